Context: an optimization exercise on an open-source flow, tuned for small area. The choices shown serve that exercise and are no tape-out recipe. Where RTL was checked, it was by simulation tests only, not by an equivalence proof against the original. Runs are listed by start time; runs that overlapped did not see each other's results, and the first one shown may already differ from the original design. The series may have gaps, and a smaller design here may also do less where the tests do not look. The RTL of runs 15 to 19 was laid out without a check of its function. Power figures rest on the tool's default switching activity, not on a simulated workload.

===== flow/constraint.sdc =====
create_clock -name core_clock -period 9.0 [get_ports {clk}]
set_input_delay 1.8000 -clock core_clock [delete_from_list [all_inputs] [get_ports {clk}]]
set_output_delay 1.8000 -clock core_clock [all_outputs]
set_load 0.01 [all_outputs]

===== flow/config.mk =====
export PLATFORM = sky130hd
export DESIGN_NAME = db_filter
export DESIGN_NICKNAME = db_filter
export VERILOG_FILES = /design/flow/design.v
export SDC_FILE = /design/flow/constraint.sdc
export NUM_CORES = 8
export LEC_CHECK = 0
export CAP_MARGIN = 20
export CORE_MARGIN = 2
export CORE_UTILIZATION = 40
export SLEW_MARGIN = 20

===== flow/design.v =====
`timescale 1ns/100ps                                  
`timescale 1ns/100ps                                  
module rom_alpha ( address_i, q_o );
input [5:0] address_i;
output [7:0] q_o;
reg [7:0] q_o;
always@(address_i)
begin
	case(address_i)
	6'd16:q_o = 8'd4;
	6'd17:q_o = 8'd4;
	6'd18:q_o = 8'd5;
	6'd19:q_o = 8'd6;
	6'd20:q_o = 8'd7;
	6'd21:q_o = 8'd8;
	6'd22:q_o = 8'd9;
	6'd23:q_o = 8'd10;
	6'd24:q_o = 8'd12;
	6'd25:q_o = 8'd13;
	6'd26:q_o = 8'd15;
	6'd27:q_o = 8'd17;
	6'd28:q_o = 8'd20;
	6'd29:q_o = 8'd22;
	6'd30:q_o = 8'd25;
	6'd31:q_o = 8'd28;
	6'd32:q_o = 8'd32;
	6'd33:q_o = 8'd36;
	6'd34:q_o = 8'd40;
	6'd35:q_o = 8'd45;
	6'd36:q_o = 8'd50;
	6'd37:q_o = 8'd56;
	6'd38:q_o = 8'd63;
	6'd39:q_o = 8'd71;
	6'd40:q_o = 8'd80;
	6'd41:q_o = 8'd90;
	6'd42:q_o = 8'd101;
	6'd43:q_o = 8'd113;
	6'd44:q_o = 8'd127;
	6'd45:q_o = 8'd144;
	6'd46:q_o = 8'd162;
	6'd47:q_o = 8'd182;
	6'd48:q_o = 8'd203;
	6'd49:q_o = 8'd226;
	6'd50:q_o = 8'd255;
	6'd51:q_o = 8'd255;
	default: q_o = 0;
endcase
end
endmodule
`timescale 1ns/100ps                                  
module rom_beta (  address_i, q_o );
input [5:0] address_i;
output [4:0] q_o;
reg [4:0] q_o;
always@(address_i)
begin
	case(address_i)
	6'd16:q_o = 5'd2;
	6'd17:q_o = 5'd2;
	6'd18:q_o = 5'd2;
	6'd19:q_o = 5'd3;
	6'd20:q_o = 5'd3;
	6'd21:q_o = 5'd3;
	6'd22:q_o = 5'd3;
	6'd23:q_o = 5'd4;
	6'd24:q_o = 5'd4;
	6'd25:q_o = 5'd4;
	6'd26:q_o = 5'd6;
	6'd27:q_o = 5'd6;
	6'd28:q_o = 5'd7;
	6'd29:q_o = 5'd7;
	6'd30:q_o = 5'd8;
	6'd31:q_o = 5'd8;
	6'd32:q_o = 5'd9;
	6'd33:q_o = 5'd9;
	6'd34:q_o = 5'd10;
	6'd35:q_o = 5'd10;
	6'd36:q_o = 5'd11;
	6'd37:q_o = 5'd11;
	6'd38:q_o = 5'd12;
	6'd39:q_o = 5'd12;
	6'd40:q_o = 5'd13;
	6'd41:q_o = 5'd13;
	6'd42:q_o = 5'd14;
	6'd43:q_o = 5'd14;
	6'd44:q_o = 5'd15;
	6'd45:q_o = 5'd15;
	6'd46:q_o = 5'd16;
	6'd47:q_o = 5'd16;
	6'd48:q_o = 5'd17;
	6'd49:q_o = 5'd17;
	6'd50:q_o = 5'd18;
	6'd51:q_o = 5'd18;
	default: q_o = 0;
endcase
end
endmodule
`timescale 1ns/100ps                                  
module rom_clip ( address_i, q_o );
input [8:0] address_i;
output [4:0] q_o;
reg [4:0] q_o; 
always@(address_i)
begin
	case(address_i)
	{3'd1,6'd23}:q_o = 5'd1;
	{3'd1,6'd24}:q_o = 5'd1;
	{3'd1,6'd25}:q_o = 5'd1;
	{3'd1,6'd26}:q_o = 5'd1;
	{3'd1,6'd27}:q_o = 5'd1;
	{3'd1,6'd28}:q_o = 5'd1;
	{3'd1,6'd29}:q_o = 5'd1;
	{3'd1,6'd30}:q_o = 5'd1;
	{3'd1,6'd31}:q_o = 5'd1;
	{3'd1,6'd32}:q_o = 5'd1;
	{3'd1,6'd33}:q_o = 5'd2;
	{3'd1,6'd34}:q_o = 5'd2;
	{3'd1,6'd35}:q_o = 5'd2;
	{3'd1,6'd36}:q_o = 5'd2;
	{3'd1,6'd37}:q_o = 5'd3;
	{3'd1,6'd38}:q_o = 5'd3;
	{3'd1,6'd39}:q_o = 5'd3;
	{3'd1,6'd40}:q_o = 5'd4;
	{3'd1,6'd41}:q_o = 5'd4;
	{3'd1,6'd42}:q_o = 5'd4;
	{3'd1,6'd43}:q_o = 5'd5;
	{3'd1,6'd44}:q_o = 5'd6;
	{3'd1,6'd45}:q_o = 5'd6;
	{3'd1,6'd46}:q_o = 5'd7;
	{3'd1,6'd47}:q_o = 5'd8;
	{3'd1,6'd48}:q_o = 5'd9;
	{3'd1,6'd49}:q_o = 5'd10;
	{3'd1,6'd50}:q_o = 5'd11;
	{3'd1,6'd51}:q_o = 5'd13;
	{3'd2,6'd21}:q_o = 5'd1;
	{3'd2,6'd22}:q_o = 5'd1;
	{3'd2,6'd23}:q_o = 5'd1;
	{3'd2,6'd24}:q_o = 5'd1;
	{3'd2,6'd25}:q_o = 5'd1;
	{3'd2,6'd26}:q_o = 5'd1;
	{3'd2,6'd27}:q_o = 5'd1;
	{3'd2,6'd28}:q_o = 5'd1;
	{3'd2,6'd29}:q_o = 5'd1;
	{3'd2,6'd30}:q_o = 5'd1;
	{3'd2,6'd31}:q_o = 5'd2;
	{3'd2,6'd32}:q_o = 5'd2;
	{3'd2,6'd33}:q_o = 5'd2;
	{3'd2,6'd34}:q_o = 5'd2;
	{3'd2,6'd35}:q_o = 5'd3;
	{3'd2,6'd36}:q_o = 5'd3;
	{3'd2,6'd37}:q_o = 5'd3;
	{3'd2,6'd38}:q_o = 5'd4;
	{3'd2,6'd39}:q_o = 5'd4;
	{3'd2,6'd40}:q_o = 5'd5;
	{3'd2,6'd41}:q_o = 5'd5;
	{3'd2,6'd42}:q_o = 5'd6;
	{3'd2,6'd43}:q_o = 5'd7;
	{3'd2,6'd44}:q_o = 5'd8;
	{3'd2,6'd45}:q_o = 5'd8;
	{3'd2,6'd46}:q_o = 5'd10;
	{3'd2,6'd47}:q_o = 5'd11;
	{3'd2,6'd48}:q_o = 5'd12;
	{3'd2,6'd49}:q_o = 5'd13;
	{3'd2,6'd50}:q_o = 5'd15;
	{3'd2,6'd51}:q_o = 5'd17;
	{3'd3,6'd17}:q_o = 5'd1;
	{3'd3,6'd18}:q_o = 5'd1;
	{3'd3,6'd19}:q_o = 5'd1;
	{3'd3,6'd20}:q_o = 5'd1;
	{3'd3,6'd21}:q_o = 5'd1;
	{3'd3,6'd22}:q_o = 5'd1;
	{3'd3,6'd23}:q_o = 5'd1;
	{3'd3,6'd24}:q_o = 5'd1;
	{3'd3,6'd25}:q_o = 5'd1;
	{3'd3,6'd26}:q_o = 5'd1;
	{3'd3,6'd27}:q_o = 5'd2;
	{3'd3,6'd28}:q_o = 5'd2;
	{3'd3,6'd29}:q_o = 5'd2;
	{3'd3,6'd30}:q_o = 5'd2;
	{3'd3,6'd31}:q_o = 5'd3;
	{3'd3,6'd32}:q_o = 5'd3;
	{3'd3,6'd33}:q_o = 5'd3;
	{3'd3,6'd34}:q_o = 5'd4;
	{3'd3,6'd35}:q_o = 5'd4;
	{3'd3,6'd36}:q_o = 5'd4;
	{3'd3,6'd37}:q_o = 5'd5;
	{3'd3,6'd38}:q_o = 5'd6;
	{3'd3,6'd39}:q_o = 5'd6;
	{3'd3,6'd40}:q_o = 5'd7;
	{3'd3,6'd41}:q_o = 5'd8;
	{3'd3,6'd42}:q_o = 5'd9;
	{3'd3,6'd43}:q_o = 5'd10;
	{3'd3,6'd44}:q_o = 5'd11;
	{3'd3,6'd45}:q_o = 5'd13;
	{3'd3,6'd46}:q_o = 5'd14;
	{3'd3,6'd47}:q_o = 5'd16;
	{3'd3,6'd48}:q_o = 5'd18;
	{3'd3,6'd49}:q_o = 5'd20;
	{3'd3,6'd50}:q_o = 5'd23;
	{3'd3,6'd51}:q_o = 5'd25;	
	default: q_o = 0;
endcase
end
endmodule
module luma_pipeline ( clk, rst, bs, 
                           qp1_i, qp2_i,
                           p0_i, p1_i, p2_i, p3_i, q0_i, q1_i, q2_i,q3_i,
                           p0_filtered, p1_filtered, p2_filtered, p3_filtered, q0_filtered, q1_filtered, q2_filtered, q3_filtered
                          );
input clk;
input rst;
input [2:0] bs;
input [7:0] p0_i, p1_i, p2_i, p3_i, q0_i, q1_i, q2_i,q3_i;
input [5:0] qp1_i;
input [5:0] qp2_i;
output [7:0] p0_filtered, p1_filtered, p2_filtered, p3_filtered, q0_filtered, q1_filtered, q2_filtered, q3_filtered;
wire [6:0] qpav1;
assign qpav1=qp1_i+qp2_i+ 7'd1;
wire [5:0] qpav;
assign qpav=qpav1[6:1];
wire [5:0] indexA;
wire [5:0] indexB;
assign indexA=(qpav<=0)?6'd0:((qpav>=6'd51)?6'd51:qpav);
assign indexB=(qpav<=0)?6'd0:((qpav>=6'd51)?6'd51:qpav);
reg [5:0] indexA_reg;
always @(posedge clk or negedge rst) begin
	if(!rst) 
		indexA_reg<=0;
	else
		indexA_reg<=indexA;
end
wire [7:0] alpha;
wire [4:0] beta;
rom_alpha alpha1 ( .address_i(indexA),.q_o(alpha));
rom_beta beta1( .address_i(indexB), .q_o(beta) );
wire [8:0] con_1;
wire [8:0] con_2;
wire [8:0] con_3;
assign con_1=p0_i-q0_i;
assign con_2=p1_i-p0_i;
assign con_3=q1_i-q0_i;
wire [8:0] con_1_1;
wire [8:0] con_2_1;
wire [8:0] con_3_1;
assign con_1_1=(con_1[8]==0)?con_1:(~con_1+8'd1);
assign con_2_1=(con_2[8]==0)?con_2:(~con_2+8'd1);
assign con_3_1=(con_3[8]==0)?con_3:(~con_3+8'd1);
wire con_1_2;
wire con_2_2;
wire con_3_2;
assign con_1_2=(con_1_1<alpha)?1'b1:1'b0;
assign con_2_2=(con_2_1<beta) ?1'b1:1'b0;
assign con_3_2=(con_3_1<beta) ?1'b1:1'b0;
wire con_bs; 
assign con_bs=con_1_2&con_2_2&con_3_2; 
reg con_bs_reg; 
always @(posedge clk or negedge rst) begin
	if(!rst) begin
		con_bs_reg<=0;
	end
	else begin
		con_bs_reg<=con_bs;
	end	
end
reg [2:0] bs_link; 
always @(posedge clk or negedge rst) begin
	if(!rst) begin
		bs_link<=0;
	end
	else begin
		bs_link<=bs;
	end	
end
wire [8:0] con_w_1;
wire [8:0] con_w_2;
assign con_w_1=p2_i-p0_i;
assign con_w_2=q2_i-q0_i;
wire [8:0] con_w_1_1;
wire [8:0] con_w_2_1;
assign con_w_1_1=(con_w_1[8]==0)?con_w_1:(~con_w_1+9'd1);
assign con_w_2_1=(con_w_2[8]==0)?con_w_2:(~con_w_2+9'd1);
wire ap_w;
wire aq_w;
assign ap_w=(con_w_1_1<beta)?1'b1:1'b0;
assign aq_w=(con_w_2_1<beta)?1'b1:1'b0;
reg ap_w_reg;
reg aq_w_reg;
always @( posedge clk or negedge rst) begin
	if(!rst) begin
		ap_w_reg<=0;
		aq_w_reg<=0;
	end
	else begin
		ap_w_reg<=ap_w;
		aq_w_reg<=aq_w;
	end
end
wire [5:0]        alpha_2;
assign            alpha_2=alpha[7:2];
wire [6:0]        alpha_2_1;
assign            alpha_2_1=alpha_2+2'd2;
wire              con_s;
assign            con_s=(con_1_1<alpha_2_1)?1'b1:1'b0;
wire              ap_s;
wire              aq_s;
assign            ap_s=(ap_w&con_s);
assign            aq_s=(aq_w&con_s);
reg ap_s_reg;
reg aq_s_reg;
always @( posedge clk or negedge rst) begin
	if(!rst) begin
		ap_s_reg<=0;
		aq_s_reg<=0;
	end
	else begin
		ap_s_reg<=ap_s;
		aq_s_reg<=aq_s;
	end
end
wire signed [8:0]        p0_i_1;
wire signed [8:0]        p1_i_1;
wire signed [8:0]        q0_i_1;
wire signed [8:0]        q1_i_1;
assign                   p0_i_1={1'b0,p0_i};
assign                   p1_i_1={1'b0,p1_i};
assign                   q0_i_1={1'b0,q0_i};
assign                   q1_i_1={1'b0,q1_i};
wire signed [10:0]       con_s_1;
assign                   con_s_1=(q0_i_1-p0_i_1)<<2;
wire signed [9:0]        con_s_2;
assign                   con_s_2=p1_i_1-q1_i_1+10'sb0000000100;
wire signed [11:0]       con_s_3;
assign                   con_s_3=con_s_1+con_s_2;
wire signed [8:0]        con_s_tc;
assign                   con_s_tc=con_s_3[11:3];
reg signed [8:0] con_s_tc_reg;
always @( posedge clk or negedge rst) begin
	if(!rst) begin
		con_s_tc_reg<=0;
	end
	else begin
		con_s_tc_reg<=con_s_tc;
	end
end
reg [7:0] p0_link, p1_link, p2_link, p3_link, q0_link,q1_link,q2_link,q3_link;
always @(posedge clk or negedge rst) begin
	if(!rst) begin
		p0_link <= 0;
        p1_link <= 0;
        p2_link <= 0;
        p3_link <= 0;
        q0_link <= 0;
        q1_link <= 0;
        q2_link <= 0;
        q3_link <= 0;        
	end
	else begin
		p0_link <= p0_i;
        p1_link <= p1_i;
        p2_link <= p2_i;
        p3_link <= p3_i;
        q0_link <= q0_i;
        q1_link <= q1_i;
        q2_link <= q2_i;
        q3_link <= q3_i; 
	end	
end
wire [4:0]       tc0;
rom_clip clip1(.address_i(({bs_link[2:0],indexA_reg[5:0]})), .q_o(tc0)); 
wire signed [5:0]        tc0_1={1'b0,tc0[4:0]};
wire signed [5:0]        tc;
assign                   tc=tc0_1+ap_w_reg+aq_w_reg;
wire signed [5:0]        dif;
wire signed [8:0]        dif_w; 
assign                   dif_w=(con_s_tc_reg<(-tc))?(-tc):((con_s_tc_reg>tc)?tc:con_s_tc_reg);
assign                   dif = dif_w[5:0] ;
wire signed [8:0]        p0_w;
assign                   p0_w={1'b0,p0_link[7:0]};
wire signed [8:0]        q0_w;
assign                   q0_w={1'b0,q0_link[7:0]};
wire signed [9:0]        p0dif;
assign                   p0dif=p0_w+dif;
wire signed [9:0]        q0dif;
assign                   q0dif=q0_w-dif;
wire signed [8:0]        p01_w;
assign                   p01_w=(p0dif<0)?9'sd0:((p0dif>9'sb011111111)?9'sb011111111:p0dif[8:0]);
wire signed [8:0]        q01_w;
assign                   q01_w=(q0dif<0)?9'sd0:((q0dif>9'sb011111111)?9'sb011111111:q0dif[8:0]);
wire signed [9:0]        p11_w_1;
assign                   p11_w_1=p0_w+q0_w+2'sb01;
wire signed [8:0]        p11_w_2;
assign                   p11_w_2=p11_w_1[9:1];
wire signed [9:0]        p1_w;
assign                   p1_w={1'b0,p1_link[7:0],1'b0};
wire signed [8:0]        p1_w_1;
assign                   p1_w_1={1'b0,p1_link[7:0]};
wire signed [8:0]        p2_w;
assign                   p2_w={1'b0,p2_link[7:0]};
wire signed [9:0]        p11db;
assign                   p11db=p2_w+p11_w_2-p1_w;
wire signed [8:0]        p11db_1;
assign                   p11db_1=p11db[9:1];
wire signed [8:0]        p11db_2;
assign                   p11db_2=(p11db_1<(-tc0_1))?(-tc0_1):((p11db_1>tc0_1)?tc0_1:p11db_1);
wire signed [8:0]        p11db_3;
assign                   p11db_3= p1_w_1+p11db_2;
wire signed [9:0]        q1_w;
assign                   q1_w={1'b0,q1_link[7:0],1'b0};
wire signed [8:0]        q1_w_1;
assign                   q1_w_1={1'b0,q1_link[7:0]};
wire signed [8:0]        q2_w;
assign                   q2_w={1'b0,q2_link[7:0]};
wire signed [9:0]        q11db;
assign                   q11db=q2_w+p11_w_2-q1_w;
wire signed [8:0]        q11db_1;
assign                   q11db_1=q11db[9:1];
wire signed [8:0]        q11db_2;
assign                   q11db_2=(q11db_1<(-tc0_1))?(-tc0_1):((q11db_1>tc0_1)?tc0_1:q11db_1);
wire signed [8:0]        q11db_3;
assign                   q11db_3= q1_w_1+q11db_2;
reg [7:0] p11_w;
always @* begin
	if((bs_link==3'd3||bs_link==3'd2||bs_link==3'd1)&&(ap_w_reg==1)) begin
		p11_w=p11db_3[7:0];
	end
	else begin
		p11_w=p1_link;
	end
end
reg [7:0] q11_w;
always @* begin
	if((bs_link==3'd3||bs_link==3'd2||bs_link==3'd1)&&(aq_w_reg==1)) begin
		q11_w=q11db_3[7:0];
	end
	else begin
		q11_w=q1_link; 
	end
end
reg [10:0] p01_s;
reg [9:0] p11_s;
reg [10:0] p21_s;
always @* begin
	if((bs_link==3'd4)&&(ap_s_reg==1)) begin
		p01_s={3'b000,p2_link[7:0]}+{2'b00,p1_link[7:0],1'b0}+{2'b00,p0_link[7:0],1'b0}+{2'b00,q0_link[7:0],1'b0}+{3'b000,q1_link[7:0]}+11'd4;
		p11_s={2'b00,p2_link[7:0]}+{2'b00,p1_link[7:0]}+{2'b00,p0_link[7:0]}+{2'b00,q0_link[7:0]}+10'd2;
		p21_s={2'b00,p3_link[7:0],1'b0}+{2'b00,p2_link[7:0],1'b0}+{3'b000,p2_link[7:0]}+{3'b000,p1_link[7:0]}+{3'b000,p0_link[7:0]}+{3'b000,q0_link[7:0]}+11'd4;
	end
	else if((bs_link==3'd4)&&(ap_s_reg==0))begin
		p01_s={1'b0,p1_link[7:0],2'b00}+{2'b00,p0_link[7:0],1'b0}+{2'b00,q1_link[7:0],1'b0}+11'd4;
		p11_s={p1_link[7:0],2'b00};
		p21_s={p2_link[7:0],3'b000};
	end
	else begin
		p01_s={p0_link[7:0],3'b000};
		p11_s={p1_link[7:0],2'b00};
		p21_s={p2_link[7:0],3'b000};
	end
end
reg [10:0] q01_s;
reg [9:0] q11_s;
reg [10:0] q21_s;
always @* begin
	if((bs_link==3'd4)&&(aq_s_reg==1)) begin
		q01_s={3'b000,p1_link[7:0]}+{2'b00,p0_link[7:0],1'b0}+{2'b00,q0_link[7:0],1'b0}+{2'b00,q1_link[7:0],1'b0}+{3'b000,q2_link[7:0]}+11'd4;
		q11_s={2'b00,q2_link[7:0]}+{2'b00,q1_link[7:0]}+{2'b00,q0_link[7:0]}+{2'b00,p0_link[7:0]}+10'd2;
		q21_s={2'b00,q3_link[7:0],1'b0}+{2'b00,q2_link[7:0],1'b0}+{3'b000,q2_link[7:0]}+{3'b000,q1_link[7:0]}+{3'b000,q0_link[7:0]}+{3'b000,p0_link[7:0]}+11'd4;
	end
	else if((bs_link==3'd4)&&(aq_s_reg==0))begin
		q01_s={1'b0,q1_link[7:0],2'b00}+{2'b00,q0_link[7:0],1'b0}+{2'b00,p1_link[7:0],1'b0}+11'd4;
		q11_s={q1_link[7:0],2'b00};
		q21_s={q2_link[7:0],3'b000};
	end
	else begin
		q01_s={q0_link[7:0],3'b000};
		q11_s={q1_link[7:0],2'b00};
		q21_s={q2_link[7:0],3'b000};
	end
end
reg [7:0]                    p0_filtered;
reg [7:0]                    p1_filtered;
reg [7:0]                    p2_filtered;
reg [7:0]                    p3_filtered;
reg [7:0]                    q0_filtered;
reg [7:0]                    q1_filtered;
reg [7:0]                    q2_filtered;
reg [7:0]                    q3_filtered;
always @(posedge clk or negedge rst) begin
	if(!rst) begin
		p0_filtered<=0;
		p1_filtered<=0;
		p2_filtered<=0;
		p3_filtered<=0;
		q0_filtered<=0;
		q1_filtered<=0;
		q2_filtered<=0;
		q3_filtered<=0;
	end
	else if((con_bs_reg==1)&&(bs_link==3'd4))begin
		p0_filtered<=p01_s[10:3];
		p1_filtered<=p11_s[9:2];
		p2_filtered<=p21_s[10:3];
		p3_filtered<=p3_link;
		q0_filtered<=q01_s[10:3];
		q1_filtered<=q11_s[9:2];
		q2_filtered<=q21_s[10:3];
		q3_filtered<=q3_link;
	end
	else if ((con_bs_reg==1)&&(bs_link==3'd3||bs_link==3'd2||bs_link==3'd1))begin
		p0_filtered<=p01_w[7:0];
		p1_filtered<=p11_w;
		p2_filtered<=p2_link;
		p3_filtered<=p3_link;
		q0_filtered<=q01_w[7:0];
		q1_filtered<=q11_w;
		q2_filtered<=q2_link;
		q3_filtered<=q3_link;
	end
	else begin
		p0_filtered<=p0_link;
		p1_filtered<=p1_link;
		p2_filtered<=p2_link;
		p3_filtered<=p3_link;
		q0_filtered<=q0_link;
		q1_filtered<=q1_link;
		q2_filtered<=q2_link;
		q3_filtered<=q3_link;
	end
end
endmodule
module chroma_pipeline( clk, rst, 
                         bs, 
                         qp1_i, qp2_i,
                         p0_i, p1_i, p2_i, p3_i, q0_i, q1_i, q2_i, q3_i,
                         p0_filtered, p1_filtered, p2_filtered, p3_filtered,
                         q0_filtered, q1_filtered, q2_filtered, q3_filtered );
input clk;
input rst;
input [2:0] bs;
input [5:0] qp1_i;
input [5:0] qp2_i;
input [7:0] p0_i, p1_i, p2_i, p3_i, q0_i, q1_i, q2_i, q3_i;
output [7:0] p0_filtered, p1_filtered, p2_filtered, p3_filtered;
output [7:0] q0_filtered, q1_filtered, q2_filtered, q3_filtered;
wire [6:0]      qpav1;
assign          qpav1=qp1_i+qp2_i+7'd1;
wire [5:0]      qpav;
assign          qpav=qpav1[6:1];
wire [5:0]      indexA;
wire [5:0]      indexB;
assign          indexA=(qpav<=0)?6'd0:((qpav>=6'd51)?6'd51:qpav);
assign          indexB=(qpav<=0)?6'd0:((qpav>=6'd51)?6'd51:qpav);
reg [5:0] indexA_reg;
always @(posedge clk or negedge rst) begin
	if(!rst) begin
		indexA_reg<=0;
	end
	else begin
		indexA_reg<=indexA; 
	end	
end
wire [7:0]      alpha;
wire [4:0]      beta;
    rom_alpha alpha1 ( .address_i(indexA), .q_o(alpha));
    rom_beta beta1( .address_i(indexB), .q_o(beta) );
wire [8:0]      con_1;
wire [8:0]      con_2;
wire [8:0]      con_3;
assign          con_1=p0_i-q0_i;
assign          con_2=p1_i-p0_i;
assign          con_3=q1_i-q0_i;
wire [8:0]      con_1_1;
wire [8:0]      con_2_1;
wire [8:0]      con_3_1;
assign          con_1_1=(con_1[8]==9'd0)?con_1:(~con_1+9'd1);
assign          con_2_1=(con_2[8]==9'd0)?con_2:(~con_2+9'd1);
assign          con_3_1=(con_3[8]==9'd0)?con_3:(~con_3+9'd1);
wire            con_1_2;
wire            con_2_2;
wire            con_3_2;
assign          con_1_2=(con_1_1<alpha)?1'b1:1'b0; 
assign          con_2_2=(con_2_1<beta )?1'b1:1'b0; 
assign          con_3_2=(con_3_1<beta )?1'b1:1'b0; 
wire con_bs; 
assign con_bs=con_1_2&con_2_2&con_3_2; 
reg [2:0] bs_link; 
always @(posedge clk or negedge rst) begin
	if(!rst) begin
		bs_link<=0;
	end
	else begin
		bs_link<=bs;
	end	
end
reg con_bs_reg; 
always @(posedge clk or negedge rst) begin
	if(!rst) begin
		con_bs_reg<=0;
	end
	else begin
		con_bs_reg<=con_bs;
	end	
end
wire signed [8:0]       p0_i_1;
wire signed [8:0]       p1_i_1;
wire signed [8:0]       q0_i_1;
wire signed [8:0]       q1_i_1;
assign                  p0_i_1={1'b0,p0_i};
assign                  p1_i_1={1'b0,p1_i};
assign                  q0_i_1={1'b0,q0_i};
assign                  q1_i_1={1'b0,q1_i};
wire signed [10:0]      con_s_1;
assign                  con_s_1=(q0_i_1-p0_i_1)<<2;
wire signed [9:0]       con_s_2;
assign                  con_s_2=p1_i_1-q1_i_1+10'sb0000000100;
wire signed [11:0]      con_s_3;
assign                  con_s_3=con_s_1+con_s_2;
wire signed [8:0]       con_s_tc;
assign                  con_s_tc=con_s_3[11:3];
reg signed [8:0] con_s_tc_reg;
always @( posedge clk or negedge rst) begin
	if(!rst) begin
		con_s_tc_reg<=0;
	end
	else begin
		con_s_tc_reg<=con_s_tc;
	end
end
reg [7:0] p0_link, p1_link, p2_link, p3_link, q0_link,q1_link,q2_link,q3_link;
always @(posedge clk or negedge rst) begin
	if(!rst) begin
		p0_link <= 0;
        p1_link <= 0;
        p2_link <= 0;
        p3_link <= 0;
        q0_link <= 0;
        q1_link <= 0;
        q2_link <= 0;
        q3_link <= 0;        
	end
	else begin
		p0_link <= p0_i;
        p1_link <= p1_i;
        p2_link <= p2_i;
        p3_link <= p3_i;
        q0_link <= q0_i;
        q1_link <= q1_i;
        q2_link <= q2_i;
        q3_link <= q3_i; 
	end	
end
wire [4:0]       tc0;
rom_clip clip1(.address_i(({bs_link[2:0],indexA_reg[5:0]})), .q_o(tc0)); 
wire signed [5:0]       tc0_1={1'b0,tc0[4:0]};
wire signed [5:0]       tc;
assign                  tc=tc0_1+2'sb01;
wire signed [5:0]       dif;
wire signed [8:0]       dif_w; 
assign                  dif_w=(con_s_tc_reg<(-tc))?(-tc):((con_s_tc_reg>tc)?tc:con_s_tc_reg);
assign                  dif = dif_w[5:0];
wire signed [8:0]       p0_w;
assign                  p0_w={1'b0,p0_link[7:0]};
wire signed [8:0]       q0_w;
assign                  q0_w={1'b0,q0_link[7:0]};
wire signed [9:0]       p0dif;
assign                  p0dif=p0_w+dif;
wire signed [9:0]       q0dif;
assign                  q0dif=q0_w-dif;
wire signed [8:0]       p01_w;
assign                  p01_w=(p0dif<0)?9'sd0:((p0dif>9'sb011111111)?9'sb011111111:p0dif[8:0]);
wire signed [8:0]       q01_w;
assign                  q01_w=(q0dif<0)?9'sd0:((q0dif>9'sb011111111)?9'sb011111111:q0dif[8:0]);
wire [9:0]              p0_s;
assign                  p0_s={p1_link[7:0],1'b0}+p0_link+q1_link+2'b10;
wire [9:0]              q0_s;
assign                  q0_s={q1_link[7:0],1'b0}+q0_link+p1_link+2'b10;
reg [7:0]               p0_filtered;
reg [7:0]               p1_filtered;
reg [7:0]               p2_filtered;
reg [7:0]               p3_filtered;
reg [7:0]               q0_filtered;
reg [7:0]               q1_filtered;
reg [7:0]               q2_filtered;
reg [7:0]               q3_filtered;
always @(posedge clk or negedge rst) begin
	if (!rst)begin
		p0_filtered<=0;
		p1_filtered<=0;
		p2_filtered<=0;
		p3_filtered<=0;
		q0_filtered<=0;
		q1_filtered<=0;
		q2_filtered<=0;
		q3_filtered<=0;
	end
	else if ((con_bs_reg==1)&&(bs_link==3'd4))begin
		p0_filtered<=p0_s[9:2];
		p1_filtered<=p1_link;
		p2_filtered<=p2_link;
		p3_filtered<=p3_link;
		q0_filtered<=q0_s[9:2];
		q1_filtered<=q1_link;
		q2_filtered<=q2_link;
		q3_filtered<=q3_link;
	end
	else if ((con_bs_reg==1)&&(bs_link==3'd3||bs_link==3'd2||bs_link==3'd1))begin
		p0_filtered<=p01_w[7:0];
		p1_filtered<=p1_link;
		p2_filtered<=p2_link;
		p3_filtered<=p3_link;
		q0_filtered<=q01_w[7:0];
		q1_filtered<=q1_link;
		q2_filtered<=q2_link;
		q3_filtered<=q3_link;
	end
	else begin
		p0_filtered<=p0_link;
		p1_filtered<=p1_link;
		p2_filtered<=p2_link;
		p3_filtered<=p3_link;
		q0_filtered<=q0_link;
		q1_filtered<=q1_link;
		q2_filtered<=q2_link;
		q3_filtered<=q3_link;
	end
end
endmodule
module db_filter ( clk,
					 rst, 
					 bs_luma,
					 bs_chroma_1, 
					 bs_chroma_2, 
                     qp1_i, qp2_i,
					 select,
					 p3_1_i, p2_1_i, p1_1_i, p0_1_i, q0_1_i, q1_1_i, q2_1_i, q3_1_i,
                     p3_2_i, p2_2_i, p1_2_i, p0_2_i, q0_2_i, q1_2_i, q2_2_i, q3_2_i,
                     p3_3_i, p2_3_i, p1_3_i, p0_3_i, q0_3_i, q1_3_i, q2_3_i, q3_3_i,
                     p3_4_i, p2_4_i, p1_4_i, p0_4_i, q0_4_i, q1_4_i, q2_4_i, q3_4_i,
					 p3_1_o, p2_1_o, p1_1_o, p0_1_o, q0_1_o, q1_1_o, q2_1_o, q3_1_o,
                     p3_2_o, p2_2_o, p1_2_o, p0_2_o, q0_2_o, q1_2_o, q2_2_o, q3_2_o,
                     p3_3_o, p2_3_o, p1_3_o, p0_3_o, q0_3_o, q1_3_o, q2_3_o, q3_3_o,
                     p3_4_o, p2_4_o, p1_4_o, p0_4_o, q0_4_o, q1_4_o, q2_4_o, q3_4_o
                    );
input clk;
input rst;
input [2:0] bs_luma;
input [2:0] bs_chroma_1;
input [2:0] bs_chroma_2;
input [5:0] qp1_i, qp2_i;
input select;                  
input [7:0] p3_1_i, p2_1_i, p1_1_i, p0_1_i, q0_1_i, q1_1_i, q2_1_i, q3_1_i;
input [7:0] p3_2_i, p2_2_i, p1_2_i, p0_2_i, q0_2_i, q1_2_i, q2_2_i, q3_2_i;
input [7:0] p3_3_i, p2_3_i, p1_3_i, p0_3_i, q0_3_i, q1_3_i, q2_3_i, q3_3_i;
input [7:0] p3_4_i, p2_4_i, p1_4_i, p0_4_i, q0_4_i, q1_4_i, q2_4_i, q3_4_i;
output [7:0] p3_1_o, p2_1_o, p1_1_o, p0_1_o, q0_1_o, q1_1_o, q2_1_o, q3_1_o;
output [7:0] p3_2_o, p2_2_o, p1_2_o, p0_2_o, q0_2_o, q1_2_o, q2_2_o, q3_2_o;
output [7:0] p3_3_o, p2_3_o, p1_3_o, p0_3_o, q0_3_o, q1_3_o, q2_3_o, q3_3_o;
output [7:0] p3_4_o, p2_4_o, p1_4_o, p0_4_o, q0_4_o, q1_4_o, q2_4_o, q3_4_o;
wire [7:0] p3_filtered_l1, p2_filtered_l1, p1_filtered_l1, p0_filtered_l1, q0_filtered_l1, q1_filtered_l1, q2_filtered_l1, q3_filtered_l1;
wire [7:0] p3_filtered_l2, p2_filtered_l2, p1_filtered_l2, p0_filtered_l2, q0_filtered_l2, q1_filtered_l2, q2_filtered_l2, q3_filtered_l2;
wire [7:0] p3_filtered_l3, p2_filtered_l3, p1_filtered_l3, p0_filtered_l3, q0_filtered_l3, q1_filtered_l3, q2_filtered_l3, q3_filtered_l3;
wire [7:0] p3_filtered_l4, p2_filtered_l4, p1_filtered_l4, p0_filtered_l4, q0_filtered_l4, q1_filtered_l4, q2_filtered_l4, q3_filtered_l4;
luma_pipeline luma1 ( .clk(clk), 
					  .rst(rst), 
					  .bs(bs_luma), 
                      .qp1_i(qp1_i), .qp2_i(qp2_i),
                      .p0_i(p0_1_i), .p1_i(p1_1_i), .p2_i(p2_1_i), .p3_i(p3_1_i), 
					  .q0_i(q0_1_i), .q1_i(q1_1_i), .q2_i(q2_1_i), .q3_i(q3_1_i), 
                      .p0_filtered(p0_filtered_l1), .p1_filtered(p1_filtered_l1), .p2_filtered(p2_filtered_l1), .p3_filtered(p3_filtered_l1), 
					  .q0_filtered(q0_filtered_l1), .q1_filtered(q1_filtered_l1), .q2_filtered(q2_filtered_l1), .q3_filtered(q3_filtered_l1)
                     );
luma_pipeline luma2 ( .clk(clk), 
					  .rst(rst), 
					  .bs(bs_luma), 
                      .qp1_i(qp1_i), .qp2_i(qp2_i),
                      .p0_i(p0_2_i), .p1_i(p1_2_i), .p2_i(p2_2_i), .p3_i(p3_2_i), 
					  .q0_i(q0_2_i), .q1_i(q1_2_i), .q2_i(q2_2_i), .q3_i(q3_2_i), 
                      .p0_filtered(p0_filtered_l2), .p1_filtered(p1_filtered_l2), .p2_filtered(p2_filtered_l2), .p3_filtered(p3_filtered_l2), 
					  .q0_filtered(q0_filtered_l2), .q1_filtered(q1_filtered_l2), .q2_filtered(q2_filtered_l2), .q3_filtered(q3_filtered_l2)
                     );
luma_pipeline luma3 ( .clk(clk), 
					  .rst(rst), 
					  .bs(bs_luma), 
                      .qp1_i(qp1_i), .qp2_i(qp2_i),
                      .p0_i(p0_3_i), .p1_i(p1_3_i), .p2_i(p2_3_i), .p3_i(p3_3_i), 
					  .q0_i(q0_3_i), .q1_i(q1_3_i), .q2_i(q2_3_i), .q3_i(q3_3_i), 
                      .p0_filtered(p0_filtered_l3), .p1_filtered(p1_filtered_l3), .p2_filtered(p2_filtered_l3), .p3_filtered(p3_filtered_l3), 
					  .q0_filtered(q0_filtered_l3), .q1_filtered(q1_filtered_l3), .q2_filtered(q2_filtered_l3), .q3_filtered(q3_filtered_l3)
                     );
luma_pipeline luma4 ( .clk(clk), 
					  .rst(rst), 
					  .bs(bs_luma), 
                      .qp1_i(qp1_i), .qp2_i(qp2_i),
                      .p0_i(p0_4_i), .p1_i(p1_4_i), .p2_i(p2_4_i), .p3_i(p3_4_i), 
					  .q0_i(q0_4_i), .q1_i(q1_4_i), .q2_i(q2_4_i), .q3_i(q3_4_i), 
                      .p0_filtered(p0_filtered_l4), .p1_filtered(p1_filtered_l4), .p2_filtered(p2_filtered_l4), .p3_filtered(p3_filtered_l4), 
					  .q0_filtered(q0_filtered_l4), .q1_filtered(q1_filtered_l4), .q2_filtered(q2_filtered_l4), .q3_filtered(q3_filtered_l4)
                     );
wire [7:0] p3_filtered_c1, p2_filtered_c1, p1_filtered_c1, p0_filtered_c1, q0_filtered_c1, q1_filtered_c1, q2_filtered_c1, q3_filtered_c1;
wire [7:0] p3_filtered_c2, p2_filtered_c2, p1_filtered_c2, p0_filtered_c2, q0_filtered_c2, q1_filtered_c2, q2_filtered_c2, q3_filtered_c2;
wire [7:0] p3_filtered_c3, p2_filtered_c3, p1_filtered_c3, p0_filtered_c3, q0_filtered_c3, q1_filtered_c3, q2_filtered_c3, q3_filtered_c3;
wire [7:0] p3_filtered_c4, p2_filtered_c4, p1_filtered_c4, p0_filtered_c4, q0_filtered_c4, q1_filtered_c4, q2_filtered_c4, q3_filtered_c4;
chroma_pipeline chroma1 ( .clk(clk), 
						  .rst(rst), 
                          .bs(bs_chroma_1), 
                          .qp1_i(qp1_i), .qp2_i(qp2_i),
                          .p0_i(p0_1_i), .p1_i(p1_1_i), .p2_i(p2_1_i), .p3_i(p3_1_i),
						  .q0_i(q0_1_i), .q1_i(q1_1_i), .q2_i(q2_1_i), .q3_i(q3_1_i),
                          .p0_filtered(p0_filtered_c1), .p1_filtered(p1_filtered_c1), .p2_filtered(p2_filtered_c1), .p3_filtered(p3_filtered_c1), 
                          .q0_filtered(q0_filtered_c1), .q1_filtered(q1_filtered_c1), .q2_filtered(q2_filtered_c1), .q3_filtered(q3_filtered_c1)
						 );
chroma_pipeline chroma2 ( .clk(clk), 
						  .rst(rst), 
                          .bs(bs_chroma_1), 
                          .qp1_i(qp1_i), .qp2_i(qp2_i),
                          .p0_i(p0_2_i), .p1_i(p1_2_i), .p2_i(p2_2_i), .p3_i(p3_2_i),
						  .q0_i(q0_2_i), .q1_i(q1_2_i), .q2_i(q2_2_i), .q3_i(q3_2_i),
                          .p0_filtered(p0_filtered_c2), .p1_filtered(p1_filtered_c2), .p2_filtered(p2_filtered_c2), .p3_filtered(p3_filtered_c2), 
                          .q0_filtered(q0_filtered_c2), .q1_filtered(q1_filtered_c2), .q2_filtered(q2_filtered_c2), .q3_filtered(q3_filtered_c2)
						 );
chroma_pipeline chroma3 ( .clk(clk), 
						  .rst(rst), 
                          .bs(bs_chroma_2), 
                          .qp1_i(qp1_i), .qp2_i(qp2_i),
                          .p0_i(p0_3_i), .p1_i(p1_3_i), .p2_i(p2_3_i), .p3_i(p3_3_i),
						  .q0_i(q0_3_i), .q1_i(q1_3_i), .q2_i(q2_3_i), .q3_i(q3_3_i),
                          .p0_filtered(p0_filtered_c3), .p1_filtered(p1_filtered_c3), .p2_filtered(p2_filtered_c3), .p3_filtered(p3_filtered_c3), 
                          .q0_filtered(q0_filtered_c3), .q1_filtered(q1_filtered_c3), .q2_filtered(q2_filtered_c3), .q3_filtered(q3_filtered_c3)
						 );
chroma_pipeline chroma4 ( .clk(clk), 
						  .rst(rst), 
                          .bs(bs_chroma_2), 
                          .qp1_i(qp1_i), .qp2_i(qp2_i),
                          .p0_i(p0_4_i), .p1_i(p1_4_i), .p2_i(p2_4_i), .p3_i(p3_4_i),
						  .q0_i(q0_4_i), .q1_i(q1_4_i), .q2_i(q2_4_i), .q3_i(q3_4_i),
                          .p0_filtered(p0_filtered_c4), .p1_filtered(p1_filtered_c4), .p2_filtered(p2_filtered_c4), .p3_filtered(p3_filtered_c4), 
                          .q0_filtered(q0_filtered_c4), .q1_filtered(q1_filtered_c4), .q2_filtered(q2_filtered_c4), .q3_filtered(q3_filtered_c4)
						 );
reg [7:0] p3_1_o, p2_1_o, p1_1_o, p0_1_o, q0_1_o, q1_1_o, q2_1_o, q3_1_o;
reg [7:0] p3_2_o, p2_2_o, p1_2_o, p0_2_o, q0_2_o, q1_2_o, q2_2_o, q3_2_o;
reg [7:0] p3_3_o, p2_3_o, p1_3_o, p0_3_o, q0_3_o, q1_3_o, q2_3_o, q3_3_o;
reg [7:0] p3_4_o, p2_4_o, p1_4_o, p0_4_o, q0_4_o, q1_4_o, q2_4_o, q3_4_o;						 
always@(*)begin
	case(select)
		1'b0:begin
			p3_1_o <= p3_filtered_l1; p2_1_o <= p2_filtered_l1; p1_1_o <= p1_filtered_l1; p0_1_o <= p0_filtered_l1; 
			p3_2_o <= p3_filtered_l2; p2_2_o <= p2_filtered_l2; p1_2_o <= p1_filtered_l2; p0_2_o <= p0_filtered_l2; 
			p3_3_o <= p3_filtered_l3; p2_3_o <= p2_filtered_l3; p1_3_o <= p1_filtered_l3; p0_3_o <= p0_filtered_l3; 
			p3_4_o <= p3_filtered_l4; p2_4_o <= p2_filtered_l4; p1_4_o <= p1_filtered_l4; p0_4_o <= p0_filtered_l4; 
			q0_1_o <= q0_filtered_l1; q1_1_o <= q1_filtered_l1; q2_1_o <= q2_filtered_l1; q3_1_o <= q3_filtered_l1; 
			q0_2_o <= q0_filtered_l2; q1_2_o <= q1_filtered_l2; q2_2_o <= q2_filtered_l2; q3_2_o <= q3_filtered_l2; 
			q0_3_o <= q0_filtered_l3; q1_3_o <= q1_filtered_l3; q2_3_o <= q2_filtered_l3; q3_3_o <= q3_filtered_l3; 
			q0_4_o <= q0_filtered_l4; q1_4_o <= q1_filtered_l4; q2_4_o <= q2_filtered_l4; q3_4_o <= q3_filtered_l4; 			
		end
		1'b1:begin
			p3_1_o <= p3_filtered_c1; p2_1_o <= p2_filtered_c1; p1_1_o <= p1_filtered_c1; p0_1_o <= p0_filtered_c1; 
			p3_2_o <= p3_filtered_c2; p2_2_o <= p2_filtered_c2; p1_2_o <= p1_filtered_c2; p0_2_o <= p0_filtered_c2; 
			p3_3_o <= p3_filtered_c3; p2_3_o <= p2_filtered_c3; p1_3_o <= p1_filtered_c3; p0_3_o <= p0_filtered_c3; 
			p3_4_o <= p3_filtered_c4; p2_4_o <= p2_filtered_c4; p1_4_o <= p1_filtered_c4; p0_4_o <= p0_filtered_c4;
			q0_1_o <= q0_filtered_c1; q1_1_o <= q1_filtered_c1; q2_1_o <= q2_filtered_c1; q3_1_o <= q3_filtered_c1;
			q0_2_o <= q0_filtered_c2; q1_2_o <= q1_filtered_c2; q2_2_o <= q2_filtered_c2; q3_2_o <= q3_filtered_c2;
			q0_3_o <= q0_filtered_c3; q1_3_o <= q1_filtered_c3; q2_3_o <= q2_filtered_c3; q3_3_o <= q3_filtered_c3;
			q0_4_o <= q0_filtered_c4; q1_4_o <= q1_filtered_c4; q2_4_o <= q2_filtered_c4; q3_4_o <= q3_filtered_c4;
		end 
	endcase
end
endmodule

===== flow/run.sh =====
#!/bin/bash
# synth_recipe.tcl (not shown) runs the flow's synth.tcl, then flattens the netlist and writes it again
# the make line also repeats each setting of config.mk as NAME=value (left out here)
make -C /OpenROAD-flow-scripts/flow DESIGN_CONFIG=/design/flow/config.mk WORK_HOME=/design/flow/orfs CLKGATE_MAP_FILE= SYNTH_SCRIPT=/design/flow/synth_recipe.tcl finish

==> results.yml, run 1 <==
routing:
  firstDrtPassIters: 8
  vias_per_cell: 5.577
  num_vias: 78160
  wl_microns: 339200
  wl_per_cell_microns: 24.20
  drc: 0
  drt_iter0_markers: 5789
  postRouteAntennaNets: 0
synth:
  synth_area_sq_mm: 0.09419
  synth_area_per_cell_sq_um: 9.332
  synth_mux_area_share_pct: 3.917
  synth_top_area_share_pct: 21.24
  synthAdderAreaFrac_pct: 34.02
  yosys.area.top_type: "ha_1"
  ys_async_sr_fraction_pct: 100.0
  synth_top_family_by_area: "adder cells"
  synth-simple-area-share_pct: 9.537
  synthFlopType: "dfrtp_1"
  synthXorXnorAreaFrac_pct: 9.020
  synthCells: 10090
  synth_compound_area_share_pct: 17.28
  ys_ff_latch: 775
  syn-num-nets: 12570
  ys_seq_area_share_pct: 20.59
  synth_edf_count: 0
  synthTopCellsByArea: "ha_1, dfrtp_1, fa_1"
  yosys_warnings: 6
  synth_cell_types: 103
clocking:
  cts_root_buf: "clkbuf_16"
  cts.sinks: 775
  cts_buffers: 96
  cts_htree_levels: 3
  cts_tree: "done"
  clk_pin_slew_ns: 0.06
  clk_path_buf_depth: 3
  clock_latency_ns: 0.76
global_routing:
  antenna_found_initial: 14
  grt_max_degree: 152
  grt_pass1_wl_microns: 499100
  track_usage_pct: 27.95
  grt_pass1_vias: 78910
  grt-ovfl-total: 0
cells_and_area:
  layout_commonest_cell: "ha_1"
  nets: 13260
  final_cell_mix: "ha_1, inv_1, a21oi_1"
  fin_util_pct: 46.10
  syn2layout_area_growth_pct: 14.89
  drive_above_1_share_pct: 6.502
  finalNonFillerCells: 14020
sta:
  finalSetupViolations: 0
  hold_viol_final: 0
  fin_crit_sh_pct: 92.89
  fmax_mhz: 119.6
  fin_setup_tns_ns: 0
  relSlewSlack_pct: 21.52
  worst_pin_slew_ns: 1.177
  period_needed_ns: 8.361
  slew_violations: 0
  finClkSkew_ns: 0.02238
  grt_setup_unrepaired: "no"
die:
  die_y_microns: 489.3
  initial_utilization_pct: 40.12
  die_w_microns: 489.3
  die_area_sq_mm: 0.2394
  row_count: 178
  ios: 536
  core-area_sq_mm: 0.2347
placement:
  place_congestion: 0.9933
  portBuffers: 535
  dp_cells: 13830
  dp.final_hpwl_microns: 272200
worst_setup_path:
  worst-setup-path-type: "flip-flop to flip-flop"
  critPathMaxFanout: 11
  r2r-start: "luma4.indexA_reg[1]"
  path_common_cell: "ha_1"
  cp.arrival_ns: 9.00
  critPathRequiredTime_ns: 9.64
  max_stage_delay_ns: 0.51
  crit_slowest_cell: "xnor2_1"
  critPathLaunchType: "flip-flop"
  startpoint: "luma4.indexA_reg[1]"
  end_kind: "flip-flop"
power_and_ir_drop:
  intPower_uw: 15590
  power_switching_uw: 14650
  peakVddDrop_mv: 0.1716
  combPwrFrac_pct: 72.1
  power_frac_clock_pct: 14.1
  power_leakage_uw: 0.05207
  pwr_density_cell_mw_per_mm2: 279.5
  p_seq_share_pct: 13.8
  sw_frac_of_total_pct: 48.45
run_status:
  status: "timing/DRC/antenna clean"
worst_hold_path:
  min_from: "chroma2.q3_link[5]"
  hold_class: "flip-flop to flip-flop"
job:
  maxCapViolations: 0
[synth_stat cells (all sizes together) (65+ instances only)]
master  instances
clkbuf        149
xor2          301
inv          1224
dfrtp         775
a21oi         848
a31oi          77
o21bai        275
nor2          571
o21ai         423
fa            597
nand3         106
mux2          218
nand2b        117
and3           65
a21o          375
mux2i         123
nor2b         180
xnor2         669
o21a          107
nand2         430
nor3          108
ha           1599
[power by group through the flow]
| stage | clock (uW) | combinational, uW | sequential, uW |
|---|---|---|---|
| 6_report | 4260 | 21800 | 4170 |
| 5_1_grt | 4490 | 24300 | 4200 |
| 4_1_cts | 4350 | 21600 | 4170 |
| 3_5_place_dp | 0 | 21400 | 4230 |
| 3_3_place_gp | 0 | 20900 | 4230 |
| 2_1_floorplan | 0 | 15700 | 4060 |
[final timing paths]
path | slack [ns] | cells after the start | to
max | 0.64 | 38 | luma2.p0_filtered[6]
min | 0.38 | 0 | chroma2.q3_filtered[5]
max reg2reg | 0.64 | 38 | luma2.p0_filtered[6]
min reg2reg | 0.38 | 0 | chroma2.q3_filtered[5]
max in group asynchronous | 5.89 | 3 | luma4.p3_link[0]
min in group asynchronous | 1.04 | 1 | chroma3.q3_link[6]
[final cells by class]
class,count,area [sq um]
Fill cell,22360,126500
Timing Repair Buffer,761,7152
Multi-Input combinational cell,7919,69660
Clock inverter,54,754.5
Clock buffer,122,2681
Antenna cell,6,15.01
Inverter,1228,4609
Tap cell,3150,3941
Sequential cell,775,19400
[per-layer routing]
layer	wire [microns]	vias up	global-route usage, %
li1	-	36350	-
met1	145600	38470	36.93
met2	155500	2674	45.56
met3	20670	670	3.446
met4	17390	0	12.89
met5	0	-	0
[cells by family (layout without fill, tap and decap cells)]
| group | count (synthesis) | count (layout) |
|---|---|---|
| XOR/XNOR | 970 | 970 |
| AO/OA/AOI/OAI | 2551 | 2551 |
| flip-flops | 775 | 775 |
| adder cells (fa/ha/maj) | 2204 | 2204 |
| AND/OR/NAND/NOR | 1853 | 1853 |
| multiplexers | 341 | 341 |
| other | 0 | 6 |
| buffers and inverters | 1399 | 2165 |
[per-stage QoR]
step           instance area (sq um)  hold slack, ns  total power, uW  worst slack [ns]
6_report                      108200          0.3825            30240            0.6395
5_1_grt                       108200          0.3935            33000           0.01214
3_3_place_gp                  104600          0.3687            25130            0.5677
2_1_floorplan                  94190          0.3597            19760             1.109
4_1_cts                       108100          0.3856            30130            0.3000
3_5_place_dp                  104600          0.3715            25660            0.3429
[critical path, delay by kind of cell, from the launching register on]
kind / cells / cell delay (ns)
muxes: 1 / 0.38
and+or+nand+nor: 9 / 1.00
DFF: 1 / 0.49
xor gates and xnor gates: 2 / 0.73
adders and majority gates: 8 / 2.31
AOI/OAI and AO/OA: 14 / 2.71
buffers and inverters: 4 / 0.61
[repair_timing]
action / in CTS / in global routing
hold buffers: 0 / 0
endpoints found under the setup margin: 0 / 87
setup buffers: 0 / 2
resized for setup: 0 / 20
==> run 2: changes to the inputs <==
==> flow/design.v (replaced) <==
`timescale 1ns/100ps                                  
`timescale 1ns/100ps                                  
module rom_alpha ( address_i, q_o );
input [5:0] address_i;
output [7:0] q_o;
reg [7:0] q_o;
always@(address_i)
begin
	case(address_i)
	6'd16:q_o = 8'd4;
	6'd17:q_o = 8'd4;
	6'd18:q_o = 8'd5;
	6'd19:q_o = 8'd6;
	6'd20:q_o = 8'd7;
	6'd21:q_o = 8'd8;
	6'd22:q_o = 8'd9;
	6'd23:q_o = 8'd10;
	6'd24:q_o = 8'd12;
	6'd25:q_o = 8'd13;
	6'd26:q_o = 8'd15;
	6'd27:q_o = 8'd17;
	6'd28:q_o = 8'd20;
	6'd29:q_o = 8'd22;
	6'd30:q_o = 8'd25;
	6'd31:q_o = 8'd28;
	6'd32:q_o = 8'd32;
	6'd33:q_o = 8'd36;
	6'd34:q_o = 8'd40;
	6'd35:q_o = 8'd45;
	6'd36:q_o = 8'd50;
	6'd37:q_o = 8'd56;
	6'd38:q_o = 8'd63;
	6'd39:q_o = 8'd71;
	6'd40:q_o = 8'd80;
	6'd41:q_o = 8'd90;
	6'd42:q_o = 8'd101;
	6'd43:q_o = 8'd113;
	6'd44:q_o = 8'd127;
	6'd45:q_o = 8'd144;
	6'd46:q_o = 8'd162;
	6'd47:q_o = 8'd182;
	6'd48:q_o = 8'd203;
	6'd49:q_o = 8'd226;
	6'd50:q_o = 8'd255;
	6'd51:q_o = 8'd255;
	default: q_o = 0;
endcase
end
endmodule
`timescale 1ns/100ps                                  
module rom_beta (  address_i, q_o );
input [5:0] address_i;
output [4:0] q_o;
reg [4:0] q_o;
always@(address_i)
begin
	case(address_i)
	6'd16:q_o = 5'd2;
	6'd17:q_o = 5'd2;
	6'd18:q_o = 5'd2;
	6'd19:q_o = 5'd3;
	6'd20:q_o = 5'd3;
	6'd21:q_o = 5'd3;
	6'd22:q_o = 5'd3;
	6'd23:q_o = 5'd4;
	6'd24:q_o = 5'd4;
	6'd25:q_o = 5'd4;
	6'd26:q_o = 5'd6;
	6'd27:q_o = 5'd6;
	6'd28:q_o = 5'd7;
	6'd29:q_o = 5'd7;
	6'd30:q_o = 5'd8;
	6'd31:q_o = 5'd8;
	6'd32:q_o = 5'd9;
	6'd33:q_o = 5'd9;
	6'd34:q_o = 5'd10;
	6'd35:q_o = 5'd10;
	6'd36:q_o = 5'd11;
	6'd37:q_o = 5'd11;
	6'd38:q_o = 5'd12;
	6'd39:q_o = 5'd12;
	6'd40:q_o = 5'd13;
	6'd41:q_o = 5'd13;
	6'd42:q_o = 5'd14;
	6'd43:q_o = 5'd14;
	6'd44:q_o = 5'd15;
	6'd45:q_o = 5'd15;
	6'd46:q_o = 5'd16;
	6'd47:q_o = 5'd16;
	6'd48:q_o = 5'd17;
	6'd49:q_o = 5'd17;
	6'd50:q_o = 5'd18;
	6'd51:q_o = 5'd18;
	default: q_o = 0;
endcase
end
endmodule
`timescale 1ns/100ps                                  
module rom_clip ( address_i, q_o );
input [8:0] address_i;
output [4:0] q_o;
reg [4:0] q_o; 
always@(address_i)
begin
	case(address_i)
	{3'd1,6'd23}:q_o = 5'd1;
	{3'd1,6'd24}:q_o = 5'd1;
	{3'd1,6'd25}:q_o = 5'd1;
	{3'd1,6'd26}:q_o = 5'd1;
	{3'd1,6'd27}:q_o = 5'd1;
	{3'd1,6'd28}:q_o = 5'd1;
	{3'd1,6'd29}:q_o = 5'd1;
	{3'd1,6'd30}:q_o = 5'd1;
	{3'd1,6'd31}:q_o = 5'd1;
	{3'd1,6'd32}:q_o = 5'd1;
	{3'd1,6'd33}:q_o = 5'd2;
	{3'd1,6'd34}:q_o = 5'd2;
	{3'd1,6'd35}:q_o = 5'd2;
	{3'd1,6'd36}:q_o = 5'd2;
	{3'd1,6'd37}:q_o = 5'd3;
	{3'd1,6'd38}:q_o = 5'd3;
	{3'd1,6'd39}:q_o = 5'd3;
	{3'd1,6'd40}:q_o = 5'd4;
	{3'd1,6'd41}:q_o = 5'd4;
	{3'd1,6'd42}:q_o = 5'd4;
	{3'd1,6'd43}:q_o = 5'd5;
	{3'd1,6'd44}:q_o = 5'd6;
	{3'd1,6'd45}:q_o = 5'd6;
	{3'd1,6'd46}:q_o = 5'd7;
	{3'd1,6'd47}:q_o = 5'd8;
	{3'd1,6'd48}:q_o = 5'd9;
	{3'd1,6'd49}:q_o = 5'd10;
	{3'd1,6'd50}:q_o = 5'd11;
	{3'd1,6'd51}:q_o = 5'd13;
	{3'd2,6'd21}:q_o = 5'd1;
	{3'd2,6'd22}:q_o = 5'd1;
	{3'd2,6'd23}:q_o = 5'd1;
	{3'd2,6'd24}:q_o = 5'd1;
	{3'd2,6'd25}:q_o = 5'd1;
	{3'd2,6'd26}:q_o = 5'd1;
	{3'd2,6'd27}:q_o = 5'd1;
	{3'd2,6'd28}:q_o = 5'd1;
	{3'd2,6'd29}:q_o = 5'd1;
	{3'd2,6'd30}:q_o = 5'd1;
	{3'd2,6'd31}:q_o = 5'd2;
	{3'd2,6'd32}:q_o = 5'd2;
	{3'd2,6'd33}:q_o = 5'd2;
	{3'd2,6'd34}:q_o = 5'd2;
	{3'd2,6'd35}:q_o = 5'd3;
	{3'd2,6'd36}:q_o = 5'd3;
	{3'd2,6'd37}:q_o = 5'd3;
	{3'd2,6'd38}:q_o = 5'd4;
	{3'd2,6'd39}:q_o = 5'd4;
	{3'd2,6'd40}:q_o = 5'd5;
	{3'd2,6'd41}:q_o = 5'd5;
	{3'd2,6'd42}:q_o = 5'd6;
	{3'd2,6'd43}:q_o = 5'd7;
	{3'd2,6'd44}:q_o = 5'd8;
	{3'd2,6'd45}:q_o = 5'd8;
	{3'd2,6'd46}:q_o = 5'd10;
	{3'd2,6'd47}:q_o = 5'd11;
	{3'd2,6'd48}:q_o = 5'd12;
	{3'd2,6'd49}:q_o = 5'd13;
	{3'd2,6'd50}:q_o = 5'd15;
	{3'd2,6'd51}:q_o = 5'd17;
	{3'd3,6'd17}:q_o = 5'd1;
	{3'd3,6'd18}:q_o = 5'd1;
	{3'd3,6'd19}:q_o = 5'd1;
	{3'd3,6'd20}:q_o = 5'd1;
	{3'd3,6'd21}:q_o = 5'd1;
	{3'd3,6'd22}:q_o = 5'd1;
	{3'd3,6'd23}:q_o = 5'd1;
	{3'd3,6'd24}:q_o = 5'd1;
	{3'd3,6'd25}:q_o = 5'd1;
	{3'd3,6'd26}:q_o = 5'd1;
	{3'd3,6'd27}:q_o = 5'd2;
	{3'd3,6'd28}:q_o = 5'd2;
	{3'd3,6'd29}:q_o = 5'd2;
	{3'd3,6'd30}:q_o = 5'd2;
	{3'd3,6'd31}:q_o = 5'd3;
	{3'd3,6'd32}:q_o = 5'd3;
	{3'd3,6'd33}:q_o = 5'd3;
	{3'd3,6'd34}:q_o = 5'd4;
	{3'd3,6'd35}:q_o = 5'd4;
	{3'd3,6'd36}:q_o = 5'd4;
	{3'd3,6'd37}:q_o = 5'd5;
	{3'd3,6'd38}:q_o = 5'd6;
	{3'd3,6'd39}:q_o = 5'd6;
	{3'd3,6'd40}:q_o = 5'd7;
	{3'd3,6'd41}:q_o = 5'd8;
	{3'd3,6'd42}:q_o = 5'd9;
	{3'd3,6'd43}:q_o = 5'd10;
	{3'd3,6'd44}:q_o = 5'd11;
	{3'd3,6'd45}:q_o = 5'd13;
	{3'd3,6'd46}:q_o = 5'd14;
	{3'd3,6'd47}:q_o = 5'd16;
	{3'd3,6'd48}:q_o = 5'd18;
	{3'd3,6'd49}:q_o = 5'd20;
	{3'd3,6'd50}:q_o = 5'd23;
	{3'd3,6'd51}:q_o = 5'd25;	
	default: q_o = 0;
endcase
end
endmodule
module rca #(parameter W = 8) (a, b, ci, s, co);
input  [W-1:0] a, b;
input          ci;
output [W-1:0] s;
output         co;
wire   [W:0]   c;
assign c[0] = ci;
genvar i;
generate for (i = 0; i < W; i = i + 1) begin : bit_
	assign s[i]   = a[i] ^ b[i] ^ c[i];
	assign c[i+1] = (a[i] & b[i]) | (c[i] & (a[i] ^ b[i]));
end endgenerate
assign co = c[W];
endmodule
module rcc #(parameter W = 8) (a, b, ci, co);
input  [W-1:0] a, b;
input          ci;
output         co;
wire   [W:0]   c;
assign c[0] = ci;
genvar i;
generate for (i = 0; i < W; i = i + 1) begin : bit_
	assign c[i+1] = (a[i] & b[i]) | (c[i] & (a[i] | b[i]));
end endgenerate
assign co = c[W];
endmodule
module beta_test (a, b, nbeta1, ok);
input  [7:0] a, b;
input  [4:0] nbeta1;
output       ok;
wire [7:0] d;
wire       co;
rca #(8) sub (.a(a), .b(~b), .ci(1'b1), .s(d), .co(co));
wire s = ~co;                         
wire [4:0] x = d[4:0] ^ {5{s}};       
wire c5;
rcc #(5) cmp (.a(x), .b(nbeta1), .ci(s), .co(c5));
assign ok = ~c5 & (d[7:5] == {3{s}});
endmodule
module line_pre ( pix, en, nalpha1, nts1, nbeta1, tc0_l, ntc0_l, tc_c,
                  edge_on, ap, aq, con_s, dm, clip_l, clip_c, difp, difq );
input  [63:0] pix;       
input         en;        
input  [7:0]  nalpha1;   
input  [7:0]  nts1;      
input  [4:0]  nbeta1;    
input  [4:0]  tc0_l;     
input  [5:0]  ntc0_l;    
input  [4:0]  tc_c;      
output        edge_on, ap, aq, con_s;
output [5:0]  dm;
output        clip_l, clip_c;
output [5:0]  difp, difq;
wire [7:0] p2 = pix[55:48], p1 = pix[47:40], p0 = pix[39:32];
wire [7:0] q0 = pix[31:24], q1 = pix[23:16], q2 = pix[15:8];
wire [8:0] e   = {1'b0, q0} - {1'b0, p0};        
wire       e_s = e[8];
wire [7:0] e_x = e[7:0] ^ {8{e_s}};
wire ca, cs;
rcc #(8) cmp_a (.a(e_x), .b(nalpha1), .ci(e_s), .co(ca));
rcc #(8) cmp_s (.a(e_x), .b(nts1),    .ci(e_s), .co(cs));
assign con_s = ~cs;
wire b_p1, b_q1;
beta_test bt_p1 (.a(p1), .b(p0), .nbeta1(nbeta1), .ok(b_p1));
beta_test bt_q1 (.a(q1), .b(q0), .nbeta1(nbeta1), .ok(b_q1));
beta_test bt_p2 (.a(p2), .b(p0), .nbeta1(nbeta1), .ok(ap));
beta_test bt_q2 (.a(q2), .b(q0), .nbeta1(nbeta1), .ok(aq));
assign edge_on = en & ~ca & b_p1 & b_q1;
wire [8:0] u = {1'b0, p1} - {1'b0, q1};
wire [9:0] w;
wire       w_co;
rca #(10) add_w (.a({e_s, e}), .b({u[8], u[8], u[8], u[8:2]}), .ci(1'b1), .s(w), .co(w_co));
wire [8:0] delta = w[9:1];
wire       s     = delta[8];
wire [7:0] y     = delta[7:0] ^ {8{s}};    
wire       big   = |y[7:5];                
assign dm = {s, delta[4:0]};
wire [4:0] dd;
wire       dc;
rca #(5) sub_d (.a(y[4:0]), .b(~tc0_l), .ci(s), .s(dd), .co(dc));
assign clip_l = big | (dc & ((~ap & ~aq) | ((ap ^ aq) & (|dd)) | (ap & aq & (|dd[4:1]))));
wire cc5;
rcc #(5) cmp_c (.a(y[4:0]), .b(~tc_c), .ci(s), .co(cc5));
assign clip_c = big | cc5;
wire [8:0] a_c = p0 + q0 + 9'd1;
wire [7:0] avg = a_c[8:1];
p1_pre pp (.x2(p2), .x1(p1), .avg(avg), .tc0(tc0_l), .ntc0(ntc0_l), .dif(difp));
p1_pre pq (.x2(q2), .x1(q1), .avg(avg), .tc0(tc0_l), .ntc0(ntc0_l), .dif(difq));
endmodule
module p1_pre (x2, x1, avg, tc0, ntc0, dif);
input  [7:0] x2, x1, avg;
input  [4:0] tc0;
input  [5:0] ntc0;
output [5:0] dif;
wire [7:0] h_s;
wire       h_co;
rca #(8) add_h (.a(x2), .b(avg), .ci(1'b0), .s(h_s), .co(h_co));
wire [7:0] h = {h_co, h_s[7:1]};
wire [7:0] t;
wire       t_co;
rca #(8) sub_t (.a(h), .b(~x1), .ci(1'b1), .s(t), .co(t_co));
wire       t_s  = ~t_co;
wire [7:0] t_y  = t ^ {8{t_s}};
wire       c5;
rcc #(5) cmp (.a(t_y[4:0]), .b(~tc0), .ci(t_s), .co(c5));
wire       clip = (|t_y[7:5]) | c5;
assign dif = clip ? (t_s ? ntc0 : {1'b0, tc0}) : t[5:0];
endmodule
module add_clip (x, z, ci, y);
input  [7:0] x;
input  [5:0] z;
input        ci;
output [7:0] y;
wire [4:0] lo;
wire       c5;
rca #(5) add_lo (.a(x[4:0]), .b(z[4:0]), .ci(ci), .s(lo), .co(c5));
wire [2:0] xh  = x[7:5];
wire [2:0] inc = {xh[2] ^ (xh[1] & xh[0]), xh[1] ^ xh[0], ~xh[0]};
wire [2:0] dec = {xh[2] ^ (~xh[1] & ~xh[0]), ~(xh[1] ^ xh[0]), ~xh[0]};
wire       sg  = z[5];
wire [2:0] hi  = (sg == c5) ? xh : (c5 ? inc : dec);
wire       ovf = ~sg & c5 & (&xh);
wire       unf = sg & ~c5 & ~(|xh);
assign y = ({hi, lo} | {8{ovf}}) & ~{8{unf}};
endmodule
module add_wrap (x, z, y);
input  [7:0] x;
input  [5:0] z;
output [7:0] y;
wire [4:0] lo;
wire       c5;
rca #(5) add_lo (.a(x[4:0]), .b(z[4:0]), .ci(1'b0), .s(lo), .co(c5));
wire [2:0] xh  = x[7:5];
wire [2:0] inc = {xh[2] ^ (xh[1] & xh[0]), xh[1] ^ xh[0], ~xh[0]};
wire [2:0] dec = {xh[2] ^ (~xh[1] & ~xh[0]), ~(xh[1] ^ xh[0]), ~xh[0]};
wire       sg  = z[5];
wire [2:0] hi  = (sg == c5) ? xh : (c5 ? inc : dec);
assign y = {hi, lo};
endmodule
module line_post ( pix, edge_on, ap, aq, con_s, dm, clip_l, clip_c, difp, difq,
                   t0, t1, t2, tcc, norm, strongf, chroma, pix_o );
input  [63:0] pix;       
input         edge_on;   
input         ap, aq;    
input         con_s;     
input  [5:0]  dm;        
input         clip_l;    
input         clip_c;    
input  [5:0]  difp, difq;  
input  [4:0]  t0, t1, t2;  
input  [4:0]  tcc;       
input         norm;      
input         strongf;   
input         chroma;
output [63:0] pix_o;
wire [7:0] p3 = pix[63:56], p2 = pix[55:48], p1 = pix[47:40], p0 = pix[39:32];
wire [7:0] q0 = pix[31:24], q1 = pix[23:16], q2 = pix[15:8],  q3 = pix[7:0];
wire luma = ~chroma;
wire fn   = edge_on & norm;
wire fs   = edge_on & strongf;
wire sp   = fs & ap & con_s & luma;
wire sq   = fs & aq & con_s & luma;
wire [4:0] tc_l = (ap & aq) ? t2 : ((ap | aq) ? t1 : t0);
wire [4:0] tcs  = chroma ? tcc : tc_l;
wire       clip = chroma ? clip_c : clip_l;
wire       s    = dm[5];
wire [5:0] z    = fn ? {s, (clip ? (tcs ^ {5{s}}) : dm[4:0])} : 6'd0;
wire       zc   = fn & clip & s;
wire [7:0] p0n, q0n;
add_clip ac_p0 (.x(p0), .z(z),  .ci(zc),  .y(p0n));
add_clip ac_q0 (.x(q0), .z(~z), .ci(~zc), .y(q0n));
wire [7:0] p1n, q1n;
add_wrap aw_p1 (.x(p1), .z((fn & ap & luma) ? difp : 6'd0), .y(p1n));
add_wrap aw_q1 (.x(q1), .z((fn & aq & luma) ? difq : 6'd0), .y(q1n));
wire [7:0] a_s;
wire       a_co;
rca #(8) add_a (.a(p0), .b(q0), .ci(1'b1), .s(a_s), .co(a_co));
wire [8:0] a_c = {a_co, a_s};
wire [7:0] pq1_s;
wire       pq1_co;
rca #(8) add_pq1 (.a(p1), .b(q1), .ci(1'b0), .s(pq1_s), .co(pq1_co));
wire [9:0] cc;
rca #(9) add_c (.a(a_c), .b({pq1_co, pq1_s}), .ci(1'b1), .s(cc[8:0]), .co(cc[9]));
wire [7:0] p0s, p1s, p2s, q0s, q1s, q2s;
strong_side ssp (.x3(p3), .x2(p2), .x1(p1), .a_c(a_c), .cc(cc), .y0(p0s), .y1(p1s), .y2(p2s));
strong_side ssq (.x3(q3), .x2(q2), .x1(q1), .a_c(a_c), .cc(cc), .y0(q0s), .y1(q1s), .y2(q2s));
wire [7:0] p0c, q0c;
tap3 t3p (.x1(p1), .x0(p0), .y1(q1), .y(p0c));
tap3 t3q (.x1(q1), .x0(q0), .y1(p1), .y(q0c));
wire [7:0] p0o = fs ? (sp ? p0s : p0c) : p0n;
wire [7:0] q0o = fs ? (sq ? q0s : q0c) : q0n;
wire [7:0] p1o = sp ? p1s : p1n;
wire [7:0] q1o = sq ? q1s : q1n;
wire [7:0] p2o = sp ? p2s : p2;
wire [7:0] q2o = sq ? q2s : q2;
assign pix_o = {p3, p2o, p1o, p0o, q0o, q1o, q2o, q3};
endmodule
module strong_side (x3, x2, x1, a_c, cc, y0, y1, y2);
input  [7:0] x3, x2, x1;
input  [8:0] a_c;
input  [9:0] cc;
output [7:0] y0, y1, y2;
wire [7:0] b_s;
wire       b_co;
rca #(8) add_b (.a(x2), .b(x1), .ci(1'b1), .s(b_s), .co(b_co));
wire [9:0] s;
rca #(9) add_s (.a(a_c), .b({b_co, b_s}), .ci(1'b0), .s(s[8:0]), .co(s[9]));
assign y1 = s[9:2];
wire [10:0] t0;
rca #(10) add_0 (.a(s), .b(cc), .ci(1'b0), .s(t0[9:0]), .co(t0[10]));
assign y0 = t0[10:3];
wire [7:0] m_s;
wire       m_co;
rca #(8) add_m (.a(x3), .b(x2), .ci(1'b1), .s(m_s), .co(m_co));
wire [10:0] t2;
rca #(10) add_2 (.a(s), .b({m_co, m_s, 1'b0}), .ci(1'b0), .s(t2[9:0]), .co(t2[10]));
assign y2 = t2[10:3];
endmodule
module tap3 (x1, x0, y1, y);
input  [7:0] x1, x0, y1;
output [7:0] y;
wire [7:0] h_s;
wire       h_co;
rca #(8) add_h (.a(x0), .b(y1), .ci(1'b0), .s(h_s), .co(h_co));
wire [7:0] r_s;
wire       r_co;
rca #(8) add_r (.a(x1), .b({h_co, h_s[7:1]}), .ci(1'b1), .s(r_s), .co(r_co));
assign y = {r_co, r_s[7:1]};
endmodule
module db_filter ( clk,
					 rst, 
					 bs_luma,
					 bs_chroma_1, 
					 bs_chroma_2, 
                     qp1_i, qp2_i,
					 select,
					 p3_1_i, p2_1_i, p1_1_i, p0_1_i, q0_1_i, q1_1_i, q2_1_i, q3_1_i,
                     p3_2_i, p2_2_i, p1_2_i, p0_2_i, q0_2_i, q1_2_i, q2_2_i, q3_2_i,
                     p3_3_i, p2_3_i, p1_3_i, p0_3_i, q0_3_i, q1_3_i, q2_3_i, q3_3_i,
                     p3_4_i, p2_4_i, p1_4_i, p0_4_i, q0_4_i, q1_4_i, q2_4_i, q3_4_i,
					 p3_1_o, p2_1_o, p1_1_o, p0_1_o, q0_1_o, q1_1_o, q2_1_o, q3_1_o,
                     p3_2_o, p2_2_o, p1_2_o, p0_2_o, q0_2_o, q1_2_o, q2_2_o, q3_2_o,
                     p3_3_o, p2_3_o, p1_3_o, p0_3_o, q0_3_o, q1_3_o, q2_3_o, q3_3_o,
                     p3_4_o, p2_4_o, p1_4_o, p0_4_o, q0_4_o, q1_4_o, q2_4_o, q3_4_o
                    );
input clk;
input rst;
input [2:0] bs_luma;
input [2:0] bs_chroma_1;
input [2:0] bs_chroma_2;
input [5:0] qp1_i, qp2_i;
input select;                  
input [7:0] p3_1_i, p2_1_i, p1_1_i, p0_1_i, q0_1_i, q1_1_i, q2_1_i, q3_1_i;
input [7:0] p3_2_i, p2_2_i, p1_2_i, p0_2_i, q0_2_i, q1_2_i, q2_2_i, q3_2_i;
input [7:0] p3_3_i, p2_3_i, p1_3_i, p0_3_i, q0_3_i, q1_3_i, q2_3_i, q3_3_i;
input [7:0] p3_4_i, p2_4_i, p1_4_i, p0_4_i, q0_4_i, q1_4_i, q2_4_i, q3_4_i;
output [7:0] p3_1_o, p2_1_o, p1_1_o, p0_1_o, q0_1_o, q1_1_o, q2_1_o, q3_1_o;
output [7:0] p3_2_o, p2_2_o, p1_2_o, p0_2_o, q0_2_o, q1_2_o, q2_2_o, q3_2_o;
output [7:0] p3_3_o, p2_3_o, p1_3_o, p0_3_o, q0_3_o, q1_3_o, q2_3_o, q3_3_o;
output [7:0] p3_4_o, p2_4_o, p1_4_o, p0_4_o, q0_4_o, q1_4_o, q2_4_o, q3_4_o;
wire [6:0] qpav1 = qp1_i + qp2_i + 7'd1;
wire [5:0] index = (qpav1[6:1] >= 6'd51) ? 6'd51 : qpav1[6:1];
wire [255:0] pix_i = {p3_1_i, p2_1_i, p1_1_i, p0_1_i, q0_1_i, q1_1_i, q2_1_i, q3_1_i,
                      p3_2_i, p2_2_i, p1_2_i, p0_2_i, q0_2_i, q1_2_i, q2_2_i, q3_2_i,
                      p3_3_i, p2_3_i, p1_3_i, p0_3_i, q0_3_i, q1_3_i, q2_3_i, q3_3_i,
                      p3_4_i, p2_4_i, p1_4_i, p0_4_i, q0_4_i, q1_4_i, q2_4_i, q3_4_i};
reg [255:0] pix_1;
reg [5:0]   index_1;
reg [2:0]   bsl_1, bsc1_1, bsc2_1;
always @(posedge clk or negedge rst) begin
	if(!rst) begin
		pix_1   <= 0;
		index_1 <= 0;
		bsl_1   <= 0;
		bsc1_1  <= 0;
		bsc2_1  <= 0;
	end
	else begin
		pix_1   <= pix_i;
		index_1 <= index;
		bsl_1   <= bs_luma;
		bsc1_1  <= bs_chroma_1;
		bsc2_1  <= bs_chroma_2;
	end
end
wire [7:0] alpha;
wire [4:0] beta;
rom_alpha alpha1 ( .address_i(index_1), .q_o(alpha));
rom_beta  beta1  ( .address_i(index_1), .q_o(beta) );
wire       en      = index_1[5] | index_1[4];      
wire [7:0] nalpha1 = ~(alpha - 8'd1);
wire [7:0] nts1    = ~({2'b00, alpha[7:2]} + 8'd1);
wire [4:0] nbeta1  = ~(beta - 5'd1);
wire [4:0] tc0_l, tc0_c1, tc0_c2;
rom_clip clip_l  (.address_i({bsl_1,  index_1}), .q_o(tc0_l));
rom_clip clip_c1 (.address_i({bsc1_1, index_1}), .q_o(tc0_c1));
rom_clip clip_c2 (.address_i({bsc2_1, index_1}), .q_o(tc0_c2));
wire [5:0] ntc0_l = 6'd0 - {1'b0, tc0_l};
wire [4:0] tc_c1  = tc0_c1 + 5'd1;
wire [4:0] tc_c2  = tc0_c2 + 5'd1;
wire [3:0] edge_on, ap, aq, con_s, clip_lm, clip_cm;
wire [23:0] dm, difp, difq;
line_pre pre1 (.pix(pix_1[255:192]), .en(en), .nalpha1(nalpha1), .nts1(nts1), .nbeta1(nbeta1), .tc0_l(tc0_l), .ntc0_l(ntc0_l), .tc_c(tc_c1),
               .edge_on(edge_on[3]), .ap(ap[3]), .aq(aq[3]), .con_s(con_s[3]), .dm(dm[23:18]), .clip_l(clip_lm[3]), .clip_c(clip_cm[3]), .difp(difp[23:18]), .difq(difq[23:18]));
line_pre pre2 (.pix(pix_1[191:128]), .en(en), .nalpha1(nalpha1), .nts1(nts1), .nbeta1(nbeta1), .tc0_l(tc0_l), .ntc0_l(ntc0_l), .tc_c(tc_c1),
               .edge_on(edge_on[2]), .ap(ap[2]), .aq(aq[2]), .con_s(con_s[2]), .dm(dm[17:12]), .clip_l(clip_lm[2]), .clip_c(clip_cm[2]), .difp(difp[17:12]), .difq(difq[17:12]));
line_pre pre3 (.pix(pix_1[127:64]),  .en(en), .nalpha1(nalpha1), .nts1(nts1), .nbeta1(nbeta1), .tc0_l(tc0_l), .ntc0_l(ntc0_l), .tc_c(tc_c2),
               .edge_on(edge_on[1]), .ap(ap[1]), .aq(aq[1]), .con_s(con_s[1]), .dm(dm[11:6]),  .clip_l(clip_lm[1]), .clip_c(clip_cm[1]), .difp(difp[11:6]),  .difq(difq[11:6]));
line_pre pre4 (.pix(pix_1[63:0]),    .en(en), .nalpha1(nalpha1), .nts1(nts1), .nbeta1(nbeta1), .tc0_l(tc0_l), .ntc0_l(ntc0_l), .tc_c(tc_c2),
               .edge_on(edge_on[0]), .ap(ap[0]), .aq(aq[0]), .con_s(con_s[0]), .dm(dm[5:0]),    .clip_l(clip_lm[0]), .clip_c(clip_cm[0]), .difp(difp[5:0]),    .difq(difq[5:0]));
wire norm_l    = (bsl_1  == 3'd1) | (bsl_1  == 3'd2) | (bsl_1  == 3'd3);
wire norm_c1   = (bsc1_1 == 3'd1) | (bsc1_1 == 3'd2) | (bsc1_1 == 3'd3);
wire norm_c2   = (bsc2_1 == 3'd1) | (bsc2_1 == 3'd2) | (bsc2_1 == 3'd3);
wire strong_l  = (bsl_1  == 3'd4);
wire strong_c1 = (bsc1_1 == 3'd4);
wire strong_c2 = (bsc2_1 == 3'd4);
reg [255:0] pix_2;
reg [3:0]   edge_on_2, ap_2, aq_2, con_s_2, clip_l_2, clip_c_2;
reg [23:0]  dm_2, difp_2, difq_2;
reg [4:0]   tc0_l_2, tc_c1_2, tc_c2_2;
reg         norm_l_2, norm_c1_2, norm_c2_2, strong_l_2, strong_c1_2, strong_c2_2;
always @(posedge clk or negedge rst) begin
	if(!rst) begin
		pix_2      <= 0;
		edge_on_2  <= 0;
		ap_2       <= 0;
		aq_2       <= 0;
		con_s_2    <= 0;
		clip_l_2   <= 0;
		clip_c_2   <= 0;
		dm_2       <= 0;
		difp_2     <= 0;
		difq_2     <= 0;
		tc0_l_2    <= 0;
		tc_c1_2    <= 0;
		tc_c2_2    <= 0;
		norm_l_2   <= 0;
		norm_c1_2  <= 0;
		norm_c2_2  <= 0;
		strong_l_2 <= 0;
		strong_c1_2<= 0;
		strong_c2_2<= 0;
	end
	else begin
		pix_2      <= pix_1;
		edge_on_2  <= edge_on;
		ap_2       <= ap;
		aq_2       <= aq;
		con_s_2    <= con_s;
		clip_l_2   <= clip_lm;
		clip_c_2   <= clip_cm;
		dm_2       <= dm;
		difp_2     <= difp;
		difq_2     <= difq;
		tc0_l_2    <= tc0_l;
		tc_c1_2    <= tc_c1;
		tc_c2_2    <= tc_c2;
		norm_l_2   <= norm_l;
		norm_c1_2  <= norm_c1;
		norm_c2_2  <= norm_c2;
		strong_l_2 <= strong_l;
		strong_c1_2<= strong_c1;
		strong_c2_2<= strong_c2;
	end
end
wire [4:0] t1 = tc0_l_2 + 5'd1;
wire [4:0] t2 = tc0_l_2 + 5'd2;
wire norm_a   = select ? norm_c1_2   : norm_l_2;
wire norm_b   = select ? norm_c2_2   : norm_l_2;
wire strong_a = select ? strong_c1_2 : strong_l_2;
wire strong_b = select ? strong_c2_2 : strong_l_2;
wire [255:0] pix_o;
line_post post1 (.pix(pix_2[255:192]), .edge_on(edge_on_2[3]), .ap(ap_2[3]), .aq(aq_2[3]), .con_s(con_s_2[3]), .dm(dm_2[23:18]), .clip_l(clip_l_2[3]), .clip_c(clip_c_2[3]),
                 .difp(difp_2[23:18]), .difq(difq_2[23:18]), .t0(tc0_l_2), .t1(t1), .t2(t2), .tcc(tc_c1_2), .norm(norm_a), .strongf(strong_a), .chroma(select), .pix_o(pix_o[255:192]));
line_post post2 (.pix(pix_2[191:128]), .edge_on(edge_on_2[2]), .ap(ap_2[2]), .aq(aq_2[2]), .con_s(con_s_2[2]), .dm(dm_2[17:12]), .clip_l(clip_l_2[2]), .clip_c(clip_c_2[2]),
                 .difp(difp_2[17:12]), .difq(difq_2[17:12]), .t0(tc0_l_2), .t1(t1), .t2(t2), .tcc(tc_c1_2), .norm(norm_a), .strongf(strong_a), .chroma(select), .pix_o(pix_o[191:128]));
line_post post3 (.pix(pix_2[127:64]),  .edge_on(edge_on_2[1]), .ap(ap_2[1]), .aq(aq_2[1]), .con_s(con_s_2[1]), .dm(dm_2[11:6]),  .clip_l(clip_l_2[1]), .clip_c(clip_c_2[1]),
                 .difp(difp_2[11:6]),  .difq(difq_2[11:6]),  .t0(tc0_l_2), .t1(t1), .t2(t2), .tcc(tc_c2_2), .norm(norm_b), .strongf(strong_b), .chroma(select), .pix_o(pix_o[127:64]));
line_post post4 (.pix(pix_2[63:0]),    .edge_on(edge_on_2[0]), .ap(ap_2[0]), .aq(aq_2[0]), .con_s(con_s_2[0]), .dm(dm_2[5:0]),    .clip_l(clip_l_2[0]), .clip_c(clip_c_2[0]),
                 .difp(difp_2[5:0]),   .difq(difq_2[5:0]),   .t0(tc0_l_2), .t1(t1), .t2(t2), .tcc(tc_c2_2), .norm(norm_b), .strongf(strong_b), .chroma(select), .pix_o(pix_o[63:0]));
assign {p3_1_o, p2_1_o, p1_1_o, p0_1_o, q0_1_o, q1_1_o, q2_1_o, q3_1_o,
        p3_2_o, p2_2_o, p1_2_o, p0_2_o, q0_2_o, q1_2_o, q2_2_o, q3_2_o,
        p3_3_o, p2_3_o, p1_3_o, p0_3_o, q0_3_o, q1_3_o, q2_3_o, q3_3_o,
        p3_4_o, p2_4_o, p1_4_o, p0_4_o, q0_4_o, q1_4_o, q2_4_o, q3_4_o} = pix_o;
endmodule
==> results.yml, run 2 <==
global_routing:
  grt_max_degree: 161
  antenna_found_initial: 4
  grt-ovfl-total: 0
  grt_pass1_wl_microns: 282900
  grt_pass1_vias: 44300
  track_usage_pct: 25.93
clocking:
  cts_htree_levels: 3
  clk_path_buf_depth: 3
  cts_hold_buf: 0
  cts.sinks: 644
  cts_tree: "done"
  cts_root_buf: "clkbuf_16"
  clk_pin_slew_ns: 0.06
  clock_latency_ns: 0.73
  cts_buffers: 83
cells_and_area:
  final_cell_mix: "inv_1, fa_1, dfrtp_1"
  multiInputGateArea_sq_mm: 0.03672
  drive_above_1_share_pct: 6.762
  layout_commonest_cell: "inv_1"
  fillers: 13360
  finalNonFillerCells: 8099
  nets: 7527
  reg_top3: "pix_1: 256 flops, pix_2: 256 flops"
  n_antenna_cell: 0
  syn2layout_area_growth_pct: 17.69
  regArea_sq_mm: 0.01612
power_and_ir_drop:
  power_frac_clock_pct: 22.0
  power_uw: 15500
  combPwrFrac_pct: 55.9
  sw_frac_of_total_pct: 43.87
  peakVddDrop_mv: 0.1630
  intPower_uw: 8701
  power_switching_uw: 6801
  power_leakage_uw: 0.03084
  p_seq_share_pct: 22.1
  pwr_density_cell_mw_per_mm2: 229.0
synth:
  synth_area_sq_mm: 0.05753
  synth_compound_area_share_pct: 11.71
  synth_mux_area_share_pct: 1.551
  ys_ff_latch: 644
  syn-num-nets: 7069
  yosys_warnings: 4
  synth-simple-area-share_pct: 10.31
  synthXorXnorAreaFrac_pct: 3.880
  ys_seq_area_share_pct: 28.01
  synthTopCellsByArea: "fa_1, dfrtp_1, inv_1"
  ys_async_sr_fraction_pct: 100.0
  synth_common_cells: "inv_1, fa_1, dfrtp_1"
  synth_edf_count: 0
  synthAdderAreaFrac_pct: 35.92
  synthFlopType: "dfrtp_1"
  synth_cell_types: 98
  synth_top_family_by_area: "adder cells"
  synth_top_area_share_pct: 29.41
  synth_area_per_cell_sq_um: 10.14
  yosysMostFrequentCell: "inv_1"
  synthCells: 5671
  yosys.area.top_type: "fa_1"
worst_hold_path:
  hold_class: "flip-flop to flip-flop"
  whs_path_depth: 0
  holdPathEnd: "pix_2[0]"
  min_from: "pix_1[0]"
sta:
  relSlewSlack_pct: 24.09
  slew_violations: 0
  grt_setup_unrepaired: "no"
  hold_viol_final: 0
  period_needed_ns: 8.764
  finClkSkew_ns: 0.03701
  worst_pin_slew_ns: 1.135
  fmax_mhz: 114.1
  fin_crit_sh_pct: 97.38
  finalSetupViolations: 0
  fin_setup_tns_ns: 0
die:
  initial_utilization_pct: 40.19
  ios: 536
  core-area_sq_mm: 0.1431
  die_w_microns: 383.2
  row_count: 139
  die_area_sq_mm: 0.1469
  die_y_microns: 383.2
job:
  maxCapViolations: 0
worst_setup_path:
  critPathRequiredTime_ns: 7.20
  path_cells: "inv_1 -> ha_1 -> fa_2 -> inv_1 -> fa_1 -> fa_1 -> buf_4 -> ha_1 -> a31o_2 -> fa_2 -> fa_2 -> fa_2 -> fa_2 -> fa_1 -> fa_1 -> inv_1 -> fa_1 -> o21ai_1 -> buf_2"
  critical-path-top-delay-family: "adder cells"
  cp.arrival_ns: 6.96
  cp_num_buf_inv: 5
  crit_slowest_cell: "fa_2"
  rr_endpoint: "difp_2[21]"
  reg2reg_depth: 24
  critPathLaunchType: "flip-flop"
  r2r-start: "pix_1[216]"
  r2r_slack_ns: 1.15
  max_stage_delay_ns: 0.59
  end_kind: "output pin"
  worst-setup-path-type: "flip-flop to output pin"
  critPathMaxFanout: 3
placement:
  dp.final_hpwl_microns: 155800
  dp_cells: 7936
  portBuffers: 535
  place_congestion: 0.9645
routing:
  vias_per_cell: 5.201
  firstDrtPassIters: 7
  drt_iter0_markers: 3147
  postRouteAntennaNets: 0
  num_vias: 42130
  wl_per_cell_microns: 23.30
  drc: 0
  wl_microns: 188700
run_status:
  status: "timing/DRC/antenna clean"
-- run 2: worst max-delay path by stage --
stage          depth (start not counted)   endpoint        from
2_1_floorplan                         21  q0_1_o[7]      select
3_3_place_gp                          18  q0_4_o[6]   pix_2[24]
3_5_place_dp                          20  q0_4_o[6]   pix_2[32]
4_1_cts                               17  p0_1_o[6]  pix_2[232]
5_1_grt                               19  q2_4_o[6]   pix_2[24]
6_report                              19  q2_4_o[6]   pix_2[24]
-- run 2: repair_timing --
item	CTS	global route
setup endpoints to repair	39	36
pin swaps	10	11
resized for setup	76	101
setup buffers	6	5
-- run 2: per-stage QoR --
| step | area (sq um) | worst slack, ns | hold WS [ns] | utilization [%] |
|---|---|---|---|---|
| after floorplan | 57530 | 0.7067 | 0.3312 | - |
| after global placement | 64650 | 0.3532 | 0.3327 | 45.17 |
| after detailed placement | 64670 | 0.2977 | 0.3347 | 45.18 |
| after CTS | 67550 | 0.0003197 | 0.3448 | 47.20 |
| after global routing | 67700 | 0.002228 | 0.3513 | 47.30 |
| final | 67700 | 0.2356 | 0.3316 | 47.30 |
-- run 2: power by group through the flow --
stage	combinational [uW]	clock (uW)	sequential (uW)
floorplan	5870	0	3340
global route	9750	3630	3460
detailed placement	8440	0	3480
global placement	8290	0	3480
finish	8670	3410	3420
CTS	8560	3510	3430
-- run 2: cell families after synthesis --
family | after synthesis
multiplexers | 86
AO/OA/AOI/OAI | 1042
XOR/XNOR | 254
adder cells (fa/ha/maj) | 1150
buffers and inverters | 1235
AND/OR/NAND/NOR | 1260
flip-flops | 644
-- run 2: layout make-up --
class,instances,area share (%)
multi-input combinational,3792,54.23
clock inverter,40,0.6228
timing repair buffer,619,8.841
inverter,989,5.485
clock buffer,112,3.497
sequential,644,23.80
tap,1903,3.517
-- run 2: metal layers --
metal	wire [microns]	global-route usage, %	vias up
met5	9	0	-
li1	-	-	19150
met4	6105	8.501	2
met3	12870	4.783	278
met1	80750	35.25	21260
met2	89000	41.84	1442
==> run 3: changes to the inputs <==
--- a/flow/config.mk
+++ b/flow/config.mk
@@ -8,4 +8,5 @@
 export CAP_MARGIN = 20
 export CORE_MARGIN = 2
 export CORE_UTILIZATION = 40
+export CTS_BUF_LIST = sky130_fd_sc_hd__clkbuf_4
 export SLEW_MARGIN = 20
==> results.yml, run 3 <==
synth:
  ys_ff_latch: 644
  ys_seq_area_share_pct: 28.01
  synth_mux_area_share_pct: 1.551
  synth-simple-area-share_pct: 10.31
  synthTopCellsByArea: "fa_1, dfrtp_1, inv_1"
  synthXorXnorAreaFrac_pct: 3.880
  synth_cell_types: 98
  synth_top_family_by_area: "adder cells"
  synthCells: 5671
  synth_compound_area_share_pct: 11.71
  synthAdderAreaFrac_pct: 35.92
  yosysMostFrequentCell: "inv_1"
  ys_async_sr_fraction_pct: 100.0
  synth_edf_count: 0
  yosys_warnings: 4
  synth_top_area_share_pct: 29.41
  synth_area_per_cell_sq_um: 10.14
  yosys.area.top_type: "fa_1"
  synth_area_sq_mm: 0.05753
  synth_common_cells: "inv_1, fa_1, dfrtp_1"
  syn-num-nets: 7069
  synthFlopType: "dfrtp_1"
routing:
  firstDrtPassIters: 6
  drc: 0
  wl_per_cell_microns: 22.88
  wl_microns: 190300
  num_vias: 43200
  drt_iter0_markers: 3370
  vias_per_cell: 5.193
  postRouteAntennaNets: 0
worst_setup_path:
  critical-path-top-delay-family: "adder cells"
  max_stage_delay_ns: 0.53
  critPathLaunchType: "flip-flop"
  worst-setup-path-type: "flip-flop to output pin"
  critPathRequiredTime_ns: 7.20
  cp.arrival_ns: 7.15
  path_cells: "inv_2 -> ha_4 -> fa_2 -> inv_2 -> fa_2 -> buf_6 -> fa_2 -> fa_2 -> fa_2 -> fa_2 -> fa_2 -> fa_2 -> buf_6 -> fa_2 -> fa_2 -> fa_2 -> mux2i_1 -> o22ai_2 -> buf_2"
  end_kind: "output pin"
  path_common_cell: "fa_2"
  critPathMaxFanout: 3
  crit_slowest_cell: "fa_2"
  cp_num_buf_inv: 5
sta:
  hold_viol_final: 0
  finClkSkew_ns: 0.06101
  slew_violations: 0
  fmax_mhz: 111.7
  grt_setup_unrepaired: "yes"
  fin_crit_sh_pct: 99.48
  period_needed_ns: 8.954
  fin_setup_tns_ns: 0
  worst_pin_slew_ns: 1.103
  relSlewSlack_pct: 26.19
  finalSetupViolations: 0
  setup_ws_ns: 0.04646
clocking:
  clk_path_buf_depth: 3
  clk_pin_slew_ns: 0.07
  cts_tree: "done"
  cts_buffers: 189
  cts.sinks: 644
  clock_latency_ns: 1.25
  cts_htree_levels: 4
  cts_root_buf: "clkbuf_4"
  cts_hold_buf: 0
placement:
  dpl_cell_area_sq_mm: 0.06467
  place_congestion: 0.9645
  detailedPlace.worstSlack_ns: 0.2977
  portBuffers: 535
  dp.final_hpwl_microns: 155800
cells_and_area:
  final_cell_mix: "inv_1, dfrtp_1, fa_1"
  syn2layout_area_growth_pct: 18.08
  nets: 7669
  fin_area_sq_mm: 0.06793
  reg_top3: "pix_1: 256 flops, pix_2: 256 flops"
  drive_above_1_share_pct: 12.84
  layout_commonest_cell: "inv_1"
  fin_util_pct: 47.46
die:
  die_area_sq_mm: 0.1469
  die_y_microns: 383.2
  row_count: 139
  core-area_sq_mm: 0.1431
  initial_utilization_pct: 40.19
  die_w_microns: 383.2
  ios: 536
global_routing:
  antenna_found_initial: 6
  grt_pass1_vias: 45400
  grt_pass1_wl_microns: 285100
  track_usage_pct: 26.20
  grt_max_degree: 161
  grt-ovfl-total: 0
job:
  maxCapViolations: 0
run_status:
  status: "timing/DRC/antenna clean"
power_and_ir_drop:
  peakVddDrop_mv: 0.1504
  pwr_density_cell_mw_per_mm2: 222.6
  power_leakage_uw: 0.03078
worst_hold_path:
  hold_class: "flip-flop to flip-flop"
-- run 3: logic make-up after synthesis --
group	Yosys count
muxes	86
and+or+nand+nor	1260
adders and majority gates	1150
xor gates and xnor gates	254
AOI/OAI and AO/OA	1042
DFF	644
buffers and inverters	1235
-- run 3: worst paths after layout --
path	from	end	slack (ns)	cells after the start
max	pix_2[32]	p0_4_o[6]	0.05	19
min	pix_1[248]	pix_2[248]	0.34	0
max reg2reg	pix_1[216]	difp_2[21]	1.13	25
min reg2reg	pix_1[248]	pix_2[248]	0.34	0
max in group asynchronous	rst	pix_1[108]	6.74	3
min in group asynchronous	rst	pix_1[197]	0.62	1
-- run 3: worst register-to-register path, cell delays in order (launching register included) --
cell and delay, ns:
dfrtp_1 0.44, inv_1 0.09, ha_1 0.24, fa_1 0.41
xor2_1 0.21, fa_1 0.44, fa_1 0.42, fa_1 0.44
inv_1 0.12, fa_1 0.24, inv_1 0.07, fa_1 0.39
fa_1 0.37, inv_1 0.08, fa_1 0.15, inv_1 0.05
fa_1 0.35, inv_1 0.08, fa_1 0.67, inv_1 0.36
nor4b_1 0.98, o22ai_1 0.27, a31oi_1 0.24, o21bai_1 0.16
a21oi_2 0.18, mux2_2 0.31
-- run 3: what timing repair did --
item	CTS	global route
pin swaps	114	121
resized for setup	360	101
setup buffers	27	20
endpoints found under the hold margin	0	0
endpoints found under the setup margin	67	43
gates cloned	0	0
-- run 3: final cells by class --
type / instances / area, sq um
fillers: 13400 / 75200
multi-input cells: 3792 / 37230
flip-flops and latches: 644 / 16120
repair buffers: 655 / 6213
inverters: 989 / 3714
well taps: 1903 / 2381
clock buffers: 265 / 1989
clock inverters: 59 / 256.5
diodes: 12 / 30.03
-- run 3: where the power goes --
group	leakage, uW	internal [uW]	switching [uW]
Clock	0.00135	1350	1340
Combinational	0.0218	3790	5220
Sequential	0.00761	3160	261
Total	0.0308	8300	6820
-- run 3: routing by layer --
metal	track usage (%)	wire length [microns]	up-vias
met5	0	27	-
met4	9.172	6497	4
met3	5.139	12520	328
met2	41.97	89600	1581
met1	35.45	81660	21730
li1	-	-	19560
-- run 3: metrics by stage --
step,cells,total power [uW],hold WS [ns]
floorplan,5671,9210,0.3312
global placement,7936,11770,0.3327
detailed placement,7936,11920,0.3347
CTS,8287,15080,0.3364
global route,8315,16510,0.3317
finish,8319,15120,0.3390
==> run 4: changes to the inputs <==
==> flow/flow/run.sh (new file) <==
#!/bin/bash
# Standard layout (standard.sh), with two changes to how it is made:
#  - Yosys's synth runs without its early "abc -fast" pass (SYNTH_ARGS=-noabc),
#    so extract_fa sees the adders before ABC restructures them; ORFS's own
#    ABC mapping runs later as usual.
#  - Port buffers are sky130_fd_sc_hd__buf_1 cells.
set -euo pipefail
export SYNTH_ARGS="-noabc"
export BUFFER_PORTS_ARGS="-buffer_cell sky130_fd_sc_hd__buf_1"
bash standard.sh > standard.log 2>&1
==> flow/standard.sh (new file) <==
#!/bin/bash
# synth_recipe.tcl (not shown) runs the flow's synth.tcl, then flattens the netlist and writes it again
# the make line also repeats each setting of config.mk as NAME=value (left out here)
make -C /OpenROAD-flow-scripts/flow DESIGN_CONFIG=/design/flow/config.mk WORK_HOME=/design/flow/orfs CLKGATE_MAP_FILE= SYNTH_SCRIPT=/design/flow/synth_recipe.tcl "${@:-finish}"
--- a/flow/config.mk
+++ b/flow/config.mk
@@ -8,5 +8,4 @@
 export CAP_MARGIN = 20
 export CORE_MARGIN = 2
 export CORE_UTILIZATION = 40
-export CTS_BUF_LIST = sky130_fd_sc_hd__clkbuf_4
 export SLEW_MARGIN = 20
removed: flow/run.sh
==> results.yml, run 4 <==
run_status:
  status: "timing/DRC/antenna clean"
power_and_ir_drop:
  peakVddDrop_mv: 0.1782
  power_leakage_uw: 0.02710
  pwr_density_cell_mw_per_mm2: 236.6
worst_setup_path:
  r2r-start: "pix_1[216]"
  end_kind: "output pin"
  worst-setup-path-type: "flip-flop to output pin"
  cp.arrival_ns: 6.99
  r2r_slack_ns: 1.28
  critPathLaunchType: "flip-flop"
  critPathMaxFanout: 3
  rr_endpoint: "clip_l_2[3]"
  reg2reg_depth: 23
  critPathRequiredTime_ns: 7.20
clocking:
  cts_htree_levels: 3
  cts.sinks: 644
  cts_tree: "done"
  clk_path_buf_depth: 3
  clk_pin_slew_ns: 0.06
  cts_root_buf: "clkbuf_16"
  cts_buffers: 77
  clock_latency_ns: 0.70
  cts_hold_buf: 0
synth:
  synth_top_area_share_pct: 30.54
  ys_async_sr_fraction_pct: 100.0
  synth_area_sq_mm: 0.05538
  synthTopCellsByArea: "fa_1, dfrtp_1, ha_1"
  yosysMostFrequentCell: "fa_1"
  synth_common_cells: "fa_1, dfrtp_1, nand2_1"
  synth_cell_types: 96
  yosys_warnings: 4
  synth_area_per_cell_sq_um: 10.91
  synthCells: 5076
  ys_ff_latch: 644
  ys_seq_area_share_pct: 29.10
  syn-num-nets: 6506
  synth_edf_count: 0
  synthFlopType: "dfrtp_1"
  yosys.area.top_type: "fa_1"
cells_and_area:
  syn2layout_area_growth_pct: 11.57
  final_cell_mix: "fa_1, dfrtp_1, buf_1"
  layout_commonest_cell: "fa_1"
  fillers: 12990
  finalNonFillerCells: 7356
  reg_top3: "pix_1: 256 flops, pix_2: 256 flops"
  fin_util_pct: 44.94
  nets: 6927
  drive_above_1_share_pct: 5.996
routing:
  wl_microns: 178200
  routed.top_layer: "met5"
  wl_per_cell_microns: 24.23
  vias_per_cell: 5.312
  firstDrtPassIters: 6
  num_vias: 39080
  met2_length_microns: 84900
  drc: 0
  dr_wl_met3_microns: 10970
  drt_iter0_markers: 3001
  postRouteAntennaNets: 0
  met1_length_microns: 76500
die:
  row_count: 136
  ios: 536
  initial_utilization_pct: 40.28
  core-area_sq_mm: 0.1375
  die_w_microns: 376.1
  die_area_sq_mm: 0.1415
  die_y_microns: 376.1
sta:
  hold_viol_final: 0
  slew_violations: 0
  relSlewSlack_pct: 14.91
  period_needed_ns: 8.787
  grt_setup_unrepaired: "no"
  fmax_mhz: 113.8
  worst_pin_slew_ns: 1.267
  finClkSkew_ns: 0.03047
  fin_crit_sh_pct: 97.63
  setup_ws_ns: 0.2130
  finalSetupViolations: 0
  fin_setup_tns_ns: 0
global_routing:
  grt_pass1_wl_microns: 266400
  grt_max_degree: 137
  grt-ovfl-total: 0
  grt_pass1_vias: 41150
  track_usage_pct: 25.45
  antenna_found_initial: 8
placement:
  portBuffers: 535
  place_congestion: 0.9280
  detailedPlace.worstSlack_ns: 0.4812
  dp.final_hpwl_microns: 144600
  dp_cells: 7208
worst_hold_path:
  holdPathEnd: "pix_2[70]"
  hold_class: "flip-flop to flip-flop"
  whs_path_depth: 0
  min_from: "pix_1[70]"
job:
  maxCapViolations: 0
run 4: changes by cell type after synthesis, moves of 29 or more:
cell,previous run,this run
o211ai_1,47,17
ha_1,273,305
mux2i_1,61,90
o21ai_0,307,233
maj3_1,23,59
inv_1,982,481
run 4: cells by family after synthesis:
logic type / share of synthesized area [%]
adders and majority gates: 38.54
xor gates and xnor gates: 3.780
DFF: 29.10
muxes: 2.264
and+or+nand+nor: 10.36
buffers and inverters: 5.587
AOI/OAI and AO/OA: 10.37
run 4: repair_timing:
action                                  4_1_cts  5_1_grt
setup buffers                                 1        3
pin swaps                                     4        5
resized for setup                            14       46
cloned                                        0        0
endpoints found under the setup margin        5       24
run 4: worst max path at each step:
stage	endpoint	startpoint	slack (ns)
2_1_floorplan	q0_3_o[7]	select	0.62
3_3_place_gp	q0_2_o[7]	select	0.58
4_1_cts	p0_4_o[6]	pix_2[40]	0.02
5_1_grt	q0_4_o[6]	pix_2[8]	0.0001
6_report	q0_4_o[6]	pix_2[8]	0.21
3_5_place_dp	q0_2_o[7]	select	0.48
run 4: metrics by stage:
stage          power (uW)  area (sq um)  hold slack (ns)
2_1_floorplan        8852         55380           0.3312
3_3_place_gp        10940         58920           0.3319
3_5_place_dp        11100         58930           0.3347
4_1_cts             14600         61640           0.3451
5_1_grt             15810         61780           0.3503
6_report            14620         61790           0.3408
run 4: worst max-delay path, stage by stage (launching register included):
cell,delay (ns)
dfrtp_1,0.36
inv_1,0.12
ha_1,0.16
inv_1,0.04
fa_1,0.47
fa_1,0.47
fa_1,0.45
fa_1,0.43
fa_1,0.46
fa_1,0.58
fa_2,0.41
fa_1,0.46
fa_1,0.46
fa_1,0.46
fa_1,0.50
a221o_1,0.35
buf_1,0.13
run 4: area by class of cell:
type | instances | area, sq um | area share (%)
Antenna cell | 8 | 20.02 | 0.03240
Sequential cell | 644 | 16120 | 26.08
Inverter | 492 | 1847 | 2.989
Timing Repair Buffer | 589 | 2486 | 4.023
Clock buffer | 104 | 2202 | 3.564
Tap cell | 1794 | 2245 | 3.633
Multi-Input combinational cell | 3693 | 36410 | 58.92
Clock inverter | 32 | 465.4 | 0.7532
run 4: metal layers:
| metal | GRT usage (%) | vias to the layer above |
|---|---|---|
| met1 | 34.80 | 19930 |
| met3 | 4.340 | 240 |
| met4 | 8.423 | 4 |
| li1 | - | 17570 |
| met5 | 0 | - |
| met2 | 41.19 | 1334 |
run 4: report_power, final:
group / switching (uW) / internal, uW
registers: 346 / 3180
logic: 4500 / 3240
clock network: 1350 / 2010
==> run 5: changes to the inputs <==
==> flow/flow/run.sh (replaced) <==
#!/bin/bash
set -euo pipefail
HERE=$(pwd)
FLOWDIR=$HERE/flow

# ORFS synth.tcl with the ABC script replaced by ours
sed -e "s#-script \$abc_script#-script $FLOWDIR/abc_area.script#" \
    $FLOW_HOME/scripts/synth_preamble.tcl > $HERE/my_synth_preamble.tcl
sed -e "s#source \$::env(SCRIPTS_DIR)/synth_preamble.tcl#source $HERE/my_synth_preamble.tcl#" \
    $FLOW_HOME/scripts/synth.tcl > $HERE/my_synth.tcl
grep -q "my_synth_preamble.tcl" $HERE/my_synth.tcl
grep -q "$FLOWDIR/abc_area.script" $HERE/my_synth_preamble.tcl
# The standard flow's synthesis script, sourcing the modified synth.tcl
sed -e "s#source \$::env(SCRIPTS_DIR)/synth.tcl#source $HERE/my_synth.tcl#" \
    $HERE/synth_recipe.tcl > $HERE/my_synth_recipe.tcl
grep -q "my_synth.tcl" $HERE/my_synth_recipe.tcl
# standard.sh with our synthesis script
sed -e "s#SYNTH_SCRIPT=[^ ]*#SYNTH_SCRIPT=$HERE/my_synth_recipe.tcl#" $HERE/standard.sh > $HERE/my_standard.sh
grep -q "my_synth_recipe.tcl" $HERE/my_standard.sh

export SYNTH_ARGS="-noabc"
export BUFFER_PORTS_ARGS="-buffer_cell sky130_fd_sc_hd__buf_1"
if [[ -s $FLOWDIR/cts_args.txt ]]; then
  export CTS_ARGS="$(cat $FLOWDIR/cts_args.txt)"
fi
bash $HERE/my_standard.sh > $HERE/standard.log 2>&1
==> flow/flow/abc_area.script (new file) <==
&get -n
&st
&dch
&nf -R 1000
&put
==> flow/flow/cts_args.txt (new file) <==
-sink_clustering_enable -repair_clock_nets -dont_use_dummy_load
==> results.yml, run 5 <==
run_status:
  status: "timing/DRC/antenna clean"
synth:
  synthAdderAreaFrac_pct: 40.88
  synthFlopType: "dfrtp_1"
  synthTopCellsByArea: "fa_1, dfrtp_1, ha_1"
  synth_compound_area_share_pct: 8.891
  synth_common_cells: "fa_1, dfrtp_1, clkinv_1"
  synth_cell_types: 57
  yosysMostFrequentCell: "fa_1"
  ys_ff_latch: 644
  synth_area_sq_mm: 0.05218
  ys_seq_area_share_pct: 30.88
  yosys_warnings: 4
  synthCells: 4548
  syn-num-nets: 5978
  synth-simple-area-share_pct: 8.517
  synth_top_area_share_pct: 32.42
  synth_area_per_cell_sq_um: 11.47
  yosys.area.top_type: "fa_1"
  synthXorXnorAreaFrac_pct: 5.153
  synth_edf_count: 0
  synth_top_family_by_area: "adder cells"
  synth_mux_area_share_pct: 1.160
  ys_async_sr_fraction_pct: 100.0
routing:
  drt_iter0_markers: 2591
  postRouteAntennaNets: 0
  drc: 0
  wl_per_cell_microns: 23.00
  vias_per_cell: 5.128
  num_vias: 35400
  wl_microns: 158800
  firstDrtPassIters: 6
die:
  die_y_microns: 365.2
  initial_utilization_pct: 40.30
  core-area_sq_mm: 0.1295
  row_count: 132
  ios: 536
  die_area_sq_mm: 0.1334
  die_w_microns: 365.2
clocking:
  cts_root_buf: "clkbuf_16"
  clock_latency_ns: 0.69
  cts_htree_levels: 3
  clk_path_buf_depth: 3
  cts_buffers: 79
  clk_pin_slew_ns: 0.06
  cts_tree: "done"
  cts.sinks: 644
  cts_hold_buf: 0
power_and_ir_drop:
  pwr_density_cell_mw_per_mm2: 230.4
  power_uw: 13500
  peakVddDrop_mv: 0.1257
  power_leakage_uw: 0.02415
sta:
  setup_ws_ns: 0.2284
  worst_pin_slew_ns: 1.181
  fmax_mhz: 114.0
  slew_violations: 0
  fin_setup_tns_ns: 0
  fin_crit_sh_pct: 97.46
  finClkSkew_ns: 0.04717
  hold_viol_final: 0
  grt_setup_unrepaired: "no"
  relSlewSlack_pct: 20.72
  finalSetupViolations: 0
  period_needed_ns: 8.772
worst_setup_path:
  max_stage_delay_ns: 0.55
  end_kind: "output pin"
  critPathMaxFanout: 3
  crit_slowest_cell: "fa_1"
  critPathLaunchType: "flip-flop"
  worst-setup-path-type: "flip-flop to output pin"
  path_common_cell: "fa_1"
  critPathRequiredTime_ns: 7.20
  cp.arrival_ns: 6.97
  path_cells: "clkinv_1 -> ha_1 -> clkinv_1 -> fa_1 -> fa_1 -> fa_1 -> fa_1 -> fa_1 -> fa_1 -> fa_1 -> fa_1 -> fa_2 -> fa_1 -> fa_1 -> nor2_1 -> o22ai_2 -> buf_2"
job:
  maxCapViolations: 0
placement:
  dp.final_hpwl_microns: 131100
  place_congestion: 0.9249
  portBuffers: 535
  detailedPlace.worstSlack_ns: 0.4483
  dpl_cell_area_sq_mm: 0.05643
cells_and_area:
  nets: 6590
  drive_above_1_share_pct: 4.091
  reg_top3: "pix_1: 256 flops, pix_2: 256 flops"
  fin_area_sq_mm: 0.05859
  syn2layout_area_growth_pct: 12.27
  layout_commonest_cell: "fa_1"
  final_cell_mix: "fa_1, dfrtp_1, buf_1"
global_routing:
  grt_pass1_wl_microns: 237300
  grt-ovfl-total: 0
  antenna_found_initial: 5
  grt_max_degree: 155
  track_usage_pct: 24.19
  grt_pass1_vias: 37550
worst_hold_path:
  hold_class: "flip-flop to flip-flop"
==> run 5: changes by cell type after synthesis, moves of 29 or more <==
| cell | previous run | this run |
|---|---|---|
| and2_0 | 1 | 73 |
| and2_1 | 73 | 0 |
| clkbuf_1 | 133 | 0 |
| clkinv_1 | 5 | 500 |
| inv_1 | 481 | 0 |
| mux2_2 | 29 | 0 |
| mux2i_1 | 90 | 29 |
| nor2_1 | 319 | 251 |
| nor3_1 | 53 | 13 |
| o21a_1 | 33 | 1 |
| o22ai_1 | 52 | 81 |
| xnor2_1 | 135 | 178 |
==> run 5: worst max-delay path, delay by kind of cell, from the launching register on <==
family | cells | cell delay, ns
adders and majority gates | 12 | 5.37
and+or+nand+nor | 1 | 0.06
AOI/OAI and AO/OA | 1 | 0.20
buffers and inverters | 3 | 0.37
DFF | 1 | 0.32
==> run 5: kinds of logic after synthesis <==
group,after synthesis
and+or+nand+nor,997
adders and majority gates,1210
xor gates and xnor gates,307
buffers and inverters,564
muxes,57
AOI/OAI and AO/OA,769
DFF,644
==> run 5: path summary, 6_finish.rpt <==
kind	cells after the start	slack (ns)	from	endpoint
worst max register to register	23	0.88	pix_1[96]	difq_2[8]
worst min register to register	0	0.32	pix_1[188]	pix_2[188]
worst max-delay path	17	0.23	pix_2[88]	q0_3_o[6]
min in group asynchronous	1	1.12	rst	pix_1[108]
worst min-delay path	0	0.32	pix_1[188]	pix_2[188]
max in group asynchronous	3	6.10	rst	pix_2[192]
==> run 5: stage by stage <==
| step | std cells | hold WS, ns | utilization, % |
|---|---|---|---|
| 3_5_place_dp | 6817 | 0.3347 | 43.58 |
| 6_report | 6904 | 0.3237 | 45.25 |
| 3_3_place_gp | 6817 | 0.3315 | 43.57 |
| 5_1_grt | 6902 | 0.3281 | 45.24 |
| 2_1_floorplan | 4548 | 0.3312 | - |
| 4_1_cts | 6896 | 0.3301 | 45.14 |
==> run 5: final cells by class <==
| cell class | instances | area [sq um] |
|---|---|---|
| sequential | 644 | 16120 |
| clock buffer | 79 | 1977 |
| timing repair buffer | 595 | 2520 |
| multi-input combinational | 3340 | 33910 |
| antenna | 4 | 10.01 |
| inverter | 500 | 1878 |
| fill | 12270 | 70900 |
| tap | 1742 | 2180 |
==> run 5: repair_timing <==
item	in CTS	in global routing
pin swaps	0	7
buffers inserted	0	4
setup endpoints to repair	4	24
cloned	0	0
gates resized for setup	12	47
hold endpoints to repair	0	0
==> run 5: routing by layer <==
layer,track usage (%),vias up,routed length [microns]
li1,-,16030,-
met1,33.41,18130,68410
met2,39.39,1028,76890
met3,3.503,222,8813
met4,7.795,0,4672
met5,0,-,0
==> run 5: power breakdown <==
group	internal [uW]	total, uW	switching [uW]
Clock	1530	2710	1190
Sequential	3180	3510	333
Combinational	3110	7270	4160
Total	7820	13500	5680
==> run 6: changes to the inputs <==
==> flow/flow/cts_args.txt (replaced) <==
-sink_clustering_enable -repair_clock_nets -dont_use_dummy_load -buf_list sky130_fd_sc_hd__clkbuf_8 -sink_clustering_size 16 -sink_clustering_max_diameter 60
==> results.yml, run 6 <==
worst_setup_path:
  end_kind: "output pin"
  rr_endpoint: "difq_2[8]"
  worst-setup-path-type: "flip-flop to output pin"
  critPathLaunchType: "flip-flop"
  critPathRequiredTime_ns: 7.20
  critPathMaxFanout: 3
  startpoint: "pix_2[96]"
  cp-endpoint: "q2_3_o[6]"
  reg2reg_depth: 23
  cp.arrival_ns: 6.97
  r2r-start: "pix_1[96]"
  r2r_slack_ns: 0.83
global_routing:
  grt-ovfl-total: 0
  grt_pass1_vias: 37450
  antenna_found_initial: 7
  track_usage_pct: 24.04
  grt_max_degree: 155
  grt_pass1_wl_microns: 236000
synth:
  synth_common_cells: "fa_1, dfrtp_1, clkinv_1"
  ys_async_sr_fraction_pct: 100.0
  yosysMostFrequentCell: "fa_1"
  synthFlopType: "dfrtp_1"
  ys_ff_latch: 644
  synth_cell_types: 57
  synth_top_area_share_pct: 32.42
  synthCells: 4548
  synth_area_sq_mm: 0.05218
  synth_edf_count: 0
  syn-num-nets: 5978
  yosys.area.top_type: "fa_1"
  yosys_warnings: 4
  ys_seq_area_share_pct: 30.88
  synth_area_per_cell_sq_um: 11.47
  synthTopCellsByArea: "fa_1, dfrtp_1, ha_1"
die:
  row_count: 132
  ios: 536
  die_w_microns: 365.2
  initial_utilization_pct: 40.30
  core-area_sq_mm: 0.1295
  die_y_microns: 365.2
  die_area_sq_mm: 0.1334
routing:
  num_vias: 35310
  wl_microns: 158200
  firstDrtPassIters: 8
  drt_iter0_markers: 2690
  vias_per_cell: 5.110
  wl_per_cell_microns: 22.90
  postRouteAntennaNets: 0
  drc: 0
placement:
  dp.final_hpwl_microns: 131100
  dpl_cell_area_sq_mm: 0.05643
  place_congestion: 0.9249
  portBuffers: 535
  dp_cells: 6817
clocking:
  cts.sinks: 644
  cts_root_buf: "clkbuf_8"
  clk_path_buf_depth: 3
  cts_tree: "done"
  cts_htree_levels: 3
  cts_hold_buf: 0
  clk_pin_slew_ns: 0.10
  clock_latency_ns: 0.82
  cts_buffers: 81
cells_and_area:
  layout_commonest_cell: "fa_1"
  reg_top3: "pix_1: 256 flops, pix_2: 256 flops"
  finalNonFillerCells: 6909
  final_cell_mix: "fa_1, dfrtp_1, buf_1"
  syn2layout_area_growth_pct: 10.89
  fillers: 12350
  fin_area_sq_mm: 0.05787
  drive_above_1_share_pct: 5.171
  nets: 6595
sta:
  worst_pin_slew_ns: 1.138
  finalSetupViolations: 0
  period_needed_ns: 8.767
  slew_violations: 0
  fmax_mhz: 114.1
  relSlewSlack_pct: 23.62
  fin_setup_tns_ns: 0
  grt_setup_unrepaired: "yes"
  hold_viol_final: 0
  finClkSkew_ns: 0.09457
  fin_crit_sh_pct: 97.42
power_and_ir_drop:
  pwr_density_cell_mw_per_mm2: 220.0
  power_uw: 12730
  power_leakage_uw: 0.02374
  peakVddDrop_mv: 0.1638
run_status:
  status: "timing/DRC/antenna clean"
worst_hold_path:
  hold_class: "flip-flop to flip-flop"
job:
  maxCapViolations: 0
==> run 6: timing repair <==
item / 4_1_cts / 5_1_grt
setup endpoints to repair: 20 / 30
buffers inserted: 1 / 6
pin swaps: 6 / 16
resized for setup: 36 / 76
==> run 6: area by class of cell <==
class                   instances  area, sq um  share of cell area, %
diodes                          4        10.01                0.01730
multi-input cells            3340        34010                  58.78
clock buffers                  81         1115                  1.927
well taps                    1742         2180                  3.767
inverters                     500         1886                  3.259
repair buffers                598         2546                  4.400
flip-flops and latches        644        16120                  27.85
==> run 6: how the worst min path moves through the flow <==
stage	startpoint	to	slack [ns]	cells after the start
floorplan	pix_1[0]	pix_2[0]	0.33	0
global placement	pix_1[59]	pix_2[59]	0.33	0
detailed placement	pix_1[120]	pix_2[120]	0.33	0
CTS	pix_1[199]	pix_2[199]	0.29	0
global route	pix_1[199]	pix_2[199]	0.30	0
finish	pix_1[199]	pix_2[199]	0.29	0
==> run 6: worst max-delay path, stage by stage (launching register included) <==
cell and delay [ns]:
dfrtp_1 0.41, clkinv_1 0.07, ha_1 0.14, clkinv_1 0.07
fa_2 0.36, fa_2 0.65, fa_1 0.48, ha_1 0.29
a31o_1 0.23, fa_1 0.46, fa_2 0.44, fa_1 0.47
fa_2 0.41, fa_1 0.46, fa_1 0.45, fa_1 0.49
nand2_1 0.05, nand2_1 0.07, buf_1 0.16
==> run 6: where the power goes <==
group / internal [uW] / switching [uW]
registers: 3170 / 332
logic: 3170 / 4190
clock network: 792 / 1070
==> run 6: logic make-up after synthesis <==
group	after synthesis	share of synthesized area [%]
buffers and inverters	564	4.517
xor gates and xnor gates	307	5.153
adders and majority gates	1210	40.88
and+or+nand+nor	997	8.517
AOI/OAI and AO/OA	769	8.891
muxes	57	1.160
DFF	644	30.88
==> run 6: stage by stage <==
step / hold slack, ns / worst slack (ns) / util [%]
finish: 0.2923 / 0.2325 / 44.69
global route: 0.3020 / -0.03967 / 44.69
CTS: 0.2920 / -0.002836 / 44.52
detailed placement: 0.3347 / 0.4483 / 43.58
global placement: 0.3315 / 0.5164 / 43.57
floorplan: 0.3312 / 1.174 / -
==> run 6: routing by layer <==
layer / global-route usage, % / wire (microns) / vias to the layer above
li1: - / - / 16010
met3: 3.205 / 8447 / 190
met1: 33.51 / 68850 / 18110
met2: 39.17 / 76580 / 996
met4: 7.391 / 4355 / 0
met5: 0 / 0 / -
==> run 7: changes to the inputs <==
--- a/flow/design.v
+++ b/flow/design.v
@@ -286,7 +286,8 @@
 wire cc5;
 rcc #(5) cmp_c (.a(y[4:0]), .b(~tc_c), .ci(s), .co(cc5));
 assign clip_c = big | cc5;
-wire [8:0] a_c = p0 + q0 + 9'd1;
+wire [8:0] a_c;
+rca #(8) add_a (.a(p0), .b(q0), .ci(1'b1), .s(a_c[7:0]), .co(a_c[8]));
 wire [7:0] avg = a_c[8:1];
 p1_pre pp (.x2(p2), .x1(p1), .avg(avg), .tc0(tc0_l), .ntc0(ntc0_l), .dif(difp));
 p1_pre pq (.x2(q2), .x1(q1), .avg(avg), .tc0(tc0_l), .ntc0(ntc0_l), .dif(difq));
@@ -376,21 +377,15 @@
 wire [7:0] p1n, q1n;
 add_wrap aw_p1 (.x(p1), .z((fn & ap & luma) ? difp : 6'd0), .y(p1n));
 add_wrap aw_q1 (.x(q1), .z((fn & aq & luma) ? difq : 6'd0), .y(q1n));
-wire [7:0] a_s;
-wire       a_co;
-rca #(8) add_a (.a(p0), .b(q0), .ci(1'b1), .s(a_s), .co(a_co));
-wire [8:0] a_c = {a_co, a_s};
-wire [7:0] pq1_s;
-wire       pq1_co;
-rca #(8) add_pq1 (.a(p1), .b(q1), .ci(1'b0), .s(pq1_s), .co(pq1_co));
+wire [8:0] pq1, ep, eq;
+rca #(8) add_pq1 (.a(p1), .b(q1), .ci(1'b0), .s(pq1[7:0]), .co(pq1[8]));
+rca #(8) add_ep  (.a(p1), .b(p0), .ci(1'b1), .s(ep[7:0]),  .co(ep[8]));
+rca #(8) add_eq  (.a(q1), .b(q0), .ci(1'b1), .s(eq[7:0]),  .co(eq[8]));
 wire [9:0] cc;
-rca #(9) add_c (.a(a_c), .b({pq1_co, pq1_s}), .ci(1'b1), .s(cc[8:0]), .co(cc[9]));
-wire [7:0] p0s, p1s, p2s, q0s, q1s, q2s;
-strong_side ssp (.x3(p3), .x2(p2), .x1(p1), .a_c(a_c), .cc(cc), .y0(p0s), .y1(p1s), .y2(p2s));
-strong_side ssq (.x3(q3), .x2(q2), .x1(q1), .a_c(a_c), .cc(cc), .y0(q0s), .y1(q1s), .y2(q2s));
-wire [7:0] p0c, q0c;
-tap3 t3p (.x1(p1), .x0(p0), .y1(q1), .y(p0c));
-tap3 t3q (.x1(q1), .x0(q0), .y1(p1), .y(q0c));
+rca #(9) add_c (.a(ep), .b(eq), .ci(1'b0), .s(cc[8:0]), .co(cc[9]));
+wire [7:0] p0s, p1s, p2s, q0s, q1s, q2s, p0c, q0c;
+strong_side ssp (.x3(p3), .x2(p2), .y0(q0), .e(ep), .pq1(pq1), .cc(cc), .y0s(p0s), .y1s(p1s), .y2s(p2s), .y0c(p0c));
+strong_side ssq (.x3(q3), .x2(q2), .y0(p0), .e(eq), .pq1(pq1), .cc(cc), .y0s(q0s), .y1s(q1s), .y2s(q2s), .y0c(q0c));
 wire [7:0] p0o = fs ? (sp ? p0s : p0c) : p0n;
 wire [7:0] q0o = fs ? (sq ? q0s : q0c) : q0n;
 wire [7:0] p1o = sp ? p1s : p1n;
@@ -399,37 +394,27 @@
 wire [7:0] q2o = sq ? q2s : q2;
 assign pix_o = {p3, p2o, p1o, p0o, q0o, q1o, q2o, q3};
 endmodule
-module strong_side (x3, x2, x1, a_c, cc, y0, y1, y2);
-input  [7:0] x3, x2, x1;
-input  [8:0] a_c;
+module strong_side (x3, x2, y0, e, pq1, cc, y0s, y1s, y2s, y0c);
+input  [7:0] x3, x2, y0;
+input  [8:0] e, pq1;
 input  [9:0] cc;
-output [7:0] y0, y1, y2;
-wire [7:0] b_s;
-wire       b_co;
-rca #(8) add_b (.a(x2), .b(x1), .ci(1'b1), .s(b_s), .co(b_co));
+output [7:0] y0s, y1s, y2s, y0c;
+wire [8:0] f;
+rca #(8) add_f (.a(x2), .b(y0), .ci(1'b0), .s(f[7:0]), .co(f[8]));
 wire [9:0] s;
-rca #(9) add_s (.a(a_c), .b({b_co, b_s}), .ci(1'b0), .s(s[8:0]), .co(s[9]));
-assign y1 = s[9:2];
+rca #(9) add_s (.a(e), .b(f), .ci(1'b1), .s(s[8:0]), .co(s[9]));
+assign y1s = s[9:2];
 wire [10:0] t0;
 rca #(10) add_0 (.a(s), .b(cc), .ci(1'b0), .s(t0[9:0]), .co(t0[10]));
-assign y0 = t0[10:3];
-wire [7:0] m_s;
-wire       m_co;
-rca #(8) add_m (.a(x3), .b(x2), .ci(1'b1), .s(m_s), .co(m_co));
+assign y0s = t0[10:3];
+wire [8:0] m;
+rca #(8) add_m (.a(x3), .b(x2), .ci(1'b1), .s(m[7:0]), .co(m[8]));
 wire [10:0] t2;
-rca #(10) add_2 (.a(s), .b({m_co, m_s, 1'b0}), .ci(1'b0), .s(t2[9:0]), .co(t2[10]));
-assign y2 = t2[10:3];
-endmodule
-module tap3 (x1, x0, y1, y);
-input  [7:0] x1, x0, y1;
-output [7:0] y;
-wire [7:0] h_s;
-wire       h_co;
-rca #(8) add_h (.a(x0), .b(y1), .ci(1'b0), .s(h_s), .co(h_co));
-wire [7:0] r_s;
-wire       r_co;
-rca #(8) add_r (.a(x1), .b({h_co, h_s[7:1]}), .ci(1'b1), .s(r_s), .co(r_co));
-assign y = {r_co, r_s[7:1]};
+rca #(10) add_2 (.a(s), .b({m, 1'b0}), .ci(1'b0), .s(t2[9:0]), .co(t2[10]));
+assign y2s = t2[10:3];
+wire [9:0] x;
+rca #(9) add_x (.a(e), .b(pq1), .ci(1'b1), .s(x[8:0]), .co(x[9]));
+assign y0c = x[9:2];
 endmodule
 module db_filter ( clk,
 					 rst, 
--- a/flow/flow/run.sh
+++ b/flow/flow/run.sh
@@ -7,8 +7,10 @@
 sed -e "s#-script \$abc_script#-script $FLOWDIR/abc_area.script#" \
     $FLOW_HOME/scripts/synth_preamble.tcl > $HERE/my_synth_preamble.tcl
 sed -e "s#source \$::env(SCRIPTS_DIR)/synth_preamble.tcl#source $HERE/my_synth_preamble.tcl#" \
+    -e "s#extract_fa {\*}\[dont_use_extract_fa_args\]#extract_fa -fa#" \
     $FLOW_HOME/scripts/synth.tcl > $HERE/my_synth.tcl
 grep -q "my_synth_preamble.tcl" $HERE/my_synth.tcl
+grep -q "extract_fa -fa" $HERE/my_synth.tcl
 grep -q "$FLOWDIR/abc_area.script" $HERE/my_synth_preamble.tcl
 # The standard flow's synthesis script, sourcing the modified synth.tcl
 sed -e "s#source \$::env(SCRIPTS_DIR)/synth.tcl#source $HERE/my_synth.tcl#" \
==> flow/flow/cts_args.txt (replaced) <==
-sink_clustering_enable -repair_clock_nets -dont_use_dummy_load -buf_list sky130_fd_sc_hd__clkbuf_16 -sink_clustering_size 24 -sink_clustering_max_diameter 70
==> results.yml, run 7 <==
power_and_ir_drop:
  pwr_density_cell_mw_per_mm2: 225.1
  power_uw: 12340
  power_leakage_uw: 0.02153
  peakVddDrop_mv: 0.1490
die:
  initial_utilization_pct: 40.25
  ios: 536
  core-area_sq_mm: 0.1217
  row_count: 128
  die_y_microns: 354.0
  die_w_microns: 354.0
  die_area_sq_mm: 0.1253
placement:
  dp_cells: 6382
  detailedPlace.worstSlack_ns: 0.4655
  dp.final_hpwl_microns: 124900
  place_congestion: 0.9158
  portBuffers: 535
global_routing:
  grt_max_degree: 166
  grt-ovfl-total: 0
  track_usage_pct: 24.68
  grt_pass1_wl_microns: 230100
  antenna_found_initial: 7
  grt_pass1_vias: 35690
clocking:
  cts_htree_levels: 2
  cts_root_buf: "clkbuf_16"
  clock_latency_ns: 0.69
  cts.sinks: 644
  cts_buffers: 57
  clk_path_buf_depth: 3
  cts_tree: "done"
  clk_pin_slew_ns: 0.10
  cts_hold_buf: 0
worst_setup_path:
  worst-setup-path-type: "flip-flop to output pin"
  cp-endpoint: "q2_2_o[6]"
  cp.arrival_ns: 7.01
  path_cells: "or2_0 -> fa_1 -> fa_2 -> fa_1 -> fa_2 -> buf_4 -> fa_1 -> fa_1 -> fa_1 -> fa_1 -> fa_1 -> fa_1 -> fa_1 -> nand2_1 -> nand2_1 -> buf_1"
  end_kind: "output pin"
  critPathRequiredTime_ns: 7.20
  r2r_slack_ns: 0.57
  r2r-start: "pix_1[88]"
  crit_slowest_cell: "fa_1"
  reg2reg_depth: 22
  critPathLaunchType: "flip-flop"
  critPathMaxFanout: 6
  startpoint: "pix_2[144]"
  path_common_cell: "fa_1"
  max_stage_delay_ns: 0.53
  rr_endpoint: "difq_2[9]"
cells_and_area:
  finalNonFillerCells: 6455
  layout_commonest_cell: "fa_1"
  syn2layout_area_growth_pct: 11.84
  drive_above_1_share_pct: 3.962
  fin_util_pct: 45.02
  final_cell_mix: "fa_1, dfrtp_1, buf_1"
  nets: 5944
  fillers: 11610
  reg_top3: "pix_1: 256 flops, pix_2: 256 flops"
routing:
  vias_per_cell: 5.214
  firstDrtPassIters: 5
  wl_per_cell_microns: 23.69
  wl_microns: 152900
  drc: 0
  routed.top_layer: "met4"
  num_vias: 33660
  drt_iter0_markers: 2774
  met1_length_microns: 66730
  met2_length_microns: 73510
  dr_wl_met3_microns: 7235
  postRouteAntennaNets: 0
synth:
  synth_edf_count: 0
  syn-num-nets: 5350
  ys_seq_area_share_pct: 32.89
  yosys.area.top_type: "fa_1"
  ys_async_sr_fraction_pct: 100.0
  synth_top_area_share_pct: 34.36
  yosys_warnings: 4
  synthFlopType: "dfrtp_1"
  synth_area_per_cell_sq_um: 11.59
  synth_area_sq_mm: 0.04899
  synthTopCellsByArea: "fa_1, dfrtp_1, xor2_1"
  yosysMostFrequentCell: "fa_1"
  synthCells: 4229
  synth_common_cells: "fa_1, dfrtp_1, nand2_1"
  synth_cell_types: 52
  ys_ff_latch: 644
sta:
  setup_ws_ns: 0.1860
  finClkSkew_ns: 0.07234
  fin_crit_sh_pct: 97.93
  period_needed_ns: 8.814
  worst_pin_slew_ns: 1.171
  hold_viol_final: 0
  finalSetupViolations: 0
  slew_violations: 0
  fin_setup_tns_ns: 0
  fmax_mhz: 113.5
  relSlewSlack_pct: 21.57
run_status:
  status: "timing/DRC/antenna clean"
worst_hold_path:
  hold_class: "flip-flop to flip-flop"
job:
  maxCapViolations: 0
run 7: cell count changes after synthesis, sizes merged, moves of 38 or more:
cell and change:
ha -305, clkinv -250, xor2 +109, o21ai +38, nor2b +44, maj3 +65
run 7: power by group:
part / total (uW) / switching, uW / internal, uW
clock network: 2170 / 1070 / 1100
registers: 3530 / 355 / 3170
logic: 6640 / 3770 / 2870
run 7: what timing repair did:
item                       in CTS  in global routing
hold endpoints to repair        0                  0
gates resized for setup         4                 51
pin swaps                       0                  6
setup endpoints to repair       2                 15
setup buffers                   0                  5
run 7: how the worst min path moves through the flow:
stage / startpoint / end / slack (ns) / depth (start not counted)
3_5_place_dp: pix_1[123] / pix_2[123] / 0.33 / 0
5_1_grt: pix_1[197] / pix_2[197] / 0.30 / 0
4_1_cts: pix_1[197] / pix_2[197] / 0.30 / 0
3_3_place_gp: pix_1[251] / pix_2[251] / 0.33 / 0
2_1_floorplan: pix_1[0] / pix_2[0] / 0.33 / 0
6_report: pix_1[197] / pix_2[197] / 0.30 / 0
run 7: stage by stage:
stage | instance area, sq um | hold slack, ns
finish | 54800 | 0.2982
global route | 54790 | 0.3048
CTS | 54570 | 0.3023
detailed placement | 53130 | 0.3347
global placement | 53130 | 0.3315
floorplan | 48990 | 0.3312
run 7: critical path, delay by kind of cell, from the launching register on:
kind	cells	cell delay, ns
DFF	1	0.44
adders and majority gates	11	5.19
and+or+nand+nor	3	0.35
buffers and inverters	2	0.34
run 7: logic make-up (layout without fill, tap and decap cells):
kind of cell | after synthesis | count (layout) | synth area share [%]
AO/OA/AOI/OAI | 718 | 718 | 8.570
XOR/XNOR | 402 | 402 | 7.186
adder cells (fa/ha/maj) | 966 | 966 | 36.92
buffers and inverters | 314 | 906 | 2.896
flip-flops | 644 | 644 | 32.89
multiplexers | 42 | 42 | 0.8683
other | 0 | 9 | 0
AND/OR/NAND/NOR | 1143 | 1143 | 10.67
run 7: area by class of cell:
| cell class | count | area (sq um) | area share (%) |
|---|---|---|---|
| Antenna cell | 9 | 22.52 | 0.04110 |
| Clock buffer | 57 | 1426 | 2.603 |
| Inverter | 250 | 938.4 | 1.713 |
| Multi-Input combinational cell | 3271 | 31680 | 57.82 |
| Sequential cell | 644 | 16130 | 29.44 |
| Tap cell | 1625 | 2033 | 3.711 |
| Timing Repair Buffer | 599 | 2565 | 4.681 |
run 7: metal layers:
layer	track usage, %	vias to the layer above
li1	-	15060
met1	34.85	17340
met2	39.87	1007
met3	2.670	250
met4	8.466	0
met5	0	-
==> run 8: changes to the inputs <==
==> flow/flow/cts_args.txt (replaced) <==
-sink_clustering_enable -repair_clock_nets -dont_use_dummy_load -buf_list sky130_fd_sc_hd__clkbuf_8 -sink_clustering_size 16 -sink_clustering_max_diameter 60
==> results.yml, run 8 <==
worst_hold_path:
  whs_path_depth: 0
  holdPathEnd: "pix_2[197]"
  min_from: "pix_1[197]"
  hold_class: "flip-flop to flip-flop"
placement:
  place_congestion: 0.9158
  portBuffers: 535
  dpl_cell_area_sq_mm: 0.05313
  detailedPlace.worstSlack_ns: 0.4655
  dp.final_hpwl_microns: 124900
synth:
  synth_top_area_share_pct: 34.36
  ys_ff_latch: 644
  synthCells: 4229
  synth_edf_count: 0
  yosysMostFrequentCell: "fa_1"
  synth_common_cells: "fa_1, dfrtp_1, nand2_1"
  synth_cell_types: 52
  synth_area_sq_mm: 0.04899
  ys_async_sr_fraction_pct: 100.0
  synthFlopType: "dfrtp_1"
  yosys_warnings: 4
  yosys.area.top_type: "fa_1"
  synthTopCellsByArea: "fa_1, dfrtp_1, xor2_1"
  synth_area_per_cell_sq_um: 11.59
  ys_seq_area_share_pct: 32.89
  syn-num-nets: 5350
sta:
  relSlewSlack_pct: 22.02
  slew_violations: 0
  fin_setup_tns_ns: 0
  setup_ws_ns: 0.2128
  fin_crit_sh_pct: 97.64
  finalSetupViolations: 0
  period_needed_ns: 8.787
  finClkSkew_ns: 0.1141
  hold_viol_final: 0
  fmax_mhz: 113.8
  worst_pin_slew_ns: 1.164
  grt_setup_unrepaired: "yes"
  holdWs_ns: 0.2890
routing:
  drt_iter0_markers: 2717
  wl_per_cell_microns: 23.65
  vias_per_cell: 5.231
  wl_microns: 153300
  postRouteAntennaNets: 0
  firstDrtPassIters: 8
  drc: 0
  num_vias: 33920
worst_setup_path:
  critPathLaunchType: "flip-flop"
  critPathRequiredTime_ns: 7.20
  cp.arrival_ns: 6.99
  r2r_slack_ns: 0.55
  worst-setup-path-type: "flip-flop to output pin"
  rr_endpoint: "difq_2[13]"
  critPathMaxFanout: 6
  r2r-start: "pix_1[152]"
  end_kind: "output pin"
  reg2reg_depth: 21
global_routing:
  grt_max_degree: 166
  grt_pass1_vias: 35880
  track_usage_pct: 24.80
  grt-ovfl-total: 0
  grt_pass1_wl_microns: 230000
  antenna_found_initial: 9
clocking:
  cts_htree_levels: 3
  clk_pin_slew_ns: 0.10
  cts.sinks: 644
  cts_root_buf: "clkbuf_8"
  cts_buffers: 73
  clock_latency_ns: 0.80
  cts_tree: "done"
  clk_path_buf_depth: 3
die:
  core-area_sq_mm: 0.1217
  die_y_microns: 354.0
  initial_utilization_pct: 40.25
  die_w_microns: 354.0
  row_count: 128
  die_area_sq_mm: 0.1253
  ios: 536
cells_and_area:
  fin_util_pct: 44.84
  nets: 5973
  syn2layout_area_growth_pct: 11.40
  drive_above_1_share_pct: 5.505
  fin_area_sq_mm: 0.05458
  final_cell_mix: "fa_1, dfrtp_1, buf_1"
  layout_commonest_cell: "fa_1"
  reg_top3: "pix_1: 256 flops, pix_2: 256 flops"
power_and_ir_drop:
  pwr_density_cell_mw_per_mm2: 219.7
  peakVddDrop_mv: 0.1232
  power_leakage_uw: 0.02140
job:
  maxCapViolations: 0
run_status:
  status: "timing/DRC/antenna clean"
==> run 8: cell counts after synthesis <==
Identical to the previous run, type by type.
==> run 8: metal layers <==
| metal | global-route usage, % | routed length (microns) | vias to the layer above |
|---|---|---|---|
| met5 | 0 | 0 | - |
| met4 | 8.958 | 5155 | 0 |
| met3 | 3.361 | 8344 | 240 |
| met2 | 39.75 | 73630 | 1136 |
| met1 | 34.65 | 66200 | 17430 |
| li1 | - | - | 15120 |
==> run 8: final cells by class <==
type,instances,area [sq um]
Clock buffer,73,1005
Antenna cell,10,25.02
Fill cell,11650,67130
Sequential cell,644,16140
Tap cell,1625,2033
Inverter,250,938.4
Multi-Input combinational cell,3271,31780
Timing Repair Buffer,612,2669
==> run 8: how the worst max path moves through the flow <==
stage | start | endpoint | slack (ns) | cells after the start
finish | pix_2[16] | q0_4_o[6] | 0.21 | 15
global route | pix_2[16] | p0_4_o[6] | -0.02 | 15
CTS | pix_2[200] | q0_1_o[6] | 0.002 | 15
detailed placement | select | p0_1_o[6] | 0.47 | 13
global placement | select | p0_1_o[2] | 0.52 | 13
floorplan | pix_2[104] | p0_3_o[6] | 1.18 | 14
==> run 8: per-stage QoR <==
stage,total power (uW),instances
floorplan,8220,4229
global placement,9948,6382
detailed placement,10120,6382
CTS,11970,6460
global route,13070,6483
finish,11990,6485
==> run 8: timing repair <==
action / 4_1_cts / 5_1_grt
gates resized for setup: 46 / 57
pin swaps: 4 / 11
setup endpoints to repair: 12 / 21
hold buffers: 0 / 0
setup buffers: 5 / 13
==> run 8: logic make-up (layout without fill, tap and decap cells) <==
| family | Yosys count | count (layout) | share of synthesized area (%) |
|---|---|---|---|
| adders and majority gates | 966 | 966 | 36.92 |
| DFF | 644 | 644 | 32.89 |
| other | 0 | 10 | 0 |
| muxes | 42 | 42 | 0.8683 |
| AOI/OAI and AO/OA | 718 | 718 | 8.570 |
| xor gates and xnor gates | 402 | 402 | 7.186 |
| buffers and inverters | 314 | 935 | 2.896 |
| and+or+nand+nor | 1143 | 1143 | 10.67 |
==> run 8: worst max-delay path, cell delays in order (launching register included) <==
cell	delay, ns
dfrtp_2	0.46
or2_0	0.24
fa_2	0.36
fa_2	0.41
fa_2	0.61
fa_2	0.50
fa_1	0.44
fa_1	0.46
fa_1	0.46
fa_1	0.48
fa_2	0.42
fa_1	0.46
fa_1	0.52
nor2_1	0.05
o22ai_2	0.16
buf_2	0.17
==> run 8: report_power, final <==
part	leakage, uW	switching [uW]	internal (uW)
clock network	0.000525	1020	717
registers	0.00760	354	3170
logic	0.0133	3790	2940
==> run 9: changes to the inputs <==
--- a/flow/design.v
+++ b/flow/design.v
@@ -211,8 +211,7 @@
 assign c[0] = ci;
 genvar i;
 generate for (i = 0; i < W; i = i + 1) begin : bit_
-	assign s[i]   = a[i] ^ b[i] ^ c[i];
-	assign c[i+1] = (a[i] & b[i]) | (c[i] & (a[i] ^ b[i]));
+	assign {c[i+1], s[i]} = a[i] + b[i] + c[i];
 end endgenerate
 assign co = c[W];
 endmodule
@@ -257,7 +256,10 @@
 output [5:0]  difp, difq;
 wire [7:0] p2 = pix[55:48], p1 = pix[47:40], p0 = pix[39:32];
 wire [7:0] q0 = pix[31:24], q1 = pix[23:16], q2 = pix[15:8];
-wire [8:0] e   = {1'b0, q0} - {1'b0, p0};        
+wire [8:0] e;                                    
+wire       e_co;
+rca #(8) sub_e (.a(q0), .b(~p0), .ci(1'b1), .s(e[7:0]), .co(e_co));
+assign e[8] = ~e_co;
 wire       e_s = e[8];
 wire [7:0] e_x = e[7:0] ^ {8{e_s}};
 wire ca, cs;
@@ -270,7 +272,10 @@
 beta_test bt_p2 (.a(p2), .b(p0), .nbeta1(nbeta1), .ok(ap));
 beta_test bt_q2 (.a(q2), .b(q0), .nbeta1(nbeta1), .ok(aq));
 assign edge_on = en & ~ca & b_p1 & b_q1;
-wire [8:0] u = {1'b0, p1} - {1'b0, q1};
+wire [8:0] u;                                    
+wire       u_co;
+rca #(8) sub_u (.a(p1), .b(~q1), .ci(1'b1), .s(u[7:0]), .co(u_co));
+assign u[8] = ~u_co;
 wire [9:0] w;
 wire       w_co;
 rca #(10) add_w (.a({e_s, e}), .b({u[8], u[8], u[8], u[8:2]}), .ci(1'b1), .s(w), .co(w_co));
==> results.yml, run 9 <==
run_status:
  status: "timing/DRC/antenna clean"
die:
  die_area_sq_mm: 0.1237
  die_y_microns: 351.8
  die_w_microns: 351.8
  initial_utilization_pct: 40.33
  ios: 536
  row_count: 127
  core-area_sq_mm: 0.1200
routing:
  firstDrtPassIters: 6
  wl_microns: 151600
  drt_iter0_markers: 2358
  num_vias: 33010
  postRouteAntennaNets: 0
  drc: 0
  wl_per_cell_microns: 23.99
  vias_per_cell: 5.223
sta:
  fin_crit_sh_pct: 97.36
  worst_pin_slew_ns: 1.149
  period_needed_ns: 8.763
  fin_setup_tns_ns: 0
  finClkSkew_ns: 0.1112
  slew_violations: 0
  relSlewSlack_pct: 23.01
  holdWs_ns: 0.2965
  fmax_mhz: 114.1
  finalSetupViolations: 0
  hold_viol_final: 0
  setup_ws_ns: 0.2372
worst_hold_path:
  hold_class: "flip-flop to flip-flop"
  whs_path_depth: 0
  holdPathEnd: "pix_2[67]"
  min_from: "pix_1[67]"
synth:
  ys_seq_area_share_pct: 33.31
  synth_area_per_cell_sq_um: 11.88
  synthFlopType: "dfrtp_1"
  yosysMostFrequentCell: "fa_1"
  synthTopCellsByArea: "fa_1, dfrtp_1, nand2_1"
  synth_edf_count: 0
  synth_common_cells: "fa_1, dfrtp_1, nand2_1"
  synth_top_area_share_pct: 36.79
  synth_mux_area_share_pct: 1.420
  ys_async_sr_fraction_pct: 100.0
  synthCells: 4072
  ys_ff_latch: 644
  yosys_warnings: 4
  synthAdderAreaFrac_pct: 37.90
  synth_area_sq_mm: 0.04838
  synth_top_family_by_area: "adder cells"
  synth_compound_area_share_pct: 8.364
  synthXorXnorAreaFrac_pct: 5.721
  yosys.area.top_type: "fa_1"
  syn-num-nets: 5241
  synth-simple-area-share_pct: 10.76
  synth_cell_types: 55
cells_and_area:
  layout_commonest_cell: "fa_1"
  nets: 5873
  syn2layout_area_growth_pct: 11.57
  reg_top3: "pix_1: 256 flops, pix_2: 256 flops"
  fin_area_sq_mm: 0.05398
  final_cell_mix: "fa_1, dfrtp_1, buf_1"
  drive_above_1_share_pct: 5.934
  fillers: 11170
global_routing:
  grt_pass1_vias: 35280
  grt-ovfl-total: 0
  antenna_found_initial: 4
  grt_pass1_wl_microns: 227800
  grt_max_degree: 153
  track_usage_pct: 25.25
clocking:
  cts_root_buf: "clkbuf_8"
  clk_path_buf_depth: 3
  cts_htree_levels: 3
  clk_pin_slew_ns: 0.08
  cts.sinks: 644
  clock_latency_ns: 0.84
  cts_tree: "done"
  cts_buffers: 75
placement:
  detailedPlace.worstSlack_ns: 0.4828
  portBuffers: 535
  dp.final_hpwl_microns: 125200
  place_congestion: 0.9479
  dpl_cell_area_sq_mm: 0.05251
power_and_ir_drop:
  pwr_density_cell_mw_per_mm2: 223.7
  power_leakage_uw: 0.02082
  power_uw: 12070
  peakVddDrop_mv: 0.1264
worst_setup_path:
  reg2reg_depth: 23
  cp.arrival_ns: 6.96
  end_kind: "output pin"
  critPathMaxFanout: 6
  r2r_slack_ns: 0.48
  worst-setup-path-type: "flip-flop to output pin"
  rr_endpoint: "clip_l_2[3]"
  r2r-start: "pix_1[232]"
  critPathLaunchType: "flip-flop"
  critPathRequiredTime_ns: 7.20
job:
  maxCapViolations: 0
run 9: cell count changes after synthesis, sizes merged, moves of 17 or more:
cell | before | now
o21ai | 269 | 223
o211ai | 28 | 4
fa | 841 | 889
nand2 | 507 | 476
xnor2 | 164 | 198
nand2b | 24 | 51
nor2b | 67 | 30
xor2 | 238 | 118
nor2 | 277 | 354
clkinv | 250 | 197
maj3 | 125 | 54
o22ai | 81 | 113
mux2 | 4 | 21
run 9: power by group:
group | total (uW) | leakage [uW] | switching [uW] | internal, uW
sequential | 3490 | 0.00761 | 332 | 3160
combinational | 6820 | 0.0127 | 3860 | 2960
clock | 1760 | 0.000539 | 1030 | 736
total | 12100 | 0.0208 | 5230 | 6850
run 9: cells by family (layout without fill, tap and decap cells):
logic type / Yosys count / after routing
simple gates: 1157 / 1157
buf+inv: 261 / 891
flops: 644 / 644
compound gates: 685 / 685
other cells: 0 / 6
xor+xnor: 316 / 316
mux: 66 / 66
fa+ha+maj: 943 / 943
run 9: layer usage:
layer	part of all wire, %	routed length [microns]	global-route usage (%)	vias up
li1	-	-	-	14660
met1	42	63920	34.32	16990
met2	48	73410	40.65	1087
met3	5.2	7903	3.829	269
met4	4.2	6370	10.53	2
met5	0.0046	7	0	-
run 9: worst max path at each step:
stage | start | end | slack (ns)
2_1_floorplan | pix_1[104] | clip_l_2[1] | 1.0
3_3_place_gp | select | q0_3_o[7] | 0.56
3_5_place_dp | pix_1[232] | clip_l_2[3] | 0.48
4_1_cts | pix_2[208] | q0_1_o[6] | -0.001
5_1_grt | pix_2[80] | q2_3_o[6] | -0.01
6_report | pix_2[208] | q2_1_o[6] | 0.24
run 9: stage by stage:
step / cells / util, %
floorplan: 4072 / -
global placement: 6218 / 43.77
detailed placement: 6218 / 43.77
CTS: 6301 / 44.78
global route: 6320 / 44.99
finish: 6320 / 44.99
run 9: layout make-up:
cell class	instances	area, sq um	share of cell area (%)
multi-input combinational	3167	31340	58.07
timing repair buffer	619	2699	5.000
inverter	197	739.5	1.370
tap	1612	2017	3.736
sequential	644	16130	29.89
antenna	6	15.01	0.02782
clock buffer	75	1032	1.912
run 9: critical path, stage by stage (launching register included):
cell and delay [ns]:
dfrtp_2 0.45, or2_0 0.26, fa_2 0.49, fa_1 0.43, fa_2 0.41, fa_1 0.58, fa_1 0.47, fa_1 0.49
fa_1 0.47, fa_1 0.49, fa_1 0.47, fa_1 0.45, fa_1 0.49, nand2_1 0.05, nand2_1 0.05, buf_1 0.15
run 9: repair_timing:
action                                  CTS  global route
setup buffers                             8            11
pin swaps                                 9            11
hold buffers                              0             0
gates resized for setup                  51            57
endpoints found under the setup margin   18            21
==> run 10: changes to the inputs <==
==> flow/flow/abc_area.script (replaced) <==
strash
dch -f
amap
strash
dch -f
amap
--- a/flow/config.mk
+++ b/flow/config.mk
@@ -7,5 +7,5 @@
 export LEC_CHECK = 0
 export CAP_MARGIN = 20
 export CORE_MARGIN = 2
-export CORE_UTILIZATION = 40
+export CORE_UTILIZATION = 60
 export SLEW_MARGIN = 20
==> results.yml, run 10 <==
run_status:
  status: "timing/DRC/antenna clean"
worst_setup_path:
  reg2reg_depth: 23
  worst-setup-path-type: "input pin to output pin"
  path_cells: "clkbuf_2 -> clkinv_1 -> buf_4 -> a22oi_1 -> or2_0 -> nor2_1 -> clkinv_1 -> nor2_1 -> fa_1 -> fa_1 -> fa_1 -> fa_1 -> fa_1 -> nor2_1 -> nand2_1 -> o21ai_1 -> clkinv_1 -> o21ai_0 -> o21ai_0 -> clkbuf_2"
  critical-path-top-delay-family: "adder cells"
  r2r_slack_ns: 0.39
  r2r-start: "pix_1[145]"
  end_kind: "output pin"
  critPathMaxFanout: 15
  critPathRequiredTime_ns: 7.20
  path_common_cell: "fa_1"
  rr_endpoint: "clip_l_2[2]"
  critPathLaunchType: "input pin"
  cp_num_buf_inv: 6
  crit_slowest_cell: "fa_1"
  max_stage_delay_ns: 0.46
  cp.arrival_ns: 7.00
die:
  die_y_microns: 286.7
  die_w_microns: 286.7
  initial_utilization_pct: 60.70
  core-area_sq_mm: 0.07900
  row_count: 103
  ios: 536
  die_area_sq_mm: 0.08220
cells_and_area:
  finalNonFillerCells: 5913
  layout_commonest_cell: "fa_1"
  drive_above_1_share_pct: 4.611
  syn2layout_area_growth_pct: 9.474
  fillers: 6401
  fin_util_pct: 66.45
  final_cell_mix: "fa_1, dfrtp_1, buf_1"
  multiInputGateArea_sq_mm: 0.02969
  reg_top3: "pix_1: 256 flops, pix_2: 256 flops"
  regArea_sq_mm: 0.01612
  nets: 6029
synth:
  synth_common_cells: "fa_1, dfrtp_1, clkinv_1"
  yosys_warnings: 4
  ys_seq_area_share_pct: 33.61
  synthFlopType: "dfrtp_1"
  synth_area_sq_mm: 0.04795
  synth_area_per_cell_sq_um: 11.26
  synth_edf_count: 0
  yosysMostFrequentCell: "fa_1"
  synthCells: 4260
  syn-num-nets: 5429
  synth_cell_types: 48
  yosys.area.top_type: "fa_1"
  ys_ff_latch: 644
  synth_top_area_share_pct: 37.11
  ys_async_sr_fraction_pct: 100.0
  synthTopCellsByArea: "fa_1, dfrtp_1, clkinv_1"
sta:
  setup_ws_ns: 0.1988
  slew_violations: 0
  fin_setup_tns_ns: 0
  period_needed_ns: 8.801
  worst_pin_slew_ns: 1.087
  fmax_mhz: 113.6
  finClkSkew_ns: 0.08932
  hold_viol_final: 0
  fin_crit_sh_pct: 97.79
  finalSetupViolations: 0
  relSlewSlack_pct: 26.99
global_routing:
  track_usage_pct: 37.85
  grt-ovfl-total: 0
  grt_pass1_wl_microns: 228000
  grt_max_degree: 165
  grt_pass1_vias: 36930
  antenna_found_initial: 5
job:
  maxCapViolations: 0
clocking:
  cts.sinks: 644
  cts_htree_levels: 3
  clk_pin_slew_ns: 0.09
  cts_buffers: 68
  cts_root_buf: "clkbuf_8"
  clk_path_buf_depth: 3
  cts_tree: "done"
  clock_latency_ns: 0.71
routing:
  drc: 0
  wl_per_cell_microns: 25.51
  wl_microns: 150800
  firstDrtPassIters: 8
  postRouteAntennaNets: 0
  drt_iter0_markers: 3559
  vias_per_cell: 6.109
  num_vias: 36120
placement:
  portBuffers: 535
  place_congestion: 0.9975
  dp.final_hpwl_microns: 124600
  dp_cells: 5832
  detailedPlace.worstSlack_ns: 0.1375
worst_hold_path:
  hold_class: "flip-flop to flip-flop"
  whs_path_depth: 0
  min_from: "pix_1[69]"
  holdPathEnd: "pix_2[69]"
power_and_ir_drop:
  peakVddDrop_mv: 0.1971
  pwr_density_cell_mw_per_mm2: 225.8
  power_uw: 11850
  power_leakage_uw: 0.02029
==> run 10: cell types whose count changed after synthesis, sizes merged, moves of 51 or more <==
cell | before | now
nand2 | 476 | 291
maj3 | 54 | 0
and2 | 80 | 5
o21ai | 223 | 312
xnor2 | 198 | 3
a21oi | 176 | 227
clkinv | 197 | 511
a22o | 1 | 88
xor2 | 118 | 0
o22ai | 113 | 203
nor2 | 354 | 497
==> run 10: worst max-delay path by stage <==
stage | slack [ns] | end | startpoint | cells after the start
after floorplan | 0.64 | p0_2_o[6] | select | 8
after global placement | 0.31 | p0_1_o[0] | select | 20
after detailed placement | 0.14 | q0_1_o[7] | select | 18
after CTS | 0.002 | p0_2_o[6] | pix_2[152] | 16
after global routing | -0.009 | p0_2_o[6] | pix_2[160] | 16
final | 0.20 | p0_2_o[6] | select | 20
==> run 10: power by group <==
group | switching [uW] | leakage [uW] | total [uW] | internal (uW)
clock | 983 | 0.000489 | 1650 | 672
combinational | 3950 | 0.0122 | 6770 | 2820
sequential | 277 | 0.00762 | 3430 | 3150
==> run 10: through the flow <==
step / hold slack, ns / area, sq um
2_1_floorplan: 0.3312 / 47950
3_3_place_gp: 0.3312 / 51270
3_5_place_dp: 0.3347 / 51270
4_1_cts: 0.3131 / 52250
5_1_grt: 0.3013 / 52500
6_report: 0.3241 / 52500
==> run 10: layout make-up <==
| type | count | area share [%] |
|---|---|---|
| multi-input cells | 3041 | 56.55 |
| flip-flops and latches | 644 | 30.70 |
| repair buffers | 594 | 4.764 |
| inverters | 511 | 3.670 |
| well taps | 1050 | 2.503 |
| clock buffers | 68 | 1.783 |
| diodes | 5 | 0.02383 |
==> run 10: what timing repair did <==
action	CTS	global route
endpoints found under the hold margin	0	0
buffers inserted	0	8
endpoints found under the setup margin	14	45
hold buffers	0	0
pin swaps	0	7
resized for setup	17	78
==> run 10: cells by family after synthesis <==
family                   count (synthesis)  synth area share [%]
AO/OA/AOI/OAI                         1156                 15.47
AND/OR/NAND/NOR                        993                 8.759
adder cells (fa/ha/maj)                889                 37.11
flip-flops                             644                 33.61
buffers and inverters                  575                 5.002
XOR/XNOR                                 3               0.05480
==> run 10: layer usage <==
metal	global-route usage, %	part of all wire (%)	wire length [microns]	vias up
li1	-	-	-	15700
met1	54.15	40	61070	18280
met2	56.87	46	69170	1802
met3	8.148	8.8	13320	342
met4	16.32	4.8	7267	0
met5	0	0	0	-
==> run 11: changes to the inputs <==
--- a/flow/config.mk
+++ b/flow/config.mk
@@ -7,5 +7,6 @@
 export LEC_CHECK = 0
 export CAP_MARGIN = 20
 export CORE_MARGIN = 2
-export CORE_UTILIZATION = 60
+export CORE_UTILIZATION = 70
+export PLACE_DENSITY = 0.8
 export SLEW_MARGIN = 20
==> results.yml, run 11 <==
power_and_ir_drop:
  p_seq_share_pct: 28.7
  power_leakage_uw: 0.02022
  sw_frac_of_total_pct: 44.59
  power_frac_clock_pct: 12.9
  peakVddDrop_mv: 0.1973
  intPower_uw: 6636
  pwr_density_cell_mw_per_mm2: 229.2
  combPwrFrac_pct: 58.4
  power_switching_uw: 5340
global_routing:
  grt_pass1_wl_microns: 229400
  antenna_found_initial: 8
  grt-ovfl-total: 0
  grt_pass1_vias: 38420
  track_usage_pct: 44.29
  grt_max_degree: 161
routing:
  met1_length_microns: 54770
  wl_microns: 151900
  firstDrtPassIters: 9
  wl_per_cell_microns: 26.47
  vias_per_cell: 6.581
  met2_length_microns: 69980
  num_vias: 37750
  drt_iter0_markers: 4380
  routed.top_layer: "met5"
  drc: 0
  postRouteAntennaNets: 0
  dr_wl_met3_microns: 18000
die:
  die_area_sq_mm: 0.07062
  die_y_microns: 265.7
  row_count: 95
  ios: 536
  initial_utilization_pct: 71.03
  core-area_sq_mm: 0.06751
  die_w_microns: 265.7
synth:
  ys_seq_area_share_pct: 33.61
  ys_async_sr_fraction_pct: 100.0
  yosys_warnings: 4
  synth_top_area_share_pct: 37.11
  synth_cell_types: 48
  yosys.area.top_type: "fa_1"
  synth_area_sq_mm: 0.04795
  synthCells: 4260
  synth_area_per_cell_sq_um: 11.26
  synthFlopType: "dfrtp_1"
  synth_edf_count: 0
  ys_ff_latch: 644
  yosysMostFrequentCell: "fa_1"
  synth_common_cells: "fa_1, dfrtp_1, clkinv_1"
  synthTopCellsByArea: "fa_1, dfrtp_1, clkinv_1"
  syn-num-nets: 5429
sta:
  worst_pin_slew_ns: 1.147
  finalSetupViolations: 0
  fmax_mhz: 112.9
  fin_crit_sh_pct: 98.44
  slew_violations: 0
  holdWs_ns: 0.2916
  hold_viol_final: 0
  relSlewSlack_pct: 22.71
  period_needed_ns: 8.859
  finClkSkew_ns: 0.06305
placement:
  portBuffers: 535
  dp.final_hpwl_microns: 122900
  place_congestion: 1.034
  dpl_cell_area_sq_mm: 0.05107
clocking:
  cts.sinks: 644
  cts_buffers: 59
  cts_root_buf: "clkbuf_8"
  clk_path_buf_depth: 3
  cts_tree: "done"
  cts_hold_buf: 0
  clk_pin_slew_ns: 0.10
  cts_htree_levels: 2
  clock_latency_ns: 0.74
job:
  maxCapViolations: 0
worst_setup_path:
  end_kind: "output pin"
  critPathRequiredTime_ns: 7.20
  critPathMaxFanout: 5
  worst-setup-path-type: "flip-flop to output pin"
  critPathLaunchType: "flip-flop"
  cp.arrival_ns: 7.06
cells_and_area:
  fillers: 4389
  reg_top3: "pix_1: 256 flops, pix_2: 256 flops"
  layout_commonest_cell: "fa_1"
  syn2layout_area_growth_pct: 8.952
  final_cell_mix: "fa_1, dfrtp_1, buf_1"
  nets: 6021
  drive_above_1_share_pct: 4.845
  fin_area_sq_mm: 0.05225
  fin_util_pct: 77.39
worst_hold_path:
  hold_class: "flip-flop to flip-flop"
run_status:
  status: "timing/DRC/antenna clean"
==> run 11: cell counts after synthesis <==
Identical to the previous run, type by type.
==> run 11: logic make-up after synthesis <==
kind of cell | count (synthesis) | share of synthesized area (%)
adders and majority gates | 889 | 37.11
DFF | 644 | 33.61
AOI/OAI and AO/OA | 1156 | 15.47
and+or+nand+nor | 993 | 8.759
xor gates and xnor gates | 3 | 0.05480
buffers and inverters | 575 | 5.002
==> run 11: worst paths after layout <==
check                                  end  cells after the start  slack, ns       start
worst max-delay path             q0_2_o[6]                     16       0.14  pix_2[136]
min in group asynchronous       pix_1[194]                      1       0.95         rst
max in group asynchronous       pix_2[179]                      3       6.13         rst
worst min-delay path            pix_2[129]                      0       0.29  pix_1[129]
worst min register to register  pix_2[129]                      0       0.29  pix_1[129]
worst max register to register   difq_2[4]                     21       0.33   pix_1[32]
==> run 11: layer usage <==
metal,GRT usage [%],up-vias
met5,0,-
met2,66.59,2683
met1,61.51,18810
met4,21.61,2
met3,11.42,590
li1,-,15670
==> run 11: final cells by class <==
type / instances / area [sq um] / share of cell area (%)
Antenna cell: 13 / 32.53 / 0.06226
Clock buffer: 59 / 812.0 / 1.554
Inverter: 511 / 1933 / 3.700
Multi-Input combinational cell: 3041 / 29750 / 56.94
Sequential cell: 644 / 16120 / 30.85
Tap cell: 873 / 1092 / 2.091
Timing Repair Buffer: 595 / 2509 / 4.801
==> run 11: worst max-delay path: stages, from the launching register on <==
cell      delay, ns
dfrtp_1        0.35
clkinv_1       0.16
nor2_2         0.19
fa_1           0.45
fa_1           0.47
fa_1           0.44
fa_2           0.52
fa_1           0.43
fa_1           0.49
fa_2           0.44
fa_1           0.46
fa_1           0.48
fa_1           0.46
fa_1           0.55
a22oi_2        0.10
o21ai_1        0.17
buf_1          0.17
==> run 11: what timing repair did <==
action                                  4_1_cts  5_1_grt
pin swaps                                     4       11
setup buffers                                 4        2
gates resized for setup                      32       90
endpoints found under the setup margin       19       51
==> run 11: power by group through the flow <==
| stage | logic [uW] | registers (uW) | clock network (uW) |
|---|---|---|---|
| after global routing | 7730 | 3470 | 1660 |
| after CTS | 6680 | 3430 | 1560 |
| after global placement | 6300 | 3480 | 0 |
| final | 7000 | 3440 | 1540 |
| after detailed placement | 6600 | 3490 | 0 |
| after floorplan | 4750 | 3380 | 0 |
==> run 11: stage by stage <==
step           setup TNS [ns]  power, uW  setup slack [ns]  cells
2_1_floorplan               0       8131            0.6410   4260
3_3_place_gp                0       9781            0.1331   5658
3_5_place_dp          -0.1011      10090          -0.05556   5658
4_1_cts                     0      11670          0.006019   5721
5_1_grt               -0.1524      12860          -0.07591   5729
6_report                    0      11980            0.1407   5736
==> run 12: changes to the inputs <==
--- a/flow/config.mk
+++ b/flow/config.mk
@@ -7,6 +7,5 @@
 export LEC_CHECK = 0
 export CAP_MARGIN = 20
 export CORE_MARGIN = 2
-export CORE_UTILIZATION = 70
-export PLACE_DENSITY = 0.8
+export CORE_UTILIZATION = 40
 export SLEW_MARGIN = 20
==> results.yml, run 12 <==
synth:
  ys_ff_latch: 644
  synthFlopType: "dfrtp_1"
  synth_cell_types: 48
  synth_area_sq_mm: 0.04795
  ys_async_sr_fraction_pct: 100.0
  synth_top_area_share_pct: 37.11
  synth_area_per_cell_sq_um: 11.26
  synth_common_cells: "fa_1, dfrtp_1, clkinv_1"
  syn-num-nets: 5429
  yosysMostFrequentCell: "fa_1"
  synthTopCellsByArea: "fa_1, dfrtp_1, clkinv_1"
  yosys_warnings: 4
  synthCells: 4260
  ys_seq_area_share_pct: 33.61
  synth_edf_count: 0
  yosys.area.top_type: "fa_1"
sta:
  worst_pin_slew_ns: 1.168
  fin_crit_sh_pct: 97.41
  fin_setup_tns_ns: 0
  finalSetupViolations: 0
  setup_ws_ns: 0.2333
  slew_violations: 0
  fmax_mhz: 114.1
  relSlewSlack_pct: 21.51
  hold_viol_final: 0
  finClkSkew_ns: 0.06082
  period_needed_ns: 8.767
routing:
  dr_wl_met3_microns: 10850
  wl_per_cell_microns: 24.48
  postRouteAntennaNets: 0
  wl_microns: 158700
  num_vias: 35270
  routed.top_layer: "met5"
  drt_iter0_markers: 3528
  drc: 0
  firstDrtPassIters: 8
  vias_per_cell: 5.441
  met2_length_microns: 75810
  met1_length_microns: 64750
cells_and_area:
  nets: 6038
  fin_area_sq_mm: 0.05335
  drive_above_1_share_pct: 5.239
  fin_util_pct: 44.64
  layout_commonest_cell: "fa_1"
  final_cell_mix: "fa_1, dfrtp_1, buf_1"
  syn2layout_area_growth_pct: 11.25
  reg_top3: "pix_1: 256 flops, pix_2: 256 flops"
clocking:
  cts.sinks: 644
  cts_htree_levels: 3
  cts_buffers: 69
  cts_hold_buf: 0
  clock_latency_ns: 0.81
  cts_root_buf: "clkbuf_8"
  cts_tree: "done"
  clk_path_buf_depth: 3
  clk_pin_slew_ns: 0.10
die:
  row_count: 127
  core-area_sq_mm: 0.1195
  die_area_sq_mm: 0.1227
  die_y_microns: 350.2
  die_w_microns: 350.2
  initial_utilization_pct: 40.13
  ios: 536
worst_hold_path:
  whs_path_depth: 0
  holdPathEnd: "pix_2[251]"
  min_from: "pix_1[251]"
  hold_class: "flip-flop to flip-flop"
worst_setup_path:
  path_cells: "clkinv_2 -> nor2_2 -> fa_1 -> fa_1 -> fa_1 -> fa_2 -> buf_4 -> fa_1 -> fa_1 -> fa_1 -> fa_2 -> fa_1 -> fa_1 -> fa_1 -> a22o_1 -> buf_1"
  critPathRequiredTime_ns: 7.20
  reg2reg_depth: 23
  path_common_cell: "fa_1"
  rr_endpoint: "clip_l_2[2]"
  critPathMaxFanout: 5
  r2r-start: "pix_1[145]"
  end_kind: "output pin"
  cp.arrival_ns: 6.97
  r2r_slack_ns: 0.34
  critPathLaunchType: "flip-flop"
  worst-setup-path-type: "flip-flop to output pin"
  crit_slowest_cell: "fa_2"
  max_stage_delay_ns: 0.52
power_and_ir_drop:
  pwr_density_cell_mw_per_mm2: 222.6
  power_switching_uw: 5204
  intPower_uw: 6673
  peakVddDrop_mv: 0.1153
  power_uw: 11880
  p_seq_share_pct: 28.9
  power_frac_clock_pct: 14.2
  sw_frac_of_total_pct: 43.81
  combPwrFrac_pct: 56.9
  power_leakage_uw: 0.02034
placement:
  portBuffers: 535
  dp.final_hpwl_microns: 131600
  dpl_cell_area_sq_mm: 0.05203
  place_congestion: 0.9445
  detailedPlace.worstSlack_ns: 0.1715
global_routing:
  grt_max_degree: 171
  grt_pass1_wl_microns: 237300
  grt-ovfl-total: 0
  antenna_found_initial: 6
  track_usage_pct: 26.45
  grt_pass1_vias: 36810
job:
  maxCapViolations: 0
run_status:
  status: "timing/DRC/antenna clean"
run 12: cell type report:
| type | count | area (sq um) |
|---|---|---|
| flip-flops and latches | 644 | 16120 |
| inverters | 511 | 1932 |
| well taps | 1612 | 2017 |
| clock buffers | 69 | 949.7 |
| multi-input cells | 3041 | 29740 |
| repair buffers | 602 | 2579 |
| diodes | 4 | 10.01 |
| fillers | 11360 | 66150 |
run 12: routing by layer:
layer	vias to the layer above	global-route usage [%]
met2	1441	41.96
met5	-	0
met1	17830	35.95
li1	15700	-
met3	300	4.475
met4	2	11.69
run 12: how the worst max path moves through the flow:
stage	start	end	slack (ns)	cells past startpoint
4_1_cts	pix_2[104]	p0_3_o[6]	-0.02	17
2_1_floorplan	select	p0_2_o[6]	0.64	8
5_1_grt	select	q0_2_o[4]	-0.007	20
3_3_place_gp	select	q0_3_o[7]	0.28	18
6_report	pix_2[200]	q2_1_o[6]	0.23	16
3_5_place_dp	select	q0_3_o[1]	0.17	18
run 12: power by group through the flow:
| stage | registers [uW] | clock network, uW | logic, uW |
|---|---|---|---|
| after floorplan | 3380 | 0 | 4750 |
| after global placement | 3490 | 0 | 6390 |
| after detailed placement | 3490 | 0 | 6540 |
| after CTS | 3440 | 1760 | 6600 |
| after global routing | 3470 | 1860 | 7650 |
| final | 3430 | 1690 | 6750 |
run 12: timing repair:
| action | CTS | global route |
|---|---|---|
| endpoints found under the setup margin | 17 | 35 |
| setup buffers | 4 | 9 |
| resized for setup | 46 | 73 |
| pin swaps | 4 | 9 |
| endpoints found under the hold margin | 0 | 0 |
run 12: per-stage QoR:
step	cells	hold WS [ns]
6_report	6483	0.2995
5_1_grt	6483	0.2996
4_1_cts	6470	0.2945
3_5_place_dp	6397	0.3347
3_3_place_gp	6397	0.3314
2_1_floorplan	4260	0.3312
run 12: kinds of logic (layout without fill, tap and decap cells):
group / Yosys count / in the layout / share of synthesized area [%]
AND/OR/NAND/NOR: 993 / 993 / 8.759
AO/OA/AOI/OAI: 1156 / 1156 / 15.47
adder cells (fa/ha/maj): 889 / 889 / 37.11
buffers and inverters: 575 / 1182 / 5.002
flip-flops: 644 / 644 / 33.61
other: 0 / 4 / 0
XOR/XNOR: 3 / 3 / 0.05480
run 12: critical path: cells and delay by family, from the launching register on:
kind,cells,cell delay [ns]
DFF,1,0.35
AOI/OAI and AO/OA,1,0.13
adders and majority gates,11,5.07
buffers and inverters,3,0.44
and+or+nand+nor,1,0.16
==> run 13: changes to the inputs <==
==> flow/flow/cts_args.txt (replaced) <==
-sink_clustering_enable -repair_clock_nets -dont_use_dummy_load -buf_list sky130_fd_sc_hd__clkbuf_16 -sink_clustering_size 30 -sink_clustering_max_diameter 60
--- a/flow/config.mk
+++ b/flow/config.mk
@@ -7,5 +7,5 @@
 export LEC_CHECK = 0
 export CAP_MARGIN = 20
 export CORE_MARGIN = 2
-export CORE_UTILIZATION = 40
+export CORE_UTILIZATION = 60
 export SLEW_MARGIN = 20
==> results.yml, run 13 <==
synth:
  synthCells: 4260
  synth_area_per_cell_sq_um: 11.26
  syn-num-nets: 5429
  ys_async_sr_fraction_pct: 100.0
  synth_common_cells: "fa_1, dfrtp_1, clkinv_1"
  yosys.area.top_type: "fa_1"
  yosysMostFrequentCell: "fa_1"
  ys_seq_area_share_pct: 33.61
  synth_cell_types: 48
  ys_ff_latch: 644
  yosys_warnings: 4
  synth_area_sq_mm: 0.04795
  synthFlopType: "dfrtp_1"
  synth_edf_count: 0
  synthTopCellsByArea: "fa_1, dfrtp_1, clkinv_1"
  synth_top_area_share_pct: 37.11
power_and_ir_drop:
  combPwrFrac_pct: 54.7
  p_seq_share_pct: 27.8
  peakVddDrop_mv: 0.2383
  power_switching_uw: 5260
  pwr_density_cell_mw_per_mm2: 233.0
  sw_frac_of_total_pct: 42.63
  power_leakage_uw: 0.02048
  intPower_uw: 7078
  power_frac_clock_pct: 17.5
sta:
  fmax_mhz: 113.5
  fin_crit_sh_pct: 97.89
  holdWs_ns: 0.3061
  grt_setup_unrepaired: "yes"
  slew_violations: 0
  finalSetupViolations: 0
  hold_viol_final: 0
  relSlewSlack_pct: 26.51
  period_needed_ns: 8.810
  finClkSkew_ns: 0.07681
  worst_pin_slew_ns: 1.102
  fin_setup_tns_ns: 0
global_routing:
  grt_max_degree: 165
  grt_pass1_wl_microns: 229200
  track_usage_pct: 37.93
  grt-ovfl-total: 0
  grt_pass1_vias: 37020
  antenna_found_initial: 6
die:
  initial_utilization_pct: 60.70
  die_y_microns: 286.7
  die_area_sq_mm: 0.08220
  core-area_sq_mm: 0.07900
  die_w_microns: 286.7
  ios: 536
  row_count: 103
worst_setup_path:
  critPathLaunchType: "flip-flop"
  crit_slowest_cell: "fa_1"
  cp.arrival_ns: 7.01
  reg2reg_depth: 23
  path_cells: "clkinvlp_4 -> nor2_2 -> fa_1 -> fa_1 -> fa_1 -> fa_2 -> fa_1 -> fa_1 -> fa_1 -> fa_1 -> fa_1 -> fa_1 -> fa_1 -> a22oi_1 -> o21ai_0 -> clkbuf_2"
  end_kind: "output pin"
  worst-setup-path-type: "flip-flop to output pin"
  critical-path-top-delay-family: "adder cells"
  cp_num_buf_inv: 2
  path_common_cell: "fa_1"
  max_stage_delay_ns: 0.52
  rr_endpoint: "clip_l_2[2]"
  critPathRequiredTime_ns: 7.20
  r2r-start: "pix_1[145]"
  r2r_slack_ns: 0.41
  critPathMaxFanout: 5
clocking:
  clk_pin_slew_ns: 0.09
  clk_path_buf_depth: 3
  cts.sinks: 644
  cts_htree_levels: 2
  cts_buffers: 58
  cts_root_buf: "clkbuf_16"
  cts_hold_buf: 0
  cts_tree: "done"
  clock_latency_ns: 0.67
cells_and_area:
  layout_commonest_cell: "fa_1"
  nets: 6015
  syn2layout_area_growth_pct: 10.41
  drive_above_1_share_pct: 4.067
  reg_top3: "pix_1: 256 flops, pix_2: 256 flops"
  final_cell_mix: "fa_1, dfrtp_1, buf_1"
placement:
  dp.final_hpwl_microns: 124600
  place_congestion: 0.9975
  portBuffers: 535
worst_hold_path:
  holdPathEnd: "pix_2[69]"
  hold_class: "flip-flop to flip-flop"
  whs_path_depth: 0
  min_from: "pix_1[69]"
job:
  maxCapViolations: 0
run_status:
  status: "timing/DRC/antenna clean"
routing:
  drt_iter0_markers: 3503
  postRouteAntennaNets: 0
  wl_microns: 151400
  wl_per_cell_microns: 25.67
  vias_per_cell: 6.141
  firstDrtPassIters: 10
  num_vias: 36220
  drc: 0
==> run 13: changes by cell type in the layout (fill, tap and decap cells not counted), sizes merged <==
cell | before | now
clkinv | 499 | 498
diode | 4 | 5
buf | 595 | 586
clkbuf | 76 | 62
clkinvlp | 0 | 1
==> run 13: cells by family after synthesis <==
kind of cell | count (synthesis) | share of synthesized area [%]
buffers and inverters | 575 | 5.002
flip-flops | 644 | 33.61
adder cells (fa/ha/maj) | 889 | 37.11
XOR/XNOR | 3 | 0.05480
AO/OA/AOI/OAI | 1156 | 15.47
AND/OR/NAND/NOR | 993 | 8.759
==> run 13: area by class of cell <==
| class | count | area (sq um) |
|---|---|---|
| Tap cell | 1050 | 1314 |
| Fill cell | 6313 | 26050 |
| Sequential cell | 644 | 16120 |
| Clock buffer | 58 | 1451 |
| Timing Repair Buffer | 590 | 2466 |
| Antenna cell | 5 | 12.51 |
| Multi-Input combinational cell | 3041 | 29660 |
| Inverter | 511 | 1924 |
==> run 13: worst max-delay path by stage <==
stage	from	end	depth (start not counted)
2_1_floorplan	select	p0_2_o[6]	8
3_3_place_gp	select	p0_1_o[0]	20
3_5_place_dp	select	q0_1_o[7]	18
4_1_cts	pix_2[24]	p0_4_o[6]	16
5_1_grt	pix_2[96]	q0_3_o[6]	17
6_report	pix_2[240]	p0_1_o[6]	16
==> run 13: routing by layer <==
metal / vias to the layer above / wire [microns] / GRT usage, %
met5: - / 29 / 0
met4: 4 / 7479 / 16.22
met3: 368 / 13640 / 8.315
met2: 1849 / 69400 / 57.20
met1: 18360 / 60860 / 54.00
li1: 15650 / - / -
==> run 13: power by group through the flow <==
stage               Sequential, uW  Combinational [uW]  Clock (uW)
detailed placement            3490                6530           0
global route                  3470                7580        2300
CTS                           3430                6560        2190
global placement              3480                6350           0
finish                        3430                6740        2160
floorplan                     3380                4750           0
==> run 13: per-stage QoR <==
step	worst slack (ns)	util (%)	total power, uW	cell area, sq um	std cells
finish	0.1901	67.02	12340	52950	5899
CTS	0.003177	66.76	12190	52740	5890
detailed placement	0.1375	64.90	10010	51270	5832
floorplan	0.6410	-	8131	47950	4260
global placement	0.3057	64.90	9831	51270	5832
global route	-0.05320	67.02	13340	52940	5897
==> run 13: what timing repair did <==
action / in CTS / in global routing
buffers inserted: 0 / 4
endpoints found under the setup margin: 8 / 46
gates resized for setup: 9 / 74
pin swaps: 0 / 3
gates cloned: 0 / 0
==> run 14: changes to the inputs <==
==> flow/flow/cts_args.txt (replaced) <==
-sink_clustering_enable -repair_clock_nets -dont_use_dummy_load -buf_list sky130_fd_sc_hd__clkbuf_8 -sink_clustering_size 20 -sink_clustering_max_diameter 50
==> results.yml, run 14 <==
run_status:
  status: "timing/DRC/antenna clean"
worst_setup_path:
  end_kind: "output pin"
  crit_slowest_cell: "fa_2"
  max_stage_delay_ns: 0.52
  critPathMaxFanout: 5
  critPathRequiredTime_ns: 7.20
  worst-setup-path-type: "flip-flop to output pin"
  cp_num_buf_inv: 3
  cp_num_cells: 16
  critical-path-top-delay-family: "adder cells"
  cp.arrival_ns: 6.99
  reg2reg_depth: 23
  path_cells: "clkinv_2 -> nor2_4 -> fa_1 -> fa_1 -> fa_1 -> fa_2 -> buf_4 -> fa_1 -> fa_1 -> fa_1 -> fa_2 -> fa_1 -> fa_1 -> fa_1 -> a22o_1 -> buf_1"
  critPathLaunchType: "flip-flop"
  path_common_cell: "fa_1"
sta:
  grt_setup_unrepaired: "yes"
  hold_viol_final: 0
  period_needed_ns: 8.790
  relSlewSlack_pct: 29.18
  fmax_mhz: 113.8
  fin_crit_sh_pct: 97.67
  finalSetupViolations: 0
  worst_pin_slew_ns: 1.054
  finClkSkew_ns: 0.09931
  slew_violations: 0
clocking:
  clk_path_buf_depth: 3
  cts_root_buf: "clkbuf_8"
  cts.sinks: 644
  clock_latency_ns: 0.73
  clk_pin_slew_ns: 0.11
  cts_tree: "done"
  cts_buffers: 77
  cts_htree_levels: 3
synth:
  ys_ff_latch: 644
  synth_cell_types: 48
  ys_seq_area_share_pct: 33.61
  syn-num-nets: 5429
  synthCells: 4260
  synthFlopType: "dfrtp_1"
  synth_area_sq_mm: 0.04795
  synthTopCellsByArea: "fa_1, dfrtp_1, clkinv_1"
  synth_edf_count: 0
  ys_async_sr_fraction_pct: 100.0
  yosysMostFrequentCell: "fa_1"
  synth_area_per_cell_sq_um: 11.26
  synth_common_cells: "fa_1, dfrtp_1, clkinv_1"
  synth_top_area_share_pct: 37.11
  yosys.area.top_type: "fa_1"
  yosys_warnings: 4
cells_and_area:
  layout_commonest_cell: "fa_1"
  fin_util_pct: 66.66
  drive_above_1_share_pct: 4.994
  finalNonFillerCells: 5924
  final_cell_mix: "fa_1, dfrtp_1, buf_1"
  nets: 6037
  fillers: 6380
  reg_top3: "pix_1: 256 flops, pix_2: 256 flops"
  syn2layout_area_growth_pct: 9.813
routing:
  vias_per_cell: 6.109
  drc: 0
  firstDrtPassIters: 8
  drt_iter0_markers: 3658
  postRouteAntennaNets: 0
  wl_microns: 150800
  num_vias: 36190
  wl_per_cell_microns: 25.46
job:
  maxCapViolations: 0
die:
  ios: 536
  die_area_sq_mm: 0.08220
  core-area_sq_mm: 0.07900
  die_w_microns: 286.7
  die_y_microns: 286.7
  initial_utilization_pct: 60.70
  row_count: 103
global_routing:
  grt-ovfl-total: 0
  grt_pass1_wl_microns: 228300
  grt_pass1_vias: 36930
  antenna_found_initial: 6
  track_usage_pct: 37.91
  grt_max_degree: 165
power_and_ir_drop:
  power_uw: 11960
  peakVddDrop_mv: 0.1838
  pwr_density_cell_mw_per_mm2: 227.1
  power_leakage_uw: 0.02034
placement:
  place_congestion: 0.9975
  dp_cells: 5832
  dp.final_hpwl_microns: 124600
  portBuffers: 535
worst_hold_path:
  hold_class: "flip-flop to flip-flop"
  whs_path_depth: 0
## run 14: cell types whose count changed in the layout (fill, tap and decap cells not counted), sizes merged
cell and change:
buf -2, diode +3, clkbuf +24, inv -2, clkinv +2
## run 14: final cells by class
class                      count  area (sq um)  area share, %
antenna                        8         20.02        0.03802
sequential                   644         16120          30.61
tap                         1050          1314          2.495
inverter                     511          1928          3.661
multi-input combinational   3041         29720          56.45
timing repair buffer         593          2495          4.738
clock buffer                  77          1060          2.012
## run 14: power by group
part	leakage [uW]	switching (uW)	internal (uW)
Clock	0.000554	990	754
Sequential	0.00762	277	3160
Combinational	0.0122	3950	2830
Total	0.0203	5220	6740
## run 14: routing by layer
metal	wire, microns	vias up	GRT usage, %	part of all wire [%]
li1	-	15710	-	-
met1	60780	18240	54.34	40
met2	69210	1880	56.91	46
met3	13560	361	8.347	9.0
met4	7294	0	15.93	4.8
met5	0	-	0	0
## run 14: path summary, 6_finish.rpt
path,from,to,slack [ns]
worst max register to register,pix_1[145],clip_l_2[2],0.46
worst min register to register,pix_1[254],pix_2[254],0.31
worst min-delay path,pix_1[254],pix_2[254],0.31
max in group asynchronous,rst,pix_1[185],6.12
min in group asynchronous,rst,pix_1[193],1.07
worst max-delay path,pix_2[200],q2_1_o[6],0.21
## run 14: cell families (layout without fill, tap and decap cells)
kind of cell / Yosys count / count (layout) / synth area share, %
adder cells (fa/ha/maj): 889 / 889 / 37.11
other: 0 / 8 / 0
flip-flops: 644 / 644 / 33.61
XOR/XNOR: 3 / 3 / 0.05480
AO/OA/AOI/OAI: 1156 / 1156 / 15.47
AND/OR/NAND/NOR: 993 / 993 / 8.759
buffers and inverters: 575 / 1181 / 5.002
## run 14: repair_timing
item,CTS,global route
setup endpoints to repair,15,51
hold buffers,0,0
pin swaps,1,9
gates cloned,0,0
gates resized for setup,22,83
buffers inserted,0,7
hold endpoints to repair,0,0
## run 14: stage by stage
step,cell area (sq um),setup TNS [ns],setup slack [ns],hold WS (ns)
after CTS,52390,0,0.004249,0.3113
final,52660,0,0.2097,0.3128
after global routing,52650,-0.04568,-0.03783,0.3060
after floorplan,47950,0,0.6410,0.3312
after detailed placement,51270,0,0.1375,0.3347
after global placement,51270,0,0.3057,0.3312
==> run 15: changes to the inputs <==
--- a/flow/design.v
+++ b/flow/design.v
@@ -1,205 +1,77 @@
 `timescale 1ns/100ps                                  
-`timescale 1ns/100ps                                  
-module rom_alpha ( address_i, q_o );
-input [5:0] address_i;
-output [7:0] q_o;
-reg [7:0] q_o;
-always@(address_i)
-begin
-	case(address_i)
-	6'd16:q_o = 8'd4;
-	6'd17:q_o = 8'd4;
-	6'd18:q_o = 8'd5;
-	6'd19:q_o = 8'd6;
-	6'd20:q_o = 8'd7;
-	6'd21:q_o = 8'd8;
-	6'd22:q_o = 8'd9;
-	6'd23:q_o = 8'd10;
-	6'd24:q_o = 8'd12;
-	6'd25:q_o = 8'd13;
-	6'd26:q_o = 8'd15;
-	6'd27:q_o = 8'd17;
-	6'd28:q_o = 8'd20;
-	6'd29:q_o = 8'd22;
-	6'd30:q_o = 8'd25;
-	6'd31:q_o = 8'd28;
-	6'd32:q_o = 8'd32;
-	6'd33:q_o = 8'd36;
-	6'd34:q_o = 8'd40;
-	6'd35:q_o = 8'd45;
-	6'd36:q_o = 8'd50;
-	6'd37:q_o = 8'd56;
-	6'd38:q_o = 8'd63;
-	6'd39:q_o = 8'd71;
-	6'd40:q_o = 8'd80;
-	6'd41:q_o = 8'd90;
-	6'd42:q_o = 8'd101;
-	6'd43:q_o = 8'd113;
-	6'd44:q_o = 8'd127;
-	6'd45:q_o = 8'd144;
-	6'd46:q_o = 8'd162;
-	6'd47:q_o = 8'd182;
-	6'd48:q_o = 8'd203;
-	6'd49:q_o = 8'd226;
-	6'd50:q_o = 8'd255;
-	6'd51:q_o = 8'd255;
-	default: q_o = 0;
-endcase
-end
-endmodule
-`timescale 1ns/100ps                                  
-module rom_beta (  address_i, q_o );
-input [5:0] address_i;
-output [4:0] q_o;
-reg [4:0] q_o;
-always@(address_i)
-begin
-	case(address_i)
-	6'd16:q_o = 5'd2;
-	6'd17:q_o = 5'd2;
-	6'd18:q_o = 5'd2;
-	6'd19:q_o = 5'd3;
-	6'd20:q_o = 5'd3;
-	6'd21:q_o = 5'd3;
-	6'd22:q_o = 5'd3;
-	6'd23:q_o = 5'd4;
-	6'd24:q_o = 5'd4;
-	6'd25:q_o = 5'd4;
-	6'd26:q_o = 5'd6;
-	6'd27:q_o = 5'd6;
-	6'd28:q_o = 5'd7;
-	6'd29:q_o = 5'd7;
-	6'd30:q_o = 5'd8;
-	6'd31:q_o = 5'd8;
-	6'd32:q_o = 5'd9;
-	6'd33:q_o = 5'd9;
-	6'd34:q_o = 5'd10;
-	6'd35:q_o = 5'd10;
-	6'd36:q_o = 5'd11;
-	6'd37:q_o = 5'd11;
-	6'd38:q_o = 5'd12;
-	6'd39:q_o = 5'd12;
-	6'd40:q_o = 5'd13;
-	6'd41:q_o = 5'd13;
-	6'd42:q_o = 5'd14;
-	6'd43:q_o = 5'd14;
-	6'd44:q_o = 5'd15;
-	6'd45:q_o = 5'd15;
-	6'd46:q_o = 5'd16;
-	6'd47:q_o = 5'd16;
-	6'd48:q_o = 5'd17;
-	6'd49:q_o = 5'd17;
-	6'd50:q_o = 5'd18;
-	6'd51:q_o = 5'd18;
-	default: q_o = 0;
-endcase
-end
-endmodule
-`timescale 1ns/100ps                                  
-module rom_clip ( address_i, q_o );
-input [8:0] address_i;
-output [4:0] q_o;
-reg [4:0] q_o; 
-always@(address_i)
-begin
-	case(address_i)
-	{3'd1,6'd23}:q_o = 5'd1;
-	{3'd1,6'd24}:q_o = 5'd1;
-	{3'd1,6'd25}:q_o = 5'd1;
-	{3'd1,6'd26}:q_o = 5'd1;
-	{3'd1,6'd27}:q_o = 5'd1;
-	{3'd1,6'd28}:q_o = 5'd1;
-	{3'd1,6'd29}:q_o = 5'd1;
-	{3'd1,6'd30}:q_o = 5'd1;
-	{3'd1,6'd31}:q_o = 5'd1;
-	{3'd1,6'd32}:q_o = 5'd1;
-	{3'd1,6'd33}:q_o = 5'd2;
-	{3'd1,6'd34}:q_o = 5'd2;
-	{3'd1,6'd35}:q_o = 5'd2;
-	{3'd1,6'd36}:q_o = 5'd2;
-	{3'd1,6'd37}:q_o = 5'd3;
-	{3'd1,6'd38}:q_o = 5'd3;
-	{3'd1,6'd39}:q_o = 5'd3;
-	{3'd1,6'd40}:q_o = 5'd4;
-	{3'd1,6'd41}:q_o = 5'd4;
-	{3'd1,6'd42}:q_o = 5'd4;
-	{3'd1,6'd43}:q_o = 5'd5;
-	{3'd1,6'd44}:q_o = 5'd6;
-	{3'd1,6'd45}:q_o = 5'd6;
-	{3'd1,6'd46}:q_o = 5'd7;
-	{3'd1,6'd47}:q_o = 5'd8;
-	{3'd1,6'd48}:q_o = 5'd9;
-	{3'd1,6'd49}:q_o = 5'd10;
-	{3'd1,6'd50}:q_o = 5'd11;
-	{3'd1,6'd51}:q_o = 5'd13;
-	{3'd2,6'd21}:q_o = 5'd1;
-	{3'd2,6'd22}:q_o = 5'd1;
-	{3'd2,6'd23}:q_o = 5'd1;
-	{3'd2,6'd24}:q_o = 5'd1;
-	{3'd2,6'd25}:q_o = 5'd1;
-	{3'd2,6'd26}:q_o = 5'd1;
-	{3'd2,6'd27}:q_o = 5'd1;
-	{3'd2,6'd28}:q_o = 5'd1;
-	{3'd2,6'd29}:q_o = 5'd1;
-	{3'd2,6'd30}:q_o = 5'd1;
-	{3'd2,6'd31}:q_o = 5'd2;
-	{3'd2,6'd32}:q_o = 5'd2;
-	{3'd2,6'd33}:q_o = 5'd2;
-	{3'd2,6'd34}:q_o = 5'd2;
-	{3'd2,6'd35}:q_o = 5'd3;
-	{3'd2,6'd36}:q_o = 5'd3;
-	{3'd2,6'd37}:q_o = 5'd3;
-	{3'd2,6'd38}:q_o = 5'd4;
-	{3'd2,6'd39}:q_o = 5'd4;
-	{3'd2,6'd40}:q_o = 5'd5;
-	{3'd2,6'd41}:q_o = 5'd5;
-	{3'd2,6'd42}:q_o = 5'd6;
-	{3'd2,6'd43}:q_o = 5'd7;
-	{3'd2,6'd44}:q_o = 5'd8;
-	{3'd2,6'd45}:q_o = 5'd8;
-	{3'd2,6'd46}:q_o = 5'd10;
-	{3'd2,6'd47}:q_o = 5'd11;
-	{3'd2,6'd48}:q_o = 5'd12;
-	{3'd2,6'd49}:q_o = 5'd13;
-	{3'd2,6'd50}:q_o = 5'd15;
-	{3'd2,6'd51}:q_o = 5'd17;
-	{3'd3,6'd17}:q_o = 5'd1;
-	{3'd3,6'd18}:q_o = 5'd1;
-	{3'd3,6'd19}:q_o = 5'd1;
-	{3'd3,6'd20}:q_o = 5'd1;
-	{3'd3,6'd21}:q_o = 5'd1;
-	{3'd3,6'd22}:q_o = 5'd1;
-	{3'd3,6'd23}:q_o = 5'd1;
-	{3'd3,6'd24}:q_o = 5'd1;
-	{3'd3,6'd25}:q_o = 5'd1;
-	{3'd3,6'd26}:q_o = 5'd1;
-	{3'd3,6'd27}:q_o = 5'd2;
-	{3'd3,6'd28}:q_o = 5'd2;
-	{3'd3,6'd29}:q_o = 5'd2;
-	{3'd3,6'd30}:q_o = 5'd2;
-	{3'd3,6'd31}:q_o = 5'd3;
-	{3'd3,6'd32}:q_o = 5'd3;
-	{3'd3,6'd33}:q_o = 5'd3;
-	{3'd3,6'd34}:q_o = 5'd4;
-	{3'd3,6'd35}:q_o = 5'd4;
-	{3'd3,6'd36}:q_o = 5'd4;
-	{3'd3,6'd37}:q_o = 5'd5;
-	{3'd3,6'd38}:q_o = 5'd6;
-	{3'd3,6'd39}:q_o = 5'd6;
-	{3'd3,6'd40}:q_o = 5'd7;
-	{3'd3,6'd41}:q_o = 5'd8;
-	{3'd3,6'd42}:q_o = 5'd9;
-	{3'd3,6'd43}:q_o = 5'd10;
-	{3'd3,6'd44}:q_o = 5'd11;
-	{3'd3,6'd45}:q_o = 5'd13;
-	{3'd3,6'd46}:q_o = 5'd14;
-	{3'd3,6'd47}:q_o = 5'd16;
-	{3'd3,6'd48}:q_o = 5'd18;
-	{3'd3,6'd49}:q_o = 5'd20;
-	{3'd3,6'd50}:q_o = 5'd23;
-	{3'd3,6'd51}:q_o = 5'd25;	
-	default: q_o = 0;
-endcase
+module db_tables ( idx, nalpha1, nts1, nbeta1, tc1, tc2, tc3 );
+input  [5:0] idx;
+output [7:0] nalpha1, nts1;
+output [4:0] nbeta1, tc1, tc2, tc3;
+reg    [7:0] nalpha1, nts1;
+reg    [4:0] nbeta1, tc1, tc2, tc3;
+always @(idx) begin
+	case (idx)
+	6'd0: begin nalpha1 = 8'd252; nts1 = 8'd253; nbeta1 = 5'd30; tc1 = 5'd0; tc2 = 5'd0; tc3 = 5'd0; end
+	6'd1: begin nalpha1 = 8'd252; nts1 = 8'd253; nbeta1 = 5'd30; tc1 = 5'd0; tc2 = 5'd0; tc3 = 5'd0; end
+	6'd2: begin nalpha1 = 8'd252; nts1 = 8'd253; nbeta1 = 5'd30; tc1 = 5'd0; tc2 = 5'd0; tc3 = 5'd0; end
+	6'd3: begin nalpha1 = 8'd252; nts1 = 8'd253; nbeta1 = 5'd30; tc1 = 5'd0; tc2 = 5'd0; tc3 = 5'd0; end
+	6'd4: begin nalpha1 = 8'd252; nts1 = 8'd253; nbeta1 = 5'd30; tc1 = 5'd0; tc2 = 5'd0; tc3 = 5'd0; end
+	6'd5: begin nalpha1 = 8'd252; nts1 = 8'd253; nbeta1 = 5'd30; tc1 = 5'd0; tc2 = 5'd0; tc3 = 5'd0; end
+	6'd6: begin nalpha1 = 8'd252; nts1 = 8'd253; nbeta1 = 5'd30; tc1 = 5'd0; tc2 = 5'd0; tc3 = 5'd0; end
+	6'd7: begin nalpha1 = 8'd252; nts1 = 8'd253; nbeta1 = 5'd30; tc1 = 5'd0; tc2 = 5'd0; tc3 = 5'd0; end
+	6'd8: begin nalpha1 = 8'd252; nts1 = 8'd253; nbeta1 = 5'd30; tc1 = 5'd0; tc2 = 5'd0; tc3 = 5'd0; end
+	6'd9: begin nalpha1 = 8'd252; nts1 = 8'd253; nbeta1 = 5'd30; tc1 = 5'd0; tc2 = 5'd0; tc3 = 5'd0; end
+	6'd10: begin nalpha1 = 8'd252; nts1 = 8'd253; nbeta1 = 5'd30; tc1 = 5'd0; tc2 = 5'd0; tc3 = 5'd0; end
+	6'd11: begin nalpha1 = 8'd252; nts1 = 8'd253; nbeta1 = 5'd30; tc1 = 5'd0; tc2 = 5'd0; tc3 = 5'd0; end
+	6'd12: begin nalpha1 = 8'd252; nts1 = 8'd253; nbeta1 = 5'd30; tc1 = 5'd0; tc2 = 5'd0; tc3 = 5'd0; end
+	6'd13: begin nalpha1 = 8'd252; nts1 = 8'd253; nbeta1 = 5'd30; tc1 = 5'd0; tc2 = 5'd0; tc3 = 5'd0; end
+	6'd14: begin nalpha1 = 8'd252; nts1 = 8'd253; nbeta1 = 5'd30; tc1 = 5'd0; tc2 = 5'd0; tc3 = 5'd0; end
+	6'd15: begin nalpha1 = 8'd252; nts1 = 8'd253; nbeta1 = 5'd30; tc1 = 5'd0; tc2 = 5'd0; tc3 = 5'd0; end
+	6'd16: begin nalpha1 = 8'd252; nts1 = 8'd253; nbeta1 = 5'd30; tc1 = 5'd0; tc2 = 5'd0; tc3 = 5'd0; end
+	6'd17: begin nalpha1 = 8'd252; nts1 = 8'd253; nbeta1 = 5'd30; tc1 = 5'd0; tc2 = 5'd0; tc3 = 5'd1; end
+	6'd18: begin nalpha1 = 8'd251; nts1 = 8'd253; nbeta1 = 5'd30; tc1 = 5'd0; tc2 = 5'd0; tc3 = 5'd1; end
+	6'd19: begin nalpha1 = 8'd250; nts1 = 8'd253; nbeta1 = 5'd29; tc1 = 5'd0; tc2 = 5'd0; tc3 = 5'd1; end
+	6'd20: begin nalpha1 = 8'd249; nts1 = 8'd253; nbeta1 = 5'd29; tc1 = 5'd0; tc2 = 5'd0; tc3 = 5'd1; end
+	6'd21: begin nalpha1 = 8'd248; nts1 = 8'd252; nbeta1 = 5'd29; tc1 = 5'd0; tc2 = 5'd1; tc3 = 5'd1; end
+	6'd22: begin nalpha1 = 8'd247; nts1 = 8'd252; nbeta1 = 5'd29; tc1 = 5'd0; tc2 = 5'd1; tc3 = 5'd1; end
+	6'd23: begin nalpha1 = 8'd246; nts1 = 8'd252; nbeta1 = 5'd28; tc1 = 5'd1; tc2 = 5'd1; tc3 = 5'd1; end
+	6'd24: begin nalpha1 = 8'd244; nts1 = 8'd251; nbeta1 = 5'd28; tc1 = 5'd1; tc2 = 5'd1; tc3 = 5'd1; end
+	6'd25: begin nalpha1 = 8'd243; nts1 = 8'd251; nbeta1 = 5'd28; tc1 = 5'd1; tc2 = 5'd1; tc3 = 5'd1; end
+	6'd26: begin nalpha1 = 8'd241; nts1 = 8'd251; nbeta1 = 5'd26; tc1 = 5'd1; tc2 = 5'd1; tc3 = 5'd1; end
+	6'd27: begin nalpha1 = 8'd239; nts1 = 8'd250; nbeta1 = 5'd26; tc1 = 5'd1; tc2 = 5'd1; tc3 = 5'd2; end
+	6'd28: begin nalpha1 = 8'd236; nts1 = 8'd249; nbeta1 = 5'd25; tc1 = 5'd1; tc2 = 5'd1; tc3 = 5'd2; end
+	6'd29: begin nalpha1 = 8'd234; nts1 = 8'd249; nbeta1 = 5'd25; tc1 = 5'd1; tc2 = 5'd1; tc3 = 5'd2; end
+	6'd30: begin nalpha1 = 8'd231; nts1 = 8'd248; nbeta1 = 5'd24; tc1 = 5'd1; tc2 = 5'd1; tc3 = 5'd2; end
+	6'd31: begin nalpha1 = 8'd228; nts1 = 8'd247; nbeta1 = 5'd24; tc1 = 5'd1; tc2 = 5'd2; tc3 = 5'd3; end
+	6'd32: begin nalpha1 = 8'd224; nts1 = 8'd246; nbeta1 = 5'd23; tc1 = 5'd1; tc2 = 5'd2; tc3 = 5'd3; end
+	6'd33: begin nalpha1 = 8'd220; nts1 = 8'd245; nbeta1 = 5'd23; tc1 = 5'd2; tc2 = 5'd2; tc3 = 5'd3; end
+	6'd34: begin nalpha1 = 8'd216; nts1 = 8'd244; nbeta1 = 5'd22; tc1 = 5'd2; tc2 = 5'd2; tc3 = 5'd4; end
+	6'd35: begin nalpha1 = 8'd211; nts1 = 8'd243; nbeta1 = 5'd22; tc1 = 5'd2; tc2 = 5'd3; tc3 = 5'd4; end
+	6'd36: begin nalpha1 = 8'd206; nts1 = 8'd242; nbeta1 = 5'd21; tc1 = 5'd2; tc2 = 5'd3; tc3 = 5'd4; end
+	6'd37: begin nalpha1 = 8'd200; nts1 = 8'd240; nbeta1 = 5'd21; tc1 = 5'd3; tc2 = 5'd3; tc3 = 5'd5; end
+	6'd38: begin nalpha1 = 8'd193; nts1 = 8'd239; nbeta1 = 5'd20; tc1 = 5'd3; tc2 = 5'd4; tc3 = 5'd6; end
+	6'd39: begin nalpha1 = 8'd185; nts1 = 8'd237; nbeta1 = 5'd20; tc1 = 5'd3; tc2 = 5'd4; tc3 = 5'd6; end
+	6'd40: begin nalpha1 = 8'd176; nts1 = 8'd234; nbeta1 = 5'd19; tc1 = 5'd4; tc2 = 5'd5; tc3 = 5'd7; end
+	6'd41: begin nalpha1 = 8'd166; nts1 = 8'd232; nbeta1 = 5'd19; tc1 = 5'd4; tc2 = 5'd5; tc3 = 5'd8; end
+	6'd42: begin nalpha1 = 8'd155; nts1 = 8'd229; nbeta1 = 5'd18; tc1 = 5'd4; tc2 = 5'd6; tc3 = 5'd9; end
+	6'd43: begin nalpha1 = 8'd143; nts1 = 8'd226; nbeta1 = 5'd18; tc1 = 5'd5; tc2 = 5'd7; tc3 = 5'd10; end
+	6'd44: begin nalpha1 = 8'd129; nts1 = 8'd223; nbeta1 = 5'd17; tc1 = 5'd6; tc2 = 5'd8; tc3 = 5'd11; end
+	6'd45: begin nalpha1 = 8'd112; nts1 = 8'd218; nbeta1 = 5'd17; tc1 = 5'd6; tc2 = 5'd8; tc3 = 5'd13; end
+	6'd46: begin nalpha1 = 8'd94; nts1 = 8'd214; nbeta1 = 5'd16; tc1 = 5'd7; tc2 = 5'd10; tc3 = 5'd14; end
+	6'd47: begin nalpha1 = 8'd74; nts1 = 8'd209; nbeta1 = 5'd16; tc1 = 5'd8; tc2 = 5'd11; tc3 = 5'd16; end
+	6'd48: begin nalpha1 = 8'd53; nts1 = 8'd204; nbeta1 = 5'd15; tc1 = 5'd9; tc2 = 5'd12; tc3 = 5'd18; end
+	6'd49: begin nalpha1 = 8'd30; nts1 = 8'd198; nbeta1 = 5'd15; tc1 = 5'd10; tc2 = 5'd13; tc3 = 5'd20; end
+	6'd50: begin nalpha1 = 8'd1; nts1 = 8'd191; nbeta1 = 5'd14; tc1 = 5'd11; tc2 = 5'd15; tc3 = 5'd23; end
+	6'd51: begin nalpha1 = 8'd1; nts1 = 8'd191; nbeta1 = 5'd14; tc1 = 5'd13; tc2 = 5'd17; tc3 = 5'd25; end
+	6'd52: begin nalpha1 = 8'd1; nts1 = 8'd191; nbeta1 = 5'd14; tc1 = 5'd13; tc2 = 5'd17; tc3 = 5'd25; end
+	6'd53: begin nalpha1 = 8'd1; nts1 = 8'd191; nbeta1 = 5'd14; tc1 = 5'd13; tc2 = 5'd17; tc3 = 5'd25; end
+	6'd54: begin nalpha1 = 8'd1; nts1 = 8'd191; nbeta1 = 5'd14; tc1 = 5'd13; tc2 = 5'd17; tc3 = 5'd25; end
+	6'd55: begin nalpha1 = 8'd1; nts1 = 8'd191; nbeta1 = 5'd14; tc1 = 5'd13; tc2 = 5'd17; tc3 = 5'd25; end
+	6'd56: begin nalpha1 = 8'd1; nts1 = 8'd191; nbeta1 = 5'd14; tc1 = 5'd13; tc2 = 5'd17; tc3 = 5'd25; end
+	6'd57: begin nalpha1 = 8'd1; nts1 = 8'd191; nbeta1 = 5'd14; tc1 = 5'd13; tc2 = 5'd17; tc3 = 5'd25; end
+	6'd58: begin nalpha1 = 8'd1; nts1 = 8'd191; nbeta1 = 5'd14; tc1 = 5'd13; tc2 = 5'd17; tc3 = 5'd25; end
+	6'd59: begin nalpha1 = 8'd1; nts1 = 8'd191; nbeta1 = 5'd14; tc1 = 5'd13; tc2 = 5'd17; tc3 = 5'd25; end
+	6'd60: begin nalpha1 = 8'd1; nts1 = 8'd191; nbeta1 = 5'd14; tc1 = 5'd13; tc2 = 5'd17; tc3 = 5'd25; end
+	6'd61: begin nalpha1 = 8'd1; nts1 = 8'd191; nbeta1 = 5'd14; tc1 = 5'd13; tc2 = 5'd17; tc3 = 5'd25; end
+	6'd62: begin nalpha1 = 8'd1; nts1 = 8'd191; nbeta1 = 5'd14; tc1 = 5'd13; tc2 = 5'd17; tc3 = 5'd25; end
+	6'd63: begin nalpha1 = 8'd1; nts1 = 8'd191; nbeta1 = 5'd14; tc1 = 5'd13; tc2 = 5'd17; tc3 = 5'd25; end
+	endcase
 end
 endmodule
 module rca #(parameter W = 8) (a, b, ci, s, co);
@@ -477,18 +349,13 @@
 		bsc2_1  <= bs_chroma_2;
 	end
 end
-wire [7:0] alpha;
-wire [4:0] beta;
-rom_alpha alpha1 ( .address_i(index_1), .q_o(alpha));
-rom_beta  beta1  ( .address_i(index_1), .q_o(beta) );
-wire       en      = index_1[5] | index_1[4];      
-wire [7:0] nalpha1 = ~(alpha - 8'd1);
-wire [7:0] nts1    = ~({2'b00, alpha[7:2]} + 8'd1);
-wire [4:0] nbeta1  = ~(beta - 5'd1);
-wire [4:0] tc0_l, tc0_c1, tc0_c2;
-rom_clip clip_l  (.address_i({bsl_1,  index_1}), .q_o(tc0_l));
-rom_clip clip_c1 (.address_i({bsc1_1, index_1}), .q_o(tc0_c1));
-rom_clip clip_c2 (.address_i({bsc2_1, index_1}), .q_o(tc0_c2));
+wire       en = index_1[5] | index_1[4];      
+wire [7:0] nalpha1, nts1;
+wire [4:0] nbeta1, tc1, tc2, tc3;
+db_tables tab (.idx(index_1), .nalpha1(nalpha1), .nts1(nts1), .nbeta1(nbeta1), .tc1(tc1), .tc2(tc2), .tc3(tc3));
+wire [4:0] tc0_l  = bsl_1[1]  ? (bsl_1[0]  ? tc3 : tc2) : tc1;
+wire [4:0] tc0_c1 = bsc1_1[1] ? (bsc1_1[0] ? tc3 : tc2) : tc1;
+wire [4:0] tc0_c2 = bsc2_1[1] ? (bsc2_1[0] ? tc3 : tc2) : tc1;
 wire [5:0] ntc0_l = 6'd0 - {1'b0, tc0_l};
 wire [4:0] tc_c1  = tc0_c1 + 5'd1;
 wire [4:0] tc_c2  = tc0_c2 + 5'd1;
==> flow/flow/cts_args.txt (replaced) <==
-sink_clustering_enable -repair_clock_nets -dont_use_dummy_load -buf_list sky130_fd_sc_hd__clkbuf_8 -sink_clustering_size 16 -sink_clustering_max_diameter 60
--- a/flow/config.mk
+++ b/flow/config.mk
@@ -7,5 +7,5 @@
 export LEC_CHECK = 0
 export CAP_MARGIN = 20
 export CORE_MARGIN = 2
-export CORE_UTILIZATION = 60
+export CORE_UTILIZATION = 40
 export SLEW_MARGIN = 20
==> results.yml, run 15 <==
cells_and_area:
  drive_above_1_share_pct: 5.587
  final_cell_mix: "fa_1, dfrtp_1, buf_1"
  regArea_sq_mm: 0.01612
  nets: 5986
  fillers: 11150
  finalNonFillerCells: 6356
  layout_commonest_cell: "fa_1"
  fin_util_pct: 45.08
  reg_top3: "pix_1: 256 flops, pix_2: 256 flops"
  syn2layout_area_growth_pct: 11.62
  multiInputGateArea_sq_mm: 0.02968
sta:
  slew_violations: 0
  finClkSkew_ns: 0.09047
  fin_crit_sh_pct: 98.25
  grt_setup_unrepaired: "yes"
  worst_pin_slew_ns: 1.215
  period_needed_ns: 8.843
  finalSetupViolations: 0
  setup_ws_ns: 0.1571
  relSlewSlack_pct: 19.03
  fmax_mhz: 113.1
  hold_viol_final: 0
power_and_ir_drop:
  pwr_density_cell_mw_per_mm2: 230.4
  intPower_uw: 6872
  sw_frac_of_total_pct: 44.05
  combPwrFrac_pct: 57.1
  p_seq_share_pct: 28.5
  peakVddDrop_mv: 0.1054
  power_frac_clock_pct: 14.4
  power_leakage_uw: 0.02037
  power_switching_uw: 5410
synth:
  yosysMostFrequentCell: "fa_1"
  yosys_warnings: 2
  syn-num-nets: 5348
  synth_area_sq_mm: 0.04776
  synth_area_per_cell_sq_um: 11.43
  synthFlopType: "dfrtp_1"
  synth_edf_count: 0
  yosys.area.top_type: "fa_1"
  synth_top_area_share_pct: 37.27
  synth_cell_types: 51
  ys_seq_area_share_pct: 33.75
  synth_common_cells: "fa_1, dfrtp_1, nor2_1"
  synthTopCellsByArea: "fa_1, dfrtp_1, nor2_1"
  ys_async_sr_fraction_pct: 100.0
  ys_ff_latch: 644
  synthCells: 4179
die:
  initial_utilization_pct: 40.39
  ios: 536
  die_w_microns: 349.5
  row_count: 126
  core-area_sq_mm: 0.1182
  die_area_sq_mm: 0.1222
  die_y_microns: 349.5
routing:
  wl_microns: 158100
  wl_per_cell_microns: 24.87
  num_vias: 34950
  postRouteAntennaNets: 0
  drc: 0
  vias_per_cell: 5.498
  drt_iter0_markers: 3287
  firstDrtPassIters: 7
global_routing:
  grt_pass1_vias: 36310
  grt-ovfl-total: 0
  antenna_found_initial: 6
  track_usage_pct: 26.36
  grt_max_degree: 155
  grt_pass1_wl_microns: 236300
worst_setup_path:
  cp.arrival_ns: 7.04
  end_kind: "output pin"
  r2r_slack_ns: 0.38
  critPathLaunchType: "input pin"
  critPathRequiredTime_ns: 7.20
  worst-setup-path-type: "input pin to output pin"
  reg2reg_depth: 23
  critPathMaxFanout: 9
clocking:
  cts_tree: "done"
  clock_latency_ns: 0.76
  clk_path_buf_depth: 3
  cts_buffers: 75
  cts_root_buf: "clkbuf_8"
  cts_hold_buf: 0
  clk_pin_slew_ns: 0.10
  cts_htree_levels: 3
  cts.sinks: 644
worst_hold_path:
  whs_path_depth: 0
  hold_class: "flip-flop to flip-flop"
placement:
  detailedPlace.worstSlack_ns: -0.1924
  portBuffers: 535
  dp_cells: 6269
  place_congestion: 0.9439
  dp.final_hpwl_microns: 131700
job:
  maxCapViolations: 0
run_status:
  status: "timing/DRC/antenna clean"
[run 15: cells by family (layout without fill, tap and decap cells)]
logic type	after synthesis	after routing	share of synthesized area (%)
and+or+nand+nor	976	976	8.850
AOI/OAI and AO/OA	1131	1131	15.40
buffers and inverters	539	1175	4.740
other	0	5	0
DFF	644	644	33.75
adders and majority gates	889	889	37.27
[run 15: layer usage]
layer,share of wire [%],GRT usage (%)
met5,0.011,0
met1,42,36.95
met2,47,41.77
met4,4.3,10.50
met3,6.2,3.524
[run 15: layout make-up]
class                   instances  share of cell area, %
inverters                     475                  3.366
well taps                    1536                  3.605
diodes                          5                0.02347
repair buffers                625                  5.157
flip-flops and latches        644                  30.24
multi-input cells            2996                  55.68
clock buffers                  75                  1.936
[run 15: worst paths after layout]
kind / startpoint / to
worst max-delay path: select / p0_4_o[4]
worst min register to register: pix_1[252] / pix_2[252]
worst min-delay path: pix_1[252] / pix_2[252]
max in group asynchronous: rst / pix_2[96]
min in group asynchronous: rst / pix_1[191]
worst max register to register: pix_1[145] / clip_l_2[2]
[run 15: timing repair]
item,4_1_cts,5_1_grt
pin swaps,0,8
resized for setup,31,70
setup endpoints to repair,17,61
setup buffers,1,6
[run 15: power by group through the flow]
stage,combinational [uW],sequential (uW),clock [uW]
after floorplan,4880,3440,0
after global placement,6680,3560,0
after detailed placement,6830,3560,0
after CTS,6870,3500,1850
after global routing,7870,3540,1960
final,7020,3500,1770
[run 15: stage by stage]
| step | total power (uW) | hold WS [ns] | cell area, sq um | TNS, ns |
|---|---|---|---|---|
| final | 12280 | 0.3103 | 53310 | 0 |
| after global routing | 13370 | 0.3257 | 53300 | -0.3687 |
| after CTS | 12220 | 0.3145 | 53100 | 0 |
| after detailed placement | 10380 | 0.3347 | 51990 | -0.7485 |
| after global placement | 10240 | 0.3316 | 51980 | -0.1504 |
| after floorplan | 8326 | 0.3312 | 47760 | 0 |
[run 15: worst max-delay path, cell delays in order]
cell and delay [ns]:
clkbuf_2 0.16, clkinv_1 0.28, buf_4 0.28, a22oi_1 0.47, or2_0 0.26, buf_4 0.18
nor2_2 0.07, clkinv_1 0.07, nor2_1 0.07, fa_1 0.42, fa_1 0.43, fa_1 0.45
fa_1 0.45, fa_1 0.47, nor4_1 0.40, a21oi_1 0.29, o21ai_0 0.17, o21ai_0 0.16
buf_1 0.16
==> run 16: changes to the inputs <==
==> flow/flow/cts_args.txt (replaced) <==
-sink_clustering_enable -repair_clock_nets -dont_use_dummy_load -buf_list sky130_fd_sc_hd__clkbuf_16 -sink_clustering_size 20 -sink_clustering_max_diameter 50
==> results.yml, run 16 <==
run_status:
  status: "timing/DRC/antenna clean"
synth:
  syn-num-nets: 5348
  synth_area_per_cell_sq_um: 11.43
  synthTopCellsByArea: "fa_1, dfrtp_1, nor2_1"
  yosysMostFrequentCell: "fa_1"
  ys_ff_latch: 644
  yosys_warnings: 2
  yosys.area.top_type: "fa_1"
  synthCells: 4179
  synth_top_area_share_pct: 37.27
  synth_edf_count: 0
  ys_async_sr_fraction_pct: 100.0
  synth_area_sq_mm: 0.04776
  synthFlopType: "dfrtp_1"
  synth_cell_types: 51
  ys_seq_area_share_pct: 33.75
  synth_common_cells: "fa_1, dfrtp_1, nor2_1"
sta:
  fmax_mhz: 113.3
  worst_pin_slew_ns: 1.203
  finClkSkew_ns: 0.05507
  fin_crit_sh_pct: 98.10
  hold_viol_final: 0
  finalSetupViolations: 0
  slew_violations: 0
  period_needed_ns: 8.829
  relSlewSlack_pct: 19.78
  grt_setup_unrepaired: "yes"
clocking:
  cts.sinks: 644
  cts_tree: "done"
  clock_latency_ns: 0.68
  cts_htree_levels: 3
  clk_pin_slew_ns: 0.06
  cts_buffers: 89
  cts_root_buf: "clkbuf_16"
  clk_path_buf_depth: 3
  cts_hold_buf: 0
worst_setup_path:
  critPathLaunchType: "input pin"
  path_common_cell: "fa_1"
  cp.arrival_ns: 7.03
  startpoint: "select"
  crit_slowest_cell: "fa_1"
  path_cells: "clkbuf_2 -> clkinv_1 -> buf_4 -> a22oi_1 -> or2_0 -> buf_4 -> nor2_2 -> clkinv_1 -> nor2_1 -> fa_1 -> fa_1 -> fa_1 -> fa_1 -> fa_1 -> nor4_1 -> a21oi_1 -> o21ai_0 -> o21ai_0 -> buf_1"
  max_stage_delay_ns: 0.47
  end_kind: "output pin"
  critPathMaxFanout: 9
  worst-setup-path-type: "input pin to output pin"
  critPathRequiredTime_ns: 7.20
  r2r-start: "pix_1[81]"
placement:
  dp_cells: 6269
  dp.final_hpwl_microns: 131700
  place_congestion: 0.9439
  portBuffers: 535
power_and_ir_drop:
  power_leakage_uw: 0.02091
  power_uw: 13370
  pwr_density_cell_mw_per_mm2: 245.6
  power_frac_clock_pct: 21.5
  sw_frac_of_total_pct: 41.49
  p_seq_share_pct: 26.2
  peakVddDrop_mv: 0.1345
  combPwrFrac_pct: 52.2
  power_switching_uw: 5547
  intPower_uw: 7823
cells_and_area:
  regArea_sq_mm: 0.01612
  finalNonFillerCells: 6368
  nets: 5998
  drive_above_1_share_pct: 5.345
  reg_top3: "pix_1: 256 flops, pix_2: 256 flops"
  syn2layout_area_growth_pct: 14.00
  final_cell_mix: "fa_1, dfrtp_1, buf_1"
  fillers: 11030
  multiInputGateArea_sq_mm: 0.02963
  layout_commonest_cell: "fa_1"
worst_hold_path:
  min_from: "pix_1[67]"
  hold_class: "flip-flop to flip-flop"
global_routing:
  antenna_found_initial: 8
  grt_pass1_wl_microns: 236800
  track_usage_pct: 26.41
  grt_pass1_vias: 36390
  grt_max_degree: 155
  grt-ovfl-total: 0
routing:
  wl_microns: 158500
  firstDrtPassIters: 9
  postRouteAntennaNets: 0
  num_vias: 35070
  drc: 0
  vias_per_cell: 5.508
  wl_per_cell_microns: 24.89
  drt_iter0_markers: 3494
die:
  initial_utilization_pct: 40.39
  core-area_sq_mm: 0.1182
  ios: 536
  die_y_microns: 349.5
  row_count: 126
  die_w_microns: 349.5
  die_area_sq_mm: 0.1222
job:
  maxCapViolations: 0
## run 16: per-layer routing
metal	track usage [%]	share of wire [%]	vias up
met5	0	0.026	-
met4	10.61	4.2	6
met3	3.668	6.2	308
met2	41.95	48	1439
met1	36.80	42	17720
li1	-	-	15600
## run 16: final cells by class
class,count,area share [%]
clock buffer,89,4.091
tap,1536,3.530
timing repair buffer,623,5.017
inverter,475,3.298
antenna,5,0.02298
multi-input combinational,2996,54.43
sequential,644,29.61
## run 16: path summary, 6_finish.rpt
check                           slack (ns)  cells past startpoint     endpoint
worst max-delay path                  0.17                     19    p0_4_o[3]
worst min-delay path                  0.33                      0    pix_2[67]
worst max register to register        0.42                     23  clip_l_2[1]
worst min register to register        0.33                      0    pix_2[67]
max in group asynchronous             6.03                      3    pix_2[96]
min in group asynchronous             1.14                      1   pix_2[165]
## run 16: kinds of logic (layout without fill, tap and decap cells)
kind of cell	Yosys count	count (layout)	synth area share [%]
simple gates	976	976	8.850
other cells	0	5	0
flops	644	644	33.75
compound gates	1131	1131	15.40
buf+inv	539	1187	4.740
fa+ha+maj	889	889	37.27
## run 16: power groups by stage
stage	Clock, uW	Combinational [uW]	Sequential [uW]
detailed placement	0	6830	3560
floorplan	0	4880	3440
global route	3070	7840	3550
finish	2880	6980	3510
global placement	0	6680	3560
CTS	2960	6860	3510
## run 16: metrics by stage
step / TNS [ns] / util [%] / setup WS, ns / hold slack (ns) / instance area (sq um)
CTS: 0 / 45.88 / 0.007973 / 0.3299 / 54240
finish: 0 / 46.04 / 0.1710 / 0.3278 / 54440
detailed placement: -0.7485 / 43.97 / -0.1924 / 0.3347 / 51990
global placement: -0.1504 / 43.97 / -0.1267 / 0.3316 / 51980
global route: -0.4393 / 46.04 / -0.06117 / 0.3338 / 54440
floorplan: 0 / - / 0.7845 / 0.3312 / 47760
## run 16: repair_timing
action	4_1_cts	5_1_grt
gates cloned	0	0
pin swaps	0	3
setup buffers	0	5
endpoints found under the setup margin	15	61
resized for setup	10	67
## run 16: critical path, delay by kind of cell
family                     cells  cell delay [ns]
buffers and inverters          6             1.13
AOI/OAI and AO/OA              4             1.07
adders and majority gates      5             2.23
and+or+nand+nor                4             0.80
==> run 17: changes to the inputs <==
==> flow/flow/cts_args.txt (replaced) <==
-sink_clustering_enable -repair_clock_nets -dont_use_dummy_load -buf_list {sky130_fd_sc_hd__clkbuf_4 sky130_fd_sc_hd__clkbuf_8} -sink_clustering_size 12 -sink_clustering_max_diameter 40
==> results.yml, run 17 <==
synth:
  synth-simple-area-share_pct: 8.850
  yosys_warnings: 2
  ys_ff_latch: 644
  synth_top_family_by_area: "adder cells"
  syn-num-nets: 5348
  synthAdderAreaFrac_pct: 37.27
  synth_cell_types: 51
  ys_async_sr_fraction_pct: 100.0
  synth_mux_area_share_pct: 0
  synthFlopType: "dfrtp_1"
  synth_area_sq_mm: 0.04776
  synth_compound_area_share_pct: 15.40
  synthCells: 4179
  synthXorXnorAreaFrac_pct: 0
  synthTopCellsByArea: "fa_1, dfrtp_1, nor2_1"
  synth_top_area_share_pct: 37.27
  synth_area_per_cell_sq_um: 11.43
  ys_seq_area_share_pct: 33.75
  yosysMostFrequentCell: "fa_1"
  synth_common_cells: "fa_1, dfrtp_1, nor2_1"
  yosys.area.top_type: "fa_1"
  synth_edf_count: 0
die:
  die_area_sq_mm: 0.1222
  ios: 536
  core-area_sq_mm: 0.1182
  die_w_microns: 349.5
  initial_utilization_pct: 40.39
  row_count: 126
  die_y_microns: 349.5
placement:
  place_congestion: 0.9439
  portBuffers: 535
  dp.final_hpwl_microns: 131700
worst_setup_path:
  worst-setup-path-type: "input pin to output pin"
  path_common_cell: "fa_1"
  end_kind: "output pin"
  critPathRequiredTime_ns: 7.20
  reg2reg_depth: 23
  rr_endpoint: "clip_l_2[2]"
  cp.arrival_ns: 7.03
  crit_slowest_cell: "fa_1"
  max_stage_delay_ns: 0.47
  path_cells: "clkbuf_2 -> clkinv_1 -> buf_4 -> a22oi_1 -> or2_0 -> buf_4 -> nor2_2 -> clkinv_1 -> nor2_1 -> fa_1 -> fa_1 -> fa_1 -> fa_1 -> fa_1 -> nor4_1 -> a21oi_1 -> o21ai_0 -> o21ai_0 -> buf_1"
  critPathLaunchType: "input pin"
  r2r_slack_ns: 0.44
  r2r-start: "pix_1[145]"
  critPathMaxFanout: 9
worst_hold_path:
  whs_path_depth: 0
  min_from: "pix_1[67]"
  hold_class: "flip-flop to flip-flop"
  holdPathEnd: "pix_2[67]"
sta:
  period_needed_ns: 8.826
  finClkSkew_ns: 0.07194
  hold_viol_final: 0
  grt_setup_unrepaired: "yes"
  fin_setup_tns_ns: 0
  slew_violations: 0
  fmax_mhz: 113.3
  finalSetupViolations: 0
  relSlewSlack_pct: 21.23
  worst_pin_slew_ns: 1.182
  holdWs_ns: 0.3204
  fin_crit_sh_pct: 98.07
routing:
  postRouteAntennaNets: 0
  wl_microns: 158900
  firstDrtPassIters: 10
  drc: 0
  wl_per_cell_microns: 24.86
  num_vias: 35170
  drt_iter0_markers: 3063
  vias_per_cell: 5.501
global_routing:
  antenna_found_initial: 6
  grt_pass1_wl_microns: 237200
  grtUsageMet1_pct: 36.78
  track_usage_pct: 26.46
  grt.busiest_layer: "met2"
  grt_pass1_vias: 36590
  grt-ovfl-total: 0
  gr-usage-met2_pct: 41.74
  grtUsageMet3_pct: 3.731
  grt_max_degree: 155
cells_and_area:
  reg_top3: "pix_1: 256 flops, pix_2: 256 flops"
  layout_commonest_cell: "fa_1"
  nets: 6022
  drive_above_1_share_pct: 6.617
  syn2layout_area_growth_pct: 12.75
  fillers: 11130
  multiInputGateArea_sq_mm: 0.02971
  final_cell_mix: "fa_1, dfrtp_1, buf_1"
  regArea_sq_mm: 0.01612
job:
  maxCapViolations: 0
clocking:
  clk_path_buf_depth: 3
  cts.sinks: 644
  clock_latency_ns: 0.84
  cts_root_buf: "clkbuf_8"
  cts_buffers: 112
  cts_htree_levels: 3
  clk_pin_slew_ns: 0.07
  cts_tree: "done"
  cts_hold_buf: 0
power_and_ir_drop:
  power_frac_clock_pct: 17.1
  combPwrFrac_pct: 55.3
  power_uw: 12730
  pwr_density_cell_mw_per_mm2: 236.5
  power_leakage_uw: 0.02063
  peakVddDrop_mv: 0.1137
  sw_frac_of_total_pct: 43.16
  power_switching_uw: 5496
  intPower_uw: 7236
  p_seq_share_pct: 27.5
run_status:
  status: "timing/DRC/antenna clean"
-- run 17: cell counts after synthesis --
No cell type changed its count.
-- run 17: layer usage --
metal	routed length (microns)	part of all wire (%)
met2	75460	47
met3	9910	6.2
met5	18	0.011
met1	66450	42
met4	7086	4.5
-- run 17: worst max-delay path, delay by kind of cell --
kind | cells | cell delay [ns]
AO/OA/AOI/OAI | 4 | 1.07
adder cells (fa/ha/maj) | 5 | 2.22
AND/OR/NAND/NOR | 4 | 0.80
buffers and inverters | 6 | 1.13
-- run 17: power groups by stage --
stage	clock network [uW]	logic (uW)	registers (uW)
2_1_floorplan	0	4880	3440
3_3_place_gp	0	6680	3560
3_5_place_dp	0	6830	3560
4_1_cts	2270	6900	3510
5_1_grt	2380	7910	3550
6_report	2180	7040	3510
-- run 17: stage by stage --
stage          std cells  instance area, sq um  setup slack [ns]  utilization (%)
2_1_floorplan       4179                 47760            0.7845                -
6_report            6392                 53840            0.1741            45.54
3_3_place_gp        6268                 51980           -0.1267            43.97
5_1_grt             6391                 53840          -0.04423            45.54
3_5_place_dp        6269                 51990           -0.1924            43.97
4_1_cts             6383                 53680          -0.02726            45.40
-- run 17: worst max-delay path by stage --
stage / start / end / slack, ns
after CTS: pix_2[24] / p0_4_o[6] / -0.03
after floorplan: select / p0_4_o[0] / 0.78
after global placement: select / q0_3_o[6] / -0.13
after detailed placement: select / q0_3_o[6] / -0.19
after global routing: select / q0_2_o[4] / -0.04
final: select / p0_4_o[3] / 0.17
-- run 17: cells by family after synthesis --
logic type	Yosys count
DFF	644
adders and majority gates	889
buffers and inverters	539
AOI/OAI and AO/OA	1131
and+or+nand+nor	976
-- run 17: layout make-up --
class,instances,area share (%)
Antenna cell,5,0.02324
Multi-Input combinational cell,2996,55.19
Sequential cell,644,29.94
Timing Repair Buffer,624,5.091
Clock buffer,112,2.863
Tap cell,1536,3.569
Inverter,475,3.332
-- run 17: timing repair --
item | CTS | global route
endpoints found under the setup margin | 25 | 65
setup buffers | 2 | 4
pin swaps | 3 | 5
gates resized for setup | 55 | 61
endpoints found under the hold margin | 0 | 0
==> run 18: changes to the inputs <==
==> flow/flow/cts_args.txt (replaced) <==
-sink_clustering_enable -repair_clock_nets -dont_use_dummy_load -buf_list sky130_fd_sc_hd__clkbuf_8 -sink_clustering_buffer sky130_fd_sc_hd__clkbuf_16 -sink_clustering_size 24 -sink_clustering_max_diameter 90
==> results.yml, run 18 <==
run_status:
  status: "timing/DRC/antenna clean"
cells_and_area:
  fin_util_pct: 45.14
  drive_above_1_share_pct: 5.306
  layout_commonest_cell: "fa_1"
  regArea_sq_mm: 0.01612
  nets: 5958
  final_cell_mix: "fa_1, dfrtp_1, buf_1"
  multiInputGateArea_sq_mm: 0.02971
  fillers: 11130
  syn2layout_area_growth_pct: 11.76
  reg_top3: "pix_1: 256 flops, pix_2: 256 flops"
synth:
  synth_cell_types: 51
  synth_area_per_cell_sq_um: 11.43
  synth_common_cells: "fa_1, dfrtp_1, nor2_1"
  syn-num-nets: 5348
  yosys_warnings: 2
  synthCells: 4179
  synth_edf_count: 0
  synth_area_sq_mm: 0.04776
  synth_top_area_share_pct: 37.27
  ys_ff_latch: 644
  ys_async_sr_fraction_pct: 100.0
  yosys.area.top_type: "fa_1"
  synthFlopType: "dfrtp_1"
  synthTopCellsByArea: "fa_1, dfrtp_1, nor2_1"
  ys_seq_area_share_pct: 33.75
  yosysMostFrequentCell: "fa_1"
clocking:
  clock_latency_ns: 0.81
  clk_path_buf_depth: 3
  cts_root_buf: "clkbuf_8"
  cts_hold_buf: 0
  cts_tree: "done"
  cts.sinks: 644
  cts_buffers: 44
  clk_pin_slew_ns: 0.09
  cts_htree_levels: 2
routing:
  wl_per_cell_microns: 24.90
  wl_microns: 157600
  firstDrtPassIters: 10
  vias_per_cell: 5.528
  drc: 0
  postRouteAntennaNets: 0
  drt_iter0_markers: 3073
  num_vias: 34980
sta:
  period_needed_ns: 8.833
  fin_setup_tns_ns: 0
  fmax_mhz: 113.2
  relSlewSlack_pct: 20.47
  grt_setup_unrepaired: "yes"
  finClkSkew_ns: 0.08287
  slew_violations: 0
  fin_crit_sh_pct: 98.15
  worst_pin_slew_ns: 1.193
  finalSetupViolations: 0
  hold_viol_final: 0
power_and_ir_drop:
  pwr_density_cell_mw_per_mm2: 231.2
  power_leakage_uw: 0.02035
  peakVddDrop_mv: 0.1283
worst_setup_path:
  cp-endpoint: "p0_2_o[3]"
  critPathMaxFanout: 9
  critPathLaunchType: "input pin"
  end_kind: "output pin"
  r2r_slack_ns: 0.49
  startpoint: "select"
  worst-setup-path-type: "input pin to output pin"
  r2r-start: "pix_1[81]"
  rr_endpoint: "clip_l_2[1]"
  cp.arrival_ns: 7.03
  reg2reg_depth: 23
  critPathRequiredTime_ns: 7.20
placement:
  place_congestion: 0.9439
  portBuffers: 535
  dp.final_hpwl_microns: 131700
die:
  die_w_microns: 349.5
  initial_utilization_pct: 40.39
  core-area_sq_mm: 0.1182
  die_y_microns: 349.5
  row_count: 126
  die_area_sq_mm: 0.1222
  ios: 536
job:
  maxCapViolations: 0
global_routing:
  grt_max_degree: 155
  grt-ovfl-total: 0
  grt_pass1_vias: 36070
  antenna_found_initial: 6
  grt_pass1_wl_microns: 235700
  track_usage_pct: 26.23
worst_hold_path:
  hold_class: "flip-flop to flip-flop"
-- run 18: stage by stage --
| step | power (uW) | instances | cell area [sq um] | setup WS [ns] | hold WS, ns |
|---|---|---|---|---|---|
| 3_5_place_dp | 10380 | 6269 | 51990 | -0.1924 | 0.3347 |
| 6_report | 12340 | 6328 | 53370 | 0.1666 | 0.3268 |
| 4_1_cts | 12270 | 6318 | 53180 | 0.0005165 | 0.3356 |
| 5_1_grt | 13420 | 6327 | 53370 | -0.05978 | 0.3474 |
| 2_1_floorplan | 8326 | 4179 | 47760 | 0.7845 | 0.3312 |
| 3_3_place_gp | 10240 | 6268 | 51980 | -0.1267 | 0.3316 |
-- run 18: worst min-delay path by stage --
| stage | startpoint | end | slack [ns] | cells after the start |
|---|---|---|---|---|
| 2_1_floorplan | pix_1[0] | pix_2[0] | 0.33 | 0 |
| 3_3_place_gp | pix_1[58] | pix_2[58] | 0.33 | 0 |
| 5_1_grt | pix_1[63] | pix_2[63] | 0.35 | 0 |
| 3_5_place_dp | pix_1[0] | pix_2[0] | 0.33 | 0 |
| 4_1_cts | pix_1[63] | pix_2[63] | 0.34 | 0 |
| 6_report | pix_1[63] | pix_2[63] | 0.33 | 0 |
-- run 18: logic make-up after synthesis --
family	after synthesis	synth area share (%)
AOI/OAI and AO/OA	1131	15.40
adders and majority gates	889	37.27
buffers and inverters	539	4.740
DFF	644	33.75
and+or+nand+nor	976	8.850
-- run 18: layout make-up --
| cell class | count | share of cell area (%) |
|---|---|---|
| inverters | 475 | 3.359 |
| well taps | 1536 | 3.601 |
| clock buffers | 44 | 1.957 |
| repair buffers | 628 | 5.190 |
| diodes | 5 | 0.02344 |
| flip-flops and latches | 644 | 30.20 |
| multi-input cells | 2996 | 55.67 |
-- run 18: critical path: stages --
cell      delay (ns)
clkbuf_2        0.17
clkinv_1        0.29
buf_4           0.28
a22oi_1         0.42
or2_0           0.27
nor2_1          0.13
clkinv_1        0.08
nor2_1          0.07
fa_1            0.42
fa_1            0.43
fa_1            0.45
fa_1            0.45
fa_1            0.51
nor3_1          0.22
nand2_1         0.10
o21ai_1         0.29
inv_2           0.16
o21ai_0         0.14
o21ai_0         0.19
buf_1           0.16
-- run 18: metal layers --
metal | GRT usage [%] | up-vias | wire, microns
met4 | 10.40 | 4 | 7232
met3 | 3.354 | 284 | 9535
li1 | - | 15510 | -
met5 | 0 | - | 28
met1 | 36.86 | 17770 | 65910
met2 | 41.59 | 1420 | 74880
-- run 18: repair_timing --
item	in CTS	in global routing
setup endpoints to repair	24	64
gates resized for setup	45	71
pin swaps	5	8
setup buffers	5	5
-- run 18: report_power, final --
part,total [uW],internal [uW],switching [uW]
Sequential,3500,3200,293
Clock,1810,804,1000
Combinational,7040,2950,4090
Total,12300,6960,5380
==> run 19: changes to the inputs <==
==> flow/flow/cts_args.txt (replaced) <==
-sink_clustering_enable -repair_clock_nets -dont_use_dummy_load -buf_list sky130_fd_sc_hd__clkbuf_8 -sink_clustering_size 20 -sink_clustering_max_diameter 75
==> results.yml, run 19 <==
worst_setup_path:
  cp.arrival_ns: 7.03
  startpoint: "select"
  critPathMaxFanout: 9
  max_stage_delay_ns: 0.47
  r2r-start: "pix_1[145]"
  critPathLaunchType: "input pin"
  path_cells: "clkbuf_2 -> clkinv_1 -> buf_4 -> a22oi_1 -> or2_0 -> buf_4 -> nor2_2 -> clkinv_1 -> nor2_1 -> fa_1 -> fa_1 -> fa_1 -> fa_1 -> fa_1 -> nor4_1 -> a21oi_1 -> o21ai_0 -> o21ai_0 -> buf_1"
  end_kind: "output pin"
  critPathRequiredTime_ns: 7.20
  crit_slowest_cell: "fa_1"
  worst-setup-path-type: "input pin to output pin"
  path_common_cell: "fa_1"
clocking:
  cts_hold_buf: 0
  cts_htree_levels: 2
  cts_buffers: 56
  cts.sinks: 644
  clock_latency_ns: 0.78
  cts_tree: "done"
  clk_pin_slew_ns: 0.08
  cts_root_buf: "clkbuf_8"
  clk_path_buf_depth: 3
sta:
  slew_violations: 0
  worst_pin_slew_ns: 1.167
  hold_viol_final: 0
  period_needed_ns: 8.833
  holdWs_ns: 0.3466
  fin_setup_tns_ns: 0
  fin_crit_sh_pct: 98.15
  grt_setup_unrepaired: "yes"
  relSlewSlack_pct: 22.21
  finalSetupViolations: 0
  finClkSkew_ns: 0.08819
  fmax_mhz: 113.2
worst_hold_path:
  hold_class: "flip-flop to flip-flop"
  min_from: "pix_1[252]"
routing:
  postRouteAntennaNets: 0
  firstDrtPassIters: 8
  wl_per_cell_microns: 24.89
  drc: 0
  vias_per_cell: 5.494
  wl_microns: 157700
  num_vias: 34820
  drt_iter0_markers: 3280
cells_and_area:
  syn2layout_area_growth_pct: 11.12
  layout_commonest_cell: "fa_1"
  final_cell_mix: "fa_1, dfrtp_1, buf_1"
  fillers: 11180
  nets: 5969
  drive_above_1_share_pct: 5.419
  reg_top3: "pix_1: 256 flops, pix_2: 256 flops"
die:
  die_y_microns: 349.5
  core-area_sq_mm: 0.1182
  row_count: 126
  die_w_microns: 349.5
  initial_utilization_pct: 40.39
  ios: 536
  die_area_sq_mm: 0.1222
global_routing:
  grtUsageMet3_pct: 3.482
  track_usage_pct: 26.26
  antenna_found_initial: 5
  grt_pass1_vias: 36180
  grt_pass1_wl_microns: 236100
  gr-usage-met2_pct: 41.65
  grt-ovfl-total: 0
  grt.busiest_layer: "met2"
  grt_max_degree: 155
  grtUsageMet1_pct: 36.77
synth:
  synth_edf_count: 0
  synthAdderAreaFrac_pct: 37.27
  yosys.area.top_type: "fa_1"
  synth_top_area_share_pct: 37.27
  syn-num-nets: 5348
  synth_cell_types: 51
  synthCells: 4179
  synth_mux_area_share_pct: 0
  synth_common_cells: "fa_1, dfrtp_1, nor2_1"
  synthFlopType: "dfrtp_1"
  synth_area_per_cell_sq_um: 11.43
  synth_area_sq_mm: 0.04776
  ys_ff_latch: 644
  synth_top_family_by_area: "adder cells"
  ys_async_sr_fraction_pct: 100.0
  synth_compound_area_share_pct: 15.40
  synth-simple-area-share_pct: 8.850
  synthTopCellsByArea: "fa_1, dfrtp_1, nor2_1"
  yosysMostFrequentCell: "fa_1"
  synthXorXnorAreaFrac_pct: 0
  ys_seq_area_share_pct: 33.75
  yosys_warnings: 2
placement:
  place_congestion: 0.9439
  portBuffers: 535
  dp.final_hpwl_microns: 131700
run_status:
  status: "timing/DRC/antenna clean"
job:
  maxCapViolations: 0
power_and_ir_drop:
  pwr_density_cell_mw_per_mm2: 227.0
  peakVddDrop_mv: 0.1243
  power_leakage_uw: 0.02024
-- run 19: area by class of cell --
cell class	count	area, sq um	area share, %
diodes	4	10.01	0.01886
clock buffers	56	770.7	1.452
inverters	475	1792	3.376
multi-input cells	2996	29690	55.95
flip-flops and latches	644	16120	30.38
well taps	1536	1922	3.622
repair buffers	627	2763	5.206
-- run 19: critical path: cells and delay by family --
family	cells	cell delay [ns]
AO/OA/AOI/OAI	4	1.03
adder cells (fa/ha/maj)	5	2.23
buffers and inverters	6	1.15
AND/OR/NAND/NOR	4	0.80
-- run 19: power by group --
group / switching [uW] / internal (uW) / total [uW]
registers: 293 / 3200 / 3500
clock network: 980 / 550 / 1530
logic: 4090 / 2930 / 7020
-- run 19: repair_timing --
action                     in CTS  in global routing
setup buffers                   2                  7
pin swaps                       2                  6
setup endpoints to repair      21                 64
resized for setup              44                 67
-- run 19: per-stage QoR --
step                instance area (sq um)  std cells  power (uW)  worst slack [ns]  util (%)
floorplan                           47760       4179        8326            0.7845         -
global placement                    51980       6268       10240           -0.1267     43.97
detailed placement                  51990       6269       10380           -0.1924     43.97
CTS                                 52880       6327       11990         -0.007613     44.73
global route                        53060       6338       13130          -0.06215     44.88
finish                              53060       6338       12050            0.1668     44.88
-- run 19: worst paths after layout --
kind,slack [ns],end,depth (start not counted)
min,0.35,pix_2[252],0
max reg2reg,0.41,clip_l_2[2],23
min reg2reg,0.35,pix_2[252],0
max,0.17,p0_4_o[3],19
min in group asynchronous,1.04,pix_1[166],1
max in group asynchronous,6.11,pix_2[96],3
-- run 19: layer usage --
metal | vias up | routed length [microns]
met5 | - | 10
met4 | 2 | 7095
met3 | 296 | 8978
met2 | 1401 | 75000
met1 | 17600 | 66640
li1 | 15520 | -
-- run 19: kinds of logic after synthesis --
| logic type | after synthesis |
|---|---|
| adders and majority gates | 889 |
| buffers and inverters | 539 |
| AOI/OAI and AO/OA | 1131 |
| DFF | 644 |
| and+or+nand+nor | 976 |
==> run 20: changes to the inputs <==
--- a/flow/design.v
+++ b/flow/design.v
@@ -325,7 +325,7 @@
 output [7:0] p3_3_o, p2_3_o, p1_3_o, p0_3_o, q0_3_o, q1_3_o, q2_3_o, q3_3_o;
 output [7:0] p3_4_o, p2_4_o, p1_4_o, p0_4_o, q0_4_o, q1_4_o, q2_4_o, q3_4_o;
 wire [6:0] qpav1 = qp1_i + qp2_i + 7'd1;
-wire [5:0] index = (qpav1[6:1] >= 6'd51) ? 6'd51 : qpav1[6:1];
+wire [5:0] index = qpav1[6:1];
 wire [255:0] pix_i = {p3_1_i, p2_1_i, p1_1_i, p0_1_i, q0_1_i, q1_1_i, q2_1_i, q3_1_i,
                       p3_2_i, p2_2_i, p1_2_i, p0_2_i, q0_2_i, q1_2_i, q2_2_i, q3_2_i,
                       p3_3_i, p2_3_i, p1_3_i, p0_3_i, q0_3_i, q1_3_i, q2_3_i, q3_3_i,
==> flow/flow/cts_args.txt (replaced) <==
-sink_clustering_enable -repair_clock_nets -dont_use_dummy_load -buf_list sky130_fd_sc_hd__clkbuf_8 -sink_clustering_size 18 -sink_clustering_max_diameter 70
--- a/flow/config.mk
+++ b/flow/config.mk
@@ -7,5 +7,5 @@
 export LEC_CHECK = 0
 export CAP_MARGIN = 20
 export CORE_MARGIN = 2
-export CORE_UTILIZATION = 40
+export CORE_UTILIZATION = 50
 export SLEW_MARGIN = 20
==> results.yml, run 20 <==
run_status:
  status: "timing/DRC/antenna clean"
synth:
  yosys.area.top_type: "fa_1"
  ys_ff_latch: 644
  ys_async_sr_fraction_pct: 100.0
  synthCells: 4194
  synth_edf_count: 0
  synthAdderAreaFrac_pct: 37.29
  yosys_warnings: 2
  synth_top_area_share_pct: 37.29
  syn-num-nets: 5363
  synthFlopType: "dfrtp_1"
  synth_area_sq_mm: 0.04772
  synthXorXnorAreaFrac_pct: 0
  synth_mux_area_share_pct: 0
  synth_cell_types: 49
  synth_top_family_by_area: "adder cells"
  synth-simple-area-share_pct: 8.922
  synthTopCellsByArea: "fa_1, dfrtp_1, nor2_1"
  synth_common_cells: "fa_1, dfrtp_1, nor2_1"
  synth_compound_area_share_pct: 15.22
  synth_area_per_cell_sq_um: 11.38
  yosysMostFrequentCell: "fa_1"
  ys_seq_area_share_pct: 33.77
die:
  die_y_microns: 312.9
  initial_utilization_pct: 50.38
  core-area_sq_mm: 0.09473
  die_w_microns: 312.9
  die_area_sq_mm: 0.09793
  ios: 536
  row_count: 113
sta:
  fin_setup_tns_ns: 0
  finClkSkew_ns: 0.06691
  fmax_mhz: 113.6
  slew_violations: 0
  finalSetupViolations: 0
  period_needed_ns: 8.806
  fin_crit_sh_pct: 97.84
  hold_viol_final: 0
  relSlewSlack_pct: 25.70
  worst_pin_slew_ns: 1.115
global_routing:
  grt_max_degree: 150
  grt-ovfl-total: 0
  track_usage_pct: 32.03
  grt_pass1_vias: 36350
  antenna_found_initial: 2
  grt_pass1_wl_microns: 231900
worst_setup_path:
  rr_endpoint: "clip_l_2[0]"
  critPathMaxFanout: 5
  cp.arrival_ns: 7.01
  cp_num_cells: 16
  end_kind: "output pin"
  worst-setup-path-type: "flip-flop to output pin"
  max_stage_delay_ns: 0.60
  r2r_slack_ns: 0.66
  r2r-start: "pix_1[17]"
  critPathLaunchType: "flip-flop"
  cp-endpoint: "p0_4_o[6]"
  critPathRequiredTime_ns: 7.20
  crit_slowest_cell: "fa_1"
  reg2reg_depth: 24
  startpoint: "pix_2[24]"
  critical-path-top-delay-family: "adder cells"
  cp_num_buf_inv: 2
  path_cells: "clkinv_2 -> nor2_2 -> fa_1 -> fa_1 -> fa_2 -> fa_1 -> fa_1 -> fa_1 -> fa_1 -> fa_2 -> fa_1 -> fa_1 -> fa_1 -> a22oi_2 -> o22ai_2 -> buf_1"
  path_common_cell: "fa_1"
routing:
  wl_microns: 152300
  postRouteAntennaNets: 0
  wl_per_cell_microns: 25.12
  drt_iter0_markers: 3113
  vias_per_cell: 5.725
  drc: 0
  firstDrtPassIters: 9
  num_vias: 34700
clocking:
  cts_htree_levels: 2
  cts_buffers: 52
  clock_latency_ns: 0.79
  clk_pin_slew_ns: 0.11
  cts_tree: "done"
  clk_path_buf_depth: 3
  cts_root_buf: "clkbuf_8"
  cts.sinks: 644
placement:
  dp.final_hpwl_microns: 127000
  place_congestion: 0.9573
  dp_cells: 5988
  portBuffers: 535
power_and_ir_drop:
  intPower_uw: 6672
  power_switching_uw: 5221
  power_frac_clock_pct: 12.4
  sw_frac_of_total_pct: 43.90
  p_seq_share_pct: 29.4
  peakVddDrop_mv: 0.1480
  power_leakage_uw: 0.02007
  pwr_density_cell_mw_per_mm2: 226.2
  combPwrFrac_pct: 58.2
cells_and_area:
  syn2layout_area_growth_pct: 10.19
  reg_top3: "pix_1: 256 flops, pix_2: 256 flops"
  nets: 5965
  finalNonFillerCells: 6062
  drive_above_1_share_pct: 5.111
  fillers: 8374
  layout_commonest_cell: "fa_1"
  final_cell_mix: "fa_1, dfrtp_1, buf_1"
job:
  maxCapViolations: 0
worst_hold_path:
  whs_path_depth: 0
  hold_class: "flip-flop to flip-flop"
[run 20: changes by cell type in the layout (fill, tap and decap cells not counted), moves of 10 or more]
cell,delta
a221oi_1,-18
fa_1,-12
o22ai_1,-15
or2_0,-12
o21ai_0,+30
a21oi_1,-12
fa_2,+12
buf_4,-15
a22oi_1,+10
clkinv_1,+14
nor2_1,+20
[run 20: cell type report]
cell class                 count  area, sq um  area share, %
clock buffer                  52        715.7          1.361
multi-input combinational   3005        29690          56.47
tap                         1265         1583          3.010
sequential                   644        16120          30.65
timing repair buffer         612         2653          5.045
inverter                     481         1814          3.450
antenna                        3        7.507        0.01428
[run 20: worst min path at each step]
stage,from,end,slack (ns)
after floorplan,pix_1[0],pix_2[0],0.33
after global placement,pix_1[63],pix_2[63],0.33
after detailed placement,pix_1[126],pix_2[126],0.33
after CTS,pix_1[197],pix_2[197],0.31
after global routing,pix_1[185],pix_2[185],0.31
final,pix_1[197],pix_2[197],0.31
[run 20: what timing repair did]
action                                  4_1_cts  5_1_grt
resized for setup                            41       62
endpoints found under the setup margin       13       31
pin swaps                                    11       14
buffers inserted                             10        9
hold buffers                                  0        0
[run 20: metal layers]
metal  share of wire, %  wire length, microns  track usage (%)  vias to the layer above
met5                  0                     0                0                        -
met4                3.2                  4848            9.428                        0
met3                6.1                  9214            4.062                      232
met2                 48                 72630            50.49                     1325
met1                 43                 65600            47.16                    17630
li1                   -                     -                -                    15520
[run 20: kinds of logic after synthesis]
family	count (synthesis)
simple gates	992
buf+inv	545
flops	644
compound gates	1124
fa+ha+maj	889
[run 20: per-stage QoR]
stage | area (sq um) | utilization (%) | hold WS [ns] | power, uW | setup WS (ns)
final | 52580 | 55.51 | 0.3071 | 11890 | 0.1941
after global routing | 52580 | 55.51 | 0.3052 | 13000 | -0.008293
after CTS | 52360 | 55.27 | 0.3069 | 11780 | -0.02537
after detailed placement | 51460 | 54.33 | 0.3347 | 10210 | 0.3458
after global placement | 51450 | 54.32 | 0.3313 | 10060 | 0.4331
after floorplan | 47720 | - | 0.3312 | 8249 | 0.6536
[run 20: power groups by stage]
stage          clock [uW]  combinational [uW]  sequential (uW)
2_1_floorplan           0                4820             3430
3_3_place_gp            0                6490             3570
3_5_place_dp            0                6650             3570
4_1_cts              1530                6750             3510
5_1_grt              1640                7820             3540
6_report             1470                6920             3500
==> run 21: changes to the inputs <==
==> flow/flow/cts_args.txt (replaced) <==
-sink_clustering_enable -repair_clock_nets -dont_use_dummy_load -buf_list sky130_fd_sc_hd__clkbuf_8 -sink_clustering_size 16 -sink_clustering_max_diameter 60
--- a/flow/config.mk
+++ b/flow/config.mk
@@ -8,4 +8,5 @@
 export CAP_MARGIN = 20
 export CORE_MARGIN = 2
 export CORE_UTILIZATION = 50
+export SETUP_SLACK_MARGIN = 0.1
 export SLEW_MARGIN = 20
==> results.yml, run 21 <==
sta:
  finClkSkew_ns: 0.07293
  period_needed_ns: 8.681
  fmax_mhz: 115.2
  slew_violations: 0
  fin_setup_tns_ns: 0
  hold_viol_final: 0
  grt_setup_unrepaired: "yes"
  finalSetupViolations: 0
  worst_pin_slew_ns: 1.129
  fin_crit_sh_pct: 96.45
  relSlewSlack_pct: 24.17
power_and_ir_drop:
  p_seq_share_pct: 29.0
  power_switching_uw: 5255
  sw_frac_of_total_pct: 43.44
  combPwrFrac_pct: 57.5
  peakVddDrop_mv: 0.1418
  intPower_uw: 6843
  power_leakage_uw: 0.02017
  pwr_density_cell_mw_per_mm2: 228.9
  power_frac_clock_pct: 13.6
clocking:
  cts_hold_buf: 0
  cts_buffers: 67
  cts_tree: "done"
  clk_path_buf_depth: 3
  cts_root_buf: "clkbuf_8"
  cts.sinks: 644
  cts_htree_levels: 3
  clock_latency_ns: 0.74
  clk_pin_slew_ns: 0.09
synth:
  synth_top_family_by_area: "adder cells"
  synth-simple-area-share_pct: 8.922
  synth_compound_area_share_pct: 15.22
  synth_mux_area_share_pct: 0
  synth_top_area_share_pct: 37.29
  yosys.area.top_type: "fa_1"
  synth_common_cells: "fa_1, dfrtp_1, nor2_1"
  synthCells: 4194
  synthAdderAreaFrac_pct: 37.29
  synthFlopType: "dfrtp_1"
  yosysMostFrequentCell: "fa_1"
  ys_ff_latch: 644
  synthTopCellsByArea: "fa_1, dfrtp_1, nor2_1"
  ys_seq_area_share_pct: 33.77
  synth_cell_types: 49
  ys_async_sr_fraction_pct: 100.0
  synth_area_sq_mm: 0.04772
  yosys_warnings: 2
  synth_edf_count: 0
  syn-num-nets: 5363
  synth_area_per_cell_sq_um: 11.38
  synthXorXnorAreaFrac_pct: 0
global_routing:
  track_usage_pct: 32.12
  grt.busiest_layer: "met2"
  grt_pass1_vias: 36440
  grt_pass1_wl_microns: 232100
  grt-ovfl-total: 0
  grtUsageMet3_pct: 4.612
  gr-usage-met2_pct: 50.53
  grtUsageMet1_pct: 47.21
  antenna_found_initial: 2
  grt_max_degree: 150
routing:
  wl_microns: 152300
  vias_per_cell: 5.735
  num_vias: 34820
  postRouteAntennaNets: 0
  drc: 0
  drt_iter0_markers: 3204
  firstDrtPassIters: 9
  wl_per_cell_microns: 25.08
placement:
  place_congestion: 0.9573
  portBuffers: 535
  dp_cells: 5988
  dp.final_hpwl_microns: 127000
worst_setup_path:
  critical-path-top-delay-family: "adder cells"
  critPathLaunchType: "flip-flop"
  critPathRequiredTime_ns: 7.20
  cp_num_buf_inv: 2
  worst-setup-path-type: "flip-flop to output pin"
  end_kind: "output pin"
  cp.arrival_ns: 6.88
  path_common_cell: "fa_1"
  max_stage_delay_ns: 0.51
  critPathMaxFanout: 4
  path_cells: "clkinvlp_4 -> nor2_2 -> fa_1 -> fa_2 -> fa_2 -> a222oi_1 -> nor2_1 -> fa_1 -> fa_2 -> fa_2 -> fa_1 -> fa_1 -> fa_1 -> fa_1 -> a22oi_2 -> o22ai_1 -> buf_1"
  crit_slowest_cell: "fa_2"
die:
  die_w_microns: 312.9
  core-area_sq_mm: 0.09473
  row_count: 113
  die_area_sq_mm: 0.09793
  die_y_microns: 312.9
  initial_utilization_pct: 50.38
  ios: 536
run_status:
  status: "timing/DRC/antenna clean"
cells_and_area:
  fin_util_pct: 55.78
  finalNonFillerCells: 6072
  final_cell_mix: "fa_1, dfrtp_1, buf_1"
  fillers: 8366
  nets: 5976
  syn2layout_area_growth_pct: 10.73
  reg_top3: "pix_1: 256 flops, pix_2: 256 flops"
  layout_commonest_cell: "fa_1"
  drive_above_1_share_pct: 5.973
job:
  maxCapViolations: 0
worst_hold_path:
  hold_class: "flip-flop to flip-flop"
-- run 21: cell counts after synthesis --
No cell type changed its count.
-- run 21: area by class of cell --
class	instances	area [sq um]	share of cell area (%)
well taps	1265	1583	2.995
multi-input cells	3005	29750	56.30
flip-flops and latches	644	16120	30.50
inverters	481	1818	3.440
repair buffers	608	2646	5.008
diodes	2	5.005	0.009471
clock buffers	67	922.1	1.745
-- run 21: metrics by stage --
step           hold WS [ns]  setup slack [ns]  cell area, sq um  total power [uW]
2_1_floorplan        0.3312            0.6536             47720              8249
3_3_place_gp         0.3313            0.4331             51450             10060
3_5_place_dp         0.3347            0.3458             51460             10210
4_1_cts              0.3342            0.1008             52610             11990
5_1_grt              0.3490           0.03993             52840             13220
6_report             0.3194            0.3192             52840             12100
-- run 21: logic make-up (layout without fill, tap and decap cells) --
logic type               Yosys count  count (layout)
other                              0               2
flip-flops                       644             644
AND/OR/NAND/NOR                  992             992
buffers and inverters            545            1156
AO/OA/AOI/OAI                   1124            1124
adder cells (fa/ha/maj)          889             889
-- run 21: what timing repair did --
| item | in CTS | in global routing |
|---|---|---|
| endpoints found under the setup margin | 19 | 45 |
| buffers inserted | 10 | 4 |
| resized for setup | 59 | 80 |
| pin swaps | 15 | 18 |
-- run 21: power by group through the flow --
stage / combinational [uW] / sequential, uW / clock [uW]
2_1_floorplan: 4820 / 3430 / 0
3_3_place_gp: 6490 / 3570 / 0
3_5_place_dp: 6650 / 3570 / 0
4_1_cts: 6760 / 3510 / 1710
5_1_grt: 7860 / 3540 / 1820
6_report: 6950 / 3500 / 1640
-- run 21: final timing paths --
path	from	end	slack, ns	cells after the start
worst max-delay path	pix_2[96]	q0_3_o[6]	0.32	17
min in group asynchronous	rst	pix_1[66]	0.97	1
worst min register to register	pix_1[60]	pix_2[60]	0.32	0
worst min-delay path	pix_1[60]	pix_2[60]	0.32	0
max in group asynchronous	rst	pix_1[62]	6.26	3
worst max register to register	pix_1[17]	clip_l_2[0]	0.64	24
-- run 21: layer usage --
metal,vias to the layer above,part of all wire (%)
met5,-,0
met4,0,3.1
met3,225,5.9
met2,1319,48
met1,17730,43
li1,15550,-
==> run 22: changes to the inputs <==
==> flow/flow/cts_args.txt (replaced) <==
-sink_clustering_enable -repair_clock_nets -dont_use_dummy_load -buf_list sky130_fd_sc_hd__clkbuf_8 -sink_clustering_size 18 -sink_clustering_max_diameter 70
--- a/flow/config.mk
+++ b/flow/config.mk
@@ -7,6 +7,6 @@
 export LEC_CHECK = 0
 export CAP_MARGIN = 20
 export CORE_MARGIN = 2
-export CORE_UTILIZATION = 50
+export CORE_UTILIZATION = 65
 export SETUP_SLACK_MARGIN = 0.1
 export SLEW_MARGIN = 20
==> results.yml, run 22 <==
run_status:
  status: "timing/DRC/antenna clean"
routing:
  wl_microns: 145200
  wl_per_cell_microns: 25.31
  vias_per_cell: 6.310
  firstDrtPassIters: 7
  postRouteAntennaNets: 0
  drc: 0
  drt_iter0_markers: 3934
  num_vias: 36200
synth:
  syn-num-nets: 5363
  synth_edf_count: 0
  synth_cell_types: 49
  yosysMostFrequentCell: "fa_1"
  synth_top_area_share_pct: 37.29
  yosys.area.top_type: "fa_1"
  synth_common_cells: "fa_1, dfrtp_1, nor2_1"
  ys_seq_area_share_pct: 33.77
  synthFlopType: "dfrtp_1"
  ys_async_sr_fraction_pct: 100.0
  yosys_warnings: 2
  synth_area_sq_mm: 0.04772
  synthCells: 4194
  synth_area_per_cell_sq_um: 11.38
  synthTopCellsByArea: "fa_1, dfrtp_1, nor2_1"
  ys_ff_latch: 644
global_routing:
  grt_max_degree: 173
  grt_pass1_vias: 37190
  track_usage_pct: 39.58
  antenna_found_initial: 2
  grt-ovfl-total: 0
  grt_pass1_wl_microns: 220600
clocking:
  cts_htree_levels: 2
  cts_root_buf: "clkbuf_8"
  clk_pin_slew_ns: 0.11
  cts_hold_buf: 0
  cts.sinks: 644
  clock_latency_ns: 0.74
  clk_path_buf_depth: 3
  cts_buffers: 51
  cts_tree: "done"
cells_and_area:
  finalNonFillerCells: 5737
  nets: 5946
  fillers: 5292
  reg_top3: "pix_1: 256 flops, pix_2: 256 flops"
  syn2layout_area_growth_pct: 9.198
  layout_commonest_cell: "fa_1"
  drive_above_1_share_pct: 5.236
  final_cell_mix: "fa_1, dfrtp_1, buf_1"
worst_setup_path:
  critPathMaxFanout: 5
  crit_slowest_cell: "fa_1"
  rr_endpoint: "clip_l_2[0]"
  end_kind: "output pin"
  critPathLaunchType: "flip-flop"
  worst-setup-path-type: "flip-flop to output pin"
  path_cells: "clkinv_2 -> nand2_1 -> fa_2 -> fa_2 -> fa_2 -> fa_1 -> fa_1 -> fa_1 -> fa_1 -> fa_1 -> fa_1 -> fa_1 -> fa_1 -> a22oi_2 -> o22ai_2 -> buf_1"
  r2r-start: "pix_1[17]"
  max_stage_delay_ns: 0.57
  critPathRequiredTime_ns: 7.20
  r2r_slack_ns: 0.57
  cp.arrival_ns: 6.93
  reg2reg_depth: 24
  path_common_cell: "fa_1"
sta:
  hold_viol_final: 0
  period_needed_ns: 8.726
  relSlewSlack_pct: 18.20
  slew_violations: 0
  finalSetupViolations: 0
  worst_pin_slew_ns: 1.227
  fin_setup_tns_ns: 0
  grt_setup_unrepaired: "yes"
  fin_crit_sh_pct: 96.96
  fmax_mhz: 114.6
  finClkSkew_ns: 0.08424
  holdWs_ns: 0.3156
worst_hold_path:
  holdPathEnd: "pix_2[1]"
  whs_path_depth: 0
  min_from: "pix_1[1]"
  hold_class: "flip-flop to flip-flop"
power_and_ir_drop:
  peakVddDrop_mv: 0.1707
  power_leakage_uw: 0.02002
  power_uw: 11880
  pwr_density_cell_mw_per_mm2: 228.0
die:
  core-area_sq_mm: 0.07283
  die_y_microns: 275.0
  initial_utilization_pct: 65.52
  die_area_sq_mm: 0.07560
  row_count: 99
  die_w_microns: 275.0
  ios: 536
job:
  maxCapViolations: 0
placement:
  portBuffers: 535
  place_congestion: 1.004
  dp.final_hpwl_microns: 119800
  dp_cells: 5675
-- run 22: changes by cell type in the layout (fill, tap and decap cells not counted), moves of 3 or more --
cell and delta:
clkbuf_8 -17, a211oi_2 +3, fa_2 -14, fa_1 +14, a211oi_1 -3, inv_2 +6
buf_4 -14, clkinv_1 -5
-- run 22: cell type report --
type	count	area (sq um)	area share (%)
multi-input cells	3005	29740	57.07
flip-flops and latches	644	16120	30.93
repair buffers	594	2531	4.857
inverters	481	1815	3.484
well taps	959	1200	2.303
clock buffers	51	701.9	1.347
diodes	3	7.507	0.01441
-- run 22: how the worst max path moves through the flow --
stage / start / to / depth (start not counted)
2_1_floorplan: select / q0_3_o[0] / 8
3_3_place_gp: select / q0_2_o[6] / 18
3_5_place_dp: select / q0_2_o[2] / 18
4_1_cts: pix_2[96] / p0_3_o[6] / 17
5_1_grt: pix_2[168] / p0_2_o[6] / 16
6_report: pix_2[88] / p0_3_o[6] / 16
-- run 22: metrics by stage --
| step | utilization [%] | setup WS [ns] | instance area [sq um] |
|---|---|---|---|
| after detailed placement | 70.07 | 0.3490 | 51030 |
| final | 71.55 | 0.2736 | 52110 |
| after floorplan | - | 0.6536 | 47720 |
| after global placement | 70.07 | 0.4486 | 51030 |
| after global routing | 71.54 | 0.06664 | 52110 |
| after CTS | 71.20 | 0.08579 | 51860 |
-- run 22: worst max-delay path: cells and delay by family (launching register included) --
family,cells,cell delay (ns)
AO/OA/AOI/OAI,2,0.40
adder cells (fa/ha/maj),11,5.01
buffers and inverters,2,0.27
flip-flops,1,0.39
AND/OR/NAND/NOR,1,0.11
-- run 22: kinds of logic after synthesis --
kind of cell	Yosys count	synth area share, %
compound gates	1124	15.22
fa+ha+maj	889	37.29
buf+inv	545	4.790
flops	644	33.77
simple gates	992	8.922
-- run 22: repair_timing --
| action | 4_1_cts | 5_1_grt |
|---|---|---|
| cloned | 0 | 0 |
| gates resized for setup | 41 | 89 |
| setup buffers | 3 | 5 |
| setup endpoints to repair | 18 | 43 |
| endpoints found under the hold margin | 0 | 0 |
| pin swaps | 5 | 14 |
-- run 22: metal layers --
| metal | GRT usage (%) | vias to the layer above | wire length (microns) |
|---|---|---|---|
| li1 | - | 15450 | - |
| met3 | 8.170 | 380 | 13670 |
| met2 | 60.78 | 2101 | 68390 |
| met1 | 56.16 | 18270 | 56250 |
| met4 | 16.57 | 0 | 6921 |
| met5 | 0 | - | 0 |
-- run 22: power by group --
group          internal (uW)  switching (uW)
clock                    504             933
combinational           2950            3990
sequential              3200             301
==> run 23: changes to the inputs <==
==> flow/flow/cts_args.txt (replaced) <==
-sink_clustering_enable -repair_clock_nets -dont_use_dummy_load -buf_list sky130_fd_sc_hd__clkbuf_8 -sink_clustering_size 20 -sink_clustering_max_diameter 75
==> results.yml, run 23 <==
clocking:
  cts_root_buf: "clkbuf_8"
  clk_pin_slew_ns: 0.12
  cts_tree: "done"
  cts_buffers: 45
  clock_latency_ns: 0.72
  cts_htree_levels: 2
  clk_path_buf_depth: 3
  cts.sinks: 644
synth:
  synthCells: 4194
  synth_compound_area_share_pct: 15.22
  synthTopCellsByArea: "fa_1, dfrtp_1, nor2_1"
  ys_async_sr_fraction_pct: 100.0
  synth_cell_types: 49
  synth_edf_count: 0
  yosys.area.top_type: "fa_1"
  syn-num-nets: 5363
  synthFlopType: "dfrtp_1"
  synth_top_family_by_area: "adder cells"
  yosys_warnings: 2
  ys_ff_latch: 644
  synthAdderAreaFrac_pct: 37.29
  synth_area_per_cell_sq_um: 11.38
  synth_area_sq_mm: 0.04772
  synth_common_cells: "fa_1, dfrtp_1, nor2_1"
  yosysMostFrequentCell: "fa_1"
  ys_seq_area_share_pct: 33.77
  synth-simple-area-share_pct: 8.922
  synthXorXnorAreaFrac_pct: 0
  synth_mux_area_share_pct: 0
  synth_top_area_share_pct: 37.29
global_routing:
  gr-usage-met2_pct: 60.80
  grtUsageMet3_pct: 7.821
  grtUsageMet1_pct: 56.50
  grt_max_degree: 173
  antenna_found_initial: 3
  grt_pass1_vias: 37120
  grt_pass1_wl_microns: 220300
  grt.busiest_layer: "met2"
  grt-ovfl-total: 0
  track_usage_pct: 39.55
worst_setup_path:
  cp-endpoint: "p0_1_o[6]"
  reg2reg_depth: 24
  worst-setup-path-type: "flip-flop to output pin"
  max_stage_delay_ns: 0.55
  r2r_slack_ns: 0.58
  critPathRequiredTime_ns: 7.20
  path_common_cell: "fa_1"
  rr_endpoint: "clip_l_2[0]"
  end_kind: "output pin"
  critPathLaunchType: "flip-flop"
  critPathMaxFanout: 4
  startpoint: "pix_2[208]"
  cp.arrival_ns: 6.93
  path_cells: "clkinv_1 -> nand2_1 -> fa_2 -> fa_1 -> fa_1 -> fa_2 -> fa_1 -> fa_1 -> fa_2 -> fa_2 -> fa_1 -> fa_1 -> fa_1 -> a22oi_2 -> o21ai_2 -> buf_2"
  crit_slowest_cell: "fa_1"
  r2r-start: "pix_1[17]"
die:
  die_y_microns: 275.0
  row_count: 99
  die_area_sq_mm: 0.07560
  core-area_sq_mm: 0.07283
  initial_utilization_pct: 65.52
  ios: 536
  die_w_microns: 275.0
cells_and_area:
  syn2layout_area_growth_pct: 9.145
  fin_util_pct: 71.51
  layout_commonest_cell: "fa_1"
  fillers: 5295
  fin_area_sq_mm: 0.05209
  drive_above_1_share_pct: 5.276
  regArea_sq_mm: 0.01612
  nets: 5947
  reg_top3: "pix_1: 256 flops, pix_2: 256 flops"
  multiInputGateArea_sq_mm: 0.02974
  final_cell_mix: "fa_1, dfrtp_1, buf_1"
routing:
  num_vias: 36260
  vias_per_cell: 6.319
  wl_microns: 145400
  drc: 0
  wl_per_cell_microns: 25.34
  drt_iter0_markers: 3905
  postRouteAntennaNets: 0
  firstDrtPassIters: 7
sta:
  hold_viol_final: 0
  finClkSkew_ns: 0.07645
  period_needed_ns: 8.730
  grt_setup_unrepaired: "yes"
  finalSetupViolations: 0
  fmax_mhz: 114.5
  fin_setup_tns_ns: 0
  relSlewSlack_pct: 14.47
  fin_crit_sh_pct: 97.00
  slew_violations: 0
  holdWs_ns: 0.2983
  worst_pin_slew_ns: 1.283
power_and_ir_drop:
  power_uw: 11810
  pwr_density_cell_mw_per_mm2: 226.7
  power_leakage_uw: 0.02002
  peakVddDrop_mv: 0.2034
job:
  maxCapViolations: 0
placement:
  dpl_cell_area_sq_mm: 0.05103
  place_congestion: 1.004
  portBuffers: 535
  dp.final_hpwl_microns: 119800
worst_hold_path:
  hold_class: "flip-flop to flip-flop"
run_status:
  status: "timing/DRC/antenna clean"
[run 23: cell count changes in the layout (fill, tap and decap cells not counted), sizes merged]
cell / before / now
diode: 3 / 4
inv: 14 / 15
buf: 589 / 594
clkinv: 467 / 466
clkbuf: 56 / 52
[run 23: kinds of logic after synthesis]
| family | count (synthesis) |
|---|---|
| AND/OR/NAND/NOR | 992 |
| buffers and inverters | 545 |
| AO/OA/AOI/OAI | 1124 |
| flip-flops | 644 |
| adder cells (fa/ha/maj) | 889 |
[run 23: worst min-delay path by stage]
stage	startpoint	to	slack [ns]	cells past startpoint
global route	pix_1[1]	pix_2[1]	0.30	0
CTS	pix_1[1]	pix_2[1]	0.30	0
floorplan	pix_1[0]	pix_2[0]	0.33	0
global placement	pix_1[255]	pix_2[255]	0.33	0
detailed placement	pix_1[127]	pix_2[127]	0.33	0
finish	pix_1[1]	pix_2[1]	0.30	0
[run 23: where the power goes]
part | internal, uW | total (uW) | switching [uW]
registers | 3200 | 3500 | 302
logic | 2960 | 6950 | 3990
clock network | 448 | 1360 | 908
[run 23: what timing repair did]
action | 4_1_cts | 5_1_grt
setup endpoints to repair | 17 | 42
resized for setup | 39 | 92
buffers inserted | 5 | 10
hold buffers | 0 | 0
pin swaps | 4 | 20
[run 23: through the flow]
step,setup WS (ns),instances
after floorplan,0.6536,4194
after global placement,0.4486,5675
after detailed placement,0.3490,5675
after CTS,0.04346,5725
after global routing,0.07642,5738
final,0.2701,5739
[run 23: area by class of cell]
cell class | instances | share of cell area (%)
inverters | 481 | 3.488
diodes | 4 | 0.01922
multi-input cells | 3005 | 57.10
clock buffers | 45 | 1.189
well taps | 959 | 2.304
repair buffers | 601 | 4.961
flip-flops and latches | 644 | 30.94
[run 23: worst max-delay path: cells and delay by family, from the launching register on]
kind                       cells  cell delay, ns
AOI/OAI and AO/OA              2            0.29
adders and majority gates     11            5.10
buffers and inverters          2            0.30
DFF                            1            0.40
and+or+nand+nor                1            0.13
[run 23: layer usage]
layer	wire (microns)	vias up
li1	-	15460
met1	56720	18270
met2	68140	2131
met3	13510	399
met4	7033	0
met5	0	-
==> run 24: changes to the inputs <==
==> flow/flow/cts_args.txt (replaced) <==
-sink_clustering_enable -repair_clock_nets -dont_use_dummy_load -buf_list sky130_fd_sc_hd__clkbuf_8 -sink_clustering_size 18 -sink_clustering_max_diameter 70
--- a/flow/config.mk
+++ b/flow/config.mk
@@ -8,5 +8,6 @@
 export CAP_MARGIN = 20
 export CORE_MARGIN = 2
 export CORE_UTILIZATION = 65
+export GPL_TIMING_DRIVEN = 0
 export SETUP_SLACK_MARGIN = 0.1
 export SLEW_MARGIN = 20
==> results.yml, run 24 <==
synth:
  synthAdderAreaFrac_pct: 37.29
  yosys.area.top_type: "fa_1"
  synth_cell_types: 49
  synthXorXnorAreaFrac_pct: 0
  synthCells: 4194
  ys_seq_area_share_pct: 33.77
  synth-simple-area-share_pct: 8.922
  synthFlopType: "dfrtp_1"
  yosys_warnings: 2
  yosysMostFrequentCell: "fa_1"
  synth_compound_area_share_pct: 15.22
  synth_top_family_by_area: "adder cells"
  synth_top_area_share_pct: 37.29
  synthTopCellsByArea: "fa_1, dfrtp_1, nor2_1"
  synth_mux_area_share_pct: 0
  syn-num-nets: 5363
  synth_common_cells: "fa_1, dfrtp_1, nor2_1"
  ys_async_sr_fraction_pct: 100.0
  ys_ff_latch: 644
  synth_area_per_cell_sq_um: 11.38
  synth_area_sq_mm: 0.04772
  synth_edf_count: 0
routing:
  postRouteAntennaNets: 0
  wl_microns: 145300
  wl_per_cell_microns: 24.99
  drc: 0
  firstDrtPassIters: 19
  vias_per_cell: 6.233
  drt_iter0_markers: 3931
  num_vias: 36240
die:
  die_w_microns: 275.0
  row_count: 99
  die_y_microns: 275.0
  initial_utilization_pct: 65.52
  die_area_sq_mm: 0.07560
  core-area_sq_mm: 0.07283
  ios: 536
power_and_ir_drop:
  p_seq_share_pct: 29.5
  sw_frac_of_total_pct: 43.83
  power_switching_uw: 5189
  power_uw: 11840
  peakVddDrop_mv: 0.1848
  power_frac_clock_pct: 11.9
  power_leakage_uw: 0.02055
  intPower_uw: 6650
  pwr_density_cell_mw_per_mm2: 223.1
  combPwrFrac_pct: 58.7
cells_and_area:
  final_cell_mix: "fa_1, dfrtp_1, buf_1"
  syn2layout_area_growth_pct: 11.22
  reg_top3: "pix_1: 256 flops, pix_2: 256 flops"
  drive_above_1_share_pct: 7.336
  multiInputGateArea_sq_mm: 0.02986
  fillers: 5193
  nets: 6024
  layout_commonest_cell: "fa_1"
  regArea_sq_mm: 0.01612
  finalNonFillerCells: 5815
placement:
  dp_cells: 5746
  portBuffers: 535
  detailedPlace.worstSlack_ns: -1.831
  dp.final_hpwl_microns: 121200
  place_congestion: 0.9754
sta:
  slew_violations: 0
  finClkSkew_ns: 0.06396
  finalSetupViolations: 0
  fin_crit_sh_pct: 97.97
  fmax_mhz: 113.4
  relSlewSlack_pct: 10.71
  fin_setup_tns_ns: 0
  setup_ws_ns: 0.1823
  hold_viol_final: 0
  worst_pin_slew_ns: 1.325
  grt_setup_unrepaired: "yes"
  period_needed_ns: 8.818
clocking:
  clk_pin_slew_ns: 0.11
  cts_hold_buf: 0
  clk_path_buf_depth: 3
  clock_latency_ns: 0.72
  cts_buffers: 48
  cts_htree_levels: 2
  cts.sinks: 644
  cts_tree: "done"
  cts_root_buf: "clkbuf_8"
global_routing:
  grt_pass1_vias: 36760
  grt_max_degree: 38
  track_usage_pct: 39.28
  antenna_found_initial: 4
  grt-ovfl-total: 0
  grt_pass1_wl_microns: 218000
worst_setup_path:
  path_cells: "inv_2 -> nand2_2 -> fa_2 -> fa_1 -> fa_1 -> fa_2 -> fa_2 -> fa_1 -> fa_1 -> fa_1 -> fa_2 -> fa_1 -> fa_1 -> a22oi_1 -> o21ai_1 -> buf_2"
  critPathMaxFanout: 5
  cp_num_buf_inv: 2
  critPathLaunchType: "flip-flop"
  cp.arrival_ns: 7.02
  worst-setup-path-type: "flip-flop to output pin"
  critPathRequiredTime_ns: 7.20
  crit_slowest_cell: "fa_1"
  max_stage_delay_ns: 0.63
  path_common_cell: "fa_1"
  end_kind: "output pin"
  critical-path-top-delay-family: "adder cells"
run_status:
  status: "timing/DRC/antenna clean"
job:
  maxCapViolations: 0
worst_hold_path:
  hold_class: "flip-flop to flip-flop"
## run 24: cell counts after synthesis
No cell type changed its count.
## run 24: area by class of cell
type / instances / share of cell area, %
buffer: 64 / 0.9053
multi-input combinational: 3005 / 56.26
clock buffer: 48 / 1.245
tap: 959 / 2.261
timing repair buffer: 611 / 5.491
sequential: 644 / 30.37
inverter: 481 / 3.458
antenna: 3 / 0.01414
## run 24: metrics by stage
stage,utilization [%],instance area [sq um],hold slack (ns)
CTS,72.49,52800,0.3138
floorplan,-,47720,0.3312
global placement,69.92,50930,0.3319
global route,72.86,53070,0.3124
detailed placement,71.23,51880,0.3347
finish,72.87,53070,0.3128
## run 24: final timing paths
kind	start	endpoint	slack, ns	depth (start not counted)
worst max-delay path	pix_2[144]	q0_2_o[6]	0.18	16
worst min-delay path	pix_1[132]	pix_2[132]	0.31	0
worst max register to register	pix_1[145]	clip_l_2[2]	0.53	23
worst min register to register	pix_1[132]	pix_2[132]	0.31	0
max in group asynchronous	rst	pix_1[134]	6.01	7
min in group asynchronous	rst	pix_2[65]	1.12	1
## run 24: kinds of logic (layout without fill, tap and decap cells)
logic type | Yosys count | after routing
compound gates | 1124 | 1124
flops | 644 | 644
fa+ha+maj | 889 | 889
buf+inv | 545 | 1204
other cells | 0 | 3
simple gates | 992 | 992
## run 24: power groups by stage
| stage | clock network [uW] | registers (uW) | logic (uW) |
|---|---|---|---|
| global route | 1520 | 3530 | 7700 |
| floorplan | 0 | 3430 | 4820 |
| CTS | 1430 | 3490 | 6720 |
| global placement | 0 | 3550 | 6270 |
| detailed placement | 0 | 3550 | 6620 |
| finish | 1400 | 3490 | 6940 |
## run 24: what timing repair did
action | 4_1_cts | 5_1_grt
setup endpoints to repair | 98 | 65
hold endpoints to repair | 0 | 0
pin swaps | 15 | 22
buffers inserted | 9 | 9
resized for setup | 83 | 87
## run 24: per-layer routing
layer	part of all wire (%)	global-route usage [%]	vias to the layer above	routed length (microns)
met4	4.8	16.15	2	7014
met2	47	60.61	1889	68700
met1	39	55.79	18330	56560
li1	-	-	15640	-
met5	0.012	0	-	17
met3	9.0	7.794	389	13050
==> run 25: changes to the inputs <==
==> flow/config.mk (replaced) <==
export PLATFORM = sky130hd
export DESIGN_NAME = db_filter
export DESIGN_NICKNAME = db_filter
export VERILOG_FILES = /design/flow/design.v
export SDC_FILE = /design/flow/constraint.sdc
export NUM_CORES = 8
export LEC_CHECK = 0
export CAP_MARGIN = 5
export CORE_MARGIN = 2
export CORE_UTILIZATION = 65
export SETUP_SLACK_MARGIN = 0.1
export SLEW_MARGIN = 5
==> results.yml, run 25 <==
sta:
  finClkSkew_ns: 0.08205
  hold_viol_final: 0
  relSlewSlack_pct: 18.18
  fin_crit_sh_pct: 96.87
  fin_setup_tns_ns: 0
  fmax_mhz: 114.7
  worst_pin_slew_ns: 1.215
  finalSetupViolations: 0
  period_needed_ns: 8.718
  grt_setup_unrepaired: "yes"
  holdWs_ns: 0.3179
  setup_ws_ns: 0.2816
  slew_violations: 0
global_routing:
  grt_max_degree: 173
  grt.busiest_layer: "met2"
  grt_pass1_vias: 37190
  grtUsageMet3_pct: 8.170
  grt-ovfl-total: 0
  track_usage_pct: 39.58
  gr-usage-met2_pct: 60.78
  antenna_found_initial: 2
  grtUsageMet1_pct: 56.16
  grt_pass1_wl_microns: 220600
die:
  core-area_sq_mm: 0.07283
  row_count: 99
  die_w_microns: 275.0
  die_area_sq_mm: 0.07560
  die_y_microns: 275.0
  initial_utilization_pct: 65.52
  ios: 536
synth:
  synth_area_sq_mm: 0.04772
  synth_area_per_cell_sq_um: 11.38
  synth_top_area_share_pct: 37.29
  yosys_warnings: 2
  synthCells: 4194
  synth_edf_count: 0
  synth_common_cells: "fa_1, dfrtp_1, nor2_1"
  yosys.area.top_type: "fa_1"
  synthTopCellsByArea: "fa_1, dfrtp_1, nor2_1"
  synthFlopType: "dfrtp_1"
  ys_async_sr_fraction_pct: 100.0
  ys_ff_latch: 644
  syn-num-nets: 5363
  synth_cell_types: 49
  ys_seq_area_share_pct: 33.77
  yosysMostFrequentCell: "fa_1"
routing:
  firstDrtPassIters: 8
  num_vias: 36260
  wl_microns: 145400
  vias_per_cell: 6.320
  wl_per_cell_microns: 25.34
  drc: 0
  postRouteAntennaNets: 0
  drt_iter0_markers: 4008
job:
  maxCapViolations: 0
cells_and_area:
  fillers: 5293
  fin_util_pct: 71.53
  layout_commonest_cell: "fa_1"
  drive_above_1_share_pct: 5.236
  syn2layout_area_growth_pct: 9.174
  nets: 5946
  final_cell_mix: "fa_1, dfrtp_1, buf_1"
  reg_top3: "pix_1: 256 flops, pix_2: 256 flops"
run_status:
  status: "timing/DRC/antenna clean"
clocking:
  clock_latency_ns: 0.74
  cts_buffers: 51
  clk_path_buf_depth: 3
  cts_root_buf: "clkbuf_8"
  cts_tree: "done"
  clk_pin_slew_ns: 0.11
  cts.sinks: 644
  cts_htree_levels: 2
worst_setup_path:
  critPathRequiredTime_ns: 7.20
  rr_endpoint: "clip_l_2[1]"
  startpoint: "pix_2[208]"
  cp-endpoint: "p0_1_o[6]"
  cp_num_cells: 16
  critPathMaxFanout: 4
  cp_num_buf_inv: 2
  end_kind: "output pin"
  r2r-start: "pix_1[81]"
  worst-setup-path-type: "flip-flop to output pin"
  critPathLaunchType: "flip-flop"
  r2r_slack_ns: 0.59
  reg2reg_depth: 24
  path_common_cell: "fa_1"
  path_cells: "clkinv_1 -> nand2_1 -> fa_2 -> fa_1 -> fa_1 -> fa_2 -> fa_1 -> fa_1 -> fa_2 -> fa_2 -> fa_1 -> fa_1 -> fa_1 -> a22oi_2 -> o21ai_2 -> buf_2"
  max_stage_delay_ns: 0.55
  cp.arrival_ns: 6.92
  critical-path-top-delay-family: "adder cells"
  crit_slowest_cell: "fa_1"
placement:
  place_congestion: 1.004
  dp.final_hpwl_microns: 119800
  portBuffers: 535
  detailedPlace.worstSlack_ns: 0.3490
power_and_ir_drop:
  power_uw: 11880
  pwr_density_cell_mw_per_mm2: 228.0
  peakVddDrop_mv: 0.1692
  power_leakage_uw: 0.02002
worst_hold_path:
  hold_class: "flip-flop to flip-flop"
## run 25: cell counts after synthesis
No cell type changed its count.
## run 25: through the flow
stage          instance area, sq um  instances
6_report                      52100       5737
5_1_grt                       52100       5736
4_1_cts                       51860       5729
3_5_place_dp                  51030       5675
3_3_place_gp                  51030       5675
2_1_floorplan                 47720       4194
## run 25: worst reg2reg max path, cell delays in order, from the launching register on
cell      delay [ns]
dfrtp_1         0.50
clkinv_1        0.17
o22ai_1         0.15
o21ai_0         0.16
fa_1            0.43
fa_1            0.41
fa_1            0.43
fa_1            0.49
fa_1            0.43
fa_1            0.40
fa_1            0.39
fa_1            0.41
fa_1            0.41
fa_1            0.56
clkinv_1        0.19
o22ai_1         0.11
fa_1            0.43
fa_1            0.41
fa_1            0.40
fa_1            0.39
fa_1            0.45
nor4_1          0.20
o21ai_0         0.13
a21oi_1         0.18
o21bai_1        0.08
## run 25: area by class of cell
| class | count | area (sq um) | share of cell area, % |
|---|---|---|---|
| Inverter | 481 | 1815 | 3.485 |
| Antenna cell | 3 | 7.507 | 0.01441 |
| Sequential cell | 644 | 16120 | 30.93 |
| Multi-Input combinational cell | 3005 | 29730 | 57.06 |
| Clock buffer | 51 | 701.9 | 1.347 |
| Timing Repair Buffer | 594 | 2531 | 4.858 |
| Tap cell | 959 | 1200 | 2.303 |
## run 25: timing repair
item / in CTS / in global routing
resized for setup: 41 / 89
buffers inserted: 3 / 5
pin swaps: 5 / 14
hold buffers: 0 / 0
endpoints found under the hold margin: 0 / 0
setup endpoints to repair: 18 / 43
## run 25: logic make-up after synthesis
family          after synthesis  share of synthesized area, %
compound gates             1124                         15.22
fa+ha+maj                   889                         37.29
buf+inv                     545                         4.790
flops                       644                         33.77
simple gates                992                         8.922
## run 25: worst min path at each step
stage	start	depth (start not counted)	slack (ns)	end
2_1_floorplan	pix_1[0]	0	0.33	pix_2[0]
3_3_place_gp	pix_1[255]	0	0.33	pix_2[255]
3_5_place_dp	pix_1[127]	0	0.33	pix_2[127]
4_1_cts	pix_1[1]	0	0.31	pix_2[1]
5_1_grt	pix_1[1]	0	0.32	pix_2[1]
6_report	pix_1[1]	0	0.32	pix_2[1]
## run 25: where the power goes
| part | switching [uW] | internal, uW |
|---|---|---|
| clock network | 934 | 504 |
| logic | 3990 | 2950 |
| registers | 301 | 3200 |
## run 25: routing by layer
layer	wire, microns	vias up
li1	-	15450
met1	56110	18220
met2	68180	2194
met3	14110	390
met4	6963	0
met5	0	-
==> run 26: changes to the inputs <==
--- a/flow/design.v
+++ b/flow/design.v
@@ -99,10 +99,11 @@
 end endgenerate
 assign co = c[W];
 endmodule
-module beta_test (a, b, nbeta1, ok);
+module beta_test (a, b, nbeta1, ok, dv);
 input  [7:0] a, b;
 input  [4:0] nbeta1;
 output       ok;
+output [5:0] dv;                      
 wire [7:0] d;
 wire       co;
 rca #(8) sub (.a(a), .b(~b), .ci(1'b1), .s(d), .co(co));
@@ -111,6 +112,7 @@
 wire c5;
 rcc #(5) cmp (.a(x), .b(nbeta1), .ci(s), .co(c5));
 assign ok = ~c5 & (d[7:5] == {3{s}});
+assign dv = {s, d[4:0]};
 endmodule
 module line_pre ( pix, en, nalpha1, nts1, nbeta1, tc0_l, ntc0_l, tc_c,
                   edge_on, ap, aq, con_s, dm, clip_l, clip_c, difp, difq );
@@ -139,10 +141,11 @@
 rcc #(8) cmp_s (.a(e_x), .b(nts1),    .ci(e_s), .co(cs));
 assign con_s = ~cs;
 wire b_p1, b_q1;
-beta_test bt_p1 (.a(p1), .b(p0), .nbeta1(nbeta1), .ok(b_p1));
-beta_test bt_q1 (.a(q1), .b(q0), .nbeta1(nbeta1), .ok(b_q1));
-beta_test bt_p2 (.a(p2), .b(p0), .nbeta1(nbeta1), .ok(ap));
-beta_test bt_q2 (.a(q2), .b(q0), .nbeta1(nbeta1), .ok(aq));
+wire [5:0] dp1, dq1, dp2, dq2;        
+beta_test bt_p1 (.a(p1), .b(p0), .nbeta1(nbeta1), .ok(b_p1), .dv(dp1));
+beta_test bt_q1 (.a(q1), .b(q0), .nbeta1(nbeta1), .ok(b_q1), .dv(dq1));
+beta_test bt_p2 (.a(p2), .b(p0), .nbeta1(nbeta1), .ok(ap),   .dv(dp2));
+beta_test bt_q2 (.a(q2), .b(q0), .nbeta1(nbeta1), .ok(aq),   .dv(dq2));
 assign edge_on = en & ~ca & b_p1 & b_q1;
 wire [8:0] u;                                    
 wire       u_co;
@@ -163,29 +166,27 @@
 wire cc5;
 rcc #(5) cmp_c (.a(y[4:0]), .b(~tc_c), .ci(s), .co(cc5));
 assign clip_c = big | cc5;
-wire [8:0] a_c;
-rca #(8) add_a (.a(p0), .b(q0), .ci(1'b1), .s(a_c[7:0]), .co(a_c[8]));
-wire [7:0] avg = a_c[8:1];
-p1_pre pp (.x2(p2), .x1(p1), .avg(avg), .tc0(tc0_l), .ntc0(ntc0_l), .dif(difp));
-p1_pre pq (.x2(q2), .x1(q1), .avg(avg), .tc0(tc0_l), .ntc0(ntc0_l), .dif(difq));
+wire [6:0] xp, xq;                               
+wire       xp_co, xq_co;
+rca #(7) sub_xp (.a({dp2[5], dp2}), .b(~{dp1, 1'b0}), .ci(1'b1), .s(xp), .co(xp_co));
+rca #(7) sub_xq (.a({dq2[5], dq2}), .b(~{dq1, 1'b0}), .ci(1'b1), .s(xq), .co(xq_co));
+wire [8:0] zp, zq;
+wire       zp_co, zq_co;
+rca #(9) add_zp (.a({xp[6], xp[6], xp}), .b({e[8], e[8:1]}), .ci(e[0]), .s(zp), .co(zp_co));
+rca #(9) sub_zq (.a({xq[6], xq[6], xq}), .b(~{e[8], e[8:1]}), .ci(1'b1), .s(zq), .co(zq_co));
+p1_pre pp (.t(zp[8:1]), .tc0(tc0_l), .ntc0(ntc0_l), .dif(difp));
+p1_pre pq (.t(zq[8:1]), .tc0(tc0_l), .ntc0(ntc0_l), .dif(difq));
 endmodule
-module p1_pre (x2, x1, avg, tc0, ntc0, dif);
-input  [7:0] x2, x1, avg;
+module p1_pre (t, tc0, ntc0, dif);
+input  [7:0] t;
 input  [4:0] tc0;
 input  [5:0] ntc0;
 output [5:0] dif;
-wire [7:0] h_s;
-wire       h_co;
-rca #(8) add_h (.a(x2), .b(avg), .ci(1'b0), .s(h_s), .co(h_co));
-wire [7:0] h = {h_co, h_s[7:1]};
-wire [7:0] t;
-wire       t_co;
-rca #(8) sub_t (.a(h), .b(~x1), .ci(1'b1), .s(t), .co(t_co));
-wire       t_s  = ~t_co;
-wire [7:0] t_y  = t ^ {8{t_s}};
+wire       t_s  = t[7];
+wire [6:0] t_y  = t[6:0] ^ {7{t_s}};
 wire       c5;
 rcc #(5) cmp (.a(t_y[4:0]), .b(~tc0), .ci(t_s), .co(c5));
-wire       clip = (|t_y[7:5]) | c5;
+wire       clip = (|t_y[6:5]) | c5;
 assign dif = clip ? (t_s ? ntc0 : {1'b0, tc0}) : t[5:0];
 endmodule
 module add_clip (x, z, ci, y);
==> flow/flow/cts_args.txt (replaced) <==
-sink_clustering_enable -repair_clock_nets -dont_use_dummy_load -buf_list sky130_fd_sc_hd__clkbuf_8 -sink_clustering_size 16 -sink_clustering_max_diameter 60
==> flow/config.mk (replaced) <==
export PLATFORM = sky130hd
export DESIGN_NAME = db_filter
export DESIGN_NICKNAME = db_filter
export VERILOG_FILES = /design/flow/design.v
export SDC_FILE = /design/flow/constraint.sdc
export NUM_CORES = 8
export LEC_CHECK = 0
export CAP_MARGIN = 20
export CORE_MARGIN = 2
export CORE_UTILIZATION = 50
export SETUP_SLACK_MARGIN = 0.1
export SLEW_MARGIN = 20
==> results.yml, run 26 <==
cells_and_area:
  syn2layout_area_growth_pct: 10.89
  reg_top3: "pix_1: 256 flops, pix_2: 256 flops"
  nets: 5891
  fin_util_pct: 55.77
  drive_above_1_share_pct: 6.098
  layout_commonest_cell: "fa_1"
  final_cell_mix: "fa_1, dfrtp_1, clkinv_1"
routing:
  dr_wl_met3_microns: 11050
  vias_per_cell: 5.810
  num_vias: 35020
  drc: 0
  wl_per_cell_microns: 24.95
  drt_iter0_markers: 3069
  firstDrtPassIters: 7
  postRouteAntennaNets: 0
  met2_length_microns: 71100
  met1_length_microns: 63120
  routed.top_layer: "met4"
  wl_microns: 150400
worst_hold_path:
  whs_path_depth: 0
  min_from: "pix_1[3]"
  hold_class: "flip-flop to flip-flop"
  holdPathEnd: "pix_2[3]"
synth:
  yosysMostFrequentCell: "fa_1"
  synthCells: 4152
  synth_edf_count: 0
  synth_top_area_share_pct: 35.81
  yosys_warnings: 2
  synth_area_sq_mm: 0.04680
  ys_ff_latch: 644
  yosys.area.top_type: "fa_1"
  synthTopCellsByArea: "fa_1, dfrtp_1, clkinv_1"
  synth_cell_types: 48
  synthFlopType: "dfrtp_1"
  ys_seq_area_share_pct: 34.44
  synth_area_per_cell_sq_um: 11.27
  ys_async_sr_fraction_pct: 100.0
  synth_common_cells: "fa_1, dfrtp_1, clkinv_1"
  syn-num-nets: 5269
worst_setup_path:
  critPathMaxFanout: 3
  cp.arrival_ns: 6.90
  end_kind: "output pin"
  critPathLaunchType: "flip-flop"
  r2r_slack_ns: 0.53
  reg2reg_depth: 23
  r2r-start: "pix_1[145]"
  worst-setup-path-type: "flip-flop to output pin"
  rr_endpoint: "clip_l_2[2]"
  critPathRequiredTime_ns: 7.20
global_routing:
  antenna_found_initial: 2
  grt_pass1_vias: 36020
  grt_max_degree: 165
  grt_pass1_wl_microns: 224900
  grt-ovfl-total: 0
  track_usage_pct: 32.02
clocking:
  cts_tree: "done"
  cts_hold_buf: 0
  cts_root_buf: "clkbuf_8"
  clk_pin_slew_ns: 0.10
  cts_buffers: 72
  cts_htree_levels: 3
  clock_latency_ns: 0.74
  cts.sinks: 644
  clk_path_buf_depth: 3
sta:
  fin_setup_tns_ns: 0
  fmax_mhz: 114.9
  finClkSkew_ns: 0.07382
  finalSetupViolations: 0
  holdWs_ns: 0.3093
  relSlewSlack_pct: 22.40
  period_needed_ns: 8.703
  slew_violations: 0
  hold_viol_final: 0
  fin_crit_sh_pct: 96.70
  grt_setup_unrepaired: "yes"
  worst_pin_slew_ns: 1.156
die:
  initial_utilization_pct: 50.29
  die_w_microns: 309.9
  ios: 536
  die_y_microns: 309.9
  core-area_sq_mm: 0.09305
  die_area_sq_mm: 0.09606
  row_count: 112
power_and_ir_drop:
  peakVddDrop_mv: 0.1775
  intPower_uw: 7064
  pwr_density_cell_mw_per_mm2: 244.8
  power_switching_uw: 5637
  p_seq_share_pct: 27.6
  power_leakage_uw: 0.01986
  sw_frac_of_total_pct: 44.38
  combPwrFrac_pct: 59.0
  power_uw: 12700
  power_frac_clock_pct: 13.4
placement:
  dp.final_hpwl_microns: 125200
  portBuffers: 535
  place_congestion: 0.9935
job:
  maxCapViolations: 0
run_status:
  status: "timing/DRC/antenna clean"
==> run 26: layer usage <==
metal / track usage, % / vias to the layer above
li1: - / 15490
met1: 46.03 / 17800
met2: 50.07 / 1481
met3: 5.428 / 255
met4: 10.44 / 0
met5: 0 / -
==> run 26: worst max path at each step <==
stage | startpoint | end | slack (ns) | cells after the start
6_report | pix_2[137] | q0_2_o[6] | 0.30 | 14
5_1_grt | select | q0_1_o[4] | 0.07 | 21
4_1_cts | pix_2[232] | p0_1_o[6] | 0.08 | 17
3_5_place_dp | select | q0_1_o[3] | 0.26 | 21
3_3_place_gp | select | q0_1_o[7] | 0.41 | 21
2_1_floorplan | select | p0_2_o[7] | 0.66 | 8
==> run 26: cell type report <==
type,count,area (sq um)
Fill cell,8233,41160
Multi-Input combinational cell,2892,28490
Sequential cell,644,16120
Timing Repair Buffer,612,2639
Inverter,552,2083
Tap cell,1254,1569
Clock buffer,72,991.0
Antenna cell,2,5.005
==> run 26: cell families after synthesis <==
| group | after synthesis | synth area share, % |
|---|---|---|
| buf+inv | 616 | 5.454 |
| xor+xnor | 3 | 0.05616 |
| flops | 644 | 34.44 |
| simple gates | 904 | 8.224 |
| fa+ha+maj | 837 | 35.81 |
| compound gates | 1148 | 16.02 |
==> run 26: repair_timing <==
| action | 4_1_cts | 5_1_grt |
|---|---|---|
| pin swaps | 11 | 16 |
| cloned | 0 | 0 |
| endpoints found under the setup margin | 17 | 39 |
| gates resized for setup | 55 | 88 |
| setup buffers | 7 | 6 |
==> run 26: power by group through the flow <==
stage               clock, uW  sequential (uW)  combinational (uW)
floorplan                   0             3430                5240
global placement            0             3560                7110
detailed placement          0             3560                7190
CTS                      1770             3500                7310
global route             1880             3540                8420
finish                   1710             3500                7490
==> run 26: critical path: stages, from the launching register on <==
cell      delay [ns]
dfrtp_1         0.49
fa_1            0.50
fa_1            0.43
fa_1            0.41
fa_1            0.45
fa_1            0.52
fa_1            0.47
fa_1            0.46
fa_1            0.58
fa_1            0.45
fa_1            0.46
fa_1            0.53
a22oi_2         0.08
o21ai_1         0.17
clkbuf_2        0.15
==> run 26: through the flow <==
step | area [sq um] | instances | worst slack, ns
floorplan | 46800 | 4152 | 0.6635
global placement | 50480 | 5940 | 0.4069
detailed placement | 50480 | 5940 | 0.2573
CTS | 51650 | 6019 | 0.08286
global route | 51890 | 6028 | 0.06731
finish | 51890 | 6028 | 0.2971
==> run 27: changes to the inputs <==
==> flow/flow/cts_args.txt (replaced) <==
-sink_clustering_enable -repair_clock_nets -dont_use_dummy_load -buf_list sky130_fd_sc_hd__clkbuf_8 -sink_clustering_size 18 -sink_clustering_max_diameter 70
--- a/flow/config.mk
+++ b/flow/config.mk
@@ -7,6 +7,6 @@
 export LEC_CHECK = 0
 export CAP_MARGIN = 20
 export CORE_MARGIN = 2
-export CORE_UTILIZATION = 50
+export CORE_UTILIZATION = 65
 export SETUP_SLACK_MARGIN = 0.1
 export SLEW_MARGIN = 20
==> results.yml, run 27 <==
run_status:
  status: "timing/DRC/antenna clean"
power_and_ir_drop:
  power_switching_uw: 5604
  p_seq_share_pct: 28.2
  sw_frac_of_total_pct: 45.01
  pwr_density_cell_mw_per_mm2: 243.2
  peakVddDrop_mv: 0.1833
  combPwrFrac_pct: 60.4
  power_uw: 12450
  power_frac_clock_pct: 11.5
  power_leakage_uw: 0.01971
  intPower_uw: 6846
routing:
  firstDrtPassIters: 9
  num_vias: 36150
  drc: 0
  wl_microns: 144900
  drt_iter0_markers: 3992
  wl_per_cell_microns: 25.42
  postRouteAntennaNets: 0
  vias_per_cell: 6.342
sta:
  hold_viol_final: 0
  finClkSkew_ns: 0.07277
  slew_violations: 0
  relSlewSlack_pct: 22.61
  grt_setup_unrepaired: "no"
  fmax_mhz: 114.1
  fin_crit_sh_pct: 97.41
  finalSetupViolations: 0
  fin_setup_tns_ns: 0
  worst_pin_slew_ns: 1.152
  setup_ws_ns: 0.2334
  period_needed_ns: 8.767
die:
  row_count: 98
  die_area_sq_mm: 0.07416
  core-area_sq_mm: 0.07136
  die_w_microns: 272.3
  initial_utilization_pct: 65.58
  ios: 536
  die_y_microns: 272.3
placement:
  portBuffers: 535
  dpl_cell_area_sq_mm: 0.05005
  detailedPlace.worstSlack_ns: 0.04563
  place_congestion: 0.9886
  dp.final_hpwl_microns: 120500
job:
  maxCapViolations: 0
synth:
  yosysMostFrequentCell: "fa_1"
  synthCells: 4152
  yosys_warnings: 2
  synth_area_sq_mm: 0.04680
  ys_ff_latch: 644
  synthTopCellsByArea: "fa_1, dfrtp_1, clkinv_1"
  syn-num-nets: 5269
  synthFlopType: "dfrtp_1"
  synth_cell_types: 48
  ys_async_sr_fraction_pct: 100.0
  synth_top_area_share_pct: 35.81
  synth_area_per_cell_sq_um: 11.27
  synth_edf_count: 0
  yosys.area.top_type: "fa_1"
  ys_seq_area_share_pct: 34.44
  synth_common_cells: "fa_1, dfrtp_1, clkinv_1"
clocking:
  clk_pin_slew_ns: 0.10
  clk_path_buf_depth: 3
  cts_buffers: 51
  cts_root_buf: "clkbuf_8"
  cts.sinks: 644
  cts_tree: "done"
  cts_htree_levels: 2
  clock_latency_ns: 0.73
  cts_hold_buf: 0
global_routing:
  grt_pass1_vias: 36800
  grt-ovfl-total: 0
  antenna_found_initial: 5
  track_usage_pct: 40.16
  grt_pass1_wl_microns: 220000
  grt_max_degree: 173
worst_setup_path:
  worst-setup-path-type: "flip-flop to output pin"
  end_kind: "output pin"
  critPathLaunchType: "flip-flop"
  critPathMaxFanout: 4
  cp.arrival_ns: 6.97
  critPathRequiredTime_ns: 7.20
cells_and_area:
  fin_util_pct: 71.73
  fillers: 5172
  final_cell_mix: "fa_1, dfrtp_1, clkinv_1"
  layout_commonest_cell: "fa_1"
  nets: 5867
  drive_above_1_share_pct: 5.223
  syn2layout_area_growth_pct: 9.387
  fin_area_sq_mm: 0.05119
  reg_top3: "pix_1: 256 flops, pix_2: 256 flops"
worst_hold_path:
  hold_class: "flip-flop to flip-flop"
-- run 27: cell counts after synthesis --
No cell type changed its count.
-- run 27: cells by family after synthesis --
kind of cell	Yosys count	synth area share (%)
AO/OA/AOI/OAI	1148	16.02
XOR/XNOR	3	0.05616
adder cells (fa/ha/maj)	837	35.81
buffers and inverters	616	5.454
flip-flops	644	34.44
AND/OR/NAND/NOR	904	8.224
-- run 27: cell type report --
cell class / instances / area [sq um] / area share (%)
Sequential cell: 644 / 16120 / 31.48
Clock buffer: 51 / 701.9 / 1.371
Inverter: 552 / 2087 / 4.077
Timing Repair Buffer: 609 / 2645 / 5.167
Tap cell: 950 / 1189 / 2.322
Multi-Input combinational cell: 2892 / 28450 / 55.57
Antenna cell: 1 / 2.502 / 0.004888
-- run 27: power by group through the flow --
stage	Combinational [uW]	Clock (uW)	Sequential, uW
after floorplan	5240	0	3430
after global placement	6940	0	3560
after detailed placement	7200	0	3570
after CTS	7270	1460	3510
after global routing	8350	1550	3540
final	7520	1430	3510
-- run 27: final timing paths --
kind | start | to | slack, ns | cells after the start
min reg2reg | pix_1[1] | pix_2[1] | 0.30 | 0
max in group asynchronous | rst | pix_1[177] | 6.14 | 3
max reg2reg | pix_1[145] | clip_l_2[2] | 0.59 | 23
min | pix_1[1] | pix_2[1] | 0.30 | 0
max | pix_2[144] | q0_2_o[7] | 0.23 | 16
min in group asynchronous | rst | pix_1[124] | 1.02 | 1
-- run 27: repair_timing --
| item | CTS | global route |
|---|---|---|
| buffers inserted | 5 | 12 |
| pin swaps | 5 | 15 |
| resized for setup | 45 | 75 |
| endpoints found under the setup margin | 26 | 62 |
-- run 27: stage by stage --
step | std cells | hold slack [ns]
floorplan | 4152 | 0.3312
global placement | 5628 | 0.3312
detailed placement | 5628 | 0.3347
CTS | 5684 | 0.3119
global route | 5699 | 0.3114
finish | 5699 | 0.3004
-- run 27: worst max-delay path: stages, from the launching register on --
cell	delay, ns
dfrtp_1	0.39
clkinv_1	0.14
nand2_1	0.15
fa_2	0.50
fa_1	0.43
fa_1	0.40
fa_2	0.47
fa_1	0.45
fa_1	0.49
fa_2	0.44
fa_1	0.46
fa_1	0.48
fa_1	0.46
fa_1	0.39
o22ai_1	0.31
a21oi_1	0.16
buf_1	0.17
-- run 27: routing by layer --
metal  up-vias  global-route usage [%]  part of all wire, %
met2      2177                   61.64                   47
met3       423                   8.005                  9.5
li1      15460                       -                    -
met1     18080                   56.42                   38
met4         4                   18.55                  5.3
met5         -                       0                0.019
==> run 28: changes to the inputs <==
==> flow/flow/abc_area.script (replaced) <==
strash
dch -f
amap -A 1000 -F 1000
--- a/flow/config.mk
+++ b/flow/config.mk
@@ -7,6 +7,6 @@
 export LEC_CHECK = 0
 export CAP_MARGIN = 20
 export CORE_MARGIN = 2
-export CORE_UTILIZATION = 65
+export CORE_UTILIZATION = 70
 export SETUP_SLACK_MARGIN = 0.1
 export SLEW_MARGIN = 20
==> results.yml, run 28 <==
run_status:
  status: "timing/DRC/antenna clean"
worst_hold_path:
  hold_class: "flip-flop to flip-flop"
  whs_path_depth: 0
  min_from: "pix_1[60]"
  holdPathEnd: "pix_2[60]"
worst_setup_path:
  critPathMaxFanout: 6
  reg2reg_depth: 25
  cp_num_buf_inv: 2
  critPathLaunchType: "flip-flop"
  r2r-start: "pix_1[169]"
  r2r_slack_ns: 0.46
  rr_endpoint: "clip_l_2[2]"
  worst-setup-path-type: "flip-flop to output pin"
  critical-path-top-delay-family: "adder cells"
  max_stage_delay_ns: 0.67
  path_common_cell: "fa_1"
  crit_slowest_cell: "fa_2"
  end_kind: "output pin"
  cp.arrival_ns: 7.02
  path_cells: "inv_2 -> nand2_1 -> fa_2 -> fa_1 -> fa_2 -> fa_2 -> fa_1 -> fa_1 -> fa_1 -> fa_1 -> fa_2 -> fa_1 -> fa_1 -> a22oi_2 -> o22ai_2 -> buf_1"
  critPathRequiredTime_ns: 7.20
clocking:
  cts_buffers: 48
  cts_tree: "done"
  cts_htree_levels: 2
  cts_root_buf: "clkbuf_8"
  cts_hold_buf: 0
  cts.sinks: 644
  clk_path_buf_depth: 3
  clock_latency_ns: 0.70
  clk_pin_slew_ns: 0.10
sta:
  finClkSkew_ns: 0.06236
  period_needed_ns: 8.822
  finalSetupViolations: 0
  relSlewSlack_pct: 22.66
  fin_setup_tns_ns: 0
  hold_viol_final: 0
  fmax_mhz: 113.3
  slew_violations: 0
  grt_setup_unrepaired: "yes"
  worst_pin_slew_ns: 1.160
  fin_crit_sh_pct: 98.03
routing:
  wl_per_cell_microns: 26.99
  wl_microns: 148800
  routed.top_layer: "met5"
  dr_wl_met3_microns: 16080
  met2_length_microns: 71260
  postRouteAntennaNets: 0
  num_vias: 37010
  firstDrtPassIters: 9
  drt_iter0_markers: 4831
  met1_length_microns: 53450
  drc: 0
  vias_per_cell: 6.713
die:
  die_area_sq_mm: 0.06883
  initial_utilization_pct: 70.94
  row_count: 94
  die_y_microns: 262.4
  ios: 536
  die_w_microns: 262.4
  core-area_sq_mm: 0.06586
placement:
  place_congestion: 1.046
  dp.final_hpwl_microns: 119300
  dpl_cell_area_sq_mm: 0.04983
  portBuffers: 535
  dp_cells: 5449
cells_and_area:
  layout_commonest_cell: "fa_1"
  multiInputGateArea_sq_mm: 0.02853
  final_cell_mix: "fa_1, dfrtp_1, buf_1"
  fin_area_sq_mm: 0.05089
  reg_top3: "pix_1: 256 flops, pix_2: 256 flops"
  regArea_sq_mm: 0.01612
  syn2layout_area_growth_pct: 8.907
  drive_above_1_share_pct: 5.166
  fillers: 4193
  nets: 5765
  finalNonFillerCells: 5513
synth:
  synth_top_area_share_pct: 35.86
  synth_common_cells: "fa_1, dfrtp_1, clkinv_1"
  yosysMostFrequentCell: "fa_1"
  ys_seq_area_share_pct: 34.49
  synthCells: 4067
  synth_cell_types: 46
  synth_area_per_cell_sq_um: 11.49
  yosys.area.top_type: "fa_1"
  synthFlopType: "dfrtp_1"
  synth_area_sq_mm: 0.04672
  ys_async_sr_fraction_pct: 100.0
  synthTopCellsByArea: "fa_1, dfrtp_1, clkinv_1"
  ys_ff_latch: 644
  synth_edf_count: 0
  yosys_warnings: 2
  syn-num-nets: 5184
power_and_ir_drop:
  sw_frac_of_total_pct: 44.70
  pwr_density_cell_mw_per_mm2: 244.0
  power_frac_clock_pct: 11.4
  combPwrFrac_pct: 60.6
  p_seq_share_pct: 28.1
  intPower_uw: 6866
  power_uw: 12420
  power_leakage_uw: 0.01919
  peakVddDrop_mv: 0.1840
  power_switching_uw: 5550
global_routing:
  antenna_found_initial: 4
  grt-ovfl-total: 0
  grt_max_degree: 187
  track_usage_pct: 43.97
  grt_pass1_wl_microns: 226700
  grt_pass1_vias: 38410
job:
  maxCapViolations: 0
-- run 28: repair_timing --
item,CTS,global route
setup buffers,7,5
endpoints found under the setup margin,18,28
pin swaps,5,8
resized for setup,43,78
-- run 28: cell families (layout without fill, tap and decap cells) --
kind of cell,Yosys count,in the layout,share of synthesized area [%]
buffers and inverters,586,1165,5.222
DFF,644,644,34.49
adders and majority gates,837,837,35.86
xor gates and xnor gates,4,4,0.07497
and+or+nand+nor,777,777,7.094
AOI/OAI and AO/OA,1219,1219,17.26
other,0,3,0
-- run 28: area by class of cell --
class,instances,share of cell area (%)
Multi-Input combinational cell,2837,56.08
Antenna cell,3,0.01475
Sequential cell,644,31.67
Clock buffer,48,1.298
Timing Repair Buffer,595,4.933
Tap cell,864,2.124
Inverter,522,3.883
-- run 28: per-stage QoR --
stage | setup slack (ns) | hold WS [ns] | util, %
after floorplan | 0.6962 | 0.3312 | -
after global placement | 0.5416 | 0.3311 | 75.63
after detailed placement | 0.5005 | 0.3347 | 75.66
after CTS | 0.09193 | 0.3271 | 76.88
after global routing | 0.06252 | 0.3226 | 77.26
final | 0.1776 | 0.3244 | 77.26
-- run 28: how the worst max path moves through the flow --
stage / start / end / slack [ns] / depth (start not counted)
floorplan: select / p0_2_o[7] / 0.70 / 8
global placement: select / p0_2_o[7] / 0.54 / 18
detailed placement: select / p0_2_o[7] / 0.50 / 18
CTS: pix_2[224] / q0_1_o[6] / 0.09 / 16
global route: pix_2[96] / q0_3_o[6] / 0.06 / 16
finish: pix_2[16] / q0_4_o[6] / 0.18 / 16
-- run 28: power by group through the flow --
| stage | Combinational (uW) | Clock, uW | Sequential [uW] |
|---|---|---|---|
| floorplan | 5160 | 0 | 3430 |
| global placement | 6760 | 0 | 3520 |
| detailed placement | 7090 | 0 | 3530 |
| CTS | 7190 | 1430 | 3480 |
| global route | 8260 | 1530 | 3520 |
| finish | 7520 | 1410 | 3490 |
-- run 28: per-layer routing --
metal / track usage [%] / up-vias
li1: - / 15270
met1: 60.62 / 18500
met2: 68.95 / 2681
met3: 9.651 / 553
met4: 19.01 / 2
met5: 0 / -
==> run 29: changes to the inputs <==
--- a/flow/config.mk
+++ b/flow/config.mk
@@ -7,6 +7,6 @@
 export LEC_CHECK = 0
 export CAP_MARGIN = 20
 export CORE_MARGIN = 2
-export CORE_UTILIZATION = 70
+export CORE_UTILIZATION = 65
 export SETUP_SLACK_MARGIN = 0.1
 export SLEW_MARGIN = 20
==> results.yml, run 29 <==
run_status:
  status: "timing/DRC/antenna clean"
global_routing:
  antenna_found_initial: 3
  grt.busiest_layer: "met2"
  grt_pass1_wl_microns: 216000
  grtUsageMet1_pct: 55.98
  grtUsageMet3_pct: 9.257
  gr-usage-met2_pct: 60.50
  grt_pass1_vias: 36430
  track_usage_pct: 39.35
  grt-ovfl-total: 0
  grt_max_degree: 178
synth:
  synthFlopType: "dfrtp_1"
  synthCells: 4067
  synth_area_per_cell_sq_um: 11.49
  synth_area_sq_mm: 0.04672
  synthTopCellsByArea: "fa_1, dfrtp_1, clkinv_1"
  synth_edf_count: 0
  ys_seq_area_share_pct: 34.49
  synth_common_cells: "fa_1, dfrtp_1, clkinv_1"
  synth_top_area_share_pct: 35.86
  ys_async_sr_fraction_pct: 100.0
  yosys_warnings: 2
  synth_cell_types: 46
  ys_ff_latch: 644
  syn-num-nets: 5184
  yosysMostFrequentCell: "fa_1"
  yosys.area.top_type: "fa_1"
worst_setup_path:
  max_stage_delay_ns: 0.56
  r2r_slack_ns: 0.69
  critPathMaxFanout: 5
  cp_num_buf_inv: 2
  worst-setup-path-type: "flip-flop to output pin"
  critical-path-top-delay-family: "adder cells"
  crit_slowest_cell: "fa_1"
  end_kind: "output pin"
  cp.arrival_ns: 7.00
  path_common_cell: "fa_1"
  critPathLaunchType: "flip-flop"
  path_cells: "clkinv_2 -> nor2_2 -> fa_1 -> fa_1 -> fa_1 -> fa_1 -> fa_2 -> fa_1 -> fa_1 -> fa_2 -> fa_1 -> fa_1 -> fa_1 -> a22oi_1 -> o21ai_0 -> buf_1"
  critPathRequiredTime_ns: 7.20
routing:
  drc: 0
  postRouteAntennaNets: 0
  vias_per_cell: 6.445
  wl_per_cell_microns: 25.51
  wl_microns: 142700
  firstDrtPassIters: 9
  drt_iter0_markers: 3989
  num_vias: 36060
die:
  initial_utilization_pct: 65.47
  row_count: 98
  die_y_microns: 272.1
  die_w_microns: 272.1
  core-area_sq_mm: 0.07136
  die_area_sq_mm: 0.07404
  ios: 536
sta:
  grt_setup_unrepaired: "yes"
  fmax_mhz: 113.7
  fin_setup_tns_ns: 0
  finClkSkew_ns: 0.06492
  relSlewSlack_pct: 23.89
  period_needed_ns: 8.797
  hold_viol_final: 0
  holdWs_ns: 0.2973
  slew_violations: 0
  fin_crit_sh_pct: 97.75
  finalSetupViolations: 0
  worst_pin_slew_ns: 1.142
power_and_ir_drop:
  power_frac_clock_pct: 11.7
  sw_frac_of_total_pct: 44.22
  combPwrFrac_pct: 59.8
  power_uw: 12180
  p_seq_share_pct: 28.6
  power_leakage_uw: 0.01918
  power_switching_uw: 5384
  pwr_density_cell_mw_per_mm2: 239.1
  peakVddDrop_mv: 0.1664
  intPower_uw: 6793
cells_and_area:
  nets: 5762
  final_cell_mix: "fa_1, dfrtp_1, buf_1"
  layout_commonest_cell: "fa_1"
  drive_above_1_share_pct: 4.932
  reg_top3: "pix_1: 256 flops, pix_2: 256 flops"
  syn2layout_area_growth_pct: 8.995
  fin_util_pct: 71.36
  fillers: 5225
  finalNonFillerCells: 5595
clocking:
  cts_root_buf: "clkbuf_8"
  cts.sinks: 644
  cts_tree: "done"
  cts_hold_buf: 0
  clk_pin_slew_ns: 0.11
  cts_htree_levels: 2
  clk_path_buf_depth: 3
  cts_buffers: 50
  clock_latency_ns: 0.73
job:
  maxCapViolations: 0
placement:
  place_congestion: 1.093
  dp.final_hpwl_microns: 116800
  portBuffers: 535
  dp_cells: 5534
worst_hold_path:
  hold_class: "flip-flop to flip-flop"
run 29: changes by cell type in the layout (fill, tap and decap cells not counted), moves of 4 or more:
cell / before / now
buf_4: 55 / 51
clkinv_2: 11 / 5
fa_2: 61 / 55
fa_1: 776 / 782
inv_2: 9 / 14
run 29: final cells by class:
cell class,instances,area (sq um),share of cell area [%]
diodes,2,5.005,0.009828
clock buffers,50,688.2,1.351
inverters,522,1976,3.879
multi-input cells,2837,28480,55.93
flip-flops and latches,644,16120,31.64
well taps,950,1189,2.334
repair buffers,590,2470,4.850
run 29: what timing repair did:
item	in CTS	in global routing
endpoints found under the setup margin	13	27
endpoints found under the hold margin	0	0
pin swaps	3	8
buffers inserted	3	6
cloned	0	0
gates resized for setup	25	88
run 29: routing by layer:
layer  routed length [microns]  part of all wire [%]  up-vias
met3                     15060                    11      419
met1                     54790                    38    18120
met2                     66710                    47     2232
met4                      6157                   4.3        6
li1                          -                     -    15280
met5                        34                 0.024        -
run 29: kinds of logic (layout without fill, tap and decap cells):
family | after synthesis | after routing | share of synthesized area [%]
buf+inv | 586 | 1162 | 5.222
simple gates | 777 | 777 | 7.094
fa+ha+maj | 837 | 837 | 35.86
flops | 644 | 644 | 34.49
compound gates | 1219 | 1219 | 17.26
other cells | 0 | 2 | 0
xor+xnor | 4 | 4 | 0.07497
run 29: power by group through the flow:
stage	clock [uW]	combinational (uW)	sequential [uW]
2_1_floorplan	0	5160	3430
3_3_place_gp	0	6760	3530
3_5_place_dp	0	6990	3530
4_1_cts	1460	7040	3480
5_1_grt	1550	8060	3510
6_report	1420	7280	3480
run 29: stage by stage:
stage | instance area [sq um] | setup slack (ns)
floorplan | 46720 | 0.6962
global placement | 49900 | 0.5899
detailed placement | 49910 | 0.5189
CTS | 50680 | 0.08475
global route | 50930 | 0.007982
finish | 50930 | 0.2028
run 29: path summary, 6_finish.rpt:
check                           start          end  cells after the start
setup / recovery            pix_2[88]    p0_3_o[7]                     16
hold / removal             pix_1[125]   pix_2[125]                      0
setup reg to reg           pix_1[144]  clip_l_2[2]                     24
hold reg to reg            pix_1[125]   pix_2[125]                      0
max in group asynchronous         rst   difq_2[13]                      3
min in group asynchronous         rst   pix_1[121]                      1
==> run 30: changes to the inputs <==
--- a/flow/design.v
+++ b/flow/design.v
@@ -331,19 +331,30 @@
                       p3_2_i, p2_2_i, p1_2_i, p0_2_i, q0_2_i, q1_2_i, q2_2_i, q3_2_i,
                       p3_3_i, p2_3_i, p1_3_i, p0_3_i, q0_3_i, q1_3_i, q2_3_i, q3_3_i,
                       p3_4_i, p2_4_i, p1_4_i, p0_4_i, q0_4_i, q1_4_i, q2_4_i, q3_4_i};
+reg valid_1, valid_2;
+always @(posedge clk or negedge rst) begin
+	if(!rst) begin
+		valid_1 <= 1'b0;
+		valid_2 <= 1'b0;
+	end
+	else begin
+		valid_1 <= 1'b1;
+		valid_2 <= valid_1;
+	end
+end
 reg [255:0] pix_1;
 reg [5:0]   index_1;
 reg [2:0]   bsl_1, bsc1_1, bsc2_1;
+always @(posedge clk)
+	pix_1   <= pix_i;
 always @(posedge clk or negedge rst) begin
 	if(!rst) begin
-		pix_1   <= 0;
 		index_1 <= 0;
 		bsl_1   <= 0;
 		bsc1_1  <= 0;
 		bsc2_1  <= 0;
 	end
 	else begin
-		pix_1   <= pix_i;
 		index_1 <= index;
 		bsl_1   <= bs_luma;
 		bsc1_1  <= bs_chroma_1;
@@ -381,29 +392,7 @@
 reg [23:0]  dm_2, difp_2, difq_2;
 reg [4:0]   tc0_l_2, tc_c1_2, tc_c2_2;
 reg         norm_l_2, norm_c1_2, norm_c2_2, strong_l_2, strong_c1_2, strong_c2_2;
-always @(posedge clk or negedge rst) begin
-	if(!rst) begin
-		pix_2      <= 0;
-		edge_on_2  <= 0;
-		ap_2       <= 0;
-		aq_2       <= 0;
-		con_s_2    <= 0;
-		clip_l_2   <= 0;
-		clip_c_2   <= 0;
-		dm_2       <= 0;
-		difp_2     <= 0;
-		difq_2     <= 0;
-		tc0_l_2    <= 0;
-		tc_c1_2    <= 0;
-		tc_c2_2    <= 0;
-		norm_l_2   <= 0;
-		norm_c1_2  <= 0;
-		norm_c2_2  <= 0;
-		strong_l_2 <= 0;
-		strong_c1_2<= 0;
-		strong_c2_2<= 0;
-	end
-	else begin
+always @(posedge clk) begin
 		pix_2      <= pix_1;
 		edge_on_2  <= edge_on;
 		ap_2       <= ap;
@@ -423,7 +412,6 @@
 		strong_l_2 <= strong_l;
 		strong_c1_2<= strong_c1;
 		strong_c2_2<= strong_c2;
-	end
 end
 wire [4:0] t1 = tc0_l_2 + 5'd1;
 wire [4:0] t2 = tc0_l_2 + 5'd2;
@@ -443,5 +431,5 @@
 assign {p3_1_o, p2_1_o, p1_1_o, p0_1_o, q0_1_o, q1_1_o, q2_1_o, q3_1_o,
         p3_2_o, p2_2_o, p1_2_o, p0_2_o, q0_2_o, q1_2_o, q2_2_o, q3_2_o,
         p3_3_o, p2_3_o, p1_3_o, p0_3_o, q0_3_o, q1_3_o, q2_3_o, q3_3_o,
-        p3_4_o, p2_4_o, p1_4_o, p0_4_o, q0_4_o, q1_4_o, q2_4_o, q3_4_o} = pix_o;
+        p3_4_o, p2_4_o, p1_4_o, p0_4_o, q0_4_o, q1_4_o, q2_4_o, q3_4_o} = pix_o & {256{valid_2}};
 endmodule
==> results.yml, run 30 <==
worst_hold_path:
  hold_class: "flip-flop to flip-flop"
power_and_ir_drop:
  power_leakage_uw: 0.01806
  peakVddDrop_mv: 0.1616
  power_switching_uw: 5465
  combPwrFrac_pct: 60.5
  intPower_uw: 6836
  pwr_density_cell_mw_per_mm2: 250.8
  sw_frac_of_total_pct: 44.43
  p_seq_share_pct: 28.1
  power_frac_clock_pct: 11.4
  power_uw: 12300
synth:
  synthTopCellsByArea: "fa_1, dfxtp_1, nor2_1"
  synth_edf_count: 0
  synth_area_sq_mm: 0.04424
  syn-num-nets: 5365
  ys_ff_latch: 646
  synthCells: 4248
  yosys.area.top_type: "fa_1"
  ys_async_sr_fraction_pct: 2.632
  synth_area_per_cell_sq_um: 10.41
  yosysMostFrequentCell: "fa_1"
  yosys_warnings: 2
  synth_common_cells: "fa_1, dfxtp_1, nor2_1"
  synth_top_area_share_pct: 37.88
  synth_cell_types: 50
  synthFlopType: "dfxtp_1"
  ys_seq_area_share_pct: 29.43
die:
  die_w_microns: 264.9
  row_count: 95
  die_y_microns: 264.9
  die_area_sq_mm: 0.07016
  initial_utilization_pct: 65.76
  core-area_sq_mm: 0.06728
  ios: 536
routing:
  num_vias: 36830
  drc: 0
  wl_microns: 143100
  wl_per_cell_microns: 24.72
  firstDrtPassIters: 9
  vias_per_cell: 6.364
  drt_iter0_markers: 4558
  postRouteAntennaNets: 0
sta:
  slew_violations: 0
  grt_setup_unrepaired: "yes"
  finalSetupViolations: 0
  fin_crit_sh_pct: 97.54
  finClkSkew_ns: 0.08055
  relSlewSlack_pct: 16.93
  period_needed_ns: 8.778
  hold_viol_final: 0
  fin_setup_tns_ns: 0
  worst_pin_slew_ns: 1.246
  fmax_mhz: 113.9
  holdWs_ns: 0.3133
clocking:
  cts_buffers: 48
  cts_htree_levels: 2
  cts_hold_buf: 0
  clock_latency_ns: 0.71
  clk_path_buf_depth: 3
  cts_tree: "done"
  cts_root_buf: "clkbuf_8"
  cts.sinks: 646
  clk_pin_slew_ns: 0.11
cells_and_area:
  fin_area_sq_mm: 0.04905
  fillers: 4990
  reg_top3: "pix_1: 256 flops, pix_2: 256 flops"
  final_cell_mix: "fa_1, dfxtp_1, nor2_1"
  drive_above_1_share_pct: 5.761
  nets: 6031
  layout_commonest_cell: "fa_1"
  syn2layout_area_growth_pct: 10.87
global_routing:
  track_usage_pct: 41.02
  antenna_found_initial: 5
  grt-ovfl-total: 0
  grt_max_degree: 148
  grt_pass1_vias: 37150
  grt_pass1_wl_microns: 216300
placement:
  dp.final_hpwl_microns: 117700
  place_congestion: 1.015
  dpl_cell_area_sq_mm: 0.04791
  portBuffers: 535
worst_setup_path:
  critPathLaunchType: "flip-flop"
  critPathRequiredTime_ns: 7.20
  critPathMaxFanout: 6
  cp.arrival_ns: 6.98
  end_kind: "output pin"
  worst-setup-path-type: "flip-flop to output pin"
job:
  maxCapViolations: 0
run_status:
  status: "timing/DRC/antenna clean"
## run 30: repair_timing
action / 4_1_cts / 5_1_grt
pin swaps: 11 / 7
setup buffers: 11 / 6
gates resized for setup: 59 / 96
endpoints found under the setup margin: 21 / 61
## run 30: worst paths after layout
check                           depth (start not counted)        from  slack, ns    endpoint
max in group asynchronous                               2         rst       7.65  index_1[4]
worst min-delay path                                    0  pix_1[129]       0.31  pix_2[129]
worst max register to register                         25  pix_1[161]       0.54  difp_2[16]
worst max-delay path                                   17  pix_2[168]       0.22   q0_2_o[6]
worst min register to register                          0  pix_1[129]       0.31  pix_2[129]
min in group asynchronous                               2         rst       1.09   bsc1_1[0]
## run 30: final cells by class
| cell class | instances | area, sq um | share of cell area, % |
|---|---|---|---|
| inverter | 512 | 1947 | 3.969 |
| clock buffer | 48 | 660.6 | 1.347 |
| tap | 873 | 1092 | 2.227 |
| antenna | 2 | 5.005 | 0.01020 |
| timing repair buffer | 616 | 2629 | 5.360 |
| sequential | 646 | 13030 | 26.56 |
| multi-input combinational | 3090 | 29680 | 60.52 |
## run 30: cells by family (layout without fill, tap and decap cells)
kind of cell / Yosys count / count (layout) / synth area share [%]
buffers and inverters: 512 / 1176 / 4.344
adder cells (fa/ha/maj): 837 / 837 / 37.88
flip-flops: 646 / 646 / 29.43
AO/OA/AOI/OAI: 1221 / 1221 / 18.23
other: 1 / 3 / 0.008477
XOR/XNOR: 6 / 6 / 0.1188
AND/OR/NAND/NOR: 1025 / 1025 / 9.995
## run 30: per-layer routing
layer / vias to the layer above / global-route usage [%] / wire [microns]
met4: 4 / 19.01 / 7492
met1: 17940 / 55.16 / 53900
met3: 490 / 9.094 / 14940
met5: - / 0 / 18
met2: 2362 / 64.26 / 66730
li1: 16040 / - / -
## run 30: power groups by stage
stage               clock network [uW]  logic, uW  registers [uW]
floorplan                            0       5080            3410
global placement                     0       6710            3510
detailed placement                   0       6980            3520
CTS                               1420       7090            3450
global route                      1510       8210            3490
finish                            1410       7440            3460
## run 30: critical path, stage by stage, from the launching register on
cell      delay, ns
dfxtp_1        0.34
clkinv_1       0.14
nand2_1        0.14
fa_2           0.50
fa_1           0.46
fa_1           0.40
fa_1           0.52
fa_1           0.46
fa_2           0.43
fa_1           0.47
fa_1           0.47
fa_2           0.43
fa_1           0.46
fa_1           0.54
a22oi_2        0.08
o22a_1         0.22
nor2_1         0.07
buf_2          0.15
## run 30: metrics by stage
step,cells,utilization (%),setup WS (ns)
floorplan,4248,-,0.4704
global placement,5719,71.22,0.4171
finish,5787,72.90,0.2217
global route,5786,72.90,0.003906
CTS,5778,72.50,0.07980
detailed placement,5719,71.22,0.2452
==> run 31: changes to the inputs <==
--- a/flow/config.mk
+++ b/flow/config.mk
@@ -7,6 +7,6 @@
 export LEC_CHECK = 0
 export CAP_MARGIN = 20
 export CORE_MARGIN = 2
-export CORE_UTILIZATION = 65
+export CORE_UTILIZATION = 50
 export SETUP_SLACK_MARGIN = 0.1
 export SLEW_MARGIN = 20
==> results.yml, run 31 <==
run_status:
  status: "timing/DRC/antenna clean"
routing:
  wl_per_cell_microns: 24.34
  firstDrtPassIters: 14
  vias_per_cell: 5.782
  postRouteAntennaNets: 0
  num_vias: 35170
  drt_iter0_markers: 3323
  wl_microns: 148000
  drc: 0
worst_hold_path:
  whs_path_depth: 0
  holdPathEnd: "pix_2[124]"
  min_from: "pix_1[124]"
  hold_class: "flip-flop to flip-flop"
synth:
  synthCells: 4248
  yosysMostFrequentCell: "fa_1"
  yosys.area.top_type: "fa_1"
  synthFlopType: "dfxtp_1"
  synth_edf_count: 0
  synth_area_per_cell_sq_um: 10.41
  ys_async_sr_fraction_pct: 2.632
  ys_seq_area_share_pct: 29.43
  synth_common_cells: "fa_1, dfxtp_1, nor2_1"
  yosys_warnings: 2
  synth_cell_types: 50
  syn-num-nets: 5365
  synth_top_area_share_pct: 37.88
  synthTopCellsByArea: "fa_1, dfxtp_1, nor2_1"
  ys_ff_latch: 646
  synth_area_sq_mm: 0.04424
global_routing:
  grt_pass1_wl_microns: 220600
  antenna_found_initial: 3
  grt_pass1_vias: 35340
  grt_max_degree: 87
  track_usage_pct: 32.81
  grt-ovfl-total: 0
clocking:
  cts_buffers: 55
  cts_root_buf: "clkbuf_8"
  cts_htree_levels: 2
  cts.sinks: 646
  clk_pin_slew_ns: 0.12
  cts_hold_buf: 0
  cts_tree: "done"
  clk_path_buf_depth: 3
  clock_latency_ns: 0.77
die:
  die_area_sq_mm: 0.09087
  die_y_microns: 301.5
  die_w_microns: 301.5
  ios: 536
  row_count: 109
  initial_utilization_pct: 50.29
  core-area_sq_mm: 0.08797
cells_and_area:
  finalNonFillerCells: 6083
  reg_top3: "pix_1: 256 flops, pix_2: 256 flops"
  layout_commonest_cell: "fa_1"
  nets: 6035
  drive_above_1_share_pct: 6.387
  final_cell_mix: "fa_1, dfxtp_1, nor2_1"
  syn2layout_area_growth_pct: 11.94
worst_setup_path:
  worst-setup-path-type: "flip-flop to output pin"
  startpoint: "pix_2[72]"
  critPathMaxFanout: 5
  critPathLaunchType: "flip-flop"
  critPathRequiredTime_ns: 7.20
  reg2reg_depth: 24
  rr_endpoint: "clip_l_2[1]"
  end_kind: "output pin"
  r2r-start: "pix_1[80]"
  r2r_slack_ns: 0.71
  cp.arrival_ns: 6.91
sta:
  grt_setup_unrepaired: "yes"
  slew_violations: 0
  relSlewSlack_pct: 30.20
  period_needed_ns: 8.710
  finClkSkew_ns: 0.06260
  finalSetupViolations: 0
  fin_setup_tns_ns: 0
  hold_viol_final: 0
  fmax_mhz: 114.8
  fin_crit_sh_pct: 96.78
  worst_pin_slew_ns: 1.047
power_and_ir_drop:
  pwr_density_cell_mw_per_mm2: 247.3
  peakVddDrop_mv: 0.1662
  power_leakage_uw: 0.01810
placement:
  dp.final_hpwl_microns: 122900
  dp_cells: 6010
  place_congestion: 0.9849
  portBuffers: 535
job:
  maxCapViolations: 0
[run 31: cell counts after synthesis]
Identical to the previous run, type by type.
[run 31: critical path, stage by stage, from the launching register on]
cell and delay [ns]:
dfxtp_1 0.37, clkinv_2 0.12, nor2_2 0.16, fa_1 0.46, fa_1 0.47, fa_2 0.40
fa_2 0.42, fa_2 0.42, fa_2 0.51, buf_4 0.17, fa_1 0.41, fa_1 0.47
fa_1 0.47, fa_1 0.45, fa_1 0.44, a22oi_1 0.19, nor2_1 0.07, buf_2 0.15
[run 31: per-stage QoR]
step	worst slack (ns)	hold WS [ns]	power [uW]	util, %	cell area, sq um
after floorplan	0.4704	0.3096	8488	-	44240
after global placement	0.3864	0.3100	10370	54.86	48260
after detailed placement	0.1914	0.3121	10460	54.87	48270
after CTS	0.07104	0.2885	12100	56.00	49260
after global routing	0.03072	0.2848	13360	56.30	49520
final	0.2899	0.2794	12250	56.30	49520
[run 31: layout make-up]
class                           count  area (sq um)
Clock buffer                       55         757.0
Multi-Input combinational cell   3090         29720
Tap cell                         1165          1458
Timing Repair Buffer              613          2606
Antenna cell                        2         5.005
Sequential cell                   646         13030
Fill cell                        8069         38440
Inverter                          512          1952
[run 31: how the worst max path moves through the flow]
stage                endpoint  slack (ns)  cells after the start
finish              q2_3_o[6]        0.29                     17
global route        p0_4_o[6]        0.03                     17
CTS                 q0_2_o[6]        0.07                     17
detailed placement  p0_3_o[0]        0.19                     17
global placement    p0_3_o[1]        0.39                     17
floorplan           q0_2_o[7]        0.47                      9
[run 31: metal layers]
layer	up-vias	global-route usage, %	routed length [microns]	part of all wire (%)
li1	16080	-	-	-
met1	17480	46.45	63230	43
met2	1387	51.93	69300	47
met3	229	5.410	10810	7.3
met4	0	10.35	4700	3.2
met5	-	0	0	0
[run 31: kinds of logic after synthesis]
group / after synthesis / share of synthesized area, %
compound gates: 1221 / 18.23
flops: 646 / 29.43
buf+inv: 512 / 4.344
simple gates: 1025 / 9.995
fa+ha+maj: 837 / 37.88
xor+xnor: 6 / 0.1188
other cells: 1 / 0.008477
[run 31: power by group]
part           switching (uW)  leakage (uW)  internal, uW
clock network             975      0.000395           542
logic                    4150        0.0122          3110
registers                 274       0.00550          3190
total                    5400        0.0181          6850
[run 31: timing repair]
action | 4_1_cts | 5_1_grt
resized for setup | 88 | 89
pin swaps | 9 | 11
endpoints found under the setup margin | 28 | 60
setup buffers | 7 | 8
endpoints found under the hold margin | 0 | 0
==> run 32: changes to the inputs <==
==> flow/flow/cts_args.txt (replaced) <==
-sink_clustering_enable -repair_clock_nets -dont_use_dummy_load -buf_list sky130_fd_sc_hd__clkbuf_8 -sink_clustering_size 14 -sink_clustering_max_diameter 60
--- a/flow/config.mk
+++ b/flow/config.mk
@@ -7,6 +7,6 @@
 export LEC_CHECK = 0
 export CAP_MARGIN = 20
 export CORE_MARGIN = 2
-export CORE_UTILIZATION = 50
+export CORE_UTILIZATION = 65
 export SETUP_SLACK_MARGIN = 0.1
 export SLEW_MARGIN = 20
==> results.yml, run 32 <==
worst_setup_path:
  end_kind: "output pin"
  critPathMaxFanout: 4
  path_common_cell: "fa_1"
  r2r-start: "pix_1[161]"
  rr_endpoint: "difp_2[16]"
  crit_slowest_cell: "fa_1"
  r2r_slack_ns: 0.56
  reg2reg_depth: 25
  cp-endpoint: "q2_2_o[6]"
  critPathLaunchType: "flip-flop"
  max_stage_delay_ns: 0.53
  critPathRequiredTime_ns: 7.20
  startpoint: "pix_2[160]"
  worst-setup-path-type: "flip-flop to output pin"
  cp.arrival_ns: 6.94
  path_cells: "clkinv_2 -> nor2_2 -> fa_1 -> fa_1 -> fa_2 -> fa_1 -> buf_4 -> fa_1 -> fa_1 -> fa_1 -> fa_2 -> fa_1 -> fa_1 -> fa_1 -> a22oi_1 -> nor2_1 -> buf_1"
placement:
  portBuffers: 535
  place_congestion: 1.015
  dp.final_hpwl_microns: 117700
  dp_cells: 5719
sta:
  slew_violations: 0
  finalSetupViolations: 0
  fmax_mhz: 114.5
  fin_crit_sh_pct: 97.06
  hold_viol_final: 0
  relSlewSlack_pct: 15.06
  fin_setup_tns_ns: 0
  finClkSkew_ns: 0.07117
  grt_setup_unrepaired: "yes"
  worst_pin_slew_ns: 1.274
  period_needed_ns: 8.736
routing:
  wl_microns: 143300
  drc: 0
  wl_per_cell_microns: 24.72
  num_vias: 37000
  vias_per_cell: 6.382
  postRouteAntennaNets: 0
  firstDrtPassIters: 10
  drt_iter0_markers: 4508
global_routing:
  grt-ovfl-total: 0
  grt_max_degree: 148
  grt_pass1_wl_microns: 216500
  antenna_found_initial: 4
  grt_pass1_vias: 37160
  track_usage_pct: 41.07
power_and_ir_drop:
  pwr_density_cell_mw_per_mm2: 252.5
  power_leakage_uw: 0.01814
  peakVddDrop_mv: 0.1980
cells_and_area:
  syn2layout_area_growth_pct: 11.22
  final_cell_mix: "fa_1, dfxtp_1, nor2_1"
  drive_above_1_share_pct: 6.114
  reg_top3: "pix_1: 256 flops, pix_2: 256 flops"
  finalNonFillerCells: 5797
  nets: 6042
  fin_util_pct: 73.13
  layout_commonest_cell: "fa_1"
synth:
  yosys_warnings: 2
  synth_edf_count: 0
  synth_common_cells: "fa_1, dfxtp_1, nor2_1"
  yosys.area.top_type: "fa_1"
  synthFlopType: "dfxtp_1"
  synth_area_sq_mm: 0.04424
  synth_top_area_share_pct: 37.88
  synthTopCellsByArea: "fa_1, dfxtp_1, nor2_1"
  synth_area_per_cell_sq_um: 10.41
  synth_cell_types: 50
  syn-num-nets: 5365
  synthCells: 4248
  ys_async_sr_fraction_pct: 2.632
  ys_ff_latch: 646
  yosysMostFrequentCell: "fa_1"
  ys_seq_area_share_pct: 29.43
clocking:
  clock_latency_ns: 0.75
  clk_path_buf_depth: 3
  cts.sinks: 646
  cts_root_buf: "clkbuf_8"
  clk_pin_slew_ns: 0.09
  cts_tree: "done"
  cts_hold_buf: 0
  cts_htree_levels: 2
  cts_buffers: 58
die:
  core-area_sq_mm: 0.06728
  initial_utilization_pct: 65.76
  die_area_sq_mm: 0.07016
  die_y_microns: 264.9
  ios: 536
  row_count: 95
  die_w_microns: 264.9
run_status:
  status: "timing/DRC/antenna clean"
worst_hold_path:
  hold_class: "flip-flop to flip-flop"
  min_from: "pix_1[129]"
job:
  maxCapViolations: 0
run 32: changes by cell type in the layout (fill, tap and decap cells not counted), moves of 4 or more:
| cell | delta |
|---|---|
| fa_1 | +13 |
| fa_2 | -13 |
| clkinv_2 | -7 |
| buf_4 | +4 |
| clkinv_1 | +4 |
| dfxtp_2 | -4 |
run 32: metrics by stage:
stage	setup WS, ns	power, uW	instance area (sq um)	hold slack (ns)
2_1_floorplan	0.4704	8488	44240	0.3096
3_3_place_gp	0.4171	10220	47910	0.3095
3_5_place_dp	0.2452	10500	47910	0.3121
4_1_cts	0.06474	12100	48910	0.2628
5_1_grt	0.07009	13360	49200	0.2619
6_report	0.2645	12420	49200	0.2658
run 32: kinds of logic (layout without fill, tap and decap cells):
| group | Yosys count | in the layout | share of synthesized area [%] |
|---|---|---|---|
| and+or+nand+nor | 1025 | 1025 | 9.995 |
| AOI/OAI and AO/OA | 1221 | 1221 | 18.23 |
| DFF | 646 | 646 | 29.43 |
| xor gates and xnor gates | 6 | 6 | 0.1188 |
| buffers and inverters | 512 | 1187 | 4.344 |
| adders and majority gates | 837 | 837 | 37.88 |
| other | 1 | 2 | 0.008477 |
run 32: critical path: cells and delay by family, from the launching register on:
family | cells | cell delay, ns
AND/OR/NAND/NOR | 2 | 0.20
adder cells (fa/ha/maj) | 11 | 5.02
flip-flops | 1 | 0.37
buffers and inverters | 3 | 0.42
AO/OA/AOI/OAI | 1 | 0.22
run 32: per-layer routing:
| layer | GRT usage [%] | up-vias | wire length (microns) |
|---|---|---|---|
| met5 | 0 | - | 17 |
| met4 | 18.74 | 4 | 7410 |
| met3 | 9.029 | 487 | 14410 |
| met2 | 64.34 | 2276 | 66710 |
| met1 | 55.38 | 18150 | 54730 |
| li1 | - | 16080 | - |
run 32: how the worst min path moves through the flow:
stage / end / slack (ns) / cells after the start
after global placement: pix_2[70] / 0.31 / 0
after detailed placement: pix_2[130] / 0.31 / 0
final: pix_2[129] / 0.27 / 0
after global routing: pix_2[185] / 0.26 / 0
after CTS: pix_2[129] / 0.26 / 0
after floorplan: pix_2[0] / 0.31 / 0
run 32: cell type report:
class / instances / area (sq um)
flip-flops and latches: 646 / 13030
diodes: 1 / 2.502
inverters: 512 / 1946
clock buffers: 58 / 798.3
repair buffers: 617 / 2635
multi-input cells: 3090 / 29700
fillers: 4968 / 18070
well taps: 873 / 1092
run 32: where the power goes:
group,switching [uW],internal (uW)
clock,961,570
combinational,4260,3170
sequential,265,3190
total,5490,6930
run 32: repair_timing:
action / 4_1_cts / 5_1_grt
endpoints found under the hold margin: 0 / 0
pin swaps: 10 / 9
buffers inserted: 10 / 8
endpoints found under the setup margin: 21 / 61
resized for setup: 63 / 99
==> run 33: changes to the inputs <==
==> flow/flow/cts_args.txt (replaced) <==
-sink_clustering_enable -repair_clock_nets -dont_use_dummy_load -buf_list sky130_fd_sc_hd__clkbuf_8 -sink_clustering_size 16 -sink_clustering_max_diameter 60
==> results.yml, run 33 <==
sta:
  finalSetupViolations: 0
  grt_setup_unrepaired: "no"
  holdWs_ns: 0.2710
  fin_crit_sh_pct: 97.03
  fin_setup_tns_ns: 0
  fmax_mhz: 114.5
  relSlewSlack_pct: 14.16
  slew_violations: 0
  period_needed_ns: 8.733
  finClkSkew_ns: 0.06758
  hold_viol_final: 0
  worst_pin_slew_ns: 1.288
global_routing:
  grt-ovfl-total: 0
  grt_max_degree: 148
  antenna_found_initial: 4
  grt_pass1_wl_microns: 216200
  track_usage_pct: 41.00
  grt_pass1_vias: 37190
cells_and_area:
  final_cell_mix: "fa_1, dfxtp_1, nor2_1"
  drive_above_1_share_pct: 6.096
  syn2layout_area_growth_pct: 11.12
  reg_top3: "pix_1: 256 flops, pix_2: 256 flops"
  fillers: 4989
  layout_commonest_cell: "fa_1"
  nets: 6040
  fin_area_sq_mm: 0.04916
worst_setup_path:
  cp_num_buf_inv: 3
  critical-path-top-delay-family: "adder cells"
  path_common_cell: "fa_1"
  crit_slowest_cell: "fa_1"
  max_stage_delay_ns: 0.54
  startpoint: "pix_2[168]"
  end_kind: "output pin"
  path_cells: "clkinv_1 -> nand2_1 -> fa_2 -> fa_1 -> fa_1 -> fa_1 -> fa_2 -> fa_1 -> fa_1 -> buf_4 -> fa_1 -> fa_1 -> fa_1 -> fa_1 -> a22oi_1 -> nor2_1 -> buf_1"
  worst-setup-path-type: "flip-flop to output pin"
  cp.arrival_ns: 6.93
  critPathMaxFanout: 6
  critPathRequiredTime_ns: 7.20
  r2r-start: "pix_1[80]"
  critPathLaunchType: "flip-flop"
clocking:
  cts_tree: "done"
  clk_path_buf_depth: 3
  cts_root_buf: "clkbuf_8"
  cts.sinks: 646
  clock_latency_ns: 0.72
  clk_pin_slew_ns: 0.11
  cts_htree_levels: 2
  cts_buffers: 55
synth:
  synth_area_sq_mm: 0.04424
  synth-simple-area-share_pct: 9.995
  ys_seq_area_share_pct: 29.43
  ys_ff_latch: 646
  synthCells: 4248
  synth_compound_area_share_pct: 18.23
  yosys_warnings: 2
  synth_top_area_share_pct: 37.88
  synthXorXnorAreaFrac_pct: 0.1188
  syn-num-nets: 5365
  synthAdderAreaFrac_pct: 37.88
  synthFlopType: "dfxtp_1"
  synth_edf_count: 0
  yosys.area.top_type: "fa_1"
  yosysMostFrequentCell: "fa_1"
  synth_common_cells: "fa_1, dfxtp_1, nor2_1"
  synth_area_per_cell_sq_um: 10.41
  synth_top_family_by_area: "adder cells"
  synth_mux_area_share_pct: 0
  synth_cell_types: 50
  ys_async_sr_fraction_pct: 2.632
  synthTopCellsByArea: "fa_1, dfxtp_1, nor2_1"
placement:
  place_congestion: 1.015
  portBuffers: 535
  dp.final_hpwl_microns: 117700
  dpl_cell_area_sq_mm: 0.04791
routing:
  drc: 0
  vias_per_cell: 6.366
  num_vias: 36890
  wl_microns: 143100
  postRouteAntennaNets: 0
  drt_iter0_markers: 4550
  wl_per_cell_microns: 24.69
  firstDrtPassIters: 8
die:
  ios: 536
  initial_utilization_pct: 65.76
  core-area_sq_mm: 0.06728
  die_w_microns: 264.9
  row_count: 95
  die_y_microns: 264.9
  die_area_sq_mm: 0.07016
power_and_ir_drop:
  p_seq_share_pct: 27.9
  power_leakage_uw: 0.01813
  combPwrFrac_pct: 60.1
  pwr_density_cell_mw_per_mm2: 252.2
  sw_frac_of_total_pct: 44.27
  peakVddDrop_mv: 0.1855
  intPower_uw: 6910
  power_frac_clock_pct: 12.0
  power_switching_uw: 5489
worst_hold_path:
  min_from: "pix_1[129]"
  hold_class: "flip-flop to flip-flop"
job:
  maxCapViolations: 0
run_status:
  status: "timing/DRC/antenna clean"
## run 33: path summary, 6_finish.rpt
check,cells past startpoint,slack (ns),endpoint
max reg2reg,24,0.60,clip_l_2[1]
min in group asynchronous,2,1.07,bsc1_1[0]
min reg2reg,0,0.27,pix_2[129]
max,17,0.27,p2_2_o[6]
max in group asynchronous,2,7.68,index_1[0]
min,0,0.27,pix_2[129]
## run 33: logic make-up after synthesis
kind of cell | Yosys count
AOI/OAI and AO/OA | 1221
other | 1
DFF | 646
buffers and inverters | 512
and+or+nand+nor | 1025
adders and majority gates | 837
xor gates and xnor gates | 6
## run 33: power groups by stage
stage	logic (uW)	clock network [uW]	registers [uW]
finish	7450	1490	3460
detailed placement	6980	0	3520
global route	8230	1600	3490
CTS	7100	1510	3460
floorplan	5080	0	3410
global placement	6710	0	3510
## run 33: final cells by class
cell class	instances	area [sq um]	share of cell area [%]
inverter	512	1944	3.955
sequential	646	13020	26.49
multi-input combinational	3090	29700	60.41
clock buffer	55	757.0	1.540
tap	873	1092	2.222
antenna	1	2.502	0.005091
timing repair buffer	618	2643	5.376
## run 33: per-layer routing
metal,GRT usage [%],routed length [microns],vias up
met5,0,25,-
met3,9.020,14620,514
met1,55.25,54280,18050
met2,64.33,66710,2286
met4,18.58,7457,4
li1,-,-,16040
## run 33: worst register-to-register path: stages (launching register included)
cell and delay (ns):
dfxtp_1 0.37, clkinv_1 0.16, o21ai_0 0.21, o21ai_0 0.14, fa_1 0.43, fa_1 0.40, fa_1 0.40, fa_1 0.40
fa_1 0.55, fa_1 0.45, fa_1 0.42, fa_1 0.40, fa_1 0.41, fa_1 0.48, clkinv_1 0.23, o22ai_1 0.14
fa_1 0.43, fa_1 0.39, fa_1 0.40, fa_1 0.41, fa_1 0.45, nor4_1 0.16, o21ai_0 0.13, o21ai_0 0.21
nand2_1 0.08
## run 33: metrics by stage
stage	worst slack, ns	instances	power (uW)	util [%]
6_report	0.2674	5795	12400	73.07
5_1_grt	0.07958	5795	13320	73.07
4_1_cts	0.04849	5784	12070	72.65
3_5_place_dp	0.2452	5719	10500	71.22
3_3_place_gp	0.4171	5719	10220	71.22
2_1_floorplan	0.4704	4248	8488	-
## run 33: what timing repair did
action / in CTS / in global routing
pin swaps: 10 / 8
hold buffers: 0 / 0
resized for setup: 62 / 99
setup endpoints to repair: 22 / 63
buffers inserted: 10 / 9
==> run 34: changes to the inputs <==
--- a/flow/config.mk
+++ b/flow/config.mk
@@ -7,6 +7,5 @@
 export LEC_CHECK = 0
 export CAP_MARGIN = 20
 export CORE_MARGIN = 2
-export CORE_UTILIZATION = 65
-export SETUP_SLACK_MARGIN = 0.1
+export CORE_UTILIZATION = 55
 export SLEW_MARGIN = 20
==> results.yml, run 34 <==
run_status:
  status: "timing/DRC/antenna clean"
clocking:
  cts.sinks: 646
  cts_buffers: 60
  cts_htree_levels: 2
  clock_latency_ns: 0.73
  cts_hold_buf: 0
  clk_pin_slew_ns: 0.10
  cts_tree: "done"
  clk_path_buf_depth: 3
  cts_root_buf: "clkbuf_8"
power_and_ir_drop:
  pwr_density_cell_mw_per_mm2: 248.5
  peakVddDrop_mv: 0.1416
  power_leakage_uw: 0.01816
  power_uw: 12260
cells_and_area:
  syn2layout_area_growth_pct: 11.49
  drive_above_1_share_pct: 5.342
  finalNonFillerCells: 5984
  layout_commonest_cell: "fa_1"
  reg_top3: "pix_1: 256 flops, pix_2: 256 flops"
  final_cell_mix: "fa_1, dfxtp_1, nor2_1"
  nets: 6042
  fillers: 6896
synth:
  synthFlopType: "dfxtp_1"
  synthAdderAreaFrac_pct: 37.88
  synth_cell_types: 50
  syn-num-nets: 5365
  synth_area_per_cell_sq_um: 10.41
  synthXorXnorAreaFrac_pct: 0.1188
  yosysMostFrequentCell: "fa_1"
  synth_top_area_share_pct: 37.88
  ys_seq_area_share_pct: 29.43
  synthTopCellsByArea: "fa_1, dfxtp_1, nor2_1"
  synth_common_cells: "fa_1, dfxtp_1, nor2_1"
  synth_edf_count: 0
  yosys.area.top_type: "fa_1"
  yosys_warnings: 2
  synth_compound_area_share_pct: 18.23
  ys_async_sr_fraction_pct: 2.632
  ys_ff_latch: 646
  synthCells: 4248
  synth_top_family_by_area: "adder cells"
  synth_mux_area_share_pct: 0
  synth-simple-area-share_pct: 9.995
  synth_area_sq_mm: 0.04424
sta:
  fin_crit_sh_pct: 97.61
  slew_violations: 0
  finalSetupViolations: 0
  fmax_mhz: 113.8
  relSlewSlack_pct: 20.78
  hold_viol_final: 0
  setup_ws_ns: 0.2155
  finClkSkew_ns: 0.07701
  period_needed_ns: 8.784
  worst_pin_slew_ns: 1.184
  fin_setup_tns_ns: 0
placement:
  dp_cells: 5910
  portBuffers: 535
  place_congestion: 1.017
  detailedPlace.worstSlack_ns: 0.08220
  dp.final_hpwl_microns: 120600
worst_hold_path:
  hold_class: "flip-flop to flip-flop"
routing:
  vias_per_cell: 5.963
  firstDrtPassIters: 9
  drc: 0
  postRouteAntennaNets: 0
  num_vias: 35680
  wl_per_cell_microns: 24.23
  drt_iter0_markers: 3558
  wl_microns: 145000
global_routing:
  grt_max_degree: 94
  grt_pass1_wl_microns: 216500
  grt-ovfl-total: 0
  track_usage_pct: 35.14
  antenna_found_initial: 2
  grt_pass1_vias: 35290
die:
  die_y_microns: 287.6
  die_w_microns: 287.6
  initial_utilization_pct: 55.28
  ios: 536
  core-area_sq_mm: 0.08003
  die_area_sq_mm: 0.08272
  row_count: 104
worst_setup_path:
  end_kind: "output pin"
  critPathRequiredTime_ns: 7.20
  worst-setup-path-type: "flip-flop to output pin"
  critPathMaxFanout: 6
  cp.arrival_ns: 6.98
  critPathLaunchType: "flip-flop"
job:
  maxCapViolations: 0
==> run 34: cell counts after synthesis <==
No cell type changed its count.
==> run 34: area by class of cell <==
class / count / area [sq um] / share of cell area (%)
antenna: 1 / 2.502 / 0.005074
clock buffer: 60 / 825.8 / 1.674
inverter: 512 / 1944 / 3.942
multi-input combinational: 3090 / 29580 / 59.97
sequential: 646 / 13030 / 26.41
tap: 1060 / 1326 / 2.689
timing repair buffer: 615 / 2619 / 5.309
==> run 34: cells by family (layout without fill, tap and decap cells) <==
group / after synthesis / after routing
DFF: 646 / 646
AOI/OAI and AO/OA: 1221 / 1221
other: 1 / 2
and+or+nand+nor: 1025 / 1025
adders and majority gates: 837 / 837
buffers and inverters: 512 / 1187
xor gates and xnor gates: 6 / 6
==> run 34: critical path: stages, from the launching register on <==
cell,delay (ns)
dfxtp_1,0.32
clkinv_1,0.13
nand2_1,0.14
fa_2,0.50
fa_1,0.48
fa_1,0.42
fa_2,0.47
fa_1,0.45
fa_1,0.48
fa_1,0.48
fa_1,0.48
fa_2,0.42
fa_1,0.46
fa_1,0.53
a22oi_1,0.08
o32a_1,0.17
nor2_1,0.12
buf_1,0.16
==> run 34: stage by stage <==
step	utilization, %	instance area [sq um]	hold WS (ns)
2_1_floorplan	-	44240	0.3096
3_3_place_gp	60.20	48180	0.3100
3_5_place_dp	60.20	48180	0.3121
4_1_cts	61.38	49120	0.2791
5_1_grt	61.63	49320	0.2879
6_report	61.63	49320	0.2843
==> run 34: per-layer routing <==
metal | vias up | GRT usage (%) | part of all wire [%]
met3 | 239 | 5.959 | 8.4
met1 | 17740 | 50.20 | 41
met4 | 2 | 9.766 | 2.9
met5 | - | 0 | 0.0076
met2 | 1623 | 55.67 | 48
li1 | 16080 | - | -
==> run 34: repair_timing <==
action | in CTS | in global routing
buffers inserted | 5 | 8
resized for setup | 38 | 83
pin swaps | 5 | 9
endpoints found under the hold margin | 0 | 0
endpoints found under the setup margin | 14 | 36
==> run 34: final timing paths <==
path / slack [ns] / end / start / depth (start not counted)
worst max register to register: 0.65 / clip_l_2[2] / pix_1[144] / 24
worst min register to register: 0.28 / pix_2[185] / pix_1[185] / 0
min in group asynchronous: 1.03 / bsc1_1[1] / rst / 2
worst max-delay path: 0.22 / q0_3_o[6] / pix_2[104] / 17
max in group asynchronous: 7.66 / bsc2_1[2] / rst / 2
worst min-delay path: 0.28 / pix_2[185] / pix_1[185] / 0
==> run 34: power by group <==
| part | leakage [uW] | internal [uW] | switching [uW] | total [uW] |
|---|---|---|---|---|
| Combinational | 0.0122 | 3080 | 4170 | 7250 |
| Clock | 0.000431 | 588 | 950 | 1540 |
| Sequential | 0.00550 | 3190 | 272 | 3470 |
==> run 35: changes to the inputs <==
--- a/flow/config.mk
+++ b/flow/config.mk
@@ -7,5 +7,5 @@
 export LEC_CHECK = 0
 export CAP_MARGIN = 20
 export CORE_MARGIN = 2
-export CORE_UTILIZATION = 55
+export CORE_UTILIZATION = 65
 export SLEW_MARGIN = 20
==> results.yml, run 35 <==
cells_and_area:
  drive_above_1_share_pct: 5.093
  reg_top3: "pix_1: 256 flops, pix_2: 256 flops"
  fin_area_sq_mm: 0.04897
  syn2layout_area_growth_pct: 10.70
  layout_commonest_cell: "fa_1"
  nets: 6028
  final_cell_mix: "fa_1, dfxtp_1, nor2_1"
  fillers: 5021
global_routing:
  track_usage_pct: 40.94
  antenna_found_initial: 3
  grt_pass1_vias: 37050
  grt.busiest_layer: "met2"
  grtUsageMet3_pct: 8.964
  grt_max_degree: 148
  gr-usage-met2_pct: 64.59
  grt-ovfl-total: 0
  grtUsageMet1_pct: 55.29
  grt_pass1_wl_microns: 215900
synth:
  synth_cell_types: 50
  yosys_warnings: 2
  synth_common_cells: "fa_1, dfxtp_1, nor2_1"
  ys_ff_latch: 646
  syn-num-nets: 5365
  synthCells: 4248
  ys_seq_area_share_pct: 29.43
  synth_area_per_cell_sq_um: 10.41
  ys_async_sr_fraction_pct: 2.632
  yosysMostFrequentCell: "fa_1"
  synth_edf_count: 0
  synth_top_area_share_pct: 37.88
  synth_area_sq_mm: 0.04424
  yosys.area.top_type: "fa_1"
  synthTopCellsByArea: "fa_1, dfxtp_1, nor2_1"
  synthFlopType: "dfxtp_1"
power_and_ir_drop:
  power_frac_clock_pct: 12.2
  pwr_density_cell_mw_per_mm2: 250.4
  p_seq_share_pct: 28.2
  peakVddDrop_mv: 0.1854
  sw_frac_of_total_pct: 44.40
  combPwrFrac_pct: 59.6
  power_switching_uw: 5443
  power_leakage_uw: 0.01808
  intPower_uw: 6817
  power_uw: 12260
sta:
  slew_violations: 0
  setup_ws_ns: 0.2032
  worst_pin_slew_ns: 1.245
  hold_viol_final: 0
  period_needed_ns: 8.797
  fin_setup_tns_ns: 0
  relSlewSlack_pct: 16.97
  holdWs_ns: 0.2743
  fin_crit_sh_pct: 97.74
  finalSetupViolations: 0
  fmax_mhz: 113.7
  finClkSkew_ns: 0.07838
  grt_setup_unrepaired: "yes"
placement:
  dpl_cell_area_sq_mm: 0.04791
  dp.final_hpwl_microns: 117700
  place_congestion: 1.015
  detailedPlace.worstSlack_ns: 0.2452
  portBuffers: 535
worst_setup_path:
  path_common_cell: "fa_1"
  critPathRequiredTime_ns: 7.20
  critPathMaxFanout: 4
  path_cells: "clkinv_1 -> nor2_2 -> fa_1 -> fa_1 -> fa_1 -> fa_1 -> fa_1 -> fa_2 -> fa_1 -> fa_1 -> fa_2 -> fa_1 -> fa_1 -> a22oi_2 -> o22a_1 -> nor2_1 -> buf_2"
  cp.arrival_ns: 7.00
  max_stage_delay_ns: 0.54
  end_kind: "output pin"
  critPathLaunchType: "flip-flop"
  crit_slowest_cell: "fa_1"
  r2r-start: "pix_1[161]"
  startpoint: "pix_2[160]"
  r2r_slack_ns: 0.57
  worst-setup-path-type: "flip-flop to output pin"
routing:
  drc: 0
  wl_per_cell_microns: 24.70
  num_vias: 36720
  firstDrtPassIters: 9
  wl_microns: 142900
  postRouteAntennaNets: 0
  drt_iter0_markers: 4444
  vias_per_cell: 6.349
die:
  core-area_sq_mm: 0.06728
  initial_utilization_pct: 65.76
  die_y_microns: 264.9
  ios: 536
  die_area_sq_mm: 0.07016
  row_count: 95
  die_w_microns: 264.9
clocking:
  clock_latency_ns: 0.72
  cts_root_buf: "clkbuf_8"
  cts_hold_buf: 0
  clk_path_buf_depth: 3
  clk_pin_slew_ns: 0.10
  cts.sinks: 646
  cts_tree: "done"
  cts_htree_levels: 2
  cts_buffers: 55
worst_hold_path:
  hold_class: "flip-flop to flip-flop"
  min_from: "pix_1[129]"
job:
  maxCapViolations: 0
run_status:
  status: "timing/DRC/antenna clean"
[run 35: cell count changes in the layout (fill, tap and decap cells not counted), moves of 2 or more]
cell and change:
nor2_1 -2, buf_2 +2, fa_2 -2, nor2_2 +2
a21oi_1 -2, clkinv_1 +4, a21oi_2 +2, fa_1 +2
clkinv_2 -2, inv_2 -2, buf_4 -10, clkbuf_8 -5
[run 35: metrics by stage]
step,std cells,utilization [%]
finish,5784,72.79
floorplan,4248,-
CTS,5776,72.46
global placement,5719,71.22
global route,5783,72.79
detailed placement,5719,71.22
[run 35: path summary, 6_finish.rpt]
kind                                   end  cells past startpoint
worst max-delay path             q0_2_o[6]                     17
worst min-delay path            pix_2[129]                      0
worst max register to register  difp_2[16]                     25
worst min register to register  pix_2[129]                      0
max in group asynchronous       index_1[4]                      2
min in group asynchronous        bsc1_1[0]                      2
[run 35: worst max-delay path, delay by kind of cell (launching register included)]
kind | cells | cell delay (ns)
AOI/OAI and AO/OA | 2 | 0.31
and+or+nand+nor | 2 | 0.21
DFF | 1 | 0.37
adders and majority gates | 11 | 5.13
buffers and inverters | 2 | 0.28
[run 35: layout make-up]
cell class / count / area (sq um) / share of cell area [%]
Antenna cell: 2 / 5.005 / 0.01022
Sequential cell: 646 / 13020 / 26.59
Inverter: 512 / 1941 / 3.963
Tap cell: 873 / 1092 / 2.231
Multi-Input combinational cell: 3090 / 29600 / 60.45
Timing Repair Buffer: 606 / 2550 / 5.207
Clock buffer: 55 / 757.0 / 1.546
[run 35: power groups by stage]
stage | Combinational [uW] | Sequential, uW | Clock, uW
after global routing | 8100 | 3490 | 1600
after detailed placement | 6980 | 3520 | 0
after CTS | 7030 | 3450 | 1510
after global placement | 6710 | 3510 | 0
final | 7310 | 3460 | 1490
after floorplan | 5080 | 3410 | 0
[run 35: metal layers]
metal  vias up  wire, microns  part of all wire (%)
met5         -              7                0.0049
met4         2           6709                   4.7
met3       438          14400                    10
met2      2259          67050                    47
met1     17990          54710                    38
li1      16030              -                     -
[run 35: repair_timing]
item	in CTS	in global routing
buffers inserted	2	5
setup endpoints to repair	13	42
pin swaps	3	6
endpoints found under the hold margin	0	0
gates resized for setup	34	88
cloned	0	0
[run 35: logic make-up after synthesis]
group,Yosys count,synth area share (%)
AO/OA/AOI/OAI,1221,18.23
XOR/XNOR,6,0.1188
adder cells (fa/ha/maj),837,37.88
buffers and inverters,512,4.344
flip-flops,646,29.43
other,1,0.008477
AND/OR/NAND/NOR,1025,9.995
==> run 36: changes to the inputs <==
--- a/flow/config.mk
+++ b/flow/config.mk
@@ -7,5 +7,5 @@
 export LEC_CHECK = 0
 export CAP_MARGIN = 20
 export CORE_MARGIN = 2
-export CORE_UTILIZATION = 65
+export CORE_UTILIZATION = 70
 export SLEW_MARGIN = 20
==> results.yml, run 36 <==
sta:
  hold_viol_final: 0
  finalSetupViolations: 0
  fmax_mhz: 113.5
  relSlewSlack_pct: 17.85
  fin_crit_sh_pct: 97.94
  finClkSkew_ns: 0.1195
  worst_pin_slew_ns: 1.232
  period_needed_ns: 8.814
  slew_violations: 0
synth:
  synthFlopType: "dfxtp_1"
  synth_area_sq_mm: 0.04424
  synth_common_cells: "fa_1, dfxtp_1, nor2_1"
  ys_seq_area_share_pct: 29.43
  synth_area_per_cell_sq_um: 10.41
  ys_async_sr_fraction_pct: 2.632
  synthCells: 4248
  yosys.area.top_type: "fa_1"
  synthTopCellsByArea: "fa_1, dfxtp_1, nor2_1"
  synth_cell_types: 50
  syn-num-nets: 5365
  yosys_warnings: 2
  synth_edf_count: 0
  ys_ff_latch: 646
  synth_top_area_share_pct: 37.88
  yosysMostFrequentCell: "fa_1"
routing:
  drc: 0
  firstDrtPassIters: 9
  drt_iter0_markers: 4866
  num_vias: 37730
  postRouteAntennaNets: 0
  wl_microns: 144300
  wl_per_cell_microns: 25.10
  vias_per_cell: 6.560
global_routing:
  antenna_found_initial: 3
  grt_pass1_wl_microns: 220200
  track_usage_pct: 44.59
  grt_pass1_vias: 38350
  grt-ovfl-total: 0
  grt_max_degree: 159
worst_setup_path:
  critPathRequiredTime_ns: 7.20
  path_cells: "clkinv_2 -> nand2_1 -> fa_2 -> fa_1 -> fa_1 -> fa_1 -> fa_2 -> fa_1 -> fa_1 -> fa_2 -> fa_1 -> fa_1 -> fa_1 -> a22oi_1 -> o22a_1 -> nor2_1 -> buf_1"
  end_kind: "output pin"
  worst-setup-path-type: "flip-flop to output pin"
  crit_slowest_cell: "fa_1"
  cp.arrival_ns: 7.01
  critPathLaunchType: "flip-flop"
  max_stage_delay_ns: 0.52
  critical-path-top-delay-family: "adder cells"
  path_common_cell: "fa_1"
  critPathMaxFanout: 4
  cp_num_buf_inv: 2
clocking:
  clock_latency_ns: 0.75
  cts_htree_levels: 2
  clk_path_buf_depth: 3
  clk_pin_slew_ns: 0.10
  cts_hold_buf: 0
  cts_tree: "done"
  cts_root_buf: "clkbuf_8"
  cts_buffers: 55
  cts.sinks: 646
power_and_ir_drop:
  power_leakage_uw: 0.01804
  intPower_uw: 6838
  power_switching_uw: 5486
  power_frac_clock_pct: 12.1
  p_seq_share_pct: 28.2
  peakVddDrop_mv: 0.2131
  pwr_density_cell_mw_per_mm2: 252.1
  combPwrFrac_pct: 59.7
  power_uw: 12320
  sw_frac_of_total_pct: 44.52
cells_and_area:
  syn2layout_area_growth_pct: 10.50
  reg_top3: "pix_1: 256 flops, pix_2: 256 flops"
  layout_commonest_cell: "fa_1"
  fillers: 4210
  finalNonFillerCells: 5751
  drive_above_1_share_pct: 4.978
  nets: 6021
  final_cell_mix: "fa_1, dfxtp_1, nor2_1"
die:
  die_area_sq_mm: 0.06522
  row_count: 92
  ios: 536
  die_w_microns: 255.4
  die_y_microns: 255.4
  core-area_sq_mm: 0.06274
  initial_utilization_pct: 70.52
run_status:
  status: "timing/DRC/antenna clean"
placement:
  place_congestion: 1.015
  portBuffers: 535
  dp_cells: 5685
  dp.final_hpwl_microns: 117200
job:
  maxCapViolations: 0
worst_hold_path:
  hold_class: "flip-flop to flip-flop"
==> run 36: cell counts after synthesis <==
No cell type changed its count.
==> run 36: area by class of cell <==
cell class / count / area (sq um) / area share, %
Timing Repair Buffer: 599 / 2501 / 5.117
Inverter: 512 / 1943 / 3.975
Tap cell: 846 / 1059 / 2.165
Antenna cell: 3 / 7.507 / 0.01536
Multi-Input combinational cell: 3090 / 29590 / 60.53
Sequential cell: 646 / 13030 / 26.65
Clock buffer: 55 / 757.0 / 1.549
==> run 36: power by group through the flow <==
stage / Sequential [uW] / Combinational (uW) / Clock [uW]
2_1_floorplan: 3410 / 5080 / 0
3_3_place_gp: 3520 / 6620 / 0
3_5_place_dp: 3530 / 6960 / 0
4_1_cts: 3470 / 7040 / 1500
5_1_grt: 3500 / 8110 / 1600
6_report: 3470 / 7360 / 1490
==> run 36: cells by family (layout without fill, tap and decap cells) <==
| kind of cell | count (synthesis) | in the layout | synth area share, % |
|---|---|---|---|
| AO/OA/AOI/OAI | 1221 | 1221 | 18.23 |
| adder cells (fa/ha/maj) | 837 | 837 | 37.88 |
| XOR/XNOR | 6 | 6 | 0.1188 |
| flip-flops | 646 | 646 | 29.43 |
| buffers and inverters | 512 | 1166 | 4.344 |
| AND/OR/NAND/NOR | 1025 | 1025 | 9.995 |
| other | 1 | 4 | 0.008477 |
==> run 36: stage by stage <==
stage,area (sq um),hold slack [ns],setup slack [ns],setup TNS [ns],utilization [%]
3_3_place_gp,47820,0.3098,0.5025,0,76.22
4_1_cts,48690,0.2673,0.004335,0,77.61
6_report,48880,0.2679,0.1858,0,77.92
5_1_grt,48880,0.2786,-0.0002314,-0.0002314,77.91
2_1_floorplan,44240,0.3096,0.4704,0,-
3_5_place_dp,47830,0.3121,0.1143,0,76.24
==> run 36: worst reg2reg max path: stages (launching register included) <==
cell and delay, ns:
dfxtp_1 0.41, clkinv_1 0.20, o21ai_0 0.19, o21ai_0 0.13, fa_1 0.40, fa_1 0.40
fa_1 0.43, fa_1 0.40, fa_1 0.51, fa_1 0.45, fa_1 0.42, fa_1 0.41
fa_1 0.41, fa_1 0.47, clkinv_1 0.24, o22ai_1 0.16, fa_1 0.45, fa_1 0.40
fa_1 0.40, fa_1 0.40, fa_1 0.44, nor4_1 0.17, o21ai_0 0.12, a21oi_1 0.14
o21ai_0 0.10
==> run 36: layer usage <==
layer	wire [microns]	share of wire, %	GRT usage [%]
met1	52220	36	59.47
met2	67000	46	69.66
met3	16550	11	9.802
met4	8567	5.9	22.76
met5	0	0	0
==> run 36: repair_timing <==
item | CTS | global route
resized for setup | 40 | 81
hold endpoints to repair | 0 | 0
endpoints found under the setup margin | 16 | 38
pin swaps | 4 | 8
setup buffers | 3 | 5
==> run 36: worst paths after layout <==
kind | start | end | slack, ns | cells past startpoint
max | pix_2[32] | q0_4_o[6] | 0.19 | 17
min | pix_1[255] | pix_2[255] | 0.27 | 0
max reg2reg | pix_1[144] | clip_l_2[2] | 0.60 | 24
min reg2reg | pix_1[255] | pix_2[255] | 0.27 | 0
max in group asynchronous | rst | index_1[4] | 7.53 | 1
min in group asynchronous | rst | bsc2_1[0] | 1.03 | 1
==> run 37: changes to the inputs <==
--- a/flow/config.mk
+++ b/flow/config.mk
@@ -7,5 +7,5 @@
 export LEC_CHECK = 0
 export CAP_MARGIN = 20
 export CORE_MARGIN = 2
-export CORE_UTILIZATION = 70
+export CORE_UTILIZATION = 60
 export SLEW_MARGIN = 20
==> results.yml, run 37 <==
run_status:
  status: "timing/DRC/antenna clean"
sta:
  fin_crit_sh_pct: 98.03
  holdWs_ns: 0.2865
  fmax_mhz: 113.3
  fin_setup_tns_ns: 0
  period_needed_ns: 8.823
  hold_viol_final: 0
  slew_violations: 0
  finalSetupViolations: 0
  worst_pin_slew_ns: 1.151
  relSlewSlack_pct: 22.46
  setup_ws_ns: 0.1774
  finClkSkew_ns: 0.06069
cells_and_area:
  reg_top3: "pix_1: 256 flops, pix_2: 256 flops"
  final_cell_mix: "fa_1, dfxtp_1, nor2_1"
  nets: 6035
  fin_util_pct: 67.37
  fin_area_sq_mm: 0.04915
  drive_above_1_share_pct: 5.167
  syn2layout_area_growth_pct: 11.11
  layout_commonest_cell: "fa_1"
global_routing:
  grt-ovfl-total: 0
  grt_pass1_vias: 35880
  antenna_found_initial: 3
  track_usage_pct: 38.11
  grt_pass1_wl_microns: 214800
  grt_max_degree: 147
synth:
  synth_edf_count: 0
  synth_mux_area_share_pct: 0
  synth_common_cells: "fa_1, dfxtp_1, nor2_1"
  synthCells: 4248
  synthXorXnorAreaFrac_pct: 0.1188
  synth_area_sq_mm: 0.04424
  ys_ff_latch: 646
  syn-num-nets: 5365
  synth_area_per_cell_sq_um: 10.41
  yosys.area.top_type: "fa_1"
  synthFlopType: "dfxtp_1"
  synth_top_family_by_area: "adder cells"
  yosysMostFrequentCell: "fa_1"
  synthAdderAreaFrac_pct: 37.88
  synthTopCellsByArea: "fa_1, dfxtp_1, nor2_1"
  yosys_warnings: 2
  synth_cell_types: 50
  ys_seq_area_share_pct: 29.43
  ys_async_sr_fraction_pct: 2.632
  synth_top_area_share_pct: 37.88
  synth-simple-area-share_pct: 9.995
  synth_compound_area_share_pct: 18.23
clocking:
  cts_buffers: 60
  cts.sinks: 646
  cts_root_buf: "clkbuf_8"
  clk_pin_slew_ns: 0.09
  cts_tree: "done"
  clock_latency_ns: 0.74
  clk_path_buf_depth: 3
  cts_htree_levels: 2
routing:
  wl_per_cell_microns: 24.36
  drt_iter0_markers: 4110
  vias_per_cell: 6.147
  wl_microns: 143200
  postRouteAntennaNets: 0
  firstDrtPassIters: 8
  num_vias: 36130
  drc: 0
placement:
  detailedPlace.worstSlack_ns: 0.07275
  dpl_cell_area_sq_mm: 0.04802
  dp.final_hpwl_microns: 118400
  place_congestion: 1.062
  portBuffers: 535
power_and_ir_drop:
  peakVddDrop_mv: 0.1671
  power_leakage_uw: 0.01812
  pwr_density_cell_mw_per_mm2: 248.6
worst_hold_path:
  min_from: "pix_1[128]"
  holdPathEnd: "pix_2[128]"
  whs_path_depth: 0
  hold_class: "flip-flop to flip-flop"
die:
  die_w_microns: 275.5
  core-area_sq_mm: 0.07296
  initial_utilization_pct: 60.64
  ios: 536
  die_y_microns: 275.5
  row_count: 99
  die_area_sq_mm: 0.07592
worst_setup_path:
  r2r_slack_ns: 0.66
  rr_endpoint: "clip_l_2[2]"
  worst-setup-path-type: "flip-flop to output pin"
  critPathLaunchType: "flip-flop"
  r2r-start: "pix_1[144]"
  critPathMaxFanout: 5
  critPathRequiredTime_ns: 7.20
  end_kind: "output pin"
  reg2reg_depth: 24
  cp.arrival_ns: 7.02
job:
  maxCapViolations: 0
==> run 37: changes by cell type in the layout (fill, tap and decap cells not counted), moves of 2 or more <==
cell        delta
buf_4         +10
clkbuf_8       +5
dfxtp_2        -4
inv_2          -4
o21ai_0        +4
o21ai_1        -4
a22oi_1        +3
a22oi_2        -3
dfxtp_1        +3
o22ai_1        -3
o22ai_2        +3
clkbuf_2       +2
clkinv_2       +2
clkinvlp_4     +2
==> run 37: layout make-up <==
class | count | area [sq um]
Clock buffer | 60 | 825.8
Fill cell | 5916 | 23800
Sequential cell | 646 | 13020
Tap cell | 959 | 1200
Timing Repair Buffer | 608 | 2566
Inverter | 512 | 1953
Multi-Input combinational cell | 3090 | 29580
Antenna cell | 3 | 7.507
==> run 37: logic make-up after synthesis <==
kind of cell,count (synthesis)
and+or+nand+nor,1025
xor gates and xnor gates,6
other,1
AOI/OAI and AO/OA,1221
DFF,646
buffers and inverters,512
adders and majority gates,837
==> run 37: per-layer routing <==
layer | global-route usage [%] | wire length (microns) | vias to the layer above
met3 | 6.020 | 12710 | 339
met2 | 60.00 | 67120 | 1916
li1 | - | - | 16110
met5 | 0 | 0 | -
met4 | 14.67 | 6061 | 0
met1 | 53.65 | 57300 | 17770
==> run 37: worst max-delay path by stage <==
stage                endpoint  startpoint  depth (start not counted)
finish              p0_3_o[6]   pix_2[88]                         17
global route        q0_3_o[7]   pix_2[88]                         17
CTS                 p0_1_o[6]  pix_2[224]                         17
detailed placement  p0_2_o[4]      select                         18
global placement    p0_2_o[3]      select                         18
floorplan           q0_2_o[7]      select                          9
==> run 37: power by group <==
| group | switching (uW) | internal (uW) | leakage [uW] | total (uW) |
|---|---|---|---|---|
| sequential | 288 | 3190 | 0.00550 | 3480 |
| combinational | 4140 | 3040 | 0.0122 | 7190 |
| clock | 966 | 588 | 0.000431 | 1550 |
| total | 5400 | 6820 | 0.0181 | 12200 |
==> run 37: stage by stage <==
step	instances	power, uW
finish	5878	12220
global route	5877	13190
CTS	5871	12040
detailed placement	5807	10460
global placement	5807	10290
floorplan	4248	8488
==> run 37: worst max-delay path: stages (launching register included) <==
cell        delay, ns
dfxtp_1          0.35
clkinvlp_4       0.15
nor2_2           0.14
fa_1             0.45
fa_1             0.49
fa_2             0.38
fa_2             0.39
fa_1             0.57
fa_1             0.45
fa_1             0.46
fa_1             0.47
fa_1             0.47
fa_1             0.46
fa_1             0.52
a22oi_1          0.08
o22a_1           0.23
nor2_1           0.08
buf_1            0.16
==> run 37: what timing repair did <==
item,CTS,global route
setup buffers,4,4
hold buffers,0,0
endpoints found under the setup margin,14,61
gates resized for setup,32,86
pin swaps,4,5

-- port drivers added, routing unchanged --
In the flow no input, the clock included, has a driving cell. The finished layouts below were timed again as built, in two steps.
Step 1 sets driving cells, clkbuf_16 on the clock port and buf_2 on the other inputs (assumed; they add their load-dependent delay and slew).
Step 2 times the ports against the registers' clock, not the clock port: input delays grow and output delays shrink by t, the midpoint of the rising clock arrivals with the driver on.
Three values: no drivers, after step 1, after step 2; two values: the first two.
run | shift t [ns] | slack for setup (ns) | worst register clock-pin slew, ns | pins driven straight from the clock port
run 1 | 0.847 | 0.639 / 0.639 / 0.527 | 0.07 / 0.07 | 1
run 2 | 0.788 | 0.236 / 0.153 / 0.297 | 0.07 / 0.07 | 1
run 3 | 1.293 | 0.046 / -0.025 / 0.305 | 0.08 / 0.08 | 1
run 4 | 0.762 | 0.213 / 0.135 / 0.410 | 0.07 / 0.07 | 1
run 5 | 0.738 | 0.228 / 0.156 / 0.418 | 0.06 / 0.06 | 1
run 6 | 0.840 | 0.233 / 0.160 / 0.380 | 0.11 / 0.11 | 1
run 7 | 0.734 | 0.186 / 0.111 / 0.375 | 0.10 / 0.10 | 1
run 8 | 0.830 | 0.213 / 0.142 / 0.315 | 0.10 / 0.10 | 1
run 9 | 0.849 | 0.237 / 0.164 / 0.415 | 0.10 / 0.10 | 1
run 10 | 0.740 | 0.199 / 0.118 / 0.118 | 0.10 / 0.10 | 1
run 11 | 0.777 | 0.141 / 0.071 / 0.246 | 0.11 / 0.11 | 1
run 12 | 0.832 | 0.233 / 0.129 / 0.129 | 0.11 / 0.11 | 1
run 13 | 0.708 | 0.190 / 0.115 / 0.163 | 0.10 / 0.10 | 1
run 14 | 0.754 | 0.210 / 0.136 / 0.155 | 0.11 / 0.11 | 1
run 15 | 0.778 | 0.157 / 0.081 / 0.081 | 0.10 / 0.10 | 1
run 16 | 0.716 | 0.171 / 0.070 / 0.070 | 0.07 / 0.07 | 1
run 17 | 0.862 | 0.174 / 0.097 / 0.097 | 0.08 / 0.08 | 1
run 18 | 0.842 | 0.167 / 0.085 / 0.085 | 0.10 / 0.10 | 1
run 19 | 0.822 | 0.167 / 0.083 / 0.083 | 0.12 / 0.12 | 1
run 20 | 0.816 | 0.194 / 0.124 / 0.275 | 0.12 / 0.12 | 1
run 21 | 0.768 | 0.319 / 0.250 / 0.355 | 0.10 / 0.10 | 1
run 22 | 0.753 | 0.274 / 0.205 / 0.337 | 0.12 / 0.12 | 1
run 23 | 0.738 | 0.270 / 0.199 / 0.293 | 0.12 / 0.12 | 1
run 24 | 0.757 | 0.182 / 0.111 / 0.113 | 0.12 / 0.12 | 1
run 25 | 0.753 | 0.282 / 0.214 / 0.336 | 0.12 / 0.12 | 1
run 26 | 0.775 | 0.297 / 0.233 / 0.327 | 0.11 / 0.11 | 1
run 27 | 0.762 | 0.233 / 0.168 / 0.283 | 0.11 / 0.11 | 1
run 28 | 0.748 | 0.178 / 0.109 / 0.323 | 0.12 / 0.12 | 1
run 29 | 0.754 | 0.203 / 0.136 / 0.408 | 0.11 / 0.11 | 1
run 30 | 0.739 | 0.222 / 0.156 / 0.245 | 0.12 / 0.12 | 1
run 31 | 0.808 | 0.290 / 0.224 / 0.369 | 0.12 / 0.12 | 1
run 32 | 0.777 | 0.264 / 0.199 / 0.305 | 0.10 / 0.10 | 1
run 33 | 0.760 | 0.267 / 0.203 / 0.255 | 0.11 / 0.11 | 1
run 34 | 0.762 | 0.216 / 0.157 / 0.317 | 0.10 / 0.10 | 1
run 35 | 0.754 | 0.203 / 0.141 / 0.235 | 0.11 / 0.11 | 1
run 36 | 0.757 | 0.186 / 0.120 / 0.216 | 0.11 / 0.11 | 1
run 37 | 0.768 | 0.177 / 0.108 / 0.180 | 0.10 / 0.10 | 1
After both steps setup and hold are still met in every run listed. For run 1, which loses most, drivers alone change the setup slack by 0.000 ns; drivers and shift together by -0.112 ns.
